Context: an optimization exercise on an open-source flow, tuned for small area and a short achievable clock period. The choices shown serve that exercise and are no tape-out recipe.
RTL that was checked went through simulation tests only; none was proved equivalent to the original.
Runs are listed by start time; runs that overlapped did not see each other's results, and the first one shown may already differ from the original design.
The series may have gaps, and a smaller design here may also do less where the tests do not look.
Function not checked in runs 5 to 8, 11, 12, 15 to 18, 28 and 29: the RTL went through the layout flow alone.
Power figures rest on the tool's default switching activity, not on a simulated workload.

==> flow/run.sh <==
#!/bin/bash
# synth_recipe.tcl (not shown) runs the flow's synth.tcl, then flattens the netlist and writes it again
# the make line also repeats each setting of config.mk as NAME=value (left out here)
make -C /OpenROAD-flow-scripts/flow DESIGN_CONFIG=/design/flow/config.mk WORK_HOME=/design/flow/orfs CLKGATE_MAP_FILE= SYNTH_SCRIPT=/design/flow/synth_recipe.tcl finish
==> flow/config.mk <==
export PLATFORM = sky130hd
export DESIGN_NAME = pluto_spi_stepper
export DESIGN_NICKNAME = pluto_spi_stepper
export VERILOG_FILES = /design/flow/design.v
export SDC_FILE = /design/flow/constraint.sdc
export NUM_CORES = 4
export LEC_CHECK = 0
export CAP_MARGIN = 20
export CORE_MARGIN = 2
export CORE_UTILIZATION = 40
export SLEW_MARGIN = 20
==> flow/constraint.sdc <==
create_clock -name core_clock -period 8.0 [get_ports {clk}]
set_input_delay 1.6000 -clock core_clock [delete_from_list [all_inputs] [get_ports {clk}]]
set_output_delay 1.6000 -clock core_clock [all_outputs]
set_load 0.01 [all_outputs]
==> flow/design.v <==
module wdt(clk, rst, ena, cnt, out);
input clk, rst, ena, cnt;
output out;
reg [6:0] timer;
wire timer_top = (timer == 7'd127);
reg internal_enable;
assign out = internal_enable && timer_top;
always @(posedge clk) begin
    if(rst) begin
        internal_enable <= 0;
        timer <= 0;
    end
    else if(ena) begin
        internal_enable <= 1;
        timer <= 0;
    end 
    else if(cnt && !timer_top) timer <= timer + 7'd1;
end
endmodule
module stepgen(clk, rst, enable, position, velocity, dirtime, steptime, step, dir, tap);
parameter W=12;
parameter F=10;
parameter T=5;
input clk, rst, enable;
output [W+F-1:0] position; reg [W+F-1:0] position;
input [F:0] velocity;
input [T-1:0] dirtime, steptime;
input [1:0] tap;
output step, dir;
reg step, dir;
reg [T-1:0] timer;
reg [1:0] state;
reg ones;
wire dbit = velocity[F];
wire pbit = (tap == 0 ? position[F] 
			: (tap == 1 ? position[F+1]
			: (tap == 2 ? position[F+2]
			: position[F+3])));
wire [W+F-1:0] xvelocity = {{W{velocity[F]}}, {1{velocity[F-1:0]}}};
always @(posedge clk) begin
	if(rst) begin
		position <= 0;
		state <= 0;
		timer <= 0;
		dir <= 0;
		ones <= 0;
		step <= 0;
	end else if(enable) begin
		if((dir != dbit) && (pbit == ones)) begin
			if(state == 1) begin
				if(timer == 0) begin
					dir <= dbit;
					timer <= dirtime;
					state <= 2;
				end else begin
						timer <= timer - 1'd1;
				end
			end else begin
				if(timer == 0) begin
					step <= 0;
					timer <= dirtime;
					state <= 1;
				end else begin
					timer <= timer - 1'd1;
				end
			end
		end else if(state == 2) begin
			if(timer == 0) begin
				state <= 0;
			end else begin
				timer <= timer - 1'd1;
			end
		end else begin
			if(timer == 0) begin
				if(pbit != ones) begin
					ones <= pbit;
					step <= 1'd1;
					timer <= steptime;
				end else begin
					step <= 0;
				end
			end else begin
				timer <= timer - 1'd1;
			end
			if(dir == dbit) 
					position <= position + xvelocity;
		end
	end
end
endmodule
module quad(clk, rst, A, B, Z, zr, out);
parameter W=14;
input clk, rst, A, B, Z, zr;
reg [(W-1):0] c, i;
reg zl;
output [2*W:0] out;
assign out = { zl, i, c };
reg [2:0] Ad, Bd;
reg [2:0] Zc;
always @(posedge clk) Ad <= rst ? 3'b0 : {Ad[1:0], A};
always @(posedge clk) Bd <= rst ? 3'b0 : {Bd[1:0], B};
wire good_one = &Zc;
wire good_zero = ~|Zc;
reg last_good;
wire index_pulse = good_one && !last_good;
wire count_enable = Ad[1] ^ Ad[2] ^ Bd[1] ^ Bd[2];
wire count_direction = Ad[1] ^ Bd[2];
always @(posedge clk)
if(rst) begin
    Zc <= 0;
    last_good <= 0;
    c <= 0;
    i <= 0;
    zl <= 0;
end else begin
    if(Z && !good_one) Zc <= Zc + 2'b1;
    else if(!good_zero) Zc <= Zc - 2'b1;
    if(good_one) last_good <= 1;
    else if(good_zero) last_good <= 0;
    if(count_enable)
    begin
	if(count_direction) c <= c + 1'd1;
	else c <= c - 1'd1;
    end 
    if(index_pulse) begin
        i <= c;
        zl <= 1;
        end else if(zr) begin
        zl <= 0;
    end
end
endmodule
module pluto_spi_stepper(clk, SCK, MOSI, MISO, SSEL, nRESET, out_en, LED, dout, din, step, dir, quadA, quadB, quadZ, up, down);
parameter W=10;
parameter F=11;
parameter T=4;
parameter QW=14;
input clk;
input SCK, SSEL, MOSI, nRESET;
output MISO;
output LED;
input [12:0] din;
input quadA;
input quadB;
input quadZ;
wire rst = ~nRESET;
output out_en;
assign out_en = ~do_tristate;
reg Spolarity;
reg[13:0] real_dout; output [13:0] dout; assign dout = real_dout;
wire[2:0] real_step; output [2:0] step; assign step = real_step ^ {3{Spolarity}};
wire[2:0] real_dir; output [2:0] dir; assign dir = real_dir;
wire real_up; output up; assign up = real_up;
wire real_down; output down; assign down = real_down;
reg Zpolarity;
wire [W+F-1:0] pos0, pos1, pos2;
reg  [F:0]     vel0, vel1, vel2;
reg [T-1:0] dirtime, steptime;
reg [1:0] tap;
reg [10:0] div2048;
wire stepcnt = ~|(div2048[5:0]);
always @(posedge clk) begin
    if(rst) div2048 <= 0;
    else div2048 <= div2048 + 1'd1;
end
wire do_enable_wdt, do_tristate;
wdt w(clk, rst, do_enable_wdt, &div2048, do_tristate);
stepgen #(W,F,T) s0(clk, rst, stepcnt, pos0, vel0, dirtime, steptime, real_step[0], real_dir[0], tap);
stepgen #(W,F,T) s1(clk, rst, stepcnt, pos1, vel1, dirtime, steptime, real_step[1], real_dir[1], tap);
stepgen #(W,F,T) s2(clk, rst, stepcnt, pos2, vel2, dirtime, steptime, real_step[2], real_dir[2], tap);
wire pwm_at_top;
reg [10:0] pwmcnt;
wire [10:0] top = 11'd2047;
assign pwm_at_top = (pwmcnt == top);
reg [15:0] pwm0;
always @(posedge clk) begin
    if(rst) pwmcnt <= 0;
    else if(pwm_at_top) pwmcnt <= 0;
    else pwmcnt <= pwmcnt + 11'd1;
end
wire [10:0] pwmrev = { 
    pwmcnt[4], pwmcnt[5], pwmcnt[6], pwmcnt[7], pwmcnt[8], pwmcnt[9],
    pwmcnt[10], pwmcnt[3:0]};
wire [10:0] pwmcmp0 = pwm0[14] ? pwmrev : pwmcnt;    
wire pwmact0 = pwm0[10:0] > pwmcmp0;
assign real_up = pwm0[12] ^ (pwm0[15] ? 1'd0 : pwmact0);
assign real_down = pwm0[13] ^ (~pwm0[15] ? 1'd0 : pwmact0);
reg qtest;
wire [2*QW:0] quad0;
wire qr0 = 1'b0;	 
quad q0(clk, rst, quadA, quadB, quadZ^Zpolarity, qr0, quad0);
reg [2:0] SCKr;
always @(posedge clk) SCKr <= rst ? 3'b0 : {SCKr[1:0], SCK};
wire SCK_risingedge = (SCKr[2:1]==2'b01);   
wire SCK_fallingedge = (SCKr[2:1]==2'b10);   
wire SCK_high = SCKr[1];   
reg [2:0] SSELr;
always @(posedge clk) SSELr <= rst ? 3'b0 : {SSELr[1:0], SSEL};
wire SSEL_active = ~SSELr[1];   
wire SSEL_startmessage = (SSELr[2:1]==2'b10);   
wire SSEL_endmessage = (SSELr[2:1]==2'b01);   
wire MOSI_data = MOSI;
reg [2:0] bitcnt;
reg byte_received;   
reg [4:0] spibytecnt;
reg [7:0] data_recvd;
reg [7:0] data_sent;
reg [7:0] data_outbuf;
always @(posedge clk) begin
	if(rst) begin
		bitcnt <= 0;
		byte_received <= 0;
		spibytecnt <= 0;
		data_recvd <= 0;
		data_sent <= 0;
	end else begin
	if(SSEL_startmessage) begin
		bitcnt <= 3'b000;
		spibytecnt <= 5'b00000;
	end
	if(SSEL_active) begin
		if(SCK_risingedge) begin
			data_recvd <= {data_recvd[6:0], MOSI_data};
			bitcnt <= bitcnt + 3'b001;
			if(bitcnt==3'b000)
				data_sent <= data_outbuf;
		end
		else if(SCK_fallingedge) begin
			data_sent <= {data_sent[6:0], 1'b0};
			if(bitcnt==3'b000) begin
				spibytecnt <= spibytecnt + 5'b00001;
			end
		end
		byte_received <= SCK_risingedge && (bitcnt==3'b111);
	end
	end
end
assign MISO = data_sent[7];   
reg [7:0] data_inbuf;
always @(posedge clk) begin
	if(rst) begin
		data_outbuf <= 0;
		data_inbuf <= 0;
		vel0 <= 0;
		vel1 <= 0;
		vel2 <= 0;
		pwm0 <= 0;
		real_dout <= 0;
		tap <= 0;
		steptime <= 0;
		Spolarity <= 0;
		dirtime <= 0;
		Zpolarity <= 0;
	end else if(SSEL_active) begin
		if(spibytecnt == 5'b00000) begin	 
			data_outbuf <= pos0[7:0];
			if(byte_received)
				data_inbuf <= data_recvd;	 
		end
		else if(spibytecnt == 5'b00001) begin	 
			data_outbuf <= pos0[15:8];
			if(byte_received)
				vel0 <= {data_recvd,data_inbuf};	 
		end
		else if(spibytecnt == 5'b00010) begin	 
			data_outbuf <= pos0[W+F-1:16];
			if(byte_received)
				data_inbuf <= data_recvd;	 
		end
		else if(spibytecnt == 5'b00011) begin	 
			data_outbuf <= 8'b0;
			if(byte_received)
				vel1 <= {data_recvd,data_inbuf};	 
		end
		else if(spibytecnt == 5'b00100) begin	 
			data_outbuf <= pos1[7:0];
			if(byte_received)
				data_inbuf <= data_recvd;	 
		end
		else if(spibytecnt == 5'b00101) begin	 
			data_outbuf <= pos1[15:8];
			if(byte_received)
				vel2 <= {data_recvd,data_inbuf};	 
		end
		else if(spibytecnt == 5'b00110) begin	 
			data_outbuf <= pos1[W+F-1:16];
			if(byte_received)
				data_inbuf <= data_recvd;	 
		end
		else if(spibytecnt == 5'b00111) begin	 
			data_outbuf <= 8'b0;
			if(byte_received)
				pwm0 <= {data_recvd,data_inbuf};	 
		end
		else if(spibytecnt == 5'b01000)  begin	 
			data_outbuf <= pos2[7:0];
			if(byte_received)
				data_inbuf <= data_recvd;	 
		end
		else if(spibytecnt == 5'b01001) begin	 
			data_outbuf <= pos2[15:8];
			if(byte_received) begin
				real_dout <= {data_recvd[5:0],data_inbuf};	 
			end
		end
		else if(spibytecnt == 5'b01010) begin	 
			data_outbuf <= pos2[W+F-1:16];
			if(byte_received)
				data_inbuf <= data_recvd;
		end
		else if(spibytecnt == 5'b01011) begin	 
			data_outbuf <= 8'b0;
			if(byte_received) begin
				tap <= data_recvd[7:6];
				steptime <= data_recvd[T-1:0];
				Spolarity <= data_inbuf[7];
				dirtime <= data_inbuf[T-1:0];
			end
		end
		else if(spibytecnt == 5'b01100) data_outbuf <= quad0[7:0];
		else if(spibytecnt == 5'b01101) data_outbuf <= quad0[15:8];
		else if(spibytecnt == 5'b01110) data_outbuf <= quad0[23:16];
		else if(spibytecnt == 5'b01111)  begin	 
			data_outbuf <= {4'b0, quad0[27:24]};
			if(byte_received) begin
				Zpolarity <= data_recvd[7];	 
			end
		end
		else if(spibytecnt == 5'b10000) data_outbuf <= din[7:0];
		else if(spibytecnt == 5'b10001) data_outbuf <= {quadA, quadB, quadZ, din[12:8]};
		else if(spibytecnt == 5'b10010) data_outbuf <= 8'b0;
		else if(spibytecnt == 5'b10011) data_outbuf <= 8'b0;
		else data_outbuf <= spibytecnt;
	end
end
assign LED = real_step[0] ^ real_dir[0];
assign do_enable_wdt = data_recvd[6] & (spibytecnt == 5'b01001) & byte_received;
endmodule
==> qor.csv, run 1 <==
stage,metric,value,unit
clocking,Clock Tree Buf Depth,3,
clocking,Clock Tree Root,clkbuf_16,
finish,Final nets,2140,
outcome,outcome,no timing/DRC/antenna violations,
clocking,hold-fix buffers at CTS,0,
route,routed length per instance,17.58,µm
finish,Final Core Density,45.26,%
power,leakage,7.404,nW
sta,Max Fclk,209.3,MHz
die,chip width,208.7,µm
synthesis,asr flop ratio synth,0,%
clocking,TritonCTS clock tree,built,
clocking,CTS resizes,0,
synthesis,Synth cell types,105,
route,TritonRoute pass-1 iters,5,
placed_design,Buffers on Ports,45,
power,Pint,2.615,mW
clocking,Inserted Clock Buffers,36,
route,# DRC,0,
sta,slew at the pin closest to its max-slew limit,1141,ps
finish,# diodes,0,
power,switch share,28.51,%
grt,"Remaining Overflow, GRT",0,
job,max-cap violation count,0,
critical_path,Startpoint Class,register,
critical_path,Worst path top cell family by delay,compound AO/OA/AOI/OAI gates,
sta,setup violators final,0,
placed_design,GP Congestion,0.9016,
placed_design,Placed Cells incl. Taps,2510,
route,DR iter-0 viols,961,
min_path,Hold/Removal Path Class,register to register,
route,Vias,14170,
sta,Worst Skew,30.21,ps
critical_path,critical path required time,6400,ps
clocking,CTS sink cnt,282,
die,Die Ht,208.7,µm
placed_design,Placed Area,0.01752,mm²
synthesis,"flops & latches, synth",282,
sta,max-slew violation count,0,
finish,final cell count without fillers,2566,
clocking,Worst-Skew Late Latency,550,ps
critical_path,Setup CP Type,register to output port,
sta,Period minus WS final,4778,ps
critical_path,Crit path buffers/inverters,1,
grt,antenna violations before repair,0,
sta,Hold WS,430.7,ps
critical_path,Setup crit end kind,output port,
synthesis,synthesis warning total,4,
route,Avg Vias per Cell,5.523,
sta,Fin. Hold Viols,0,
power,combinational fraction of design power,16.1,%
grt,first-pass GRT wire length,71470,µm
grt,vias in the first global route,13300,
grt,largest net degree at the start of global routing,167,
power,Clock Power Share,42.0,%
die,DIE AREA,0.04354,mm²
synthesis,most used flip-flop cell after synthesis,dfxtp_1,
synthesis,syn nets,2145,
clocking,"Reg clk slew, reported paths",60,ps
clocking,htree depth,2,
power,worst vdd ir,197.4,µV
power,P_sw,1.043,mW
sta,RSZ-0062 raised after global routing,false,
synthesis,register area share after synthesis,33.69,%
finish,# fillers,4076,
critical_path,Worst Path Arrival,3180,ps
power,power density over cell area,196.6,mW/mm²
critical_path,Max stage delay on crit path,550,ps
sta,setup total negative slack,0,ps
critical_path,Critical-path top delay cell,clkdlybuf4s50_1,
sta,slew margin rel.,23.38,%
die,# rows,74,
die,I/O pins,46,
finish,multi-input logic area,0.01044,mm²
finish,layout cells sized above 1,6.096,%
synthesis,Post-Syn Area,0.01675,mm²
placed_design,detailed placement HPWL,32090,µm
synthesis,post-synthesis average cell area,8.290,µm²
sta,period utilisation layout,59.72,%
synthesis,"EDFF count, synth",0,
die,Core ar.,0.04111,mm²
synthesis,Post-Synthesis Cells,2021,
clocking,Setup Buffers After CTS,0,
route,Detailed Route WL,45100,µm
finish,area grow syn2layout,11.04,%
die,Initial Util,40.76,%
critical_path,worst path cell trace,mux2i_1 > ha_1 > a2111oi_0 > nand2_1 > a41oi_1 > nor3b_1 > xor2_1 > clkdlybuf4s50_1,
grt,total global-route track usage,20.31,%
critical_path,crit path max fanout,7,
route,Detail Route Antenna Nets,0,
finish,"Design Area, Final",0.01861,mm²
finish,Reg area,0.005645,mm²
power,Reg power frac,41.9,%
[logic make-up after synthesis]
| family | after synthesis | share of synthesized area [%] |
|---|---|---|
| compound gates | 518 | 21.10 |
| flops | 282 | 33.69 |
| fa+ha+maj | 103 | 7.916 |
| mux | 72 | 4.533 |
| buf+inv | 154 | 4.025 |
| simple gates | 802 | 23.82 |
| xor+xnor | 90 | 4.906 |
[routing by layer]
layer | vias up | wire, µm | global-route usage [%]
met2 | 331 | 20440 | 33.06
li1 | 7108 | - | -
met4 | 0 | 1494 | 7.414
met3 | 85 | 2220 | 3.547
met5 | - | 0 | 0
met1 | 6647 | 20950 | 27.00
[placed cells by master (no fill, tap or decap), types with 14 or more instances in the layout]
| master | n |
|---|---|
| o211a_1 | 15 |
| a21boi_0 | 92 |
| dfxtp_1 | 282 |
| a22oi_1 | 20 |
| mux2i_1 | 68 |
| buf_4 | 14 |
| nand2b_1 | 30 |
| a31oi_1 | 20 |
| nor2b_1 | 83 |
| nand3_1 | 58 |
| and2_1 | 57 |
| nor2_1 | 115 |
| ha_1 | 98 |
| clkdlybuf4s50_1 | 44 |
| o21ai_0 | 109 |
| nand2_1 | 316 |
| a21o_1 | 23 |
| inv_1 | 49 |
| a21oi_1 | 92 |
| xor2_1 | 43 |
| or3_1 | 15 |
| clkbuf_16 | 36 |
| xnor2_1 | 44 |
| nor3_1 | 42 |
[state kept, by name, indices dropped and copies added, names as in the netlist, 5 cells and up]
| register | cells |
|---|---|
| q0.i | 14 |
| vel1 | 12 |
| spibytecnt | 5 |
| data_recvd | 8 |
| data_sent | 8 |
| s1.position | 21 |
| vel0 | 12 |
| s2.position | 21 |
| data_outbuf | 8 |
| pwmcnt | 11 |
| real_dout | 14 |
| pwm0 | 15 |
| s0.position | 21 |
| w.timer | 7 |
| div2048 | 11 |
| vel2 | 12 |
| data_inbuf | 8 |
| q0.c | 14 |
[synthesized netlist by cell type (all sizes together) (20+ instances only)]
library cell / instances / area (µm²)
ha: 98 / 1226
buf: 35 / 227.7
a21oi: 96 / 503.0
nor2b: 83 / 519.3
nor3: 50 / 291.5
nor2: 119 / 466.7
mux2i: 68 / 680.7
xnor2: 47 / 445.4
dfxtp: 282 / 5645
o21ai: 118 / 598.1
clkbuf: 68 / 255.2
inv: 51 / 191.4
xor2: 43 / 376.6
nand3: 58 / 290.3
a21o: 23 / 172.7
a31oi: 20 / 125.1
and2: 58 / 365.3
nand2: 318 / 1204
nand2b: 32 / 210.2
a22oi: 20 / 150.1
a21boi: 104 / 780.8
[power groups by stage]
stage          clock (mW)  combinational (mW)  sequential [mW]
2_1_floorplan           0               0.469             1.53
3_3_place_gp            0               0.574             1.56
3_5_place_dp            0               0.588             1.56
4_1_cts              1.57               0.591             1.53
5_1_grt              1.63               0.662             1.54
6_report             1.54               0.591             1.53
[area by class of cell]
type                            count  share of cell area, %
Clock buffer                       46                  5.313
Clock inverter                     10                 0.5245
Inverter                           51                  1.029
Multi-Input combinational cell   1585                  56.11
Sequential cell                   282                  30.34
Tap cell                          532                  3.578
Timing Repair Buffer               60                  3.100
[metrics by stage]
step           setup slack (ps)  power (mW)
6_report                   3222       3.658
5_1_grt                    2950       3.829
4_1_cts                    3178       3.690
3_5_place_dp               3782       2.147
3_3_place_gp               3795       2.133
2_1_floorplan              4354       1.999
[final timing paths]
path                            slack, ps                     start  depth (start not counted)                   to
worst max register to register       4520  spibytecnt[0]$_SDFF_PN0_                         10  tap[1]$_SDFFE_PN0P_
worst min register to register        430       SSELr[0]$_SDFF_PN0_                          1  SSELr[1]$_SDFF_PN0_
worst min-delay path                  430       SSELr[0]$_SDFF_PN0_                          1  SSELr[1]$_SDFF_PN0_
worst max-delay path                 3220     pwm0[14]$_SDFFE_PN0P_                          8                 down
==> run 2, diff against run 1 <==
==> flow/design.v (replaced) <==
module wdt(clk, rst, ena, cnt, out_en);
input clk, rst, ena, cnt;
output out_en;
reg [6:0] timer;
reg internal_enable;
reg out_en;
wire timer_top = (timer == 7'd127);
always @(posedge clk) begin
    if(rst) begin
        internal_enable <= 0;
        timer <= 0;
    end
    else if(ena) begin
        internal_enable <= 1;
        timer <= 0;
    end
    else if(cnt && !timer_top) timer <= timer + 7'd1;
end
always @(posedge clk)
    out_en <= rst | ena | ~(internal_enable & (timer_top | (cnt & (timer == 7'd126))));
endmodule
module stepgen(clk, rst, enable, position, velocity, dirtime, steptime, pol, pol_n, stepx, dir, tap, step_n, dir_n);
parameter W=12;
parameter F=10;
parameter T=5;
localparam STATE_STEP = 2'd0;
localparam STATE_DIRCHANGE = 2'd1;
localparam STATE_DIRWAIT = 2'd2;
input clk, rst, enable;
output [W+F-1:0] position; reg [W+F-1:0] position;
input [F:0] velocity;
input [T-1:0] dirtime, steptime;
input [1:0] tap;
input pol, pol_n;
output stepx, dir;
reg stepx, dir;
output step_n, dir_n;
reg step_n, dir_n;
reg [T-1:0] timer, timer_n;
reg [1:0] state, state_n;
reg ones, ones_n;
reg [W+F-1:0] position_n;
wire step = stepx ^ pol;
wire dbit = velocity[F];
wire pbit = (tap == 0 ? position[F]
			: (tap == 1 ? position[F+1]
			: (tap == 2 ? position[F+2]
			: position[F+3])));
wire [W+F-1:0] xvelocity = {{W{velocity[F]}}, {1{velocity[F-1:0]}}};
always @* begin
	position_n = position;
	state_n = state;
	timer_n = timer;
	dir_n = dir;
	ones_n = ones;
	step_n = step;
	if(rst) begin
		position_n = 0;
		state_n = STATE_STEP;
		timer_n = 0;
		dir_n = 0;
		ones_n = 0;
		step_n = 0;
	end else if(enable) begin
		if((dir != dbit) && (pbit == ones)) begin
			if(state == STATE_DIRCHANGE) begin
				if(timer == 0) begin
					dir_n = dbit;
					timer_n = dirtime;
					state_n = STATE_DIRWAIT;
				end else begin
					timer_n = timer - 1'd1;
				end
			end else begin
				if(timer == 0) begin
					step_n = 0;
					timer_n = dirtime;
					state_n = STATE_DIRCHANGE;
				end else begin
					timer_n = timer - 1'd1;
				end
			end
		end else if(state == STATE_DIRWAIT) begin
			if(timer == 0) begin
				state_n = STATE_STEP;
			end else begin
				timer_n = timer - 1'd1;
			end
		end else begin
			if(timer == 0) begin
				if(pbit != ones) begin
					ones_n = pbit;
					step_n = 1'd1;
					timer_n = steptime;
				end else begin
					step_n = 0;
				end
			end else begin
				timer_n = timer - 1'd1;
			end
			if(dir == dbit)
				position_n = position + xvelocity;
		end
	end
end
always @(posedge clk) begin
	position <= position_n;
	state <= state_n;
	timer <= timer_n;
	dir <= dir_n;
	ones <= ones_n;
	stepx <= step_n ^ pol_n;
end
endmodule
module quad(clk, rst, A, B, Z, c, i);
parameter W=14;
input clk, rst, A, B, Z;
output [W-1:0] c, i;
reg [(W-1):0] c, i;
reg [2:0] Ad, Bd;
reg [2:0] Zc;
always @(posedge clk) Ad <= rst ? 3'b0 : {Ad[1:0], A};
always @(posedge clk) Bd <= rst ? 3'b0 : {Bd[1:0], B};
wire good_one = &Zc;
wire good_zero = ~|Zc;
reg last_good;
wire index_pulse = good_one && !last_good;
wire count_enable = Ad[1] ^ Ad[2] ^ Bd[1] ^ Bd[2];
wire count_direction = Ad[1] ^ Bd[2];
always @(posedge clk)
if(rst) begin
    Zc <= 0;
    last_good <= 0;
    c <= 0;
    i <= 0;
end else begin
    if(Z && !good_one) Zc <= Zc + 3'd1;
    else if(!good_zero) Zc <= Zc - 3'd1;
    if(good_one) last_good <= 1;
    else if(good_zero) last_good <= 0;
    if(count_enable) c <= c + {{(W-1){~count_direction}}, 1'b1};
    if(index_pulse) i <= c;
end
endmodule
module pluto_spi_stepper(clk, SCK, MOSI, MISO, SSEL, nRESET, out_en, LED, dout, din, step, dir, quadA, quadB, quadZ, up, down);
parameter W=10;
parameter F=11;
parameter T=4;
parameter QW=14;
input clk;
input SCK, SSEL, MOSI, nRESET;
output MISO;
output LED;
input [12:0] din;
input quadA;
input quadB;
input quadZ;
output out_en;
output [13:0] dout;
output [2:0] step;
output [2:0] dir;
output up;
output down;
wire rst = ~nRESET;
reg [10:0] cnt;
wire [10:0] cnt_n = rst ? 11'd0 : cnt + 11'd1;
always @(posedge clk) cnt <= cnt_n;
reg stepcnt, cnt_top;
always @(posedge clk) begin
    stepcnt <= rst | (&cnt[5:0]);
    cnt_top <= ~rst & (cnt == 11'd2046);
end
reg [2:0] SCKr;
always @(posedge clk) SCKr <= rst ? 3'b0 : {SCKr[1:0], SCK};
wire SCK_risingedge = (SCKr[2:1]==2'b01);
wire SCK_fallingedge = (SCKr[2:1]==2'b10);
reg [2:0] SSELr;
always @(posedge clk) SSELr <= rst ? 3'b0 : {SSELr[1:0], SSEL};
wire SSEL_active = ~SSELr[1];
wire SSEL_startmessage = (SSELr[2:1]==2'b10);
reg [2:0] bitcnt;
reg byte_received;
reg [4:0] spibytecnt;
reg [7:0] data_recvd;
reg [7:0] data_sent;
reg [7:0] data_outbuf;
always @(posedge clk) begin
	if(rst) begin
		bitcnt <= 0;
		byte_received <= 0;
		spibytecnt <= 0;
		data_sent <= 0;
	end else begin
	if(SSEL_startmessage) begin
		bitcnt <= 3'b000;
		spibytecnt <= 5'b00000;
	end
	if(SSEL_active) begin
		if(SCK_risingedge) begin
			bitcnt <= bitcnt + 3'b001;
			if(bitcnt==3'b000)
				data_sent <= data_outbuf;
		end
		else if(SCK_fallingedge) begin
			data_sent <= {data_sent[6:0], 1'b0};
			if(bitcnt==3'b000) begin
				spibytecnt <= spibytecnt + 5'b00001;
			end
		end
		byte_received <= SCK_risingedge && (bitcnt==3'b111);
	end
	end
end
always @(posedge clk)
	if(SSEL_active & SCK_risingedge)
		data_recvd <= {data_recvd[6:0], MOSI};
assign MISO = data_sent[7];
reg [7:0] data_inbuf;
reg [F:0] vel0, vel1, vel2;
reg [15:0] pwm0;
reg [13:0] real_dout;
reg [T-1:0] dirtime, steptime;
reg [1:0] tap;
reg Spolarity, Zpolarity;
wire wr = SSEL_active & byte_received;
wire wr_inbuf = wr & ~spibytecnt[0] & (spibytecnt[4:2] != 3'b011) & ~spibytecnt[4];
wire wr1 = wr & (spibytecnt == 5'd1);
wire wr3 = wr & (spibytecnt == 5'd3);
wire wr5 = wr & (spibytecnt == 5'd5);
wire wr7 = wr & (spibytecnt == 5'd7);
wire wr9 = wr & (spibytecnt == 5'd9);
wire wr11 = wr & (spibytecnt == 5'd11);
wire wr15 = wr & (spibytecnt == 5'd15);
wire [15:0] rword = {data_recvd, data_inbuf};
wire [15:0] pwm0_n = rst ? 16'd0 : wr7 ? rword : pwm0;
wire Spolarity_n = rst ? 1'b0 : wr11 ? data_inbuf[7] : Spolarity;
always @(posedge clk) begin
	pwm0 <= pwm0_n;
	Spolarity <= Spolarity_n;
	if(rst) begin
		data_inbuf <= 0;
		vel0 <= 0;
		vel1 <= 0;
		vel2 <= 0;
		real_dout <= 0;
		tap <= 0;
		steptime <= 0;
		dirtime <= 0;
		Zpolarity <= 0;
	end else begin
		if(wr_inbuf) data_inbuf <= data_recvd;
		if(wr1) vel0 <= rword[F:0];
		if(wr3) vel1 <= rword[F:0];
		if(wr5) vel2 <= rword[F:0];
		if(wr9) real_dout <= rword[13:0];
		if(wr11) begin
			tap <= data_recvd[7:6];
			steptime <= data_recvd[T-1:0];
			dirtime <= data_inbuf[T-1:0];
		end
		if(wr15) Zpolarity <= data_recvd[7];
	end
end
assign dout = real_dout;
wire [W+F-1:0] pos0, pos1, pos2;
wire step0_n, dir0_n;
wire s1_n, d1_n, s2_n, d2_n;
stepgen #(W,F,T) s0(clk, rst, stepcnt, pos0, vel0, dirtime, steptime, Spolarity, Spolarity_n, step[0], dir[0], tap, step0_n, dir0_n);
stepgen #(W,F,T) s1(clk, rst, stepcnt, pos1, vel1, dirtime, steptime, Spolarity, Spolarity_n, step[1], dir[1], tap, s1_n, d1_n);
stepgen #(W,F,T) s2(clk, rst, stepcnt, pos2, vel2, dirtime, steptime, Spolarity, Spolarity_n, step[2], dir[2], tap, s2_n, d2_n);
reg LED;
always @(posedge clk) LED <= step0_n ^ dir0_n;
wire do_enable_wdt = data_recvd[6] & (spibytecnt == 5'b01001) & byte_received;
wdt w(clk, rst, do_enable_wdt, cnt_top, out_en);
wire [10:0] pwmrev_n = {cnt_n[4], cnt_n[5], cnt_n[6], cnt_n[7], cnt_n[8], cnt_n[9], cnt_n[10], cnt_n[3:0]};
wire [10:0] pwmcmp_n = pwm0_n[14] ? pwmrev_n : cnt_n;
wire pwmact_n = pwm0_n[10:0] > pwmcmp_n;
reg up, down;
always @(posedge clk) begin
	up <= pwm0_n[12] ^ (~pwm0_n[15] & pwmact_n);
	down <= pwm0_n[13] ^ (pwm0_n[15] & pwmact_n);
end
wire [QW-1:0] qc, qi;
quad q0(clk, rst, quadA, quadB, quadZ^Zpolarity, qc, qi);
always @(posedge clk) if(SSEL_active) begin
	case(spibytecnt)
	5'd0: data_outbuf <= pos0[7:0];
	5'd1: data_outbuf <= pos0[15:8];
	5'd2: data_outbuf <= pos0[W+F-1:16];
	5'd3: data_outbuf <= 8'b0;
	5'd4: data_outbuf <= pos1[7:0];
	5'd5: data_outbuf <= pos1[15:8];
	5'd6: data_outbuf <= pos1[W+F-1:16];
	5'd7: data_outbuf <= 8'b0;
	5'd8: data_outbuf <= pos2[7:0];
	5'd9: data_outbuf <= pos2[15:8];
	5'd10: data_outbuf <= pos2[W+F-1:16];
	5'd11: data_outbuf <= 8'b0;
	5'd12: data_outbuf <= qc[7:0];
	5'd13: data_outbuf <= {qi[1:0], qc[13:8]};
	5'd14: data_outbuf <= qi[9:2];
	5'd15: data_outbuf <= {4'b0, qi[13:10]};
	5'd16: data_outbuf <= din[7:0];
	5'd17: data_outbuf <= {quadA, quadB, quadZ, din[12:8]};
	5'd18: data_outbuf <= 8'b0;
	5'd19: data_outbuf <= 8'b0;
	default: data_outbuf <= {3'b0, spibytecnt};
	endcase
end
endmodule
==> run 2 against run 1 <==
  * Utilization up 0.25 points
  * Sequential cell count down 5
  * Synthesized cell count down 5.6%
  * First-iteration DRC count up 3.7%
  * Total power down 10%
  * Area after synthesis down 8.1%
  * Count of clock-buffer cells in the layout down 3
  * Final cell count down 4.9%
  * Combinational power down about 30%
  * Still clean
  * Critical path type is now primary input to register
  * Clock skew down 17 ps
  * Largest cell class unchanged
  * Worst setup slack better by 37 ps
==> qor.csv, run 2 <==
stage,metric,value,unit
synthesis,post-synthesis average cell area,8.071,µm²
power,Clock Power Share,42.3,%
grt,"Remaining Overflow, GRT",0,
critical_path,Crit path buffers/inverters,4,
synthesis,"EDFF count, synth",16,
critical_path,Critical-path top delay cell,buf_4,
grt,vias in the first global route,12930,
placed_design,Placed Cells incl. Taps,2383,
die,Initial Util,40.77,%
grt,antenna violations before repair,1,
route,Detail Route Antenna Nets,0,
finish,layout cells sized above 1,4.819,%
placed_design,Placement Setup Slack,2636,ps
clocking,CTS sink cnt,277,
power,switch share,26.54,%
synthesis,synth top area cells,"dfxtp_1, ha_1, a21oi_1",
placed_design,Buffers on Ports,45,
clocking,hold-fix buffers at CTS,0,
route,routed length per instance,17.71,µm
synthesis,syn nets,2031,
finish,biggest regs,"s0.position x21, s1.position x21, s2.position x21",
critical_path,Worst Path Arrival,5190,ps
synthesis,Synth cell types,78,
sta,Fin. Hold Viols,0,
clocking,htree depth,1,
power,power density over cell area,191.3,mW/mm²
route,TritonRoute pass-1 iters,6,
sta,max-slew violation count,0,
synthesis,most instantiated library cell after synthesis,nand2_1,
route,DR iter-0 viols,997,
critical_path,crit path max fanout,110,
sta,RSZ-0062 raised after global routing,false,
placed_design,detailed placement HPWL,31410,µm
clocking,CTS resizes,0,
critical_path,Max stage delay on crit path,910,ps
sta,setup total negative slack,0,ps
clocking,Clock Tree Buf Depth,3,
die,DIE AREA,0.04007,mm²
clocking,"Reg clk slew, reported paths",60,ps
synthesis,cell accounting for the most synthesized area,dfxtp_1,
sta,setup violators final,0,
clocking,TritonCTS clock tree,built,
finish,Final nets,2029,
synthesis,most used flip-flop cell after synthesis,dfxtp_1,
die,# rows,71,
synthesis,Yosys top cell area share,33.95,%
sta,Period minus WS final,4741,ps
min_path,Hold/Removal Path Class,register to register,
clocking,Worst-Skew Late Latency,570,ps
synthesis,Post-Syn Area,0.01539,mm²
power,Pint,2.414,mW
finish,"commonest non-fill, non-tap cells in the layout","nand2_1, dfxtp_1, a21oi_1",
finish,"most common cell after layout, fill and taps aside",nand2_1,
synthesis,register area share after synthesis,37.07,%
critical_path,worst path cell trace,buf_2 > buf_4 > inv_6 > buf_4 > a21oi_1 > ha_1 > o211ai_1 > nand2_1 > o21ai_0 > a211oi_1 > o21ai_0 > xnor2_1,
power,combinational fraction of design power,12.6,%
sta,Max Fclk,210.9,MHz
power,leakage,6.690,nW
synthesis,asr flop ratio synth,0,%
sta,period utilisation layout,59.27,%
grt,first-pass GRT wire length,69540,µm
route,Detailed Route WL,43230,µm
route,Vias,13630,
power,P_sw,872.1,µW
critical_path,Setup crit end kind,register,
critical_path,Startpoint Class,primary input,
route,# DRC,0,
finish,# diodes,0,
die,Core ar.,0.03776,mm²
critical_path,Worst path top cell family by delay,buffers and inverters,
sta,slew margin rel.,24.21,%
die,Die Ht,200.2,µm
die,chip width,200.2,µm
route,Avg Vias per Cell,5.584,
power,Reg power frac,45.1,%
grt,total global-route track usage,21.13,%
critical_path,critical path required time,8450,ps
clocking,Inserted Clock Buffers,31,
placed_design,GP Congestion,0.9161,
finish,Final Core Density,45.51,%
clocking,Clock Tree Root,clkbuf_16,
finish,area grow syn2layout,11.62,%
outcome,outcome,no timing/DRC/antenna violations,
synthesis,Post-synth top cells,"nand2_1, dfxtp_1, a21oi_1, nor2_1, ha_1",
critical_path,Setup CP Type,primary input to register,
finish,final cell count without fillers,2441,
clocking,Setup Buffers After CTS,0,
sta,slew at the pin closest to its max-slew limit,1133,ps
grt,largest net degree at the start of global routing,111,
sta,final setup margin,3259,ps
synthesis,synthesis warning total,4,
sta,Worst Skew,13.16,ps
power,worst vdd ir,157.3,µV
die,I/O pins,46,
synthesis,Post-Synthesis Cells,1907,
synthesis,"flops & latches, synth",277,
job,max-cap violation count,0,
-- run 2: changes by cell type in the layout (fill, tap and decap cells not counted), moves of 30 or more --
cell,delta
a21boi_0,-88
a21oi_1,+143
and2_1,-33
mux2i_1,-30
nor2_1,+39
nor2b_1,-71
-- run 2: power groups by stage --
stage	clock network [mW]	registers, mW	logic, mW
detailed placement	0	1.51	0.411
finish	1.39	1.48	0.413
global placement	0	1.51	0.403
floorplan	0	1.49	0.325
CTS	1.42	1.48	0.414
global route	1.48	1.49	0.464
-- run 2: area by class of cell --
cell class                 count  area [µm²]
multi-input combinational   1472        9061
tap                          511       639.4
sequential                   277        5705
timing repair buffer          56       528.0
clock buffer                  43       860.8
fill                        3748       20570
clock inverter                15       130.1
inverter                      67       256.5
-- run 2: worst paths after layout --
check / start / cells past startpoint / slack (ps) / to
min: SCKr[0]$_SDFF_PN0_ / 1 / 440 / SCKr[1]$_SDFF_PN0_
min reg2reg: SCKr[0]$_SDFF_PN0_ / 1 / 440 / SCKr[1]$_SDFF_PN0_
max reg2reg: SSELr[1]$_SDFF_PN0_ / 15 / 3630 / up$_DFF_P_
max: nRESET / 12 / 3260 / up$_DFF_P_
-- run 2: cell families after synthesis --
family                   share of synthesized area, %
buffers and inverters                           4.105
flip-flops                                      37.07
XOR/XNOR                                        4.926
adder cells (fa/ha/maj)                         8.617
multiplexers                                    3.642
AND/OR/NAND/NOR                                 20.86
AO/OA/AOI/OAI                                   20.79
-- run 2: metal layers --
metal,track usage (%),up-vias,routed length (µm)
li1,-,6759,-
met1,29.83,6424,20230
met2,33.41,370,19010
met3,2.815,78,2662
met4,6.610,0,1321
met5,0,-,0
-- run 2: through the flow --
stage | cell area (µm²) | hold WS [ps] | total power, mW
6_report | 17180 | 438.6 | 3.287
4_1_cts | 17180 | 440.4 | 3.317
3_5_place_dp | 16180 | 420.0 | 1.922
2_1_floorplan | 15390 | 411.9 | 1.817
3_3_place_gp | 16180 | 413.7 | 1.913
5_1_grt | 17180 | 449.3 | 3.434
==> run 3, diff against run 2 <==
--- a/flow/config.mk
+++ b/flow/config.mk
@@ -5,7 +5,9 @@
 export SDC_FILE = /design/flow/constraint.sdc
 export NUM_CORES = 4
 export LEC_CHECK = 0
+export ABC_CLOCK_PERIOD_IN_PS = 2500
 export CAP_MARGIN = 20
 export CORE_MARGIN = 2
 export CORE_UTILIZATION = 40
+export SETUP_SLACK_MARGIN = 5
 export SLEW_MARGIN = 20
==> run 3 against run 2 <==
  * Still clean
  * Global-route usage rose by 1.1 points
  * Register-to-register slack improved by 1400 ps
  * First-iteration DRC count rose by 14%
  * Hold slack barely moved
  * Total power rose by 1.0%
  * Cell area rose by 4.5%
  * Critical path type unchanged
  * Critical endpoint unchanged
==> qor.csv, run 3 <==
stage,metric,value,unit
critical_path,Setup crit end kind,register,
finish,"most common cell after layout, fill and taps aside",nand2_1,
finish,multi-input logic area,0.009268,mm²
grt,largest net degree at the start of global routing,103,
sta,Fin. Hold Viols,0,
sta,Hold WS,439.0,ps
synthesis,register area share after synthesis,37.07,%
die,I/O pins,46,
critical_path,critical path required time,8440,ps
sta,Worst Skew,20.51,ps
clocking,CTS sink cnt,277,
route,# DRC,0,
critical_path,worst reg2reg path startpoint,spibytecnt[0]$_SDFF_PN0_,
route,Avg Vias per Cell,5.617,
min_path,Hold/Removal Path Class,register to register,
synthesis,Synth cell types,78,
sta,Max Fclk,329.1,MHz
grt,total global-route track usage,22.20,%
min_path,hold endpoint,q0.Bd[1]$_SDFF_PN0_,
synthesis,Yosys top cell area share,33.95,%
finish,Final Core Density,47.54,%
finish,layout cells sized above 1,9.160,%
placed_design,detailed placement HPWL,30920,µm
critical_path,Worst Path Arrival,3480,ps
route,Vias,13970,
power,Clock Power Share,41.5,%
synthesis,syn nets,2031,
power,switch share,27.08,%
job,max-cap violation count,0,
finish,biggest regs,"s0.position x21, s1.position x21, s2.position x21",
route,TritonRoute pass-1 iters,5,
grt,antenna violations before repair,1,
grt,vias in the first global route,13050,
die,# rows,71,
placed_design,GP Congestion,0.9147,
finish,area grow syn2layout,16.61,%
grt,first-pass GRT wire length,71640,µm
critical_path,Worst R2R Setup Slack,5000,ps
sta,setup violators final,0,
synthesis,asr flop ratio synth,0,%
clocking,htree depth,1,
die,Initial Util,40.77,%
power,leakage,7.131,nW
clocking,hold-fix buffers at CTS,0,
synthesis,"flops & latches, synth",277,
placed_design,Buffers on Ports,45,
synthesis,"EDFF count, synth",16,
sta,slew at the pin closest to its max-slew limit,1052,ps
critical_path,crit path max fanout,8,
clocking,TritonCTS clock tree,built,
sta,max-slew violation count,0,
placed_design,Placed Cells incl. Taps,2384,
die,Core ar.,0.03776,mm²
sta,Period minus WS final,3038,ps
power,P_sw,898.8,µW
clocking,Inserted Clock Buffers,31,
grt,"Remaining Overflow, GRT",0,
sta,slew margin rel.,29.74,%
finish,"commonest non-fill, non-tap cells in the layout","nand2_1, dfxtp_1, a21oi_1",
power,worst vdd ir,153.0,µV
synthesis,cell accounting for the most synthesized area,dfxtp_1,
min_path,Hold Crit Start,q0.Bd[0]$_SDFF_PN0_,
min_path,Hold Path Depth,1,
route,Detailed Route WL,46850,µm
clocking,Clock Tree Root,clkbuf_16,
die,chip width,200.2,µm
critical_path,r2r endpoint,up$_DFF_P_,
sta,final setup margin,4962,ps
power,Reg power frac,44.6,%
finish,final cell count without fillers,2488,
synthesis,synth top area cells,"dfxtp_1, ha_1, a21oi_1",
synthesis,Post-Synthesis Cells,1907,
route,DR iter-0 viols,1141,
synthesis,most used flip-flop cell after synthesis,dfxtp_1,
finish,Reg area,0.005727,mm²
critical_path,Setup CP Type,primary input to register,
synthesis,Post-Syn Area,0.01539,mm²
synthesis,post-synthesis average cell area,8.071,µm²
power,combinational fraction of design power,13.9,%
clocking,"Reg clk slew, reported paths",60,ps
sta,setup total negative slack,0,ps
critical_path,reg2reg path depth,15,
sta,period utilisation layout,37.98,%
placed_design,Placement Setup Slack,2943,ps
die,DIE AREA,0.04007,mm²
route,Detail Route Antenna Nets,0,
clocking,Worst-Skew Late Latency,580,ps
critical_path,Startpoint Class,primary input,
finish,# fillers,3724,
power,power density over cell area,185.0,mW/mm²
synthesis,synthesis warning total,4,
sta,RSZ-0062 raised after global routing,true,
route,routed length per instance,18.83,µm
die,Die Ht,200.2,µm
power,Pint,2.421,mW
finish,Final nets,2076,
synthesis,most instantiated library cell after synthesis,nand2_1,
synthesis,Post-synth top cells,"nand2_1, dfxtp_1, a21oi_1, nor2_1, ha_1",
clocking,Clock Tree Buf Depth,3,
outcome,outcome,no timing/DRC/antenna violations,
## run 3: worst max-delay path by stage
stage	from	end	cells after the start
3_5_place_dp	nRESET	up$_DFF_P_	13
6_report	nRESET	up$_DFF_P_	13
2_1_floorplan	nRESET	up$_DFF_P_	14
5_1_grt	spibytecnt[0]$_SDFF_PN0_	up$_DFF_P_	15
4_1_cts	nRESET	up$_DFF_P_	13
3_3_place_gp	nRESET	up$_DFF_P_	13
## run 3: cells by family (layout without fill, tap and decap cells)
family                     after synthesis  count (layout)  synth area share (%)
buffers and inverters                  158             227                 4.105
AOI/OAI and AO/OA                      518             518                 20.79
other                                    0               1                     0
adders and majority gates              103             103                 8.617
and+or+nand+nor                        719             719                 20.86
xor gates and xnor gates                84              84                 4.926
DFF                                    277             277                 37.07
muxes                                   48              48                 3.642
## run 3: stage by stage
stage / power [mW] / instance area, µm²
floorplan: 1.821 / 15460
global placement: 1.915 / 16230
detailed placement: 1.922 / 16230
CTS: 3.325 / 17500
finish: 3.320 / 17950
global route: 3.460 / 17950
## run 3: final cells by class
cell class	count	share of cell area, %
clock inverter	15	0.6971
timing repair inverter	5	0.3974
sequential	277	31.91
tap	511	3.562
inverter	67	1.624
multi-input combinational	1472	51.63
antenna	1	0.01394
timing repair buffer	98	5.500
clock buffer	42	4.664
## run 3: routing by layer
layer  wire (µm)  track usage (%)  up-vias
met3        3317            4.588      105
met5           0                0        -
li1            -                -     6841
met1       21130            30.00     6577
met2       20420            34.66      451
met4        1987            8.742        0
## run 3: repair_timing
action / CTS / global route
resized for setup: 57 / 45
cloned: 5 / 4
endpoints found under the setup margin: 36 / 13
setup buffers: 12 / 25
pin swaps: 5 / 24
## run 3: critical path, cell delays in order
cell       delay (ps)
buf_12             80
buf_16            130
clkinv_16          70
a21oi_4           260
a21oi_2           100
ha_1              340
o21a_1            140
o211ai_1          100
nand2_1            90
o21ai_2            60
a211oi_2          240
o21ai_1           120
xnor2_1           140
## run 3: power groups by stage
stage | combinational, mW | clock [mW] | sequential [mW]
2_1_floorplan | 0.328 | 0 | 1.49
3_3_place_gp | 0.405 | 0 | 1.51
4_1_cts | 0.435 | 1.41 | 1.48
5_1_grt | 0.514 | 1.46 | 1.49
3_5_place_dp | 0.412 | 0 | 1.51
6_report | 0.462 | 1.38 | 1.48
==> run 4, diff against run 3 <==
--- a/flow/config.mk
+++ b/flow/config.mk
@@ -5,7 +5,6 @@
 export SDC_FILE = /design/flow/constraint.sdc
 export NUM_CORES = 4
 export LEC_CHECK = 0
-export ABC_CLOCK_PERIOD_IN_PS = 2500
 export CAP_MARGIN = 20
 export CORE_MARGIN = 2
 export CORE_UTILIZATION = 40
==> run 4 against run 3 <==
  * Final cell count unchanged
  * Largest cell class unchanged
  * Largest power group unchanged
  * Maximum frequency unchanged
  * Sequential cell count unchanged
==> qor.csv, run 4 <==
stage,metric,value,unit
critical_path,Setup crit end kind,register,
synthesis,most instantiated library cell after synthesis,nand2_1,
critical_path,Startpoint Class,primary input,
clocking,htree depth,1,
route,routed length per instance,18.83,µm
synthesis,Yosys top cell area share,33.95,%
synthesis,register area share after synthesis,37.07,%
power,leakage,7.131,nW
grt,largest net degree at the start of global routing,103,
route,WL met2,20420,µm
route,Vias,13970,
synthesis,cell accounting for the most synthesized area,dfxtp_1,
sta,max-slew violation count,0,
synthesis,post-synthesis average cell area,8.071,µm²
critical_path,Worst Path Arrival,3480,ps
route,met3 wire len,3317,µm
synthesis,multiplexer area fraction after synthesis,3.642,%
route,Avg Vias per Cell,5.617,
critical_path,critical path required time,8440,ps
critical_path,crit path max fanout,8,
sta,setup violators final,0,
synthesis,Post-Synthesis Cells,1907,
placed_design,Buffers on Ports,45,
synthesis,most used flip-flop cell after synthesis,dfxtp_1,
sta,period utilisation layout,37.98,%
synthesis,synthesis warning total,4,
die,Die Ht,200.2,µm
sta,Worst Skew,20.51,ps
grt,antenna violations before repair,1,
grt,first-pass GRT wire length,71640,µm
grt,"Remaining Overflow, GRT",0,
route,Highest Signal Layer,met4,
synthesis,"flops & latches, synth",277,
finish,Final nets,2076,
route,# DRC,0,
finish,area grow syn2layout,16.61,%
synthesis,Synth Area in Adders,8.616,%
clocking,Clock Tree Root,clkbuf_16,
power,power density over cell area,185.0,mW/mm²
placed_design,GP Congestion,0.9147,
sta,setup total negative slack,0,ps
clocking,Clock Tree Buf Depth,3,
synthesis,post-synthesis compound-gate area fraction,20.79,%
grt,total global-route track usage,22.20,%
die,# rows,71,
synthesis,xor/xnor share of the synthesized area,4.926,%
sta,RSZ-0062 raised after global routing,true,
outcome,outcome,no timing/DRC/antenna violations,
sta,slew margin rel.,29.74,%
synthesis,Synth cell types,78,
synthesis,asr flop ratio synth,0,%
sta,Period minus WS final,3038,ps
sta,Max Fclk,329.1,MHz
die,chip width,200.2,µm
power,worst vdd ir,153.0,µV
die,Initial Util,40.77,%
clocking,Inserted Clock Buffers,31,
clocking,CTS sink cnt,277,
finish,final cell count without fillers,2488,
route,Detail Route Antenna Nets,0,
synthesis,"EDFF count, synth",16,
synthesis,Synth Area in Simple Gates,20.86,%
route,DR iter-0 viols,1141,
clocking,"Reg clk slew, reported paths",60,ps
finish,layout cells sized above 1,9.160,%
placed_design,detailed placement HPWL,30920,µm
synthesis,synth top area cells,"dfxtp_1, ha_1, a21oi_1",
die,Core ar.,0.03776,mm²
synthesis,syn nets,2031,
clocking,TritonCTS clock tree,built,
finish,biggest regs,"s0.position x21, s1.position x21, s2.position x21",
die,I/O pins,46,
grt,vias in the first global route,13050,
min_path,Hold Path Depth,1,
sta,slew at the pin closest to its max-slew limit,1052,ps
finish,"most common cell after layout, fill and taps aside",nand2_1,
min_path,Hold/Removal Path Class,register to register,
route,M1 wire length,21130,µm
synthesis,Post-Syn Area,0.01539,mm²
critical_path,Setup CP Type,primary input to register,
sta,Fin. Hold Viols,0,
die,DIE AREA,0.04007,mm²
route,Detailed Route WL,46850,µm
placed_design,Placed Cells incl. Taps,2384,
synthesis,largest family of logic cells by synthesized area,simple AND/OR/NAND/NOR gates,
route,TritonRoute pass-1 iters,5,
synthesis,Post-synth top cells,"nand2_1, dfxtp_1, a21oi_1, nor2_1, ha_1",
job,max-cap violation count,0,
clocking,Worst-Skew Late Latency,580,ps
critical_path,reg2reg path depth,15,
finish,# fillers,3724,
finish,"commonest non-fill, non-tap cells in the layout","nand2_1, dfxtp_1, a21oi_1",
==> run 4: cell counts after synthesis <==
No cell type changed its count.
==> run 4: final timing paths <==
| path | startpoint | end | slack [ps] |
|---|---|---|---|
| max | nRESET | up$_DFF_P_ | 4960 |
| min reg2reg | q0.Bd[0]$_SDFF_PN0_ | q0.Bd[1]$_SDFF_PN0_ | 440 |
| min | q0.Bd[0]$_SDFF_PN0_ | q0.Bd[1]$_SDFF_PN0_ | 440 |
| max reg2reg | spibytecnt[0]$_SDFF_PN0_ | up$_DFF_P_ | 5000 |
==> run 4: cell type report <==
cell class / instances / area (µm²) / share of cell area [%]
clock buffers: 42 / 837.1 / 4.664
diodes: 1 / 2.502 / 0.01394
well taps: 511 / 639.4 / 3.562
clock inverters: 15 / 125.1 / 0.6971
inverters: 67 / 291.5 / 1.624
flip-flops and latches: 277 / 5727 / 31.91
multi-input cells: 1472 / 9268 / 51.63
repair buffers: 98 / 987.2 / 5.500
repair inverters: 5 / 71.32 / 0.3974
==> run 4: stage by stage <==
stage	cell area, µm²	setup WS (ps)	utilization [%]	hold slack [ps]	total power [mW]
floorplan	15460	4744	-	411.9	1.821
global placement	16230	2998	42.98	421.0	1.915
detailed placement	16230	2943	42.98	424.9	1.922
CTS	17500	4959	46.34	439.5	3.325
global route	17950	4849	47.53	452.6	3.460
finish	17950	4962	47.54	439.0	3.320
==> run 4: critical path, cell delays in order <==
cell	delay, ps
buf_12	80
buf_16	130
clkinv_16	70
a21oi_4	260
a21oi_2	100
ha_1	340
o21a_1	140
o211ai_1	100
nand2_1	90
o21ai_2	60
a211oi_2	240
o21ai_1	120
xnor2_1	140
==> run 4: kinds of logic after synthesis <==
family          count (synthesis)
flops                         277
xor+xnor                       84
buf+inv                       158
simple gates                  719
fa+ha+maj                     103
compound gates                518
mux                            48
==> run 4: metal layers <==
metal / global-route usage (%) / up-vias
met4: 8.742 / 0
met3: 4.588 / 105
met1: 30.00 / 6577
li1: - / 6841
met5: 0 / -
met2: 34.66 / 451
==> run 4: timing repair <==
action | CTS | global route
hold buffers | 0 | 0
gates resized for setup | 57 | 45
pin swaps | 5 | 24
endpoints found under the setup margin | 36 | 13
buffers inserted | 12 | 25
gates cloned | 5 | 4
==> run 4: where the power goes <==
part | internal, mW | switching, mW
sequential | 1.43 | 0.0493
combinational | 0.196 | 0.266
clock | 0.792 | 0.584
==> run 5, diff against run 4 <==
--- a/flow/design.v
+++ b/flow/design.v
@@ -27,7 +27,7 @@
 localparam STATE_DIRCHANGE = 2'd1;
 localparam STATE_DIRWAIT = 2'd2;
 input clk, rst, enable;
-output [W+F-1:0] position; reg [W+F-1:0] position;
+output [W+F-1:0] position;
 input [F:0] velocity;
 input [T-1:0] dirtime, steptime;
 input [1:0] tap;
@@ -39,55 +39,48 @@
 reg [T-1:0] timer, timer_n;
 reg [1:0] state, state_n;
 reg ones, ones_n;
-reg [W+F-1:0] position_n;
+reg [W+F-1:0] P;
+reg pinc, pdec;
+wire [W-1:0] hi = P[W+F-1:F];
+wire [W-1:0] t = hi ^ {W{pdec}};
+wire [W-1:0] m;
+assign m[0] = pinc | pdec;
+genvar k;
+generate for (k = 1; k < W; k = k + 1) begin : g_m
+	assign m[k] = (pinc | pdec) & (&t[k-1:0]);
+end endgenerate
+assign position = {hi ^ m, P[F-1:0]};
+wire [F:0] lo = {1'b0, P[F-1:0]} + {1'b0, velocity[F-1:0]};
 wire step = stepx ^ pol;
 wire dbit = velocity[F];
-wire pbit = (tap == 0 ? position[F]
-			: (tap == 1 ? position[F+1]
-			: (tap == 2 ? position[F+2]
-			: position[F+3])));
-wire [W+F-1:0] xvelocity = {{W{velocity[F]}}, {1{velocity[F-1:0]}}};
+wire pbit = P[F + tap];
+wire tz = (timer == 0);
+wire c1 = (dir != dbit) && (pbit == ones);
+reg upd;
 always @* begin
-	position_n = position;
+	upd = 1'b0;
 	state_n = state;
 	timer_n = timer;
 	dir_n = dir;
 	ones_n = ones;
 	step_n = step;
-	if(rst) begin
-		position_n = 0;
-		state_n = STATE_STEP;
-		timer_n = 0;
-		dir_n = 0;
-		ones_n = 0;
-		step_n = 0;
-	end else if(enable) begin
-		if((dir != dbit) && (pbit == ones)) begin
-			if(state == STATE_DIRCHANGE) begin
-				if(timer == 0) begin
+	if(enable) begin
+		if(!tz) timer_n = timer - 1'd1;
+		if(c1) begin
+			if(tz) begin
+				timer_n = dirtime;
+				if(state == STATE_DIRCHANGE) begin
 					dir_n = dbit;
-					timer_n = dirtime;
 					state_n = STATE_DIRWAIT;
 				end else begin
-					timer_n = timer - 1'd1;
-				end
-			end else begin
-				if(timer == 0) begin
 					step_n = 0;
-					timer_n = dirtime;
 					state_n = STATE_DIRCHANGE;
-				end else begin
-					timer_n = timer - 1'd1;
 				end
 			end
 		end else if(state == STATE_DIRWAIT) begin
-			if(timer == 0) begin
-				state_n = STATE_STEP;
-			end else begin
-				timer_n = timer - 1'd1;
-			end
+			if(tz) state_n = STATE_STEP;
 		end else begin
-			if(timer == 0) begin
+			if(tz) begin
 				if(pbit != ones) begin
 					ones_n = pbit;
 					step_n = 1'd1;
@@ -95,21 +88,33 @@
 				end else begin
 					step_n = 0;
 				end
-			end else begin
-				timer_n = timer - 1'd1;
 			end
-			if(dir == dbit)
-				position_n = position + xvelocity;
+			upd = (dir == dbit);
 		end
 	end
+	if(rst) begin
+		state_n = STATE_STEP;
+		timer_n = 0;
+		dir_n = 0;
+		ones_n = 0;
+		step_n = 0;
+	end
 end
 always @(posedge clk) begin
-	position <= position_n;
 	state <= state_n;
 	timer <= timer_n;
 	dir <= dir_n;
 	ones <= ones_n;
 	stepx <= step_n ^ pol_n;
+	if(rst) begin
+		P <= 0; pinc <= 0; pdec <= 0;
+	end else if(upd) begin
+		P[F-1:0] <= lo[F-1:0];
+		pinc <= lo[F] & ~velocity[F];
+		pdec <= ~lo[F] & velocity[F];
+	end else begin
+		P <= position; pinc <= 0; pdec <= 0;
+	end
 end
 endmodule
 module quad(clk, rst, A, B, Z, c, i);
@@ -124,9 +129,18 @@
 wire good_one = &Zc;
 wire good_zero = ~|Zc;
 reg last_good;
+wire [2:0] Zc_z0 = good_zero ? Zc : Zc - 3'd1;
+wire [2:0] Zc_z1 = good_one ? Zc - 3'd1 : Zc + 3'd1;
 wire index_pulse = good_one && !last_good;
 wire count_enable = Ad[1] ^ Ad[2] ^ Bd[1] ^ Bd[2];
 wire count_direction = Ad[1] ^ Bd[2];
+wire [W-1:0] ct = c ^ {W{~count_direction}};
+wire [W-1:0] cmask;
+assign cmask[0] = 1'b1;
+genvar k;
+generate for (k = 1; k < W; k = k + 1) begin : g_m
+    assign cmask[k] = &ct[k-1:0];
+end endgenerate
 always @(posedge clk)
 if(rst) begin
     Zc <= 0;
@@ -134,11 +148,10 @@
     c <= 0;
     i <= 0;
 end else begin
-    if(Z && !good_one) Zc <= Zc + 3'd1;
-    else if(!good_zero) Zc <= Zc - 3'd1;
+    Zc <= Z ? Zc_z1 : Zc_z0;
     if(good_one) last_good <= 1;
     else if(good_zero) last_good <= 0;
-    if(count_enable) c <= c + {{(W-1){~count_direction}}, 1'b1};
+    if(count_enable) c <= c ^ cmask;
     if(index_pulse) i <= c;
 end
 endmodule
@@ -163,7 +176,14 @@
 output down;
 wire rst = ~nRESET;
 reg [10:0] cnt;
-wire [10:0] cnt_n = rst ? 11'd0 : cnt + 11'd1;
+wire [10:0] cnt_cy;
+assign cnt_cy[0] = 1'b1;
+genvar k;
+generate for (k = 1; k < 11; k = k + 1) begin : g_cy
+    assign cnt_cy[k] = &cnt[k-1:0];
+end endgenerate
+wire [10:0] cnt_inc = cnt ^ cnt_cy;
+wire [10:0] cnt_n = rst ? 11'd0 : cnt_inc;
 always @(posedge clk) cnt <= cnt_n;
 reg stepcnt, cnt_top;
 always @(posedge clk) begin
@@ -188,12 +208,10 @@
 	if(rst) begin
 		bitcnt <= 0;
 		byte_received <= 0;
-		spibytecnt <= 0;
 		data_sent <= 0;
 	end else begin
 	if(SSEL_startmessage) begin
 		bitcnt <= 3'b000;
-		spibytecnt <= 5'b00000;
 	end
 	if(SSEL_active) begin
 		if(SCK_risingedge) begin
@@ -203,14 +221,18 @@
 		end
 		else if(SCK_fallingedge) begin
 			data_sent <= {data_sent[6:0], 1'b0};
-			if(bitcnt==3'b000) begin
-				spibytecnt <= spibytecnt + 5'b00001;
-			end
 		end
 		byte_received <= SCK_risingedge && (bitcnt==3'b111);
 	end
 	end
 end
+wire sb_inc = SSEL_active & ~SCK_risingedge & SCK_fallingedge & (bitcnt == 3'b000);
+wire [4:0] spibytecnt_n = rst ? 5'd0 : sb_inc ? spibytecnt + 5'd1 : SSEL_startmessage ? 5'd0 : spibytecnt;
+reg sb_is7;
+always @(posedge clk) begin
+	spibytecnt <= spibytecnt_n;
+	sb_is7 <= (spibytecnt_n == 5'd7);
+end
 always @(posedge clk)
 	if(SSEL_active & SCK_risingedge)
 		data_recvd <= {data_recvd[6:0], MOSI};
@@ -227,7 +249,7 @@
 wire wr1 = wr & (spibytecnt == 5'd1);
 wire wr3 = wr & (spibytecnt == 5'd3);
 wire wr5 = wr & (spibytecnt == 5'd5);
-wire wr7 = wr & (spibytecnt == 5'd7);
+wire wr7 = wr & sb_is7;
 wire wr9 = wr & (spibytecnt == 5'd9);
 wire wr11 = wr & (spibytecnt == 5'd11);
 wire wr15 = wr & (spibytecnt == 5'd15);
@@ -272,39 +294,40 @@
 always @(posedge clk) LED <= step0_n ^ dir0_n;
 wire do_enable_wdt = data_recvd[6] & (spibytecnt == 5'b01001) & byte_received;
 wdt w(clk, rst, do_enable_wdt, cnt_top, out_en);
-wire [10:0] pwmrev_n = {cnt_n[4], cnt_n[5], cnt_n[6], cnt_n[7], cnt_n[8], cnt_n[9], cnt_n[10], cnt_n[3:0]};
-wire [10:0] pwmcmp_n = pwm0_n[14] ? pwmrev_n : cnt_n;
-wire pwmact_n = pwm0_n[10:0] > pwmcmp_n;
+wire [15:0] pwm0_w = wr7 ? rword : pwm0;
+wire [10:0] pwmrev_n = {cnt_inc[4], cnt_inc[5], cnt_inc[6], cnt_inc[7], cnt_inc[8], cnt_inc[9], cnt_inc[10], cnt_inc[3:0]};
+wire [10:0] pwmcmp_n = pwm0_w[14] ? pwmrev_n : cnt_inc;
+wire pwmact_n = pwm0_w[10:0] > pwmcmp_n;
 reg up, down;
 always @(posedge clk) begin
-	up <= pwm0_n[12] ^ (~pwm0_n[15] & pwmact_n);
-	down <= pwm0_n[13] ^ (pwm0_n[15] & pwmact_n);
+	up <= ~rst & (pwm0_w[12] ^ (~pwm0_w[15] & pwmact_n));
+	down <= ~rst & (pwm0_w[13] ^ (pwm0_w[15] & pwmact_n));
 end
 wire [QW-1:0] qc, qi;
 quad q0(clk, rst, quadA, quadB, quadZ^Zpolarity, qc, qi);
-always @(posedge clk) if(SSEL_active) begin
+reg [7:0] outbuf_r;
+always @* begin
 	case(spibytecnt)
-	5'd0: data_outbuf <= pos0[7:0];
-	5'd1: data_outbuf <= pos0[15:8];
-	5'd2: data_outbuf <= pos0[W+F-1:16];
-	5'd3: data_outbuf <= 8'b0;
-	5'd4: data_outbuf <= pos1[7:0];
-	5'd5: data_outbuf <= pos1[15:8];
-	5'd6: data_outbuf <= pos1[W+F-1:16];
-	5'd7: data_outbuf <= 8'b0;
-	5'd8: data_outbuf <= pos2[7:0];
-	5'd9: data_outbuf <= pos2[15:8];
-	5'd10: data_outbuf <= pos2[W+F-1:16];
-	5'd11: data_outbuf <= 8'b0;
-	5'd12: data_outbuf <= qc[7:0];
-	5'd13: data_outbuf <= {qi[1:0], qc[13:8]};
-	5'd14: data_outbuf <= qi[9:2];
-	5'd15: data_outbuf <= {4'b0, qi[13:10]};
-	5'd16: data_outbuf <= din[7:0];
-	5'd17: data_outbuf <= {quadA, quadB, quadZ, din[12:8]};
-	5'd18: data_outbuf <= 8'b0;
-	5'd19: data_outbuf <= 8'b0;
-	default: data_outbuf <= {3'b0, spibytecnt};
+	5'd0: outbuf_r = pos0[7:0];
+	5'd1: outbuf_r = pos0[15:8];
+	5'd2: outbuf_r = pos0[W+F-1:16];
+	5'd4: outbuf_r = pos1[7:0];
+	5'd5: outbuf_r = pos1[15:8];
+	5'd6: outbuf_r = pos1[W+F-1:16];
+	5'd8: outbuf_r = pos2[7:0];
+	5'd9: outbuf_r = pos2[15:8];
+	5'd10: outbuf_r = pos2[W+F-1:16];
+	5'd12: outbuf_r = qc[7:0];
+	5'd13: outbuf_r = {qi[1:0], qc[13:8]};
+	5'd14: outbuf_r = qi[9:2];
+	5'd15: outbuf_r = {4'b0, qi[13:10]};
+	5'd20, 5'd21, 5'd22, 5'd23, 5'd24, 5'd25, 5'd26, 5'd27,
+	5'd28, 5'd29, 5'd30, 5'd31: outbuf_r = {3'b0, spibytecnt};
+	default: outbuf_r = 8'b0;
 	endcase
 end
+wire sel_in0 = (spibytecnt == 5'd16);
+wire sel_in1 = (spibytecnt == 5'd17);
+always @(posedge clk) if(SSEL_active)
+	data_outbuf <= outbuf_r | ({8{sel_in0}} & din[7:0]) | ({8{sel_in1}} & {quadA, quadB, quadZ, din[12:8]});
 endmodule
==> flow/flow/run.sh (new file) <==
#!/bin/bash
# Own layout flow: the standard ORFS flow (same synthesis script and
# register mapping), with
#  - an area-oriented ABC script for the gate mapping (flow/abc_area.script),
#  - plain buffers on the ports instead of the delay cells buffer_ports picks.
# Each tool's output goes to a log file in this folder.
set -euo pipefail
W=$PWD
MARGIN=${MARGIN:-5}
# synthesis script: the standard flow's, with abc given our own script
{
  echo "proc abc {args} { set i [lsearch \$args -script]; if {\$i >= 0} { lset args [expr {\$i+1}] $W/flow/abc_area.script }; yosys abc {*}\$args }"
  cat synth_recipe.tcl
} > my_synth.tcl
make -C "$FLOW_HOME" DESIGN_CONFIG=$W/config.mk WORK_HOME=$W/orfs CLKGATE_MAP_FILE= \
  SYNTH_SCRIPT=$W/my_synth.tcl CAP_MARGIN=20 CORE_MARGIN=2 CORE_UTILIZATION=40 SLEW_MARGIN=20 \
  SETUP_SLACK_MARGIN=$MARGIN "BUFFER_PORTS_ARGS=-buffer_cell sky130_fd_sc_hd__buf_2" \
  finish > make_finish.log 2>&1
R=$W/orfs/results/$FLOW_PLATFORM/pluto_spi_stepper/base
: # left out here: write the final layout as DEF
==> flow/flow/abc_area.script (new file) <==
strash
&get -n
&fraig -x
&put
scorr
dc2
strash
&get -n
&dch -f
&nf -R 20
&put
topo
dnsize -c
==> flow/standard.sh (new file) <==
#!/bin/bash
# synth_recipe.tcl (not shown) runs the flow's synth.tcl, then flattens the netlist and writes it again
# the make line also repeats each setting of config.mk as NAME=value (left out here)
make -C /OpenROAD-flow-scripts/flow DESIGN_CONFIG=/design/flow/config.mk WORK_HOME=/design/flow/orfs CLKGATE_MAP_FILE= SYNTH_SCRIPT=/design/flow/synth_recipe.tcl "${@:-finish}"
--- a/flow/config.mk
+++ b/flow/config.mk
@@ -8,5 +8,4 @@
 export CAP_MARGIN = 20
 export CORE_MARGIN = 2
 export CORE_UTILIZATION = 40
-export SETUP_SLACK_MARGIN = 5
 export SLEW_MARGIN = 20
removed: flow/run.sh
==> run 5 against run 4 <==
  * Still clean on timing, DRC and antenna
  * Sequential share of layout area rose by 6.0 points
  * Global-route usage fell by 1.3 points
  * First-iteration DRC count fell by 7.6%
  * Count of clock-buffer cells in the layout rose by 5
  * Synthesized cell count fell by 19%
  * Clock skew fell by 8.1 ps
  * Register-to-register slack got worse by 130 ps
  * Area after synthesis fell by 13%
  * Sequential cell count rose by 7
  * Via count fell by 19%
  * Critical path type is now register to register
  * Largest cell class unchanged
  * Highest routed layer unchanged
==> qor.csv, run 5 <==
stage,metric,value,unit
finish,"commonest non-fill, non-tap cells in the layout","nor2_1, dfxtp_1, o21ai_0",
synthesis,Synth Area in Adders,6.707,%
critical_path,critical path required time,8450,ps
route,Detailed Route WL,37340,µm
sta,setup violators final,0,
clocking,htree depth,1,
synthesis,synth top area cells,"dfxtp_1, nor2_1, o21ai_0",
grt,first-pass GRT wire length,58720,µm
route,Detail Route Antenna Nets,0,
outcome,outcome,no timing/DRC/antenna violations,
synthesis,Synth Area in Simple Gates,19.19,%
grt,"Remaining Overflow, GRT",0,
sta,slew at the pin closest to its max-slew limit,1045,ps
synthesis,most used flip-flop cell after synthesis,dfxtp_1,
route,DR iter-0 viols,1054,
finish,"most common cell after layout, fill and taps aside",nor2_1,
route,Avg Vias per Cell,5.385,
die,Initial Util,40.25,%
clocking,Clock Tree Root,clkbuf_16,
synthesis,register area share after synthesis,43.64,%
synthesis,largest family of logic cells by synthesized area,simple AND/OR/NAND/NOR gates,
power,power density over cell area,206.3,mW/mm²
critical_path,Setup CP Type,register to register,
sta,max-slew violation count,0,
synthesis,Synth cell types,56,
sta,Period minus WS final,3134,ps
sta,Max Fclk,319.1,MHz
grt,vias in the first global route,10700,
sta,slew margin rel.,30.18,%
synthesis,Yosys top cell area share,40.06,%
clocking,hold-fix buffers at CTS,0,
synthesis,post-synthesis compound-gate area fraction,18.63,%
finish,Reg area,0.005858,mm²
synthesis,most instantiated library cell after synthesis,nor2_1,
sta,Worst Skew,12.41,ps
clocking,Clock Tree Buf Depth,3,
sta,final setup margin,4866,ps
critical_path,Setup crit end kind,register,
finish,Final nets,1721,
die,I/O pins,46,
sta,RSZ-0062 raised after global routing,true,
finish,area grow syn2layout,15.52,%
sta,period utilisation layout,39.17,%
min_path,Hold Path Depth,1,
grt,total global-route track usage,20.92,%
sta,Fin. Hold Viols,0,
finish,layout cells sized above 1,8.722,%
route,Vias,11300,
grt,largest net degree at the start of global routing,85,
job,max-cap violation count,0,
synthesis,post-synthesis average cell area,8.709,µm²
die,chip width,187.0,µm
clocking,TritonCTS clock tree,built,
synthesis,cell accounting for the most synthesized area,dfxtp_1,
power,Total Power,3.192,mW
placed_design,Buffers on Ports,45,
route,TritonRoute pass-1 iters,6,
finish,biggest regs,"s0.P x21, s1.P x21, s2.P x21",
die,Die Ht,187.0,µm
die,DIE AREA,0.03497,mm²
power,leakage,6.130,nW
synthesis,Post-Syn Area,0.01339,mm²
placed_design,detailed placement HPWL,26860,µm
critical_path,reg2reg path depth,17,
synthesis,syn nets,1629,
die,Core ar.,0.03328,mm²
clocking,Inserted Clock Buffers,30,
finish,multi-input logic area,0.007463,mm²
synthesis,Post-Synthesis Cells,1538,
synthesis,multiplexer area fraction after synthesis,3.382,%
critical_path,Worst Path Arrival,3580,ps
synthesis,synthesis warning total,4,
sta,Hold WS,441.4,ps
route,routed length per instance,17.79,µm
clocking,CTS sink cnt,284,
critical_path,Startpoint Class,register,
power,worst vdd ir,183.1,µV
grt,antenna violations before repair,1,
clocking,"Reg clk slew, reported paths",60,ps
synthesis,Post-synth top cells,"nor2_1, dfxtp_1, o21ai_0, nand2_1, a21oi_1",
clocking,Worst-Skew Late Latency,570,ps
synthesis,"EDFF count, synth",16,
sta,setup total negative slack,0,ps
placed_design,Placement Setup Slack,4454,ps
synthesis,xor/xnor share of the synthesized area,6.604,%
placed_design,GP Congestion,0.9319,
critical_path,crit path max fanout,5,
die,# rows,67,
finish,# fillers,3289,
route,# DRC,0,
finish,# diodes,0,
synthesis,asr flop ratio synth,0,%
min_path,Hold/Removal Path Class,register to register,
synthesis,"flops & latches, synth",284,
run 5: cells by family after synthesis:
kind of cell / after synthesis
fa+ha+maj: 70
flops: 284
simple gates: 568
mux: 40
compound gates: 415
buf+inv: 60
xor+xnor: 101
run 5: report_power, final:
part	switching (mW)	internal, mW
clock network	0.573	0.857
logic	0.146	0.0974
registers	0.0468	1.47
total	0.766	2.43
run 5: final timing paths:
check / startpoint / to / slack, ps
hold reg to reg: SCKr[0]$_SDFF_PN0_ / SCKr[1]$_SDFF_PN0_ / 440
setup / recovery: byte_received$_SDFFE_PN0N_ / up$_DFF_P_ / 4870
hold / removal: SCKr[0]$_SDFF_PN0_ / SCKr[1]$_SDFF_PN0_ / 440
setup reg to reg: byte_received$_SDFFE_PN0N_ / up$_DFF_P_ / 4870
run 5: cell type report:
class,count,share of cell area (%)
Tap cell,448,3.623
Multi-Input combinational cell,1194,48.24
Timing Repair Buffer,66,2.491
Inverter,54,1.318
Clock buffer,47,5.790
Sequential cell,284,37.86
Clock inverter,6,0.6793
run 5: layer usage:
layer  part of all wire, %  GRT usage, %  routed length, µm
met4                   3.4         7.387               1279
met5                     0             0                  0
met2                    46         34.96              17150
met3                   5.9         2.683               2189
met1                    45         27.81              16720
run 5: per-stage QoR:
stage	std cells	instance area, µm²	utilization (%)
global placement	2033	14230	42.75
detailed placement	2033	14230	42.75
CTS	2095	15370	46.20
floorplan	1538	13430	-
finish	2099	15470	46.49
global route	2099	15470	46.49
run 5: worst max-delay path: stages (launching register included):
cell,delay (ps)
dfxtp_2,330
nor2b_4,250
nand2_8,100
mux2_1,340
ha_1,310
a21oi_1,130
o21ai_0,100
a21oi_1,150
nor2b_1,60
o21ai_1,130
nand2b_1,70
a21oi_1,120
nor2_1,60
a211oi_2,210
o21ai_1,110
o21ai_2,90
nand2b_4,150
mux2_4,300
run 5: timing repair:
action	CTS	global route
setup endpoints to repair	5	24
setup buffers	9	4
hold endpoints to repair	0	0
resized for setup	22	20
pin swaps	5	11
==> run 6, diff against run 5 <==
==> flow/run.sh (new file) <==
#!/bin/bash
# synth_recipe.tcl (not shown) runs the flow's synth.tcl, then flattens the netlist and writes it again
# the make line also repeats each setting of config.mk as NAME=value (left out here)
make -C /OpenROAD-flow-scripts/flow DESIGN_CONFIG=/design/flow/config.mk WORK_HOME=/design/flow/orfs CLKGATE_MAP_FILE= SYNTH_SCRIPT=/design/flow/synth_recipe.tcl finish
--- a/flow/config.mk
+++ b/flow/config.mk
@@ -8,4 +8,5 @@
 export CAP_MARGIN = 20
 export CORE_MARGIN = 2
 export CORE_UTILIZATION = 40
+export SETUP_SLACK_MARGIN = 5
 export SLEW_MARGIN = 20
removed: flow/flow/run.sh
removed: flow/flow/abc_area.script
removed: flow/standard.sh
==> run 6 against run 5 <==
  * Critical path depth decreased by 3
  * Non-clock buffer count decreased by 4
  * Combinational power increased by 18%
  * Register-to-register slack improved by 160 ps
  * Synthesized cell count increased by 16%
==> qor.csv, run 6 <==
stage,metric,value,unit
power,power density over cell area,193.2,mW/mm²
grt,largest net degree at the start of global routing,201,
power,combinational fraction of design power,8.4,%
die,Die Ht,200.8,µm
finish,# diodes,0,
die,Core ar.,0.03847,mm²
clocking,"Reg clk slew, reported paths",60,ps
sta,final setup margin,5027,ps
grt,total global-route track usage,19.78,%
critical_path,Setup CP Type,register to register,
finish,"Design Area, Final",0.01762,mm²
critical_path,Worst path top cell family by delay,simple AND/OR/NAND/NOR gates,
synthesis,synth top area cells,"dfxtp_1, nand2_1, ha_1",
clocking,Clock Tree Root,clkbuf_16,
clocking,htree depth,2,
critical_path,Max stage delay on crit path,470,ps
synthesis,Post-synth top cells,"dfxtp_1, nand2_1, a21boi_0, nand3_1, clkbuf_1",
sta,RSZ-0062 raised after global routing,true,
route,# DRC,0,
finish,layout cells sized above 1,7.949,%
grt,vias in the first global route,11940,
placed_design,Placed Area,0.01628,mm²
finish,Final nets,1866,
finish,# fillers,3746,
sta,Max Fclk,336.4,MHz
sta,setup total negative slack,0,ps
grt,antenna violations before repair,0,
route,Detail Route Antenna Nets,0,
sta,max-slew violation count,0,
placed_design,GP Congestion,0.8618,
sta,slew at the pin closest to its max-slew limit,1106,ps
min_path,hold endpoint,cnt[0]$_SDFF_PN0_,
route,routed length per instance,17.88,µm
finish,biggest regs,"s0.P x21, s1.P x21, s2.P x21",
min_path,Hold/Removal Path Class,register to register,
synthesis,xor/xnor share of the synthesized area,6.335,%
grt,"Remaining Overflow, GRT",0,
synthesis,Post-Synthesis Cells,1786,
critical_path,reg2reg path depth,14,
die,Initial Util,40.26,%
die,I/O pins,46,
synthesis,most used flip-flop cell after synthesis,dfxtp_1,
placed_design,Placement Setup Slack,4083,ps
sta,setup violators final,0,
placed_design,Placed Cells incl. Taps,2254,
finish,"most common cell after layout, fill and taps aside",dfxtp_1,
power,switch share,24.31,%
critical_path,worst reg2reg path startpoint,cnt[0]$_SDFF_PN0_,
finish,Final Core Density,45.80,%
synthesis,Yosys top cell area share,34.65,%
synthesis,largest family of logic cells by synthesized area,simple AND/OR/NAND/NOR gates,
power,Clock Power Share,47.2,%
power,Reg power frac,44.4,%
synthesis,register area share after synthesis,37.75,%
synthesis,Synth Area in Simple Gates,23.57,%
sta,Fin. Hold Viols,0,
job,max-cap violation count,0,
clocking,Worst-Skew Late Latency,520,ps
synthesis,synthesis warning total,4,
power,worst vdd ir,135.2,µV
grt,first-pass GRT wire length,64850,µm
critical_path,worst path cell trace,ha_2 > nand3_2 > inv_2 > nand3_4 > nor2_4 > ha_4 > xor2_4 > mux2i_1 > ha_1 > o21a_1 > nor2_1 > or3b_2 > a21oi_2 > mux2_2,
route,Avg Vias per Cell,5.486,
placed_design,Buffers on Ports,45,
synthesis,Synth Area in Adders,5.802,%
min_path,Hold Crit Start,cnt[0]$_SDFF_PN0_,
outcome,outcome,no timing/DRC/antenna violations,
critical_path,r2r endpoint,up$_DFF_P_,
critical_path,Startpoint Class,register,
clocking,Clock Tree Buf Depth,3,
critical_path,critical path required time,8410,ps
synthesis,Post-Syn Area,0.01548,mm²
power,leakage,6.879,nW
placed_design,detailed placement HPWL,28230,µm
clocking,CTS sink cnt,284,
die,chip width,200.8,µm
clocking,hold-fix buffers at CTS,0,
route,Vias,12710,
finish,"commonest non-fill, non-tap cells in the layout","dfxtp_1, nand2_1, a21boi_0",
die,# rows,72,
critical_path,Setup crit end kind,register,
clocking,TritonCTS clock tree,built,
route,Detailed Route WL,41420,µm
critical_path,Worst R2R Setup Slack,5030,ps
synthesis,post-synthesis compound-gate area fraction,17.15,%
sta,Period minus WS final,2973,ps
synthesis,asr flop ratio synth,0,%
synthesis,Synth cell types,81,
sta,slew margin rel.,26.04,%
synthesis,multiplexer area fraction after synthesis,5.438,%
die,DIE AREA,0.04030,mm²
clocking,Inserted Clock Buffers,34,
synthesis,"flops & latches, synth",284,
finish,area grow syn2layout,13.77,%
route,DR iter-0 viols,947,
synthesis,syn nets,1877,
critical_path,crit path launch,cnt[0]$_SDFF_PN0_,
synthesis,"EDFF count, synth",16,
synthesis,post-synthesis average cell area,8.670,µm²
critical_path,Critical-path top delay cell,or3b_2,
power,P_sw,827.4,µW
sta,Worst Skew,16.73,ps
power,Pint,2.576,mW
finish,final cell count without fillers,2317,
critical_path,crit path max fanout,3,
synthesis,most instantiated library cell after synthesis,dfxtp_1,
sta,period utilisation layout,37.16,%
critical_path,Crit path buffers/inverters,1,
route,TritonRoute pass-1 iters,5,
critical_path,Worst Path Arrival,3380,ps
synthesis,cell accounting for the most synthesized area,dfxtp_1,
min_path,Hold Path Depth,1,
## run 6: cell types whose count changed after synthesis, sizes merged, moves of 71 or more
cell | previous run | this run
nand3 | 26 | 97
nor2 | 273 | 69
nand2 | 115 | 243
clkbuf | 0 | 86
o21ai | 197 | 70
a21boi | 5 | 102
## run 6: per-stage QoR
stage                     total power [mW]  hold slack [ps]
after floorplan                      1.750            411.9
after global placement               1.814            423.1
after detailed placement             1.824            427.1
after CTS                            3.432            447.3
after global routing                 3.547            436.8
final                                3.403            414.3
## run 6: cell families (layout without fill, tap and decap cells)
family / after synthesis / after routing
and+or+nand+nor: 711 / 711
xor gates and xnor gates: 112 / 112
adders and majority gates: 70 / 70
DFF: 284 / 284
muxes: 77 / 77
AOI/OAI and AO/OA: 380 / 380
buffers and inverters: 152 / 165
## run 6: what timing repair did
item / CTS / global route
pin swaps: 4 / 5
buffers inserted: 0 / 1
gates resized for setup: 34 / 23
cloned: 0 / 2
endpoints found under the setup margin: 23 / 9
endpoints found under the hold margin: 0 / 0
## run 6: layout make-up
| cell class | instances | area [µm²] | area share [%] |
|---|---|---|---|
| Inverter | 43 | 161.4 | 0.9162 |
| Timing Repair Buffer | 62 | 598.1 | 3.395 |
| Clock inverter | 11 | 158.9 | 0.9020 |
| Sequential cell | 284 | 5856 | 33.24 |
| Multi-Input combinational cell | 1350 | 9185 | 52.14 |
| Clock buffer | 49 | 1010 | 5.732 |
| Tap cell | 518 | 648.1 | 3.679 |
## run 6: worst max-delay path by stage
stage	endpoint	depth (start not counted)	slack [ps]
floorplan	up$_DFF_P_	10	5010
global placement	up$_DFF_P_	11	4270
detailed placement	up$_DFF_P_	11	4080
CTS	up$_DFF_P_	14	4950
global route	up$_DFF_P_	14	4910
finish	up$_DFF_P_	14	5030
## run 6: power groups by stage
stage / combinational, mW / clock (mW) / sequential (mW)
2_1_floorplan: 0.228 / 0 / 1.52
3_3_place_gp: 0.274 / 0 / 1.54
3_5_place_dp: 0.283 / 0 / 1.54
4_1_cts: 0.284 / 1.64 / 1.51
5_1_grt: 0.326 / 1.70 / 1.52
6_report: 0.287 / 1.61 / 1.51
## run 6: routing by layer
metal  global-route usage, %  vias to the layer above  wire, µm
li1                        -                     6281         -
met3                   3.019                       52      1888
met5                       0                        -         0
met4                   4.974                        0       833
met1                   27.48                     6108     19950
met2                   32.20                      269     18750
==> run 7, diff against run 6 <==
--- a/flow/design.v
+++ b/flow/design.v
@@ -294,15 +294,42 @@
 always @(posedge clk) LED <= step0_n ^ dir0_n;
 wire do_enable_wdt = data_recvd[6] & (spibytecnt == 5'b01001) & byte_received;
 wdt w(clk, rst, do_enable_wdt, cnt_top, out_en);
-wire [15:0] pwm0_w = wr7 ? rword : pwm0;
 wire [10:0] pwmrev_n = {cnt_inc[4], cnt_inc[5], cnt_inc[6], cnt_inc[7], cnt_inc[8], cnt_inc[9], cnt_inc[10], cnt_inc[3:0]};
-wire [10:0] pwmcmp_n = pwm0_w[14] ? pwmrev_n : cnt_inc;
-wire pwmact_n = pwm0_w[10:0] > pwmcmp_n;
+wire act_h = pwm_gt(pwm0[10:0], pwm0[14] ? pwmrev_n : cnt_inc);
+wire act_w = pwm_gt(rword[10:0], rword[14] ? pwmrev_n : cnt_inc);
+wire up_h = pwm0[12] ^ (~pwm0[15] & act_h);
+wire up_w = rword[12] ^ (~rword[15] & act_w);
+wire down_h = pwm0[13] ^ (pwm0[15] & act_h);
+wire down_w = rword[13] ^ (rword[15] & act_w);
 reg up, down;
 always @(posedge clk) begin
-	up <= ~rst & (pwm0_w[12] ^ (~pwm0_w[15] & pwmact_n));
-	down <= ~rst & (pwm0_w[13] ^ (pwm0_w[15] & pwmact_n));
+	up <= ~rst & (wr7 ? up_w : up_h);
+	down <= ~rst & (wr7 ? down_w : down_h);
 end
+function pwm_gt(input [10:0] a, input [10:0] b);
+	reg [15:0] g, e;
+	reg [7:0] g1, e1;
+	reg [3:0] g2, e2;
+	reg [1:0] g3, e3;
+	integer n;
+	begin
+		g = {5'b0, a & ~b};
+		e = {5'h1f, ~(a ^ b)};
+		for (n = 0; n < 8; n = n + 1) begin
+			g1[n] = g[2*n+1] | (e[2*n+1] & g[2*n]);
+			e1[n] = e[2*n+1] & e[2*n];
+		end
+		for (n = 0; n < 4; n = n + 1) begin
+			g2[n] = g1[2*n+1] | (e1[2*n+1] & g1[2*n]);
+			e2[n] = e1[2*n+1] & e1[2*n];
+		end
+		for (n = 0; n < 2; n = n + 1) begin
+			g3[n] = g2[2*n+1] | (e2[2*n+1] & g2[2*n]);
+			e3[n] = e2[2*n+1] & e2[2*n];
+		end
+		pwm_gt = g3[1] | (e3[1] & g3[0]);
+	end
+endfunction
 wire [QW-1:0] qc, qi;
 quad q0(clk, rst, quadA, quadB, quadZ^Zpolarity, qc, qi);
 reg [7:0] outbuf_r;
==> flow/flow/run.sh (new file) <==
#!/bin/bash
# Own layout flow: the standard ORFS flow (same synthesis script and
# register mapping), with
#  - an area-oriented ABC script for the gate mapping (flow/abc_area.script),
#  - plain buffers on the ports instead of the delay cells buffer_ports picks.
# Each tool's output goes to a log file in this folder.
set -euo pipefail
W=$PWD
MARGIN=${MARGIN:-5}
# synthesis script: the standard flow's, with abc given our own script
{
  echo "proc abc {args} { set i [lsearch \$args -script]; if {\$i >= 0} { lset args [expr {\$i+1}] $W/flow/abc_area.script }; yosys abc {*}\$args }"
  cat synth_recipe.tcl
} > my_synth.tcl
make -C "$FLOW_HOME" DESIGN_CONFIG=$W/config.mk WORK_HOME=$W/orfs CLKGATE_MAP_FILE= \
  SYNTH_SCRIPT=$W/my_synth.tcl CAP_MARGIN=20 CORE_MARGIN=2 CORE_UTILIZATION=40 SLEW_MARGIN=20 \
  SETUP_SLACK_MARGIN=$MARGIN "BUFFER_PORTS_ARGS=-buffer_cell sky130_fd_sc_hd__buf_2" \
  finish > make_finish.log 2>&1
R=$W/orfs/results/$FLOW_PLATFORM/pluto_spi_stepper/base
: # left out here: write the final layout as DEF
==> flow/flow/abc_area.script (new file) <==
strash
&get -n
&fraig -x
&put
scorr
dc2
strash
&get -n
&dch -f
&nf -R 20
&put
topo
dnsize -c
==> flow/standard.sh (new file) <==
#!/bin/bash
# synth_recipe.tcl (not shown) runs the flow's synth.tcl, then flattens the netlist and writes it again
# the make line also repeats each setting of config.mk as NAME=value (left out here)
make -C /OpenROAD-flow-scripts/flow DESIGN_CONFIG=/design/flow/config.mk WORK_HOME=/design/flow/orfs CLKGATE_MAP_FILE= SYNTH_SCRIPT=/design/flow/synth_recipe.tcl "${@:-finish}"
--- a/flow/config.mk
+++ b/flow/config.mk
@@ -8,5 +8,4 @@
 export CAP_MARGIN = 20
 export CORE_MARGIN = 2
 export CORE_UTILIZATION = 40
-export SETUP_SLACK_MARGIN = 5
 export SLEW_MARGIN = 20
removed: flow/run.sh
==> run 7 against run 6 <==
  * Sequential cell count stayed put
  * Die area is 12% lower
  * Still clean on timing, DRC and antenna
  * Count of clock-buffer cells in the layout stayed put
  * Largest power group is now sequential cells
  * Sequential power hardly changed
  * Combinational power is 21% lower
  * Cell area is 11% lower
==> qor.csv, run 7 <==
stage,metric,value,unit
synthesis,synth top area cells,"dfxtp_1, nor2_1, o21ai_0",
clocking,TritonCTS clock tree,built,
critical_path,Setup crit end kind,register,
sta,max-slew violation count,0,
grt,"Remaining Overflow, GRT",0,
clocking,"Reg clk slew, reported paths",60,ps
synthesis,Synth cell types,55,
finish,layout cells sized above 1,8.294,%
synthesis,"EDFF count, synth",16,
synthesis,Post-Synthesis Cells,1581,
sta,Fin. Hold Viols,0,
route,routed length per instance,17.46,µm
finish,"Design Area, Final",0.01565,mm²
job,max-cap violation count,0,
critical_path,Worst R2R Setup Slack,4790,ps
sta,Worst Skew,28.80,ps
synthesis,most instantiated library cell after synthesis,nor2_1,
route,TritonRoute pass-1 iters,6,
sta,setup violators final,0,
clocking,Inserted Clock Buffers,34,
clocking,Worst-Skew Late Latency,510,ps
die,DIE AREA,0.03548,mm²
route,Vias,11580,
finish,Final Core Density,46.68,%
synthesis,cell accounting for the most synthesized area,dfxtp_1,
clocking,Clock Tree Root,clkbuf_16,
sta,Hold WS,431.8,ps
clocking,htree depth,2,
sta,slew at the pin closest to its max-slew limit,1017,ps
min_path,Hold Crit Start,q0.Ad[0]$_SDFF_PN0_,
sta,Max Fclk,311.7,MHz
synthesis,Post-Syn Area,0.01360,mm²
synthesis,"flops & latches, synth",284,
min_path,Hold/Removal Path Class,register to register,
placed_design,Buffers on Ports,45,
power,worst vdd ir,127.1,µV
synthesis,register area share after synthesis,43.00,%
grt,first-pass GRT wire length,60230,µm
synthesis,synthesis warning total,4,
finish,area grow syn2layout,15.14,%
die,Core ar.,0.03353,mm²
route,# DRC,0,
finish,biggest regs,"s0.P x21, s1.P x21, s2.P x21",
synthesis,Post-synth top cells,"nor2_1, dfxtp_1, o21ai_0, a21oi_1, nand2_1",
grt,vias in the first global route,11000,
sta,setup total negative slack,0,ps
min_path,hold endpoint,q0.Ad[1]$_SDFF_PN0_,
synthesis,post-synthesis average cell area,8.599,µm²
sta,slew margin rel.,32.18,%
synthesis,syn nets,1681,
placed_design,detailed placement HPWL,26610,µm
finish,# diodes,0,
route,Detailed Route WL,37290,µm
critical_path,r2r endpoint,up$_DFF_P_,
synthesis,most used flip-flop cell after synthesis,dfxtp_1,
synthesis,Yosys top cell area share,39.46,%
placed_design,Placed Area,0.01443,mm²
outcome,outcome,no timing/DRC/antenna violations,
critical_path,reg2reg path depth,16,
power,power density over cell area,204.4,mW/mm²
die,Initial Util,40.54,%
min_path,Hold Path Depth,1,
sta,RSZ-0062 raised after global routing,true,
critical_path,worst reg2reg path startpoint,cnt[1]$_SDFF_PN0_,
grt,total global-route track usage,21.09,%
route,Avg Vias per Cell,5.423,
sta,Period minus WS final,3208,ps
critical_path,critical path required time,8410,ps
critical_path,Worst Path Arrival,3610,ps
die,chip width,188.4,µm
grt,antenna violations before repair,0,
critical_path,Setup CP Type,register to register,
clocking,CTS sink cnt,284,
die,Die Ht,188.4,µm
die,# rows,67,
finish,"most common cell after layout, fill and taps aside",nor2_1,
route,DR iter-0 viols,858,
die,I/O pins,46,
critical_path,crit path max fanout,5,
critical_path,Startpoint Class,register,
clocking,Clock Tree Buf Depth,3,
route,Detail Route Antenna Nets,0,
finish,"commonest non-fill, non-tap cells in the layout","nor2_1, dfxtp_1, o21ai_0",
sta,period utilisation layout,40.10,%
synthesis,asr flop ratio synth,0,%
clocking,hold-fix buffers at CTS,0,
grt,largest net degree at the start of global routing,79,
placed_design,GP Congestion,0.8935,
finish,Final nets,1768,
power,leakage,6.114,nW
-- run 7: cell count changes after synthesis, sizes merged, moves of 53 or more --
cell / delta
and2: -53
nand2: -136
nand3: -74
clkbuf: -86
o21ai: +141
nor2: +224
a21boi: -99
clkinv: +54
-- run 7: worst max-delay path by stage --
stage,to,start,depth (start not counted)
2_1_floorplan,up$_DFF_P_,cnt[0]$_SDFF_PN0_,19
3_3_place_gp,s0.P[7]$_SDFFE_PN0P_,nRESET,5
3_5_place_dp,s0.P[7]$_SDFFE_PN0P_,nRESET,5
4_1_cts,up$_DFF_P_,cnt[0]$_SDFF_PN0_,19
5_1_grt,up$_DFF_P_,cnt[1]$_SDFF_PN0_,19
6_report,up$_DFF_P_,cnt[1]$_SDFF_PN0_,16
-- run 7: per-stage QoR --
step           instances  power (mW)  worst slack [ps]
2_1_floorplan       1581       1.686              4949
3_3_place_gp        2074       1.752              3904
3_5_place_dp        2074       1.763              3877
4_1_cts             2136       3.230              4753
5_1_grt             2136       3.325              4584
6_report            2136       3.199              4792
-- run 7: repair_timing --
| item | in CTS | in global routing |
|---|---|---|
| pin swaps | 5 | 6 |
| resized for setup | 17 | 30 |
| setup endpoints to repair | 52 | 58 |
| setup buffers | 6 | 0 |
-- run 7: power breakdown --
part,total [mW],switching (mW),internal (mW)
logic,0.228,0.138,0.0897
clock network,1.46,0.590,0.870
registers,1.51,0.0426,1.47
total,3.20,0.770,2.43
-- run 7: per-layer routing --
layer  vias up  part of all wire [%]  routed length, µm  track usage [%]
met4         0                   2.9               1072            7.121
met1      5433                    48              17770            29.23
li1       5799                     -                  -                -
met5         -                     0                  0                0
met3        68                   5.2               1946            3.297
met2       283                    44              16500            33.54
-- run 7: logic make-up after synthesis --
family          Yosys count  synth area share (%)
fa+ha+maj                79                 7.436
simple gates            591                 19.68
xor+xnor                 98                 6.313
mux                      28                 2.347
flops                   284                 43.00
compound gates          441                 19.41
buf+inv                  60                 1.822
-- run 7: final cells by class --
type	count	area [µm²]
inverters	54	202.7
flip-flops and latches	284	5863
clock inverters	7	38.79
fillers	3294	17880
clock buffers	49	1008
well taps	448	560.5
repair buffers	57	345.3
multi-input cells	1237	7635
-- run 7: worst max-delay path, cell delays in order, from the launching register on --
cell	delay [ps]
dfxtp_4	360
ha_4	160
and3_4	190
buf_4	130
ha_1	180
xor2_1	360
mux2i_1	140
ha_1	290
o21ai_1	80
nand2b_1	80
a21oi_2	120
nor2b_1	50
o2111ai_1	170
nand3_1	140
nor2b_2	180
or3_1	340
and3_1	140
==> run 8, diff against run 7 <==
--- a/flow/flow/run.sh
+++ b/flow/flow/run.sh
@@ -6,7 +6,7 @@
 # Each tool's output goes to a log file in this folder.
 set -euo pipefail
 W=$PWD
-MARGIN=${MARGIN:-5}
+MARGIN=5.3
 # synthesis script: the standard flow's, with abc given our own script
 {
   echo "proc abc {args} { set i [lsearch \$args -script]; if {\$i >= 0} { lset args [expr {\$i+1}] $W/flow/abc_area.script }; yosys abc {*}\$args }"
==> run 8 against run 7 <==
  * Highest routed layer unchanged
  * Hold slack better by 3.0 ps
  * Critical path type unchanged
  * Clock skew down 0.88 ps
  * Sequential share of layout area down 0.83 points
  * Maximum frequency up 0.94%
  * Critical endpoint unchanged
  * Utilization up 1.2 points
  * Sequential power about the same
  * Die area unchanged
==> qor.csv, run 8 <==
stage,metric,value,unit
power,P_sw,784.2,µW
grt,first-pass GRT wire length,59510,µm
power,switch share,23.63,%
finish,biggest regs,"s0.P x21, s1.P x21, s2.P x21",
sta,slew at the pin closest to its max-slew limit,844.7,ps
clocking,Inserted Clock Buffers,34,
synthesis,Post-synth top cells,"nor2_1, dfxtp_1, o21ai_0, a21oi_1, nand2_1",
power,power density over cell area,206.9,mW/mm²
synthesis,cell accounting for the most synthesized area,dfxtp_1,
sta,setup violators final,0,
die,Core ar.,0.03353,mm²
critical_path,reg2reg path depth,16,
route,Vias,11680,
grt,vias in the first global route,10790,
synthesis,"flops & latches, synth",284,
die,chip width,188.4,µm
placed_design,Buffers on Ports,45,
power,Pint,2.535,mW
critical_path,Critical-path top delay cell,dfxtp_4,
critical_path,worst setup path end,up$_DFF_P_,
die,# rows,67,
sta,RSZ-0062 raised after global routing,true,
synthesis,register area share after synthesis,43.00,%
synthesis,synth top area cells,"dfxtp_1, nor2_1, o21ai_0",
clocking,"Reg clk slew, reported paths",60,ps
route,routed length per instance,17.53,µm
finish,Final nets,1778,
synthesis,synthesis warning total,4,
clocking,Clock Tree Buf Depth,3,
critical_path,Startpoint Class,register,
die,DIE AREA,0.03548,mm²
grt,total global-route track usage,20.96,%
critical_path,worst reg2reg path startpoint,cnt[0]$_SDFF_PN0_,
finish,layout cells sized above 1,11.63,%
critical_path,crit path max fanout,5,
synthesis,"EDFF count, synth",16,
sta,period utilisation layout,39.72,%
finish,"most common cell after layout, fill and taps aside",nor2_1,
grt,antenna violations before repair,0,
clocking,htree depth,2,
critical_path,Worst R2R Setup Slack,4820,ps
sta,setup total negative slack,0,ps
critical_path,Max stage delay on crit path,360,ps
critical_path,most frequent CP cell,ha_1,
placed_design,detailed placement HPWL,26680,µm
critical_path,worst path cell trace,ha_4 > and3_4 > buf_4 > ha_1 > xor2_1 > mux2i_1 > ha_1 > o21ai_1 > nand2b_1 > a21oi_2 > nor2b_1 > o2111ai_1 > nand3_1 > nor2b_2 > or3_1 > and3_1,
power,Reg power frac,45.5,%
sta,slew margin rel.,43.48,%
critical_path,Setup crit end kind,register,
die,Initial Util,40.54,%
min_path,Hold Path Depth,1,
clocking,TritonCTS clock tree,built,
synthesis,syn nets,1681,
die,I/O pins,46,
sta,Fin. Hold Viols,0,
route,DR iter-0 viols,865,
route,# DRC,0,
clocking,Worst-Skew Late Latency,520,ps
power,combinational fraction of design power,6.9,%
synthesis,Yosys top cell area share,39.46,%
critical_path,Worst Path Arrival,3570,ps
critical_path,r2r endpoint,up$_DFF_P_,
grt,"Remaining Overflow, GRT",0,
finish,Final Core Density,47.84,%
power,worst vdd ir,114.1,µV
critical_path,Setup CP Type,register to register,
clocking,CTS sink cnt,284,
synthesis,post-synthesis average cell area,8.599,µm²
placed_design,Placement Setup Slack,4492,ps
die,Die Ht,188.4,µm
sta,Max Fclk,314.7,MHz
synthesis,Synth cell types,55,
synthesis,asr flop ratio synth,0,%
min_path,Hold Crit Start,SSELr[0]$_SDFF_PN0_,
finish,# diodes,0,
critical_path,critical path required time,8400,ps
clocking,Clock Tree Root,clkbuf_16,
finish,"commonest non-fill, non-tap cells in the layout","nor2_1, dfxtp_1, o21ai_0",
route,TritonRoute pass-1 iters,8,
clocking,hold-fix buffers at CTS,0,
sta,Worst Skew,27.92,ps
synthesis,most used flip-flop cell after synthesis,dfxtp_1,
synthesis,most instantiated library cell after synthesis,nor2_1,
sta,Period minus WS final,3178,ps
route,Detail Route Antenna Nets,0,
outcome,outcome,no timing/DRC/antenna violations,
power,leakage,6.238,nW
route,Avg Vias per Cell,5.432,
min_path,Hold/Removal Path Class,register to register,
sta,final setup margin,4822,ps
placed_design,GP Congestion,0.8538,
critical_path,crit path launch,cnt[0]$_SDFF_PN0_,
finish,area grow syn2layout,17.99,%
grt,largest net degree at the start of global routing,100,
route,Detailed Route WL,37680,µm
sta,max-slew violation count,0,
critical_path,Worst path top cell family by delay,simple AND/OR/NAND/NOR gates,
finish,# fillers,3244,
critical_path,Crit path buffers/inverters,1,
job,max-cap violation count,0,
synthesis,Post-Synthesis Cells,1581,
power,Clock Power Share,47.6,%
critical_path,Crit path depth,16,
synthesis,Post-Syn Area,0.01360,mm²
==> run 8: cell counts after synthesis <==
Identical to the previous run, type by type.
==> run 8: repair_timing <==
item / in CTS / in global routing
setup endpoints to repair: 90 / 56
buffers inserted: 8 / 9
pin swaps: 5 / 24
resized for setup: 29 / 77
==> run 8: worst min path at each step <==
stage                          end  slack, ps
6_report       SSELr[1]$_SDFF_PN0_        430
5_1_grt        SSELr[1]$_SDFF_PN0_        450
4_1_cts        q0.Ad[1]$_SDFF_PN0_        440
3_5_place_dp   SSELr[1]$_SDFF_PN0_        430
3_3_place_gp   q0.Bd[1]$_SDFF_PN0_        420
2_1_floorplan   SCKr[1]$_SDFF_PN0_        410
==> run 8: worst register-to-register path, stage by stage (launching register included) <==
cell	delay [ps]
dfxtp_4	360
ha_4	160
and3_4	190
buf_4	130
ha_1	190
xor2_1	340
mux2i_1	140
ha_1	290
o21ai_1	80
nand2b_1	80
a21oi_2	110
nor2b_1	50
o2111ai_1	200
nand3_1	110
nor2b_2	160
or3_1	340
and3_1	140
==> run 8: through the flow <==
stage / total power [mW] / cell area (µm²) / cells / hold slack [ps]
2_1_floorplan: 1.687 / 13670 / 1581 / 412.6
3_3_place_gp: 1.749 / 14450 / 2073 / 416.5
3_5_place_dp: 1.760 / 14450 / 2073 / 426.7
4_1_cts: 3.349 / 15720 / 2141 / 442.0
5_1_grt: 3.448 / 16040 / 2150 / 448.0
6_report: 3.319 / 16040 / 2150 / 434.8
==> run 8: cell type report <==
type                       instances  area [µm²]  area share [%]
tap                              448       560.5           3.494
clock buffer                      47       970.9           6.053
clock inverter                    13       170.2           1.061
multi-input combinational       1237        7841           48.88
sequential                       284        5876           36.63
inverter                          54       212.7           1.326
timing repair buffer              67       410.4           2.558
==> run 8: kinds of logic (layout without fill, tap and decap cells) <==
logic type	Yosys count	count (layout)	synth area share (%)
DFF	284	284	43.00
and+or+nand+nor	591	591	19.68
adders and majority gates	79	79	7.436
xor gates and xnor gates	98	98	6.313
AOI/OAI and AO/OA	441	441	19.41
muxes	28	28	2.347
buffers and inverters	60	181	1.822
==> run 8: power groups by stage <==
| stage | clock network (mW) | registers (mW) | logic, mW |
|---|---|---|---|
| 6_report | 1.58 | 1.51 | 0.229 |
| 4_1_cts | 1.61 | 1.51 | 0.226 |
| 5_1_grt | 1.67 | 1.51 | 0.261 |
| 3_5_place_dp | 0 | 1.54 | 0.221 |
| 3_3_place_gp | 0 | 1.54 | 0.212 |
| 2_1_floorplan | 0 | 1.53 | 0.160 |
==> run 8: layer usage <==
layer,global-route usage [%],part of all wire [%],vias to the layer above
li1,-,-,5832
met1,29.47,46,5466
met2,33.05,45,313
met3,3.334,6.0,67
met4,6.490,2.8,0
met5,0,0,-
==> run 9, diff against run 8 <==
--- a/flow/design.v
+++ b/flow/design.v
@@ -175,20 +175,18 @@
 output up;
 output down;
 wire rst = ~nRESET;
-reg [10:0] cnt;
-wire [10:0] cnt_cy;
-assign cnt_cy[0] = 1'b1;
+reg [10:0] pc;
+wire [10:0] pc_cy;
+assign pc_cy[0] = 1'b1;
 genvar k;
 generate for (k = 1; k < 11; k = k + 1) begin : g_cy
-    assign cnt_cy[k] = &cnt[k-1:0];
+    assign pc_cy[k] = &pc[k-1:0];
 end endgenerate
-wire [10:0] cnt_inc = cnt ^ cnt_cy;
-wire [10:0] cnt_n = rst ? 11'd0 : cnt_inc;
-always @(posedge clk) cnt <= cnt_n;
+always @(posedge clk) pc <= rst ? 11'd1 : pc ^ pc_cy;
 reg stepcnt, cnt_top;
 always @(posedge clk) begin
-    stepcnt <= rst | (&cnt[5:0]);
-    cnt_top <= ~rst & (cnt == 11'd2046);
+    stepcnt <= rst | (pc[5:0] == 6'd0);
+    cnt_top <= ~rst & (pc == 11'd2047);
 end
 reg [2:0] SCKr;
 always @(posedge clk) SCKr <= rst ? 3'b0 : {SCKr[1:0], SCK};
@@ -294,9 +292,9 @@
 always @(posedge clk) LED <= step0_n ^ dir0_n;
 wire do_enable_wdt = data_recvd[6] & (spibytecnt == 5'b01001) & byte_received;
 wdt w(clk, rst, do_enable_wdt, cnt_top, out_en);
-wire [10:0] pwmrev_n = {cnt_inc[4], cnt_inc[5], cnt_inc[6], cnt_inc[7], cnt_inc[8], cnt_inc[9], cnt_inc[10], cnt_inc[3:0]};
-wire act_h = pwm_gt(pwm0[10:0], pwm0[14] ? pwmrev_n : cnt_inc);
-wire act_w = pwm_gt(rword[10:0], rword[14] ? pwmrev_n : cnt_inc);
+wire [10:0] pwmrev_n = {pc[4], pc[5], pc[6], pc[7], pc[8], pc[9], pc[10], pc[3:0]};
+wire act_h = pwm_gt(pwm0[10:0], pwm0[14] ? pwmrev_n : pc);
+wire act_w = pwm_gt(rword[10:0], rword[14] ? pwmrev_n : pc);
 wire up_h = pwm0[12] ^ (~pwm0[15] & act_h);
 wire up_w = rword[12] ^ (~rword[15] & act_w);
 wire down_h = pwm0[13] ^ (pwm0[15] & act_h);
--- a/flow/flow/run.sh
+++ b/flow/flow/run.sh
@@ -6,7 +6,7 @@
 # Each tool's output goes to a log file in this folder.
 set -euo pipefail
 W=$PWD
-MARGIN=5.3
+MARGIN=5.2
 # synthesis script: the standard flow's, with abc given our own script
 {
   echo "proc abc {args} { set i [lsearch \$args -script]; if {\$i >= 0} { lset args [expr {\$i+1}] $W/flow/abc_area.script }; yosys abc {*}\$args }"
==> run 9 against run 8 <==
  * Still clean on timing, DRC and antenna
  * Synthesized cell count rose by 0.63%
  * Non-clock buffer count fell by 4
  * Area after synthesis rose by 0.13%
  * Register-to-register slack improved by 540 ps
  * Via count rose by 0.29%
  * First-iteration DRC count fell by 8.1%
  * Sequential power barely moved
  * Critical endpoint is now data_outbuf[5]$_DFFE_PN_
  * Largest cell class unchanged
==> qor.csv, run 9 <==
stage,metric,value,unit
grt,first-pass GRT wire length,58330,µm
synthesis,register area share after synthesis,42.94,%
die,# rows,67,
sta,max-slew violation count,0,
sta,Max Fclk,371.0,MHz
route,# DRC,0,
placed_design,Buffers on Ports,45,
sta,setup violators final,0,
critical_path,worst path cell trace,buf_2 > a222oi_1 > nand2_1 > a221oi_1 > o211ai_1,
synthesis,Synth Area in Simple Gates,19.48,%
die,Initial Util,40.60,%
finish,# diodes,0,
synthesis,most instantiated library cell after synthesis,nor2_1,
finish,multi-input logic area,0.007586,mm²
placed_design,Placed Cells incl. Taps,2087,
sta,period utilisation layout,33.70,%
route,Vias,11710,
finish,# fillers,3331,
route,DR iter-0 viols,795,
power,Total Power,3.334,mW
die,Die Ht,188.5,µm
route,Detail Route Antenna Nets,0,
finish,"commonest non-fill, non-tap cells in the layout","nor2_1, dfxtp_1, o21ai_0",
sta,Worst Skew,16.21,ps
die,chip width,188.5,µm
sta,slew margin rel.,33.50,%
clocking,Worst-Skew Late Latency,510,ps
synthesis,Post-Syn Area,0.01361,mm²
placed_design,GP Congestion,0.8699,
power,worst vdd ir,123.1,µV
finish,Reg area,0.005866,mm²
job,max-cap violation count,0,
synthesis,cell accounting for the most synthesized area,dfxtp_1,
critical_path,Worst Path Arrival,2900,ps
grt,total global-route track usage,20.40,%
critical_path,Setup CP Type,primary input to register,
grt,vias in the first global route,10850,
route,TritonRoute pass-1 iters,5,
critical_path,Setup crit end kind,register,
clocking,Clock Tree Root,clkbuf_16,
synthesis,post-synthesis average cell area,8.556,µm²
critical_path,Critical-path top delay cell,a221oi_1,
synthesis,Yosys top cell area share,39.41,%
synthesis,Synth cell types,58,
power,leakage,6.113,nW
synthesis,Post-Synthesis Cells,1591,
clocking,CTS sink cnt,284,
synthesis,largest family of logic cells by synthesized area,compound AO/OA/AOI/OAI gates,
clocking,Inserted Clock Buffers,34,
critical_path,Startpoint Class,primary input,
sta,Hold WS,430.2,ps
synthesis,most used flip-flop cell after synthesis,dfxtp_1,
synthesis,"flops & latches, synth",284,
power,power density over cell area,211.9,mW/mm²
synthesis,synthesis warning total,4,
critical_path,Max stage delay on crit path,460,ps
finish,area grow syn2layout,15.59,%
clocking,htree depth,2,
synthesis,multiplexer area fraction after synthesis,2.206,%
synthesis,xor/xnor share of the synthesized area,6.112,%
synthesis,syn nets,1691,
clocking,TritonCTS clock tree,built,
sta,Fin. Hold Viols,0,
finish,layout cells sized above 1,8.660,%
finish,"most common cell after layout, fill and taps aside",nor2_1,
clocking,"Reg clk slew, reported paths",60,ps
sta,RSZ-0062 raised after global routing,true,
sta,Period minus WS final,2696,ps
finish,Final nets,1784,
die,DIE AREA,0.03552,mm²
outcome,outcome,no timing/DRC/antenna violations,
critical_path,crit path max fanout,1,
grt,"Remaining Overflow, GRT",0,
synthesis,"EDFF count, synth",16,
min_path,Hold/Removal Path Class,register to register,
synthesis,post-synthesis compound-gate area fraction,19.72,%
grt,largest net degree at the start of global routing,77,
synthesis,Synth Area in Adders,7.426,%
synthesis,synth top area cells,"dfxtp_1, o21ai_0, nor2_1",
clocking,hold-fix buffers at CTS,0,
grt,antenna violations before repair,0,
clocking,Clock Tree Buf Depth,3,
route,routed length per instance,16.90,µm
sta,setup total negative slack,0,ps
sta,slew at the pin closest to its max-slew limit,995.4,ps
finish,final cell count without fillers,2157,
route,Avg Vias per Cell,5.430,
route,Detailed Route WL,36450,µm
critical_path,critical path required time,8200,ps
placed_design,detailed placement HPWL,25830,µm
synthesis,Post-synth top cells,"nor2_1, dfxtp_1, o21ai_0, nand2_1, a21oi_1",
die,Core ar.,0.03353,mm²
synthesis,asr flop ratio synth,0,%
die,I/O pins,46,
finish,biggest regs,"s0.P x21, s1.P x21, s2.P x21",
[run 9: cell types whose count changed after synthesis, moves of 10 or more]
cell,delta
xor2_1,-21
nand2_1,+22
xnor2_1,+18
nor3_1,-10
o21ai_0,+10
nor2_1,-16
a21oi_1,-20
nand3_1,+11
clkinv_1,+11
[run 9: layer usage]
layer  global-route usage (%)  vias up  share of wire (%)
li1                         -     5839                  -
met1                    27.59     5609                 47
met2                    34.83      218                 48
met3                    2.496       46                4.0
met4                    4.627        0                1.7
met5                        0        -                  0
[run 9: final timing paths]
kind | endpoint | start | cells after the start | slack [ps]
min reg2reg | pc[0]$_SDFF_PN1_ | pc[0]$_SDFF_PN1_ | 1 | 430
max reg2reg | s2.pdec$_SDFF_PN0_ | s2.P[1]$_SDFFE_PN0P_ | 14 | 5360
max | data_outbuf[5]$_DFFE_PN_ | din[5] | 5 | 5300
min | pc[0]$_SDFF_PN1_ | pc[0]$_SDFF_PN1_ | 1 | 430
[run 9: cell families (layout without fill, tap and decap cells)]
kind of cell             after synthesis  count (layout)
AO/OA/AOI/OAI                        447             447
XOR/XNOR                              95              95
adder cells (fa/ha/maj)               79              79
buffers and inverters                 71             189
flip-flops                           284             284
multiplexers                          26              26
AND/OR/NAND/NOR                      589             589
[run 9: worst max-delay path: cells and delay by family]
kind | cells | cell delay, ps
AOI/OAI and AO/OA | 3 | 1050
and+or+nand+nor | 1 | 140
buffers and inverters | 1 | 110
[run 9: power by group]
group | switching [mW] | leakage, nW | internal, mW
sequential | 0.0501 | 2.34 | 1.48
combinational | 0.172 | 3.24 | 0.119
clock | 0.594 | 0.537 | 0.922
total | 0.816 | 6.11 | 2.52
[run 9: per-stage QoR]
stage | cell area (µm²) | setup WS, ps | util [%]
floorplan | 13610 | 5225 | -
global placement | 14420 | 4446 | 43.01
detailed placement | 14420 | 4417 | 43.01
CTS | 15560 | 5181 | 46.41
global route | 15740 | 5144 | 46.93
finish | 15740 | 5304 | 46.93
[run 9: area by class of cell]
cell class | instances | share of cell area (%)
clock buffers | 47 | 6.250
clock inverters | 14 | 0.7315
flip-flops and latches | 284 | 37.28
well taps | 448 | 3.562
inverters | 65 | 1.551
repair buffers | 63 | 2.417
multi-input cells | 1236 | 48.21
[run 9: repair_timing]
item,4_1_cts,5_1_grt
hold endpoints to repair,0,0
resized for setup,9,47
setup buffers,0,9
setup endpoints to repair,32,25
gates cloned,0,0
pin swaps,2,9
==> run 10, diff against run 9 <==
--- a/flow/flow/run.sh
+++ b/flow/flow/run.sh
@@ -13,7 +13,7 @@
   cat synth_recipe.tcl
 } > my_synth.tcl
 make -C "$FLOW_HOME" DESIGN_CONFIG=$W/config.mk WORK_HOME=$W/orfs CLKGATE_MAP_FILE= \
-  SYNTH_SCRIPT=$W/my_synth.tcl CAP_MARGIN=20 CORE_MARGIN=2 CORE_UTILIZATION=40 SLEW_MARGIN=20 \
+  SYNTH_SCRIPT=$W/my_synth.tcl CAP_MARGIN=20 CORE_MARGIN=2 CORE_UTILIZATION=55 SLEW_MARGIN=20 \
   SETUP_SLACK_MARGIN=$MARGIN "BUFFER_PORTS_ARGS=-buffer_cell sky130_fd_sc_hd__buf_2" \
   finish > make_finish.log 2>&1
 R=$W/orfs/results/$FLOW_PLATFORM/pluto_spi_stepper/base
==> run 10 against run 9 <==
  * Total power is 4.7% lower
  * Count of clock-buffer cells in the layout unchanged
  * Global-route usage increased by 6.3 points
  * Utilization grew 16 points
  * Die area decreased by 27%
  * Sequential share of layout area is 0.84 points higher
  * Area after synthesis unchanged
  * Maximum frequency is 0.93% lower
  * Worst setup slack lost 25 ps
  * First-iteration DRC count rose by 21%
  * Wire length decreased by 2.4%
  * Largest cell class unchanged
==> qor.csv, run 10 <==
stage,metric,value,unit
critical_path,Max stage delay on crit path,420,ps
clocking,"Reg clk slew, reported paths",60,ps
critical_path,Critical-path top delay cell,a222oi_1,
placed_design,GP Congestion,0.8648,
synthesis,register area share after synthesis,42.94,%
synthesis,"flops & latches, synth",284,
synthesis,most used flip-flop cell after synthesis,dfxtp_1,
synthesis,Post-Synthesis Cells,1591,
job,max-cap violation count,0,
finish,"most common cell after layout, fill and taps aside",nor2_1,
clocking,Clock Tree Buf Depth,3,
critical_path,Worst Path Arrival,3020,ps
synthesis,Yosys top cell area share,39.41,%
route,TritonRoute pass-1 iters,5,
route,Detail Route Antenna Nets,0,
synthesis,post-synthesis average cell area,8.556,µm²
sta,setup violators final,0,
finish,Final Core Density,63.29,%
sta,Fin. Hold Viols,0,
synthesis,Post-Syn Area,0.01361,mm²
route,met3 wire len,1793,µm
finish,Reg area,0.005867,mm²
die,DIE AREA,0.02603,mm²
finish,Final nets,1772,
clocking,TritonCTS clock tree,built,
die,Core ar.,0.02432,mm²
finish,# diodes,0,
clocking,Inserted Clock Buffers,31,
critical_path,Startpoint Class,register,
clocking,CTS sink cnt,284,
route,Highest Signal Layer,met4,
clocking,Clock Tree Root,clkbuf_16,
clocking,Worst-Skew Late Latency,570,ps
min_path,Hold/Removal Path Class,register to register,
synthesis,asr flop ratio synth,0,%
route,Vias,11610,
sta,slew at the pin closest to its max-slew limit,1118,ps
die,Initial Util,55.98,%
sta,period utilisation layout,34.01,%
critical_path,crit path max fanout,6,
sta,setup total negative slack,0,ps
finish,layout cells sized above 1,8.501,%
placed_design,Placement Setup Slack,4450,ps
synthesis,syn nets,1691,
route,Detailed Route WL,35570,µm
critical_path,Crit path buffers/inverters,0,
route,routed length per instance,17.63,µm
power,leakage,6.012,nW
sta,final setup margin,5279,ps
critical_path,Setup crit end kind,register,
critical_path,Setup CP Type,register to register,
finish,"commonest non-fill, non-tap cells in the layout","nor2_1, dfxtp_1, o21ai_0",
route,WL met2,16260,µm
sta,max-slew violation count,0,
critical_path,critical path required time,8300,ps
clocking,htree depth,1,
synthesis,"EDFF count, synth",16,
die,chip width,161.3,µm
grt,first-pass GRT wire length,56300,µm
synthesis,most instantiated library cell after synthesis,nor2_1,
grt,total global-route track usage,26.72,%
die,I/O pins,46,
critical_path,worst path cell trace,ha_1 > and3_1 > ha_1 > a222oi_1 > nand3_1 > a221oi_1 > o211ai_1 > a211o_1,
finish,# fillers,2130,
synthesis,cell accounting for the most synthesized area,dfxtp_1,
finish,area grow syn2layout,13.07,%
grt,antenna violations before repair,0,
placed_design,Buffers on Ports,45,
sta,RSZ-0062 raised after global routing,true,
sta,Period minus WS final,2721,ps
die,Die Ht,161.3,µm
synthesis,synth top area cells,"dfxtp_1, o21ai_0, nor2_1",
placed_design,detailed placement HPWL,25100,µm
route,Avg Vias per Cell,5.752,
route,# DRC,0,
route,DR iter-0 viols,959,
sta,Max Fclk,367.5,MHz
sta,Worst Skew,19.69,ps
critical_path,most frequent CP cell,ha_1,
sta,slew margin rel.,25.43,%
grt,"Remaining Overflow, GRT",0,
die,# rows,57,
synthesis,Synth cell types,58,
route,M1 wire length,16610,µm
grt,vias in the first global route,10680,
outcome,outcome,no timing/DRC/antenna violations,
grt,largest net degree at the start of global routing,84,
synthesis,synthesis warning total,4,
power,power density over cell area,206.4,mW/mm²
finish,multi-input logic area,0.007584,mm²
critical_path,Worst path top cell family by delay,compound AO/OA/AOI/OAI gates,
finish,biggest regs,"s0.P x21, s1.P x21, s2.P x21",
power,worst vdd ir,186.6,µV
synthesis,Post-synth top cells,"nor2_1, dfxtp_1, o21ai_0, nand2_1, a21oi_1",
run 10: what timing repair did:
action | in CTS | in global routing
pin swaps | 3 | 15
setup endpoints to repair | 14 | 24
setup buffers | 0 | 3
hold buffers | 0 | 0
resized for setup | 10 | 49
run 10: per-layer routing:
layer	global-route usage, %	up-vias
met5	0	-
met4	7.427	0
met3	3.184	55
met2	43.26	252
met1	37.84	5479
li1	-	5822
run 10: power breakdown:
part,internal [mW],switching [mW]
logic,0.116,0.167
registers,1.48,0.0527
clock network,0.790,0.574
total,2.38,0.794
run 10: cells by family (layout without fill, tap and decap cells):
logic type	Yosys count	in the layout	synth area share [%]
buf+inv	71	174	2.123
simple gates	589	589	19.48
mux	26	26	2.206
xor+xnor	95	95	6.112
flops	284	284	42.94
fa+ha+maj	79	79	7.426
compound gates	447	447	19.72
run 10: final timing paths:
path / startpoint / endpoint / slack (ps) / cells past startpoint
setup / recovery: spibytecnt[0]$_DFF_P_ / data_outbuf[3]$_DFFE_PN_ / 5280 / 8
hold / removal: pc[0]$_SDFF_PN1_ / pc[0]$_SDFF_PN1_ / 440 / 1
setup reg to reg: spibytecnt[0]$_DFF_P_ / data_outbuf[3]$_DFFE_PN_ / 5280 / 8
hold reg to reg: pc[0]$_SDFF_PN1_ / pc[0]$_SDFF_PN1_ / 440 / 1
run 10: worst reg2reg max path, cell delays in order, from the launching register on:
cell and delay (ps):
dfxtp_4 360, ha_1 240, and3_1 210, ha_1 280, a222oi_1 420, nand3_1 200
a221oi_1 290, o211ai_1 180, a211o_1 270
run 10: stage by stage:
stage	area [µm²]	hold WS [ps]	cells	total power, mW
after global routing	15390	450.0	2018	3.299
after CTS	15260	436.9	2015	3.192
final	15390	437.1	2018	3.176
after detailed placement	14250	422.6	1960	1.837
after global placement	14250	419.4	1960	1.832
after floorplan	13610	394.7	1591	1.752
run 10: layout make-up:
cell class	count	area share [%]
Tap cell	324	2.634
Inverter	65	1.593
Multi-Input combinational cell	1236	49.27
Timing Repair Buffer	54	2.073
Clock inverter	8	0.3008
Sequential cell	284	38.12
Clock buffer	47	6.015
==> run 11, diff against run 10 <==
--- a/flow/design.v
+++ b/flow/design.v
@@ -42,13 +42,15 @@
 reg [W+F-1:0] P;
 reg pinc, pdec;
 wire [W-1:0] hi = P[W+F-1:F];
-wire [W-1:0] t = hi ^ {W{pdec}};
-wire [W-1:0] m;
-assign m[0] = pinc | pdec;
+wire [W-1:0] upm, dnm;
+assign upm[0] = 1'b1;
+assign dnm[0] = 1'b1;
 genvar k;
 generate for (k = 1; k < W; k = k + 1) begin : g_m
-	assign m[k] = (pinc | pdec) & (&t[k-1:0]);
+	assign upm[k] = &hi[k-1:0];
+	assign dnm[k] = ~|hi[k-1:0];
 end endgenerate
+wire [W-1:0] m = ({W{pinc}} & upm) | ({W{pdec}} & dnm);
 assign position = {hi ^ m, P[F-1:0]};
 wire [F:0] lo = {1'b0, P[F-1:0]} + {1'b0, velocity[F-1:0]};
 wire step = stepx ^ pol;
@@ -134,13 +136,15 @@
 wire index_pulse = good_one && !last_good;
 wire count_enable = Ad[1] ^ Ad[2] ^ Bd[1] ^ Bd[2];
 wire count_direction = Ad[1] ^ Bd[2];
-wire [W-1:0] ct = c ^ {W{~count_direction}};
-wire [W-1:0] cmask;
-assign cmask[0] = 1'b1;
+wire [W-1:0] upm, dnm;
+assign upm[0] = 1'b1;
+assign dnm[0] = 1'b1;
 genvar k;
 generate for (k = 1; k < W; k = k + 1) begin : g_m
-    assign cmask[k] = &ct[k-1:0];
+    assign upm[k] = &c[k-1:0];
+    assign dnm[k] = ~|c[k-1:0];
 end endgenerate
+wire [W-1:0] cmask = count_direction ? upm : dnm;
 always @(posedge clk)
 if(rst) begin
     Zc <= 0;
--- a/flow/flow/run.sh
+++ b/flow/flow/run.sh
@@ -6,7 +6,7 @@
 # Each tool's output goes to a log file in this folder.
 set -euo pipefail
 W=$PWD
-MARGIN=5.2
+MARGIN=5.3
 # synthesis script: the standard flow's, with abc given our own script
 {
   echo "proc abc {args} { set i [lsearch \$args -script]; if {\$i >= 0} { lset args [expr {\$i+1}] $W/flow/abc_area.script }; yosys abc {*}\$args }"
==> run 11 against run 10 <==
  * Count of clock-buffer cells in the layout is 2 lower
  * Combinational power rose by 9.9%
  * Worst setup slack better by 16 ps
  * Utilization is 0.88 points higher
  * Total power grew 2.7%
  * Via count is 1.4% higher
  * Synthesized cell count fell by 1.0%
  * Critical endpoint is now q0.c[13]$_SDFFE_PN0P_
==> qor.csv, run 11 <==
stage,metric,value,unit
outcome,outcome,no timing/DRC/antenna violations,
clocking,Worst-Skew Late Latency,560,ps
critical_path,Worst Path Arrival,3150,ps
power,Total Power,3.262,mW
sta,period utilisation layout,33.81,%
route,Vias,11770,
synthesis,Post-synth top cells,"dfxtp_1, nor2_1, o21ai_0, nand2_1, a21oi_1",
route,# DRC,0,
clocking,Clock Tree Buf Depth,3,
synthesis,largest family of logic cells by synthesized area,compound AO/OA/AOI/OAI gates,
synthesis,Synth Area in Simple Gates,19.50,%
min_path,Hold Crit Start,w.internal_enable$_SDFFE_PN0P_,
critical_path,Setup crit end kind,register,
die,chip width,161.0,µm
grt,antenna violations before repair,0,
route,TritonRoute pass-1 iters,5,
route,DR iter-0 viols,997,
die,DIE AREA,0.02591,mm²
critical_path,crit path max fanout,7,
sta,final setup margin,5295,ps
sta,setup total negative slack,0,ps
job,max-cap violation count,0,
clocking,TritonCTS clock tree,built,
clocking,Clock Tree Root,clkbuf_16,
power,worst vdd ir,156.7,µV
finish,"most common cell after layout, fill and taps aside",nor2_1,
synthesis,cell accounting for the most synthesized area,dfxtp_1,
finish,"Design Area, Final",0.01556,mm²
clocking,"Reg clk slew, reported paths",60,ps
grt,vias in the first global route,10960,
finish,Final Core Density,64.17,%
placed_design,Placed Area,0.01420,mm²
synthesis,register area share after synthesis,43.13,%
sta,Fin. Hold Viols,0,
min_path,Hold Path Depth,1,
placed_design,GP Congestion,0.8940,
critical_path,Critical-path top delay cell,or4_4,
clocking,Inserted Clock Buffers,31,
finish,biggest regs,"s0.P x21, s1.P x21, s2.P x21",
synthesis,Yosys top cell area share,39.59,%
finish,area grow syn2layout,14.82,%
clocking,hold-fix buffers at CTS,0,
die,# rows,57,
critical_path,reg2reg path depth,11,
finish,layout cells sized above 1,10.67,%
synthesis,"EDFF count, synth",16,
critical_path,Setup CP Type,register to register,
sta,Worst Skew,20.40,ps
synthesis,syn nets,1675,
synthesis,multiplexer area fraction after synthesis,2.345,%
critical_path,Worst path top cell family by delay,simple AND/OR/NAND/NOR gates,
sta,setup violators final,0,
sta,slew at the pin closest to its max-slew limit,1039,ps
clocking,CTS sink cnt,284,
critical_path,r2r endpoint,q0.c[13]$_SDFFE_PN0P_,
synthesis,most used flip-flop cell after synthesis,dfxtp_1,
placed_design,Buffers on Ports,45,
critical_path,Worst R2R Setup Slack,5290,ps
finish,"commonest non-fill, non-tap cells in the layout","nor2_1, dfxtp_1, o21ai_0",
die,Core ar.,0.02425,mm²
route,Detail Route Antenna Nets,0,
sta,Period minus WS final,2705,ps
critical_path,most frequent CP cell,or3_4,
clocking,htree depth,1,
finish,Final nets,1763,
sta,Max Fclk,369.7,MHz
min_path,Hold/Removal Path Class,register to register,
route,routed length per instance,18.13,µm
grt,first-pass GRT wire length,57700,µm
route,Avg Vias per Cell,5.853,
critical_path,Max stage delay on crit path,430,ps
placed_design,detailed placement HPWL,25950,µm
sta,RSZ-0062 raised after global routing,true,
grt,total global-route track usage,27.56,%
synthesis,synth top area cells,"dfxtp_1, o21ai_0, nor2_1",
power,power density over cell area,209.7,mW/mm²
critical_path,worst reg2reg path startpoint,q0.c[0]$_SDFFE_PN0P_,
synthesis,asr flop ratio synth,0,%
synthesis,xor/xnor share of the synthesized area,4.007,%
critical_path,Startpoint Class,register,
grt,largest net degree at the start of global routing,91,
min_path,hold endpoint,w.out_en$_DFF_P_,
synthesis,post-synthesis average cell area,8.605,µm²
synthesis,Post-Syn Area,0.01355,mm²
sta,max-slew violation count,0,
synthesis,Synth cell types,57,
sta,slew margin rel.,30.70,%
power,leakage,6.265,nW
synthesis,Post-Synthesis Cells,1575,
die,Die Ht,161.0,µm
synthesis,post-synthesis compound-gate area fraction,21.54,%
finish,# diodes,0,
critical_path,critical path required time,8450,ps
synthesis,Synth Area in Adders,7.459,%
route,Detailed Route WL,36460,µm
critical_path,Crit path buffers/inverters,1,
synthesis,most instantiated library cell after synthesis,dfxtp_1,
critical_path,worst path cell trace,or3_4 > or3_4 > nor3_4 > nand2b_1 > or2_1 > or4_4 > nor3_2 > a41oi_1 > nor2_1 > buf_4 > a21oi_1,
placed_design,Placement Setup Slack,4214,ps
die,I/O pins,46,
die,Initial Util,55.89,%
synthesis,synthesis warning total,4,
grt,"Remaining Overflow, GRT",0,
critical_path,Crit path depth,11,
synthesis,"flops & latches, synth",284,
run 11: where the power goes:
group / switching (mW) / internal (mW) / total [mW]
logic: 0.185 / 0.126 / 0.311
registers: 0.0503 / 1.48 / 1.53
clock network: 0.578 / 0.847 / 1.43
run 11: routing by layer:
layer / up-vias / wire, µm / track usage (%)
met1: 5569 / 16850 / 37.93
met4: 0 / 1032 / 9.456
met2: 279 / 16650 / 44.69
met5: - / 0 / 0
li1: 5852 / - / -
met3: 70 / 1934 / 3.929
run 11: repair_timing:
action | 4_1_cts | 5_1_grt
gates resized for setup | 41 | 66
gates cloned | 0 | 0
pin swaps | 8 | 16
endpoints found under the setup margin | 62 | 61
setup buffers | 2 | 6
run 11: kinds of logic after synthesis:
logic type | after synthesis
xor+xnor | 62
compound gates | 474
flops | 284
buf+inv | 67
mux | 28
simple gates | 581
fa+ha+maj | 79
run 11: cell type report:
class	count	area, µm²
repair buffers	61	362.8
flip-flops and latches	284	5874
fillers	2133	8687
well taps	324	405.4
multi-input cells	1224	7664
inverters	61	231.5
clock inverters	12	115.1
clock buffers	45	908.4
run 11: through the flow:
step | std cells | hold slack (ps)
4_1_cts | 2005 | 400.9
5_1_grt | 2011 | 419.2
6_report | 2011 | 401.8
2_1_floorplan | 1575 | 374.4
3_5_place_dp | 1946 | 384.8
3_3_place_gp | 1946 | 380.9
run 11: worst max path at each step:
stage	slack, ps	to	from
global placement	4240	s1.P[20]$_SDFFE_PN0N_	nRESET
CTS	5240	s1.P[14]$_SDFFE_PN0N_	nRESET
floorplan	5330	data_outbuf[0]$_DFFE_PN_	din[0]
finish	5290	q0.c[13]$_SDFFE_PN0P_	q0.c[0]$_SDFFE_PN0P_
detailed placement	4210	s1.P[19]$_SDFFE_PN0N_	nRESET
global route	5160	q0.c[13]$_SDFFE_PN0P_	q0.c[0]$_SDFFE_PN0P_
==> run 12, diff against run 11 <==
--- a/flow/design.v
+++ b/flow/design.v
@@ -150,13 +150,14 @@
     Zc <= 0;
     last_good <= 0;
     c <= 0;
-    i <= 0;
 end else begin
     Zc <= Z ? Zc_z1 : Zc_z0;
     if(good_one) last_good <= 1;
     else if(good_zero) last_good <= 0;
     if(count_enable) c <= c ^ cmask;
-    if(index_pulse) i <= c;
+end
+always @(posedge clk) begin
+    if(index_pulse | rst) i <= c & {W{~rst}};
 end
 endmodule
 module pluto_spi_stepper(clk, SCK, MOSI, MISO, SSEL, nRESET, out_en, LED, dout, din, step, dir, quadA, quadB, quadZ, up, down);
@@ -256,34 +257,22 @@
 wire wr11 = wr & (spibytecnt == 5'd11);
 wire wr15 = wr & (spibytecnt == 5'd15);
 wire [15:0] rword = {data_recvd, data_inbuf};
-wire [15:0] pwm0_n = rst ? 16'd0 : wr7 ? rword : pwm0;
 wire Spolarity_n = rst ? 1'b0 : wr11 ? data_inbuf[7] : Spolarity;
+wire [15:0] rword_r = rword & {16{~rst}};
 always @(posedge clk) begin
-	pwm0 <= pwm0_n;
-	Spolarity <= Spolarity_n;
-	if(rst) begin
-		data_inbuf <= 0;
-		vel0 <= 0;
-		vel1 <= 0;
-		vel2 <= 0;
-		real_dout <= 0;
-		tap <= 0;
-		steptime <= 0;
-		dirtime <= 0;
-		Zpolarity <= 0;
-	end else begin
-		if(wr_inbuf) data_inbuf <= data_recvd;
-		if(wr1) vel0 <= rword[F:0];
-		if(wr3) vel1 <= rword[F:0];
-		if(wr5) vel2 <= rword[F:0];
-		if(wr9) real_dout <= rword[13:0];
-		if(wr11) begin
-			tap <= data_recvd[7:6];
-			steptime <= data_recvd[T-1:0];
-			dirtime <= data_inbuf[T-1:0];
-		end
-		if(wr15) Zpolarity <= data_recvd[7];
+	if(wr_inbuf | rst) data_inbuf <= rword_r[15:8];
+	if(wr1 | rst) vel0 <= rword_r[F:0];
+	if(wr3 | rst) vel1 <= rword_r[F:0];
+	if(wr5 | rst) vel2 <= rword_r[F:0];
+	if(wr7 | rst) pwm0 <= rword_r;
+	if(wr9 | rst) real_dout <= rword_r[13:0];
+	if(wr11 | rst) begin
+		tap <= rword_r[15:14];
+		steptime <= rword_r[T+7:8];
+		dirtime <= rword_r[T-1:0];
+		Spolarity <= rword_r[7];
 	end
+	if(wr15 | rst) Zpolarity <= rword_r[15];
 end
 assign dout = real_dout;
 wire [W+F-1:0] pos0, pos1, pos2;
--- a/flow/flow/run.sh
+++ b/flow/flow/run.sh
@@ -6,7 +6,7 @@
 # Each tool's output goes to a log file in this folder.
 set -euo pipefail
 W=$PWD
-MARGIN=5.3
+MARGIN=5.2
 # synthesis script: the standard flow's, with abc given our own script
 {
   echo "proc abc {args} { set i [lsearch \$args -script]; if {\$i >= 0} { lset args [expr {\$i+1}] $W/flow/abc_area.script }; yosys abc {*}\$args }"
==> run 12 against run 11 <==
  * Cell area is 1.5% lower
  * Area after synthesis is 0.77% lower
  * Global-route usage is 0.66 points lower
  * Still clean on timing, DRC and antenna
  * Sequential share of layout area is 6.9 points higher
  * Critical path depth is 10 lower
==> qor.csv, run 12 <==
stage,metric,value,unit
outcome,outcome,no timing/DRC/antenna violations,
sta,slew margin rel.,23.33,%
grt,vias in the first global route,9729,
power,Reg power frac,46.5,%
critical_path,Crit path buffers/inverters,1,
route,TritonRoute pass-1 iters,7,
synthesis,asr flop ratio synth,0,%
synthesis,Synth cell types,49,
sta,setup violators final,0,
die,Core ar.,0.02418,mm²
critical_path,Worst R2R Setup Slack,5270,ps
route,Vias,10320,
placed_design,GP Congestion,0.9603,
synthesis,synth top area cells,"edfxtp_1, dfxtp_1, ha_1",
grt,"Remaining Overflow, GRT",0,
synthesis,Synth Area in Simple Gates,15.49,%
synthesis,largest family of logic cells by synthesized area,compound AO/OA/AOI/OAI gates,
critical_path,worst setup path end,dout[7],
finish,"commonest non-fill, non-tap cells in the layout","dfxtp_1, nand2_1, edfxtp_1",
clocking,Worst-Skew Late Latency,570,ps
grt,largest net degree at the start of global routing,75,
finish,"most common cell after layout, fill and taps aside",dfxtp_1,
clocking,Inserted Clock Buffers,31,
synthesis,post-synthesis average cell area,10.17,µm²
critical_path,r2r endpoint,data_outbuf[3]$_DFFE_PN_,
route,Detailed Route WL,34420,µm
grt,first-pass GRT wire length,54410,µm
power,switch share,27.48,%
critical_path,worst path cell trace,buf_2,
power,leakage,6.079,nW
synthesis,"EDFF count, synth",115,
synthesis,synthesis warning total,4,
power,combinational fraction of design power,14.7,%
job,max-cap violation count,0,
placed_design,Buffers on Ports,45,
grt,total global-route track usage,26.90,%
power,Clock Power Share,38.8,%
power,power density over cell area,244.8,mW/mm²
sta,max-slew violation count,0,
die,I/O pins,46,
synthesis,multiplexer area fraction after synthesis,2.149,%
critical_path,Setup CP Type,register to output port,
critical_path,Max stage delay on crit path,410,ps
critical_path,crit path max fanout,1,
synthesis,cell accounting for the most synthesized area,edfxtp_1,
sta,setup total negative slack,0,ps
route,Detail Route Antenna Nets,0,
sta,Hold WS,422.2,ps
sta,Period minus WS final,2739,ps
synthesis,syn nets,1422,
finish,Final nets,1505,
synthesis,most used flip-flop cell after synthesis,dfxtp_1,
critical_path,Worst Path Arrival,1140,ps
critical_path,Critical-path top delay cell,edfxtp_1,
clocking,Clock Tree Root,clkbuf_16,
sta,slew at the pin closest to its max-slew limit,1141,ps
clocking,CTS sink cnt,284,
synthesis,register area share after synthesis,50.83,%
power,worst vdd ir,167.8,µV
clocking,Clock Tree Buf Depth,3,
critical_path,crit path launch,real_dout[7]$_DFFE_PP_,
die,Initial Util,55.63,%
power,Pint,2.722,mW
die,# rows,57,
route,DR iter-0 viols,900,
critical_path,Crit path depth,1,
grt,antenna violations before repair,0,
placed_design,detailed placement HPWL,24600,µm
finish,layout cells sized above 1,10.28,%
synthesis,Post-Syn Area,0.01345,mm²
critical_path,reg2reg path depth,8,
clocking,"Reg clk slew, reported paths",60,ps
finish,area grow syn2layout,13.99,%
die,Die Ht,160.4,µm
synthesis,most instantiated library cell after synthesis,dfxtp_1,
die,chip width,160.4,µm
critical_path,worst reg2reg path startpoint,spibytecnt[0]$_DFF_P_,
min_path,Hold Crit Start,pc[0]$_SDFF_PN1_,
sta,period utilisation layout,34.23,%
finish,Final Core Density,63.41,%
synthesis,xor/xnor share of the synthesized area,4.624,%
clocking,TritonCTS clock tree,built,
sta,Max Fclk,365.2,MHz
sta,RSZ-0062 raised after global routing,true,
synthesis,Post-synth top cells,"dfxtp_1, nand2_1, edfxtp_1, o21ai_0",
min_path,Hold/Removal Path Class,register to register,
synthesis,Post-Synthesis Cells,1322,
synthesis,"flops & latches, synth",284,
critical_path,Setup crit end kind,output port,
synthesis,post-synthesis compound-gate area fraction,17.21,%
clocking,htree depth,1,
route,# DRC,0,
sta,Fin. Hold Viols,0,
synthesis,Yosys top cell area share,25.68,%
finish,biggest regs,"s0.P x21, s1.P x21, s2.P x21",
finish,# diodes,0,
die,DIE AREA,0.02572,mm²
route,routed length per instance,19.62,µm
critical_path,Worst path top cell family by delay,flip-flops,
critical_path,Startpoint Class,register,
critical_path,critical path required time,6400,ps
sta,Worst Skew,12.93,ps
power,P_sw,1.031,mW
synthesis,Synth Area in Adders,7.517,%
route,Avg Vias per Cell,5.881,
## run 12: timing repair
item,4_1_cts,5_1_grt
hold buffers,0,0
pin swaps,0,6
buffers inserted,0,2
endpoints found under the setup margin,65,30
gates resized for setup,7,46
## run 12: cell type report
cell class	instances	area (µm²)
flip-flops and latches	284	6843
repair buffers	56	317.8
clock buffers	39	858.3
well taps	324	405.4
multi-input cells	966	6462
fillers	2014	8846
inverters	66	249.0
clock inverters	19	195.2
## run 12: worst min path at each step
stage,cells after the start,endpoint,slack [ps]
global placement,1,pc[0]$_SDFF_PN1_,400
finish,1,pc[0]$_SDFF_PN1_,420
global route,1,pc[0]$_SDFF_PN1_,440
detailed placement,1,pc[0]$_SDFF_PN1_,410
CTS,1,pc[0]$_SDFF_PN1_,420
floorplan,1,w.out_en$_DFF_P_,370
## run 12: stage by stage
stage	setup slack, ps	cells	area (µm²)	total power, mW
5_1_grt	5163	1754	15330	3.925
6_report	5261	1754	15330	3.753
3_5_place_dp	4294	1694	14110	2.294
2_1_floorplan	5004	1322	13450	2.124
3_3_place_gp	4381	1694	14110	2.284
4_1_cts	5213	1752	15180	3.749
## run 12: layer usage
metal / GRT usage (%) / wire length [µm] / share of wire, %
met1: 39.76 / 16120 / 47
met2: 41.79 / 15180 / 44
met3: 4.416 / 2314 / 6.7
met4: 6.224 / 802 / 2.3
met5: 0 / 0 / 0
## run 12: cell families (layout without fill, tap and decap cells)
| family | after synthesis | count (layout) |
|---|---|---|
| adders and majority gates | 79 | 79 |
| xor gates and xnor gates | 71 | 71 |
| DFF | 284 | 284 |
| and+or+nand+nor | 432 | 432 |
| AOI/OAI and AO/OA | 359 | 359 |
| muxes | 25 | 25 |
| buffers and inverters | 72 | 180 |
## run 12: power groups by stage
stage	logic [mW]	clock network (mW)	registers (mW)
2_1_floorplan	0.391	0	1.73
3_3_place_gp	0.515	0	1.77
3_5_place_dp	0.525	0	1.77
4_1_cts	0.530	1.48	1.74
5_1_grt	0.630	1.54	1.76
6_report	0.552	1.46	1.74
==> run 13, diff against run 12 <==
--- a/flow/design.v
+++ b/flow/design.v
@@ -110,12 +110,11 @@
 	stepx <= step_n ^ pol_n;
 	if(rst) begin
 		P <= 0; pinc <= 0; pdec <= 0;
-	end else if(upd) begin
-		P[F-1:0] <= lo[F-1:0];
-		pinc <= lo[F] & ~velocity[F];
-		pdec <= ~lo[F] & velocity[F];
 	end else begin
-		P <= position; pinc <= 0; pdec <= 0;
+		P[W+F-1:F] <= position[W+F-1:F];
+		if(upd) P[F-1:0] <= lo[F-1:0];
+		pinc <= upd & lo[F] & ~velocity[F];
+		pdec <= upd & ~lo[F] & velocity[F];
 	end
 end
 endmodule
--- a/flow/flow/run.sh
+++ b/flow/flow/run.sh
@@ -14,7 +14,7 @@
 } > my_synth.tcl
 make -C "$FLOW_HOME" DESIGN_CONFIG=$W/config.mk WORK_HOME=$W/orfs CLKGATE_MAP_FILE= \
   SYNTH_SCRIPT=$W/my_synth.tcl CAP_MARGIN=20 CORE_MARGIN=2 CORE_UTILIZATION=55 SLEW_MARGIN=20 \
-  SETUP_SLACK_MARGIN=$MARGIN "BUFFER_PORTS_ARGS=-buffer_cell sky130_fd_sc_hd__buf_2" \
+  SETUP_SLACK_MARGIN=$MARGIN CTS_CLUSTER_SIZE=22 CTS_CLUSTER_DIAMETER=100 "BUFFER_PORTS_ARGS=-buffer_cell sky130_fd_sc_hd__buf_2" \
   finish > make_finish.log 2>&1
 R=$W/orfs/results/$FLOW_PLATFORM/pluto_spi_stepper/base
 : # left out here: write the final layout as DEF
==> run 13 against run 12 <==
  * Count of clock-buffer cells in the layout fell by 11
  * Global-route usage fell by 1.4 points
  * Final cell count fell by 1.4%
  * First-iteration DRC count rose by 0.33%
  * Hold slack improved by 21 ps
  * Die area fell by 0.22%
  * Critical endpoint unchanged
  * Largest cell class unchanged
  * Largest power group unchanged
==> qor.csv, run 13 <==
stage,metric,value,unit
synthesis,"EDFF count, synth",115,
finish,# diodes,0,
route,DR iter-0 viols,903,
placed_design,Buffers on Ports,45,
critical_path,worst path cell trace,buf_2,
clocking,CTS sink cnt,284,
clocking,Clock Tree Root,clkbuf_16,
route,routed length per instance,18.84,µm
critical_path,critical path required time,6400,ps
synthesis,Post-synth top cells,"dfxtp_1, a21oi_1, edfxtp_1, o21ai_0, nand2_1",
route,Avg Vias per Cell,5.776,
sta,Fin. Hold Viols,0,
finish,layout cells sized above 1,9.680,%
finish,"commonest non-fill, non-tap cells in the layout","dfxtp_1, edfxtp_1, a21oi_1",
grt,total global-route track usage,25.47,%
placed_design,detailed placement HPWL,23740,µm
finish,area grow syn2layout,10.43,%
critical_path,Max stage delay on crit path,430,ps
route,TritonRoute pass-1 iters,7,
clocking,Inserted Clock Buffers,16,
grt,antenna violations before repair,0,
die,Initial Util,55.67,%
clocking,Clock Tree Buf Depth,3,
finish,multi-input logic area,0.006492,mm²
synthesis,Yosys top cell area share,25.73,%
sta,slew at the pin closest to its max-slew limit,995.5,ps
grt,first-pass GRT wire length,51820,µm
die,DIE AREA,0.02566,mm²
route,Detailed Route WL,32580,µm
finish,Reg area,0.006845,mm²
synthesis,Post-Synthesis Cells,1322,
clocking,Worst-Skew Late Latency,510,ps
sta,setup total negative slack,0,ps
clocking,"Reg clk slew, reported paths",90,ps
sta,slew margin rel.,33.56,%
critical_path,Setup CP Type,register to output port,
sta,Period minus WS final,2700,ps
finish,biggest regs,"s0.P x21, s1.P x21, s2.P x21",
sta,Worst Skew,22.84,ps
synthesis,"flops & latches, synth",284,
placed_design,Placement Setup Slack,4149,ps
synthesis,register area share after synthesis,50.95,%
critical_path,Worst Path Arrival,1100,ps
sta,Max Fclk,370.3,MHz
critical_path,Crit path buffers/inverters,1,
synthesis,Post-Syn Area,0.01342,mm²
sta,max-slew violation count,0,
die,Die Ht,160.2,µm
synthesis,asr flop ratio synth,0,%
critical_path,Worst path top cell family by delay,flip-flops,
finish,final cell count without fillers,1729,
route,Detail Route Antenna Nets,0,
finish,"most common cell after layout, fill and taps aside",dfxtp_1,
grt,largest net degree at the start of global routing,65,
synthesis,synthesis warning total,4,
sta,setup violators final,0,
placed_design,GP Congestion,0.8941,
outcome,outcome,no timing/DRC/antenna violations,
die,Core ar.,0.02411,mm²
sta,final setup margin,5300,ps
die,I/O pins,46,
grt,vias in the first global route,9390,
critical_path,Setup crit end kind,output port,
finish,Final nets,1495,
critical_path,Critical-path top delay cell,edfxtp_1,
die,# rows,57,
power,leakage,5.865,nW
synthesis,syn nets,1422,
clocking,htree depth,1,
finish,# fillers,2107,
min_path,Hold/Removal Path Class,register to register,
sta,RSZ-0062 raised after global routing,true,
synthesis,most used flip-flop cell after synthesis,dfxtp_1,
synthesis,cell accounting for the most synthesized area,edfxtp_1,
placed_design,Placed Cells incl. Taps,1693,
synthesis,post-synthesis average cell area,10.15,µm²
route,Vias,9987,
critical_path,crit path max fanout,1,
synthesis,Synth cell types,55,
power,Total Power,3.197,mW
clocking,hold-fix buffers at CTS,0,
power,worst vdd ir,168.7,µV
route,# DRC,0,
power,power density over cell area,215.7,mW/mm²
grt,"Remaining Overflow, GRT",0,
synthesis,synth top area cells,"edfxtp_1, dfxtp_1, ha_1",
job,max-cap violation count,0,
synthesis,most instantiated library cell after synthesis,dfxtp_1,
critical_path,Startpoint Class,register,
clocking,TritonCTS clock tree,built,
sta,period utilisation layout,33.75,%
die,chip width,160.2,µm
-- run 13: cell types whose count changed after synthesis, moves of 7 or more --
| cell | change |
|---|---|
| a22o_1 | -35 |
| a21oi_1 | +31 |
| nand2_1 | -28 |
| and2_0 | +23 |
| nor3_1 | +9 |
| o21a_1 | +8 |
| nor2_1 | +7 |
-- run 13: final timing paths --
path,startpoint,end,slack (ps),depth (start not counted)
hold / removal,SSELr[0]$_SDFF_PN0_,SSELr[1]$_SDFF_PN0_,440,1
setup / recovery,real_dout[7]$_DFFE_PP_,dout[7],5300,1
hold reg to reg,SSELr[0]$_SDFF_PN0_,SSELr[1]$_SDFF_PN0_,440,1
setup reg to reg,spibytecnt[4]$_DFF_P_,data_outbuf[4]$_DFFE_PN_,5320,9
-- run 13: metal layers --
| metal | share of wire (%) | track usage [%] | vias to the layer above | routed length (µm) |
|---|---|---|---|---|
| met1 | 48 | 37.78 | 4762 | 15720 |
| met4 | 1.6 | 4.791 | 0 | 524 |
| met3 | 5.1 | 3.351 | 34 | 1650 |
| met2 | 45 | 40.48 | 223 | 14680 |
| met5 | 0 | 0 | - | 0 |
| li1 | - | - | 4968 | - |
-- run 13: cell type report --
class	count	area share (%)
Clock buffer	28	3.217
Inverter	60	1.587
Multi-Input combinational cell	972	43.81
Sequential cell	284	46.19
Tap cell	324	2.736
Timing Repair Buffer	61	2.457
-- run 13: repair_timing --
action                                  in CTS  in global routing
endpoints found under the setup margin      84                 57
gates resized for setup                     14                 69
setup buffers                                0                  8
pin swaps                                    2                 23
gates cloned                                 0                  0
-- run 13: worst reg2reg max path, cell delays in order (launching register included) --
cell        delay, ps
dfxtp_1           520
clkinvlp_4        230
nand2_1           170
nor3_1             60
buf_4             180
a222oi_1          520
a21boi_1          230
o2111ai_1         140
a221oi_2          300
nand2_1            80
-- run 13: through the flow --
step                area [µm²]  hold slack (ps)  utilization, %
floorplan                13420            394.7               -
global placement         14080            420.1           58.39
detailed placement       14080            424.2           58.41
CTS                      14600            445.9           60.58
global route             14820            467.2           61.48
finish                   14820            443.0           61.48
-- run 13: where the power goes --
group          leakage (nW)  internal (mW)  switching, mW
clock                 0.228          0.410          0.470
sequential             2.56           1.63          0.113
combinational          3.08          0.240          0.329
total                  5.86           2.28          0.912
-- run 13: cell families (layout without fill, tap and decap cells) --
group           count (synthesis)  in the layout  synth area share, %
mux                            24             24                2.079
xor+xnor                       75             75                4.895
compound gates                361            361                16.62
fa+ha+maj                      79             79                7.534
buf+inv                        66            149                2.014
simple gates                  433            433                15.92
flops                         284            284                50.95
==> run 14, diff against run 13 <==
--- a/flow/flow/run.sh
+++ b/flow/flow/run.sh
@@ -14,7 +14,7 @@
 } > my_synth.tcl
 make -C "$FLOW_HOME" DESIGN_CONFIG=$W/config.mk WORK_HOME=$W/orfs CLKGATE_MAP_FILE= \
   SYNTH_SCRIPT=$W/my_synth.tcl CAP_MARGIN=20 CORE_MARGIN=2 CORE_UTILIZATION=55 SLEW_MARGIN=20 \
-  SETUP_SLACK_MARGIN=$MARGIN CTS_CLUSTER_SIZE=22 CTS_CLUSTER_DIAMETER=100 "BUFFER_PORTS_ARGS=-buffer_cell sky130_fd_sc_hd__buf_2" \
+  SETUP_SLACK_MARGIN=$MARGIN CTS_CLUSTER_SIZE=27 CTS_CLUSTER_DIAMETER=100 "BUFFER_PORTS_ARGS=-buffer_cell sky130_fd_sc_hd__buf_2" \
   finish > make_finish.log 2>&1
 R=$W/orfs/results/$FLOW_PLATFORM/pluto_spi_stepper/base
 : # left out here: write the final layout as DEF
==> run 14 against run 13 <==
  * Clock skew is 1.8 ps lower
  * Sequential cell count did not move
  * Count of clock-buffer cells in the layout is 6 lower
  * Global-route usage is essentially flat
  * Critical path depth unchanged
  * Combinational power about the same
  * Sequential share of layout area is 0.13 points higher
  * Final cell count down 0.17%
  * Total power down 1.6%
  * Largest power group unchanged
==> qor.csv, run 14 <==
stage,metric,value,unit
critical_path,Crit path depth,1,
sta,max-slew violation count,0,
synthesis,syn nets,1422,
critical_path,worst path cell trace,buf_2,
synthesis,synth top area cells,"edfxtp_1, dfxtp_1, ha_1",
synthesis,most instantiated library cell after synthesis,dfxtp_1,
outcome,outcome,no timing/DRC/antenna violations,
power,leakage,5.852,nW
route,DR iter-0 viols,843,
clocking,TritonCTS clock tree,built,
critical_path,Worst path top cell family by delay,flip-flops,
finish,"commonest non-fill, non-tap cells in the layout","dfxtp_1, edfxtp_1, a21oi_1",
synthesis,Yosys top cell area share,25.73,%
synthesis,Post-synth top cells,"dfxtp_1, a21oi_1, edfxtp_1, o21ai_0, nand2_1",
placed_design,Placed Area,0.01408,mm²
critical_path,Startpoint Class,register,
die,DIE AREA,0.02566,mm²
route,TritonRoute pass-1 iters,6,
route,Avg Vias per Cell,5.815,
finish,Final nets,1494,
die,Initial Util,55.67,%
placed_design,GP Congestion,0.8941,
power,Total Power,3.146,mW
synthesis,register area share after synthesis,50.95,%
min_path,Hold Path Depth,1,
die,Core ar.,0.02411,mm²
finish,area grow syn2layout,10.16,%
synthesis,"EDFF count, synth",115,
synthesis,Synth cell types,55,
grt,total global-route track usage,25.48,%
synthesis,post-synthesis average cell area,10.15,µm²
sta,period utilisation layout,33.80,%
synthesis,cell accounting for the most synthesized area,edfxtp_1,
synthesis,synthesis warning total,4,
route,Detailed Route WL,32650,µm
critical_path,Crit path buffers/inverters,1,
clocking,Worst-Skew Late Latency,510,ps
sta,Max Fclk,369.8,MHz
finish,biggest regs,"s0.P x21, s1.P x21, s2.P x21",
grt,antenna violations before repair,0,
power,worst vdd ir,180.1,µV
sta,Worst Skew,21.02,ps
critical_path,Critical-path top delay cell,edfxtp_1,
grt,first-pass GRT wire length,51870,µm
sta,Fin. Hold Viols,0,
finish,Final Core Density,61.33,%
sta,Period minus WS final,2704,ps
power,power density over cell area,212.8,mW/mm²
die,Die Ht,160.2,µm
clocking,"Reg clk slew, reported paths",110,ps
route,Vias,10040,
clocking,Clock Tree Buf Depth,3,
critical_path,Setup CP Type,register to output port,
clocking,hold-fix buffers at CTS,0,
finish,"most common cell after layout, fill and taps aside",dfxtp_1,
synthesis,"flops & latches, synth",284,
sta,setup violators final,0,
route,routed length per instance,18.91,µm
placed_design,Buffers on Ports,45,
critical_path,Worst Path Arrival,1100,ps
critical_path,critical path required time,6400,ps
critical_path,Max stage delay on crit path,440,ps
route,Detail Route Antenna Nets,0,
die,I/O pins,46,
grt,largest net degree at the start of global routing,65,
finish,"Design Area, Final",0.01478,mm²
clocking,Clock Tree Root,clkbuf_16,
die,# rows,57,
sta,setup total negative slack,0,ps
critical_path,crit path max fanout,1,
sta,slew margin rel.,30.59,%
clocking,CTS sink cnt,284,
synthesis,Post-Synthesis Cells,1322,
clocking,htree depth,1,
critical_path,reg2reg path depth,15,
synthesis,Post-Syn Area,0.01342,mm²
sta,slew at the pin closest to its max-slew limit,1040,ps
finish,# diodes,0,
critical_path,Setup crit end kind,output port,
synthesis,asr flop ratio synth,0,%
route,# DRC,0,
sta,RSZ-0062 raised after global routing,true,
min_path,Hold/Removal Path Class,register to register,
grt,"Remaining Overflow, GRT",0,
finish,layout cells sized above 1,9.772,%
clocking,Inserted Clock Buffers,14,
synthesis,most used flip-flop cell after synthesis,dfxtp_1,
placed_design,detailed placement HPWL,23740,µm
job,max-cap violation count,0,
grt,vias in the first global route,9410,
die,chip width,160.2,µm
run 14: cell types whose count changed in the layout (fill, tap and decap cells not counted), sizes merged:
cell	delta
clkbuf	-6
buf	+1
clkinv	+1
inv	+1
run 14: timing repair:
action                     4_1_cts  5_1_grt
gates cloned                     0        0
setup buffers                    0        9
gates resized for setup         13       70
setup endpoints to repair       84       58
pin swaps                        2       25
run 14: cell families after synthesis:
group	Yosys count	share of synthesized area, %
XOR/XNOR	75	4.895
buffers and inverters	66	2.014
multiplexers	24	2.079
adder cells (fa/ha/maj)	79	7.534
flip-flops	284	50.95
AND/OR/NAND/NOR	433	15.92
AO/OA/AOI/OAI	361	16.62
run 14: cell type report:
cell class                      count  area [µm²]
Timing Repair Buffer               62       371.6
Fill cell                        2100        9323
Clock inverter                      2       13.76
Clock buffer                       22       411.6
Tap cell                          324       405.4
Multi-Input combinational cell    972        6497
Inverter                           60       235.2
Sequential cell                   284        6848
run 14: worst paths after layout:
kind	endpoint	slack, ps	start
worst max-delay path	dout[7]	5300	real_dout[7]$_DFFE_PP_
worst max register to register	s0.P[10]$_SDFFE_PN0P_	5330	s0.P[0]$_SDFFE_PN0P_
worst min-delay path	pc[0]$_SDFF_PN1_	450	pc[0]$_SDFF_PN1_
worst min register to register	pc[0]$_SDFF_PN1_	450	pc[0]$_SDFF_PN1_
run 14: routing by layer:
layer / GRT usage, % / part of all wire (%)
met1: 37.68 / 47
met3: 3.455 / 5.9
met2: 40.20 / 45
met4: 5.528 / 1.8
met5: 0 / 0
run 14: per-stage QoR:
stage	hold WS, ps	setup slack (ps)	instances
detailed placement	424.2	4149	1693
floorplan	394.7	5296	1322
CTS	449.7	5211	1717
global route	470.2	5110	1726
global placement	420.1	4189	1693
finish	446.0	5296	1726
run 14: where the power goes:
group	leakage, nW	internal [mW]	switching, mW
Combinational	3.08	0.241	0.330
Sequential	2.56	1.63	0.113
Clock	0.208	0.364	0.464
==> run 15, diff against run 14 <==
--- a/flow/design.v
+++ b/flow/design.v
@@ -264,7 +264,6 @@
 	if(wr3 | rst) vel1 <= rword_r[F:0];
 	if(wr5 | rst) vel2 <= rword_r[F:0];
 	if(wr7 | rst) pwm0 <= rword_r;
-	if(wr9 | rst) real_dout <= rword_r[13:0];
 	if(wr11 | rst) begin
 		tap <= rword_r[15:14];
 		steptime <= rword_r[T+7:8];
@@ -273,6 +272,9 @@
 	end
 	if(wr15 | rst) Zpolarity <= rword_r[15];
 end
+always @(posedge clk)
+	if(rst) real_dout <= 0;
+	else if(wr9) real_dout <= rword[13:0];
 assign dout = real_dout;
 wire [W+F-1:0] pos0, pos1, pos2;
 wire step0_n, dir0_n;
--- a/flow/flow/run.sh
+++ b/flow/flow/run.sh
@@ -13,7 +13,7 @@
   cat synth_recipe.tcl
 } > my_synth.tcl
 make -C "$FLOW_HOME" DESIGN_CONFIG=$W/config.mk WORK_HOME=$W/orfs CLKGATE_MAP_FILE= \
-  SYNTH_SCRIPT=$W/my_synth.tcl CAP_MARGIN=20 CORE_MARGIN=2 CORE_UTILIZATION=55 SLEW_MARGIN=20 \
+  SYNTH_SCRIPT=$W/my_synth.tcl CAP_MARGIN=20 CORE_MARGIN=2 CORE_UTILIZATION=65 SLEW_MARGIN=20 \
   SETUP_SLACK_MARGIN=$MARGIN CTS_CLUSTER_SIZE=27 CTS_CLUSTER_DIAMETER=100 "BUFFER_PORTS_ARGS=-buffer_cell sky130_fd_sc_hd__buf_2" \
   finish > make_finish.log 2>&1
 R=$W/orfs/results/$FLOW_PLATFORM/pluto_spi_stepper/base
==> run 15 against run 14 <==
  * Clock skew is 15 ps higher
  * Area after synthesis rose by 0.56%
  * Hold slack worse by 19 ps
  * Utilization increased by 11 points
  * Combinational power rose by 6.0%
  * Largest power group unchanged
  * Synthesized cell count grew 3.4%
  * Worst setup slack got worse by 44 ps
  * Clock power fell by 2%
  * Global-route usage rose by 2.5 points
==> qor.csv, run 15 <==
stage,metric,value,unit
route,Vias,10440,
clocking,Clock Tree Buf Depth,3,
die,DIE AREA,0.02193,mm²
grt,antenna violations before repair,1,
grt,total global-route track usage,27.97,%
synthesis,Yosys top cell area share,27.15,%
synthesis,multiplexer area fraction after synthesis,2.003,%
sta,Max Fclk,363.9,MHz
sta,setup violators final,0,
critical_path,critical path required time,8400,ps
route,TritonRoute pass-1 iters,6,
die,Core ar.,0.02030,mm²
finish,Final nets,1534,
synthesis,xor/xnor share of the synthesized area,4.349,%
sta,setup total negative slack,0,ps
clocking,CTS sink cnt,284,
synthesis,Post-Syn Area,0.01349,mm²
critical_path,Worst Path Arrival,3150,ps
clocking,TritonCTS clock tree,built,
die,Die Ht,148.1,µm
finish,# fillers,1549,
clocking,Inserted Clock Buffers,14,
finish,biggest regs,"s0.P x21, s1.P x21, s2.P x21",
route,routed length per instance,18.33,µm
critical_path,worst path cell trace,buf_6 > buf_16 > o21ai_0 > nor3_1 > nand2_1 > nor4_1,
power,leakage,5.871,nW
min_path,Hold/Removal Path Class,register to register,
finish,"commonest non-fill, non-tap cells in the layout","dfxtp_1, nor2_1, o21ai_0",
critical_path,Startpoint Class,primary input,
finish,layout cells sized above 1,8.183,%
finish,area grow syn2layout,9.151,%
synthesis,synthesis warning total,4,
clocking,Clock Tree Root,clkbuf_16,
sta,slew at the pin closest to its max-slew limit,968.4,ps
clocking,"Reg clk slew, reported paths",110,ps
die,# rows,52,
sta,slew margin rel.,35.31,%
synthesis,most used flip-flop cell after synthesis,dfxtp_1,
die,chip width,148.1,µm
synthesis,Post-Synthesis Cells,1367,
sta,final setup margin,5252,ps
synthesis,post-synthesis compound-gate area fraction,17.18,%
synthesis,most instantiated library cell after synthesis,dfxtp_1,
synthesis,register area share after synthesis,49.62,%
critical_path,Max stage delay on crit path,310,ps
sta,Period minus WS final,2748,ps
synthesis,Synth Area in Adders,7.492,%
sta,Worst Skew,36.11,ps
synthesis,asr flop ratio synth,0,%
grt,largest net degree at the start of global routing,87,
route,Detailed Route WL,31370,µm
synthesis,Synth Area in Simple Gates,17.38,%
die,I/O pins,46,
route,Avg Vias per Cell,6.099,
sta,Fin. Hold Viols,0,
finish,Final Core Density,72.56,%
placed_design,detailed placement HPWL,22260,µm
synthesis,largest family of logic cells by synthesized area,simple AND/OR/NAND/NOR gates,
route,Detail Route Antenna Nets,0,
power,power density over cell area,214.3,mW/mm²
clocking,Worst-Skew Late Latency,510,ps
critical_path,Setup CP Type,primary input to register,
placed_design,Placement Setup Slack,4182,ps
sta,max-slew violation count,0,
critical_path,Critical-path top delay cell,buf_6,
grt,first-pass GRT wire length,48710,µm
outcome,outcome,no timing/DRC/antenna violations,
synthesis,Synth cell types,56,
route,# DRC,0,
synthesis,syn nets,1467,
synthesis,synth top area cells,"dfxtp_1, edfxtp_1, ha_1",
route,DR iter-0 viols,937,
critical_path,Worst R2R Setup Slack,5280,ps
critical_path,Setup crit end kind,register,
synthesis,cell accounting for the most synthesized area,dfxtp_1,
synthesis,"EDFF count, synth",101,
critical_path,crit path max fanout,86,
clocking,htree depth,1,
sta,period utilisation layout,34.35,%
placed_design,Buffers on Ports,45,
power,worst vdd ir,176.8,µV
synthesis,post-synthesis average cell area,9.871,µm²
placed_design,GP Congestion,0.9217,
synthesis,Post-synth top cells,"dfxtp_1, o21ai_0, nor2_1, nand2_1, a21oi_1",
job,max-cap violation count,0,
finish,# diodes,0,
grt,"Remaining Overflow, GRT",0,
die,Initial Util,66.48,%
grt,vias in the first global route,9297,
synthesis,"flops & latches, synth",284,
sta,RSZ-0062 raised after global routing,true,
finish,"most common cell after layout, fill and taps aside",dfxtp_1,
[run 15: cell count changes in the layout (fill, tap and decap cells not counted), moves of 8 or more]
cell,before,now
xor2_1,34,25
nand2_1,105,113
o21ai_0,99,117
nor2_1,93,117
dfxtp_1,162,175
nor3_1,29,17
edfxtp_1,115,101
and2_0,74,84
nor2b_1,17,32
a21oi_1,109,93
[run 15: power breakdown]
group	switching, mW	leakage, nW	internal, mW
Sequential	0.115	2.53	1.62
Clock	0.455	0.201	0.357
Combinational	0.342	3.14	0.263
Total	0.911	5.87	2.24
[run 15: stage by stage]
| step | hold WS, ps | power, mW | instances | cell area, µm² |
|---|---|---|---|---|
| after floorplan | 386.3 | 2.158 | 1367 | 13490 |
| after global placement | 399.1 | 2.302 | 1684 | 14070 |
| after detailed placement | 408.9 | 2.319 | 1684 | 14070 |
| after CTS | 431.8 | 3.116 | 1708 | 14530 |
| after global routing | 450.8 | 3.316 | 1712 | 14730 |
| final | 426.6 | 3.156 | 1712 | 14730 |
[run 15: critical path, delay by kind of cell]
family          cells  cell delay (ps)
compound gates      1              260
buf+inv             2              610
simple gates        3              590
[run 15: kinds of logic after synthesis]
logic type / after synthesis
multiplexers: 23
flip-flops: 284
buffers and inverters: 65
XOR/XNOR: 67
AND/OR/NAND/NOR: 475
adder cells (fa/ha/maj): 79
AO/OA/AOI/OAI: 374
[run 15: repair_timing]
action / in CTS / in global routing
gates resized for setup: 11 / 59
setup endpoints to repair: 122 / 21
hold buffers: 0 / 0
pin swaps: 0 / 10
buffers inserted: 0 / 4
[run 15: worst paths after layout]
kind / start / endpoint / cells after the start
min reg2reg: pc[0]$_SDFF_PN1_ / pc[0]$_SDFF_PN1_ / 1
max reg2reg: spibytecnt[0]$_DFF_P_ / data_outbuf[2]$_DFFE_PN_ / 10
min: pc[0]$_SDFF_PN1_ / pc[0]$_SDFF_PN1_ / 1
max: nRESET / sb_is7$_DFF_P_ / 6
[run 15: final cells by class]
type	instances	area, µm²	share of cell area (%)
Multi-Input combinational cell	1018	6686	45.40
Sequential cell	284	6716	45.60
Tap cell	270	337.8	2.294
Inverter	59	221.5	1.504
Clock buffer	23	405.4	2.752
Clock inverter	1	16.27	0.1104
Timing Repair Buffer	57	345.3	2.345
[run 15: metal layers]
layer | share of wire, % | routed length, µm | vias to the layer above | track usage (%)
met3 | 5.7 | 1791 | 40 | 3.129
met1 | 46 | 14420 | 5012 | 41.84
li1 | - | - | 5093 | -
met5 | 0 | 0 | - | 0
met2 | 46 | 14560 | 296 | 44.54
met4 | 1.9 | 598 | 0 | 5.810
==> run 16, diff against run 15 <==
--- a/flow/flow/run.sh
+++ b/flow/flow/run.sh
@@ -6,14 +6,14 @@
 # Each tool's output goes to a log file in this folder.
 set -euo pipefail
 W=$PWD
-MARGIN=5.2
+MARGIN=5.35
 # synthesis script: the standard flow's, with abc given our own script
 {
   echo "proc abc {args} { set i [lsearch \$args -script]; if {\$i >= 0} { lset args [expr {\$i+1}] $W/flow/abc_area.script }; yosys abc {*}\$args }"
   cat synth_recipe.tcl
 } > my_synth.tcl
 make -C "$FLOW_HOME" DESIGN_CONFIG=$W/config.mk WORK_HOME=$W/orfs CLKGATE_MAP_FILE= \
-  SYNTH_SCRIPT=$W/my_synth.tcl CAP_MARGIN=20 CORE_MARGIN=2 CORE_UTILIZATION=65 SLEW_MARGIN=20 \
+  SYNTH_SCRIPT=$W/my_synth.tcl CAP_MARGIN=20 CORE_MARGIN=2 CORE_UTILIZATION=55 SLEW_MARGIN=20 \
   SETUP_SLACK_MARGIN=$MARGIN CTS_CLUSTER_SIZE=27 CTS_CLUSTER_DIAMETER=100 "BUFFER_PORTS_ARGS=-buffer_cell sky130_fd_sc_hd__buf_2" \
   finish > make_finish.log 2>&1
 R=$W/orfs/results/$FLOW_PLATFORM/pluto_spi_stepper/base
==> run 16 against run 15 <==
  * Register-to-register slack better by 20 ps
  * Clock skew decreased by 16 ps
  * Critical path type is now register to register
  * Area after synthesis unchanged
  * Sequential share of layout area decreased by 1.1 points
  * Critical path depth grew 5
  * Hold slack got worse by 4.2 ps
  * Global-route usage down 2.4 points
  * Total power up 1.4%
  * Final cell count up 4.1%
  * Clock power grew 0.6%
  * Worst setup slack better by 51 ps
==> qor.csv, run 16 <==
stage,metric,value,unit
outcome,outcome,no timing/DRC/antenna violations,
sta,slew at the pin closest to its max-slew limit,931.3,ps
sta,period utilisation layout,33.72,%
critical_path,Setup crit end kind,register,
die,Core ar.,0.02418,mm²
route,Vias,10400,
route,Detail Route Antenna Nets,0,
die,I/O pins,46,
die,# rows,57,
power,Pint,2.265,mW
finish,biggest regs,"s0.P x21, s1.P x21, s2.P x21",
sta,RSZ-0062 raised after global routing,true,
power,Total Power,3.200,mW
synthesis,synth top area cells,"dfxtp_1, edfxtp_1, ha_1",
synthesis,register area share after synthesis,49.62,%
synthesis,most used flip-flop cell after synthesis,dfxtp_1,
clocking,Worst-Skew Late Latency,500,ps
grt,vias in the first global route,9607,
critical_path,critical path required time,8440,ps
route,Detailed Route WL,33490,µm
job,max-cap violation count,0,
synthesis,Post-synth top cells,"dfxtp_1, o21ai_0, nor2_1, nand2_1, a21oi_1",
sta,final setup margin,5303,ps
synthesis,"EDFF count, synth",101,
placed_design,GP Congestion,0.8349,
synthesis,synthesis warning total,4,
route,DR iter-0 viols,900,
synthesis,cell accounting for the most synthesized area,dfxtp_1,
power,worst vdd ir,156.9,µV
route,TritonRoute pass-1 iters,7,
power,Clock Power Share,25.5,%
clocking,CTS sink cnt,284,
placed_design,Placement Setup Slack,4266,ps
synthesis,syn nets,1467,
sta,slew margin rel.,37.91,%
min_path,Hold/Removal Path Class,register to register,
finish,Final Core Density,62.67,%
placed_design,Placed Cells incl. Taps,1738,
route,Avg Vias per Cell,5.837,
sta,Max Fclk,370.7,MHz
grt,antenna violations before repair,0,
grt,"Remaining Overflow, GRT",0,
synthesis,Yosys top cell area share,27.15,%
power,switch share,29.21,%
finish,"most common cell after layout, fill and taps aside",dfxtp_1,
finish,# diodes,0,
sta,Worst Skew,19.94,ps
finish,layout cells sized above 1,13.24,%
critical_path,Worst Path Arrival,3130,ps
critical_path,Setup CP Type,register to register,
synthesis,"flops & latches, synth",284,
sta,Fin. Hold Viols,0,
route,# DRC,0,
synthesis,asr flop ratio synth,0,%
die,chip width,160.6,µm
clocking,Clock Tree Buf Depth,3,
sta,setup violators final,0,
placed_design,Buffers on Ports,45,
finish,"commonest non-fill, non-tap cells in the layout","dfxtp_1, nor2_1, o21ai_0",
synthesis,Post-Syn Area,0.01349,mm²
power,combinational fraction of design power,20.1,%
power,power density over cell area,211.2,mW/mm²
clocking,Inserted Clock Buffers,14,
synthesis,most instantiated library cell after synthesis,dfxtp_1,
synthesis,post-synthesis average cell area,9.871,µm²
finish,Final nets,1551,
clocking,Clock Tree Root,clkbuf_16,
synthesis,Post-Synthesis Cells,1367,
route,routed length per instance,18.79,µm
synthesis,Synth cell types,56,
sta,setup total negative slack,0,ps
finish,area grow syn2layout,12.29,%
critical_path,Startpoint Class,register,
grt,total global-route track usage,25.57,%
sta,Period minus WS final,2697,ps
clocking,htree depth,1,
sta,max-slew violation count,0,
clocking,hold-fix buffers at CTS,0,
die,DIE AREA,0.02580,mm²
grt,largest net degree at the start of global routing,120,
clocking,"Reg clk slew, reported paths",100,ps
finish,final cell count without fillers,1782,
die,Initial Util,55.81,%
power,leakage,6.010,nW
power,P_sw,934.6,µW
critical_path,crit path max fanout,3,
placed_design,detailed placement HPWL,23210,µm
grt,first-pass GRT wire length,52230,µm
die,Die Ht,160.6,µm
power,Reg power frac,54.4,%
clocking,TritonCTS clock tree,built,
## run 16: cell families (layout without fill, tap and decap cells)
group	count (synthesis)	in the layout	synth area share (%)
xor gates and xnor gates	67	67	4.349
buffers and inverters	65	156	1.975
DFF	284	284	49.62
and+or+nand+nor	475	475	17.38
adders and majority gates	79	79	7.492
AOI/OAI and AO/OA	374	374	17.18
muxes	23	23	2.003
## run 16: worst paths after layout
path | from | to | slack [ps] | cells past startpoint
min | pc[0]$_SDFF_PN1_ | pc[0]$_SDFF_PN1_ | 420 | 1
max reg2reg | q0.c[0]$_SDFFE_PN0P_ | q0.c[13]$_SDFFE_PN0P_ | 5300 | 11
max | q0.c[0]$_SDFFE_PN0P_ | q0.c[13]$_SDFFE_PN0P_ | 5300 | 11
min reg2reg | pc[0]$_SDFF_PN1_ | pc[0]$_SDFF_PN1_ | 420 | 1
## run 16: worst max-delay path, stage by stage, from the launching register on
cell and delay [ps]:
dfxtp_4 350, or3_4 380, or3_4 340, or3_4 350, nor2_4 110, nand2_2 70, or3_4 350, nor4_4 210
a31oi_1 80, a21oi_2 190, o21ai_1 80, a21oi_1 120
## run 16: through the flow
step	hold WS [ps]	instance area [µm²]
2_1_floorplan	386.3	13490
3_3_place_gp	398.7	14150
3_5_place_dp	401.8	14160
4_1_cts	427.1	14790
5_1_grt	452.2	15150
6_report	422.4	15150
## run 16: timing repair
item | CTS | global route
resized for setup | 68 | 79
buffers inserted | 5 | 15
cloned | 0 | 1
pin swaps | 13 | 59
setup endpoints to repair | 158 | 78
## run 16: layout make-up
class | instances | area, µm²
fill | 2046 | 9025
multi-input combinational | 1018 | 6869
sequential | 284 | 6735
timing repair buffer | 74 | 490.5
tap | 324 | 405.4
clock buffer | 22 | 401.6
inverter | 59 | 234.0
clock inverter | 1 | 16.27
## run 16: power groups by stage
stage,sequential [mW],combinational (mW),clock [mW]
global route,1.75,0.731,0.884
detailed placement,1.77,0.560,0
finish,1.74,0.643,0.817
global placement,1.77,0.552,0
floorplan,1.73,0.431,0
CTS,1.74,0.600,0.838
## run 16: layer usage
layer | part of all wire, % | vias to the layer above | global-route usage, %
met3 | 4.7 | 54 | 2.712
met4 | 2.4 | 0 | 6.388
met5 | 0 | - | 0
met2 | 46 | 231 | 41.22
li1 | - | 5125 | -
met1 | 47 | 4991 | 37.14
==> run 17, diff against run 16 <==
--- a/flow/flow/run.sh
+++ b/flow/flow/run.sh
@@ -6,13 +6,13 @@
 # Each tool's output goes to a log file in this folder.
 set -euo pipefail
 W=$PWD
-MARGIN=5.35
+MARGIN=5.2
 # synthesis script: the standard flow's, with abc given our own script
 {
   echo "proc abc {args} { set i [lsearch \$args -script]; if {\$i >= 0} { lset args [expr {\$i+1}] $W/flow/abc_area.script }; yosys abc {*}\$args }"
   cat synth_recipe.tcl
 } > my_synth.tcl
-make -C "$FLOW_HOME" DESIGN_CONFIG=$W/config.mk WORK_HOME=$W/orfs CLKGATE_MAP_FILE= \
+make -C "$FLOW_HOME" DESIGN_CONFIG=$W/config.mk WORK_HOME=$W/orfs CLKGATE_MAP_FILE= ADDER_MAP_FILE= \
   SYNTH_SCRIPT=$W/my_synth.tcl CAP_MARGIN=20 CORE_MARGIN=2 CORE_UTILIZATION=55 SLEW_MARGIN=20 \
   SETUP_SLACK_MARGIN=$MARGIN CTS_CLUSTER_SIZE=27 CTS_CLUSTER_DIAMETER=100 "BUFFER_PORTS_ARGS=-buffer_cell sky130_fd_sc_hd__buf_2" \
   finish > make_finish.log 2>&1
==> run 17 against run 16 <==
  * Sequential share of layout area rose by 3.4 points
  * Die area fell by 5.8%
  * Worst setup slack got worse by 62 ps
  * Global-route usage rose by 0.87 points
  * Sequential cell count did not move
  * Wire length fell by 3.4%
  * Critical path depth fell by 10
  * Still clean on timing, DRC and antenna
  * Largest cell class is now registers
==> qor.csv, run 17 <==
stage,metric,value,unit
outcome,outcome,no timing/DRC/antenna violations,
die,Initial Util,56.09,%
min_path,hold endpoint,q0.Bd[1]$_SDFF_PN0_,
route,# DRC,0,
finish,# diodes,0,
placed_design,detailed placement HPWL,23360,µm
synthesis,"flops & latches, synth",284,
power,P_sw,870.4,µW
power,Clock Power Share,26.8,%
power,power density over cell area,217.9,mW/mm²
placed_design,Buffers on Ports,45,
synthesis,synthesis warning total,4,
finish,layout cells sized above 1,9.130,%
synthesis,Synth cell types,56,
sta,slew margin rel.,30.54,%
placed_design,Placed Cells incl. Taps,1629,
power,Pint,2.183,mW
clocking,"Reg clk slew, reported paths",110,ps
grt,largest net degree at the start of global routing,63,
die,Die Ht,155.9,µm
synthesis,most instantiated library cell after synthesis,dfxtp_1,
critical_path,Worst R2R Setup Slack,5260,ps
critical_path,Worst Path Arrival,1160,ps
clocking,CTS sink cnt,284,
clocking,TritonCTS clock tree,built,
route,Avg Vias per Cell,6.019,
finish,Final Core Density,61.90,%
critical_path,Worst path top cell family by delay,flip-flops,
die,DIE AREA,0.02432,mm²
synthesis,"EDFF count, synth",101,
grt,antenna violations before repair,0,
clocking,hold-fix buffers at CTS,0,
job,max-cap violation count,0,
grt,"Remaining Overflow, GRT",0,
grt,first-pass GRT wire length,49870,µm
finish,"commonest non-fill, non-tap cells in the layout","dfxtp_1, nand2_1, nor2_1",
route,Vias,10020,
clocking,Clock Tree Root,clkbuf_16,
synthesis,Post-synth top cells,"dfxtp_1, nand2_1, nor2_1, o21ai_0, a21oi_1",
min_path,Hold Crit Start,q0.Bd[0]$_SDFF_PN0_,
route,TritonRoute pass-1 iters,7,
synthesis,most used flip-flop cell after synthesis,dfxtp_1,
critical_path,Crit path buffers/inverters,1,
critical_path,worst path cell trace,buf_2,
synthesis,Post-Syn Area,0.01270,mm²
power,switch share,28.50,%
finish,final cell count without fillers,1665,
critical_path,worst reg2reg path startpoint,vel2[1]$_DFFE_PP_,
critical_path,critical path required time,6400,ps
die,# rows,55,
critical_path,r2r endpoint,s2.P[10]$_SDFFE_PN0P_,
sta,Fin. Hold Viols,0,
power,combinational fraction of design power,16.3,%
sta,Period minus WS final,2759,ps
critical_path,Max stage delay on crit path,470,ps
clocking,htree depth,1,
die,chip width,155.9,µm
synthesis,synth top area cells,"dfxtp_1, edfxtp_1, o21ai_0",
critical_path,Setup CP Type,register to output port,
critical_path,Critical-path top delay cell,dfxtp_1,
critical_path,Startpoint Class,register,
synthesis,asr flop ratio synth,0,%
synthesis,post-synthesis average cell area,9.783,µm²
power,leakage,5.195,nW
finish,"most common cell after layout, fill and taps aside",dfxtp_1,
die,Core ar.,0.02264,mm²
route,Detail Route Antenna Nets,0,
synthesis,cell accounting for the most synthesized area,dfxtp_1,
finish,"Design Area, Final",0.01401,mm²
clocking,Worst-Skew Late Latency,500,ps
die,I/O pins,46,
power,Total Power,3.054,mW
clocking,Inserted Clock Buffers,14,
route,routed length per instance,19.42,µm
critical_path,crit path max fanout,2,
sta,period utilisation layout,34.49,%
synthesis,Post-Synthesis Cells,1298,
sta,setup violators final,0,
sta,max-slew violation count,0,
clocking,Clock Tree Buf Depth,3,
finish,Final nets,1393,
sta,Hold WS,446.4,ps
route,Detailed Route WL,32340,µm
finish,# fillers,1957,
finish,biggest regs,"s0.P x21, s1.P x21, s2.P x21",
finish,area grow syn2layout,10.36,%
power,Reg power frac,56.9,%
sta,Max Fclk,362.4,MHz
synthesis,Yosys top cell area share,28.85,%
min_path,Hold Path Depth,1,
power,worst vdd ir,143.7,µV
placed_design,Placed Area,0.01332,mm²
critical_path,Setup crit end kind,output port,
sta,setup total negative slack,0,ps
synthesis,register area share after synthesis,52.73,%
sta,RSZ-0062 raised after global routing,true,
placed_design,GP Congestion,0.8943,
grt,total global-route track usage,26.44,%
placed_design,Placement Setup Slack,4228,ps
critical_path,reg2reg path depth,10,
sta,slew at the pin closest to its max-slew limit,1040,ps
min_path,Hold/Removal Path Class,register to register,
route,DR iter-0 viols,976,
synthesis,syn nets,1319,
sta,Worst Skew,17.96,ps
sta,final setup margin,5241,ps
grt,vias in the first global route,9027,
## run 17: changes by cell type in the layout (fill, tap and decap cells not counted), moves of 12 or more
| cell | delta |
|---|---|
| ha_1 | -71 |
| clkinv_1 | -29 |
| a21oi_1 | +19 |
| nand2_1 | +18 |
| xor2_1 | +18 |
| a21oi_2 | -16 |
| dfxtp_1 | +16 |
| nor2b_1 | -15 |
| xnor2_1 | +15 |
| or2_0 | +14 |
| nor3_1 | +12 |
## run 17: logic make-up (layout without fill, tap and decap cells)
group / count (synthesis) / in the layout / share of synthesized area, %
AOI/OAI and AO/OA: 358 / 358 / 17.28
xor gates and xnor gates: 101 / 101 / 6.966
muxes: 25 / 25 / 2.266
buffers and inverters: 32 / 114 / 1.123
DFF: 284 / 284 / 52.73
and+or+nand+nor: 492 / 492 / 19.15
adders and majority gates: 6 / 6 / 0.4730
## run 17: layout make-up
class                           instances  area (µm²)  share of cell area (%)
Sequential cell                       284        6703                   47.83
Multi-Input combinational cell        982        6045                   43.13
Clock buffer                           23       405.4                   2.893
Timing Repair Buffer                   64       385.4                   2.750
Tap cell                              285       356.6                   2.545
Inverter                               26       102.6                  0.7321
Clock inverter                          1       16.27                  0.1161
## run 17: timing repair
item,in CTS,in global routing
pin swaps,5,16
setup buffers,2,10
setup endpoints to repair,90,42
hold endpoints to repair,0,0
gates resized for setup,28,28
## run 17: power groups by stage
stage | combinational [mW] | sequential, mW | clock [mW]
detailed placement | 0.460 | 1.77 | 0
global route | 0.557 | 1.75 | 0.880
CTS | 0.472 | 1.73 | 0.833
global placement | 0.452 | 1.76 | 0
floorplan | 0.351 | 1.72 | 0
finish | 0.498 | 1.74 | 0.818
## run 17: worst reg2reg max path, cell delays in order (launching register included)
cell and delay (ps):
edfxtp_1 460, xnor2_2 210, o21ai_2 90, maj3_2 320
maj3_2 320, maj3_2 340, o211ai_1 320, a311oi_2 170
o21ai_1 190, xnor2_1 140, a21oi_1 80
## run 17: worst max-delay path by stage
stage | start | endpoint | slack (ps) | depth (start not counted)
after CTS | nRESET | s1.stepx$_DFF_P_ | 5050 | 5
after global placement | nRESET | s2.stepx$_DFF_P_ | 4290 | 5
after floorplan | vel2[1]$_DFFE_PP_ | s2.P[10]$_SDFFE_PN0P_ | 5240 | 10
after detailed placement | nRESET | s2.stepx$_DFF_P_ | 4230 | 5
final | s1.stepx$_DFF_P_ | step[1] | 5240 | 1
after global routing | vel2[1]$_DFFE_PP_ | s2.P[10]$_SDFFE_PN0P_ | 5130 | 10
## run 17: layer usage
layer / up-vias / global-route usage (%) / wire (µm)
li1: 4894 / - / -
met1: 4785 / 37.32 / 14530
met2: 293 / 43.19 / 15060
met3: 49 / 3.333 / 1930
met4: 0 / 7.296 / 816
met5: - / 0 / 0
==> run 18, diff against run 17 <==
==> flow/flow/run.sh (replaced) <==
#!/bin/bash
# Own layout flow: the standard ORFS flow (synth_recipe.tcl, the same
# yosys passes and flip-flop mapping, so the registers keep the standard
# synthesis's names and cell types), with these changes:
#  - ABC maps the gates with an area-oriented script (flow/abc_area.script)
#    instead of ORFS's speed script, and yosys's full/half-adder extraction
#    (ADDER_MAP_FILE) is left out so that ABC maps the adders as well;
#  - the port buffers are buf_2 cells rather than the delay cells
#    buffer_ports picks by default;
#  - the clock tree clusters up to 27 sinks per leaf buffer.
# Clock period, SDC, floorplan rules, power grid and the rest are the standard flow's.
# Each tool's output goes to a log file in this folder.
set -euo pipefail
W=$PWD
MARGIN=5.0
# synthesis script: the standard flow's own, with abc given our script
{
  echo "proc abc {args} { set i [lsearch \$args -script]; if {\$i >= 0} { lset args [expr {\$i+1}] $W/flow/abc_area.script }; yosys abc {*}\$args }"
  cat synth_recipe.tcl
} > my_synth.tcl
make -C "$FLOW_HOME" DESIGN_CONFIG=$W/config.mk WORK_HOME=$W/orfs CLKGATE_MAP_FILE= ADDER_MAP_FILE= \
  SYNTH_SCRIPT=$W/my_synth.tcl CAP_MARGIN=20 CORE_MARGIN=2 CORE_UTILIZATION=55 SLEW_MARGIN=20 \
  SETUP_SLACK_MARGIN=$MARGIN CTS_CLUSTER_SIZE=27 CTS_CLUSTER_DIAMETER=100 \
  "BUFFER_PORTS_ARGS=-buffer_cell sky130_fd_sc_hd__buf_2" \
  finish > make_finish.log 2>&1
R=$W/orfs/results/$FLOW_PLATFORM/pluto_spi_stepper/base
: # left out here: write the final layout as DEF
==> run 18 against run 17 <==
  * Register-to-register slack worse by 180 ps
  * Die area unchanged
  * Worst setup slack worse by 160 ps
  * Sequential power about the same
  * Still clean on timing, DRC and antenna
==> qor.csv, run 18 <==
stage,metric,value,unit
outcome,outcome,no timing/DRC/antenna violations,
grt,total global-route track usage,27.07,%
sta,setup total negative slack,0,ps
synthesis,"flops & latches, synth",284,
critical_path,Max stage delay on crit path,580,ps
grt,first-pass GRT wire length,51070,µm
grt,GR peak layer,met2,
finish,# fillers,1940,
clocking,htree depth,1,
grt,antenna violations before repair,1,
clocking,CTS sink cnt,284,
finish,"most common cell after layout, fill and taps aside",dfxtp_1,
route,Detailed Route WL,32870,µm
critical_path,critical path required time,8210,ps
synthesis,synth top area cells,"dfxtp_1, edfxtp_1, o21ai_0",
placed_design,Placed Area,0.01333,mm²
synthesis,Post-Syn Area,0.01270,mm²
grt,"Remaining Overflow, GRT",0,
finish,"commonest non-fill, non-tap cells in the layout","dfxtp_1, nand2_1, nor2_1",
critical_path,Setup crit end kind,register,
sta,Worst Skew,20.06,ps
power,leakage,5.159,nW
route,TritonRoute pass-1 iters,6,
die,Die Ht,155.9,µm
synthesis,Synth cell types,56,
placed_design,Placed Cells incl. Taps,1631,
die,chip width,155.9,µm
critical_path,most frequent CP cell,a221oi_1,
synthesis,most instantiated library cell after synthesis,dfxtp_1,
synthesis,Post-Synthesis Cells,1298,
synthesis,Post-synth top cells,"dfxtp_1, nand2_1, nor2_1, o21ai_0, a21oi_1",
sta,Max Fclk,342.8,MHz
sta,period utilisation layout,36.46,%
sta,RSZ-0062 raised after global routing,true,
grt,grt met3 use,4.639,%
critical_path,Worst Path Arrival,3130,ps
min_path,Hold Path Depth,1,
clocking,Clock Tree Root,clkbuf_16,
clocking,TritonCTS clock tree,built,
critical_path,Startpoint Class,register,
route,routed length per instance,19.78,µm
finish,layout cells sized above 1,7.553,%
placed_design,Buffers on Ports,45,
synthesis,"EDFF count, synth",101,
critical_path,worst reg2reg path startpoint,spibytecnt[1]$_DFF_P_,
min_path,Hold/Removal Path Class,register to register,
grt,GRT met1 Usage,38.10,%
min_path,Hold Crit Start,q0.Ad[0]$_SDFF_PN0_,
finish,area grow syn2layout,9.636,%
synthesis,cell accounting for the most synthesized area,dfxtp_1,
critical_path,Crit path buffers/inverters,1,
placed_design,GP Congestion,0.8977,
route,Vias,9990,
synthesis,syn nets,1319,
critical_path,worst path cell trace,clkinv_1 > nand2_1 > nor2_1 > a22o_1 > a221oi_1 > nand4_1 > a221oi_1 > nand3_1,
synthesis,asr flop ratio synth,0,%
sta,slew at the pin closest to its max-slew limit,1028,ps
synthesis,Yosys top cell area share,28.85,%
sta,max-slew violation count,0,
finish,final cell count without fillers,1662,
sta,Period minus WS final,2917,ps
grt,largest net degree at the start of global routing,76,
synthesis,post-synthesis average cell area,9.783,µm²
route,Avg Vias per Cell,6.011,
critical_path,r2r endpoint,data_outbuf[0]$_DFFE_PN_,
finish,"Design Area, Final",0.01392,mm²
synthesis,synthesis warning total,4,
finish,Final nets,1390,
job,max-cap violation count,0,
synthesis,register area share after synthesis,52.73,%
sta,Fin. Hold Viols,0,
die,DIE AREA,0.02432,mm²
power,worst vdd ir,215.5,µV
die,I/O pins,46,
route,Detail Route Antenna Nets,0,
critical_path,crit path max fanout,8,
die,# rows,55,
clocking,Inserted Clock Buffers,14,
min_path,hold endpoint,q0.Ad[1]$_SDFF_PN0_,
sta,setup violators final,0,
grt,vias in the first global route,9117,
die,Core ar.,0.02264,mm²
critical_path,Worst R2R Setup Slack,5080,ps
critical_path,Worst path top cell family by delay,compound AO/OA/AOI/OAI gates,
clocking,Clock Tree Buf Depth,3,
route,# DRC,0,
die,Initial Util,56.09,%
critical_path,Setup CP Type,register to register,
critical_path,reg2reg path depth,8,
placed_design,detailed placement HPWL,23350,µm
sta,slew margin rel.,31.29,%
route,DR iter-0 viols,983,
power,power density over cell area,219.2,mW/mm²
synthesis,most used flip-flop cell after synthesis,dfxtp_1,
finish,biggest regs,"s0.P x21, s1.P x21, s2.P x21",
clocking,"Reg clk slew, reported paths",100,ps
finish,# diodes,0,
clocking,Worst-Skew Late Latency,510,ps
critical_path,Critical-path top delay cell,a221oi_1,
grt,met2 usage,42.39,%
## run 18: cell types whose count changed in the layout (fill, tap and decap cells not counted), sizes merged
cell	change
buf	-3
clkinv	-2
clkinvlp	+1
inv	+1
## run 18: cells by family (layout without fill, tap and decap cells)
kind of cell,count (synthesis),in the layout,share of synthesized area [%]
buffers and inverters,32,111,1.123
AND/OR/NAND/NOR,492,492,19.15
multiplexers,25,25,2.266
AO/OA/AOI/OAI,358,358,17.28
adder cells (fa/ha/maj),6,6,0.4730
flip-flops,284,284,52.73
XOR/XNOR,101,101,6.966
## run 18: worst max-delay path by stage
stage	startpoint	to	slack, ps	depth (start not counted)
floorplan	nRESET	sb_is7$_DFF_P_	5130	4
global placement	nRESET	w.out_en$_DFF_P_	4350	4
finish	spibytecnt[1]$_DFF_P_	data_outbuf[0]$_DFFE_PN_	5080	8
detailed placement	nRESET	s1.stepx$_DFF_P_	4280	5
CTS	vel0[1]$_DFFE_PP_	s0.pdec$_SDFF_PN0_	4970	10
global route	nRESET	sb_is7$_DFF_P_	4950	6
## run 18: power by group
group | total [mW] | leakage (nW) | switching, mW | internal (mW)
Combinational | 0.483 | 2.43 | 0.282 | 0.201
Sequential | 1.74 | 2.53 | 0.124 | 1.61
Clock | 0.832 | 0.202 | 0.473 | 0.359
Total | 3.05 | 5.16 | 0.879 | 2.17
## run 18: per-stage QoR
| stage | setup WS [ps] | power (mW) | util [%] | hold WS, ps |
|---|---|---|---|---|
| finish | 5083 | 3.051 | 61.49 | 445.1 |
| global route | 4950 | 3.185 | 61.49 | 461.4 |
| detailed placement | 4285 | 2.221 | 58.88 | 424.7 |
| CTS | 4968 | 3.050 | 60.98 | 450.1 |
| global placement | 4349 | 2.212 | 58.85 | 417.2 |
| floorplan | 5133 | 2.066 | - | 411.7 |
## run 18: what timing repair did
item | in CTS | in global routing
endpoints found under the setup margin | 17 | 17
resized for setup | 15 | 19
pin swaps | 1 | 8
hold buffers | 0 | 0
setup buffers | 0 | 7
hold endpoints to repair | 0 | 0
## run 18: final cells by class
type	instances	area (µm²)	area share, %
Clock buffer	23	405.4	2.912
Timing Repair Buffer	61	359.1	2.579
Inverter	26	101.3	0.7280
Tap cell	285	356.6	2.561
Sequential cell	284	6698	48.11
Clock inverter	1	16.27	0.1168
Multi-Input combinational cell	982	5986	42.99
## run 18: layer usage
metal | wire, µm | up-vias
met5 | 0 | -
met4 | 1202 | 0
met3 | 1962 | 73
met2 | 14930 | 285
met1 | 14780 | 4755
li1 | - | 4877
==> run 19, diff against run 18 <==
--- a/flow/design.v
+++ b/flow/design.v
@@ -264,6 +264,7 @@
 	if(wr3 | rst) vel1 <= rword_r[F:0];
 	if(wr5 | rst) vel2 <= rword_r[F:0];
 	if(wr7 | rst) pwm0 <= rword_r;
+	if(wr9 | rst) real_dout <= rword_r[13:0];
 	if(wr11 | rst) begin
 		tap <= rword_r[15:14];
 		steptime <= rword_r[T+7:8];
@@ -272,9 +273,6 @@
 	end
 	if(wr15 | rst) Zpolarity <= rword_r[15];
 end
-always @(posedge clk)
-	if(rst) real_dout <= 0;
-	else if(wr9) real_dout <= rword[13:0];
 assign dout = real_dout;
 wire [W+F-1:0] pos0, pos1, pos2;
 wire step0_n, dir0_n;
--- a/flow/flow/run.sh
+++ b/flow/flow/run.sh
@@ -12,7 +12,7 @@
 # Each tool's output goes to a log file in this folder.
 set -euo pipefail
 W=$PWD
-MARGIN=5.0
+MARGIN=5.2
 # synthesis script: the standard flow's own, with abc given our script
 {
   echo "proc abc {args} { set i [lsearch \$args -script]; if {\$i >= 0} { lset args [expr {\$i+1}] $W/flow/abc_area.script }; yosys abc {*}\$args }"
==> run 19 against run 18 <==
  * First-iteration DRC count fell by 7.8%
  * Wire length fell by 4.1%
  * Clock skew fell by 1.7 ps
  * Critical path type unchanged
  * Worst setup slack improved by 170 ps
  * Area after synthesis fell by 0.24%
  * Synthesized cell count fell by 3.0%
  * Highest routed layer unchanged
  * Non-clock buffer count fell by 1
  * Combinational power rose by 3%
  * Via count fell by 2.3%
  * Register-to-register slack improved by 170 ps
  * Largest cell class unchanged
  * Sequential share of layout area rose by 0.89 points
  * Utilization rose by 0.13 points
==> qor.csv, run 19 <==
stage,metric,value,unit
clocking,Clock Tree Buf Depth,3,
critical_path,worst path cell trace,and2_0 > nor2_2 > a211oi_2 > o31ai_2 > buf_4 > maj3_1 > nand2_1 > a311o_1 > a31oi_1 > xnor2_1 > a21oi_1,
grt,antenna violations before repair,0,
finish,biggest regs,"s0.P x21, s1.P x21, s2.P x21",
route,# DRC,0,
die,Initial Util,55.95,%
clocking,CTS sink cnt,284,
synthesis,"flops & latches, synth",284,
synthesis,cell accounting for the most synthesized area,edfxtp_1,
clocking,TritonCTS clock tree,built,
route,DR iter-0 viols,906,
placed_design,GP Congestion,0.8809,
critical_path,Setup crit end kind,register,
finish,Final nets,1350,
sta,Max Fclk,364.0,MHz
synthesis,Post-Syn Area,0.01267,mm²
power,power density over cell area,219.8,mW/mm²
synthesis,synthesis warning total,4,
route,Detail Route Antenna Nets,0,
grt,first-pass GRT wire length,49390,µm
die,Die Ht,155.8,µm
die,DIE AREA,0.02426,mm²
critical_path,Setup CP Type,register to register,
power,switch share,28.29,%
synthesis,Post-synth top cells,"dfxtp_1, nand2_1, edfxtp_1, a21oi_1, nor2_1",
critical_path,Max stage delay on crit path,420,ps
sta,period utilisation layout,34.34,%
route,routed length per instance,19.43,µm
min_path,Hold/Removal Path Class,register to register,
sta,slew margin rel.,38.20,%
sta,Worst Skew,18.37,ps
critical_path,Startpoint Class,register,
critical_path,Crit path depth,11,
grt,total global-route track usage,26.14,%
synthesis,asr flop ratio synth,0,%
power,worst vdd ir,167.5,µV
synthesis,Post-Synthesis Cells,1259,
power,combinational fraction of design power,16.2,%
finish,Final Core Density,61.62,%
synthesis,post-synthesis average cell area,10.06,µm²
finish,# fillers,1937,
route,Avg Vias per Cell,6.015,
grt,GR peak layer,met2,
finish,"most common cell after layout, fill and taps aside",dfxtp_1,
clocking,Worst-Skew Late Latency,500,ps
job,max-cap violation count,0,
finish,layout cells sized above 1,8.601,%
sta,max-slew violation count,0,
synthesis,syn nets,1280,
power,leakage,5.124,nW
placed_design,detailed placement HPWL,22260,µm
critical_path,crit path launch,vel2[2]$_DFFE_PP_,
critical_path,Worst R2R Setup Slack,5250,ps
synthesis,register area share after synthesis,53.97,%
clocking,Clock Tree Root,clkbuf_16,
sta,setup total negative slack,0,ps
die,chip width,155.8,µm
sta,final setup margin,5253,ps
critical_path,Worst path top cell family by delay,compound AO/OA/AOI/OAI gates,
critical_path,crit path max fanout,3,
clocking,htree depth,1,
critical_path,worst reg2reg path startpoint,vel2[2]$_DFFE_PP_,
grt,"Remaining Overflow, GRT",0,
sta,Hold WS,446.9,ps
grt,met2 usage,41.99,%
die,I/O pins,46,
power,Reg power frac,57.0,%
grt,GRT met1 Usage,38.32,%
power,Total Power,3.067,mW
placed_design,Placement Setup Slack,4004,ps
sta,RSZ-0062 raised after global routing,true,
die,Core ar.,0.02264,mm²
sta,Period minus WS final,2747,ps
placed_design,Buffers on Ports,45,
clocking,Inserted Clock Buffers,14,
die,# rows,55,
grt,vias in the first global route,8934,
finish,area grow syn2layout,10.13,%
sta,Fin. Hold Viols,0,
power,Pint,2.199,mW
synthesis,most used flip-flop cell after synthesis,dfxtp_1,
synthesis,Synth cell types,53,
synthesis,"EDFF count, synth",115,
route,Vias,9757,
power,Clock Power Share,26.8,%
synthesis,synth top area cells,"edfxtp_1, dfxtp_1, a21oi_1",
synthesis,Yosys top cell area share,27.26,%
critical_path,Crit path buffers/inverters,1,
finish,# diodes,0,
route,TritonRoute pass-1 iters,8,
critical_path,Critical-path top delay cell,edfxtp_1,
grt,largest net degree at the start of global routing,97,
critical_path,critical path required time,8380,ps
grt,grt met3 use,3.250,%
critical_path,worst setup path end,s2.P[10]$_SDFFE_PN0P_,
clocking,"Reg clk slew, reported paths",100,ps
sta,setup violators final,0,
route,Detailed Route WL,31520,µm
outcome,outcome,no timing/DRC/antenna violations,
power,P_sw,867.5,µW
critical_path,r2r endpoint,s2.P[10]$_SDFFE_PN0P_,
synthesis,most instantiated library cell after synthesis,dfxtp_1,
critical_path,Worst Path Arrival,3130,ps
finish,"commonest non-fill, non-tap cells in the layout","dfxtp_1, nand2_1, edfxtp_1",
critical_path,reg2reg path depth,11,
sta,slew at the pin closest to its max-slew limit,927.0,ps
[run 19: cell types whose count changed after synthesis, sizes merged, moves of 5 or more]
cell,before,now
and2,89,80
dfxtp,183,169
edfxtp,101,115
nand2,129,118
nand2b,15,22
nor2,114,109
nor3,28,33
o21ai,113,93
or2,17,7
[run 19: layout make-up]
class / instances / area [µm²] / share of cell area [%]
clock buffer: 22 / 411.6 / 2.950
multi-input combinational: 943 / 5863 / 42.02
clock inverter: 2 / 16.27 / 0.1166
timing repair buffer: 60 / 364.1 / 2.610
inverter: 26 / 103.9 / 0.7443
sequential: 284 / 6837 / 49.00
tap: 285 / 356.6 / 2.556
[run 19: worst reg2reg max path, cell delays in order, from the launching register on]
cell      delay [ps]
edfxtp_1         420
and2_0           240
nor2_2           220
a211oi_2         120
o31ai_2          350
buf_4            170
maj3_1           190
nand2_1          100
a311o_1          390
a31oi_1          200
xnor2_1          140
a21oi_1           80
[run 19: kinds of logic (layout without fill, tap and decap cells)]
group | after synthesis | count (layout) | synth area share (%)
buffers and inverters | 32 | 110 | 1.126
AND/OR/NAND/NOR | 469 | 469 | 18.31
multiplexers | 27 | 27 | 2.430
AO/OA/AOI/OAI | 339 | 339 | 16.62
flip-flops | 284 | 284 | 53.97
XOR/XNOR | 100 | 100 | 6.914
adder cells (fa/ha/maj) | 8 | 8 | 0.6321
[run 19: power by group through the flow]
stage / logic [mW] / clock network (mW) / registers, mW
after detailed placement: 0.469 / 0 / 1.78
after floorplan: 0.356 / 0 / 1.74
after global routing: 0.557 / 0.889 / 1.77
final: 0.497 / 0.820 / 1.75
after global placement: 0.461 / 0 / 1.78
after CTS: 0.482 / 0.841 / 1.75
[run 19: routing by layer]
metal / up-vias / share of wire, %
met5: - / 0
met4: 0 / 1.4
met3: 29 / 5.3
met2: 246 / 46
met1: 4696 / 47
li1: 4786 / -
[run 19: worst min-delay path by stage]
| stage | from | to | slack, ps | cells past startpoint |
|---|---|---|---|---|
| 2_1_floorplan | SCKr[0]$_SDFF_PN0_ | SCKr[1]$_SDFF_PN0_ | 410 | 1 |
| 3_3_place_gp | SCKr[0]$_SDFF_PN0_ | SCKr[1]$_SDFF_PN0_ | 420 | 1 |
| 3_5_place_dp | SCKr[0]$_SDFF_PN0_ | SCKr[1]$_SDFF_PN0_ | 420 | 1 |
| 4_1_cts | w.internal_enable$_SDFFE_PN0P_ | w.internal_enable$_SDFFE_PN0P_ | 450 | 2 |
| 5_1_grt | w.internal_enable$_SDFFE_PN0P_ | w.internal_enable$_SDFFE_PN0P_ | 460 | 2 |
| 6_report | w.internal_enable$_SDFFE_PN0P_ | w.internal_enable$_SDFFE_PN0P_ | 450 | 2 |
[run 19: per-stage QoR]
step,instances,area [µm²]
global route,1622,13950
finish,1622,13950
global placement,1589,13280
floorplan,1259,12680
detailed placement,1589,13300
CTS,1618,13820
[run 19: repair_timing]
item / in CTS / in global routing
setup buffers: 5 / 4
gates resized for setup: 21 / 22
hold buffers: 0 / 0
setup endpoints to repair: 146 / 48
pin swaps: 5 / 10
==> run 20, diff against run 19 <==
--- a/flow/flow/run.sh
+++ b/flow/flow/run.sh
@@ -7,7 +7,7 @@
 #    (ADDER_MAP_FILE) is left out so that ABC maps the adders as well;
 #  - the port buffers are buf_2 cells rather than the delay cells
 #    buffer_ports picks by default;
-#  - the clock tree clusters up to 27 sinks per leaf buffer.
+#  - the clock tree clusters up to 22 sinks per leaf buffer.
 # Clock period, SDC, floorplan rules, power grid and the rest are the standard flow's.
 # Each tool's output goes to a log file in this folder.
 set -euo pipefail
@@ -20,7 +20,7 @@
 } > my_synth.tcl
 make -C "$FLOW_HOME" DESIGN_CONFIG=$W/config.mk WORK_HOME=$W/orfs CLKGATE_MAP_FILE= ADDER_MAP_FILE= \
   SYNTH_SCRIPT=$W/my_synth.tcl CAP_MARGIN=20 CORE_MARGIN=2 CORE_UTILIZATION=55 SLEW_MARGIN=20 \
-  SETUP_SLACK_MARGIN=$MARGIN CTS_CLUSTER_SIZE=27 CTS_CLUSTER_DIAMETER=100 \
+  SETUP_SLACK_MARGIN=$MARGIN CTS_CLUSTER_SIZE=22 CTS_CLUSTER_DIAMETER=100 \
   "BUFFER_PORTS_ARGS=-buffer_cell sky130_fd_sc_hd__buf_2" \
   finish > make_finish.log 2>&1
 R=$W/orfs/results/$FLOW_PLATFORM/pluto_spi_stepper/base
==> run 20 against run 19 <==
  * Clock skew shrank 8.2 ps
  * Largest cell class unchanged
  * Non-clock buffer count is 1 lower
  * Final cell count increased by 0.12%
  * Sequential share of layout area shrank 0.079 points
  * Maximum frequency is 0.16% lower
  * Still clean on timing, DRC and antenna
  * Clock power grew 4.8%
  * Count of clock-buffer cells in the layout grew 4
  * Register-to-register slack about the same
  * First-iteration DRC count rose by 6.8%
==> qor.csv, run 20 <==
stage,metric,value,unit
outcome,outcome,no timing/DRC/antenna violations,
critical_path,reg2reg path depth,11,
die,Die Ht,155.8,µm
finish,"commonest non-fill, non-tap cells in the layout","dfxtp_1, nand2_1, edfxtp_1",
route,TritonRoute pass-1 iters,6,
synthesis,Synth cell types,53,
critical_path,critical path required time,8390,ps
placed_design,detailed placement HPWL,22260,µm
finish,# fillers,1934,
grt,total global-route track usage,26.31,%
finish,Final nets,1351,
synthesis,register area share after synthesis,53.97,%
clocking,CTS sink cnt,284,
route,Detail Route Antenna Nets,0,
synthesis,Post-Syn Area,0.01267,mm²
synthesis,post-synthesis average cell area,10.06,µm²
power,leakage,5.133,nW
synthesis,synth top area cells,"edfxtp_1, dfxtp_1, a21oi_1",
sta,RSZ-0062 raised after global routing,true,
synthesis,Yosys top cell area share,27.26,%
placed_design,Buffers on Ports,45,
grt,"Remaining Overflow, GRT",0,
sta,Max Fclk,363.4,MHz
sta,max-slew violation count,0,
route,# DRC,0,
finish,multi-input logic area,0.005858,mm²
route,routed length per instance,19.53,µm
sta,Period minus WS final,2752,ps
grt,vias in the first global route,8969,
sta,setup total negative slack,0,ps
job,max-cap violation count,0,
finish,# diodes,0,
finish,area grow syn2layout,10.31,%
min_path,hold endpoint,w.internal_enable$_SDFFE_PN0P_,
synthesis,synthesis warning total,4,
sta,final setup margin,5248,ps
die,I/O pins,46,
sta,slew margin rel.,35.87,%
clocking,Clock Tree Buf Depth,3,
route,Vias,9710,
critical_path,Startpoint Class,register,
min_path,Hold/Removal Path Class,register to register,
grt,antenna violations before repair,0,
placed_design,Placement Setup Slack,4004,ps
clocking,htree depth,1,
die,DIE AREA,0.02426,mm²
placed_design,GP Congestion,0.8809,
grt,largest net degree at the start of global routing,97,
route,Avg Vias per Cell,5.979,
die,# rows,55,
sta,slew at the pin closest to its max-slew limit,961.9,ps
sta,setup violators final,0,
synthesis,most instantiated library cell after synthesis,dfxtp_1,
synthesis,Post-synth top cells,"dfxtp_1, nand2_1, edfxtp_1, a21oi_1, nor2_1",
die,chip width,155.8,µm
finish,layout cells sized above 1,8.364,%
die,Initial Util,55.95,%
critical_path,Setup CP Type,register to register,
route,DR iter-0 viols,968,
finish,"most common cell after layout, fill and taps aside",dfxtp_1,
sta,period utilisation layout,34.40,%
power,power density over cell area,222.2,mW/mm²
synthesis,cell accounting for the most synthesized area,edfxtp_1,
critical_path,Worst R2R Setup Slack,5250,ps
clocking,Worst-Skew Late Latency,500,ps
synthesis,"flops & latches, synth",284,
min_path,Hold Path Depth,2,
critical_path,Setup crit end kind,register,
synthesis,most used flip-flop cell after synthesis,dfxtp_1,
critical_path,worst reg2reg path startpoint,vel2[2]$_DFFE_PP_,
critical_path,r2r endpoint,s2.P[10]$_SDFFE_PN0P_,
synthesis,Post-Synthesis Cells,1259,
sta,Worst Skew,10.16,ps
sta,Fin. Hold Viols,0,
critical_path,crit path max fanout,3,
clocking,TritonCTS clock tree,built,
finish,Reg area,0.006837,mm²
die,Core ar.,0.02264,mm²
grt,first-pass GRT wire length,49760,µm
synthesis,syn nets,1280,
synthesis,asr flop ratio synth,0,%
power,worst vdd ir,182.3,µV
route,Detailed Route WL,31720,µm
synthesis,"EDFF count, synth",115,
clocking,Inserted Clock Buffers,16,
clocking,"Reg clk slew, reported paths",90,ps
finish,biggest regs,"s0.P x21, s1.P x21, s2.P x21",
critical_path,Worst Path Arrival,3140,ps
min_path,Hold Crit Start,w.internal_enable$_SDFFE_PN0P_,
clocking,Clock Tree Root,clkbuf_16,
[run 20: cell count changes in the layout (fill, tap and decap cells not counted)]
cell,before,now
clkbuf_1,6,9
clkbuf_16,15,17
buf_4,13,12
clkbuf_8,1,0
clkinv_1,24,25
clkinv_4,2,1
clkinvlp_4,1,0
nor3b_1,2,3
nor3b_2,1,0
[run 20: power by group]
| part | internal [mW] | switching, mW |
|---|---|---|
| Sequential | 1.63 | 0.122 |
| Clock | 0.398 | 0.461 |
| Combinational | 0.207 | 0.289 |
| Total | 2.23 | 0.872 |
[run 20: critical path: stages, from the launching register on]
cell and delay, ps:
edfxtp_1 410, and2_0 240, nor2_2 220, a211oi_2 130, o31ai_2 360, buf_4 170
maj3_1 190, nand2_1 110, a311o_1 390, a31oi_1 200, xnor2_1 140, a21oi_1 80
[run 20: routing by layer]
| layer | wire length, µm | up-vias | track usage, % |
|---|---|---|---|
| li1 | - | 4784 | - |
| met1 | 14750 | 4652 | 38.28 |
| met2 | 14770 | 244 | 42.56 |
| met3 | 1706 | 30 | 3.389 |
| met4 | 486 | 0 | 5.374 |
| met5 | 0 | - | 0 |
[run 20: worst max path at each step]
| stage | start | to | slack [ps] | cells after the start |
|---|---|---|---|---|
| 5_1_grt | vel2[2]$_DFFE_PP_ | s2.P[10]$_SDFFE_PN0P_ | 5140 | 11 |
| 3_5_place_dp | nRESET | data_inbuf[5]$_DFFE_PP_ | 4000 | 3 |
| 3_3_place_gp | nRESET | q0.i[0]$_DFFE_PP_ | 3950 | 3 |
| 6_report | vel2[2]$_DFFE_PP_ | s2.P[10]$_SDFFE_PN0P_ | 5250 | 11 |
| 4_1_cts | nRESET | s0.stepx$_DFF_P_ | 5210 | 7 |
| 2_1_floorplan | SCKr[1]$_SDFF_PN0_ | data_sent[2]$_SDFFE_PN0P_ | 5240 | 5 |
[run 20: final cells by class]
cell class,count,share of cell area (%)
clock buffers,26,3.286
inverters,26,0.7431
multi-input cells,943,41.92
clock inverters,1,0.02686
flip-flops and latches,284,48.92
repair buffers,59,2.552
well taps,285,2.552
[run 20: logic make-up after synthesis]
family / count (synthesis) / share of synthesized area [%]
compound gates: 339 / 16.62
flops: 284 / 53.97
fa+ha+maj: 8 / 0.6321
buf+inv: 32 / 1.126
mux: 27 / 2.430
simple gates: 469 / 18.31
xor+xnor: 100 / 6.914
[run 20: repair_timing]
| action | in CTS | in global routing |
|---|---|---|
| hold endpoints to repair | 0 | 0 |
| hold buffers | 0 | 0 |
| setup buffers | 5 | 3 |
| resized for setup | 22 | 20 |
| pin swaps | 5 | 6 |
| setup endpoints to repair | 146 | 43 |
[run 20: stage by stage]
| step | std cells | cell area (µm²) | hold WS (ps) | util (%) | total power [mW] |
|---|---|---|---|---|---|
| final | 1624 | 13970 | 445.4 | 61.72 | 3.105 |
| after floorplan | 1259 | 12680 | 412.6 | - | 2.095 |
| after detailed placement | 1589 | 13300 | 421.5 | 58.72 | 2.247 |
| after global routing | 1624 | 13970 | 463.0 | 61.72 | 3.246 |
| after CTS | 1621 | 13850 | 448.0 | 61.19 | 3.105 |
| after global placement | 1589 | 13280 | 416.5 | 58.66 | 2.238 |
==> run 21, diff against run 20 <==
--- a/flow/flow/run.sh
+++ b/flow/flow/run.sh
@@ -19,7 +19,7 @@
   cat synth_recipe.tcl
 } > my_synth.tcl
 make -C "$FLOW_HOME" DESIGN_CONFIG=$W/config.mk WORK_HOME=$W/orfs CLKGATE_MAP_FILE= ADDER_MAP_FILE= \
-  SYNTH_SCRIPT=$W/my_synth.tcl CAP_MARGIN=20 CORE_MARGIN=2 CORE_UTILIZATION=55 SLEW_MARGIN=20 \
+  SYNTH_SCRIPT=$W/my_synth.tcl CAP_MARGIN=20 CORE_MARGIN=2 CORE_UTILIZATION=45 SLEW_MARGIN=20 \
   SETUP_SLACK_MARGIN=$MARGIN CTS_CLUSTER_SIZE=22 CTS_CLUSTER_DIAMETER=100 \
   "BUFFER_PORTS_ARGS=-buffer_cell sky130_fd_sc_hd__buf_2" \
   finish > make_finish.log 2>&1
==> run 21 against run 20 <==
  * Critical endpoint is now s1.pdec$_SDFF_PN0_
  * Register-to-register slack better by 40 ps
  * Clock power up 3.0%
  * Utilization down 11 points
  * Largest power group unchanged
  * Cell area up 1.2%
  * Maximum frequency up 1.6%
  * Area after synthesis unchanged
  * Clock skew up 7.0 ps
  * Count of clock-buffer cells in the layout up 2
==> qor.csv, run 21 <==
stage,metric,value,unit
finish,area grow syn2layout,11.61,%
route,Vias,9832,
die,Initial Util,45.60,%
route,Detail Route Antenna Nets,0,
synthesis,largest family of logic cells by synthesized area,simple AND/OR/NAND/NOR gates,
clocking,Worst-Skew Late Latency,510,ps
synthesis,most instantiated library cell after synthesis,dfxtp_1,
critical_path,Setup crit end kind,register,
sta,slew margin rel.,31.59,%
synthesis,Synth Area in Simple Gates,18.31,%
synthesis,Post-Synthesis Cells,1259,
sta,Max Fclk,369.3,MHz
synthesis,"EDFF count, synth",115,
critical_path,Crit path buffers/inverters,0,
power,P_sw,887.4,µW
synthesis,synthesis warning total,4,
route,DR iter-0 viols,1004,
grt,total global-route track usage,21.82,%
power,Total Power,3.137,mW
synthesis,cell accounting for the most synthesized area,edfxtp_1,
min_path,Hold Path Depth,2,
grt,antenna violations before repair,0,
min_path,Hold Crit Start,w.internal_enable$_SDFFE_PN0P_,
synthesis,most used flip-flop cell after synthesis,dfxtp_1,
critical_path,Max stage delay on crit path,440,ps
finish,layout cells sized above 1,8.834,%
route,Avg Vias per Cell,5.696,
clocking,CTS sink cnt,284,
synthesis,post-synthesis average cell area,10.06,µm²
sta,setup total negative slack,0,ps
sta,Hold WS,442.0,ps
synthesis,Synth cell types,53,
placed_design,detailed placement HPWL,23080,µm
synthesis,syn nets,1280,
sta,RSZ-0062 raised after global routing,true,
finish,"most common cell after layout, fill and taps aside",dfxtp_1,
outcome,outcome,no timing/DRC/antenna violations,
finish,Final nets,1358,
clocking,Inserted Clock Buffers,16,
power,worst vdd ir,176.5,µV
sta,Period minus WS final,2708,ps
critical_path,Worst Path Arrival,3160,ps
synthesis,synth top area cells,"edfxtp_1, dfxtp_1, a21oi_1",
placed_design,GP Congestion,0.8423,
synthesis,"flops & latches, synth",284,
route,Detailed Route WL,32470,µm
critical_path,Startpoint Class,register,
synthesis,xor/xnor share of the synthesized area,6.914,%
critical_path,crit path launch,vel1[1]$_DFFE_PP_,
critical_path,reg2reg path depth,10,
power,combinational fraction of design power,16.0,%
grt,"Remaining Overflow, GRT",0,
die,DIE AREA,0.02951,mm²
critical_path,r2r endpoint,s1.pdec$_SDFF_PN0_,
power,power density over cell area,221.9,mW/mm²
clocking,htree depth,1,
power,switch share,28.29,%
placed_design,Placed Area,0.01342,mm²
placed_design,Placement Setup Slack,4386,ps
critical_path,Worst path top cell family by delay,compound AO/OA/AOI/OAI gates,
clocking,"Reg clk slew, reported paths",100,ps
power,Reg power frac,55.8,%
die,# rows,61,
min_path,Hold/Removal Path Class,register to register,
die,chip width,171.8,µm
route,routed length per instance,18.81,µm
synthesis,post-synthesis compound-gate area fraction,16.62,%
sta,final setup margin,5292,ps
job,max-cap violation count,0,
sta,slew at the pin closest to its max-slew limit,1024,ps
route,# DRC,0,
critical_path,most frequent CP cell,maj3_2,
critical_path,Critical-path top delay cell,edfxtp_1,
die,I/O pins,46,
critical_path,Setup CP Type,register to register,
sta,Worst Skew,17.11,ps
grt,vias in the first global route,8909,
synthesis,Synth Area in Adders,0.6321,%
power,Clock Power Share,28.2,%
sta,setup violators final,0,
synthesis,register area share after synthesis,53.97,%
critical_path,worst path cell trace,xnor2_2 > o21ai_2 > maj3_2 > maj3_2 > maj3_2 > a211oi_4 > o311ai_1 > o21ai_1 > o211a_1 > o2111a_1,
clocking,TritonCTS clock tree,built,
synthesis,Post-Syn Area,0.01267,mm²
min_path,hold endpoint,w.internal_enable$_SDFFE_PN0P_,
finish,"commonest non-fill, non-tap cells in the layout","dfxtp_1, nand2_1, edfxtp_1",
critical_path,Worst R2R Setup Slack,5290,ps
route,TritonRoute pass-1 iters,6,
finish,biggest regs,"s0.P x21, s1.P x21, s2.P x21",
synthesis,Yosys top cell area share,27.26,%
placed_design,Placed Cells incl. Taps,1684,
synthesis,asr flop ratio synth,0,%
critical_path,worst reg2reg path startpoint,vel1[1]$_DFFE_PP_,
clocking,Clock Tree Buf Depth,3,
finish,"Design Area, Final",0.01414,mm²
grt,first-pass GRT wire length,49810,µm
grt,largest net degree at the start of global routing,75,
power,Pint,2.249,mW
synthesis,Post-synth top cells,"dfxtp_1, nand2_1, edfxtp_1, a21oi_1, nor2_1",
critical_path,critical path required time,8450,ps
placed_design,Buffers on Ports,45,
power,leakage,5.181,nW
sta,Fin. Hold Viols,0,
finish,final cell count without fillers,1726,
sta,max-slew violation count,0,
sta,period utilisation layout,33.84,%
clocking,Clock Tree Root,clkbuf_16,
critical_path,crit path max fanout,4,
synthesis,multiplexer area fraction after synthesis,2.430,%
die,Die Ht,171.8,µm
finish,Final Core Density,50.89,%
die,Core ar.,0.02778,mm²
-- run 21: final cells by class --
| class | instances | area (µm²) |
|---|---|---|
| Antenna cell | 1 | 2.502 |
| Tap cell | 378 | 473.0 |
| Sequential cell | 284 | 6837 |
| Inverter | 26 | 102.6 |
| Timing Repair Buffer | 66 | 396.6 |
| Fill cell | 2622 | 13640 |
| Multi-Input combinational cell | 943 | 5851 |
| Clock buffer | 28 | 476.7 |
-- run 21: logic make-up after synthesis --
kind of cell	Yosys count
AO/OA/AOI/OAI	339
XOR/XNOR	100
adder cells (fa/ha/maj)	8
buffers and inverters	32
flip-flops	284
multiplexers	27
AND/OR/NAND/NOR	469
-- run 21: worst max path at each step --
| stage | slack [ps] | depth (start not counted) | to |
|---|---|---|---|
| detailed placement | 4390 | 3 | q0.i[9]$_DFFE_PP_ |
| global route | 5130 | 10 | s0.pinc$_SDFF_PN0_ |
| CTS | 5200 | 10 | s0.pdec$_SDFF_PN0_ |
| finish | 5290 | 10 | s1.pdec$_SDFF_PN0_ |
| global placement | 4390 | 3 | q0.i[9]$_DFFE_PP_ |
| floorplan | 5240 | 5 | data_sent[2]$_SDFFE_PN0P_ |
-- run 21: timing repair --
item                                    4_1_cts  5_1_grt
setup buffers                                 4        9
endpoints found under the hold margin         0        0
gates resized for setup                      17       22
hold buffers                                  0        0
gates cloned                                  0        0
pin swaps                                     4       10
endpoints found under the setup margin       78       44
-- run 21: worst register-to-register path: cells and delay by family (launching register included) --
kind	cells	cell delay, ps
flip-flops	1	440
adder cells (fa/ha/maj)	3	1000
XOR/XNOR	1	190
AO/OA/AOI/OAI	6	1010
-- run 21: power groups by stage --
stage | logic, mW | clock network (mW) | registers, mW
2_1_floorplan | 0.356 | 0 | 1.74
3_3_place_gp | 0.462 | 0 | 1.78
3_5_place_dp | 0.471 | 0 | 1.78
4_1_cts | 0.483 | 0.902 | 1.75
5_1_grt | 0.564 | 0.949 | 1.77
6_report | 0.502 | 0.885 | 1.75
-- run 21: layer usage --
| metal | vias to the layer above | routed length (µm) | global-route usage [%] |
|---|---|---|---|
| li1 | 4815 | - | - |
| met1 | 4712 | 15080 | 31.00 |
| met2 | 264 | 14610 | 34.59 |
| met3 | 41 | 1992 | 3.705 |
| met4 | 0 | 791 | 5.773 |
| met5 | - | 0 | 0 |
==> run 22, diff against run 21 <==
--- a/flow/flow/run.sh
+++ b/flow/flow/run.sh
@@ -12,14 +12,14 @@
 # Each tool's output goes to a log file in this folder.
 set -euo pipefail
 W=$PWD
-MARGIN=5.2
+MARGIN=5.1
 # synthesis script: the standard flow's own, with abc given our script
 {
   echo "proc abc {args} { set i [lsearch \$args -script]; if {\$i >= 0} { lset args [expr {\$i+1}] $W/flow/abc_area.script }; yosys abc {*}\$args }"
   cat synth_recipe.tcl
 } > my_synth.tcl
 make -C "$FLOW_HOME" DESIGN_CONFIG=$W/config.mk WORK_HOME=$W/orfs CLKGATE_MAP_FILE= ADDER_MAP_FILE= \
-  SYNTH_SCRIPT=$W/my_synth.tcl CAP_MARGIN=20 CORE_MARGIN=2 CORE_UTILIZATION=45 SLEW_MARGIN=20 \
+  SYNTH_SCRIPT=$W/my_synth.tcl CAP_MARGIN=20 CORE_MARGIN=2 CORE_UTILIZATION=55 SLEW_MARGIN=20 \
   SETUP_SLACK_MARGIN=$MARGIN CTS_CLUSTER_SIZE=22 CTS_CLUSTER_DIAMETER=100 \
   "BUFFER_PORTS_ARGS=-buffer_cell sky130_fd_sc_hd__buf_2" \
   finish > make_finish.log 2>&1
==> run 22 against run 21 <==
  * Wire length fell by 2.3%
  * Total power is 0.83% lower
  * Global-route usage up 3.9 points
  * Sequential share of layout area increased by 0.73 points
  * Hold slack better by 11 ps
  * Critical path depth shrank 6
  * First-iteration DRC count increased by 2.3%
  * Final cell count fell by 5.8%
  * Utilization rose by 11 points
  * Synthesized cell count did not move
  * Highest routed layer unchanged
==> qor.csv, run 22 <==
stage,metric,value,unit
clocking,Worst-Skew Late Latency,510,ps
finish,Final nets,1353,
route,DR iter-0 viols,1027,
critical_path,Worst Path Arrival,2940,ps
placed_design,Placed Cells incl. Taps,1590,
sta,Fin. Hold Viols,0,
clocking,htree depth,1,
critical_path,Crit path depth,4,
grt,largest net degree at the start of global routing,89,
critical_path,worst path cell trace,buf_6 > clkinv_8 > nor2_1 > clkinv_1,
die,Die Ht,155.8,µm
sta,slew at the pin closest to its max-slew limit,950.8,ps
min_path,Hold/Removal Path Class,register to register,
sta,slew margin rel.,36.61,%
route,# DRC,0,
critical_path,Critical-path top delay cell,buf_6,
synthesis,Post-synth top cells,"dfxtp_1, nand2_1, edfxtp_1, a21oi_1, nor2_1",
finish,Final Core Density,61.52,%
finish,# diodes,0,
sta,Worst Skew,17.78,ps
sta,setup total negative slack,0,ps
finish,"commonest non-fill, non-tap cells in the layout","dfxtp_1, nand2_1, edfxtp_1",
synthesis,cell accounting for the most synthesized area,edfxtp_1,
route,Vias,9806,
finish,# fillers,1963,
synthesis,"EDFF count, synth",115,
critical_path,crit path max fanout,65,
synthesis,synthesis warning total,4,
synthesis,Post-Synthesis Cells,1259,
finish,area grow syn2layout,9.946,%
power,worst vdd ir,195.5,µV
job,max-cap violation count,0,
placed_design,Placement Setup Slack,3912,ps
finish,multi-input logic area,0.005793,mm²
finish,final cell count without fillers,1626,
clocking,"Reg clk slew, reported paths",90,ps
critical_path,critical path required time,8150,ps
critical_path,worst reg2reg path startpoint,vel1[1]$_DFFE_PP_,
clocking,TritonCTS clock tree,built,
sta,final setup margin,5210,ps
sta,Period minus WS final,2790,ps
power,power density over cell area,223.3,mW/mm²
critical_path,Crit path buffers/inverters,3,
clocking,CTS sink cnt,284,
outcome,outcome,no timing/DRC/antenna violations,
placed_design,Buffers on Ports,45,
sta,Hold WS,452.6,ps
synthesis,Yosys top cell area share,27.26,%
clocking,Clock Tree Buf Depth,3,
grt,vias in the first global route,8840,
route,routed length per instance,19.51,µm
grt,"Remaining Overflow, GRT",0,
sta,setup violators final,0,
sta,max-slew violation count,0,
sta,period utilisation layout,34.88,%
critical_path,Worst R2R Setup Slack,5250,ps
power,leakage,5.131,nW
grt,first-pass GRT wire length,48520,µm
critical_path,worst setup path end,steptime[0]$_DFFE_PP_,
die,Core ar.,0.02264,mm²
finish,layout cells sized above 1,7.905,%
critical_path,Setup CP Type,primary input to register,
critical_path,r2r endpoint,s1.pdec$_SDFF_PN0_,
sta,Max Fclk,358.4,MHz
placed_design,detailed placement HPWL,22410,µm
grt,total global-route track usage,25.71,%
synthesis,register area share after synthesis,53.97,%
route,Detail Route Antenna Nets,0,
finish,Reg area,0.006837,mm²
grt,antenna violations before repair,1,
die,# rows,55,
critical_path,reg2reg path depth,10,
die,chip width,155.8,µm
critical_path,Max stage delay on crit path,370,ps
finish,biggest regs,"s0.P x21, s1.P x21, s2.P x21",
clocking,Inserted Clock Buffers,16,
placed_design,GP Congestion,0.8503,
critical_path,Startpoint Class,primary input,
route,Detailed Route WL,31720,µm
critical_path,crit path launch,nRESET,
synthesis,Post-Syn Area,0.01267,mm²
die,I/O pins,46,
sta,RSZ-0062 raised after global routing,false,
route,TritonRoute pass-1 iters,8,
synthesis,"flops & latches, synth",284,
critical_path,Worst path top cell family by delay,buffers and inverters,
synthesis,asr flop ratio synth,0,%
route,Avg Vias per Cell,6.031,
synthesis,syn nets,1280,
die,DIE AREA,0.02426,mm²
finish,"most common cell after layout, fill and taps aside",dfxtp_1,
synthesis,post-synthesis average cell area,10.06,µm²
synthesis,most used flip-flop cell after synthesis,dfxtp_1,
clocking,Clock Tree Root,clkbuf_16,
die,Initial Util,55.95,%
synthesis,Synth cell types,53,
critical_path,Setup crit end kind,register,
synthesis,most instantiated library cell after synthesis,dfxtp_1,
synthesis,synth top area cells,"edfxtp_1, dfxtp_1, a21oi_1",
## run 22: cell count changes in the layout (fill, tap and decap cells not counted), moves of 2 or more
cell and delta:
buf_6 -2, nor3_2 -3, nor3_1 +3, buf_4 -4
nor2_1 +2, nor2_2 -2
## run 22: worst min path at each step
| stage | from | endpoint | slack (ps) | cells past startpoint |
|---|---|---|---|---|
| 6_report | w.internal_enable$_SDFFE_PN0P_ | w.internal_enable$_SDFFE_PN0P_ | 450 | 2 |
| 5_1_grt | SCKr[0]$_SDFF_PN0_ | SCKr[1]$_SDFF_PN0_ | 470 | 1 |
| 4_1_cts | w.internal_enable$_SDFFE_PN0P_ | w.internal_enable$_SDFFE_PN0P_ | 450 | 2 |
| 3_5_place_dp | q0.Ad[0]$_SDFF_PN0_ | q0.Ad[1]$_SDFF_PN0_ | 440 | 1 |
| 3_3_place_gp | SCKr[0]$_SDFF_PN0_ | SCKr[1]$_SDFF_PN0_ | 430 | 1 |
| 2_1_floorplan | SCKr[0]$_SDFF_PN0_ | SCKr[1]$_SDFF_PN0_ | 410 | 1 |
## run 22: layout make-up
type | instances | share of cell area, %
clock buffers | 27 | 3.396
inverters | 26 | 0.7905
multi-input cells | 943 | 41.59
flip-flops and latches | 284 | 49.08
well taps | 285 | 2.560
repair buffers | 61 | 2.578
## run 22: timing repair
item / CTS / global route
hold buffers: 0 / 0
setup buffers: 3 / 5
pin swaps: 3 / 7
setup endpoints to repair: 108 / 18
gates resized for setup: 17 / 15
## run 22: cell families (layout without fill, tap and decap cells)
logic type      count (synthesis)  count (layout)  share of synthesized area, %
fa+ha+maj                       8               8                        0.6321
flops                         284             284                         53.97
xor+xnor                      100             100                         6.914
compound gates                339             339                         16.62
mux                            27              27                         2.430
buf+inv                        32             114                         1.126
simple gates                  469             469                         18.31
## run 22: metal layers
metal / GRT usage, % / routed length, µm / up-vias
li1: - / - / 4789
met4: 6.640 / 684 / 0
met3: 3.278 / 1626 / 41
met1: 38.24 / 15250 / 4720
met5: 0 / 0 / -
met2: 39.99 / 14170 / 256
## run 22: worst register-to-register path, stage by stage, from the launching register on
cell,delay [ps]
edfxtp_1,440
xnor2_2,200
o21ai_2,90
maj3_2,350
maj3_2,340
maj3_2,340
a211oi_2,270
o311ai_1,110
o21ai_1,130
o211a_1,220
o2111a_1,220
## run 22: metrics by stage
| step | cell area [µm²] | power (mW) |
|---|---|---|
| 2_1_floorplan | 12670 | 2.093 |
| 3_3_place_gp | 13270 | 2.235 |
| 3_5_place_dp | 13270 | 2.246 |
| 4_1_cts | 13840 | 3.119 |
| 5_1_grt | 13930 | 3.254 |
| 6_report | 13930 | 3.111 |
## run 22: power by group
group / switching, mW / internal (mW) / total, mW
registers: 0.123 / 1.63 / 1.75
clock network: 0.462 / 0.408 / 0.870
logic: 0.287 / 0.204 / 0.491
==> run 23, diff against run 22 <==
--- a/flow/flow/run.sh
+++ b/flow/flow/run.sh
@@ -12,14 +12,14 @@
 # Each tool's output goes to a log file in this folder.
 set -euo pipefail
 W=$PWD
-MARGIN=5.1
+MARGIN=5.3
 # synthesis script: the standard flow's own, with abc given our script
 {
   echo "proc abc {args} { set i [lsearch \$args -script]; if {\$i >= 0} { lset args [expr {\$i+1}] $W/flow/abc_area.script }; yosys abc {*}\$args }"
   cat synth_recipe.tcl
 } > my_synth.tcl
 make -C "$FLOW_HOME" DESIGN_CONFIG=$W/config.mk WORK_HOME=$W/orfs CLKGATE_MAP_FILE= ADDER_MAP_FILE= \
-  SYNTH_SCRIPT=$W/my_synth.tcl CAP_MARGIN=20 CORE_MARGIN=2 CORE_UTILIZATION=55 SLEW_MARGIN=20 \
+  SYNTH_SCRIPT=$W/my_synth.tcl CAP_MARGIN=20 CORE_MARGIN=2 CORE_UTILIZATION=45 SLEW_MARGIN=20 \
   SETUP_SLACK_MARGIN=$MARGIN CTS_CLUSTER_SIZE=22 CTS_CLUSTER_DIAMETER=100 \
   "BUFFER_PORTS_ARGS=-buffer_cell sky130_fd_sc_hd__buf_2" \
   finish > make_finish.log 2>&1
==> run 23 against run 22 <==
  * Utilization is 10 points lower
  * Cell area is 1.9% higher
  * Via count is 0.27% lower
  * Die area is 22% higher
  * First-iteration DRC count is 12% lower
  * Wire length is 1.8% higher
  * Hold slack worse by 8.2 ps
  * Worst setup slack better by 110 ps
  * Sequential cell count stayed put
  * Clock power is 0.5% higher
  * Largest power group unchanged
  * Critical path type is now register to register
==> qor.csv, run 23 <==
stage,metric,value,unit
finish,# fillers,2570,
finish,layout cells sized above 1,9.651,%
route,Avg Vias per Cell,5.670,
grt,first-pass GRT wire length,50470,µm
sta,slew at the pin closest to its max-slew limit,1049,ps
clocking,CTS sink cnt,284,
power,worst vdd ir,137.8,µV
power,Pint,2.249,mW
critical_path,worst path cell trace,or3_1 > nor2_1 > nand2_1 > nand3_1 > a221oi_1 > nand3_1 > a221oi_1 > o31ai_1,
placed_design,Placed Cells incl. Taps,1684,
placed_design,detailed placement HPWL,23090,µm
power,switch share,28.18,%
finish,"Design Area, Final",0.01419,mm²
finish,Final nets,1358,
critical_path,Setup CP Type,register to register,
critical_path,crit path max fanout,10,
critical_path,Crit path buffers/inverters,0,
synthesis,Post-Synthesis Cells,1259,
sta,Max Fclk,373.5,MHz
power,P_sw,882.7,µW
critical_path,Setup crit end kind,register,
critical_path,Worst path top cell family by delay,simple AND/OR/NAND/NOR gates,
critical_path,Worst Path Arrival,2980,ps
finish,multi-input logic area,0.005881,mm²
die,DIE AREA,0.02951,mm²
critical_path,Startpoint Class,register,
route,TritonRoute pass-1 iters,5,
clocking,Inserted Clock Buffers,16,
clocking,Clock Tree Root,clkbuf_16,
die,# rows,61,
sta,max-slew violation count,0,
synthesis,cell accounting for the most synthesized area,edfxtp_1,
power,combinational fraction of design power,16.1,%
critical_path,worst reg2reg path startpoint,spibytecnt[2]$_DFF_P_,
job,max-cap violation count,0,
synthesis,most used flip-flop cell after synthesis,dfxtp_1,
route,Detail Route Antenna Nets,0,
synthesis,Post-synth top cells,"dfxtp_1, nand2_1, edfxtp_1, a21oi_1, nor2_1",
outcome,outcome,no timing/DRC/antenna violations,
clocking,htree depth,1,
route,Vias,9780,
critical_path,crit path launch,spibytecnt[2]$_DFF_P_,
finish,biggest regs,"s0.P x21, s1.P x21, s2.P x21",
finish,Final Core Density,51.09,%
die,Die Ht,171.8,µm
route,Detailed Route WL,32280,µm
power,Total Power,3.132,mW
sta,RSZ-0062 raised after global routing,true,
grt,total global-route track usage,22.09,%
die,I/O pins,46,
grt,"Remaining Overflow, GRT",0,
synthesis,register area share after synthesis,53.97,%
die,chip width,171.8,µm
power,Clock Power Share,27.9,%
clocking,"Reg clk slew, reported paths",90,ps
power,leakage,5.196,nW
power,Reg power frac,55.9,%
synthesis,syn nets,1280,
finish,"commonest non-fill, non-tap cells in the layout","dfxtp_1, edfxtp_1, nand2_1",
synthesis,Post-Syn Area,0.01267,mm²
sta,setup total negative slack,0,ps
synthesis,Synth cell types,53,
synthesis,Yosys top cell area share,27.26,%
finish,final cell count without fillers,1725,
die,Initial Util,45.60,%
synthesis,"flops & latches, synth",284,
placed_design,Placed Area,0.01342,mm²
sta,Period minus WS final,2677,ps
critical_path,Max stage delay on crit path,730,ps
clocking,Worst-Skew Late Latency,500,ps
finish,Reg area,0.006842,mm²
finish,# diodes,0,
placed_design,Buffers on Ports,45,
synthesis,post-synthesis average cell area,10.06,µm²
min_path,Hold Crit Start,pc[0]$_SDFF_PN1_,
critical_path,critical path required time,8310,ps
sta,slew margin rel.,29.93,%
synthesis,"EDFF count, synth",115,
sta,period utilisation layout,33.47,%
synthesis,synth top area cells,"edfxtp_1, dfxtp_1, a21oi_1",
finish,area grow syn2layout,12.05,%
clocking,Clock Tree Buf Depth,3,
clocking,hold-fix buffers at CTS,0,
die,Core ar.,0.02778,mm²
finish,"most common cell after layout, fill and taps aside",dfxtp_1,
route,DR iter-0 viols,905,
critical_path,Critical-path top delay cell,nor2_1,
synthesis,asr flop ratio synth,0,%
min_path,Hold/Removal Path Class,register to register,
sta,Worst Skew,16.50,ps
sta,setup violators final,0,
placed_design,GP Congestion,0.8856,
grt,antenna violations before repair,0,
clocking,TritonCTS clock tree,built,
sta,Fin. Hold Viols,0,
route,routed length per instance,18.71,µm
route,# DRC,0,
power,power density over cell area,220.6,mW/mm²
synthesis,synthesis warning total,4,
grt,largest net degree at the start of global routing,57,
synthesis,most instantiated library cell after synthesis,dfxtp_1,
grt,vias in the first global route,9118,
## run 23: cell counts after synthesis
Identical to the previous run, type by type.
## run 23: path summary, 6_finish.rpt
path / endpoint / slack (ps) / depth (start not counted)
max: data_outbuf[4]$_DFFE_PN_ / 5320 / 8
min: pc[0]$_SDFF_PN1_ / 440 / 1
max reg2reg: data_outbuf[4]$_DFFE_PN_ / 5320 / 8
min reg2reg: pc[0]$_SDFF_PN1_ / 440 / 1
## run 23: logic make-up after synthesis
| logic type | count (synthesis) | share of synthesized area [%] |
|---|---|---|
| simple gates | 469 | 18.31 |
| compound gates | 339 | 16.62 |
| flops | 284 | 53.97 |
| xor+xnor | 100 | 6.914 |
| buf+inv | 32 | 1.126 |
| mux | 27 | 2.430 |
| fa+ha+maj | 8 | 0.6321 |
## run 23: area by class of cell
class / instances / share of cell area, %
clock buffer: 28 / 3.358
tap: 378 / 3.332
sequential: 284 / 48.20
multi-input combinational: 943 / 41.43
timing repair buffer: 66 / 2.909
inverter: 26 / 0.7757
## run 23: routing by layer
metal	GRT usage, %	up-vias	part of all wire, %
li1	-	4797	-
met1	31.74	4670	47
met2	35.01	270	45
met3	3.083	43	6.0
met4	5.992	0	2.4
met5	0	-	0
## run 23: power by group through the flow
stage	registers (mW)	logic, mW	clock network [mW]
floorplan	1.74	0.357	0
global placement	1.78	0.463	0
detailed placement	1.78	0.471	0
CTS	1.75	0.491	0.902
global route	1.77	0.565	0.954
finish	1.75	0.505	0.874
## run 23: what timing repair did
item	4_1_cts	5_1_grt
setup endpoints to repair	105	72
hold endpoints to repair	0	0
pin swaps	11	13
gates cloned	0	0
buffers inserted	10	3
resized for setup	27	27
## run 23: through the flow
stage                     hold slack [ps]  worst slack, ps
after floorplan                     412.6             5308
after global placement              420.7             4066
after CTS                           446.1             5305
final                               444.5             5323
after detailed placement            420.6             4056
after global routing                470.4             5157
==> run 24, diff against run 23 <==
--- a/flow/flow/run.sh
+++ b/flow/flow/run.sh
@@ -12,14 +12,14 @@
 # Each tool's output goes to a log file in this folder.
 set -euo pipefail
 W=$PWD
-MARGIN=5.3
+MARGIN=5.4
 # synthesis script: the standard flow's own, with abc given our script
 {
   echo "proc abc {args} { set i [lsearch \$args -script]; if {\$i >= 0} { lset args [expr {\$i+1}] $W/flow/abc_area.script }; yosys abc {*}\$args }"
   cat synth_recipe.tcl
 } > my_synth.tcl
 make -C "$FLOW_HOME" DESIGN_CONFIG=$W/config.mk WORK_HOME=$W/orfs CLKGATE_MAP_FILE= ADDER_MAP_FILE= \
-  SYNTH_SCRIPT=$W/my_synth.tcl CAP_MARGIN=20 CORE_MARGIN=2 CORE_UTILIZATION=45 SLEW_MARGIN=20 \
+  SYNTH_SCRIPT=$W/my_synth.tcl CAP_MARGIN=20 CORE_MARGIN=2 CORE_UTILIZATION=55 SLEW_MARGIN=20 \
   SETUP_SLACK_MARGIN=$MARGIN CTS_CLUSTER_SIZE=22 CTS_CLUSTER_DIAMETER=100 \
   "BUFFER_PORTS_ARGS=-buffer_cell sky130_fd_sc_hd__buf_2" \
   finish > make_finish.log 2>&1
==> run 24 against run 23 <==
  * Area after synthesis stayed put
  * Total power is 1.3% higher
  * Clock skew is 10 ps higher
  * Global-route usage rose by 4.4 points
  * Worst setup slack worse by 51 ps
  * Clock power barely moved
==> qor.csv, run 24 <==
stage,metric,value,unit
outcome,outcome,no timing/DRC/antenna violations,
die,I/O pins,46,
route,Highest Signal Layer,met4,
power,P_sw,897.1,µW
power,Clock Power Share,27.6,%
clocking,Inserted Clock Buffers,16,
route,TritonRoute pass-1 iters,8,
route,Detail Route Antenna Nets,0,
finish,Final nets,1375,
synthesis,asr flop ratio synth,0,%
clocking,htree depth,1,
synthesis,Post-Synthesis Cells,1259,
finish,# diodes,0,
die,# rows,55,
critical_path,Critical-path top delay cell,edfxtp_1,
critical_path,Setup CP Type,register to register,
placed_design,GP Congestion,0.8799,
sta,setup total negative slack,0,ps
clocking,CTS sink cnt,284,
critical_path,critical path required time,8430,ps
die,chip width,155.8,µm
route,Detailed Route WL,32350,µm
synthesis,synthesis warning total,4,
finish,biggest regs,"s0.P x21, s1.P x21, s2.P x21",
sta,slew margin rel.,36.69,%
synthesis,"EDFF count, synth",115,
min_path,Hold Crit Start,w.internal_enable$_SDFFE_PN0P_,
synthesis,Post-synth top cells,"dfxtp_1, nand2_1, edfxtp_1, a21oi_1, nor2_1",
sta,RSZ-0062 raised after global routing,true,
clocking,TritonCTS clock tree,built,
grt,antenna violations before repair,0,
min_path,Hold/Removal Path Class,register to register,
synthesis,Yosys top cell area share,27.26,%
route,routed length per instance,19.61,µm
finish,area grow syn2layout,13.21,%
grt,"Remaining Overflow, GRT",0,
synthesis,syn nets,1280,
finish,layout cells sized above 1,12.83,%
critical_path,Max stage delay on crit path,430,ps
sta,Period minus WS final,2728,ps
sta,slew at the pin closest to its max-slew limit,949.6,ps
critical_path,most frequent CP cell,maj3_2,
critical_path,worst reg2reg path startpoint,vel1[1]$_DFFE_PP_,
critical_path,Startpoint Class,register,
min_path,Hold Path Depth,2,
sta,period utilisation layout,34.11,%
synthesis,register area share after synthesis,53.97,%
grt,total global-route track usage,26.50,%
sta,Hold WS,442.6,ps
synthesis,Synth cell types,53,
route,Vias,9937,
critical_path,Worst Path Arrival,3160,ps
route,M1 wire length,14790,µm
finish,"commonest non-fill, non-tap cells in the layout","dfxtp_1, edfxtp_1, nand2_1",
die,Initial Util,55.95,%
route,DR iter-0 viols,841,
power,switch share,28.27,%
placed_design,detailed placement HPWL,22200,µm
route,met3 wire len,2052,µm
route,Avg Vias per Cell,6.026,
die,Die Ht,155.8,µm
sta,max-slew violation count,0,
finish,Final Core Density,63.35,%
critical_path,crit path max fanout,4,
synthesis,"flops & latches, synth",284,
sta,Worst Skew,26.64,ps
job,max-cap violation count,0,
power,worst vdd ir,137.3,µV
power,combinational fraction of design power,17.1,%
power,leakage,5.327,nW
grt,vias in the first global route,8933,
sta,Max Fclk,366.5,MHz
clocking,Clock Tree Buf Depth,3,
placed_design,Buffers on Ports,45,
critical_path,r2r endpoint,s1.pdec$_SDFF_PN0_,
grt,first-pass GRT wire length,49830,µm
die,DIE AREA,0.02426,mm²
sta,setup violators final,0,
synthesis,Post-Syn Area,0.01267,mm²
sta,Fin. Hold Viols,0,
critical_path,worst path cell trace,xnor2_2 > o21ai_2 > maj3_2 > maj3_2 > maj3_2 > a211oi_2 > o311ai_1 > o21ai_1 > o211a_1 > o2111a_1,
route,WL met2,14660,µm
power,power density over cell area,221.2,mW/mm²
critical_path,Setup crit end kind,register,
power,Total Power,3.173,mW
finish,"most common cell after layout, fill and taps aside",dfxtp_1,
clocking,Clock Tree Root,clkbuf_16,
synthesis,post-synthesis average cell area,10.06,µm²
clocking,Worst-Skew Late Latency,510,ps
critical_path,reg2reg path depth,10,
power,Pint,2.276,mW
synthesis,synth top area cells,"edfxtp_1, dfxtp_1, a21oi_1",
clocking,"Reg clk slew, reported paths",100,ps
grt,largest net degree at the start of global routing,89,
critical_path,Worst R2R Setup Slack,5270,ps
die,Core ar.,0.02264,mm²
route,# DRC,0,
power,Reg power frac,55.3,%
synthesis,cell accounting for the most synthesized area,edfxtp_1,
min_path,hold endpoint,w.internal_enable$_SDFFE_PN0P_,
synthesis,most instantiated library cell after synthesis,dfxtp_1,
synthesis,most used flip-flop cell after synthesis,dfxtp_1,
==> run 24: cell counts after synthesis <==
No cell type changed its count.
==> run 24: metal layers <==
layer,global-route usage [%],vias to the layer above
met1,39.33,4739
met2,40.81,320
met3,3.667,43
met4,7.558,0
met5,0,-
li1,-,4835
==> run 24: cells by family after synthesis <==
logic type,synth area share [%]
xor+xnor,6.914
buf+inv,1.126
flops,53.97
fa+ha+maj,0.6321
mux,2.430
simple gates,18.31
compound gates,16.62
==> run 24: power by group through the flow <==
stage               logic, mW  clock network [mW]  registers, mW
global route            0.603               0.945           1.77
global placement        0.464                   0           1.78
floorplan               0.359                   0           1.74
CTS                     0.513               0.891           1.75
detailed placement      0.472                   0           1.78
finish                  0.544               0.875           1.75
==> run 24: cell type report <==
type | instances | area (µm²)
clock buffers | 28 | 476.7
inverters | 26 | 115.1
well taps | 285 | 356.6
repair buffers | 83 | 558.0
flip-flops and latches | 284 | 6852
fillers | 1888 | 8298
multi-input cells | 943 | 5984
==> run 24: stage by stage <==
stage,instance area [µm²],instances,worst slack [ps]
global route,14340,1649,5165
finish,14340,1649,5272
detailed placement,13320,1589,4211
CTS,14110,1636,5276
global placement,13320,1589,4220
floorplan,12730,1259,5402
==> run 24: repair_timing <==
item,4_1_cts,5_1_grt
endpoints found under the setup margin,167,119
resized for setup,47,41
hold buffers,0,0
pin swaps,23,38
buffers inserted,19,13
==> run 24: worst max path at each step <==
stage / from / end / slack, ps / depth (start not counted)
2_1_floorplan: din[2] / data_outbuf[2]$_DFFE_PN_ / 5400 / 5
3_3_place_gp: nRESET / pwm0[10]$_DFFE_PP_ / 4220 / 3
3_5_place_dp: nRESET / pwm0[9]$_DFFE_PP_ / 4210 / 3
4_1_cts: real_dout[13]$_DFFE_PP_ / dout[13] / 5280 / 1
5_1_grt: vel1[1]$_DFFE_PP_ / s1.pdec$_SDFF_PN0_ / 5170 / 10
6_report: vel1[1]$_DFFE_PP_ / s1.pdec$_SDFF_PN0_ / 5270 / 10
==> run 24: critical path: cells and delay by family (launching register included) <==
| kind | cells | cell delay (ps) |
|---|---|---|
| compound gates | 6 | 1050 |
| xor+xnor | 1 | 200 |
| fa+ha+maj | 3 | 970 |
| flops | 1 | 430 |
==> run 25, diff against run 24 <==
--- a/flow/flow/run.sh
+++ b/flow/flow/run.sh
@@ -12,7 +12,7 @@
 # Each tool's output goes to a log file in this folder.
 set -euo pipefail
 W=$PWD
-MARGIN=5.4
+MARGIN=5.3
 # synthesis script: the standard flow's own, with abc given our script
 {
   echo "proc abc {args} { set i [lsearch \$args -script]; if {\$i >= 0} { lset args [expr {\$i+1}] $W/flow/abc_area.script }; yosys abc {*}\$args }"
==> run 25 against run 24 <==
  * Critical path depth shrank 9
  * Clock power decreased by 0.6%
  * Worst setup slack better by 44 ps
  * Clock skew fell by 1.2 ps
  * Via count shrank 1.9%
  * Cell area decreased by 1.5%
  * Maximum frequency up 1.6%
  * Hold slack improved by 6.8 ps
  * Area after synthesis did not move
  * First-iteration DRC count up 9.0%
  * Still clean on timing, DRC and antenna
  * Largest cell class unchanged
  * Utilization shrank 0.93 points
==> qor.csv, run 25 <==
stage,metric,value,unit
outcome,outcome,no timing/DRC/antenna violations,
critical_path,worst path cell trace,buf_2,
sta,max-slew violation count,0,
synthesis,"EDFF count, synth",115,
synthesis,post-synthesis average cell area,10.06,µm²
clocking,"Reg clk slew, reported paths",90,ps
synthesis,asr flop ratio synth,0,%
critical_path,Max stage delay on crit path,430,ps
synthesis,Post-Synthesis Cells,1259,
route,met3 wire len,1839,µm
route,M1 wire length,14860,µm
min_path,Hold/Removal Path Class,register to register,
critical_path,crit path max fanout,1,
synthesis,Synth cell types,53,
sta,period utilisation layout,33.56,%
job,max-cap violation count,0,
die,Initial Util,55.95,%
route,TritonRoute pass-1 iters,7,
die,chip width,155.8,µm
power,worst vdd ir,173.2,µV
synthesis,syn nets,1280,
sta,slew at the pin closest to its max-slew limit,904.5,ps
critical_path,Critical-path top delay cell,edfxtp_1,
finish,"most common cell after layout, fill and taps aside",dfxtp_1,
synthesis,"flops & latches, synth",284,
critical_path,Worst R2R Setup Slack,5330,ps
finish,Final nets,1358,
route,Detailed Route WL,31720,µm
sta,Fin. Hold Viols,0,
grt,antenna violations before repair,0,
clocking,Inserted Clock Buffers,16,
grt,first-pass GRT wire length,49070,µm
synthesis,register area share after synthesis,53.97,%
synthesis,synth top area cells,"edfxtp_1, dfxtp_1, a21oi_1",
route,# DRC,0,
clocking,Worst-Skew Late Latency,500,ps
critical_path,Setup crit end kind,output port,
critical_path,Setup CP Type,register to output port,
clocking,htree depth,1,
critical_path,Worst path top cell family by delay,flip-flops,
route,routed length per instance,19.45,µm
finish,area grow syn2layout,11.56,%
synthesis,Yosys top cell area share,27.26,%
finish,biggest regs,"s0.P x21, s1.P x21, s2.P x21",
route,Highest Signal Layer,met4,
die,I/O pins,46,
sta,Max Fclk,372.5,MHz
route,DR iter-0 viols,917,
clocking,Clock Tree Root,clkbuf_16,
placed_design,Buffers on Ports,45,
power,power density over cell area,221.9,mW/mm²
placed_design,detailed placement HPWL,22180,µm
sta,RSZ-0062 raised after global routing,true,
finish,# diodes,0,
power,Total Power,3.135,mW
power,leakage,5.206,nW
synthesis,cell accounting for the most synthesized area,edfxtp_1,
synthesis,most used flip-flop cell after synthesis,dfxtp_1,
route,Detail Route Antenna Nets,0,
sta,setup total negative slack,0,ps
sta,setup violators final,0,
clocking,Clock Tree Buf Depth,3,
synthesis,synthesis warning total,4,
synthesis,most instantiated library cell after synthesis,dfxtp_1,
sta,slew margin rel.,39.70,%
die,DIE AREA,0.02426,mm²
finish,# fillers,1931,
finish,"commonest non-fill, non-tap cells in the layout","dfxtp_1, nand2_1, edfxtp_1",
synthesis,Post-synth top cells,"dfxtp_1, nand2_1, edfxtp_1, a21oi_1, nor2_1",
route,Vias,9748,
critical_path,reg2reg path depth,10,
critical_path,worst setup path end,dout[7],
finish,Final Core Density,62.42,%
die,Die Ht,155.8,µm
critical_path,worst reg2reg path startpoint,vel1[1]$_DFFE_PP_,
critical_path,Worst Path Arrival,1080,ps
critical_path,Crit path depth,1,
grt,"Remaining Overflow, GRT",0,
clocking,TritonCTS clock tree,built,
finish,layout cells sized above 1,9.807,%
route,Avg Vias per Cell,5.977,
critical_path,critical path required time,6400,ps
route,WL met2,14320,µm
placed_design,GP Congestion,0.8806,
die,# rows,55,
critical_path,Startpoint Class,register,
clocking,CTS sink cnt,284,
critical_path,crit path launch,real_dout[7]$_DFFE_PP_,
grt,vias in the first global route,8854,
clocking,hold-fix buffers at CTS,0,
die,Core ar.,0.02264,mm²
sta,Worst Skew,25.45,ps
synthesis,Post-Syn Area,0.01267,mm²
critical_path,Crit path buffers/inverters,1,
sta,Period minus WS final,2685,ps
critical_path,r2r endpoint,s1.pdec$_SDFF_PN0_,
grt,total global-route track usage,25.97,%
grt,largest net degree at the start of global routing,86,
-- run 25: cell counts after synthesis --
No cell type changed its count.
-- run 25: worst min path at each step --
| stage | slack (ps) | depth (start not counted) | startpoint | endpoint |
|---|---|---|---|---|
| 6_report | 450 | 2 | w.internal_enable$_SDFFE_PN0P_ | w.internal_enable$_SDFFE_PN0P_ |
| 5_1_grt | 470 | 0 | data_recvd[3]$_DFFE_PP_ | data_recvd[4]$_DFFE_PP_ |
| 4_1_cts | 450 | 2 | w.internal_enable$_SDFFE_PN0P_ | w.internal_enable$_SDFFE_PN0P_ |
| 3_5_place_dp | 430 | 1 | SCKr[0]$_SDFF_PN0_ | SCKr[1]$_SDFF_PN0_ |
| 3_3_place_gp | 430 | 2 | w.internal_enable$_SDFFE_PN0P_ | w.internal_enable$_SDFFE_PN0P_ |
| 2_1_floorplan | 410 | 1 | SCKr[0]$_SDFF_PN0_ | SCKr[1]$_SDFF_PN0_ |
-- run 25: worst register-to-register path, cell delays in order, from the launching register on --
cell and delay (ps):
edfxtp_1 460, xnor2_2 200, o21ai_2 90, maj3_2 310
maj3_2 330, maj3_2 350, a211oi_2 250, o311ai_1 120
o21ai_1 140, o211a_1 220, o2111a_1 180
-- run 25: metal layers --
layer,global-route usage (%),vias up
li1,-,4800
met1,38.29,4621
met2,41.09,287
met3,3.306,40
met4,6.073,0
met5,0,-
-- run 25: final cells by class --
cell class                 count  area, µm²  share of cell area [%]
timing repair buffer          66      417.9                   2.957
sequential                   284       6839                   48.39
clock buffer                  27      473.0                   3.347
tap                          285      356.6                   2.523
inverter                      26      110.1                  0.7791
multi-input combinational    943       5936                   42.00
-- run 25: power breakdown --
part           leakage [nW]  total [mW]  internal, mW  switching, mW
registers              2.56        1.75          1.63          0.127
clock network         0.227       0.870         0.408          0.463
logic                  2.42       0.511         0.218          0.293
-- run 25: cell families after synthesis --
kind of cell,after synthesis,synth area share [%]
buffers and inverters,32,1.126
flip-flops,284,53.97
AND/OR/NAND/NOR,469,18.31
AO/OA/AOI/OAI,339,16.62
adder cells (fa/ha/maj),8,0.6321
multiplexers,27,2.430
XOR/XNOR,100,6.914
-- run 25: what timing repair did --
| item | CTS | global route |
|---|---|---|
| setup endpoints to repair | 261 | 53 |
| pin swaps | 9 | 20 |
| buffers inserted | 6 | 10 |
| resized for setup | 28 | 28 |
-- run 25: stage by stage --
stage	std cells	setup WS (ps)	cell area (µm²)	hold WS (ps)
finish	1631	5315	14130	449.4
global route	1631	5199	14130	473.9
CTS	1621	5301	13910	447.0
detailed placement	1588	4031	13290	426.3
global placement	1588	4049	13280	426.4
floorplan	1259	5308	12690	412.6
==> run 26, diff against run 25 <==
--- a/flow/flow/run.sh
+++ b/flow/flow/run.sh
@@ -20,7 +20,7 @@
 } > my_synth.tcl
 make -C "$FLOW_HOME" DESIGN_CONFIG=$W/config.mk WORK_HOME=$W/orfs CLKGATE_MAP_FILE= ADDER_MAP_FILE= \
   SYNTH_SCRIPT=$W/my_synth.tcl CAP_MARGIN=20 CORE_MARGIN=2 CORE_UTILIZATION=55 SLEW_MARGIN=20 \
-  SETUP_SLACK_MARGIN=$MARGIN CTS_CLUSTER_SIZE=22 CTS_CLUSTER_DIAMETER=100 \
+  SETUP_SLACK_MARGIN=$MARGIN TNS_END_PERCENT=10 CTS_CLUSTER_SIZE=22 CTS_CLUSTER_DIAMETER=100 \
   "BUFFER_PORTS_ARGS=-buffer_cell sky130_fd_sc_hd__buf_2" \
   finish > make_finish.log 2>&1
 R=$W/orfs/results/$FLOW_PLATFORM/pluto_spi_stepper/base
==> run 26 against run 25 <==
  * Maximum frequency fell by 1.7%
  * Clock power down 0.7%
  * Critical path depth grew 3
  * Final cell count decreased by 0.18%
  * Largest power group unchanged
==> qor.csv, run 26 <==
stage,metric,value,unit
critical_path,Critical-path top delay cell,nor2_1,
synthesis,most used flip-flop cell after synthesis,dfxtp_1,
die,DIE AREA,0.02426,mm²
synthesis,Yosys top cell area share,27.26,%
die,chip width,155.8,µm
route,DR iter-0 viols,818,
sta,max-slew violation count,0,
placed_design,Placed Cells incl. Taps,1587,
sta,setup violators final,0,
synthesis,Post-synth top cells,"dfxtp_1, nand2_1, edfxtp_1, a21oi_1, nor2_1",
sta,slew at the pin closest to its max-slew limit,934.6,ps
grt,vias in the first global route,8969,
synthesis,Synth Area in Adders,0.6321,%
min_path,Hold/Removal Path Class,register to register,
critical_path,worst path cell trace,or3_1 > nor2_1 > nand2_1 > nand2_1,
route,Vias,9745,
critical_path,Crit path buffers/inverters,0,
critical_path,Max stage delay on crit path,700,ps
synthesis,multiplexer area fraction after synthesis,2.430,%
finish,area grow syn2layout,10.69,%
clocking,Worst-Skew Late Latency,500,ps
critical_path,Worst Path Arrival,2860,ps
sta,slew margin rel.,37.69,%
synthesis,"flops & latches, synth",284,
sta,Fin. Hold Viols,0,
synthesis,most instantiated library cell after synthesis,dfxtp_1,
synthesis,cell accounting for the most synthesized area,edfxtp_1,
sta,Max Fclk,366.3,MHz
route,Detail Route Antenna Nets,0,
grt,antenna violations before repair,0,
clocking,Inserted Clock Buffers,16,
synthesis,asr flop ratio synth,0,%
clocking,"Reg clk slew, reported paths",100,ps
synthesis,post-synthesis compound-gate area fraction,16.62,%
grt,GRT met1 Usage,38.12,%
grt,largest net degree at the start of global routing,94,
route,# DRC,0,
die,Initial Util,55.95,%
synthesis,register area share after synthesis,53.97,%
finish,# fillers,1935,
critical_path,most frequent CP cell,nand2_1,
placed_design,GP Congestion,0.9062,
grt,total global-route track usage,26.09,%
synthesis,synthesis warning total,4,
critical_path,Setup CP Type,register to register,
sta,Worst Skew,14.19,ps
grt,first-pass GRT wire length,49320,µm
route,Avg Vias per Cell,5.986,
synthesis,synth top area cells,"edfxtp_1, dfxtp_1, a21oi_1",
placed_design,detailed placement HPWL,22280,µm
critical_path,crit path max fanout,12,
synthesis,"EDFF count, synth",115,
die,I/O pins,46,
outcome,outcome,no timing/DRC/antenna violations,
job,max-cap violation count,0,
critical_path,Worst path top cell family by delay,simple AND/OR/NAND/NOR gates,
clocking,hold-fix buffers at CTS,0,
placed_design,Buffers on Ports,45,
power,worst vdd ir,177.4,µV
synthesis,syn nets,1280,
grt,GR peak layer,met2,
clocking,Clock Tree Buf Depth,3,
finish,final cell count without fillers,1628,
sta,RSZ-0062 raised after global routing,true,
synthesis,Synth Area in Simple Gates,18.31,%
power,power density over cell area,222.5,mW/mm²
die,Core ar.,0.02264,mm²
finish,# diodes,0,
finish,biggest regs,"s0.P x21, s1.P x21, s2.P x21",
synthesis,largest family of logic cells by synthesized area,simple AND/OR/NAND/NOR gates,
clocking,Clock Tree Root,clkbuf_16,
sta,setup total negative slack,0,ps
die,Die Ht,155.8,µm
route,TritonRoute pass-1 iters,9,
finish,Final nets,1355,
route,routed length per instance,19.43,µm
clocking,TritonCTS clock tree,built,
finish,layout cells sized above 1,8.488,%
critical_path,critical path required time,8130,ps
finish,multi-input logic area,0.005867,mm²
sta,period utilisation layout,34.12,%
synthesis,xor/xnor share of the synthesized area,6.914,%
grt,grt met3 use,3.583,%
finish,Reg area,0.006837,mm²
synthesis,Post-Synthesis Cells,1259,
synthesis,Post-Syn Area,0.01267,mm²
route,Detailed Route WL,31640,µm
finish,"most common cell after layout, fill and taps aside",dfxtp_1,
clocking,CTS sink cnt,284,
critical_path,Startpoint Class,register,
sta,Period minus WS final,2730,ps
synthesis,Synth cell types,53,
grt,met2 usage,41.32,%
critical_path,Setup crit end kind,register,
die,# rows,55,
power,leakage,5.164,nW
clocking,htree depth,1,
grt,"Remaining Overflow, GRT",0,
synthesis,post-synthesis average cell area,10.06,µm²
finish,"commonest non-fill, non-tap cells in the layout","dfxtp_1, nand2_1, edfxtp_1",
run 26: worst paths after layout:
kind | depth (start not counted) | start | slack, ps | to
worst min-delay path | 2 | w.internal_enable$_SDFFE_PN0P_ | 440 | w.internal_enable$_SDFFE_PN0P_
worst min register to register | 2 | w.internal_enable$_SDFFE_PN0P_ | 440 | w.internal_enable$_SDFFE_PN0P_
worst max register to register | 4 | spibytecnt[4]$_DFF_P_ | 5270 | vel0[1]$_DFFE_PP_
worst max-delay path | 4 | spibytecnt[4]$_DFF_P_ | 5270 | vel0[1]$_DFFE_PP_
run 26: cells by family (layout without fill, tap and decap cells):
| group | Yosys count | in the layout |
|---|---|---|
| AO/OA/AOI/OAI | 339 | 339 |
| XOR/XNOR | 100 | 100 |
| adder cells (fa/ha/maj) | 8 | 8 |
| buffers and inverters | 32 | 116 |
| flip-flops | 284 | 284 |
| multiplexers | 27 | 27 |
| AND/OR/NAND/NOR | 469 | 469 |
run 26: layer usage:
layer	wire [µm]	vias up
met1	14500	4609
met5	0	-
met3	1989	40
met2	14380	301
met4	764	0
li1	-	4795
run 26: tightest hold or removal path, cell delays in order (launching register included):
cell and delay, ps:
dfxtp_1 310, clkinv_1 40, a21oi_1 50
run 26: stage by stage:
stage | instance area, µm² | total power [mW] | worst slack (ps) | hold WS, ps | utilization, %
CTS | 13850 | 3.115 | 5087 | 446.3 | 61.16
global route | 14020 | 3.270 | 5106 | 472.1 | 61.93
finish | 14020 | 3.120 | 5270 | 441.3 | 61.93
floorplan | 12690 | 2.095 | 5271 | 412.6 | -
global placement | 13270 | 2.238 | 4002 | 425.2 | 58.61
detailed placement | 13270 | 2.249 | 4016 | 426.3 | 58.62
run 26: area by class of cell:
| class | instances | share of cell area [%] |
|---|---|---|
| inverter | 26 | 0.7852 |
| clock buffer | 27 | 3.373 |
| timing repair buffer | 63 | 2.704 |
| sequential | 284 | 48.76 |
| multi-input combinational | 943 | 41.84 |
| tap | 285 | 2.543 |
run 26: where the power goes:
| group | internal [mW] | switching [mW] | leakage (nW) | total (mW) |
|---|---|---|---|---|
| Sequential | 1.63 | 0.123 | 2.56 | 1.75 |
| Combinational | 0.213 | 0.292 | 2.38 | 0.506 |
| Clock | 0.407 | 0.457 | 0.227 | 0.864 |
| Total | 2.25 | 0.872 | 5.16 | 3.12 |
run 26: repair_timing:
item	CTS	global route
pin swaps	3	24
gates resized for setup	14	25
setup buffers	4	10
endpoints found under the setup margin	214	86
==> run 27, diff against run 26 <==
--- a/flow/flow/run.sh
+++ b/flow/flow/run.sh
@@ -20,7 +20,7 @@
 } > my_synth.tcl
 make -C "$FLOW_HOME" DESIGN_CONFIG=$W/config.mk WORK_HOME=$W/orfs CLKGATE_MAP_FILE= ADDER_MAP_FILE= \
   SYNTH_SCRIPT=$W/my_synth.tcl CAP_MARGIN=20 CORE_MARGIN=2 CORE_UTILIZATION=55 SLEW_MARGIN=20 \
-  SETUP_SLACK_MARGIN=$MARGIN TNS_END_PERCENT=10 CTS_CLUSTER_SIZE=22 CTS_CLUSTER_DIAMETER=100 \
+  SETUP_SLACK_MARGIN=$MARGIN GPL_TIMING_DRIVEN=0 CTS_CLUSTER_SIZE=22 CTS_CLUSTER_DIAMETER=100 \
   "BUFFER_PORTS_ARGS=-buffer_cell sky130_fd_sc_hd__buf_2" \
   finish > make_finish.log 2>&1
 R=$W/orfs/results/$FLOW_PLATFORM/pluto_spi_stepper/base
==> run 27 against run 26 <==
  * Largest cell class unchanged
  * Clock skew increased by 2.0 ps
  * Clock power increased by 2%
  * Global-route usage decreased by 0.26 points
  * Sequential power about the same
  * Utilization increased by 1.1 points
  * Cell area increased by 1.8%
  * Area after synthesis unchanged
==> qor.csv, run 27 <==
stage,metric,value,unit
outcome,outcome,no timing/DRC/antenna violations,
sta,max-slew violation count,0,
route,Detailed Route WL,31620,µm
finish,biggest regs,"s0.P x21, s1.P x21, s2.P x21",
critical_path,crit path launch,vel1[1]$_DFFE_PP_,
placed_design,GP Congestion,0.8693,
critical_path,critical path required time,8360,ps
grt,vias in the first global route,8910,
synthesis,Yosys top cell area share,27.26,%
power,combinational fraction of design power,16.8,%
synthesis,cell accounting for the most synthesized area,edfxtp_1,
route,# DRC,0,
sta,Fin. Hold Viols,0,
die,Die Ht,155.8,µm
placed_design,Placed Area,0.01337,mm²
critical_path,Critical-path top delay cell,edfxtp_1,
die,DIE AREA,0.02426,mm²
synthesis,Synth cell types,53,
synthesis,most used flip-flop cell after synthesis,dfxtp_1,
clocking,"Reg clk slew, reported paths",100,ps
critical_path,Crit path buffers/inverters,0,
grt,largest net degree at the start of global routing,57,
sta,setup violators final,0,
power,Pint,2.266,mW
synthesis,"EDFF count, synth",115,
synthesis,syn nets,1280,
min_path,Hold/Removal Path Class,register to register,
clocking,Clock Tree Root,clkbuf_16,
clocking,Worst-Skew Late Latency,500,ps
die,Core ar.,0.02264,mm²
die,chip width,155.8,µm
sta,Period minus WS final,2689,ps
synthesis,most instantiated library cell after synthesis,dfxtp_1,
finish,"commonest non-fill, non-tap cells in the layout","dfxtp_1, nand2_1, edfxtp_1",
finish,final cell count without fillers,1639,
synthesis,"flops & latches, synth",284,
sta,Max Fclk,371.9,MHz
synthesis,asr flop ratio synth,0,%
finish,"Design Area, Final",0.01427,mm²
synthesis,synth top area cells,"edfxtp_1, dfxtp_1, a21oi_1",
critical_path,Worst Path Arrival,3050,ps
die,I/O pins,46,
sta,RSZ-0062 raised after global routing,true,
placed_design,Buffers on Ports,45,
sta,slew at the pin closest to its max-slew limit,932.1,ps
clocking,htree depth,1,
synthesis,post-synthesis average cell area,10.06,µm²
route,Avg Vias per Cell,5.970,
power,power density over cell area,220.9,mW/mm²
critical_path,worst path cell trace,xnor2_2 > o21ai_2 > maj3_2 > maj3_2 > maj3_2 > o211ai_1 > a311oi_1 > o21ai_1 > xnor2_1 > a21oi_1,
sta,slew margin rel.,37.79,%
grt,"Remaining Overflow, GRT",0,
synthesis,Post-Syn Area,0.01267,mm²
synthesis,register area share after synthesis,53.97,%
synthesis,Post-synth top cells,"dfxtp_1, nand2_1, edfxtp_1, a21oi_1, nor2_1",
critical_path,Setup CP Type,register to register,
finish,area grow syn2layout,12.68,%
power,Reg power frac,55.4,%
placed_design,Placement Setup Slack,4160,ps
placed_design,detailed placement HPWL,21490,µm
sta,final setup margin,5311,ps
power,switch share,28.14,%
critical_path,crit path max fanout,3,
clocking,TritonCTS clock tree,built,
sta,Worst Skew,16.15,ps
route,Vias,9785,
die,Initial Util,55.95,%
critical_path,Startpoint Class,register,
route,routed length per instance,19.29,µm
clocking,Clock Tree Buf Depth,3,
power,Clock Power Share,27.9,%
synthesis,synthesis warning total,4,
critical_path,Worst path top cell family by delay,adder cells,
route,Detail Route Antenna Nets,0,
critical_path,worst reg2reg path startpoint,vel1[1]$_DFFE_PP_,
critical_path,Max stage delay on crit path,430,ps
power,P_sw,887.6,µW
clocking,CTS sink cnt,284,
finish,layout cells sized above 1,10.78,%
die,# rows,55,
min_path,Hold Crit Start,q0.Ad[0]$_SDFF_PN0_,
critical_path,most frequent CP cell,maj3_2,
critical_path,Setup crit end kind,register,
grt,total global-route track usage,25.83,%
finish,Reg area,0.006847,mm²
grt,antenna violations before repair,1,
finish,multi-input logic area,0.005908,mm²
finish,# fillers,1910,
route,DR iter-0 viols,841,
grt,first-pass GRT wire length,48830,µm
job,max-cap violation count,0,
sta,setup total negative slack,0,ps
placed_design,Placed Cells incl. Taps,1593,
clocking,Inserted Clock Buffers,16,
power,leakage,5.283,nW
power,Total Power,3.154,mW
synthesis,Post-Synthesis Cells,1259,
sta,period utilisation layout,33.61,%
finish,"most common cell after layout, fill and taps aside",dfxtp_1,
finish,# diodes,0,
finish,Final nets,1366,
route,TritonRoute pass-1 iters,7,
power,worst vdd ir,171.6,µV
run 27: logic make-up after synthesis:
kind of cell | count (synthesis) | synth area share, %
flip-flops | 284 | 53.97
multiplexers | 27 | 2.430
AND/OR/NAND/NOR | 469 | 18.31
XOR/XNOR | 100 | 6.914
adder cells (fa/ha/maj) | 8 | 0.6321
buffers and inverters | 32 | 1.126
AO/OA/AOI/OAI | 339 | 16.62
run 27: timing repair:
action                     in CTS  in global routing
pin swaps                       7                 17
resized for setup              30                 30
setup endpoints to repair      91                 76
gates cloned                    1                  1
hold buffers                    0                  0
buffers inserted                8                  9
run 27: area by class of cell:
cell class                 count  area share [%]
buffer                         6          0.3418
sequential                   284           47.96
clock buffer                  27           3.313
timing repair buffer          68           3.620
multi-input combinational    943           41.39
inverter                      26          0.8765
tap                          285           2.498
run 27: final timing paths:
| path | cells after the start | slack (ps) | end |
|---|---|---|---|
| setup / recovery | 10 | 5310 | s1.P[10]$_SDFFE_PN0P_ |
| hold / removal | 1 | 440 | q0.Ad[1]$_SDFF_PN0_ |
| setup reg to reg | 10 | 5310 | s1.P[10]$_SDFFE_PN0P_ |
| hold reg to reg | 1 | 440 | q0.Ad[1]$_SDFF_PN0_ |
run 27: stage by stage:
step           util, %  hold slack [ps]
2_1_floorplan        -            412.6
3_3_place_gp     58.64            417.5
3_5_place_dp     59.03            427.7
4_1_cts          62.07            449.5
5_1_grt          63.05            472.5
6_report         63.05            442.1
run 27: power groups by stage:
stage	clock network, mW	registers, mW	logic [mW]
floorplan	0	1.74	0.357
global placement	0	1.77	0.464
detailed placement	0	1.77	0.478
CTS	0.895	1.74	0.501
global route	0.950	1.76	0.590
finish	0.880	1.75	0.529
run 27: routing by layer:
metal	part of all wire [%]	up-vias	routed length [µm]	global-route usage, %
met2	46	255	14570	40.37
li1	-	4814	-	-
met4	2.1	0	650	6.597
met3	6.0	46	1892	3.472
met1	46	4670	14510	38.17
met5	0	-	0	0
run 27: worst register-to-register path, cell delays in order (launching register included):
cell,delay [ps]
edfxtp_1,430
xnor2_2,190
o21ai_2,100
maj3_2,310
maj3_2,340
maj3_2,350
o211ai_1,280
a311oi_1,150
o21ai_1,190
xnor2_1,140
a21oi_1,80
==> run 28, diff against run 27 <==
--- a/flow/design.v
+++ b/flow/design.v
@@ -284,17 +284,13 @@
 always @(posedge clk) LED <= step0_n ^ dir0_n;
 wire do_enable_wdt = data_recvd[6] & (spibytecnt == 5'b01001) & byte_received;
 wdt w(clk, rst, do_enable_wdt, cnt_top, out_en);
+wire [15:0] pwm0_w = wr7 ? rword : pwm0;
 wire [10:0] pwmrev_n = {pc[4], pc[5], pc[6], pc[7], pc[8], pc[9], pc[10], pc[3:0]};
-wire act_h = pwm_gt(pwm0[10:0], pwm0[14] ? pwmrev_n : pc);
-wire act_w = pwm_gt(rword[10:0], rword[14] ? pwmrev_n : pc);
-wire up_h = pwm0[12] ^ (~pwm0[15] & act_h);
-wire up_w = rword[12] ^ (~rword[15] & act_w);
-wire down_h = pwm0[13] ^ (pwm0[15] & act_h);
-wire down_w = rword[13] ^ (rword[15] & act_w);
+wire act_n = pwm_gt(pwm0_w[10:0], pwm0_w[14] ? pwmrev_n : pc);
 reg up, down;
 always @(posedge clk) begin
-	up <= ~rst & (wr7 ? up_w : up_h);
-	down <= ~rst & (wr7 ? down_w : down_h);
+	up <= ~rst & (pwm0_w[12] ^ (~pwm0_w[15] & act_n));
+	down <= ~rst & (pwm0_w[13] ^ (pwm0_w[15] & act_n));
 end
 function pwm_gt(input [10:0] a, input [10:0] b);
 	reg [15:0] g, e;
--- a/flow/flow/run.sh
+++ b/flow/flow/run.sh
@@ -20,7 +20,7 @@
 } > my_synth.tcl
 make -C "$FLOW_HOME" DESIGN_CONFIG=$W/config.mk WORK_HOME=$W/orfs CLKGATE_MAP_FILE= ADDER_MAP_FILE= \
   SYNTH_SCRIPT=$W/my_synth.tcl CAP_MARGIN=20 CORE_MARGIN=2 CORE_UTILIZATION=55 SLEW_MARGIN=20 \
-  SETUP_SLACK_MARGIN=$MARGIN GPL_TIMING_DRIVEN=0 CTS_CLUSTER_SIZE=22 CTS_CLUSTER_DIAMETER=100 \
+  SETUP_SLACK_MARGIN=$MARGIN CTS_CLUSTER_SIZE=22 CTS_CLUSTER_DIAMETER=100 \
   "BUFFER_PORTS_ARGS=-buffer_cell sky130_fd_sc_hd__buf_2" \
   finish > make_finish.log 2>&1
 R=$W/orfs/results/$FLOW_PLATFORM/pluto_spi_stepper/base
==> run 28 against run 27 <==
  * Critical endpoint is now s1.pdec$_SDFF_PN0_
  * Still clean on timing, DRC and antenna
  * Total power decreased by 0.13%
  * Maximum frequency decreased by 8.8%
  * Via count increased by 3.6%
==> qor.csv, run 28 <==
stage,metric,value,unit
outcome,outcome,no timing/DRC/antenna violations,
synthesis,most instantiated library cell after synthesis,dfxtp_1,
synthesis,Post-Synthesis Cells,1238,
clocking,Inserted Clock Buffers,16,
sta,slew margin rel.,27.94,%
clocking,"Reg clk slew, reported paths",100,ps
synthesis,synthesis warning total,4,
sta,period utilisation layout,36.84,%
grt,vias in the first global route,9292,
synthesis,asr flop ratio synth,0,%
route,M1 wire length,15050,µm
route,Highest Signal Layer,met4,
clocking,TritonCTS clock tree,built,
power,leakage,5.500,nW
synthesis,register area share after synthesis,54.54,%
sta,max-slew violation count,0,
route,Detail Route Antenna Nets,0,
job,max-cap violation count,0,
grt,antenna violations before repair,0,
grt,largest net degree at the start of global routing,69,
synthesis,Post-Syn Area,0.01253,mm²
power,power density over cell area,215.6,mW/mm²
route,met3 wire len,3679,µm
critical_path,crit path launch,vel1[1]$_DFFE_PP_,
clocking,Clock Tree Buf Depth,3,
die,Die Ht,155.0,µm
sta,Max Fclk,339.3,MHz
finish,multi-input logic area,0.005984,mm²
finish,biggest regs,"s0.P x21, s1.P x21, s2.P x21",
die,DIE AREA,0.02401,mm²
sta,setup violators final,0,
clocking,Clock Tree Root,clkbuf_16,
synthesis,syn nets,1259,
critical_path,Setup crit end kind,register,
grt,"Remaining Overflow, GRT",0,
placed_design,detailed placement HPWL,24020,µm
placed_design,GP Congestion,0.9132,
critical_path,Setup CP Type,register to register,
route,Avg Vias per Cell,6.096,
grt,total global-route track usage,28.97,%
route,DR iter-0 viols,1053,
finish,# diodes,0,
critical_path,worst reg2reg path startpoint,vel1[1]$_DFFE_PP_,
synthesis,"flops & latches, synth",284,
route,WL met2,15650,µm
finish,area grow syn2layout,16.55,%
sta,slew at the pin closest to its max-slew limit,1080,ps
sta,Worst Skew,15.72,ps
die,I/O pins,46,
sta,Fin. Hold Viols,0,
route,routed length per instance,21.21,µm
route,# DRC,0,
die,Core ar.,0.02250,mm²
min_path,Hold/Removal Path Class,register to register,
synthesis,Synth cell types,54,
critical_path,crit path max fanout,3,
finish,layout cells sized above 1,15.97,%
synthesis,cell accounting for the most synthesized area,edfxtp_1,
clocking,hold-fix buffers at CTS,0,
finish,# fillers,1830,
placed_design,Buffers on Ports,45,
route,Detailed Route WL,35280,µm
die,chip width,155.0,µm
sta,RSZ-0062 raised after global routing,true,
synthesis,synth top area cells,"edfxtp_1, dfxtp_1, a21oi_1",
sta,Period minus WS final,2947,ps
synthesis,Post-synth top cells,"dfxtp_1, nand2_1, edfxtp_1, a21oi_1, nor2_1",
min_path,Hold Crit Start,SCKr[0]$_SDFF_PN0_,
synthesis,most used flip-flop cell after synthesis,dfxtp_1,
clocking,htree depth,1,
critical_path,Worst Path Arrival,3390,ps
synthesis,"EDFF count, synth",115,
route,Vias,10140,
synthesis,Yosys top cell area share,27.55,%
finish,Final nets,1389,
die,# rows,55,
route,TritonRoute pass-1 iters,5,
sta,setup total negative slack,0,ps
power,Total Power,3.150,mW
grt,first-pass GRT wire length,53980,µm
finish,"commonest non-fill, non-tap cells in the layout","dfxtp_1, nand2_1, edfxtp_1",
synthesis,post-synthesis average cell area,10.12,µm²
critical_path,critical path required time,8450,ps
clocking,CTS sink cnt,284,
critical_path,Startpoint Class,register,
finish,Reg area,0.006844,mm²
finish,"most common cell after layout, fill and taps aside",dfxtp_1,
clocking,Worst-Skew Late Latency,500,ps
die,Initial Util,55.70,%
power,worst vdd ir,201.2,µV
[run 28: layout make-up]
cell class | count | area share (%)
inverters | 19 | 0.5567
well taps | 285 | 2.441
flip-flops and latches | 284 | 46.85
clock buffers | 28 | 3.263
multi-input cells | 929 | 40.96
repair buffers | 118 | 5.927
[run 28: worst max-delay path: stages (launching register included)]
cell,delay (ps)
edfxtp_1,450
xnor2_2,220
o21ai_2,90
maj3_2,320
maj3_2,340
maj3_2,340
maj3_2,360
a21boi_2,190
o311ai_2,120
nand2_1,100
a31o_4,180
nand2_1,60
nor2_1,100
[run 28: cell families after synthesis]
| kind of cell | share of synthesized area [%] |
|---|---|
| AND/OR/NAND/NOR | 18.00 |
| adder cells (fa/ha/maj) | 0.5590 |
| AO/OA/AOI/OAI | 16.39 |
| multiplexers | 3.154 |
| XOR/XNOR | 6.428 |
| buffers and inverters | 0.9283 |
| flip-flops | 54.54 |
[run 28: timing repair]
action                                  in CTS  in global routing
endpoints found under the setup margin     259                104
pin swaps                                   38                 33
hold endpoints to repair                     0                  0
resized for setup                           35                 68
setup buffers                               44                 17
[run 28: path summary, 6_finish.rpt]
kind / end / slack (ps) / cells after the start
max reg2reg: s1.pdec$_SDFF_PN0_ / 5050 / 12
max: s1.pdec$_SDFF_PN0_ / 5050 / 12
min: SCKr[1]$_SDFF_PN0_ / 440 / 1
min reg2reg: SCKr[1]$_SDFF_PN0_ / 440 / 1
[run 28: routing by layer]
layer  track usage, %  up-vias
li1                 -     4822
met1            42.61     4847
met2            44.72      407
met3            5.265       61
met4            6.922        0
met5                0        -
[run 28: stage by stage]
step | setup WS, ps | util [%] | hold WS, ps | cells | area, µm²
2_1_floorplan | 5311 | - | 408.3 | 1238 | 12620
3_3_place_gp | 4250 | 58.99 | 417.2 | 1574 | 13280
3_5_place_dp | 4236 | 58.99 | 421.1 | 1574 | 13280
4_1_cts | 5112 | 63.24 | 442.8 | 1646 | 14230
5_1_grt | 4916 | 64.92 | 451.8 | 1663 | 14610
6_report | 5053 | 64.92 | 438.9 | 1663 | 14610
[run 28: where the power goes]
| part | switching [mW] | leakage (nW) | internal (mW) |
|---|---|---|---|
| logic | 0.297 | 2.71 | 0.229 |
| registers | 0.124 | 2.56 | 1.62 |
| clock network | 0.469 | 0.228 | 0.410 |
| total | 0.890 | 5.50 | 2.26 |
==> run 29, diff against run 28 <==
--- a/flow/design.v
+++ b/flow/design.v
@@ -39,20 +39,32 @@
 reg [T-1:0] timer, timer_n;
 reg [1:0] state, state_n;
 reg ones, ones_n;
+localparam S = 6;
 reg [W+F-1:0] P;
-reg pinc, pdec;
+reg pc0, pc1, ps;
+wire [F-S-1:0] mid = P[F-1:S];
 wire [W-1:0] hi = P[W+F-1:F];
+wire mid_ones = &mid;
+wire [F-S-1:0] mmid;
+assign mmid[0] = pc0;
 wire [W-1:0] upm, dnm;
 assign upm[0] = 1'b1;
 assign dnm[0] = 1'b1;
 genvar k;
+generate for (k = 1; k < F-S; k = k + 1) begin : g_mm
+	assign mmid[k] = pc0 & (&mid[k-1:0]);
+end endgenerate
 generate for (k = 1; k < W; k = k + 1) begin : g_m
 	assign upm[k] = &hi[k-1:0];
 	assign dnm[k] = ~|hi[k-1:0];
 end endgenerate
+wire cc = pc1 | (pc0 & mid_ones);
+wire pinc = cc & ~ps;
+wire pdec = ~cc & ps;
 wire [W-1:0] m = ({W{pinc}} & upm) | ({W{pdec}} & dnm);
-assign position = {hi ^ m, P[F-1:0]};
-wire [F:0] lo = {1'b0, P[F-1:0]} + {1'b0, velocity[F-1:0]};
+assign position = {hi ^ m, mid ^ mmid, P[S-1:0]};
+wire [S:0] lo0 = {1'b0, P[S-1:0]} + {1'b0, velocity[S-1:0]};
+wire [F-S:0] lo1 = {1'b0, P[F-1:S]} + {1'b0, velocity[F-1:S]};
 wire step = stepx ^ pol;
 wire dbit = velocity[F];
 wire pbit = P[F + tap];
@@ -109,12 +121,16 @@
 	ones <= ones_n;
 	stepx <= step_n ^ pol_n;
 	if(rst) begin
-		P <= 0; pinc <= 0; pdec <= 0;
+		P <= 0; pc0 <= 0; pc1 <= 0; ps <= 0;
 	end else begin
-		P[W+F-1:F] <= position[W+F-1:F];
-		if(upd) P[F-1:0] <= lo[F-1:0];
-		pinc <= upd & lo[F] & ~velocity[F];
-		pdec <= upd & ~lo[F] & velocity[F];
+		P[W+F-1:S] <= position[W+F-1:S];
+		if(upd) begin
+			P[S-1:0] <= lo0[S-1:0];
+			P[F-1:S] <= lo1[F-S-1:0];
+		end
+		pc0 <= upd & lo0[S];
+		pc1 <= upd & lo1[F-S];
+		ps <= upd & velocity[F];
 	end
 end
 endmodule
@@ -284,13 +300,17 @@
 always @(posedge clk) LED <= step0_n ^ dir0_n;
 wire do_enable_wdt = data_recvd[6] & (spibytecnt == 5'b01001) & byte_received;
 wdt w(clk, rst, do_enable_wdt, cnt_top, out_en);
-wire [15:0] pwm0_w = wr7 ? rword : pwm0;
 wire [10:0] pwmrev_n = {pc[4], pc[5], pc[6], pc[7], pc[8], pc[9], pc[10], pc[3:0]};
-wire act_n = pwm_gt(pwm0_w[10:0], pwm0_w[14] ? pwmrev_n : pc);
+wire act_h = pwm_gt(pwm0[10:0], pwm0[14] ? pwmrev_n : pc);
+wire act_w = pwm_gt(rword[10:0], rword[14] ? pwmrev_n : pc);
+wire up_h = pwm0[12] ^ (~pwm0[15] & act_h);
+wire up_w = rword[12] ^ (~rword[15] & act_w);
+wire down_h = pwm0[13] ^ (pwm0[15] & act_h);
+wire down_w = rword[13] ^ (rword[15] & act_w);
 reg up, down;
 always @(posedge clk) begin
-	up <= ~rst & (pwm0_w[12] ^ (~pwm0_w[15] & act_n));
-	down <= ~rst & (pwm0_w[13] ^ (pwm0_w[15] & act_n));
+	up <= ~rst & (wr7 ? up_w : up_h);
+	down <= ~rst & (wr7 ? down_w : down_h);
 end
 function pwm_gt(input [10:0] a, input [10:0] b);
 	reg [15:0] g, e;
==> run 29 against run 28 <==
  * Via count down 3.1%
  * Area after synthesis up 2.7%
  * Non-clock buffer count shrank 57
  * Still clean
  * Highest routed layer unchanged
  * Register-to-register slack worse by 20 ps
  * Largest cell class unchanged
  * Global-route usage shrank 2.7 points
  * Sequential power hardly changed
  * Largest power group unchanged
==> qor.csv, run 29 <==
stage,metric,value,unit
route,WL met2,14240,µm
finish,biggest regs,"s0.P x21, s1.P x21, s2.P x21",
grt,"Remaining Overflow, GRT",0,
synthesis,Post-synth top cells,"dfxtp_1, nand2_1, edfxtp_1, a21oi_1",
synthesis,synthesis warning total,4,
finish,final cell count without fillers,1659,
critical_path,Startpoint Class,register,
synthesis,multiplexer area fraction after synthesis,2.790,%
sta,max-slew violation count,0,
synthesis,post-synthesis compound-gate area fraction,14.88,%
synthesis,Post-Synthesis Cells,1262,
synthesis,Yosys top cell area share,26.83,%
sta,Hold WS,416.9,ps
power,worst vdd ir,249.4,µV
critical_path,Setup CP Type,register to register,
synthesis,Synth cell types,53,
power,power density over cell area,216.6,mW/mm²
finish,# fillers,1888,
route,# DRC,0,
route,Avg Vias per Cell,5.918,
route,TritonRoute pass-1 iters,5,
clocking,Clock Tree Root,clkbuf_16,
sta,Period minus WS final,2971,ps
synthesis,"EDFF count, synth",115,
placed_design,detailed placement HPWL,22550,µm
route,Detailed Route WL,31870,µm
power,P_sw,867.2,µW
outcome,outcome,no timing/DRC/antenna violations,
placed_design,Placed Cells incl. Taps,1621,
finish,"most common cell after layout, fill and taps aside",dfxtp_1,
clocking,Clock Tree Buf Depth,3,
sta,Worst Skew,27.77,ps
synthesis,post-synthesis average cell area,10.20,µm²
clocking,Inserted Clock Buffers,17,
route,met3 wire len,2040,µm
synthesis,Post-Syn Area,0.01287,mm²
route,Detail Route Antenna Nets,0,
power,leakage,5.252,nW
synthesis,most instantiated library cell after synthesis,dfxtp_1,
finish,"commonest non-fill, non-tap cells in the layout","dfxtp_1, edfxtp_1, nand2_1",
route,Highest Signal Layer,met4,
die,# rows,55,
clocking,Worst-Skew Late Latency,510,ps
clocking,TritonCTS clock tree,built,
grt,largest net degree at the start of global routing,79,
critical_path,crit path max fanout,5,
route,M1 wire length,14890,µm
finish,layout cells sized above 1,9.955,%
synthesis,cell accounting for the most synthesized area,edfxtp_1,
grt,first-pass GRT wire length,50190,µm
synthesis,Synth Area in Adders,1.167,%
critical_path,critical path required time,8240,ps
power,Clock Power Share,29.0,%
synthesis,most used flip-flop cell after synthesis,dfxtp_1,
finish,# diodes,0,
sta,slew margin rel.,42.59,%
sta,RSZ-0062 raised after global routing,true,
synthesis,xor/xnor share of the synthesized area,8.030,%
finish,Final nets,1357,
critical_path,worst path cell trace,and4_4 > a311oi_4 > or4b_4 > or3_4 > or4_4 > mux2i_2 > xnor2_1 > or3_1 > nand4_1,
sta,Max Fclk,336.6,MHz
critical_path,Worst path top cell family by delay,simple AND/OR/NAND/NOR gates,
power,Pint,2.239,mW
finish,area grow syn2layout,11.41,%
sta,Fin. Hold Viols,0,
synthesis,synth top area cells,"edfxtp_1, dfxtp_1, xnor2_1",
sta,setup violators final,0,
route,Vias,9818,
grt,antenna violations before repair,0,
sta,period utilisation layout,37.13,%
critical_path,Critical-path top delay cell,or4b_4,
critical_path,Setup crit end kind,register,
power,Total Power,3.106,mW
job,max-cap violation count,0,
grt,vias in the first global route,9034,
route,routed length per instance,19.21,µm
sta,setup total negative slack,0,ps
power,combinational fraction of design power,14.5,%
die,DIE AREA,0.02464,mm²
synthesis,asr flop ratio synth,0,%
synthesis,register area share after synthesis,53.59,%
synthesis,largest family of logic cells by synthesized area,simple AND/OR/NAND/NOR gates,
die,I/O pins,46,
synthesis,"flops & latches, synth",287,
finish,multi-input logic area,0.006066,mm²
clocking,CTS sink cnt,287,
synthesis,syn nets,1283,
critical_path,Max stage delay on crit path,510,ps
power,Reg power frac,56.5,%
clocking,htree depth,1,
min_path,Hold/Removal Path Class,register to register,
clocking,"Reg clk slew, reported paths",110,ps
critical_path,Worst R2R Setup Slack,5030,ps
finish,Reg area,0.006915,mm²
critical_path,Crit path buffers/inverters,0,
critical_path,Worst Path Arrival,3210,ps
route,DR iter-0 viols,965,
placed_design,GP Congestion,0.9056,
synthesis,Synth Area in Simple Gates,18.49,%
die,chip width,157.0,µm
sta,slew at the pin closest to its max-slew limit,861.2,ps
grt,total global-route track usage,26.23,%
power,switch share,27.92,%
die,Die Ht,157.0,µm
die,Initial Util,56.50,%
die,Core ar.,0.02278,mm²
placed_design,Buffers on Ports,45,
-- run 29: cell families after synthesis --
kind of cell	Yosys count
buffers and inverters	30
AOI/OAI and AO/OA	314
and+or+nand+nor	466
xor gates and xnor gates	118
muxes	32
DFF	287
adders and majority gates	15
-- run 29: stage by stage --
step           worst slack (ps)  utilization [%]  area (µm²)
2_1_floorplan              5224                -       12920
6_report                   5029            62.95       14340
3_5_place_dp               4107            59.60       13580
4_1_cts                    5063            62.36       14200
5_1_grt                    4910            62.95       14340
3_3_place_gp               4073            59.48       13550
-- run 29: worst paths after layout --
path,start,endpoint,cells past startpoint
worst max-delay path,s1.P[6]$_SDFF_PN0_,data_outbuf[4]$_DFFE_PN_,9
worst min-delay path,w.internal_enable$_SDFFE_PN0P_,w.out_en$_DFF_P_,1
worst max register to register,s1.P[6]$_SDFF_PN0_,data_outbuf[4]$_DFFE_PN_,9
worst min register to register,w.internal_enable$_SDFFE_PN0P_,w.out_en$_DFF_P_,1
-- run 29: cell type report --
class	instances	area share (%)
inverter	24	0.7243
multi-input combinational	945	42.30
clock buffer	28	3.255
clock inverter	1	0.1396
sequential	287	48.23
timing repair buffer	61	2.618
tap	313	2.731
-- run 29: power by group through the flow --
| stage | Sequential (mW) | Combinational, mW | Clock (mW) |
|---|---|---|---|
| 3_5_place_dp | 1.78 | 0.434 | 0 |
| 2_1_floorplan | 1.75 | 0.328 | 0 |
| 6_report | 1.75 | 0.450 | 0.901 |
| 3_3_place_gp | 1.78 | 0.425 | 0 |
| 5_1_grt | 1.77 | 0.504 | 0.971 |
| 4_1_cts | 1.75 | 0.444 | 0.924 |
-- run 29: layer usage --
metal,track usage [%],up-vias
met3,3.221,42
met1,38.78,4693
li1,-,4802
met2,41.23,281
met5,0,-
met4,6.335,0
-- run 29: worst register-to-register path: stages, from the launching register on --
cell	delay [ps]
dfxtp_4	360
and4_4	210
a311oi_4	240
or4b_4	510
or3_4	350
or4_4	440
mux2i_2	180
xnor2_1	170
or3_1	140
nand4_1	100
-- run 29: timing repair --
action	in CTS	in global routing
setup buffers	4	5
hold buffers	0	0
endpoints found under the setup margin	193	52
pin swaps	1	4
hold endpoints to repair	0	0
gates resized for setup	26	26

afterwards: timing with drivers on the ports:
No port has a modelled driver above. Below, the same layouts with a new extraction and two added sets of constraints. Step 1, drivers: a clkbuf_16 drives clk and a buf_2 each remaining input, both assumed. Step 2 adds t to the input delays and takes it off the output delays; t is the mean of the earliest and latest rising clock arrival at the registers after step 1. Input paths then give back, and output paths get back, about the clock's delay inside the block. Slacks: no drivers / after step 1 / after step 2; pairs: no drivers / after step 1.
run | t (ns) | slack for setup (ns) | hold slack, ns | slew at the worst register clock pin (ns) | pins driven straight from the clock port
run 1 | 0.597 | 3.222 / 3.168 / 3.764 | 0.431 / 0.431 / 0.431 | 0.06 / 0.06 | 1
run 2 | 0.617 | 3.259 / 3.290 / 2.672 | 0.439 / 0.439 / 0.439 | 0.07 / 0.07 | 1
run 3 | 0.619 | 4.962 / 4.951 / 4.332 | 0.439 / 0.439 / 0.439 | 0.07 / 0.07 | 1
run 4 | 0.619 | 4.962 / 4.951 / 4.332 | 0.439 / 0.439 / 0.439 | 0.07 / 0.07 | 1
run 5 | 0.607 | 4.866 / 4.866 / 4.535 | 0.441 / 0.441 / 0.441 | 0.06 / 0.06 | 1
run 6 | 0.566 | 5.027 / 4.984 / 4.697 | 0.414 / 0.414 / 0.414 | 0.07 / 0.07 | 1
run 7 | 0.553 | 4.792 / 4.792 / 4.693 | 0.432 / 0.432 / 0.432 | 0.06 / 0.06 | 1
run 8 | 0.556 | 4.822 / 4.822 / 4.822 | 0.435 / 0.435 / 0.435 | 0.06 / 0.06 | 1
run 9 | 0.555 | 5.304 / 5.308 / 4.779 | 0.430 / 0.430 / 0.430 | 0.06 / 0.06 | 1
run 10 | 0.606 | 5.279 / 5.271 / 4.821 | 0.437 / 0.437 / 0.437 | 0.07 / 0.07 | 1
run 11 | 0.599 | 5.295 / 5.295 / 4.731 | 0.402 / 0.402 / 0.402 | 0.07 / 0.07 | 1
run 12 | 0.615 | 5.261 / 5.211 / 4.727 | 0.422 / 0.422 / 0.422 | 0.06 / 0.06 | 1
run 13 | 0.546 | 5.300 / 5.250 / 4.888 | 0.443 / 0.443 / 0.443 | 0.10 / 0.10 | 1
run 14 | 0.539 | 5.296 / 5.251 / 4.870 | 0.446 / 0.446 / 0.446 | 0.11 / 0.11 | 1
run 15 | 0.538 | 5.252 / 5.265 / 4.727 | 0.427 / 0.427 / 0.427 | 0.12 / 0.12 | 1
run 16 | 0.542 | 5.303 / 5.303 / 4.956 | 0.422 / 0.422 / 0.422 | 0.12 / 0.12 | 1
run 17 | 0.542 | 5.241 / 5.193 / 4.912 | 0.446 / 0.446 / 0.446 | 0.11 / 0.11 | 1
run 18 | 0.550 | 5.083 / 5.083 / 4.580 | 0.445 / 0.445 / 0.445 | 0.12 / 0.12 | 1
run 19 | 0.542 | 5.253 / 5.243 / 4.795 | 0.447 / 0.447 / 0.447 | 0.11 / 0.11 | 1
run 20 | 0.540 | 5.248 / 5.248 / 4.753 | 0.445 / 0.445 / 0.445 | 0.09 / 0.09 | 1
run 21 | 0.548 | 5.292 / 5.292 / 4.799 | 0.442 / 0.442 / 0.442 | 0.10 / 0.10 | 1
run 22 | 0.543 | 5.210 / 5.220 / 4.677 | 0.453 / 0.453 / 0.453 | 0.10 / 0.10 | 1
run 23 | 0.544 | 5.323 / 5.311 / 4.849 | 0.444 / 0.444 / 0.444 | 0.10 / 0.10 | 1
run 24 | 0.546 | 5.272 / 5.236 / 4.891 | 0.443 / 0.443 / 0.443 | 0.10 / 0.10 | 1
run 25 | 0.542 | 5.315 / 5.267 / 4.826 | 0.449 / 0.449 / 0.449 | 0.10 / 0.10 | 1
run 26 | 0.544 | 5.270 / 5.264 / 4.721 | 0.441 / 0.441 / 0.441 | 0.10 / 0.10 | 1
run 27 | 0.548 | 5.311 / 5.281 / 4.869 | 0.442 / 0.442 / 0.442 | 0.10 / 0.10 | 1
run 28 | 0.544 | 5.053 / 5.053 / 4.805 | 0.439 / 0.439 / 0.439 | 0.10 / 0.10 | 1
run 29 | 0.550 | 5.029 / 5.029 / 4.728 | 0.417 / 0.417 / 0.417 | 0.11 / 0.11 | 1
After both steps setup and hold are still met in every run listed.
